From an optimization exercise on the open Yosys and OpenROAD flow, aimed at small area; shortcuts taken in it are not production practice.
RTL that was checked went through simulation tests only; none was proved equivalent to the original.
Runs are listed by start time; runs that overlapped did not see each other's results, and the first one shown may already differ from the original design.
Some runs may be left out. An edit can pass the tests and still lose a function that they never use.
The RTL of runs 1 to 14, 16, 25, 29 to 32, 34 to 36, 43, 46, 47 and 49 was laid out without a check of its function.

File: design/flow/run.sh
#!/bin/bash
# synth_recipe.tcl (not shown) runs the flow's synth.tcl, then flattens the netlist and writes it again
# the make line also repeats each setting of config.mk as NAME=value (left out here)
make -C /OpenROAD-flow-scripts/flow DESIGN_CONFIG=/design/flow/config.mk WORK_HOME=/design/flow/orfs CLKGATE_MAP_FILE= SYNTH_SCRIPT=/design/flow/synth_recipe.tcl finish
File: design/flow/c1_weights_bias.hex
ff 4e df f9 e1
22 38 c7 f2 23
ce e1 09 f7 eb
0e 28 d3 e5 1a
23 f6 e1 f0 0d
e1
0b 03 15 e3 38
c2 02 e6 bb f8
b9 ff c5 e0 e0
43 ea 43 4d 0a
3f 56 03 14 61
0a
17 c7 f1 c1 c5
d6 23 4e f5 f1
18 1b 08 dc ce
11 ee ff 10 e9
f4 1b fe 36 05
fd
f8 eb 97 13 f6
20 c6 e3 d6 5f
1a 2b e2 f5 1a
2a 4d 12 f8 f7
ea 02 dd ff 26
fa
b8 e1 b0 dd 08
d0 40 aa f4 0d
f6 19 f5 39 0c
45 f1 f5 07 0f
fe dd 13 28 cb
1a
0f 96 dd d5 18
48 0c 34 13 db
04 24 ad 24 ee
36 cd d2 09 03
f3 e2 4a b8 d8
03
File: design/flow/constraint.sdc
create_clock -name core_clock -period 18.0 [get_ports {clk}]
set_input_delay 3.6000 -clock core_clock [delete_from_list [all_inputs] [get_ports {clk}]]
set_output_delay 3.6000 -clock core_clock [all_outputs]
set_load 0.01 [all_outputs]
File: design/flow/design.v
module adder_tree #(parameter BIT_WIDTH = 32) (
    input signed [BIT_WIDTH*25 - 1 : 0] in,
	input signed [7:0] bias,
	output signed [BIT_WIDTH - 1 : 0] out
);
    wire signed [BIT_WIDTH - 1 : 0] product [24:0];
    wire signed [BIT_WIDTH - 1 : 0] sum [22:0];
	genvar x;
	generate
		for (x = 0; x < 25; x = x + 1) begin : product_count
			assign product[x] = in[BIT_WIDTH*(x + 1) - 1 : BIT_WIDTH*x];
		end
		for (x = 0; x < 12; x = x + 1) begin : adder_tree_layer1_C1
			assign sum[x] = product[x * 2] + product[x * 2 + 1];
		end
		for (x = 0; x < 6; x = x + 1) begin : adder_tree_layer2_C1
			assign sum[x + 12] = sum[x * 2] + sum[x * 2 + 1];
		end
		for (x = 0; x < 3; x = x + 1) begin : adder_tree_layer3_C1
			assign sum[x + 18] = sum[x * 2 + 12] + sum[x * 2 + 13];
		end
		assign sum[21] = sum[18] + sum[19];
		assign sum[22] = sum[20] + product[24];
      assign out = sum[21] + sum[22] + bias;
	endgenerate
endmodule
module relu #(parameter BIT_WIDTH = 32)(
    input signed [BIT_WIDTH - 1 : 0] in,
    output signed [BIT_WIDTH - 1 : 0] out
);
    assign out = (in[BIT_WIDTH - 1]) ? 32'b0 : in;
endmodule
module multiplication #(parameter IN_WIDTH = 8, OUT_WIDTH = 32) (
    input signed [IN_WIDTH*5 - 1 : 0] in0, in1, in2, in3, in4,
    input signed [199 : 0] filter,
    output signed [OUT_WIDTH*25 - 1 : 0] out
);
    wire signed [IN_WIDTH - 1 : 0] matrix [4:0][4:0];
    wire signed [7:0] array_filter [24:0];
    genvar x, y;
    generate
		for (x = 0; x < 25; x = x + 1) begin : filter_count
			assign array_filter[x] = filter[8*(x + 1) - 1 : 8*x];
		end
      for (x = 0; x < 5; x = x + 1) begin : matrix_count
			assign matrix[0][x] = in0[IN_WIDTH*(x + 1) - 1 : IN_WIDTH*x];
         assign matrix[1][x] = in1[IN_WIDTH*(x + 1) - 1 : IN_WIDTH*x];
			assign matrix[2][x] = in2[IN_WIDTH*(x + 1) - 1 : IN_WIDTH*x];
         assign matrix[3][x] = in3[IN_WIDTH*(x + 1) - 1 : IN_WIDTH*x];
         assign matrix[4][x] = in4[IN_WIDTH*(x + 1) - 1 : IN_WIDTH*x];
			assign out[OUT_WIDTH*(x + 1) - 1 : OUT_WIDTH*x] = matrix[0][x] * array_filter[x];
			assign out[OUT_WIDTH*(x + 6) - 1 : OUT_WIDTH*(x + 5)] = matrix[1][x] * array_filter[x + 5];
			assign out[OUT_WIDTH*(x + 11) - 1 : OUT_WIDTH*(10 + x)] = matrix[2][x] * array_filter[x + 10];
			assign out[OUT_WIDTH*(x + 16) - 1 : OUT_WIDTH*(15 + x)] = matrix[3][x] * array_filter[x + 15];
			assign out[OUT_WIDTH*(x + 21) - 1 : OUT_WIDTH*(20 + x)] = matrix[4][x] * array_filter[x + 20];
		end
    endgenerate
endmodule
module row_buffer #(parameter LENGTH = 32, BIT_WIDTH = 8)(
	input [BIT_WIDTH-1:0] in,
	input clk, en,
	output [BIT_WIDTH-1:0] out
);
	reg [BIT_WIDTH-1:0] rb [LENGTH-1:0];
	integer i;
	always @(posedge clk) begin
		if (en)	begin
			for(i = LENGTH - 1; i > 0; i = i - 1) begin
				rb[i] <= rb[i-1];
			end
			rb[0] <= in;
		end
	end
	assign out = rb[LENGTH-1];
endmodule
module row_buffer_4 #(parameter LENGTH = 32, BIT_WIDTH = 8)(
	input [BIT_WIDTH-1:0] in,
	input clk, en,
	output [BIT_WIDTH-1:0] out0, out1, out2, out3
);	
	row_buffer #(.LENGTH(LENGTH), .BIT_WIDTH(BIT_WIDTH)) rb0 (
		.in(in), .clk(clk), .en(en), .out(out0)
	);
	row_buffer #(.LENGTH(LENGTH), .BIT_WIDTH(BIT_WIDTH)) rb1 (
		.in(out0), .clk(clk), .en(en), .out(out1)
	);
	row_buffer #(.LENGTH(LENGTH), .BIT_WIDTH(BIT_WIDTH)) rb2 (
		.in(out1), .clk(clk), .en(en), .out(out2)
	);
	row_buffer #(.LENGTH(LENGTH), .BIT_WIDTH(BIT_WIDTH)) rb3 (
		.in(out2), .clk(clk), .en(en), .out(out3)
	);
endmodule
module matrix_buffer #(parameter BIT_WIDTH = 8, SIZE = 32) (
    input signed [BIT_WIDTH - 1 : 0] in,
    input clk, en,
    output signed [BIT_WIDTH*5 - 1 : 0] out0, out1, out2, out3, out4
);
    reg signed [BIT_WIDTH - 1 : 0] matrix [4:0] [4:0];
    wire signed [BIT_WIDTH - 1 : 0] out_rb [3:0];
    integer i;
    row_buffer_4 #(.LENGTH(SIZE), .BIT_WIDTH(BIT_WIDTH)) rb (
        .in(in), .clk(clk), .en(en),
        .out0(out_rb[0]), .out1(out_rb[1]), .out2(out_rb[2]), .out3(out_rb[3])
    );
    always @(posedge clk) begin
        if (en) begin
            for (i = 4; i > 0; i = i - 1) begin
                matrix[0][i] <= matrix[0][i - 1];
                matrix[1][i] <= matrix[1][i - 1];
                matrix[2][i] <= matrix[2][i - 1];
                matrix[3][i] <= matrix[3][i - 1];
                matrix[4][i] <= matrix[4][i - 1];
            end
            matrix[0][0] <= in;
            matrix[1][0] <= out_rb[0];
            matrix[2][0] <= out_rb[1];
            matrix[3][0] <= out_rb[2];
            matrix[4][0] <= out_rb[3];
        end
    end
    genvar x;
    generate
        for (x = 0; x < 5; x = x + 1) begin : row_count
            assign out0[BIT_WIDTH*(x + 1) - 1 : BIT_WIDTH*x] = matrix[0][x];
            assign out1[BIT_WIDTH*(x + 1) - 1 : BIT_WIDTH*x] = matrix[1][x];
            assign out2[BIT_WIDTH*(x + 1) - 1 : BIT_WIDTH*x] = matrix[2][x];
            assign out3[BIT_WIDTH*(x + 1) - 1 : BIT_WIDTH*x] = matrix[3][x];
            assign out4[BIT_WIDTH*(x + 1) - 1 : BIT_WIDTH*x] = matrix[4][x];
        end
    endgenerate
endmodule
module weights_bias #(parameter SIZE = 26, NUM = 6, BIT_WIDTH = 8)(
	output [(BIT_WIDTH*SIZE*NUM)-1:0] out
);
	reg [BIT_WIDTH-1:0] para [SIZE*NUM - 1:0];
	genvar i;
	initial begin
		$readmemh("c1_weights_bias.hex", para);
	end
	generate
		for (i = 0; i < (SIZE*NUM); i = i + 1) begin : para_count
			assign out[BIT_WIDTH*i +: BIT_WIDTH] = para[i];
		end
	endgenerate
endmodule
module convolutional_layer_1 #(parameter IN_WIDTH = 8, OUT_WIDTH = 32, MAPS = 6) (
	input signed [IN_WIDTH - 1 : 0] in,
	input clk, en,
	output signed [OUT_WIDTH*MAPS - 1 : 0] out
);				
	genvar x, y;
	wire signed [26 * MAPS * 8 - 1 : 0] filter;
	wire signed [IN_WIDTH*5 - 1 : 0] matrix [4:0];
	wire signed [OUT_WIDTH*25 - 1 : 0] out_mul [MAPS - 1 : 0];
	wire signed [OUT_WIDTH - 1 : 0] out_add [MAPS - 1 : 0];
	weights_bias #(.SIZE(26), .NUM(MAPS)) wb (
		.out(filter)
	);
	matrix_buffer #(.BIT_WIDTH(IN_WIDTH), .SIZE(OUT_WIDTH)) mb (
		.in(in), .clk(clk), .en(en),
		.out0(matrix[0]), .out1(matrix[1]), .out2(matrix[2]), .out3(matrix[3]), .out4(matrix[4])
	);
	generate
		for (x = 0; x < MAPS; x = x + 1) begin : maps_count
			multiplication #(.IN_WIDTH(IN_WIDTH), .OUT_WIDTH(OUT_WIDTH)) mul (
				.in0(matrix[0]), .in1(matrix[1]), .in2(matrix[2]), .in3(matrix[3]), .in4(matrix[4]),
				.filter(filter[208*(x + 1) - 9 : 208*x]), .out(out_mul[x])
			);
			adder_tree #(.BIT_WIDTH(OUT_WIDTH)) add (
				.in(out_mul[x]), .bias(filter[208*(x + 1) - 1 : 208*(x + 1) - 8]), .out(out_add[x])
			);
			relu #(.BIT_WIDTH(OUT_WIDTH)) activation (
				.in(out_add[x]), .out(out[OUT_WIDTH*(x + 1) - 1 : OUT_WIDTH*x])
			);
		end
	endgenerate
endmodule
File: design/flow/config.mk
export PLATFORM = sky130hd
export DESIGN_NAME = convolutional_layer_1
export DESIGN_NICKNAME = convolutional_layer_1
export VERILOG_FILES = /design/flow/design.v
export SDC_FILE = /design/flow/constraint.sdc
export NUM_CORES = 8
export LEC_CHECK = 0
export CAP_MARGIN = 20
export CORE_MARGIN = 2
export CORE_UTILIZATION = 45
export SLEW_MARGIN = 20
==> results of run 1 <==
==> kinds of logic (layout without fill, tap and decap cells) <==
logic type,count (synthesis),in the layout,synth area share [%]
simple gates,1510,1510,3.100
xor+xnor,1390,1390,5.246
compound gates,1764,1764,4.748
fa+ha+maj,8762,8762,61.55
flops,1064,1064,13.75
buf+inv,6921,7706,11.26
other cells,1,160,0.001614
mux,79,79,0.3495
==> layout make-up <==
class	instances	area share [%]
diodes	130	0.1295
clock buffers	165	1.483
clock inverters	93	0.4188
inverters	6828	10.21
multi-input cells	13540	69.53
flip-flops and latches	1064	12.72
well taps	6890	3.431
repair buffers	620	2.081
==> sequential cells by signal, indices dropped and copies added, names as in the netlist <==
| name | flops |
|---|---|
| mb.matrix | 200 |
| mb.rb.rb0.rb | 216 |
| mb.rb.rb1.rb | 216 |
| mb.rb.rb2.rb | 216 |
| mb.rb.rb3.rb | 216 |
==> stage by stage <==
stage / setup WS, ns / instances / util [%]
final: 0.2522 / 29330 / 48.91
after global routing: -0.001542 / 29310 / 48.90
after CTS: 0.02148 / 29160 / 48.76
after detailed placement: 1.017 / 28900 / 47.83
after global placement: 1.061 / 28900 / 47.81
after floorplan: 2.419 / 21520 / -
==> worst min path at each step <==
stage	slack, ns	cells after the start	start	to
2_1_floorplan	0.40	0	mb.rb.rb1.rb[31][0]	mb.matrix[14][0]
3_3_place_gp	0.40	0	mb.rb.rb2.rb[17][7]	mb.rb.rb2.rb[18][7]
3_5_place_dp	0.40	0	mb.rb.rb1.rb[31][5]	mb.matrix[14][5]
4_1_cts	0.36	0	mb.rb.rb0.rb[31][1]	mb.matrix[19][1]
5_1_grt	0.38	0	mb.rb.rb1.rb[18][7]	mb.rb.rb1.rb[19][7]
6_report	0.37	0	mb.rb.rb0.rb[31][2]	mb.matrix[19][2]
==> layout by cell type (no fill, tap or decap), types with 26 or more instances in the layout <==
cell type / n
nand2_1: 358
edfxtp_1: 1064
nor2b_1: 110
o21a_1: 63
a21oi_1: 631
a31o_2: 32
fa_1: 4441
conb_1: 30
or2_2: 61
xor2_1: 402
clkbuf_16: 146
a21o_1: 280
inv_1: 6816
o21bai_1: 101
nand3_1: 88
nor2_1: 438
xnor2_1: 954
o41ai_1: 26
ha_1: 4315
nor3_1: 174
diode_2: 130
clkdlybuf4s50_1: 169
nand2b_1: 72
buf_4: 439
and3_1: 56
o21ai_0: 357
or3_1: 44
a21boi_0: 26
a31oi_1: 32
mux2i_1: 61
and2_1: 26
==> routing by layer <==
| layer | GRT usage [%] | part of all wire [%] |
|---|---|---|
| met1 | 45.71 | 41 |
| met2 | 54.54 | 45 |
| met3 | 5.680 | 6.2 |
| met4 | 20.14 | 7.4 |
| met5 | 0 | 0.016 |
==> worst register-to-register path: cells and delay by family (launching register included) <==
family	cells	cell delay (ns)
buffers and inverters	2	0.92
DFF	1	0.64
==> what timing repair did <==
item                                    CTS  global route
resized for setup                         1            26
cloned                                    0             0
hold endpoints to repair                  0             0
buffers inserted                          0            38
endpoints found under the setup margin   14            91
==> qor.csv, run 1 <==
metric;value;unit
fin_crit_sh;98.60;%
grt_pass1_vias;160800;
synthArstFlopShare;0;%
grt_overflow_total;0;
cts_sinks;1064;
ant_nets;0;
finClkSkew;0.09470;ns
area_delta_synth_final;8.134;%
drtIter0Drc;11920;
yosys-top-cells-count;inv_1, fa_1, ha_1;
max_freq;56.35;MHz
critical_path_class;register to output port;
cts_tree;yes;
setup_viol;0;
hpwl;801100;um
grt_start_max_net_pins;153;
synth_flop_cell;edfxtp_1;
reg2reg_to;mb.matrix[21][7];
reg2reg_slack;16.15;ns
grt_usage;34.78;%
whs;0.3726;ns
synth.largest_area_cell;fa_1;
drc;0;
totalWireLength;895600;um
ys_warn_count;9;
synth.most_common_cell;inv_1;
path_buf_inv;11;
slowest_stage;fa_1;
seqCellArea;31950;um^2
synth_top_cell_area_share;38.31;%
worstPathRequired;14.40;ns
status;timing/DRC/antenna clean;
path_delay_family;adder cells;
drive_gt1_share;3.878;%
root_buffer;clkbuf_16;
finalHoldViolCount;0;
critPathLaunchType;register;
vias_per_cell;5.180;
die_h;722.6;um
drt_pass1_iterations;8;
numCtsBuffers;145;
startpoint;mb.matrix[7][0];
ys_ff_latch;1064;
clock_path_buffers;4;
path_clk_slew;0.06;ns
design_area;251200;um^2
ys_types;91;
critPathCaptureType;output port;
die_w;722.6;um
core-area;513700;um^2
grt_pass1_wl;1248000;um
avgSynthCellArea;10.81;um^2
crit_fanout;26;
antenna_found_initial;46;
tns;0;ns
hp-class;register to register;
cp.depth;41;
worstMarginPinSlew;1.236;ns
port_buffers;171;
reg2reg_from;mb.matrix[22][7];
multi_input_area;174700;um^2
r2r_cells;2;
h-tree-depth;4;
slowest_delay;0.81;ns
gp_congestion;1.122;
vias;151900;
endpoint;out[142];
ctsHoldBuffers;0;
syn-cell-area;232300;um^2
critPathArrivalTime;14.15;ns
synth.area.top_cells;fa_1, ha_1, edfxtp_1, inv_1, xnor2_1;
drv_cap;0;
synthesis.instances;21490;
fill_cells;47750;
num_io_pins;202;
wl_per_cell;30.54;um
relSlewSlack;17.03;%
nNetsFinal;30970;
initial_core_util;45.23;%
ys_seq_area_share;13.75;%
core.rowCount;263;
placed_cell_area;245700;um^2
path_common_cell;fa_1;
slew_viol_final;0;
insertion_delay;0.93;ns
die_area;522100;um^2
finalCriticalPeriod;17.75;ns
synth_edf_count;1064;
Power of run 1 is not shown: default switching activity piles up to over one toggle a cycle in this logic, so the estimate is an artifact.
## Run 2: large edit since run 1, in outline
design/flow/design.v: 178 -> 4178 lines; modules unchanged: 0
  convolutional_layer_1: edited, 32 -> 4166 lines, shown in part
  fa_cell: new, 4 lines
  fa1_cell: new, 4 lines
  ha_cell: new, 4 lines
  removed: adder_tree, relu, multiplication, row_buffer, row_buffer_4, matrix_buffer, weights_bias
==> module convolutional_layer_1, changes in run 2, first 53 of 4198 lines <==
@@ -1,32 +1,4166 @@
-module convolutional_layer_1 #(parameter IN_WIDTH = 8, OUT_WIDTH = 32, MAPS = 6) (
-	input signed [IN_WIDTH - 1 : 0] in,
-	input clk, en,
-	output signed [OUT_WIDTH*MAPS - 1 : 0] out
-);				
-	genvar x, y;
-	wire signed [26 * MAPS * 8 - 1 : 0] filter;
-	wire signed [IN_WIDTH*5 - 1 : 0] matrix [4:0];
-	wire signed [OUT_WIDTH*25 - 1 : 0] out_mul [MAPS - 1 : 0];
-	wire signed [OUT_WIDTH - 1 : 0] out_add [MAPS - 1 : 0];
-	weights_bias #(.SIZE(26), .NUM(MAPS)) wb (
-		.out(filter)
-	);
-	matrix_buffer #(.BIT_WIDTH(IN_WIDTH), .SIZE(OUT_WIDTH)) mb (
-		.in(in), .clk(clk), .en(en),
-		.out0(matrix[0]), .out1(matrix[1]), .out2(matrix[2]), .out3(matrix[3]), .out4(matrix[4])
-	);
-	generate
-		for (x = 0; x < MAPS; x = x + 1) begin : maps_count
-			multiplication #(.IN_WIDTH(IN_WIDTH), .OUT_WIDTH(OUT_WIDTH)) mul (
-				.in0(matrix[0]), .in1(matrix[1]), .in2(matrix[2]), .in3(matrix[3]), .in4(matrix[4]),
-				.filter(filter[208*(x + 1) - 9 : 208*x]), .out(out_mul[x])
-			);
-			adder_tree #(.BIT_WIDTH(OUT_WIDTH)) add (
-				.in(out_mul[x]), .bias(filter[208*(x + 1) - 1 : 208*(x + 1) - 8]), .out(out_add[x])
-			);
-			relu #(.BIT_WIDTH(OUT_WIDTH)) activation (
-				.in(out_add[x]), .out(out[OUT_WIDTH*(x + 1) - 1 : OUT_WIDTH*x])
-			);
-		end
-	endgenerate
+module convolutional_layer_1 (
+  input signed [7:0] in,
+  input clk, en,
+  output signed [191:0] out
+);
+  reg [7:0] u [0:132];
+  integer i;
+  always @(posedge clk) begin
+    if (en) begin
+      u[0] <= {~in[7], in[6:0]};
+      for (i = 1; i < 133; i = i + 1) u[i] <= u[i-1];
+    end
+  end
+  wire [7:0] x0 = u[0];
+  wire [7:0] x1 = u[1];
+  wire [7:0] x2 = u[2];
+  wire [7:0] x3 = u[3];
+  wire [7:0] x4 = u[4];
+  wire [7:0] x5 = u[32];
+  wire [7:0] x6 = u[33];
+  wire [7:0] x7 = u[34];
==> module fa_cell as of run 2 <==
module fa_cell (input a, b, c, output s, co);
  assign s = a ^ b ^ c;
  assign co = (a & b) | (a & c) | (b & c);
endmodule
==> module fa1_cell as of run 2 <==
module fa1_cell (input a, b, output s, co);
  assign s = ~(a ^ b);
  assign co = a | b;
endmodule
==> module ha_cell as of run 2 <==
module ha_cell (input a, b, output s, co);
  assign s = a ^ b;
  assign co = a & b;
endmodule
removed: design/flow/c1_weights_bias.hex
--- a/design/flow/config.mk
+++ b/design/flow/config.mk
@@ -9,3 +9,5 @@
 export CORE_MARGIN = 2
 export CORE_UTILIZATION = 45
 export SLEW_MARGIN = 20
+export SYNTH_HIERARCHICAL = 1
+export SYNTH_MINIMUM_KEEP_SIZE = 0
==> run 2 against run 1 <==
Net effect:
- die area decreased by 67%
- clock-buffer cell count decreased by 40
- final area decreased by 67%
- worst hold slack got worse by 0.011 ns
- sequential cell count unchanged
- first-iteration DRC count decreased by 57%
- critical path depth decreased by 11
- maximum frequency decreased by 0.60%
- global-route usage increased by 5.4 points
- cell count decreased by 77%
- synthesized area decreased by 68%
- critical path type unchanged
==> qor.csv, run 2 <==
metric;value;unit;change
critPathLaunchType;register;;
max_freq;56.01;MHz;-0.60%
core.rowCount;149;;-43%
die_area;170300;um^2;-67%
wl_per_cell;48.96;um;+60%
h-tree-depth;3;;-1
critPathCaptureType;output port;;
path_common_cell;fa_1;;
port_buffers;111;;-35%
status;timing/DRC/antenna clean;;
rsz0062_at_grt;true;;
synth.largest_area_cell;fa_1;;
grt_start_max_net_pins;208;;+36%
area_delta_synth_final;11.41;%;
critPathArrivalTime;14.26;ns;+0.11 ns
synth.area.top_cells;fa_1, edfxtp_1, inv_1, ha_1, buf_4;;
num_io_pins;202;;unchanged
ys_ff_latch;1064;;unchanged
ys_seq_area_share;42.52;%;+29 points
synthesis.instances;4054;;-81%
finalCriticalPeriod;17.86;ns;+0.1076 ns
reg2reg_to;u[98][4];;
critical_path_class;register to output port;;
yosys-top-cells-count;fa_1, edfxtp_1, inv_1;;
totalWireLength;329900;um;-63%
regMostFlops;u;;
grt_overflow_total;0;;unchanged
grt_usage;40.18;%;+5.4 points
die_h;412.6;um;-43%
fin_crit_sh;99.20;%;+0.60 points
synth_edf_count;1064;;unchanged
initial_core_util;45.44;%;+0.20 points
ant_nets;0;;unchanged
hpwl;291700;um;-64%
vias;38060;;-75%
cts_sinks;1064;;unchanged
vias_per_cell;5.649;;+9.1%
crit_fanout;10;;-62%
cts_tree;yes;;
numCtsBuffers;108;;-26%
whs_path_depth;0;;unchanged
slowest_delay;0.82;ns;about the same
slowest_stage;fa_2;;
top_regs;u: 1064 flops;;
core-area;165400;um^2;-68%
hp-start;u[94][0];;
drc;0;;unchanged
worstMarginPinSlew;1.220;ns;-0.01581 ns
holdPathEnd;u[95][0];;
reg2reg_slack;16.66;ns;+0.51 ns
startpoint;u[100][0];;
drv_cap;0;;unchanged
slew_viol_final;0;;unchanged
nNetsFinal;6466;;-79%
avgSynthCellArea;18.53;um^2;+71%
syn-cell-area;75130;um^2;-68%
post-place-ws;0.4284;ns;-0.5884 ns
worstPathRequired;14.40;ns;about the same
final_cell_mix;fa_1, edfxtp_1, inv_1;;
ys_types;17;;-81%
relSlewSlack;18.61;%;+1.6 points
synthArstFlopShare;0;%;unchanged
setup_viol;0;;unchanged
grt_pass1_vias;40770;;-75%
root_buffer;clkbuf_16;;
die_w;412.6;um;-43%
synth_flop_cell;edfxtp_1;;
grt_pass1_wl;423600;um;-66%
clock_path_buffers;3;;-1
ctsHoldBuffers;0;;unchanged
reg2reg_from;u[97][4];;
synth.most_common_cell;fa_1;;
path_clk_slew;0.06;ns;about the same
hp-class;register to register;;
finalHoldViolCount;0;;unchanged
drtIter0Drc;5089;;-57%
finClkSkew;0.07949;ns;-0.01521 ns
gp_congestion;1.135;;+1.1%
drt_pass1_iterations;5;;-3
layout_setup_ws;0.1446;ns;-0.1076 ns
final_common_cell;fa_1;;
antenna_found_initial;21;;-54%
ys_warn_count;8;;-1
largest_reg_flops;1064;;
insertion_delay;0.78;ns;-0.15 ns
r2r_cells;0;;-2
synth_top_cell_area_share;48.84;%;+11 points
drive_gt1_share;8.330;%;+4.5 points
run 2: critical path, delay by kind of cell (launching register included):
family        cells  cell delay (ns)
fa+ha+maj        22            11.08
simple gates      1             0.18
flops             1             0.67
buf+inv           6             1.27
xor+xnor          1             0.27
run 2: cell families (layout without fill, tap and decap cells):
kind of cell             count (synthesis)  in the layout  synth area share, %
adder cells (fa/ha/maj)               2005           2005                51.70
flip-flops                            1064           1064                42.52
buffers and inverters                  875           1270                4.831
AND/OR/NAND/NOR                        100            100               0.7727
XOR/XNOR                                 9              9               0.1632
other                                    1            101             0.004991
run 2: per-layer routing:
layer	routed length, um	GRT usage (%)	vias to the layer above
li1	-	-	13420
met3	32420	11.71	762
met5	51	0	-
met4	30320	29.12	8
met2	141900	56.71	2487
met1	125300	53.40	21390
run 2: worst max path at each step:
| stage | depth (start not counted) | endpoint | slack (ns) |
|---|---|---|---|
| finish | 30 | out[34] | 0.14 |
| global route | 31 | out[34] | -0.02 |
| CTS | 33 | out[34] | 0.01 |
| detailed placement | 34 | out[129] | 0.43 |
| global placement | 34 | out[128] | 0.40 |
| floorplan | 31 | out[32] | 2.82 |
run 2: stage by stage:
step | instance area (um^2) | cells | hold slack [ns] | TNS (ns) | util (%)
4_1_cts | 83570 | 6719 | 0.3500 | 0 | 50.54
6_report | 83710 | 6738 | 0.3614 | 0 | 50.62
2_1_floorplan | 75470 | 4143 | 0.4003 | 0 | -
5_1_grt | 83680 | 6727 | 0.3623 | -0.01725 | 50.60
3_5_place_dp | 80000 | 6520 | 0.4045 | 0 | 48.38
3_3_place_gp | 79980 | 6519 | 0.4004 | 0 | 48.37
run 2: final cells by class:
class,instances,area [um^2]
Fill cell,13470,81650
Inverter,780,2932
Tap cell,2189,2739
Antenna cell,11,27.53
Clock buffer,125,2766
Multi-Input combinational cell,2204,39950
Clock inverter,72,778.2
Sequential cell,1064,31950
Timing Repair Buffer,293,2564
run 2: per-module statistics from Yosys, one instance, submodules excluded:
| module | copies in the design | cell area (um^2) | cells |
|---|---|---|---|
| ha_cell | 140 | 12.51 | 1 |
| convolutional_layer_1 | 1 | 35860 | 1931 |
| fa_cell | 1833 | 20.02 | 1 |
| fa1_cell | 30 | 27.53 | 5 |
run 2: timing repair:
action,4_1_cts,5_1_grt
hold endpoints to repair,0,0
pin swaps,0,1
setup buffers,2,7
endpoints found under the setup margin,34,35
resized for setup,5,13
Power of run 2 is left out for the same reason.
## Run 3: large edit since run 2, in outline
design/flow/design.v: 4178 -> 4514 lines; modules unchanged: 2
  convolutional_layer_1: edited, 4166 -> 4506 lines, shown in part
  removed: fa1_cell
==> module convolutional_layer_1, changes in run 3, first 46 of 7559 lines <==
@@ -36,4131 +36,4471 @@
   wire [7:0] x22 = u[130];
   wire [7:0] x23 = u[131];
   wire [7:0] x24 = u[132];
-  wire s1, c2;
-  ha_cell hs1 (.a(x8[0]), .b(~x15[0]), .s(s1), .co(c2));
-  wire s3, c4;
-  fa_cell fs3 (.a(x8[1]), .b(~x15[1]), .c(c2), .s(s3), .co(c4));
+  wire i1 = ~x15[0];
+  wire s2, c3;
+  ha_cell hs2 (.a(x8[0]), .b(i1), .s(s2), .co(c3));
+  wire i4 = ~x15[1];
   wire s5, c6;
-  fa_cell fs5 (.a(x8[2]), .b(~x15[2]), .c(c4), .s(s5), .co(c6));
-  wire s7, c8;
-  fa_cell fs7 (.a(x8[3]), .b(~x15[3]), .c(c6), .s(s7), .co(c8));
-  wire s9, c10;
-  fa_cell fs9 (.a(x8[4]), .b(~x15[4]), .c(c8), .s(s9), .co(c10));
+  fa_cell fs5 (.a(x8[1]), .b(i4), .c(c3), .s(s5), .co(c6));
+  wire i7 = ~x15[2];
+  wire s8, c9;
+  fa_cell fs8 (.a(x8[2]), .b(i7), .c(c6), .s(s8), .co(c9));
+  wire i10 = ~x15[3];
   wire s11, c12;
-  fa_cell fs11 (.a(x8[5]), .b(~x15[5]), .c(c10), .s(s11), .co(c12));
-  wire s13, c14;
-  fa_cell fs13 (.a(x8[6]), .b(~x15[6]), .c(c12), .s(s13), .co(c14));
-  wire s15, c16;
-  fa_cell fs15 (.a(x8[7]), .b(~x15[7]), .c(c14), .s(s15), .co(c16));
-  wire [8:0] x25 = {c16, s15, s13, s11, s9, s7, s5, s3, s1};
+  fa_cell fs11 (.a(x8[3]), .b(i10), .c(c9), .s(s11), .co(c12));
+  wire i13 = ~x15[4];
+  wire s14, c15;
+  fa_cell fs14 (.a(x8[4]), .b(i13), .c(c12), .s(s14), .co(c15));
+  wire i16 = ~x15[5];
   wire s17, c18;
-  ha_cell hs17 (.a(x17[0]), .b(~x24[0]), .s(s17), .co(c18));
-  wire s19, c20;
-  fa_cell fs19 (.a(x17[1]), .b(~x24[1]), .c(c18), .s(s19), .co(c20));
-  wire s21, c22;
-  fa_cell fs21 (.a(x17[2]), .b(~x24[2]), .c(c20), .s(s21), .co(c22));
+  fa_cell fs17 (.a(x8[5]), .b(i16), .c(c15), .s(s17), .co(c18));
+  wire i19 = ~x15[6];
+  wire s20, c21;
+  fa_cell fs20 (.a(x8[6]), .b(i19), .c(c18), .s(s20), .co(c21));
+  wire i22 = ~x15[7];
==> run 3 against run 2 <==
Net effect:
- the layout now fails its checks (setup timing)
- worst setup slack got worse by 1.5 ns
- cell count increased by 0.99%
- sequential cell count unchanged
- via count down 0.20%
- critical path depth is 14 higher
- synthesized cell count decreased by 11%
- clock skew grew 0.0080 ns
- worst hold slack worse by 0.0050 ns
- wire length decreased by 4.7%
- maximum frequency fell by 7.9%
- clock-buffer cell count rose by 1
- die area decreased by 2.2%
==> qor.csv, run 3 <==
metric;value;unit;change
critPathArrivalTime;15.79;ns;+1.53 ns
drc;0;;unchanged
fill_cells;12930;;-4.0%
placed_cell_area;82210;um^2;+2.8%
cts_tree;yes;;
reg2reg_to;u[37][6];;
hp-class;register to register;;
vias_per_cell;5.582;;-1.2%
path_delay_family;adder cells;;
drv_cap;0;;unchanged
drt_pass1_iterations;5;;unchanged
ys_warn_count;8;;unchanged
ant_nets;0;;unchanged
synthesis.instances;3593;;-11%
ys_ff_latch;1064;;unchanged
grt_overflow_total;0;;unchanged
max_freq;51.58;MHz;-7.9%
synth.most_common_cell;fa_1;;
wl_per_cell;46.20;um;-5.6%
core-area;162400;um^2;-1.8%
num_io_pins;202;;unchanged
final_common_cell;fa_1;;
top_regs;u: 1064 flops;;
slew_viol_final;0;;unchanged
ys_seq_area_share;43.50;%;+0.98 points
avgSynthCellArea;20.44;um^2;+10%
die_area;166500;um^2;-2.2%
reg2reg_slack;16.37;ns;-0.29 ns
cts_sinks;1064;;unchanged
worstMarginPinSlew;1.086;ns;-0.1338 ns
hpwl;273100;um;-6.4%
vias;37990;;-0.20%
drtIter0Drc;4513;;-11%
crit_fanout;7;;-3
clock_path_buffers;3;;unchanged
hp-start;u[28][3];;
setup_viol;85;;+85
worstPathRequired;14.40;ns;about the same
synth.area.top_cells;fa_1, edfxtp_1, ha_1, inv_1, buf_4;;
path_common_cell;fa_1;;
synth.largest_area_cell;fa_1;;
fin_crit_sh;107.7;%;+8.5 points
finClkSkew;0.08752;ns;+0.008029 ns
slowest_stage;fa_1;;
ys_types;15;;-2
die_h;408;um;-1.1%
antenna_found_initial;19;;-9.5%
layout_setup_ws;-1.389;ns;-1.533 ns
synthArstFlopShare;0;%;unchanged
die_w;408;um;-1.1%
path_buf_inv;8;;+2
critPathLaunchType;register;;
holdPathEnd;u[29][3];;
drive_gt1_share;26.71;%;+18 points
finalCriticalPeriod;19.39;ns;+1.533 ns
slowest_delay;0.57;ns;-0.25 ns
grt_start_max_net_pins;181;;-13%
core.rowCount;148;;-0.67%
whs;0.3564;ns;-0.005027 ns
grt_pass1_wl;410900;um;-3.0%
reg2reg_from;u[36][6];;
initial_core_util;45.23;%;-0.21 points
regMostFlops;u;;
grt_pass1_vias;41890;;+2.7%
area_delta_synth_final;19.28;%;
syn-cell-area;73450;um^2;-2.2%
totalWireLength;314400;um;-4.7%
port_buffers;111;;unchanged
whs_path_depth;0;;unchanged
synth_edf_count;1064;;unchanged
final_cell_mix;fa_1, edfxtp_1, buf_4;;
design_area;87610;um^2;+4.7%
grt_usage;39.12;%;-1.1 points
synth_top_cell_area_share;48.68;%;-0.16 points
critical_path_class;register to output port;;
root_buffer;clkbuf_16;;
insertion_delay;0.83;ns;+0.05 ns
r2r_cells;1;;+1
largest_reg_flops;1064;;unchanged
h-tree-depth;3;;unchanged
yosys-top-cells-count;fa_1, edfxtp_1, inv_1;;
synth_flop_cell;edfxtp_1;;
relSlewSlack;27.38;%;+8.8 points
fin_util;53.94;%;+3.3 points
numCtsBuffers;110;;+1.9%
tns;-64.80;ns;-64.80 ns
finalHoldViolCount;0;;unchanged
critPathCaptureType;output port;;
nNetsFinal;6567;;+1.6%
status;complete, but fails checks;;
gp_congestion;1.065;;-6.2%
check-failures;setup timing;;
rsz0062_at_grt;true;;
path_clk_slew;0.06;ns;about the same
[run 3: cell types whose count changed in the layout (fill, tap and decap cells not counted), moves of 33 or more]
cell             delta
and2_1             -33
inv_1             -501
fa_1              -158
nor2b_4            +35
fa_2              +111
ha_1               +35
buf_6              +92
buf_12             +43
buf_4             +451
buf_2              +33
clkdlybuf4s50_1   -102
[run 3: kinds of logic (layout without fill, tap and decap cells)]
group	count (synthesis)	count (layout)	synth area share, %
other	1	96	0.005106
AND/OR/NAND/NOR	102	102	0.9335
flip-flops	1064	1064	43.50
XOR/XNOR	7	8	0.2249
adder cells (fa/ha/maj)	2030	2030	52.84
buffers and inverters	389	1330	2.499
[run 3: worst max-delay path by stage]
stage / from / to / slack, ns / cells after the start
2_1_floorplan: u[2][0] / out[66] / -0.008 / 39
3_3_place_gp: u[100][0] / out[75] / -1.10 / 40
3_5_place_dp: u[100][0] / out[74] / -1.29 / 40
4_1_cts: u[0][0] / out[74] / -1.52 / 43
5_1_grt: u[0][0] / out[67] / -1.64 / 44
6_report: u[0][0] / out[67] / -1.39 / 44
[run 3: per-module statistics from Yosys, one instance, submodules excluded]
module / flops+latches / cells
convolutional_layer_1: 1064 / 1563
fa_cell: 0 / 1
ha_cell: 0 / 1
[run 3: final cells by class]
cell class,instances,area [um^2],area share (%)
inverters,294,1104,1.260
multi-input cells,2230,40880,46.66
clock buffers,126,2813,3.211
flip-flops and latches,1064,31950,36.47
repair buffers,827,7212,8.232
clock inverters,83,910.9,1.040
diodes,6,15.01,0.01714
well taps,2175,2721,3.106
[run 3: metal layers]
metal | wire (um) | global-route usage (%) | vias up
met2 | 133100 | 54.60 | 2256
li1 | - | - | 13700
met1 | 122500 | 53.61 | 21330
met3 | 34530 | 13.08 | 685
met5 | 69 | 0 | -
met4 | 24150 | 23.17 | 14
[run 3: repair_timing]
| item | in CTS | in global routing |
|---|---|---|
| hold buffers | 0 | 0 |
| pin swaps | 55 | 26 |
| setup buffers | 55 | 25 |
| gates cloned | 4 | 1 |
| gates resized for setup | 662 | 120 |
| setup endpoints to repair | 102 | 102 |
[run 3: per-stage QoR]
stage	worst slack [ns]	cells
after floorplan	-0.008228	3682
after global placement	-1.096	6519
after detailed placement	-1.286	6519
after CTS	-1.520	6784
after global routing	-1.639	6800
final	-1.389	6805
Power of run 3 is left out for the same reason.
==> run 4: too many edits to list; what changed since run 3 <==
design/flow/design.v: 4514 -> 4715 lines; modules unchanged: 2
  convolutional_layer_1: edited, 4506 -> 4707 lines, shown in part
==> module convolutional_layer_1, changes in run 4, first 41 of 6191 lines <==
@@ -321,7 +321,7 @@
   ha_cell hs282 (.a(i281), .b(s205), .s(s282), .co(c283));
   wire i284 = ~x5[1];
   wire s285, c286;
-  fa_cell fs285 (.a(i284), .b(s208), .c(c283), .s(s285), .co(c286));
+  fa_cell fs285 (.a(i284), .b(c283), .c(s208), .s(s285), .co(c286));
   wire i287 = ~x5[2];
   wire s288, c289;
   fa_cell fs288 (.a(i287), .b(s211), .c(c286), .s(s288), .co(c289));
@@ -343,9 +343,9 @@
   wire s305, c306;
   ha_cell hs305 (.a(x12[0]), .b(s26), .s(s305), .co(c306));
   wire s307, c308;
-  fa_cell fs307 (.a(x12[1]), .b(s29), .c(c306), .s(s307), .co(c308));
+  fa_cell fs307 (.a(x12[1]), .b(c306), .c(s29), .s(s307), .co(c308));
   wire s309, c310;
-  fa_cell fs309 (.a(x12[2]), .b(s32), .c(c308), .s(s309), .co(c310));
+  fa_cell fs309 (.a(x12[2]), .b(c308), .c(s32), .s(s309), .co(c310));
   wire s311, c312;
   fa_cell fs311 (.a(x12[3]), .b(s35), .c(c310), .s(s311), .co(c312));
   wire s313, c314;
@@ -406,32 +406,32 @@
   fa_cell fs367 (.a(x18[1]), .b(c365), .c(i366), .s(s367), .co(c368));
   wire i369 = ~s51;
   wire s370, c371;
-  fa_cell fs370 (.a(x18[2]), .b(c368), .c(i369), .s(s370), .co(c371));
+  fa_cell fs370 (.a(x18[2]), .b(i369), .c(c368), .s(s370), .co(c371));
   wire i372 = ~s53;
   wire s373, c374;
-  fa_cell fs373 (.a(x18[3]), .b(c371), .c(i372), .s(s373), .co(c374));
+  fa_cell fs373 (.a(x18[3]), .b(i372), .c(c371), .s(s373), .co(c374));
   wire i375 = ~s55;
   wire s376, c377;
-  fa_cell fs376 (.a(x18[4]), .b(c374), .c(i375), .s(s376), .co(c377));
+  fa_cell fs376 (.a(x18[4]), .b(i375), .c(c374), .s(s376), .co(c377));
   wire i378 = ~s57;
   wire s379, c380;
-  fa_cell fs379 (.a(x18[5]), .b(c377), .c(i378), .s(s379), .co(c380));
+  fa_cell fs379 (.a(x18[5]), .b(i378), .c(c377), .s(s379), .co(c380));
   wire i381 = ~s59;
   wire s382, c383;
==> run 4 against run 3 <==
Net effect:
- the run now finishes clean
- via count fell by 4.9%
- sequential share of layout area up 2.0 points
- worst setup slack improved by 1.7 ns
- worst hold slack better by 0.022 ns
- utilization down 3.5 points
- die area is 1.4% higher
- clock skew fell by 0.042 ns
- synthesized area increased by 1.4%
- critical path depth fell by 11
- synthesized cell count up 5.6%
- wire length down 11%
==> qor.csv, run 4 <==
metric;value;unit;change
status;timing/DRC/antenna clean;;
critPathArrivalTime;14.06;ns;-1.73 ns
drtIter0Drc;4638;;+2.8%
totalWireLength;281300;um;-11%
root_buffer;clkbuf_16;;
worstMarginPinSlew;1.136;ns;+0.05010 ns
ys_warn_count;8;;unchanged
relSlewSlack;24.26;%;-3.1 points
regMostFlops;u;;
final_cell_mix;fa_1, edfxtp_1, inv_1;;
worstPathRequired;14.40;ns;about the same
core.rowCount;149;;+0.68%
hpwl;242700;um;-11%
die_w;410.8;um;+0.68%
vias_per_cell;5.561;;-0.37%
synthXorXnorAreaFrac;0.2790;%;+0.054 points
path_delay_family;adder cells;;
top_regs;u: 1064 flops;;
multi_input_area;40390;um^2;-1.2%
syn-cell-area;74460;um^2;+1.4%
grt_overflow_total;0;;unchanged
path_clk_slew;0.06;ns;about the same
ctsHoldBuffers;0;;unchanged
seqCellArea;31950;um^2;unchanged
avgSynthCellArea;19.62;um^2;-4.0%
grt_start_max_net_pins;179;;-1.1%
initial_core_util;45.23;%;about the same
num_io_pins;202;;unchanged
cts_sinks;1064;;unchanged
area_delta_synth_final;11.55;%;
setup_viol;0;;-100%
grt_usage;34.24;%;-4.9 points
grt_pass1_wl;366600;um;-11%
port_buffers;111;;unchanged
critical_path_class;register to output port;;
critPathCaptureType;output port;;
clock_path_buffers;3;;unchanged
synth_compound_area_share;0;%;unchanged
critPathLaunchType;register;;
wl_per_cell;43.28;um;-6.3%
synth_edf_count;1064;;unchanged
die_h;410.8;um;+0.68%
crit_fanout;8;;+1
finalCriticalPeriod;17.66;ns;-1.728 ns
hp-class;register to register;;
finClkSkew;0.04528;ns;-0.04224 ns
ys_seq_area_share;42.91;%;-0.59 points
use_met2;51.03;%;-3.6 points
drive_gt1_share;10.13;%;-17 points
drv_cap;0;;unchanged
ant_nets;0;;unchanged
drc;0;;unchanged
synth_top_family_by_area;adder cells;;
slowest_delay;0.61;ns;+0.04 ns
grt_pass1_vias;39950;;-4.6%
finalHoldViolCount;0;;unchanged
synth_top_cell_area_share;48.56;%;-0.12 points
nNetsFinal;6260;;-4.7%
synthMuxAreaShare;0;%;unchanged
antenna_found_initial;14;;-5
yosys-top-cells-count;fa_1, edfxtp_1, inv_1;;
path_common_cell;fa_1;;
gr-usage-met3;10.41;%;-2.7 points
slowest_stage;fa_1;;
vias;36140;;-4.9%
slew_viol_final;0;;unchanged
synth.most_common_cell;fa_1;;
synthesis.instances;3795;;+5.6%
fill_cells;13530;;+4.6%
busiest_layer;met2;;
ys_ff_latch;1064;;unchanged
ys_types;18;;+3
h-tree-depth;3;;unchanged
largest_reg_flops;1064;;unchanged
placedCellCount;6258;;-4.0%
numCtsBuffers;109;;-0.91%
fin_crit_sh;98.11;%;-9.6 points
final_common_cell;fa_1;;
die_area;168700;um^2;+1.4%
drt_pass1_iterations;5;;unchanged
gp_congestion;1.059;;-0.54%
synth_fa_ha_area_share;52.46;%;-0.38 points
cts_tree;yes;;
core-area;164600;um^2;+1.4%
finalNonFillerCells;6498;;-4.5%
path_buf_inv;4;;-4
synthArstFlopShare;0;%;unchanged
synth.largest_area_cell;fa_1;;
synth.area.top_cells;fa_1, edfxtp_1, ha_1, inv_1, buf_4;;
use_met1;46.59;%;-7.0 points
max_freq;56.62;MHz;+9.8%
synth-simple-area-share;0.9495;%;+0.016 points
insertion_delay;0.75;ns;-0.08 ns
synth_flop_cell;edfxtp_1;;
[run 4: cell type report]
class | instances | share of cell area, %
Tap cell | 2189 | 3.298
Sequential cell | 1064 | 38.47
Inverter | 479 | 2.165
Clock buffer | 130 | 3.405
Multi-Input combinational cell | 2246 | 48.63
Timing Repair Buffer | 312 | 3.206
Clock inverter | 73 | 0.8180
Antenna cell | 5 | 0.01506
[run 4: per-layer routing]
layer | share of wire [%] | up-vias
li1 | - | 13050
met1 | 39 | 20520
met2 | 45 | 1989
met3 | 9.9 | 568
met4 | 5.5 | 12
met5 | 0.076 | -
[run 4: worst paths after layout]
check / endpoint / depth (start not counted) / start / slack [ns]
setup / recovery: out[98] / 33 / u[67][1] / 0.34
hold / removal: u[49][1] / 0 / u[48][1] / 0.38
setup reg to reg: u[97][3] / 1 / u[96][3] / 16.53
hold reg to reg: u[49][1] / 0 / u[48][1] / 0.38
[run 4: what timing repair did]
item	4_1_cts	5_1_grt
gates resized for setup	5	17
buffers inserted	11	21
setup endpoints to repair	34	34
pin swaps	2	9
cloned	0	0
[run 4: through the flow]
step | hold WS, ns | util [%] | setup TNS (ns) | setup slack (ns) | cell area (um^2)
6_report | 0.3788 | 50.45 | 0 | 0.3396 | 83060
2_1_floorplan | 0.4003 | - | 0 | 2.138 | 74790
3_5_place_dp | 0.4045 | 48.13 | 0 | 0.5049 | 79230
5_1_grt | 0.3998 | 50.45 | -0.02599 | -0.009721 | 83040
4_1_cts | 0.3882 | 50.32 | 0 | 0.001547 | 82830
3_3_place_gp | 0.4001 | 48.13 | 0 | 0.5802 | 79230
[run 4: Yosys stat by module (local to each module, per instance)]
module	cells inside	flops+latches
convolutional_layer_1	1757	1064
ha_cell	1	0
fa_cell	1	0
[run 4: cells by family after synthesis]
| kind of cell | Yosys count |
|---|---|
| adder cells (fa/ha/maj) | 2038 |
| XOR/XNOR | 16 |
| flip-flops | 1064 |
| buffers and inverters | 574 |
| AND/OR/NAND/NOR | 102 |
| other | 1 |
Power of run 4 is left out for the same reason.
--- run 5: outline of the changes from run 4 ---
design/flow/design.v: 4715 -> 5139 lines; modules unchanged: 2
  convolutional_layer_1: edited, 4707 -> 5131 lines, shown in part
==> module convolutional_layer_1, changes in run 5, first 40 of 6318 lines <==
@@ -1464,3244 +1464,3668 @@
   fa_cell fs1425 (.a(s731), .b(i1424), .c(s1422), .s(s1425), .co(c1426));
   wire s1427, c1428;
   fa_cell fs1427 (.a(x22[1]), .b(s187), .c(s393), .s(s1427), .co(c1428));
-  wire s1429, c1430;
-  fa_cell fs1429 (.a(s483), .b(c1423), .c(s282), .s(s1429), .co(c1430));
-  wire s1431, c1432;
-  fa_cell fs1431 (.a(s909), .b(c1426), .c(s733), .s(s1431), .co(c1432));
-  wire i1433 = ~s1429;
-  wire s1434, c1435;
-  fa_cell fs1434 (.a(c1421), .b(s1427), .c(i1433), .s(s1434), .co(c1435));
-  wire s1436, c1437;
-  fa_cell fs1436 (.a(s65), .b(s1372), .c(s26), .s(s1436), .co(c1437));
+  wire i1429 = ~c1421;
+  wire s1430, c1431;
+  fa_cell fs1430 (.a(i1429), .b(s483), .c(c1423), .s(s1430), .co(c1431));
+  wire i1432 = ~s1427;
+  wire s1433, c1434;
+  fa_cell fs1433 (.a(s282), .b(s909), .c(i1432), .s(s1433), .co(c1434));
+  wire s1435, c1436;
+  fa_cell fs1435 (.a(c1426), .b(s733), .c(s1430), .s(s1435), .co(c1436));
+  wire i1437 = ~x14[0];
   wire s1438, c1439;
-  fa_cell fs1438 (.a(s1436), .b(s189), .c(c1428), .s(s1438), .co(c1439));
+  fa_cell fs1438 (.a(i1437), .b(s65), .c(s1372), .s(s1438), .co(c1439));
   wire s1440, c1441;
-  fa_cell fs1440 (.a(x14[0]), .b(c1430), .c(s485), .s(s1440), .co(c1441));
-  wire s1442, c1443;
-  fa_cell fs1442 (.a(s285), .b(s911), .c(c1432), .s(s1442), .co(c1443));
-  wire s1444, c1445;
-  fa_cell fs1444 (.a(s395), .b(s1438), .c(c1435), .s(s1444), .co(c1445));
+  fa_cell fs1440 (.a(s26), .b(s1438), .c(s189), .s(s1440), .co(c1441));
+  wire i1442 = ~c1431;
+  wire s1443, c1444;
+  fa_cell fs1443 (.a(c1428), .b(s395), .c(i1442), .s(s1443), .co(c1444));
+  wire i1445 = ~s1440;
   wire s1446, c1447;
-  fa_cell fs1446 (.a(s1440), .b(s735), .c(s1442), .s(s1446), .co(c1447));
-  wire i1448 = ~s1444;
-  wire s1449, c1450;
==> run 5 against run 4 <==
Net effect:
- synthesized cell count increased by 11%
- sequential share of layout area fell by 0.46 points
- clock skew increased by 0.0090 ns
- sequential cell count stayed put
- still clean on timing, DRC and antenna
- synthesized area up 2.1%
- utilization down 0.24 points
- first-iteration DRC count increased by 3.0%
- register-to-register slack got worse by 0.12 ns
- highest routed layer unchanged
- via count grew 4.1%
==> qor.csv, run 5 <==
metric;value;unit;change
hpwl;263700;um;+8.6%
cts_tree;yes;;
cts_sinks;1064;;unchanged
worstPathRequired;14.40;ns;about the same
h-tree-depth;3;;unchanged
synth.most_common_cell;fa_1;;
vias_per_cell;5.487;;-1.3%
drv_cap;0;;unchanged
regMostFlops;u;;
critPathArrivalTime;14.01;ns;-0.05 ns
nNetsFinal;6612;;+5.6%
root_buffer;clkbuf_16;;
synth_edf_count;1064;;unchanged
tns;0;ns;unchanged
whs_path_depth;0;;unchanged
path_clk_slew;0.06;ns;about the same
top_regs;u: 1064 flops;;
setup_viol;0;;unchanged
r2r_cells;0;;-1
clock_path_buffers;3;;unchanged
finalCriticalPeriod;17.61;ns;-0.05328 ns
critPathLaunchType;register;;
post_cts_buffers;0;;-11
rsz0062_at_grt;false;;
slowest_stage;edfxtp_1;;
finClkSkew;0.05430;ns;+0.009017 ns
grt_overflow_total;0;;unchanged
wl_per_cell;44.10;um;+1.9%
synthArstFlopShare;0;%;unchanged
ctsResizeCount;0;;-5
totalWireLength;302400;um;+7.5%
drc;0;;unchanged
final_cell_mix;fa_1, edfxtp_1, inv_1;;
path_common_cell;fa_1;;
gp_congestion;1.068;;+0.77%
core.rowCount;150;;+0.67%
critical_path_class;register to output port;;
yosys-top-cells-count;fa_1, edfxtp_1, inv_1;;
slowest_delay;0.80;ns;+0.19 ns
slew_viol_final;0;;unchanged
core-area;167400;um^2;+1.7%
synth_top_cell_area_share;47.55;%;-1.0 points
die_area;172300;um^2;+2.1%
relSlewSlack;16.53;%;-7.7 points
synthesis.instances;4219;;+11%
crit_fanout;9;;+1
port_buffers;111;;unchanged
grt_pass1_wl;391200;um;+6.7%
largest_reg_flops;1064;;unchanged
insertion_delay;0.77;ns;+0.02 ns
antenna_found_initial;8;;-6
drt_pass1_iterations;5;;unchanged
ctsHoldBuffers;0;;unchanged
initial_core_util;45.42;%;+0.19 points
finalHoldViolCount;0;;unchanged
syn-cell-area;76030;um^2;+2.1%
avgSynthCellArea;18.02;um^2;-8.1%
grt_pass1_vias;41310;;+3.4%
ys_warn_count;8;;unchanged
vias;37620;;+4.1%
critPathCaptureType;output port;;
numCtsBuffers;108;;-0.92%
grt_usage;35.83;%;+1.6 points
num_io_pins;202;;unchanged
ys_types;18;;unchanged
final_common_cell;fa_1;;
grt_start_max_net_pins;127;;-29%
hp-class;register to register;;
status;timing/DRC/antenna clean;;
synth.area.top_cells;fa_1, edfxtp_1, inv_1, ha_1, buf_4;;
area_delta_synth_final;10.57;%;
worstMarginPinSlew;1.252;ns;+0.1160 ns
synth_flop_cell;edfxtp_1;;
fin_crit_sh;97.82;%;-0.30 points
synth.largest_area_cell;fa_1;;
drive_gt1_share;7.289;%;-2.8 points
ant_nets;0;;unchanged
drtIter0Drc;4779;;+3.0%
die_w;415.1;um;+1.0%
ys_ff_latch;1064;;unchanged
ys_seq_area_share;42.02;%;-0.89 points
die_h;415.1;um;+1.0%
max_freq;56.80;MHz;+0.30%
-- run 5: changes by cell type after synthesis --
cell     delta
nor2b_2     -8
nor2_2      -2
inv_1     +424
and2_2      +4
and2_1     +11
nor2b_1     -5
xnor2_1     -1
xor2_1      +1
-- run 5: metrics by stage --
step           hold WS [ns]  instance area [um^2]  std cells  util, %  worst slack (ns)
6_report             0.3880                 84070       6857    50.22            0.3929
3_5_place_dp         0.4045                 80500       6657    48.09             1.100
2_1_floorplan        0.4003                 76370       4308        -             3.236
4_1_cts              0.3897                 84020       6854    50.19            0.2928
3_3_place_gp         0.4004                 80500       6657    48.09             1.256
5_1_grt              0.3990                 84070       6855    50.22           0.07828
-- run 5: area by class of cell --
cell class              count  area [um^2]
diodes                      2        5.005
clock buffers             125         2788
clock inverters            72        735.7
fillers                 13800        83340
inverters                 903         3390
multi-input cells        2246        40320
flip-flops and latches   1064        31950
well taps                2204         2758
repair buffers            241         2127
-- run 5: layer usage --
metal	wire length, um	vias to the layer above	global-route usage (%)	part of all wire [%]
li1	-	13750	-	-
met1	125500	21480	50.34	42
met2	134800	1897	53.05	45
met3	28280	484	10.76	9.4
met4	13710	8	13.49	4.5
met5	61	-	0	0.020
-- run 5: final timing paths --
check                                end     start  slack [ns]
worst max register to register  u[37][5]  u[36][5]       16.41
worst min-delay path            u[22][2]  u[21][2]        0.39
worst max-delay path            out[175]  u[66][0]        0.39
worst min register to register  u[22][2]  u[21][2]        0.39
-- run 5: worst max-delay path: cells and delay by family (launching register included) --
family	cells	cell delay, ns
DFF	1	0.80
buffers and inverters	5	0.90
and+or+nand+nor	1	0.24
xor gates and xnor gates	2	0.78
adders and majority gates	25	10.56
-- run 5: logic make-up (layout without fill, tap and decap cells) --
| family | after synthesis | count (layout) | synth area share [%] |
|---|---|---|---|
| buf+inv | 998 | 1341 | 5.421 |
| simple gates | 102 | 102 | 0.9100 |
| flops | 1064 | 1064 | 42.02 |
| xor+xnor | 16 | 16 | 0.2732 |
| other cells | 1 | 92 | 0.004932 |
| fa+ha+maj | 2038 | 2038 | 51.37 |
-- run 5: modules after synthesis (local to each module, per instance) --
| module | cells inside | times used | flip-flops and latches | area (um^2) |
|---|---|---|---|---|
| ha_cell | 1 | 232 | 0 | 12.51 |
| fa_cell | 1 | 1806 | 0 | 20.02 |
| convolutional_layer_1 | 2181 | 1 | 1064 | 36980 |
Power of run 5 is left out for the same reason.
==> run 6, diff against run 5 <==
==> design/flow/design.v: back to that of run 4 <==
--- a/design/flow/config.mk
+++ b/design/flow/config.mk
@@ -8,6 +8,7 @@
 export CAP_MARGIN = 20
 export CORE_MARGIN = 2
 export CORE_UTILIZATION = 45
+export CTS_BUF_LIST = sky130_fd_sc_hd__clkbuf_8
 export SLEW_MARGIN = 20
 export SYNTH_HIERARCHICAL = 1
 export SYNTH_MINIMUM_KEEP_SIZE = 0
==> run 6 against run 5 <==
Net effect:
- critical endpoint is now out[98]
- synthesized cell count is 10% lower
- non-clock buffer count is 81 higher
- final area is 1.1% lower
- cell count is 3.3% lower
- still clean on timing, DRC and antenna
- clock-buffer cell count is 55 higher
- via count is 1.8% lower
- maximum frequency is 0.44% lower
==> qor.csv, run 6 <==
metric;value;unit;change
insertion_delay;0.93;ns;+0.16 ns
h-tree-depth;4;;+1
cts_tree;yes;;
fill_cells;13610;;-1.4%
critPathLaunchType;register;;
antenna_found_initial;23;;+15
drc;0;;unchanged
root_buffer;clkbuf_8;;
grt_pass1_vias;40730;;-1.4%
finalHoldViolCount;0;;unchanged
grt_usage;34.43;%;-1.4 points
gr-usage-met3;11.07;%;+0.31 points
yosys-top-cells-count;fa_1, edfxtp_1, inv_1;;
nNetsFinal;6338;;-4.1%
core-area;164600;um^2;-1.7%
drive_gt1_share;11.81;%;+4.5 points
drt_pass1_iterations;7;;+2
ant_nets;0;;unchanged
top_regs;u: 1064 flops;;
hp-class;register to register;;
slowest_delay;0.79;ns;about the same
max_freq;56.54;MHz;-0.44%
setup_viol;0;;unchanged
synthMuxAreaShare;0;%;unchanged
worstPathRequired;14.40;ns;about the same
regMostFlops;u;;
grt_start_max_net_pins;179;;+41%
ys_seq_area_share;42.91;%;+0.89 points
slew_viol_final;0;;unchanged
num_io_pins;202;;unchanged
clock_path_buffers;3;;unchanged
critPathArrivalTime;14.09;ns;+0.08 ns
synth_compound_area_share;0;%;unchanged
largest_reg_flops;1064;;unchanged
drv_cap;0;;unchanged
hp-start;u[20][1];;
gp_congestion;1.059;;-0.77%
die_h;410.8;um;-1.0%
critical_path_class;register to output port;;
path_clk_slew;0.06;ns;about the same
initial_core_util;45.23;%;-0.19 points
synth_top_cell_area_share;48.56;%;+1.0 points
wl_per_cell;42.62;um;-3.4%
placedCellCount;6258;;-6.0%
synth_edf_count;1064;;unchanged
synth.area.top_cells;fa_1, edfxtp_1, ha_1, inv_1, buf_4;;
use_met1;46.36;%;-4.0 points
status;timing/DRC/antenna clean;;
synth_fa_ha_area_share;52.46;%;+1.1 points
synthArstFlopShare;0;%;unchanged
holdPathEnd;u[21][1];;
path_common_cell;fa_1;;
finalNonFillerCells;6633;;-3.3%
finalCriticalPeriod;17.69;ns;+0.07796 ns
grt_overflow_total;0;;unchanged
synth.largest_area_cell;fa_1;;
grt_pass1_wl;368900;um;-5.7%
synth-simple-area-share;0.9495;%;+0.039 points
vias_per_cell;5.567;;+1.5%
synthXorXnorAreaFrac;0.2790;%;+0.0058 points
finClkSkew;0.1043;ns;+0.05001 ns
tns;0;ns;unchanged
busiest_layer;met2;;
critPathCaptureType;output port;;
vias;36930;;-1.8%
avgSynthCellArea;19.62;um^2;+8.9%
layout_setup_ws;0.3149;ns;-0.07796 ns
final_cell_mix;fa_1, edfxtp_1, inv_1;;
r2r_cells;0;;unchanged
reg2reg_from;u[100][6];;
syn-cell-area;74460;um^2;-2.1%
slowest_stage;fa_1;;
worstMarginPinSlew;1.155;ns;-0.09715 ns
synth_top_family_by_area;adder cells;;
hpwl;242700;um;-8.0%
fin_crit_sh;98.25;%;+0.43 points
cts_sinks;1064;;unchanged
reg2reg_to;u[101][6];;
totalWireLength;282700;um;-6.5%
crit_fanout;8;;-1
post-place-ws;0.5049;ns;-0.5948 ns
drtIter0Drc;4477;;-6.3%
relSlewSlack;23.00;%;+6.5 points
port_buffers;111;;unchanged
synth_flop_cell;edfxtp_1;;
die_w;410.8;um;-1.0%
numCtsBuffers;177;;+64%
core.rowCount;149;;-0.67%
ys_types;18;;unchanged
die_area;168700;um^2;-2.1%
reg2reg_slack;16.45;ns;+0.04 ns
use_met2;51.03;%;-2.0 points
area_delta_synth_final;11.63;%;
ys_ff_latch;1064;;unchanged
ys_warn_count;8;;unchanged
whs_path_depth;0;;unchanged
synthesis.instances;3795;;-10%
final_common_cell;fa_1;;
path_delay_family;adder cells;;
synth.most_common_cell;fa_1;;
path_buf_inv;4;;-1
==> run 6: changes by cell type after synthesis, sizes merged <==
cell / previous run / this run
and2: 73 / 58
inv: 903 / 479
nor2: 12 / 14
nor2b: 17 / 30
xnor2: 9 / 10
xor2: 7 / 6
==> run 6: logic make-up after synthesis <==
group | Yosys count
and+or+nand+nor | 102
other | 1
xor gates and xnor gates | 16
buffers and inverters | 574
adders and majority gates | 2038
DFF | 1064
==> run 6: worst max-delay path by stage <==
stage          slack [ns]  startpoint  cells past startpoint  endpoint
6_report             0.31    u[34][0]                     32   out[98]
5_1_grt             -0.02    u[67][1]                     34  out[103]
4_1_cts              0.05   u[132][0]                     36   out[98]
3_5_place_dp         0.50     u[3][2]                     32   out[98]
3_3_place_gp         0.58     u[3][2]                     32   out[96]
2_1_floorplan        2.14    u[68][0]                     32  out[100]
==> run 6: area by class of cell <==
class,instances,area [um^2],share of cell area [%]
multi-input combinational,2246,40430,48.64
timing repair buffer,322,2755,3.315
clock inverter,147,952.2,1.146
tap,2189,2739,3.295
clock buffer,180,2477,2.981
sequential,1064,31950,38.44
inverter,479,1798,2.163
antenna,6,15.01,0.01806
==> run 6: Yosys stat by module (local to each module, per instance) <==
module | cells | flip-flops and latches | area [um^2] | times used
ha_cell | 1 | 0 | 12.51 | 232
convolutional_layer_1 | 1757 | 1064 | 35400 | 1
fa_cell | 1 | 0 | 20.02 | 1806
==> run 6: routing by layer <==
metal,part of all wire [%],vias up
li1,-,13240
met1,39,20960
met3,11,601
met2,45,2113
met5,0.024,-
met4,5.8,10
==> run 6: through the flow <==
stage	instance area, um^2	util, %	hold slack [ns]
6_report	83110	50.49	0.3445
5_1_grt	83100	50.48	0.3766
4_1_cts	82870	50.34	0.3529
3_5_place_dp	79230	48.13	0.4045
3_3_place_gp	79230	48.13	0.4001
2_1_floorplan	74790	-	0.4003
==> run 6: repair_timing <==
item / CTS / global route
hold buffers: 0 / 0
buffers inserted: 21 / 21
setup endpoints to repair: 34 / 34
cloned: 0 / 0
gates resized for setup: 15 / 17
pin swaps: 7 / 4
Power of run 6 is left out for the same reason.
==> run 7, diff against run 6 <==
--- a/design/flow/config.mk
+++ b/design/flow/config.mk
@@ -8,7 +8,8 @@
 export CAP_MARGIN = 20
 export CORE_MARGIN = 2
 export CORE_UTILIZATION = 45
-export CTS_BUF_LIST = sky130_fd_sc_hd__clkbuf_8
+export CTS_BUF_LIST = sky130_fd_sc_hd__clkbuf_4
+export CTS_CLUSTER_SIZE = 30
 export SLEW_MARGIN = 20
 export SYNTH_HIERARCHICAL = 1
 export SYNTH_MINIMUM_KEEP_SIZE = 0
==> run 7 against run 6 <==
Net effect:
- die area unchanged
- sequential share of layout area shrank 0.12 points
- sequential cell count unchanged
- clock skew rose by 0.043 ns
- non-clock buffer count increased by 13
- wire length is 0.29% higher
- via count is 1.9% higher
- synthesized area stayed put
- synthesized cell count unchanged
- global-route usage up 0.12 points
- worst hold slack worse by 0.0054 ns
==> qor.csv, run 7 <==
metric;value;unit;change
drc;0;;unchanged
ant_nets;0;;unchanged
grt_start_max_net_pins;179;;unchanged
max_freq;56.74;MHz;+0.35%
cts_sinks;1064;;unchanged
vias_per_cell;5.531;;-0.64%
insertion_delay;1.21;ns;+0.28 ns
die_area;168700;um^2;unchanged
num_io_pins;202;;unchanged
synth.area.top_cells;fa_1, edfxtp_1, ha_1, inv_1, buf_4;;
vias;37610;;+1.9%
gp_congestion;1.059;;unchanged
slowest_stage;fa_1;;
synth_edf_count;1064;;unchanged
final_cell_mix;fa_1, edfxtp_1, inv_1;;
finalHoldViolCount;0;;unchanged
multi_input_area;40560;um^2;+0.34%
setup_viol;0;;unchanged
critPathCaptureType;output port;;
crit_fanout;5;;-3
reg2reg_from;u[100][6];;
cts_tree;yes;;
finClkSkew;0.1471;ns;+0.04280 ns
clock_path_buffers;4;;+1
ys_ff_latch;1064;;unchanged
hp-class;register to register;;
slew_viol_final;0;;unchanged
holdPathEnd;u[106][1];;
design_area;83380;um^2;+0.32%
fin_util;50.65;%;+0.16 points
numCtsBuffers;299;;+69%
critPathArrivalTime;14.02;ns;-0.07 ns
grt_usage;34.55;%;+0.12 points
area_delta_synth_final;11.98;%;
die_h;410.8;um;unchanged
syn-cell-area;74460;um^2;unchanged
synthArstFlopShare;0;%;unchanged
top_regs;u: 1064 flops;;
root_buffer;clkbuf_4;;
finalCriticalPeriod;17.62;ns;-0.06107 ns
placedCellCount;6258;;unchanged
placed_cell_area;79230;um^2;unchanged
tns;0;ns;unchanged
reg2reg_to;u[101][6];;
grt_pass1_wl;370500;um;+0.44%
yosys-top-cells-count;fa_1, edfxtp_1, inv_1;;
slowest_delay;0.77;ns;-0.02 ns
drt_pass1_iterations;6;;-1
ys_types;18;;unchanged
regMostFlops;u;;
path_clk_slew;0.06;ns;about the same
seqCellArea;31950;um^2;unchanged
finalNonFillerCells;6800;;+2.5%
path_common_cell;fa_1;;
final_common_cell;fa_1;;
synthesis.instances;3795;;unchanged
status;timing/DRC/antenna clean;;
synth_flop_cell;edfxtp_1;;
ys_warn_count;8;;unchanged
nNetsFinal;6473;;+2.1%
port_buffers;111;;unchanged
critPathLaunchType;register;;
hpwl;242700;um;unchanged
core-area;164600;um^2;unchanged
grt_overflow_total;0;;unchanged
antenna_found_initial;22;;-4.3%
ys_seq_area_share;42.91;%;unchanged
critical_path_class;register to output port;;
fin_crit_sh;97.91;%;-0.34 points
synth.largest_area_cell;fa_1;;
hp-start;u[105][1];;
largest_reg_flops;1064;;unchanged
totalWireLength;283500;um;+0.29%
relSlewSlack;22.84;%;-0.17 points
drive_gt1_share;17.00;%;+5.2 points
drtIter0Drc;4352;;-2.8%
fill_cells;13700;;+0.65%
die_w;410.8;um;unchanged
worstPathRequired;14.40;ns;about the same
whs_path_depth;0;;unchanged
core.rowCount;149;;unchanged
avgSynthCellArea;19.62;um^2;unchanged
reg2reg_slack;16.46;ns;about the same
wl_per_cell;41.69;um;-2.2%
drv_cap;0;;unchanged
r2r_cells;0;;unchanged
initial_core_util;45.23;%;unchanged
worstMarginPinSlew;1.157;ns;+0.002506 ns
synth_top_cell_area_share;48.56;%;unchanged
h-tree-depth;5;;+1
synth.most_common_cell;fa_1;;
grt_pass1_vias;41830;;+2.7%
==> run 7: cell count changes in the layout (fill, tap and decap cells not counted), moves of 23 or more <==
cell | before | now
fa_2 | 22 | 61
clkdlybuf4s50_1 | 108 | 76
clkinv_2 | 26 | 3
dlygate4sd2_1 | 0 | 23
clkbuf_8 | 180 | 0
clkbuf_4 | 0 | 421
inv_1 | 523 | 477
fa_1 | 1784 | 1745
==> run 7: logic make-up after synthesis <==
family	count (synthesis)	synth area share (%)
xor+xnor	16	0.2790
fa+ha+maj	2038	52.46
buf+inv	574	3.398
flops	1064	42.91
other cells	1	0.005037
simple gates	102	0.9495
==> run 7: worst max-delay path by stage <==
stage	start	to	slack, ns	cells after the start
floorplan	u[68][0]	out[100]	2.14	32
global placement	u[3][2]	out[96]	0.58	32
detailed placement	u[3][2]	out[98]	0.50	32
CTS	u[36][0]	out[167]	-0.02	34
global route	u[97][0]	out[96]	-0.02	36
finish	u[128][0]	out[98]	0.38	35
==> run 7: repair_timing <==
action | CTS | global route
setup buffers | 46 | 9
gates cloned | 0 | 0
setup endpoints to repair | 43 | 45
hold buffers | 0 | 0
resized for setup | 84 | 34
pin swaps | 23 | 15
==> run 7: critical path, delay by kind of cell (launching register included) <==
family	cells	cell delay (ns)
adder cells (fa/ha/maj)	25	10.91
buffers and inverters	7	0.95
flip-flops	1	0.43
XOR/XNOR	2	0.41
AND/OR/NAND/NOR	1	0.12
==> run 7: per-stage QoR <==
stage	hold slack, ns	setup slack, ns
after floorplan	0.4003	2.138
after global placement	0.4001	0.5802
after detailed placement	0.4045	0.5049
after CTS	0.3543	-0.02134
after global routing	0.3615	-0.01635
final	0.3391	0.3760
==> run 7: final cells by class <==
| class | count | area share, % |
|---|---|---|
| Multi-Input combinational cell | 2246 | 48.65 |
| Tap cell | 2189 | 3.285 |
| Sequential cell | 1064 | 38.32 |
| Clock buffer | 421 | 3.791 |
| Inverter | 479 | 2.156 |
| Antenna cell | 10 | 0.03001 |
| Clock inverter | 56 | 0.3196 |
| Timing Repair Buffer | 335 | 3.451 |
==> run 7: per-module statistics from Yosys (local to each module, per instance) <==
module	flip-flops and latches	cell area, um^2	times used	cells inside
convolutional_layer_1	1064	35400	1	1757
fa_cell	0	20.02	1806	1
ha_cell	0	12.51	232	1
==> run 7: layer usage <==
| layer | routed length, um | global-route usage, % |
|---|---|---|
| met3 | 30610 | 11.89 |
| met4 | 17140 | 18.27 |
| met5 | 138 | 0 |
| met2 | 126100 | 50.50 |
| met1 | 109500 | 45.91 |
Power of run 7 is left out for the same reason.
==> run 8, diff against run 7 <==
--- a/design/flow/config.mk
+++ b/design/flow/config.mk
@@ -8,7 +8,8 @@
 export CAP_MARGIN = 20
 export CORE_MARGIN = 2
 export CORE_UTILIZATION = 45
-export CTS_BUF_LIST = sky130_fd_sc_hd__clkbuf_4
+export CTS_BUF_LIST = sky130_fd_sc_hd__clkbuf_16
+export CTS_CLUSTER_DIAMETER = 150
 export CTS_CLUSTER_SIZE = 30
 export SLEW_MARGIN = 20
 export SYNTH_HIERARCHICAL = 1
==> run 8 against run 7 <==
Net effect:
- clock-buffer cell count fell by 373
- synthesized area did not move
- final area decreased by 2.8%
- die area stayed put
- critical path depth shrank 1
- highest routed layer unchanged
- clock skew shrank 0.088 ns
- utilization shrank 1.4 points
- still clean on timing, DRC and antenna
- sequential share of layout area increased by 1.1 points
- critical path type unchanged
- first-iteration DRC count is 4.1% higher
- cell count down 6.5%
- sequential cell count unchanged
==> qor.csv, run 8 <==
metric;value;unit;change
die_area;168700;um^2;unchanged
design_area;81020;um^2;-2.8%
whs_path_depth;0;;unchanged
slowest_stage;edfxtp_1;;
critPathArrivalTime;14.08;ns;+0.06 ns
grt_pass1_vias;39460;;-5.7%
critical_path_class;register to output port;;
grt_pass1_wl;363200;um;-2.0%
synth_top_cell_area_share;48.56;%;unchanged
tns;0;ns;unchanged
synth_flop_cell;edfxtp_1;;
hp-class;register to register;;
drv_cap;0;;unchanged
critPathLaunchType;register;;
vias_per_cell;5.649;;+2.1%
largest_reg_flops;1064;;unchanged
yosys-top-cells-count;fa_1, edfxtp_1, inv_1;;
final_common_cell;fa_1;;
wl_per_cell;43.98;um;+5.5%
regMostFlops;u;;
setup_viol;0;;unchanged
synth.area.top_cells;fa_1, edfxtp_1, ha_1, inv_1, buf_4;;
r2r_cells;0;;unchanged
fin_crit_sh;98.22;%;+0.31 points
ys_ff_latch;1064;;unchanged
top_regs;u: 1064 flops;;
synth.largest_area_cell;fa_1;;
path_common_cell;fa_1;;
slew_viol_final;0;;unchanged
core.rowCount;149;;unchanged
syn-cell-area;74460;um^2;unchanged
drive_gt1_share;7.951;%;-9.0 points
hpwl;242700;um;unchanged
num_io_pins;202;;unchanged
status;timing/DRC/antenna clean;;
synth_edf_count;1064;;unchanged
final_cell_mix;fa_1, edfxtp_1, inv_1;;
antenna_found_initial;16;;-27%
vias;35910;;-4.5%
drt_pass1_iterations;7;;+1
finClkSkew;0.05921;ns;-0.08790 ns
avgSynthCellArea;19.62;um^2;unchanged
drtIter0Drc;4532;;+4.1%
die_h;410.8;um;unchanged
port_buffers;111;;unchanged
cts_tree;yes;;
synth.most_common_cell;fa_1;;
worstPathRequired;14.40;ns;about the same
nNetsFinal;6197;;-4.3%
worstMarginPinSlew;1.169;ns;+0.01179 ns
slowest_delay;0.60;ns;-0.17 ns
die_w;410.8;um;unchanged
core-area;164600;um^2;unchanged
grt_overflow_total;0;;unchanged
clock_path_buffers;3;;-1
whs;0.3738;ns;+0.03472 ns
crit_fanout;9;;+4
grt_usage;33.89;%;-0.66 points
path_clk_slew;0.11;ns;+0.05 ns
critPathCaptureType;output port;;
max_freq;56.56;MHz;-0.31%
drc;0;;unchanged
grt_start_max_net_pins;179;;unchanged
cts_sinks;1064;;unchanged
gp_congestion;1.059;;unchanged
finalCriticalPeriod;17.68;ns;+0.05564 ns
area_delta_synth_final;8.816;%;
ant_nets;0;;unchanged
insertion_delay;0.73;ns;-0.48 ns
synthesis.instances;3795;;unchanged
synthArstFlopShare;0;%;unchanged
placed_cell_area;79230;um^2;unchanged
initial_core_util;45.23;%;unchanged
finalHoldViolCount;0;;unchanged
ys_warn_count;8;;unchanged
ys_types;18;;unchanged
numCtsBuffers;47;;-84%
ys_seq_area_share;42.91;%;unchanged
totalWireLength;279500;um;-1.4%
h-tree-depth;2;;-3
relSlewSlack;22.05;%;-0.79 points
root_buffer;clkbuf_16;;
## run 8: stage by stage
stage	std cells	util, %	setup WS, ns
after global routing	6352	49.21	-0.01234
after CTS	6328	49.07	0.003985
after floorplan	3884	-	2.138
after global placement	6258	48.13	0.5802
final	6356	49.22	0.3203
after detailed placement	6258	48.13	0.5049
## run 8: timing repair
| item | CTS | global route |
|---|---|---|
| endpoints found under the setup margin | 21 | 34 |
| resized for setup | 4 | 15 |
| setup buffers | 7 | 24 |
| hold buffers | 0 | 0 |
| pin swaps | 1 | 9 |
## run 8: cell type report
| type | count | area (um^2) |
|---|---|---|
| Fill cell | 13660 | 83600 |
| Multi-Input combinational cell | 2246 | 40380 |
| Sequential cell | 1064 | 31950 |
| Tap cell | 2189 | 2739 |
| Timing Repair Buffer | 311 | 2655 |
| Inverter | 479 | 1798 |
| Clock buffer | 48 | 1201 |
| Clock inverter | 15 | 287.8 |
| Antenna cell | 4 | 10.01 |
## run 8: modules after synthesis, one instance, submodules excluded
module,cell area (um^2),flops+latches,times used,cells
convolutional_layer_1,35400,1064,1,1757
fa_cell,20.02,0,1806,1
ha_cell,12.51,0,232,1
## run 8: cell families after synthesis
group,Yosys count,synth area share [%]
buffers and inverters,574,3.398
adders and majority gates,2038,52.46
other,1,0.005037
DFF,1064,42.91
and+or+nand+nor,102,0.9495
xor gates and xnor gates,16,0.2790
## run 8: routing by layer
| metal | part of all wire (%) | GRT usage, % |
|---|---|---|
| met5 | 0.024 | 0 |
| met4 | 5.9 | 16.08 |
| met3 | 10 | 9.787 |
| met2 | 45 | 50.34 |
| met1 | 39 | 46.40 |
## run 8: worst paths after layout
kind | startpoint | to | slack [ns]
worst max-delay path | u[34][1] | out[98] | 0.32
worst min-delay path | u[69][4] | u[70][4] | 0.37
worst max register to register | u[100][6] | u[101][6] | 16.46
worst min register to register | u[69][4] | u[70][4] | 0.37
## run 8: worst max-delay path: cells and delay by family, from the launching register on
kind                       cells  cell delay (ns)
adders and majority gates     25            11.09
and+or+nand+nor                1             0.15
buffers and inverters          6             1.13
xor gates and xnor gates       2             0.39
DFF                            1             0.60
Power of run 8 is left out for the same reason.
==> run 9, diff against run 8 <==
--- a/design/flow/config.mk
+++ b/design/flow/config.mk
@@ -9,8 +9,8 @@
 export CORE_MARGIN = 2
 export CORE_UTILIZATION = 45
 export CTS_BUF_LIST = sky130_fd_sc_hd__clkbuf_16
-export CTS_CLUSTER_DIAMETER = 150
-export CTS_CLUSTER_SIZE = 30
+export CTS_CLUSTER_DIAMETER = 100
+export CTS_CLUSTER_SIZE = 25
 export SLEW_MARGIN = 20
 export SYNTH_HIERARCHICAL = 1
 export SYNTH_MINIMUM_KEEP_SIZE = 0
==> run 9 against run 8 <==
Net effect:
- still clean on timing, DRC and antenna
- synthesized cell count stayed put
- sequential share of layout area is 0.14 points lower
- worst hold slack better by 0.032 ns
- cell count is 0.35% higher
- register-to-register slack better by 0.10 ns
- clock skew is 0.016 ns lower
- wire length is 0.14% lower
- final area is 0.35% higher
- sequential cell count stayed put
- clock-buffer cell count is 11 higher
- critical path type unchanged
==> qor.csv, run 9 <==
metric;value;unit;change
status;timing/DRC/antenna clean;;
finalNonFillerCells;6378;;+0.35%
vias;35860;;-0.13%
max_freq;56.56;MHz;about the same
nNetsFinal;6212;;+0.24%
critPathLaunchType;register;;
path_common_cell;fa_1;;
holdPathEnd;u[119][6];;
placed_cell_area;79230;um^2;unchanged
synth_fa_ha_area_share;52.46;%;unchanged
drt_pass1_iterations;5;;-2
synth_flop_cell;edfxtp_1;;
synth_top_family_by_area;adder cells;;
top_regs;u: 1064 flops;;
synth_edf_count;1064;;unchanged
num_io_pins;202;;unchanged
finalCriticalPeriod;17.68;ns;+0.0008850 ns
core-area;164600;um^2;unchanged
layout_setup_ws;0.3195;ns;-0.0008850 ns
finClkSkew;0.04294;ns;-0.01627 ns
reg2reg_to;u[97][3];;
drv_cap;0;;unchanged
numCtsBuffers;59;;+26%
slowest_stage;ha_1;;
finalHoldViolCount;0;;unchanged
insertion_delay;0.73;ns;about the same
avgSynthCellArea;19.62;um^2;unchanged
path_clk_slew;0.09;ns;-0.02 ns
final_cell_mix;fa_1, edfxtp_1, inv_1;;
drc;0;;unchanged
multi_input_area;40390;um^2;about the same
synthXorXnorAreaFrac;0.2790;%;unchanged
yosys-top-cells-count;fa_1, edfxtp_1, inv_1;;
drive_gt1_share;8.371;%;+0.42 points
crit_fanout;8;;-1
hp-start;u[118][6];;
synthArstFlopShare;0;%;unchanged
worstPathRequired;14.40;ns;about the same
cts_sinks;1064;;unchanged
cts_tree;yes;;
grt_pass1_wl;363300;um;about the same
critPathArrivalTime;14.08;ns;about the same
initial_core_util;45.23;%;unchanged
h-tree-depth;2;;unchanged
reg2reg_from;u[96][3];;
core.rowCount;149;;unchanged
grt_start_max_net_pins;179;;unchanged
synth.largest_area_cell;fa_1;;
slew_viol_final;0;;unchanged
final_common_cell;fa_1;;
fill_cells;13650;;-0.066%
hp-class;register to register;;
design_area;81300;um^2;+0.35%
root_buffer;clkbuf_16;;
hpwl;242700;um;unchanged
ant_nets;0;;unchanged
critical_path_class;register to output port;;
antenna_found_initial;15;;-1
gp_congestion;1.059;;unchanged
ys_types;18;;unchanged
grt_overflow_total;0;;unchanged
clock_path_buffers;3;;unchanged
die_area;168700;um^2;unchanged
synthMuxAreaShare;0;%;unchanged
drtIter0Drc;4519;;-0.29%
port_buffers;111;;unchanged
die_w;410.8;um;unchanged
ys_seq_area_share;42.91;%;unchanged
setup_viol;0;;unchanged
worstMarginPinSlew;1.107;ns;-0.06248 ns
synthesis.instances;3795;;unchanged
syn-cell-area;74460;um^2;unchanged
grt_pass1_vias;39500;;+0.12%
grt_usage;33.89;%;about the same
synth.area.top_cells;fa_1, edfxtp_1, ha_1, inv_1, buf_4;;
critPathCaptureType;output port;;
relSlewSlack;26.21;%;+4.2 points
slowest_delay;0.65;ns;+0.05 ns
ys_ff_latch;1064;;unchanged
reg2reg_slack;16.56;ns;+0.10 ns
seqCellArea;31950;um^2;unchanged
area_delta_synth_final;9.197;%;
synth-simple-area-share;0.9495;%;unchanged
r2r_cells;1;;+1
ctsHoldBuffers;0;;unchanged
placedCellCount;6258;;unchanged
wl_per_cell;43.77;um;-0.48%
die_h;410.8;um;unchanged
synth_compound_area_share;0;%;unchanged
ys_warn_count;8;;unchanged
totalWireLength;279100;um;-0.14%
regMostFlops;u;;
whs_path_depth;0;;unchanged
synth.most_common_cell;fa_1;;
largest_reg_flops;1064;;unchanged
synth_top_cell_area_share;48.56;%;unchanged
post-place-ws;0.5049;ns;unchanged
vias_per_cell;5.622;;-0.48%
fin_crit_sh;98.23;%;about the same
-- run 9: logic make-up (layout without fill, tap and decap cells) --
kind of cell	count (synthesis)	after routing
flops	1064	1064
buf+inv	574	871
other cells	1	98
fa+ha+maj	2038	2038
simple gates	102	102
xor+xnor	16	16
-- run 9: cell type report --
class / count / share of cell area (%)
Antenna cell: 8 / 0.02462
Clock buffer: 59 / 1.816
Clock inverter: 19 / 0.3109
Inverter: 479 / 2.211
Multi-Input combinational cell: 2246 / 49.67
Sequential cell: 1064 / 39.30
Tap cell: 2189 / 3.369
Timing Repair Buffer: 314 / 3.298
-- run 9: per-layer routing --
layer	up-vias	GRT usage (%)	wire, um
li1	12890	-	-
met1	20450	45.88	109500
met2	1956	50.51	125200
met3	566	10.42	28170
met4	4	15.87	16270
met5	-	0	23
-- run 9: modules after synthesis (local to each module, per instance) --
module | cells | flip-flops and latches | area [um^2]
convolutional_layer_1 | 1757 | 1064 | 35400
fa_cell | 1 | 0 | 20.02
ha_cell | 1 | 0 | 12.51
-- run 9: critical path, delay by kind of cell, from the launching register on --
family	cells	cell delay [ns]
AND/OR/NAND/NOR	1	0.15
buffers and inverters	7	1.05
XOR/XNOR	2	0.39
adder cells (fa/ha/maj)	25	11.41
flip-flops	1	0.37
-- run 9: worst max path at each step --
stage             start       end  depth (start not counted)
2_1_floorplan  u[68][0]  out[100]                         32
3_3_place_gp    u[3][2]   out[96]                         32
3_5_place_dp    u[3][2]   out[98]                         32
4_1_cts        u[35][0]   out[98]                         33
5_1_grt        u[67][1]  out[103]                         34
6_report       u[33][0]   out[98]                         35
-- run 9: stage by stage --
step,util [%],hold WS (ns),TNS (ns)
detailed placement,48.13,0.4045,0
finish,49.39,0.4058,0
global route,49.38,0.4125,-0.01509
CTS,49.23,0.4063,-0.001058
global placement,48.13,0.4001,0
floorplan,-,0.4003,0
-- run 9: timing repair --
action | CTS | global route
resized for setup | 5 | 17
endpoints found under the hold margin | 0 | 0
cloned | 0 | 0
setup buffers | 10 | 23
pin swaps | 1 | 9
endpoints found under the setup margin | 34 | 34
Power of run 9 is left out for the same reason.
==> run 10, diff against run 9 <==
--- a/design/flow/config.mk
+++ b/design/flow/config.mk
@@ -10,7 +10,7 @@
 export CORE_UTILIZATION = 45
 export CTS_BUF_LIST = sky130_fd_sc_hd__clkbuf_16
 export CTS_CLUSTER_DIAMETER = 100
-export CTS_CLUSTER_SIZE = 25
+export CTS_CLUSTER_SIZE = 20
 export SLEW_MARGIN = 20
 export SYNTH_HIERARCHICAL = 1
 export SYNTH_MINIMUM_KEEP_SIZE = 0
==> run 10 against run 9 <==
Net effect:
- final area is 0.44% higher
- non-clock buffer count decreased by 2
- register-to-register slack lost 0.03 ns
- highest routed layer unchanged
==> qor.csv, run 10 <==
metric;value;unit;change
num_io_pins;202;;unchanged
max_freq;56.72;MHz;+0.28%
synthMuxAreaShare;0;%;unchanged
setup_viol;0;;unchanged
drc;0;;unchanged
insertion_delay;0.72;ns;about the same
status;timing/DRC/antenna clean;;
antenna_found_initial;18;;+3
fill_cells;13620;;-0.23%
yosys-top-cells-count;fa_1, edfxtp_1, inv_1;;
die_w;410.8;um;unchanged
grt_pass1_wl;364000;um;+0.20%
critPathLaunchType;register;;
worstMarginPinSlew;1.126;ns;+0.01970 ns
ctsHoldBuffers;0;;unchanged
hp-class;register to register;;
holdPathEnd;u[26][6];;
final_common_cell;fa_1;;
cts_tree;yes;;
synth-simple-area-share;0.9495;%;unchanged
wl_per_cell;43.77;um;about the same
post-place-ws;0.5049;ns;unchanged
reg2reg_slack;16.53;ns;-0.03 ns
drv_cap;0;;unchanged
hp-start;u[25][6];;
hpwl;242700;um;unchanged
vias_per_cell;5.611;;-0.20%
ys_seq_area_share;42.91;%;unchanged
path_common_cell;fa_1;;
relSlewSlack;24.90;%;-1.3 points
seqCellArea;31950;um^2;unchanged
largest_reg_flops;1064;;unchanged
layout_setup_ws;0.3689;ns;+0.04943 ns
cts_sinks;1064;;unchanged
ys_ff_latch;1064;;unchanged
synthArstFlopShare;0;%;unchanged
slew_viol_final;0;;unchanged
fin_crit_sh;97.95;%;-0.27 points
h-tree-depth;3;;+1
grt_start_max_net_pins;179;;unchanged
ys_warn_count;8;;unchanged
critPathCaptureType;output port;;
path_clk_slew;0.09;ns;about the same
synth_top_family_by_area;adder cells;;
finalCriticalPeriod;17.63;ns;-0.04943 ns
whs_path_depth;0;;unchanged
nNetsFinal;6223;;+0.18%
finClkSkew;0.05742;ns;+0.01449 ns
drt_pass1_iterations;5;;unchanged
synth.area.top_cells;fa_1, edfxtp_1, ha_1, inv_1, buf_4;;
synth.largest_area_cell;fa_1;;
syn-cell-area;74460;um^2;unchanged
r2r_cells;0;;-1
reg2reg_to;u[97][7];;
multi_input_area;40390;um^2;about the same
drive_gt1_share;8.683;%;+0.31 points
grt_overflow_total;0;;unchanged
worstPathRequired;14.40;ns;about the same
whs;0.3919;ns;-0.01385 ns
core.rowCount;149;;unchanged
synth_fa_ha_area_share;52.46;%;unchanged
grt_usage;34.04;%;+0.15 points
port_buffers;111;;unchanged
synthXorXnorAreaFrac;0.2790;%;unchanged
critPathArrivalTime;14.03;ns;-0.05 ns
synth.most_common_cell;fa_1;;
core-area;164600;um^2;unchanged
top_regs;u: 1064 flops;;
root_buffer;clkbuf_16;;
numCtsBuffers;72;;+22%
die_area;168700;um^2;unchanged
clock_path_buffers;3;;unchanged
regMostFlops;u;;
drtIter0Drc;4359;;-3.5%
die_h;410.8;um;unchanged
gp_congestion;1.059;;unchanged
ant_nets;0;;unchanged
area_delta_synth_final;9.676;%;
final_cell_mix;fa_1, edfxtp_1, inv_1;;
crit_fanout;8;;unchanged
slowest_stage;fa_2;;
finalHoldViolCount;0;;unchanged
synth_top_cell_area_share;48.56;%;unchanged
slowest_delay;0.60;ns;-0.05 ns
critical_path_class;register to output port;;
synth_edf_count;1064;;unchanged
initial_core_util;45.23;%;unchanged
synth_flop_cell;edfxtp_1;;
synthesis.instances;3795;;unchanged
grt_pass1_vias;39690;;+0.47%
avgSynthCellArea;19.62;um^2;unchanged
totalWireLength;279500;um;+0.15%
reg2reg_from;u[96][7];;
ys_types;18;;unchanged
vias;35840;;-0.061%
synth_compound_area_share;0;%;unchanged
## run 10: how the worst max path moves through the flow
stage / startpoint / end / slack, ns / depth (start not counted)
2_1_floorplan: u[68][0] / out[100] / 2.14 / 32
3_3_place_gp: u[3][2] / out[96] / 0.58 / 32
3_5_place_dp: u[3][2] / out[98] / 0.50 / 32
4_1_cts: u[35][0] / out[98] / 0.001 / 33
5_1_grt: u[67][1] / out[103] / -0.02 / 34
6_report: u[67][1] / out[102] / 0.37 / 33
## run 10: per-module statistics from Yosys, one instance, submodules excluded
module                 times used  cells inside
ha_cell                       232             1
convolutional_layer_1           1          1757
fa_cell                      1806             1
## run 10: logic make-up (layout without fill, tap and decap cells)
kind of cell	Yosys count	after routing
buffers and inverters	574	882
flip-flops	1064	1064
XOR/XNOR	16	16
adder cells (fa/ha/maj)	2038	2038
other	1	96
AND/OR/NAND/NOR	102	102
## run 10: stage by stage
step	TNS [ns]	area [um^2]	utilization, %	cells
after CTS	0	81420	49.46	6359
after floorplan	0	74790	-	3884
after global routing	-0.08635	81650	49.60	6381
after detailed placement	0	79230	48.13	6258
after global placement	0	79230	48.13	6258
final	0	81660	49.61	6387
## run 10: worst max-delay path: cells and delay by family (launching register included)
family / cells / cell delay (ns)
xor gates and xnor gates: 2 / 0.39
adders and majority gates: 26 / 11.51
buffers and inverters: 4 / 0.83
DFF: 1 / 0.40
and+or+nand+nor: 1 / 0.16
## run 10: final cells by class
type	count	share of cell area, %
multi-input combinational	2246	49.46
sequential	1064	39.13
tap	2189	3.354
timing repair buffer	312	3.265
clock buffer	72	2.206
inverter	479	2.202
clock inverter	19	0.3693
antenna	6	0.01839
## run 10: what timing repair did
item | 4_1_cts | 5_1_grt
gates resized for setup | 5 | 18
setup endpoints to repair | 34 | 34
setup buffers | 10 | 21
pin swaps | 2 | 9
## run 10: routing by layer
layer | part of all wire, % | global-route usage, %
met1 | 39 | 45.89
met2 | 45 | 50.30
met3 | 10 | 10.76
met4 | 6.0 | 16.82
met5 | 0.033 | 0
Power of run 10 is left out for the same reason.
==> run 11, diff against run 10 <==
==> design/flow/flow/run.sh (new file) <==
#!/bin/bash
# Standard layout, with the tools' output kept in this folder.
set -e
bash standard.sh > standard.log 2>&1
==> design/flow/standard.sh (new file) <==
#!/bin/bash
# synth_recipe.tcl (not shown) runs the flow's synth.tcl, then flattens the netlist and writes it again
# the make line also repeats each setting of config.mk as NAME=value (left out here)
make -C /OpenROAD-flow-scripts/flow DESIGN_CONFIG=/design/flow/config.mk WORK_HOME=/design/flow/orfs CLKGATE_MAP_FILE= SYNTH_SCRIPT=/design/flow/synth_recipe.tcl "${@:-finish}"
--- a/design/flow/config.mk
+++ b/design/flow/config.mk
@@ -10,7 +10,7 @@
 export CORE_UTILIZATION = 45
 export CTS_BUF_LIST = sky130_fd_sc_hd__clkbuf_16
 export CTS_CLUSTER_DIAMETER = 100
-export CTS_CLUSTER_SIZE = 20
+export CTS_CLUSTER_SIZE = 25
 export SLEW_MARGIN = 20
 export SYNTH_HIERARCHICAL = 1
 export SYNTH_MINIMUM_KEEP_SIZE = 0
removed: design/flow/run.sh
==> run 11 against run 10 <==
Net effect:
- still clean
- non-clock buffer count is 2 higher
- synthesized area stayed put
- via count hardly changed
- first-iteration DRC count is 3.7% higher
- synthesized cell count stayed put
- critical path depth is 2 higher
- sequential share of layout area is 0.17 points higher
- critical endpoint is now out[98]
==> qor.csv, run 11 <==
metric;value;unit;change
area_delta_synth_final;9.197;%;
worstMarginPinSlew;1.107;ns;-0.01970 ns
ys_warn_count;8;;unchanged
dr_wl_met2;125200;um;+0.38%
hpwl;242700;um;unchanged
core-area;164600;um^2;unchanged
drv_cap;0;;unchanged
synth.most_common_cell;fa_1;;
initial_core_util;45.23;%;unchanged
synth.area.top_cells;fa_1, edfxtp_1, ha_1, inv_1, buf_4;;
vias_per_cell;5.622;;+0.20%
fin_crit_sh;98.23;%;+0.27 points
synthesis.instances;3795;;unchanged
critPathArrivalTime;14.08;ns;+0.05 ns
critPathLaunchType;register;;
synth_top_family_by_area;adder cells;;
hp-start;u[118][6];;
synth.largest_area_cell;fa_1;;
grt_pass1_vias;39500;;-0.47%
gp_congestion;1.059;;unchanged
finClkSkew;0.04294;ns;-0.01449 ns
numCtsBuffers;59;;-18%
top_regs;u: 1064 flops;;
grt_usage;33.89;%;-0.15 points
wl_per_cell;43.77;um;about the same
setup_viol;0;;unchanged
drt_pass1_iterations;5;;unchanged
syn-cell-area;74460;um^2;unchanged
h-tree-depth;2;;-1
relSlewSlack;26.21;%;+1.3 points
clock_path_buffers;3;;unchanged
critical_path_class;register to output port;;
reg2reg_slack;16.56;ns;+0.03 ns
ys_ff_latch;1064;;unchanged
grt_overflow_total;0;;unchanged
path_common_cell;fa_1;;
finalHoldViolCount;0;;unchanged
status;timing/DRC/antenna clean;;
grt_start_max_net_pins;179;;unchanged
slowest_delay;0.65;ns;+0.05 ns
slew_viol_final;0;;unchanged
cts_sinks;1064;;unchanged
slowest_stage;ha_1;;
critPathCaptureType;output port;;
route.met3.wl;28170;um;about the same
drive_gt1_share;8.371;%;-0.31 points
drtIter0Drc;4519;;+3.7%
grt_pass1_wl;363300;um;-0.20%
root_buffer;clkbuf_16;;
regMostFlops;u;;
totalWireLength;279100;um;-0.15%
synth_compound_area_share;0;%;unchanged
num_io_pins;202;;unchanged
die_area;168700;um^2;unchanged
finalCriticalPeriod;17.68;ns;+0.04943 ns
die_w;410.8;um;unchanged
ys_seq_area_share;42.91;%;unchanged
crit_fanout;8;;unchanged
ctsHoldBuffers;0;;unchanged
synthArstFlopShare;0;%;unchanged
synth_flop_cell;edfxtp_1;;
met1_length;109500;um;-0.16%
reg2reg_to;u[97][3];;
antenna_found_initial;15;;-3
placedCellCount;6258;;unchanged
highest-signal-layer;met5;;
synth-simple-area-share;0.9495;%;unchanged
nNetsFinal;6212;;-0.18%
core.rowCount;149;;unchanged
holdPathEnd;u[119][6];;
whs_path_depth;0;;unchanged
layout_setup_ws;0.3195;ns;-0.04943 ns
reg2reg_from;u[96][3];;
r2r_cells;1;;+1
port_buffers;111;;unchanged
fin_util;49.39;%;-0.22 points
synthMuxAreaShare;0;%;unchanged
hp-class;register to register;;
cts_tree;yes;;
yosys-top-cells-count;fa_1, edfxtp_1, inv_1;;
ant_nets;0;;unchanged
synthXorXnorAreaFrac;0.2790;%;unchanged
vias;35860;;+0.061%
worstPathRequired;14.40;ns;about the same
final_cell_mix;fa_1, edfxtp_1, inv_1;;
avgSynthCellArea;19.62;um^2;unchanged
ys_types;18;;unchanged
final_common_cell;fa_1;;
max_freq;56.56;MHz;-0.28%
synth_fa_ha_area_share;52.46;%;unchanged
path_clk_slew;0.09;ns;about the same
largest_reg_flops;1064;;unchanged
drc;0;;unchanged
post-place-ws;0.5049;ns;unchanged
synth_edf_count;1064;;unchanged
synth_top_cell_area_share;48.56;%;unchanged
die_h;410.8;um;unchanged
finalNonFillerCells;6378;;-0.14%
insertion_delay;0.73;ns;about the same
[run 11: per-module statistics from Yosys, one instance, submodules excluded]
module	copies in the design	flip-flops and latches	cell area (um^2)	cells
convolutional_layer_1	1	1064	35400	1757
fa_cell	1806	0	20.02	1
ha_cell	232	0	12.51	1
[run 11: cell families (layout without fill, tap and decap cells)]
kind of cell / count (synthesis) / after routing
flops: 1064 / 1064
other cells: 1 / 98
xor+xnor: 16 / 16
fa+ha+maj: 2038 / 2038
simple gates: 102 / 102
buf+inv: 574 / 871
[run 11: critical path, delay by kind of cell (launching register included)]
family | cells | cell delay, ns
flops | 1 | 0.37
xor+xnor | 2 | 0.39
buf+inv | 7 | 1.05
fa+ha+maj | 25 | 11.41
simple gates | 1 | 0.15
[run 11: worst max-delay path by stage]
| stage | start | to | slack, ns | cells past startpoint |
|---|---|---|---|---|
| detailed placement | u[3][2] | out[98] | 0.50 | 32 |
| global placement | u[3][2] | out[96] | 0.58 | 32 |
| CTS | u[35][0] | out[98] | -0.001 | 33 |
| finish | u[33][0] | out[98] | 0.32 | 35 |
| floorplan | u[68][0] | out[100] | 2.14 | 32 |
| global route | u[67][1] | out[103] | -0.006 | 34 |
[run 11: area by class of cell]
class | count | area, um^2
Fill cell | 13650 | 83310
Multi-Input combinational cell | 2246 | 40390
Sequential cell | 1064 | 31950
Tap cell | 2189 | 2739
Timing Repair Buffer | 314 | 2681
Inverter | 479 | 1798
Clock buffer | 59 | 1476
Clock inverter | 19 | 252.7
Antenna cell | 8 | 20.02
[run 11: timing repair]
item | 4_1_cts | 5_1_grt
pin swaps | 1 | 9
gates resized for setup | 5 | 17
setup endpoints to repair | 34 | 34
buffers inserted | 10 | 23
[run 11: per-stage QoR]
step | area [um^2] | TNS (ns) | hold slack, ns
2_1_floorplan | 74790 | 0 | 0.4003
4_1_cts | 81050 | -0.001058 | 0.4063
3_5_place_dp | 79230 | 0 | 0.4045
5_1_grt | 81280 | -0.01509 | 0.4125
3_3_place_gp | 79230 | 0 | 0.4001
6_report | 81300 | 0 | 0.4058
[run 11: per-layer routing]
metal  up-vias  track usage, %
met4         4           15.87
met1     20450           45.88
met5         -               0
met3       566           10.42
li1      12890               -
met2      1956           50.51
Power of run 11 is left out for the same reason.
==> run 12, diff against run 11 <==
==> design/flow/run.sh (new file) <==
#!/bin/bash
# synth_recipe.tcl (not shown) runs the flow's synth.tcl, then flattens the netlist and writes it again
# the make line also repeats each setting of config.mk as NAME=value (left out here)
make -C /OpenROAD-flow-scripts/flow DESIGN_CONFIG=/design/flow/config.mk WORK_HOME=/design/flow/orfs CLKGATE_MAP_FILE= SYNTH_SCRIPT=/design/flow/synth_recipe.tcl finish
--- a/design/flow/config.mk
+++ b/design/flow/config.mk
@@ -7,7 +7,7 @@
 export LEC_CHECK = 0
 export CAP_MARGIN = 20
 export CORE_MARGIN = 2
-export CORE_UTILIZATION = 45
+export CORE_UTILIZATION = 65
 export CTS_BUF_LIST = sky130_fd_sc_hd__clkbuf_16
 export CTS_CLUSTER_DIAMETER = 100
 export CTS_CLUSTER_SIZE = 25
removed: design/flow/flow/run.sh
removed: design/flow/standard.sh
==> run 12 against run 11 <==
Net effect:
- the layout now fails its checks (setup timing)
- wire length shrank 2.7%
- clock-buffer cell count is 3 lower
- register-to-register slack worse by 0.14 ns
- clock skew grew 0.0039 ns
- sequential share of layout area up 0.47 points
- non-clock buffer count decreased by 39
- critical path depth did not move
- worst hold slack lost 0.0075 ns
- via count grew 7.6%
- utilization grew 21 points
- worst setup slack lost 0.35 ns
- die area decreased by 30%
- highest routed layer unchanged
==> qor.csv, run 12 <==
metric;value;unit;change
status;complete, but fails checks;;
check-failures;setup timing;;
port_buffers;111;;unchanged
vias;38600;;+7.6%
layout_setup_ws;-0.02869;ns;-0.3482 ns
hpwl;223400;um;-7.9%
finalHoldViolCount;0;;unchanged
worstMarginPinSlew;1.245;ns;+0.1379 ns
drtIter0Drc;5832;;+29%
ys_ff_latch;1064;;unchanged
slew_viol_final;0;;unchanged
final_common_cell;fa_1;;
critical_path_class;register to output port;;
area_delta_synth_final;7.903;%;
largest_reg_flops;1064;;unchanged
cts_sinks;1064;;unchanged
synth_flop_cell;edfxtp_1;;
grt_pass1_wl;358000;um;-1.5%
yosys-top-cells-count;fa_1, edfxtp_1, inv_1;;
worstPathRequired;14.40;ns;about the same
synth_top_cell_area_share;48.56;%;unchanged
ys_seq_area_share;42.91;%;unchanged
core-area;114000;um^2;-31%
critPathArrivalTime;14.43;ns;+0.35 ns
clock_path_buffers;3;;unchanged
synthesis.instances;3795;;unchanged
grt_pass1_vias;42660;;+8.0%
path_common_cell;fa_1;;
relSlewSlack;17.02;%;-9.2 points
gp_congestion;1.191;;+12%
critPathCaptureType;output port;;
ctsHoldBuffers;0;;unchanged
grt_overflow_total;0;;unchanged
whs;0.3983;ns;-0.007460 ns
critPathLaunchType;register;;
synth_edf_count;1064;;unchanged
fin_util;70.45;%;+21 points
root_buffer;clkbuf_16;;
crit_fanout;8;;unchanged
max_freq;55.47;MHz;-1.9%
slowest_delay;0.63;ns;-0.02 ns
syn-cell-area;74460;um^2;unchanged
top_regs;u: 1064 flops;;
ant_nets;0;;unchanged
hp-class;register to register;;
wl_per_cell;47.95;um;+9.6%
antenna_found_initial;21;;+6
finClkSkew;0.04681;ns;+0.003870 ns
synthArstFlopShare;0;%;unchanged
slowest_stage;edfxtp_1;;
die_h;342.5;um;-17%
fill_cells;6812;;-50%
fin_crit_sh;100.2;%;+1.9 points
drc;0;;unchanged
grt_start_max_net_pins;218;;+22%
grt_usage;48.16;%;+14 points
drv_cap;0;;unchanged
ys_warn_count;8;;unchanged
setup_viol;2;;+2
initial_core_util;65.29;%;+20 points
num_io_pins;202;;unchanged
drive_gt1_share;7.979;%;-0.39 points
final_cell_mix;fa_1, edfxtp_1, inv_1;;
h-tree-depth;2;;unchanged
insertion_delay;0.74;ns;about the same
synth.largest_area_cell;fa_1;;
path_clk_slew;0.12;ns;+0.03 ns
regMostFlops;u;;
numCtsBuffers;56;;-5.1%
ys_types;18;;unchanged
synth.area.top_cells;fa_1, edfxtp_1, ha_1, inv_1, buf_4;;
totalWireLength;271500;um;-2.7%
die_area;117300;um^2;-30%
core.rowCount;124;;-17%
finalCriticalPeriod;18.03;ns;+0.3482 ns
drt_pass1_iterations;7;;+2
synth.most_common_cell;fa_1;;
die_w;342.5;um;-17%
avgSynthCellArea;19.62;um^2;unchanged
cts_tree;yes;;
vias_per_cell;6.816;;+21%
nNetsFinal;6170;;-0.68%
==> run 12: final timing paths <==
kind         slack, ns  startpoint  depth (start not counted)        to
min               0.40    u[72][6]                          0  u[73][6]
max reg2reg      16.42    u[67][4]                          0  u[68][4]
min reg2reg       0.40    u[72][6]                          0  u[73][6]
max              -0.03    u[35][0]                         35   out[97]
==> run 12: routing by layer <==
layer  part of all wire [%]  track usage [%]
met4                    8.6            31.87
met1                     31            58.32
met3                     16            24.54
met2                     44            68.04
met5                   0.23            3.268
==> run 12: layout make-up <==
cell class | instances | area, um^2 | area share (%)
clock inverter | 16 | 301.5 | 0.3753
tap | 1512 | 1892 | 2.355
timing repair buffer | 275 | 2496 | 3.107
inverter | 479 | 1798 | 2.238
sequential | 1064 | 31950 | 39.77
multi-input combinational | 2246 | 40470 | 50.37
antenna | 14 | 35.03 | 0.04361
clock buffer | 56 | 1401 | 1.744
==> run 12: repair_timing <==
item                                    in CTS  in global routing
buffers inserted                            11                 19
pin swaps                                    1                 11
gates resized for setup                     15                 41
endpoints found under the setup margin      33                 33
==> run 12: cells by family (layout without fill, tap and decap cells) <==
| kind of cell | Yosys count | after routing | synth area share (%) |
|---|---|---|---|
| adder cells (fa/ha/maj) | 2038 | 2038 | 52.46 |
| AND/OR/NAND/NOR | 102 | 102 | 0.9495 |
| flip-flops | 1064 | 1064 | 42.91 |
| other | 1 | 104 | 0.005037 |
| XOR/XNOR | 16 | 16 | 0.2790 |
| buffers and inverters | 574 | 826 | 3.398 |
==> run 12: worst max-delay path, delay by kind of cell, from the launching register on <==
kind	cells	cell delay, ns
XOR/XNOR	2	0.42
AND/OR/NAND/NOR	1	0.14
flip-flops	1	0.63
buffers and inverters	6	1.05
adder cells (fa/ha/maj)	26	11.44
==> run 12: Yosys stat by module, one instance, submodules excluded <==
| module | cell area [um^2] | copies in the design |
|---|---|---|
| convolutional_layer_1 | 35400 | 1 |
| fa_cell | 20.02 | 1806 |
| ha_cell | 12.51 | 232 |
==> run 12: stage by stage <==
step	std cells	setup WS (ns)	area, um^2	TNS [ns]
floorplan	3884	2.138	74790	0
global placement	5544	0.5470	78140	0
detailed placement	5544	0.3393	78140	0
CTS	5627	0.003684	80000	0
global route	5648	-0.1600	80310	-0.9375
finish	5662	-0.02869	80340	-0.05676
Power of run 12 is left out for the same reason.
==> run 13, diff against run 12 <==
==> design/flow/flow/run.sh (new file) <==
#!/bin/bash
# Standard synthesis, then the standard layout with small port buffers.
set -e
bash standard.sh synth > synth.log 2>&1
bash standard.sh BUFFER_PORTS_ARGS="-buffer_cell sky130_fd_sc_hd__buf_2" finish > layout.log 2>&1
==> design/flow/standard.sh (new file) <==
#!/bin/bash
# synth_recipe.tcl (not shown) runs the flow's synth.tcl, then flattens the netlist and writes it again
# the make line also repeats each setting of config.mk as NAME=value (left out here)
make -C /OpenROAD-flow-scripts/flow DESIGN_CONFIG=/design/flow/config.mk WORK_HOME=/design/flow/orfs CLKGATE_MAP_FILE= SYNTH_SCRIPT=/design/flow/synth_recipe.tcl "${@:-finish}"
--- a/design/flow/config.mk
+++ b/design/flow/config.mk
@@ -7,7 +7,7 @@
 export LEC_CHECK = 0
 export CAP_MARGIN = 20
 export CORE_MARGIN = 2
-export CORE_UTILIZATION = 65
+export CORE_UTILIZATION = 45
 export CTS_BUF_LIST = sky130_fd_sc_hd__clkbuf_16
 export CTS_CLUSTER_DIAMETER = 100
 export CTS_CLUSTER_SIZE = 25
removed: design/flow/run.sh
==> run 13 against run 12 <==
Net effect:
- now clean on timing, DRC and antenna
- wire length up 1.3%
- maximum frequency up 1.9%
- sequential share of layout area is essentially flat
- via count fell by 7.0%
- highest routed layer unchanged
- critical path type unchanged
- first-iteration DRC count decreased by 18%
- utilization down 22 points
- synthesized cell count stayed put
- register-to-register slack better by 0.11 ns
- final area hardly changed
==> qor.csv, run 13 <==
metric;value;unit;change
status;timing/DRC/antenna clean;;
design_area;80370;um^2;about the same
path_common_cell;fa_1;;
synth.most_common_cell;fa_1;;
grt_pass1_wl;358700;um;+0.20%
synth_fa_ha_area_share;52.46;%;unchanged
gp_congestion;1.101;;-7.5%
drive_gt1_share;9.437;%;+1.5 points
final_common_cell;fa_1;;
critPathCaptureType;output port;;
relSlewSlack;24.96;%;+7.9 points
synth.largest_area_cell;fa_1;;
synthXorXnorAreaFrac;0.2790;%;unchanged
critical_path_class;register to output port;;
ys_seq_area_share;42.91;%;unchanged
ant_nets;0;;unchanged
finClkSkew;0.05366;ns;+0.006856 ns
area_delta_synth_final;7.947;%;about the same
grt_pass1_vias;39550;;-7.3%
largest_reg_flops;1064;;unchanged
avgSynthCellArea;19.62;um^2;unchanged
reg2reg_slack;16.53;ns;+0.11 ns
startpoint;u[132][0];;
synth.area.top_cells;fa_1, edfxtp_1, ha_1, inv_1, buf_4;;
vias;35880;;-7.0%
reg2reg_to;u[131][6];;
slowest_delay;0.56;ns;-0.07 ns
finalCriticalPeriod;17.70;ns;-0.3297 ns
initial_core_util;45.23;%;-20 points
synth_edf_count;1064;;unchanged
worstMarginPinSlew;1.126;ns;-0.1191 ns
finalHoldViolCount;0;;unchanged
core.rowCount;149;;+20%
hp-class;register to register;;
die_area;168700;um^2;+44%
totalWireLength;275100;um;+1.3%
h-tree-depth;2;;unchanged
path_clk_slew;0.10;ns;-0.02 ns
drc;0;;unchanged
regMostFlops;u;;
slew_viol_final;0;;unchanged
grt_start_max_net_pins;207;;-5.0%
grt_overflow_total;0;;unchanged
layout_setup_ws;0.3010;ns;+0.3297 ns
fin_crit_sh;98.33;%;-1.8 points
r2r_cells;0;;unchanged
num_io_pins;202;;unchanged
hp-start;u[50][7];;
insertion_delay;0.75;ns;about the same
multi_input_area;40340;um^2;-0.31%
yosys-top-cells-count;fa_1, edfxtp_1, inv_1;;
die_h;410.8;um;+20%
ys_types;18;;unchanged
cts_sinks;1064;;unchanged
synth-simple-area-share;0.9495;%;unchanged
post-place-ws;0.7662;ns;+0.4269 ns
slowest_stage;fa_1;;
seqCellArea;31950;um^2;unchanged
drtIter0Drc;4803;;-18%
synth_compound_area_share;0;%;unchanged
setup_viol;0;;-2
nNetsFinal;6153;;-0.28%
ys_ff_latch;1064;;unchanged
hpwl;237700;um;+6.4%
reg2reg_from;u[130][6];;
synthesis.instances;3795;;unchanged
synthArstFlopShare;0;%;unchanged
synth_top_family_by_area;adder cells;;
holdPathEnd;u[51][7];;
fill_cells;13600;;+100%
drt_pass1_iterations;5;;-2
synthMuxAreaShare;0;%;unchanged
numCtsBuffers;58;;+3.6%
final_cell_mix;fa_1, edfxtp_1, inv_1;;
critPathArrivalTime;14.10;ns;-0.33 ns
grt_usage;33.38;%;-15 points
wl_per_cell;43.55;um;-9.2%
synth_flop_cell;edfxtp_1;;
path_buf_inv;7;;+1
placed_cell_area;78460;um^2;+0.40%
core-area;164600;um^2;+44%
cts_tree;yes;;
max_freq;56.50;MHz;+1.9%
critPathLaunchType;register;;
crit_fanout;8;;unchanged
drv_cap;0;;unchanged
clock_path_buffers;3;;unchanged
top_regs;u: 1064 flops;;
root_buffer;clkbuf_16;;
path_delay_family;adder cells;;
vias_per_cell;5.681;;-17%
synth_top_cell_area_share;48.56;%;unchanged
whs_path_depth;0;;unchanged
syn-cell-area;74460;um^2;unchanged
ys_warn_count;8;;unchanged
worstPathRequired;14.40;ns;about the same
antenna_found_initial;13;;-38%
tns;0;ns;+0.05676 ns
port_buffers;111;;unchanged
die_w;410.8;um;+20%
[run 13: logic make-up after synthesis]
logic type               count (synthesis)
XOR/XNOR                                16
flip-flops                            1064
AND/OR/NAND/NOR                        102
adder cells (fa/ha/maj)               2038
buffers and inverters                  574
other                                    1
[run 13: area by class of cell]
| cell class | instances | share of cell area (%) |
|---|---|---|
| multi-input cells | 2246 | 50.19 |
| flip-flops and latches | 1064 | 39.75 |
| well taps | 2189 | 3.408 |
| inverters | 479 | 2.237 |
| repair buffers | 256 | 2.103 |
| clock buffers | 58 | 1.806 |
| clock inverters | 19 | 0.4841 |
| diodes | 5 | 0.01557 |
[run 13: routing by layer]
metal  vias to the layer above  global-route usage [%]  share of wire, %
li1                      12770                       -                 -
met1                     20410                   44.61                39
met2                      2012                   49.35                45
met3                       681                   10.86                10
met4                        12                   16.91               6.3
met5                         -                       0             0.028
[run 13: metrics by stage]
step	utilization [%]	cells	hold WS (ns)
floorplan	-	3884	0.4003
global placement	47.66	6230	0.4002
detailed placement	47.66	6230	0.4045
CTS	48.78	6307	0.4073
global route	48.82	6311	0.4022
finish	48.82	6316	0.3783
[run 13: worst max path at each step]
stage               endpoint  depth (start not counted)
floorplan           out[100]                         32
global placement     out[97]                         33
detailed placement   out[98]                         34
CTS                  out[98]                         36
global route        out[100]                         37
finish               out[98]                         37
[run 13: repair_timing]
action / 4_1_cts / 5_1_grt
endpoints found under the setup margin: 8 / 19
setup buffers: 0 / 4
resized for setup: 2 / 4
pin swaps: 0 / 1
hold buffers: 0 / 0
[run 13: modules after synthesis (local to each module, per instance)]
module	cells inside	copies in the design
convolutional_layer_1	1757	1
fa_cell	1	1806
ha_cell	1	232
Power of run 13 is left out for the same reason.
==> run 14, diff against run 13 <==
--- a/design/flow/config.mk
+++ b/design/flow/config.mk
@@ -11,6 +11,7 @@
 export CTS_BUF_LIST = sky130_fd_sc_hd__clkbuf_16
 export CTS_CLUSTER_DIAMETER = 100
 export CTS_CLUSTER_SIZE = 25
+export GPL_TIMING_DRIVEN = 0
 export SLEW_MARGIN = 20
 export SYNTH_HIERARCHICAL = 1
 export SYNTH_MINIMUM_KEEP_SIZE = 0
==> run 14 against run 13 <==
Net effect:
- utilization is 0.51 points higher
- critical path type unchanged
- via count is 1.6% lower
- global-route usage is 0.84 points higher
- synthesized cell count stayed put
- sequential share of layout area is 0.41 points lower
- synthesized area stayed put
- maximum frequency is 0.35% lower
==> qor.csv, run 14 <==
metric;value;unit;change
status;timing/DRC/antenna clean;;
finClkSkew;0.05350;ns;-0.0001658 ns
fin_util;49.33;%;+0.51 points
worstMarginPinSlew;1.247;ns;+0.1219 ns
drive_gt1_share;11.48;%;+2.0 points
grt_usage;34.22;%;+0.84 points
die_w;410.8;um;unchanged
final_cell_mix;fa_1, edfxtp_1, inv_1;;
drtIter0Drc;4068;;-15%
core-area;164600;um^2;unchanged
path_clk_slew;0.10;ns;about the same
hpwl;240300;um;+1.1%
grt_overflow_total;0;;unchanged
largest_reg_flops;1064;;unchanged
hp-class;register to register;;
critPathLaunchType;register;;
ctsHoldBuffers;0;;unchanged
clock_path_buffers;3;;unchanged
vias_per_cell;5.538;;-2.5%
critPathCaptureType;output port;;
synthArstFlopShare;0;%;unchanged
fin_crit_sh;98.68;%;+0.35 points
synth.area.top_cells;fa_1, edfxtp_1, ha_1, inv_1, buf_4;;
post-place-ws;-0.002399;ns;-0.7686 ns
core.rowCount;149;;unchanged
antenna_found_initial;15;;+2
startpoint;u[68][2];;
finalHoldViolCount;0;;unchanged
slowest_stage;edfxtp_1;;
ys_seq_area_share;42.91;%;unchanged
die_h;410.8;um;unchanged
initial_core_util;45.23;%;unchanged
syn-cell-area;74460;um^2;unchanged
relSlewSlack;16.84;%;-8.1 points
reg2reg_from;u[128][4];;
path_common_cell;fa_1;;
critPathArrivalTime;14.16;ns;+0.06 ns
ys_ff_latch;1064;;unchanged
insertion_delay;0.73;ns;-0.02 ns
critical_path_class;register to output port;;
grt_start_max_net_pins;152;;-27%
drt_pass1_iterations;5;;unchanged
top_regs;u: 1064 flops;;
slowest_delay;0.73;ns;+0.17 ns
max_freq;56.30;MHz;-0.35%
h-tree-depth;2;;unchanged
regMostFlops;u;;
tns;0;ns;unchanged
totalWireLength;282100;um;+2.5%
num_io_pins;202;;unchanged
reg2reg_slack;16.40;ns;-0.13 ns
ant_nets;0;;unchanged
ys_types;18;;unchanged
numCtsBuffers;59;;+1.7%
finalCriticalPeriod;17.76;ns;+0.06286 ns
avgSynthCellArea;19.62;um^2;unchanged
wl_per_cell;44.23;um;+1.6%
area_delta_synth_final;9.074;%;
drv_cap;0;;unchanged
setup_viol;0;;unchanged
fill_cells;13580;;-0.16%
whs;0.4023;ns;+0.02399 ns
nNetsFinal;6212;;+0.96%
layout_setup_ws;0.2382;ns;-0.06286 ns
synth.most_common_cell;fa_1;;
die_area;168700;um^2;unchanged
synthesis.instances;3795;;unchanged
yosys-top-cells-count;fa_1, edfxtp_1, inv_1;;
worstPathRequired;14.40;ns;about the same
synth_top_cell_area_share;48.56;%;unchanged
endpoint;out[101];;
drc;0;;unchanged
r2r_cells;0;;unchanged
synth.largest_area_cell;fa_1;;
gp_congestion;1.026;;-6.8%
crit_fanout;6;;-2
vias;35320;;-1.6%
grt_pass1_vias;38870;;-1.7%
synth_edf_count;1064;;unchanged
slew_viol_final;0;;unchanged
grt_pass1_wl;363000;um;+1.2%
port_buffers;111;;unchanged
cts_tree;yes;;
final_common_cell;fa_1;;
reg2reg_to;u[129][4];;
cts_sinks;1064;;unchanged
synth_flop_cell;edfxtp_1;;
root_buffer;clkbuf_16;;
ys_warn_count;8;;unchanged
## run 14: cell counts after synthesis
Identical to the previous run, type by type.
## run 14: cell families (layout without fill, tap and decap cells)
family	count (synthesis)	after routing	synth area share (%)
XOR/XNOR	16	16	0.2790
adder cells (fa/ha/maj)	2038	2038	52.46
buffers and inverters	574	873	3.398
flip-flops	1064	1064	42.91
other	1	95	0.005037
AND/OR/NAND/NOR	102	102	0.9495
## run 14: per-stage QoR
step           cells  area (um^2)
3_5_place_dp    6207        78570
4_1_cts         6334        80770
5_1_grt         6375        81210
6_report        6377        81210
3_3_place_gp    6184        78080
2_1_floorplan   3884        74790
## run 14: how the worst min path moves through the flow
stage / startpoint / end / slack [ns] / cells after the start
after floorplan: u[101][0] / u[102][0] / 0.40 / 0
after global placement: u[126][3] / u[127][3] / 0.40 / 0
after detailed placement: u[101][0] / u[102][0] / 0.40 / 0
after CTS: u[26][7] / u[27][7] / 0.40 / 0
after global routing: u[26][7] / u[27][7] / 0.41 / 0
final: u[26][7] / u[27][7] / 0.40 / 0
## run 14: worst max-delay path, delay by kind of cell, from the launching register on
kind	cells	cell delay [ns]
flip-flops	1	0.73
AND/OR/NAND/NOR	1	0.20
buffers and inverters	6	0.62
adder cells (fa/ha/maj)	24	11.41
XOR/XNOR	2	0.45
## run 14: Yosys stat by module, one instance, submodules excluded
| module | copies in the design | cell area (um^2) | cells inside |
|---|---|---|---|
| fa_cell | 1806 | 20.02 | 1 |
| ha_cell | 232 | 12.51 | 1 |
| convolutional_layer_1 | 1 | 35400 | 1757 |
## run 14: layout make-up
class / count / area [um^2] / share of cell area, %
sequential: 1064 / 31950 / 39.34
clock buffer: 59 / 1476 / 1.818
timing repair buffer: 219 / 1765 / 2.174
clock inverter: 21 / 272.8 / 0.3359
tap: 2189 / 2739 / 3.372
multi-input combinational: 2246 / 40460 / 49.82
buffer: 95 / 732.0 / 0.9013
inverter: 479 / 1805 / 2.223
antenna: 5 / 12.51 / 0.01541
## run 14: layer usage
metal  global-route usage (%)  wire length, um  vias up
li1                         -                -    12890
met1                    46.97           113600    20350
met2                    52.24           129800     1660
met3                    9.634            25350      415
met4                    13.25            13280        6
met5                        0               34        -
## run 14: repair_timing
action,in CTS,in global routing
pin swaps,2,9
gates resized for setup,12,34
cloned,0,1
setup endpoints to repair,34,34
setup buffers,47,36
Power of run 14 is left out for the same reason.
==> run 15: too many edits to list; what changed since run 14 <==
design/flow/design.v: 4715 -> 4677 lines; modules unchanged: 2
  convolutional_layer_1: edited, 4707 -> 4669 lines, shown in part
==> module convolutional_layer_1, changes in run 15, first 40 of 8168 lines <==
@@ -85,4623 +85,4585 @@
   wire s47, c48;
   fa_cell fs47 (.a(x17[7]), .b(i46), .c(c45), .s(s47), .co(c48));
   wire s49, c50;
-  ha_cell hs49 (.a(x1[1]), .b(x7[0]), .s(s49), .co(c50));
+  ha_cell hs49 (.a(x1[0]), .b(x11[0]), .s(s49), .co(c50));
   wire s51, c52;
-  fa_cell fs51 (.a(x1[2]), .b(x7[1]), .c(c50), .s(s51), .co(c52));
+  fa_cell fs51 (.a(x1[1]), .b(x11[1]), .c(c50), .s(s51), .co(c52));
   wire s53, c54;
-  fa_cell fs53 (.a(x1[3]), .b(x7[2]), .c(c52), .s(s53), .co(c54));
+  fa_cell fs53 (.a(x1[2]), .b(x11[2]), .c(c52), .s(s53), .co(c54));
   wire s55, c56;
-  fa_cell fs55 (.a(x1[4]), .b(x7[3]), .c(c54), .s(s55), .co(c56));
+  fa_cell fs55 (.a(x1[3]), .b(x11[3]), .c(c54), .s(s55), .co(c56));
   wire s57, c58;
-  fa_cell fs57 (.a(x1[5]), .b(x7[4]), .c(c56), .s(s57), .co(c58));
+  fa_cell fs57 (.a(x1[4]), .b(x11[4]), .c(c56), .s(s57), .co(c58));
   wire s59, c60;
-  fa_cell fs59 (.a(x1[6]), .b(x7[5]), .c(c58), .s(s59), .co(c60));
+  fa_cell fs59 (.a(x1[5]), .b(x11[5]), .c(c58), .s(s59), .co(c60));
   wire s61, c62;
-  fa_cell fs61 (.a(x1[7]), .b(x7[6]), .c(c60), .s(s61), .co(c62));
+  fa_cell fs61 (.a(x1[6]), .b(x11[6]), .c(c60), .s(s61), .co(c62));
   wire s63, c64;
-  ha_cell hs63 (.a(x7[7]), .b(c62), .s(s63), .co(c64));
-  wire s65, c66;
-  ha_cell hs65 (.a(x9[0]), .b(x20[0]), .s(s65), .co(c66));
-  wire s67, c68;
-  fa_cell fs67 (.a(x9[1]), .b(x20[1]), .c(c66), .s(s67), .co(c68));
+  fa_cell fs63 (.a(x1[7]), .b(x11[7]), .c(c62), .s(s63), .co(c64));
+  wire i65 = ~x16[0];
+  wire s66, c67;
+  ha_cell hs66 (.a(x7[0]), .b(i65), .s(s66), .co(c67));
+  wire i68 = ~x16[1];
   wire s69, c70;
-  fa_cell fs69 (.a(x9[2]), .b(x20[2]), .c(c68), .s(s69), .co(c70));
-  wire s71, c72;
-  fa_cell fs71 (.a(x9[3]), .b(x20[3]), .c(c70), .s(s71), .co(c72));
-  wire s73, c74;
--- a/design/flow/config.mk
+++ b/design/flow/config.mk
@@ -11,7 +11,6 @@
 export CTS_BUF_LIST = sky130_fd_sc_hd__clkbuf_16
 export CTS_CLUSTER_DIAMETER = 100
 export CTS_CLUSTER_SIZE = 25
-export GPL_TIMING_DRIVEN = 0
 export SLEW_MARGIN = 20
 export SYNTH_HIERARCHICAL = 1
 export SYNTH_MINIMUM_KEEP_SIZE = 0
==> run 15 against run 14 <==
Net effect:
- synthesized area decreased by 0.35%
- die area is 0.35% lower
- largest cell class unchanged
- still clean
- clock-buffer cell count decreased by 6
- utilization decreased by 0.91 points
==> qor.csv, run 15 <==
metric;value;unit;change
synth_fa_ha_area_share;52.47;%;about the same
placedCellCount;6188;;-0.31%
vias_per_cell;5.820;;+5.1%
ys_warn_count;8;;unchanged
ys_seq_area_share;43.06;%;+0.15 points
drtIter0Drc;4918;;+21%
drv_cap;0;;unchanged
synthArstFlopShare;0;%;unchanged
fin_util;48.42;%;-0.91 points
fill_cells;13810;;+1.7%
ys_types;16;;-2
finalHoldViolCount;0;;unchanged
synthesis.instances;3778;;-0.45%
layout_setup_ws;0.1932;ns;-0.04499 ns
tns;0;ns;unchanged
wl_per_cell;49.63;um;+12%
synth_flop_cell;edfxtp_1;;
gp_congestion;1.085;;+5.7%
yosys-top-cells-count;fa_1, edfxtp_1, inv_1;;
antenna_found_initial;28;;+13
synth_top_family_by_area;adder cells;;
core.rowCount;149;;unchanged
final_cell_mix;fa_1, edfxtp_1, inv_1;;
synth-simple-area-share;0.8229;%;-0.13 points
critical_path_class;register to output port;;
synth.largest_area_cell;fa_1;;
synth.area.top_cells;fa_1, edfxtp_1, ha_1, inv_1, buf_4;;
synth.most_common_cell;fa_1;;
hp-class;register to register;;
ctsResizeCount;0;;-12
reg2reg_slack;16.27;ns;-0.13 ns
critPathArrivalTime;14.21;ns;+0.05 ns
nNetsFinal;6085;;-2.0%
top_regs;u: 1064 flops;;
post-place-ws;1.009;ns;+1.011 ns
finClkSkew;0.03542;ns;-0.01807 ns
max_freq;56.16;MHz;-0.25%
worstPathRequired;14.40;ns;about the same
drt_pass1_iterations;5;;unchanged
slowest_stage;fa_1;;
largest_reg_flops;1064;;unchanged
die_w;410.1;um;-0.17%
vias;36450;;+3.2%
critPathCaptureType;output port;;
synth_top_cell_area_share;49.08;%;+0.52 points
totalWireLength;310900;um;+10%
final_common_cell;fa_1;;
fin_crit_sh;98.93;%;+0.25 points
insertion_delay;0.72;ns;about the same
port_buffers;111;;unchanged
slowest_delay;1.14;ns;+0.41 ns
synth_edf_count;1064;;unchanged
critPathLaunchType;register;;
numCtsBuffers;53;;-10%
synthXorXnorAreaFrac;0.2631;%;-0.016 points
status;timing/DRC/antenna clean;;
rsz0062_at_grt;false;;
regMostFlops;u;;
grt_start_max_net_pins;176;;+16%
path_clk_slew;0.11;ns;about the same
post_cts_buffers;0;;-100%
cts_tree;yes;;
finalCriticalPeriod;17.81;ns;+0.04499 ns
drive_gt1_share;7.403;%;-4.1 points
slew_viol_final;0;;unchanged
relSlewSlack;14.14;%;-2.7 points
area_delta_synth_final;7.312;%;
ys_ff_latch;1064;;unchanged
grt_pass1_wl;397200;um;+9.4%
worstMarginPinSlew;1.288;ns;+0.04043 ns
h-tree-depth;2;;unchanged
root_buffer;clkbuf_16;;
drc;0;;unchanged
setup_viol;0;;unchanged
ant_nets;0;;unchanged
syn-cell-area;74190;um^2;-0.35%
grt_overflow_total;0;;unchanged
cts_sinks;1064;;unchanged
finalNonFillerCells;6264;;-1.8%
die_h;410.1;um;-0.17%
synth_compound_area_share;0;%;unchanged
grt_pass1_vias;39370;;+1.3%
grt_usage;37.83;%;+3.6 points
die_area;168100;um^2;-0.35%
ctsHoldBuffers;0;;unchanged
hpwl;273700;um;+14%
core-area;164400;um^2;-0.11%
crit_fanout;17;;+11
num_io_pins;202;;unchanged
path_common_cell;fa_1;;
initial_core_util;45.12;%;-0.11 points
clock_path_buffers;3;;unchanged
synthMuxAreaShare;0;%;unchanged
avgSynthCellArea;19.64;um^2;about the same
run 15: final timing paths:
path	start	to	depth (start not counted)
worst max-delay path	u[65][0]	out[98]	32
worst min-delay path	u[22][7]	u[23][7]	0
worst max register to register	u[68][0]	u[69][0]	1
worst min register to register	u[22][7]	u[23][7]	0
run 15: metal layers:
| layer | track usage [%] | part of all wire [%] | vias up |
|---|---|---|---|
| li1 | - | - | 12570 |
| met1 | 53.24 | 41 | 21120 |
| met2 | 54.37 | 43 | 2149 |
| met3 | 12.20 | 10 | 591 |
| met4 | 16.37 | 5.3 | 22 |
| met5 | 0 | 0.048 | - |
run 15: cell type report:
cell class | count | area (um^2) | area share [%]
antenna | 9 | 22.52 | 0.02829
tap | 2189 | 2739 | 3.440
clock buffer | 53 | 1326 | 1.666
multi-input combinational | 2230 | 40080 | 50.34
clock inverter | 13 | 222.7 | 0.2797
timing repair buffer | 229 | 1488 | 1.868
inverter | 477 | 1790 | 2.249
sequential | 1064 | 31950 | 40.13
run 15: per-module statistics from Yosys (local to each module, per instance):
module	times used	cells
convolutional_layer_1	1	1758
fa_cell	1819	1
ha_cell	201	1
run 15: worst max-delay path: cells and delay by family (launching register included):
kind / cells / cell delay, ns
adder cells (fa/ha/maj): 24 / 11.63
flip-flops: 1 / 0.74
buffers and inverters: 5 / 0.55
XOR/XNOR: 2 / 0.35
AND/OR/NAND/NOR: 1 / 0.19
run 15: cells by family (layout without fill, tap and decap cells):
logic type	after synthesis	after routing
xor+xnor	18	18
flops	1064	1064
fa+ha+maj	2020	2020
buf+inv	573	772
other cells	1	99
simple gates	102	102
run 15: metrics by stage:
stage | hold WS, ns | cell area [um^2]
after floorplan | 0.4003 | 74530
after global placement | 0.4001 | 78020
after detailed placement | 0.4045 | 78020
after CTS | 0.4123 | 79570
after global routing | 0.4183 | 79600
final | 0.4082 | 79620
Power of run 15 is left out for the same reason.
==> run 16, diff against run 15 <==
==> design/flow/design.v: back to that of run 4 <==
==> design/flow/flow/run.sh (replaced) <==
#!/bin/bash
# Standard synthesis, then the standard layout with small port buffers.
set -e
bash standard.sh synth > synth.log 2>&1
bash standard.sh BUFFER_PORTS_ARGS="-buffer_cell sky130_fd_sc_hd__buf_1" finish > layout.log 2>&1
--- a/design/flow/config.mk
+++ b/design/flow/config.mk
@@ -10,7 +10,7 @@
 export CORE_UTILIZATION = 45
 export CTS_BUF_LIST = sky130_fd_sc_hd__clkbuf_16
 export CTS_CLUSTER_DIAMETER = 100
-export CTS_CLUSTER_SIZE = 25
+export CTS_CLUSTER_SIZE = 30
 export SLEW_MARGIN = 20
 export SYNTH_HIERARCHICAL = 1
 export SYNTH_MINIMUM_KEEP_SIZE = 0
==> run 16 against run 15 <==
Net effect:
- non-clock buffer count rose by 37
- via count down 1.6%
- highest routed layer unchanged
- critical path depth grew 5
- global-route usage fell by 3.7 points
- synthesized cell count increased by 0.45%
- worst setup slack better by 0.12 ns
- clock-buffer cell count is 1 lower
==> qor.csv, run 16 <==
metric;value;unit;change
status;timing/DRC/antenna clean;;
slew_viol_final;0;;unchanged
reg2reg_to;u[97][7];;
grt_start_max_net_pins;211;;+20%
max_freq;56.53;MHz;+0.65%
relSlewSlack;27.87;%;+14 points
area_delta_synth_final;7.523;%;
yosys-top-cells-count;fa_1, edfxtp_1, inv_1;;
final_cell_mix;fa_1, edfxtp_1, inv_1;;
hp-class;register to register;;
nNetsFinal;6156;;+1.2%
grt_usage;34.14;%;-3.7 points
drt_pass1_iterations;8;;+3
r2r_cells;0;;-1
gr-usage-met3;9.060;%;-3.1 points
insertion_delay;0.70;ns;-0.02 ns
worstMarginPinSlew;1.082;ns;-0.2059 ns
syn-cell-area;74460;um^2;+0.35%
synth.most_common_cell;fa_1;;
die_w;410.8;um;+0.17%
reg2reg_slack;16.57;ns;+0.30 ns
vias_per_cell;5.675;;-2.5%
cts_sinks;1064;;unchanged
synth_top_cell_area_share;48.56;%;-0.52 points
top_regs;u: 1064 flops;;
antenna_found_initial;12;;-57%
reg2reg_from;u[96][7];;
root_buffer;clkbuf_16;;
regMostFlops;u;;
ys_ff_latch;1064;;unchanged
synth_flop_cell;edfxtp_1;;
use_met2;51.56;%;-2.8 points
cts_tree;yes;;
ys_seq_area_share;42.91;%;-0.15 points
drv_cap;0;;unchanged
critPathLaunchType;register;;
port_buffers;111;;unchanged
core-area;164600;um^2;+0.11%
clock_path_buffers;3;;unchanged
setup_viol;0;;unchanged
largest_reg_flops;1064;;unchanged
synthesis.instances;3795;;+0.45%
die_h;410.8;um;+0.17%
drtIter0Drc;4809;;-2.2%
path_common_cell;fa_1;;
drive_gt1_share;6.786;%;-0.62 points
synth_edf_count;1064;;unchanged
num_io_pins;202;;unchanged
startpoint;u[132][0];;
synthArstFlopShare;0;%;unchanged
finalCriticalPeriod;17.69;ns;-0.1156 ns
rsz0062_at_grt;false;;
vias;35860;;-1.6%
path_clk_slew;0.12;ns;about the same
numCtsBuffers;51;;-3.8%
hpwl;244800;um;-11%
critPathCaptureType;output port;;
finClkSkew;0.03617;ns;+0.0007467 ns
critical_path_class;register to output port;;
ys_types;18;;+2
use_met1;47.30;%;-5.9 points
fill_cells;13770;;-0.30%
drc;0;;unchanged
cp.depth;37;;+16%
critPathArrivalTime;14.09;ns;-0.12 ns
finalHoldViolCount;0;;unchanged
gp_congestion;1.069;;-1.4%
die_area;168700;um^2;+0.35%
grt_overflow_total;0;;unchanged
crit_fanout;8;;-9
wl_per_cell;44.46;um;-10%
grt_pass1_wl;365300;um;-8.0%
worstPathRequired;14.40;ns;about the same
path_buf_inv;7;;+2
ant_nets;0;;unchanged
endpoint;out[97];;
ys_warn_count;8;;unchanged
fin_crit_sh;98.28;%;-0.64 points
slowest_stage;fa_1;;
tns;0;ns;unchanged
synth.largest_area_cell;fa_1;;
busiest_layer;met2;;
totalWireLength;280900;um;-9.6%
initial_core_util;45.23;%;+0.11 points
core.rowCount;149;;unchanged
grt_pass1_vias;39320;;-0.12%
avgSynthCellArea;19.62;um^2;about the same
final_common_cell;fa_1;;
path_delay_family;adder cells;;
slowest_delay;0.55;ns;-0.59 ns
h-tree-depth;2;;unchanged
synth.area.top_cells;fa_1, edfxtp_1, ha_1, inv_1, buf_4;;
run 16: cell type report:
| class | instances | area, um^2 | area share, % |
|---|---|---|---|
| antenna | 3 | 7.507 | 0.009377 |
| clock buffer | 52 | 1301 | 1.625 |
| clock inverter | 19 | 304.0 | 0.3798 |
| inverter | 479 | 1798 | 2.246 |
| multi-input combinational | 2246 | 40330 | 50.37 |
| sequential | 1064 | 31950 | 39.91 |
| tap | 2189 | 2739 | 3.421 |
| timing repair buffer | 266 | 1629 | 2.035 |
run 16: worst min path at each step:
stage                    from         to  slack [ns]  cells past startpoint
floorplan           u[101][0]  u[102][0]        0.40                      0
detailed placement  u[107][1]  u[108][1]        0.40                      0
global route         u[94][5]   u[95][5]        0.42                      0
global placement    u[123][7]  u[124][7]        0.40                      0
finish               u[94][5]   u[95][5]        0.41                      0
CTS                  u[94][5]   u[95][5]        0.42                      0
run 16: Yosys stat by module, one instance, submodules excluded:
module                 cell area (um^2)  flops+latches
convolutional_layer_1             35400           1064
fa_cell                           20.02              0
ha_cell                           12.51              0
run 16: kinds of logic after synthesis:
logic type	Yosys count	synth area share [%]
fa+ha+maj	2038	52.46
other cells	1	0.005037
buf+inv	574	3.398
flops	1064	42.91
simple gates	102	0.9495
xor+xnor	16	0.2790
run 16: layer usage:
metal / vias to the layer above / share of wire (%)
met5: - / 0.0043
met4: 2 / 5.3
met3: 530 / 9.9
met2: 2020 / 45
met1: 20550 / 39
li1: 12750 / -
run 16: repair_timing:
| item | in CTS | in global routing |
|---|---|---|
| endpoints found under the setup margin | 0 | 17 |
| hold buffers | 0 | 0 |
| gates resized for setup | 0 | 3 |
| buffers inserted | 0 | 1 |
run 16: through the flow:
step | setup slack [ns] | instance area (um^2) | hold WS, ns | std cells | utilization [%]
floorplan | 2.138 | 74790 | 0.4003 | 3884 | -
global placement | 0.9077 | 78400 | 0.4002 | 6242 | 47.63
detailed placement | 0.7994 | 78400 | 0.4045 | 6242 | 47.63
CTS | 0.01725 | 80010 | 0.4178 | 6313 | 48.60
global route | 0.009624 | 80050 | 0.4193 | 6315 | 48.63
finish | 0.3088 | 80060 | 0.4113 | 6318 | 48.63
Power of run 16 is left out for the same reason.
==> run 17, diff against run 16 <==
==> design/flow/design.v: back to that of run 15 <==
--- a/design/flow/config.mk
+++ b/design/flow/config.mk
@@ -10,7 +10,7 @@
 export CORE_UTILIZATION = 45
 export CTS_BUF_LIST = sky130_fd_sc_hd__clkbuf_16
 export CTS_CLUSTER_DIAMETER = 100
-export CTS_CLUSTER_SIZE = 30
+export CTS_CLUSTER_SIZE = 25
 export SLEW_MARGIN = 20
 export SYNTH_HIERARCHICAL = 1
 export SYNTH_MINIMUM_KEEP_SIZE = 0
==> run 17 against run 16 <==
Net effect:
- still clean
- sequential share of layout area increased by 0.19 points
- utilization decreased by 0.17 points
- first-iteration DRC count decreased by 3.2%
- highest routed layer unchanged
==> qor.csv, run 17 <==
metric;value;unit;change
status;timing/DRC/antenna clean;;
die_w;410.1;um;-0.17%
die_h;410.1;um;-0.17%
slowest_stage;edfxtp_1;;
slew_viol_final;0;;unchanged
synth.largest_area_cell;fa_1;;
slowest_delay;0.84;ns;+0.29 ns
synth_fa_ha_area_share;52.47;%;about the same
drc;0;;unchanged
drv_cap;0;;unchanged
hpwl;273200;um;+12%
drtIter0Drc;4653;;-3.2%
critPathCaptureType;output port;;
grt_usage;38.03;%;+3.9 points
top_regs;u: 1064 flops;;
ctsResizeCount;0;;unchanged
fin_crit_sh;97.51;%;-0.78 points
finClkSkew;0.04969;ns;+0.01352 ns
grt_pass1_vias;38920;;-1.0%
final_common_cell;fa_1;;
synth_compound_area_share;0;%;unchanged
worstPathRequired;14.40;ns;about the same
path_clk_slew;0.11;ns;about the same
yosys-top-cells-count;fa_1, edfxtp_1, inv_1;;
core.rowCount;149;;unchanged
cts_sinks;1064;;unchanged
synth_edf_count;1064;;unchanged
rsz0062_at_grt;false;;
synth.area.top_cells;fa_1, edfxtp_1, ha_1, inv_1, buf_4;;
num_io_pins;202;;unchanged
critical_path_class;register to output port;;
core-area;164400;um^2;-0.11%
synthXorXnorAreaFrac;0.2631;%;-0.016 points
ctsHoldBuffers;0;;unchanged
synth_top_family_by_area;adder cells;;
tns;0;ns;unchanged
vias_per_cell;5.760;;+1.5%
ys_warn_count;8;;unchanged
drive_gt1_share;4.859;%;-1.9 points
numCtsBuffers;56;;+9.8%
synthMuxAreaShare;0;%;unchanged
wl_per_cell;49.76;um;+12%
h-tree-depth;2;;unchanged
synthArstFlopShare;0;%;unchanged
port_buffers;111;;unchanged
nNetsFinal;6090;;-1.1%
synth.most_common_cell;fa_1;;
antenna_found_initial;27;;+15
setup_viol;0;;unchanged
ant_nets;0;;unchanged
grt_overflow_total;0;;unchanged
ys_seq_area_share;43.06;%;+0.15 points
synth_top_cell_area_share;49.08;%;+0.52 points
hp-class;register to register;;
max_freq;56.98;MHz;+0.80%
vias;36120;;+0.74%
final_cell_mix;fa_1, edfxtp_1, inv_1;;
grt_start_max_net_pins;191;;-9.5%
post_cts_buffers;0;;unchanged
synth-simple-area-share;0.8229;%;-0.13 points
syn-cell-area;74190;um^2;-0.35%
insertion_delay;0.74;ns;+0.04 ns
avgSynthCellArea;19.64;um^2;about the same
whs;0.4082;ns;-0.003064 ns
root_buffer;clkbuf_16;;
critPathLaunchType;register;;
finalHoldViolCount;0;;unchanged
relSlewSlack;20.59;%;-7.3 points
totalWireLength;312000;um;+11%
grt_pass1_wl;397700;um;+8.9%
synthesis.instances;3778;;-0.45%
initial_core_util;45.12;%;-0.11 points
largest_reg_flops;1064;;unchanged
worstMarginPinSlew;1.188;ns;+0.1056 ns
clock_path_buffers;3;;unchanged
layout_setup_ws;0.4486;ns;+0.1398 ns
regMostFlops;u;;
ys_types;16;;-2
path_common_cell;fa_1;;
critPathArrivalTime;13.95;ns;-0.14 ns
ys_ff_latch;1064;;unchanged
die_area;168100;um^2;-0.35%
crit_fanout;18;;+10
cts_tree;yes;;
finalCriticalPeriod;17.55;ns;-0.1398 ns
post-place-ws;1.224;ns;+0.4246 ns
fin_util;48.46;%;-0.17 points
synth_flop_cell;edfxtp_1;;
fill_cells;13680;;-0.65%
drt_pass1_iterations;5;;-3
area_delta_synth_final;7.403;%;
gp_congestion;1.068;;-0.12%
[run 17: cell types whose count changed after synthesis, moves of 4 or more]
cell     previous run  this run
ha_1              232       201
nor2_2              6         0
and2_4             20         0
and2_1             35        80
nor2b_2            14         0
xnor2_1             3         7
fa_1             1806      1819
buf_6               5         1
nor2b_1            16        11
[run 17: final cells by class]
cell class,instances,area [um^2],share of cell area [%]
Antenna cell,7,17.52,0.02198
Timing Repair Buffer,231,1399,1.755
Clock buffer,56,1401,1.759
Inverter,477,1790,2.247
Sequential cell,1064,31950,40.09
Clock inverter,17,309.0,0.3878
Multi-Input combinational cell,2230,40080,50.30
Tap cell,2189,2739,3.437
[run 17: modules after synthesis (local to each module, per instance)]
module | cell area [um^2] | times used | flops+latches | cells
ha_cell | 12.51 | 201 | 0 | 1
fa_cell | 20.02 | 1819 | 0 | 1
convolutional_layer_1 | 35270 | 1 | 1064 | 1758
[run 17: cell families after synthesis]
kind of cell,count (synthesis)
other,1
AND/OR/NAND/NOR,102
adder cells (fa/ha/maj),2020
flip-flops,1064
XOR/XNOR,18
buffers and inverters,573
[run 17: final timing paths]
kind,from,to,slack (ns),cells after the start
worst max-delay path,u[96][0],out[99],0.45,35
worst min register to register,u[71][6],u[72][6],0.41,0
worst min-delay path,u[71][6],u[72][6],0.41,0
worst max register to register,u[68][0],u[69][0],16.25,1
[run 17: stage by stage]
step / instances / cell area [um^2]
2_1_floorplan: 3867 / 74530
3_3_place_gp: 6189 / 77930
3_5_place_dp: 6191 / 77960
4_1_cts: 6264 / 79670
5_1_grt: 6264 / 79670
6_report: 6271 / 79690
[run 17: metal layers]
layer	GRT usage [%]	wire (um)	vias up
li1	-	-	12620
met1	53.67	127300	20800
met2	54.21	135000	2160
met3	13.63	34680	524
met4	14.93	14820	22
met5	0	166	-
[run 17: worst max-delay path, delay by kind of cell, from the launching register on]
kind | cells | cell delay, ns
adders and majority gates | 24 | 10.97
DFF | 1 | 0.84
buffers and inverters | 8 | 0.82
xor gates and xnor gates | 2 | 0.35
and+or+nand+nor | 1 | 0.18
Power of run 17 is left out for the same reason.
==> run 18, diff against run 17 <==
--- a/design/flow/config.mk
+++ b/design/flow/config.mk
@@ -7,7 +7,7 @@
 export LEC_CHECK = 0
 export CAP_MARGIN = 20
 export CORE_MARGIN = 2
-export CORE_UTILIZATION = 45
+export CORE_UTILIZATION = 55
 export CTS_BUF_LIST = sky130_fd_sc_hd__clkbuf_16
 export CTS_CLUSTER_DIAMETER = 100
 export CTS_CLUSTER_SIZE = 25
==> run 18 against run 17 <==
Net effect:
- critical path depth decreased by 8
- sequential share of layout area increased by 0.30 points
- synthesized area unchanged
- non-clock buffer count decreased by 7
- global-route usage increased by 8.3 points
- still clean on timing, DRC and antenna
- critical endpoint is now out[143]
- first-iteration DRC count increased by 25%
- utilization increased by 11 points
- via count increased by 5.4%
- cell count decreased by 6.8%
- highest routed layer unchanged
==> qor.csv, run 18 <==
metric;value;unit;change
status;timing/DRC/antenna clean;;
tns;0;ns;unchanged
clock_path_buffers;3;;unchanged
hpwl;266300;um;-2.6%
port_buffers;111;;unchanged
top_regs;u: 1064 flops;;
synth_top_cell_area_share;49.08;%;unchanged
vias_per_cell;6.511;;+13%
ys_warn_count;8;;unchanged
area_delta_synth_final;6.607;%;
grt_start_max_net_pins;197;;+3.1%
core-area;133600;um^2;-19%
die_area;137900;um^2;-18%
final_cell_mix;fa_1, edfxtp_1, inv_1;;
die_h;371.3;um;-9.5%
antenna_found_initial;36;;+33%
hp-class;register to register;;
grt_pass1_vias;41940;;+7.7%
vias;38070;;+5.4%
finalHoldViolCount;0;;unchanged
core.rowCount;134;;-10%
ctsResizeCount;0;;unchanged
cts_tree;yes;;
wl_per_cell;52.50;um;+5.5%
ys_seq_area_share;43.06;%;unchanged
synthesis.instances;3778;;unchanged
grt_pass1_wl;397800;um;about the same
insertion_delay;0.73;ns;about the same
critPathLaunchType;register;;
placed_cell_area;77330;um^2;-0.80%
nNetsFinal;6082;;-0.13%
avgSynthCellArea;19.64;um^2;unchanged
finalNonFillerCells;5847;;-6.8%
path_delay_family;adder cells;;
relSlewSlack;17.78;%;-2.8 points
grt_overflow_total;0;;unchanged
crit_fanout;12;;-6
rsz0062_at_grt;false;;
finalCriticalPeriod;17.42;ns;-0.1308 ns
final_common_cell;fa_1;;
critPathArrivalTime;13.82;ns;-0.13 ns
cts_sinks;1064;;unchanged
setup_viol;0;;unchanged
path_buf_inv;3;;-5
critPathCaptureType;output port;;
placedCellCount;5762;;-6.9%
worstPathRequired;14.40;ns;about the same
synth.area.top_cells;fa_1, edfxtp_1, ha_1, inv_1, buf_4;;
ys_ff_latch;1064;;unchanged
slew_viol_final;0;;unchanged
yosys-top-cells-count;fa_1, edfxtp_1, inv_1;;
drc;0;;unchanged
synthArstFlopShare;0;%;unchanged
reg2reg_slack;16.45;ns;+0.20 ns
grt_usage;46.35;%;+8.3 points
h-tree-depth;2;;unchanged
design_area;79100;um^2;-0.74%
totalWireLength;307000;um;-1.6%
path_clk_slew;0.11;ns;about the same
max_freq;57.40;MHz;+0.75%
fin_crit_sh;96.78;%;-0.73 points
synth.most_common_cell;fa_1;;
drive_gt1_share;4.648;%;-0.21 points
slowest_delay;1.22;ns;+0.38 ns
worstMarginPinSlew;1.233;ns;+0.04574 ns
initial_core_util;55.52;%;+10 points
drt_pass1_iterations;5;;unchanged
drv_cap;0;;unchanged
synth_flop_cell;edfxtp_1;;
ant_nets;0;;unchanged
largest_reg_flops;1064;;unchanged
critical_path_class;register to output port;;
synth_edf_count;1064;;unchanged
post_cts_buffers;0;;unchanged
gp_congestion;1.176;;+10%
num_io_pins;202;;unchanged
slowest_stage;fa_1;;
ys_types;16;;unchanged
ctsHoldBuffers;0;;unchanged
synth.largest_area_cell;fa_1;;
numCtsBuffers;55;;-1.8%
regMostFlops;u;;
drtIter0Drc;5810;;+25%
finClkSkew;0.03735;ns;-0.01234 ns
syn-cell-area;74190;um^2;unchanged
die_w;371.3;um;-9.5%
path_common_cell;fa_1;;
root_buffer;clkbuf_16;;
-- run 18: per-layer routing --
layer	track usage [%]	part of all wire (%)	vias to the layer above
met4	26.28	7.3	30
li1	-	-	12580
met3	25.04	16	877
met2	63.90	42	3285
met5	0	0.065	-
met1	58.50	34	21300
-- run 18: kinds of logic (layout without fill, tap and decap cells) --
logic type,after synthesis,after routing,synth area share [%]
xor+xnor,18,18,0.2631
simple gates,102,102,0.8230
buf+inv,573,772,3.376
flops,1064,1064,43.06
fa+ha+maj,2020,2020,52.47
other cells,1,103,0.005054
-- run 18: stage by stage --
| step | hold WS [ns] | util (%) | setup slack (ns) |
|---|---|---|---|
| detailed placement | 0.4045 | 57.87 | 1.383 |
| floorplan | 0.4003 | - | 2.884 |
| global route | 0.4100 | 59.17 | 0.2780 |
| global placement | 0.4002 | 57.87 | 1.331 |
| finish | 0.4079 | 59.19 | 0.5794 |
| CTS | 0.3913 | 59.14 | 0.6099 |
-- run 18: per-module statistics from Yosys, one instance, submodules excluded --
| module | cells | times used |
|---|---|---|
| ha_cell | 1 | 201 |
| fa_cell | 1 | 1819 |
| convolutional_layer_1 | 1758 | 1 |
-- run 18: final cells by class --
| type | instances | area (um^2) |
|---|---|---|
| Inverter | 477 | 1790 |
| Clock buffer | 55 | 1376 |
| Tap cell | 1768 | 2212 |
| Fill cell | 9477 | 54530 |
| Clock inverter | 16 | 316.6 |
| Antenna cell | 13 | 32.53 |
| Timing Repair Buffer | 224 | 1338 |
| Multi-Input combinational cell | 2230 | 40080 |
| Sequential cell | 1064 | 31950 |
-- run 18: final timing paths --
kind	start	endpoint	depth (start not counted)
worst max register to register	u[67][2]	u[68][2]	0
worst min-delay path	u[17][5]	u[18][5]	0
worst max-delay path	u[100][1]	out[143]	27
worst min register to register	u[17][5]	u[18][5]	0
Power of run 18 is left out for the same reason.
==> run 19, diff against run 18 <==
==> design/flow/config.mk (replaced) <==
export PLATFORM = sky130hd
export DESIGN_NAME = convolutional_layer_1
export DESIGN_NICKNAME = convolutional_layer_1
export VERILOG_FILES = /design/flow/design.v
export SDC_FILE = /design/flow/constraint.sdc
export NUM_CORES = 8
export LEC_CHECK = 0
export CAP_MARGIN = 5
export CORE_MARGIN = 2
export CORE_UTILIZATION = 45
export CTS_BUF_LIST = sky130_fd_sc_hd__clkbuf_16
export CTS_CLUSTER_DIAMETER = 100
export CTS_CLUSTER_SIZE = 25
export SLEW_MARGIN = 5
export SYNTH_HIERARCHICAL = 1
export SYNTH_MINIMUM_KEEP_SIZE = 0
==> run 19 against run 18 <==
Net effect:
- sequential share of layout area is 0.29 points lower
- wire length grew 1.6%
- worst hold slack lost 0.0029 ns
- critical path depth grew 4
- non-clock buffer count increased by 5
- sequential cell count stayed put
==> qor.csv, run 19 <==
metric;value;unit;change
status;timing/DRC/antenna clean;;
ys_types;16;;unchanged
gp_congestion;1.068;;-9.2%
fill_cells;13640;;+44%
avgSynthCellArea;19.64;um^2;unchanged
finalCriticalPeriod;17.49;ns;+0.06518 ns
drt_pass1_iterations;7;;+2
clock_path_buffers;3;;unchanged
finalHoldViolCount;0;;unchanged
nNetsFinal;6088;;+0.099%
drc;0;;unchanged
ys_ff_latch;1064;;unchanged
initial_core_util;45.12;%;-10 points
syn-cell-area;74190;um^2;unchanged
final_cell_mix;fa_1, edfxtp_1, inv_1;;
antenna_found_initial;22;;-39%
path_clk_slew;0.10;ns;about the same
cts_sinks;1064;;unchanged
slew_viol_final;0;;unchanged
insertion_delay;0.73;ns;about the same
slowest_delay;0.93;ns;-0.29 ns
grt_overflow_total;0;;unchanged
finClkSkew;0.02793;ns;-0.009420 ns
core.rowCount;149;;+11%
max_freq;57.19;MHz;-0.37%
vias_per_cell;5.762;;-12%
crit_fanout;18;;+6
top_regs;u: 1064 flops;;
synth_flop_cell;edfxtp_1;;
critPathLaunchType;register;;
setup_viol;0;;unchanged
hp-class;register to register;;
synth.largest_area_cell;fa_1;;
grt_pass1_vias;39020;;-7.0%
worstMarginPinSlew;1.199;ns;-0.03422 ns
fin_crit_sh;97.14;%;+0.36 points
relSlewSlack;20.06;%;+2.3 points
critPathArrivalTime;13.89;ns;+0.07 ns
ys_warn_count;8;;unchanged
critPathCaptureType;output port;;
ctsResizeCount;0;;unchanged
grt_start_max_net_pins;191;;-3.0%
drtIter0Drc;4533;;-22%
hpwl;273200;um;+2.6%
ctsHoldBuffers;0;;unchanged
vias;36100;;-5.2%
area_delta_synth_final;7.373;%;
worstPathRequired;14.40;ns;about the same
h-tree-depth;2;;unchanged
ys_seq_area_share;43.06;%;unchanged
slowest_stage;fa_1;;
grt_usage;37.96;%;-8.4 points
synthArstFlopShare;0;%;unchanged
num_io_pins;202;;unchanged
cts_tree;yes;;
rsz0062_at_grt;false;;
regMostFlops;u;;
ant_nets;0;;unchanged
die_h;410.1;um;+10%
tns;0;ns;unchanged
drv_cap;0;;unchanged
post_cts_buffers;0;;unchanged
die_area;168100;um^2;+22%
synth_edf_count;1064;;unchanged
core-area;164400;um^2;+23%
wl_per_cell;49.77;um;-5.2%
drive_gt1_share;4.813;%;+0.17 points
grt_pass1_wl;397200;um;-0.14%
synth_top_cell_area_share;49.08;%;unchanged
path_common_cell;fa_1;;
largest_reg_flops;1064;;unchanged
totalWireLength;311900;um;+1.6%
port_buffers;111;;unchanged
synth.most_common_cell;fa_1;;
synthesis.instances;3778;;unchanged
synth.area.top_cells;fa_1, edfxtp_1, ha_1, inv_1, buf_4;;
yosys-top-cells-count;fa_1, edfxtp_1, inv_1;;
numCtsBuffers;56;;+1.8%
critical_path_class;register to output port;;
die_w;410.1;um;+10%
final_common_cell;fa_1;;
root_buffer;clkbuf_16;;
## run 19: cell count changes in the layout (fill, tap and decap cells not counted), sizes merged, moves of 2 or more
cell    change
buf         +4
clkbuf      +2
diode       -8
inv         +3
## run 19: metrics by stage
stage | util [%] | hold slack [ns] | worst slack (ns) | std cells | instance area [um^2]
after CTS | 48.44 | 0.3871 | 0.4604 | 6261 | 79650
after detailed placement | 47.39 | 0.4045 | 1.263 | 6189 | 77930
after global placement | 47.39 | 0.4003 | 1.282 | 6189 | 77930
after floorplan | - | 0.4003 | 2.884 | 3867 | 74530
final | 48.45 | 0.4050 | 0.5142 | 6266 | 79670
after global routing | 48.44 | 0.4099 | 0.1076 | 6261 | 79650
## run 19: cells by family (layout without fill, tap and decap cells)
family                   after synthesis  in the layout  share of synthesized area, %
flip-flops                          1064           1064                         43.06
adder cells (fa/ha/maj)             2020           2020                         52.47
AND/OR/NAND/NOR                      102            102                        0.8230
buffers and inverters                573            778                         3.376
other                                  1             95                      0.005054
XOR/XNOR                              18             18                        0.2631
## run 19: cell type report
class,instances,area [um^2],area share (%)
multi-input cells,2230,40080,50.31
repair buffers,229,1369,1.718
inverters,477,1790,2.247
clock inverters,16,321.6,0.4036
diodes,5,12.51,0.01571
well taps,2189,2739,3.438
clock buffers,56,1401,1.759
flip-flops and latches,1064,31950,40.11
## run 19: critical path, delay by kind of cell, from the launching register on
family	cells	cell delay (ns)
fa+ha+maj	23	11.30
flops	1	0.70
buf+inv	5	0.58
xor+xnor	2	0.35
simple gates	1	0.18
## run 19: worst paths after layout
| kind | slack [ns] | startpoint | end | cells past startpoint |
|---|---|---|---|---|
| hold / removal | 0.41 | u[29][5] | u[30][5] | 0 |
| setup / recovery | 0.51 | u[65][0] | out[98] | 31 |
| setup reg to reg | 16.27 | u[68][0] | u[69][0] | 1 |
| hold reg to reg | 0.41 | u[29][5] | u[30][5] | 0 |
## run 19: per-layer routing
metal / up-vias / track usage (%) / wire length [um]
li1: 12600 / - / -
met1: 20850 / 54.17 / 128700
met2: 2100 / 54.15 / 134300
met3: 530 / 12.67 / 33470
met4: 22 / 14.86 / 15310
met5: - / 0 / 138
## run 19: per-module statistics from Yosys (local to each module, per instance)
module | area (um^2) | cells inside | flip-flops and latches
ha_cell | 12.51 | 1 | 0
fa_cell | 20.02 | 1 | 0
convolutional_layer_1 | 35270 | 1758 | 1064
Power of run 19 is left out for the same reason.
==> run 20: too many edits to list; what changed since run 19 <==
design/flow/design.v: 4677 -> 4383 lines; modules unchanged: 2
  convolutional_layer_1: edited, 4669 -> 4375 lines, shown in part
==> module convolutional_layer_1, changes in run 20, first 46 of 7973 lines <==
@@ -60,4610 +60,4316 @@
   wire i22 = ~x15[7];
   wire s23, c24;
   fa_cell fs23 (.a(x8[7]), .b(i22), .c(c21), .s(s23), .co(c24));
-  wire i25 = ~x24[0];
-  wire s26, c27;
-  ha_cell hs26 (.a(x17[0]), .b(i25), .s(s26), .co(c27));
-  wire i28 = ~x24[1];
+  wire s25, c26;
+  ha_cell hs25 (.a(x1[0]), .b(x3[0]), .s(s25), .co(c26));
+  wire s27, c28;
+  fa_cell fs27 (.a(x1[1]), .b(x3[1]), .c(c26), .s(s27), .co(c28));
   wire s29, c30;
-  fa_cell fs29 (.a(x17[1]), .b(i28), .c(c27), .s(s29), .co(c30));
-  wire i31 = ~x24[2];
-  wire s32, c33;
-  fa_cell fs32 (.a(x17[2]), .b(i31), .c(c30), .s(s32), .co(c33));
-  wire i34 = ~x24[3];
+  fa_cell fs29 (.a(x1[2]), .b(x3[2]), .c(c28), .s(s29), .co(c30));
+  wire s31, c32;
+  fa_cell fs31 (.a(x1[3]), .b(x3[3]), .c(c30), .s(s31), .co(c32));
+  wire s33, c34;
+  fa_cell fs33 (.a(x1[4]), .b(x3[4]), .c(c32), .s(s33), .co(c34));
   wire s35, c36;
-  fa_cell fs35 (.a(x17[3]), .b(i34), .c(c33), .s(s35), .co(c36));
-  wire i37 = ~x24[4];
-  wire s38, c39;
-  fa_cell fs38 (.a(x17[4]), .b(i37), .c(c36), .s(s38), .co(c39));
-  wire i40 = ~x24[5];
-  wire s41, c42;
-  fa_cell fs41 (.a(x17[5]), .b(i40), .c(c39), .s(s41), .co(c42));
-  wire i43 = ~x24[6];
-  wire s44, c45;
-  fa_cell fs44 (.a(x17[6]), .b(i43), .c(c42), .s(s44), .co(c45));
-  wire i46 = ~x24[7];
-  wire s47, c48;
-  fa_cell fs47 (.a(x17[7]), .b(i46), .c(c45), .s(s47), .co(c48));
-  wire s49, c50;
-  ha_cell hs49 (.a(x1[0]), .b(x11[0]), .s(s49), .co(c50));
+  fa_cell fs35 (.a(x1[5]), .b(x3[5]), .c(c34), .s(s35), .co(c36));
+  wire s37, c38;
+  fa_cell fs37 (.a(x1[6]), .b(x3[6]), .c(c36), .s(s37), .co(c38));
+  wire s39, c40;
+  fa_cell fs39 (.a(x1[7]), .b(x3[7]), .c(c38), .s(s39), .co(c40));
+  wire i41 = ~x20[0];
+  wire s42, c43;
==> design/flow/config.mk (replaced) <==
export PLATFORM = sky130hd
export DESIGN_NAME = convolutional_layer_1
export DESIGN_NICKNAME = convolutional_layer_1
export VERILOG_FILES = /design/flow/design.v
export SDC_FILE = /design/flow/constraint.sdc
export NUM_CORES = 8
export LEC_CHECK = 0
export CAP_MARGIN = 20
export CORE_MARGIN = 2
export CORE_UTILIZATION = 55
export CTS_BUF_LIST = sky130_fd_sc_hd__clkbuf_16
export CTS_CLUSTER_DIAMETER = 100
export CTS_CLUSTER_SIZE = 25
export SLEW_MARGIN = 20
export SYNTH_HIERARCHICAL = 1
export SYNTH_MINIMUM_KEEP_SIZE = 0
==> run 20 against run 19 <==
Net effect:
- worst setup slack got worse by 0.15 ns
- global-route usage increased by 6.8 points
- final area decreased by 3.9%
- largest cell class unchanged
- utilization increased by 11 points
- non-clock buffer count decreased by 9
- synthesized area decreased by 3.0%
- worst hold slack improved by 0.0016 ns
- synthesized cell count decreased by 4.9%
- register-to-register slack improved by 0.24 ns
- still clean
==> qor.csv, run 20 <==
metric;value;unit;change
root_buffer;clkbuf_16;;
post-place-ws;1.072;ns;-0.1904 ns
die_w;365.7;um;-11%
num_io_pins;202;;unchanged
whs;0.4066;ns;+0.001628 ns
crit_fanout;18;;unchanged
synthArstFlopShare;0;%;unchanged
tns;0;ns;unchanged
antenna_found_initial;16;;-27%
ys_warn_count;8;;unchanged
ys_types;16;;unchanged
path_clk_slew;0.10;ns;about the same
holdPathEnd;u[71][5];;
synthesis.instances;3593;;-4.9%
die_h;365.7;um;-11%
synth.largest_area_cell;fa_1;;
gp_congestion;1.126;;+5.5%
synthXorXnorAreaFrac;0.1183;%;-0.14 points
core-area;129600;um^2;-21%
synth_flop_cell;edfxtp_1;;
synth.area.top_cells;fa_1, edfxtp_1, ha_1, inv_1, buf_4;;
initial_core_util;55.49;%;+10 points
yosys-top-cells-count;fa_1, edfxtp_1, inv_1;;
ys_seq_area_share;44.41;%;+1.3 points
relSlewSlack;17.86;%;-2.2 points
insertion_delay;0.71;ns;-0.02 ns
finalCriticalPeriod;17.64;ns;+0.1511 ns
synth_top_cell_area_share;48.95;%;-0.13 points
fin_crit_sh;97.98;%;+0.84 points
final_common_cell;fa_1;;
grt_pass1_vias;39810;;+2.0%
critical_path_class;register to output port;;
synth-simple-area-share;0.8748;%;+0.052 points
path_buf_inv;4;;-1
synth_edf_count;1064;;unchanged
die_area;133700;um^2;-20%
grt_overflow_total;0;;unchanged
path_delay_family;adder cells;;
drc;0;;unchanged
avgSynthCellArea;20.02;um^2;+2.0%
largest_reg_flops;1064;;unchanged
finClkSkew;0.05533;ns;+0.02740 ns
hp-start;u[70][5];;
top_regs;u: 1064 flops;;
area_delta_synth_final;6.452;%;
wl_per_cell;51.39;um;+3.3%
synth_compound_area_share;0;%;unchanged
port_buffers;111;;unchanged
reg2reg_slack;16.51;ns;+0.24 ns
cts_tree;yes;;
clock_path_buffers;3;;unchanged
synth.most_common_cell;fa_1;;
grt_start_max_net_pins;208;;+8.9%
drive_gt1_share;4.960;%;+0.15 points
hpwl;246300;um;-9.8%
grt_usage;44.71;%;+6.8 points
reg2reg_from;u[67][4];;
critPathCaptureType;output port;;
finalHoldViolCount;0;;unchanged
numCtsBuffers;53;;-5.4%
critPathArrivalTime;14.04;ns;+0.15 ns
h-tree-depth;2;;unchanged
hp-class;register to register;;
slowest_delay;0.89;ns;-0.04 ns
rsz0062_at_grt;false;;
synth_fa_ha_area_share;51.40;%;-1.1 points
setup_viol;0;;unchanged
ant_nets;0;;unchanged
vias_per_cell;6.465;;+12%
core.rowCount;132;;-11%
whs_path_depth;0;;unchanged
regMostFlops;u;;
critPathLaunchType;register;;
totalWireLength;288900;um;-7.4%
worstMarginPinSlew;1.232;ns;+0.03306 ns
worstPathRequired;14.40;ns;about the same
path_common_cell;fa_1;;
nNetsFinal;5772;;-5.2%
drv_cap;0;;unchanged
slowest_stage;fa_1;;
grt_pass1_wl;371800;um;-6.4%
syn-cell-area;71940;um^2;-3.0%
vias;36340;;+0.65%
r2r_cells;0;;-1
synth_top_family_by_area;adder cells;;
slew_viol_final;0;;unchanged
drt_pass1_iterations;5;;-2
reg2reg_to;u[68][4];;
drtIter0Drc;5508;;+22%
status;timing/DRC/antenna clean;;
final_cell_mix;fa_1, edfxtp_1, inv_1;;
cts_sinks;1064;;unchanged
layout_setup_ws;0.3632;ns;-0.1511 ns
ys_ff_latch;1064;;unchanged
synthMuxAreaShare;0;%;unchanged
max_freq;56.70;MHz;-0.86%
cp.depth;30;;-3.2%
-- run 20: through the flow --
step | utilization (%) | std cells | area, um^2
2_1_floorplan | - | 3682 | 72280
3_3_place_gp | 57.88 | 5549 | 75040
3_5_place_dp | 57.88 | 5549 | 75040
4_1_cts | 59.05 | 5613 | 76560
5_1_grt | 59.06 | 5614 | 76570
6_report | 59.07 | 5621 | 76590
-- run 20: modules after synthesis (local to each module, per instance) --
| module | area [um^2] | cells inside | flip-flops and latches |
|---|---|---|---|
| convolutional_layer_1 | 34970 | 1693 | 1064 |
| fa_cell | 20.02 | 1 | 0 |
| ha_cell | 12.51 | 1 | 0 |
-- run 20: logic make-up (layout without fill, tap and decap cells) --
family | after synthesis | after routing
AND/OR/NAND/NOR | 102 | 102
buffers and inverters | 518 | 707
flip-flops | 1064 | 1064
XOR/XNOR | 8 | 8
other | 1 | 98
adder cells (fa/ha/maj) | 1900 | 1900
-- run 20: worst max path at each step --
| stage | slack, ns | from | to |
|---|---|---|---|
| after floorplan | 2.83 | u[98][0] | out[10] |
| after global placement | 1.21 | u[4][0] | out[4] |
| after detailed placement | 1.07 | u[4][0] | out[2] |
| after CTS | 0.32 | u[4][0] | out[2] |
| after global routing | 0.16 | u[4][0] | out[2] |
| final | 0.36 | u[4][0] | out[2] |
-- run 20: timing repair --
action / 4_1_cts / 5_1_grt
hold buffers: 0 / 0
buffers inserted: 0 / 0
gates resized for setup: 0 / 1
setup endpoints to repair: 0 / 2
-- run 20: final cells by class --
type	count	area, um^2
well taps	1742	2180
multi-input cells	2100	38050
clock inverters	11	193.9
fillers	9157	53060
diodes	8	20.02
inverters	423	1588
clock buffers	53	1326
repair buffers	220	1280
flip-flops and latches	1064	31950
-- run 20: routing by layer --
layer,routed length [um],vias up,track usage [%]
met4,18640,18,22.71
met1,102100,20420,57.87
met2,124700,3119,63.22
met3,43100,794,21.59
li1,-,11980,-
met5,342,-,1.307
Power of run 20 is left out for the same reason.
==> run 21, diff against run 20 <==
--- a/design/flow/config.mk
+++ b/design/flow/config.mk
@@ -9,8 +9,8 @@
 export CORE_MARGIN = 2
 export CORE_UTILIZATION = 55
 export CTS_BUF_LIST = sky130_fd_sc_hd__clkbuf_16
-export CTS_CLUSTER_DIAMETER = 100
-export CTS_CLUSTER_SIZE = 25
+export CTS_CLUSTER_DIAMETER = 70
+export CTS_CLUSTER_SIZE = 30
 export SLEW_MARGIN = 20
 export SYNTH_HIERARCHICAL = 1
 export SYNTH_MINIMUM_KEEP_SIZE = 0
==> run 21 against run 20 <==
Net effect:
- via count increased by 1.4%
- final area increased by 1.3%
- critical path type unchanged
- synthesized area unchanged
- still clean on timing, DRC and antenna
- worst hold slack lost 0.0065 ns
==> qor.csv, run 21 <==
metric;value;unit;change
antenna_found_initial;18;;+2
worstMarginPinSlew;1.223;ns;-0.009452 ns
grt_start_max_net_pins;208;;unchanged
vias;36840;;+1.4%
ant_nets;0;;unchanged
grt_usage;44.88;%;+0.16 points
hpwl;246300;um;unchanged
path_common_cell;fa_1;;
finalCriticalPeriod;17.77;ns;+0.1323 ns
vias_per_cell;6.494;;+0.46%
crit_fanout;18;;unchanged
insertion_delay;0.72;ns;about the same
synth.most_common_cell;fa_1;;
worstPathRequired;14.40;ns;about the same
yosys-top-cells-count;fa_1, edfxtp_1, inv_1;;
path_delay_family;adder cells;;
die_area;133700;um^2;unchanged
syn-cell-area;71940;um^2;unchanged
synthesis.instances;3593;;unchanged
drc;0;;unchanged
ys_types;16;;unchanged
critPathArrivalTime;14.17;ns;+0.13 ns
grt_overflow_total;0;;unchanged
critPathLaunchType;register;;
synth_flop_cell;edfxtp_1;;
synth.area.top_cells;fa_1, edfxtp_1, ha_1, inv_1, buf_4;;
rsz0062_at_grt;false;;
slew_viol_final;0;;unchanged
ys_warn_count;8;;unchanged
ys_seq_area_share;44.41;%;unchanged
hp-class;register to register;;
finClkSkew;0.08435;ns;+0.02902 ns
final_common_cell;fa_1;;
setup_viol;0;;unchanged
synth_top_cell_area_share;48.95;%;unchanged
synthArstFlopShare;0;%;unchanged
finalHoldViolCount;0;;unchanged
numCtsBuffers;66;;+25%
gp_congestion;1.126;;unchanged
grt_pass1_wl;372400;um;+0.16%
core.rowCount;132;;unchanged
drt_pass1_iterations;5;;unchanged
slowest_delay;0.97;ns;+0.08 ns
drive_gt1_share;5.888;%;+0.93 points
cts_tree;yes;;
ys_ff_latch;1064;;unchanged
die_h;365.7;um;unchanged
nNetsFinal;5786;;+0.24%
area_delta_synth_final;7.826;%;
critPathCaptureType;output port;;
relSlewSlack;18.49;%;+0.63 points
num_io_pins;202;;unchanged
grt_pass1_vias;39970;;+0.41%
final_cell_mix;fa_1, edfxtp_1, inv_1;;
largest_reg_flops;1064;;unchanged
synth_edf_count;1064;;unchanged
die_w;365.7;um;unchanged
top_regs;u: 1064 flops;;
clock_path_buffers;3;;unchanged
drv_cap;0;;unchanged
port_buffers;111;;unchanged
fin_crit_sh;98.72;%;+0.73 points
h-tree-depth;3;;+1
status;timing/DRC/antenna clean;;
root_buffer;clkbuf_16;;
regMostFlops;u;;
ctsHoldBuffers;0;;unchanged
tns;0;ns;unchanged
synth.largest_area_cell;fa_1;;
path_buf_inv;4;;unchanged
slowest_stage;fa_1;;
avgSynthCellArea;20.02;um^2;unchanged
post_cts_buffers;0;;unchanged
max_freq;56.28;MHz;-0.74%
ctsResizeCount;0;;unchanged
initial_core_util;55.49;%;unchanged
core-area;129600;um^2;unchanged
totalWireLength;289800;um;+0.30%
critical_path_class;register to output port;;
wl_per_cell;51.08;um;-0.62%
path_clk_slew;0.10;ns;about the same
drtIter0Drc;5523;;+0.27%
cts_sinks;1064;;unchanged
## run 21: logic make-up after synthesis
kind of cell / Yosys count / share of synthesized area (%)
xor+xnor: 8 / 0.1183
buf+inv: 518 / 3.193
other cells: 1 / 0.005212
simple gates: 102 / 0.8748
fa+ha+maj: 1900 / 51.40
flops: 1064 / 44.41
## run 21: metal layers
layer  track usage [%]  vias to the layer above  part of all wire (%)
met4             23.16                       22                   6.6
met2             63.41                     3274                    43
met1             58.25                    20630                    35
li1                  -                    12050                     -
met3             21.35                      858                    15
met5            0.9804                        -                  0.11
## run 21: area by class of cell
cell class | instances | area (um^2)
fill | 9043 | 52070
multi-input combinational | 2100 | 38050
sequential | 1064 | 31950
tap | 1742 | 2180
clock buffer | 66 | 1652
inverter | 423 | 1588
timing repair buffer | 221 | 1311
clock inverter | 49 | 828.3
antenna | 8 | 20.02
## run 21: final timing paths
path                  from  endpoint  slack [ns]  cells after the start
hold / removal    u[37][1]  u[38][1]        0.40                      0
setup / recovery   u[4][0]    out[2]        0.23                     30
setup reg to reg  u[67][4]  u[68][4]       16.47                      0
hold reg to reg   u[37][1]  u[38][1]        0.40                      0
## run 21: metrics by stage
step	cells	cell area, um^2	hold WS, ns	setup WS, ns	util [%]
after floorplan	3682	72280	0.4003	2.834	-
after detailed placement	5549	75040	0.4045	1.072	57.88
after CTS	5664	77520	0.3984	0.3197	59.79
final	5673	77570	0.4001	0.2309	59.83
after global placement	5549	75040	0.4005	1.212	57.88
after global routing	5665	77550	0.4045	0.05416	59.82
## run 21: per-module statistics from Yosys (local to each module, per instance)
module	flops+latches	times used	area, um^2	cells inside
fa_cell	0	1759	20.02	1
convolutional_layer_1	1064	1	34970	1693
ha_cell	0	141	12.51	1
Power of run 21 is left out for the same reason.
==> run 22, diff against run 21 <==
--- a/design/flow/config.mk
+++ b/design/flow/config.mk
@@ -9,8 +9,8 @@
 export CORE_MARGIN = 2
 export CORE_UTILIZATION = 55
 export CTS_BUF_LIST = sky130_fd_sc_hd__clkbuf_16
-export CTS_CLUSTER_DIAMETER = 70
-export CTS_CLUSTER_SIZE = 30
+export CTS_CLUSTER_DIAMETER = 60
+export CTS_CLUSTER_SIZE = 35
 export SLEW_MARGIN = 20
 export SYNTH_HIERARCHICAL = 1
 export SYNTH_MINIMUM_KEEP_SIZE = 0
==> run 22 against run 21 <==
Net effect:
- first-iteration DRC count is 6.2% higher
- sequential cell count is the same
- global-route usage down 0.087 points
- still clean on timing, DRC and antenna
- worst hold slack worse by 0.015 ns
- non-clock buffer count unchanged
- via count down 0.67%
- critical endpoint unchanged
- sequential share of layout area is 0.17 points lower
- highest routed layer unchanged
- die area unchanged
==> qor.csv, run 22 <==
metric;value;unit;change
highest-signal-layer;met5;;
drtIter0Drc;5868;;+6.2%
worstMarginPinSlew;1.235;ns;+0.01198 ns
area_delta_synth_final;8.277;%;
finalCriticalPeriod;17.62;ns;-0.1521 ns
design_area;77900;um^2;+0.42%
critPathCaptureType;output port;;
cts_sinks;1064;;unchanged
met1_length;102100;um;-0.33%
grt_pass1_wl;372500;um;about the same
regMostFlops;u;;
route.met3.wl;43410;um;+1.5%
crit_fanout;17;;-1
tns;0;ns;unchanged
synthesis.instances;3593;;unchanged
synthArstFlopShare;0;%;unchanged
drv_cap;0;;unchanged
insertion_delay;0.73;ns;about the same
critical_path_class;register to output port;;
grt_pass1_vias;40110;;+0.36%
critPathLaunchType;register;;
core-area;129600;um^2;unchanged
wl_per_cell;50.68;um;-0.78%
nNetsFinal;5793;;+0.12%
finalHoldViolCount;0;;unchanged
synth.largest_area_cell;fa_1;;
seqCellArea;31950;um^2;unchanged
avgSynthCellArea;20.02;um^2;unchanged
worstPathRequired;14.40;ns;about the same
fin_crit_sh;97.87;%;-0.84 points
cts_tree;yes;;
hpwl;246300;um;unchanged
ys_types;16;;unchanged
rsz0062_at_grt;false;;
slowest_stage;fa_1;;
final_cell_mix;fa_1, edfxtp_1, inv_1;;
slew_viol_final;0;;unchanged
ant_nets;0;;unchanged
hp-class;register to register;;
setup_viol;0;;unchanged
relSlewSlack;17.69;%;-0.80 points
ys_ff_latch;1064;;unchanged
top_regs;u: 1064 flops;;
numCtsBuffers;73;;+11%
placedCellCount;5549;;unchanged
largest_reg_flops;1064;;unchanged
grt_start_max_net_pins;208;;unchanged
antenna_found_initial;18;;unchanged
dr_wl_met2;123300;um;-1.4%
die_area;133700;um^2;unchanged
die_w;365.7;um;unchanged
h-tree-depth;3;;unchanged
ys_seq_area_share;44.41;%;unchanged
post_cts_buffers;0;;unchanged
finalNonFillerCells;5688;;+0.26%
synth_top_cell_area_share;48.95;%;unchanged
totalWireLength;288300;um;-0.52%
final_common_cell;fa_1;;
drive_gt1_share;6.518;%;+0.63 points
synth.area.top_cells;fa_1, edfxtp_1, ha_1, inv_1, buf_4;;
slowest_delay;0.85;ns;-0.12 ns
yosys-top-cells-count;fa_1, edfxtp_1, inv_1;;
grt_usage;44.79;%;-0.087 points
num_io_pins;202;;unchanged
die_h;365.7;um;unchanged
status;timing/DRC/antenna clean;;
vias_per_cell;6.434;;-0.93%
reg2reg_slack;16.47;ns;about the same
max_freq;56.76;MHz;+0.86%
gp_congestion;1.126;;unchanged
multi_input_area;38050;um^2;about the same
fill_cells;9012;;-0.34%
clock_path_buffers;3;;unchanged
synth_flop_cell;edfxtp_1;;
ys_warn_count;8;;unchanged
critPathArrivalTime;14.02;ns;-0.15 ns
initial_core_util;55.49;%;unchanged
placed_cell_area;75040;um^2;unchanged
port_buffers;111;;unchanged
path_common_cell;fa_1;;
vias;36600;;-0.67%
root_buffer;clkbuf_16;;
core.rowCount;132;;unchanged
synth.most_common_cell;fa_1;;
path_clk_slew;0.09;ns;about the same
drc;0;;unchanged
finClkSkew;0.1050;ns;+0.02061 ns
drt_pass1_iterations;6;;+1
syn-cell-area;71940;um^2;unchanged
grt_overflow_total;0;;unchanged
synth_edf_count;1064;;unchanged
-- run 22: changes by cell type in the layout (fill, tap and decap cells not counted), sizes merged --
cell    change
inv        +18
clkbuf      +7
clkinv      -6
diode       -5
bufinv      +1
-- run 22: cell families (layout without fill, tap and decap cells) --
logic type    after synthesis  in the layout  share of synthesized area [%]
flops                    1064           1064                          44.41
buf+inv                   518            779                          3.193
other cells                 1             93                       0.005212
fa+ha+maj                1900           1900                          51.40
xor+xnor                    8              8                         0.1183
simple gates              102            102                         0.8748
-- run 22: repair_timing --
action                                  CTS  global route
gates resized for setup                   0             1
hold buffers                              0             0
endpoints found under the setup margin    0             3
-- run 22: worst paths after layout --
path            start       end  cells after the start
min          u[30][1]  u[31][1]                      0
min reg2reg  u[30][1]  u[31][1]                      0
max reg2reg  u[97][3]  u[98][3]                      0
max           u[4][0]    out[2]                     30
-- run 22: area by class of cell --
| cell class | count | share of cell area, % |
|---|---|---|
| antenna | 3 | 0.009637 |
| clock buffer | 73 | 2.345 |
| clock inverter | 62 | 1.272 |
| inverter | 423 | 2.038 |
| multi-input combinational | 2100 | 48.84 |
| sequential | 1064 | 41.02 |
| tap | 1742 | 2.798 |
| timing repair buffer | 221 | 1.678 |
-- run 22: critical path: cells and delay by family (launching register included) --
| kind | cells | cell delay (ns) |
|---|---|---|
| adder cells (fa/ha/maj) | 24 | 11.35 |
| buffers and inverters | 4 | 0.79 |
| flip-flops | 1 | 0.75 |
| AND/OR/NAND/NOR | 1 | 0.19 |
| XOR/XNOR | 1 | 0.16 |
-- run 22: per-module statistics from Yosys (local to each module, per instance) --
module / times used / cells inside / cell area, um^2 / flops+latches
ha_cell: 141 / 1 / 12.51 / 0
convolutional_layer_1: 1 / 1693 / 34970 / 1064
fa_cell: 1759 / 1 / 20.02 / 0
-- run 22: through the flow --
stage	worst slack, ns	util (%)	hold WS, ns
detailed placement	1.072	57.88	0.4045
finish	0.3830	60.08	0.3855
global route	0.1968	60.08	0.3892
CTS	0.2874	60.05	0.3741
floorplan	2.834	-	0.4003
global placement	1.212	57.88	0.4005
-- run 22: per-layer routing --
layer / track usage, % / vias up
li1: - / 12090
met1: 58.38 / 20320
met2: 62.83 / 3318
met3: 21.55 / 847
met4: 23.29 / 22
met5: 0.2542 / -
Power of run 22 is left out for the same reason.
==> run 23, diff against run 22 <==
==> design/flow/flow/run.sh (replaced) <==
#!/bin/bash
# Standard synthesis, then the standard layout with small port buffers.
set -e
bash standard.sh synth > synth.log 2>&1
bash standard.sh BUFFER_PORTS_ARGS="-buffer_cell sky130_fd_sc_hd__buf_1" GPL_KEEP_OVERFLOW=0 finish > layout.log 2>&1
--- a/design/flow/config.mk
+++ b/design/flow/config.mk
@@ -9,8 +9,8 @@
 export CORE_MARGIN = 2
 export CORE_UTILIZATION = 55
 export CTS_BUF_LIST = sky130_fd_sc_hd__clkbuf_16
-export CTS_CLUSTER_DIAMETER = 60
-export CTS_CLUSTER_SIZE = 35
+export CTS_CLUSTER_DIAMETER = 100
+export CTS_CLUSTER_SIZE = 25
 export SLEW_MARGIN = 20
 export SYNTH_HIERARCHICAL = 1
 export SYNTH_MINIMUM_KEEP_SIZE = 0
==> run 23 against run 22 <==
Net effect:
- synthesized cell count unchanged
- worst setup slack worse by 0.19 ns
- utilization shrank 0.78 points
- via count shrank 0.96%
- non-clock buffer count shrank 60
- sequential share of layout area grew 0.54 points
- largest cell class unchanged
- sequential cell count unchanged
==> qor.csv, run 23 <==
metric;value;unit;change
synth_flop_cell;edfxtp_1;;
grt_overflow_total;0;;unchanged
grt_start_max_net_pins;43;;-79%
relSlewSlack;12.80;%;-4.9 points
die_w;365.7;um;unchanged
synth_edf_count;1064;;unchanged
grt_pass1_wl;373200;um;+0.20%
finalCriticalPeriod;17.81;ns;+0.1929 ns
grt_usage;44.92;%;+0.13 points
status;timing/DRC/antenna clean;;
post_cts_buffers;0;;unchanged
critPathLaunchType;register;;
area_delta_synth_final;6.871;%;
clock_path_buffers;3;;unchanged
synthesis.instances;3593;;unchanged
design_area;76890;um^2;-1.3%
synth_top_cell_area_share;48.95;%;unchanged
gp_congestion;1.158;;+2.8%
drtIter0Drc;5318;;-9.4%
worstMarginPinSlew;1.308;ns;+0.07334 ns
synth.largest_area_cell;fa_1;;
hp-class;register to register;;
die_h;365.7;um;unchanged
totalWireLength;289200;um;+0.34%
root_buffer;clkbuf_16;;
antenna_found_initial;28;;+10
synth.most_common_cell;fa_1;;
critPathArrivalTime;14.21;ns;+0.19 ns
h-tree-depth;2;;-1
largest_reg_flops;1064;;unchanged
drt_pass1_iterations;5;;-1
ys_warn_count;8;;unchanged
synth.area.top_cells;fa_1, edfxtp_1, ha_1, inv_1, buf_4;;
critPathCaptureType;output port;;
insertion_delay;0.72;ns;about the same
path_common_cell;fa_1;;
ctsHoldBuffers;0;;unchanged
drv_cap;0;;unchanged
ys_ff_latch;1064;;unchanged
path_clk_slew;0.11;ns;+0.02 ns
placed_cell_area;75110;um^2;about the same
finalHoldViolCount;0;;unchanged
wl_per_cell;51.92;um;+2.4%
slowest_delay;0.93;ns;+0.08 ns
yosys-top-cells-count;fa_1, edfxtp_1, inv_1;;
initial_core_util;55.49;%;unchanged
path_delay_family;adder cells;;
vias;36250;;-0.96%
num_io_pins;202;;unchanged
syn-cell-area;71940;um^2;unchanged
finClkSkew;0.03857;ns;-0.06639 ns
hpwl;247000;um;+0.27%
tns;0;ns;unchanged
avgSynthCellArea;20.02;um^2;unchanged
crit_fanout;9;;-8
grt_pass1_vias;39610;;-1.3%
numCtsBuffers;56;;-23%
drive_gt1_share;3.742;%;-2.8 points
nNetsFinal;5716;;-1.3%
ant_nets;0;;unchanged
ys_types;16;;unchanged
final_cell_mix;fa_1, edfxtp_1, inv_1;;
cts_tree;yes;;
regMostFlops;u;;
fin_crit_sh;98.94;%;+1.1 points
cts_sinks;1064;;unchanged
top_regs;u: 1064 flops;;
drc;0;;unchanged
ctsResizeCount;0;;unchanged
path_buf_inv;4;;unchanged
rsz0062_at_grt;false;;
core.rowCount;132;;unchanged
final_common_cell;fa_1;;
ys_seq_area_share;44.41;%;unchanged
max_freq;56.15;MHz;-1.1%
vias_per_cell;6.506;;+1.1%
slew_viol_final;0;;unchanged
setup_viol;0;;unchanged
core-area;129600;um^2;unchanged
slowest_stage;fa_1;;
worstPathRequired;14.40;ns;about the same
die_area;133700;um^2;unchanged
synthArstFlopShare;0;%;unchanged
critical_path_class;register to output port;;
port_buffers;111;;unchanged
-- run 23: cell counts after synthesis --
Identical to the previous run, type by type.
-- run 23: area by class of cell --
type                       count  area, um^2
fill                        9171       52760
multi-input combinational   2100       38060
sequential                  1064       31950
tap                         1742        2180
inverter                     423        1588
clock buffer                  56        1401
timing repair buffer         161        1386
clock inverter                17       300.3
antenna                        8       20.02
-- run 23: Yosys stat by module, one instance, submodules excluded --
module	copies in the design	cells inside
ha_cell	141	1
convolutional_layer_1	1	1693
fa_cell	1759	1
-- run 23: kinds of logic (layout without fill, tap and decap cells) --
kind of cell	Yosys count	after routing	share of synthesized area [%]
xor gates and xnor gates	8	8	0.1183
adders and majority gates	1900	1900	51.40
buffers and inverters	518	657	3.193
DFF	1064	1064	44.41
other	1	98	0.005212
and+or+nand+nor	102	102	0.8748
-- run 23: per-layer routing --
| metal | vias up | part of all wire, % | track usage, % |
|---|---|---|---|
| met2 | 3180 | 43 | 62.96 |
| met4 | 22 | 6.8 | 24.24 |
| met1 | 20310 | 36 | 59.75 |
| met5 | - | 0.052 | 0 |
| met3 | 824 | 14 | 19.52 |
| li1 | 11910 | - | - |
-- run 23: worst paths after layout --
check / startpoint / end / slack, ns / depth (start not counted)
setup / recovery: u[4][0] / out[0] / 0.19 / 30
hold / removal: u[13][7] / u[14][7] / 0.41 / 0
setup reg to reg: u[0][5] / u[1][5] / 16.38 / 0
hold reg to reg: u[13][7] / u[14][7] / 0.41 / 0
-- run 23: through the flow --
| step | util, % | hold WS, ns | worst slack, ns | std cells |
|---|---|---|---|---|
| final | 59.30 | 0.4089 | 0.1900 | 5571 |
| after global placement | 57.20 | 0.4004 | -23.55 | 5440 |
| after floorplan | - | 0.4003 | 2.834 | 3682 |
| after CTS | 59.25 | 0.3954 | 0.1569 | 5561 |
| after detailed placement | 57.93 | 0.4045 | 1.030 | 5488 |
| after global routing | 59.29 | 0.4179 | 0.1270 | 5564 |
Power of run 23 is left out for the same reason.
--- run 24: outline of the changes from run 23 ---
design/flow/design.v: 4383 -> 4357 lines; modules unchanged: 2
  convolutional_layer_1: edited, 4375 -> 4349 lines, shown in part
==> module convolutional_layer_1, changes in run 24, first 48 of 7724 lines <==
@@ -60,4316 +60,4290 @@
   wire i22 = ~x15[7];
   wire s23, c24;
   fa_cell fs23 (.a(x8[7]), .b(i22), .c(c21), .s(s23), .co(c24));
-  wire s25, c26;
-  ha_cell hs25 (.a(x1[0]), .b(x3[0]), .s(s25), .co(c26));
-  wire s27, c28;
-  fa_cell fs27 (.a(x1[1]), .b(x3[1]), .c(c26), .s(s27), .co(c28));
+  wire i25 = ~x24[0];
+  wire s26, c27;
+  ha_cell hs26 (.a(x13[0]), .b(i25), .s(s26), .co(c27));
+  wire i28 = ~x24[1];
   wire s29, c30;
-  fa_cell fs29 (.a(x1[2]), .b(x3[2]), .c(c28), .s(s29), .co(c30));
-  wire s31, c32;
-  fa_cell fs31 (.a(x1[3]), .b(x3[3]), .c(c30), .s(s31), .co(c32));
-  wire s33, c34;
-  fa_cell fs33 (.a(x1[4]), .b(x3[4]), .c(c32), .s(s33), .co(c34));
+  fa_cell fs29 (.a(x13[1]), .b(i28), .c(c27), .s(s29), .co(c30));
+  wire i31 = ~x24[2];
+  wire s32, c33;
+  fa_cell fs32 (.a(x13[2]), .b(i31), .c(c30), .s(s32), .co(c33));
+  wire i34 = ~x24[3];
   wire s35, c36;
-  fa_cell fs35 (.a(x1[5]), .b(x3[5]), .c(c34), .s(s35), .co(c36));
-  wire s37, c38;
-  fa_cell fs37 (.a(x1[6]), .b(x3[6]), .c(c36), .s(s37), .co(c38));
-  wire s39, c40;
-  fa_cell fs39 (.a(x1[7]), .b(x3[7]), .c(c38), .s(s39), .co(c40));
-  wire i41 = ~x20[0];
-  wire s42, c43;
-  ha_cell hs42 (.a(x10[0]), .b(i41), .s(s42), .co(c43));
-  wire i44 = ~x20[1];
-  wire s45, c46;
-  fa_cell fs45 (.a(x10[1]), .b(i44), .c(c43), .s(s45), .co(c46));
-  wire i47 = ~x20[2];
-  wire s48, c49;
-  fa_cell fs48 (.a(x10[2]), .b(i47), .c(c46), .s(s48), .co(c49));
-  wire i50 = ~x20[3];
+  fa_cell fs35 (.a(x13[3]), .b(i34), .c(c33), .s(s35), .co(c36));
+  wire i37 = ~x24[4];
+  wire s38, c39;
+  fa_cell fs38 (.a(x13[4]), .b(i37), .c(c36), .s(s38), .co(c39));
+  wire i40 = ~x24[5];
+  wire s41, c42;
+  fa_cell fs41 (.a(x13[5]), .b(i40), .c(c39), .s(s41), .co(c42));
+  wire i43 = ~x24[6];
+  wire s44, c45;
==> design/flow/flow/run.sh (replaced) <==
#!/bin/bash
# Standard synthesis, then the standard layout with small port buffers.
set -e
bash standard.sh synth > synth.log 2>&1
bash standard.sh BUFFER_PORTS_ARGS="-buffer_cell sky130_fd_sc_hd__buf_1" finish > layout.log 2>&1
==> run 24 against run 23 <==
Net effect:
- still clean
- sequential share of layout area increased by 0.34 points
- clock skew increased by 0.018 ns
- utilization shrank 0.33 points
- register-to-register slack gained 0.14 ns
- synthesized area shrank 0.64%
- maximum frequency is 2.1% higher
- cell count rose by 0.61%
- first-iteration DRC count fell by 5.2%
- clock-buffer cell count is 1 higher
- critical endpoint is now out[128]
==> qor.csv, run 24 <==
metric;value;unit;change
ant_nets;0;;unchanged
slowest_stage;fa_1;;
cts_sinks;1064;;unchanged
initial_core_util;55.28;%;-0.21 points
critPathCaptureType;output port;;
critPathLaunchType;register;;
max_freq;57.34;MHz;+2.1%
numCtsBuffers;56;;unchanged
synthMuxAreaShare;0;%;unchanged
reg2reg_from;u[130][5];;
critical_path_class;register to output port;;
layout_setup_ws;0.5595;ns;+0.3695 ns
largest_reg_flops;1064;;unchanged
wl_per_cell;49.42;um;-4.8%
antenna_found_initial;23;;-18%
avgSynthCellArea;19.96;um^2;-0.33%
synth.largest_area_cell;fa_1;;
synthArstFlopShare;0;%;unchanged
synth_edf_count;1064;;unchanged
holdPathEnd;u[29][2];;
ys_ff_latch;1064;;unchanged
path_common_cell;fa_1;;
die_h;364.5;um;-0.32%
synth_fa_ha_area_share;51.01;%;-0.39 points
finalHoldViolCount;0;;unchanged
num_io_pins;202;;unchanged
setup_viol;0;;unchanged
grt_pass1_vias;38840;;-1.9%
core-area;129300;um^2;-0.25%
ctsResizeCount;0;;unchanged
yosys-top-cells-count;fa_1, edfxtp_1, inv_1;;
rsz0062_at_grt;false;;
drt_pass1_iterations;5;;unchanged
port_buffers;111;;unchanged
nNetsFinal;5735;;+0.33%
synth_top_cell_area_share;48.09;%;-0.86 points
r2r_cells;0;;unchanged
drtIter0Drc;5044;;-5.2%
insertion_delay;0.72;ns;about the same
ys_seq_area_share;44.70;%;+0.29 points
tns;0;ns;unchanged
path_clk_slew;0.10;ns;about the same
die_w;364.5;um;-0.32%
synthXorXnorAreaFrac;0.1155;%;-0.0027 points
core.rowCount;132;;unchanged
hpwl;235700;um;-4.6%
grt_pass1_wl;359800;um;-3.6%
synth_compound_area_share;0;%;unchanged
vias;35620;;-1.7%
drive_gt1_share;5.006;%;+1.3 points
synth-simple-area-share;0.9242;%;+0.049 points
relSlewSlack;23.57;%;+11 points
status;timing/DRC/antenna clean;;
final_cell_mix;fa_1, edfxtp_1, inv_1;;
synthesis.instances;3582;;-0.31%
grt_start_max_net_pins;200;;+370%
totalWireLength;277000;um;-4.2%
whs_path_depth;0;;unchanged
die_area;132900;um^2;-0.63%
syn-cell-area;71480;um^2;-0.64%
ys_warn_count;8;;unchanged
ctsHoldBuffers;0;;unchanged
drv_cap;0;;unchanged
critPathArrivalTime;13.84;ns;-0.37 ns
worstMarginPinSlew;1.147;ns;-0.1615 ns
synth_top_family_by_area;adder cells;;
grt_usage;43.21;%;-1.7 points
synth_flop_cell;edfxtp_1;;
post_cts_buffers;0;;unchanged
hp-start;u[28][2];;
slew_viol_final;0;;unchanged
regMostFlops;u;;
top_regs;u: 1064 flops;;
fin_crit_sh;96.89;%;-2.1 points
grt_overflow_total;0;;unchanged
crit_fanout;14;;+5
post-place-ws;1.325;ns;+0.2958 ns
clock_path_buffers;3;;unchanged
h-tree-depth;2;;unchanged
finClkSkew;0.05685;ns;+0.01828 ns
gp_congestion;1.182;;+2.0%
slowest_delay;0.82;ns;-0.11 ns
drc;0;;unchanged
reg2reg_to;u[131][5];;
cts_tree;yes;;
synth.area.top_cells;fa_1, edfxtp_1, ha_1, inv_1, buf_4;;
final_common_cell;fa_1;;
area_delta_synth_final;6.692;%;
hp-class;register to register;;
worstPathRequired;14.40;ns;about the same
vias_per_cell;6.356;;-2.3%
synth.most_common_cell;fa_1;;
reg2reg_slack;16.52;ns;+0.14 ns
root_buffer;clkbuf_16;;
finalCriticalPeriod;17.44;ns;-0.3695 ns
ys_types;18;;+2
-- run 24: changes by cell type in the layout (fill, tap and decap cells not counted), moves of 3 or more --
cell,before,now
buf_4,0,92
buf_8,10,0
and2_1,57,53
and2_2,3,0
ha_1,141,167
nor2b_2,0,9
buf_16,7,0
nor2_1,15,11
inv_1,423,429
fa_1,1757,1717
buf_12,29,3
-- run 24: metrics by stage --
step | std cells | hold slack [ns] | utilization, % | cell area [um^2]
3_5_place_dp | 5525 | 0.4045 | 57.60 | 74480
4_1_cts | 5597 | 0.3680 | 58.96 | 76240
6_report | 5605 | 0.3861 | 58.98 | 76270
2_1_floorplan | 3671 | 0.4003 | - | 71820
5_1_grt | 5597 | 0.3843 | 58.96 | 76250
3_3_place_gp | 5525 | 0.4002 | 57.59 | 74480
-- run 24: critical path: cells and delay by family (launching register included) --
| family | cells | cell delay, ns |
|---|---|---|
| AND/OR/NAND/NOR | 1 | 0.38 |
| XOR/XNOR | 1 | 0.15 |
| adder cells (fa/ha/maj) | 23 | 10.91 |
| flip-flops | 1 | 0.69 |
| buffers and inverters | 7 | 0.94 |
-- run 24: worst max-delay path by stage --
stage                          from  endpoint  slack (ns)  cells past startpoint
after floorplan            u[35][0]   out[65]        2.95                     30
after global placement     u[65][0]   out[64]        1.46                     31
after detailed placement   u[65][0]   out[64]        1.33                     31
after CTS                  u[65][0]   out[64]        0.60                     31
after global routing       u[35][0]   out[64]        0.35                     31
final                     u[132][0]  out[128]        0.56                     32
-- run 24: cell type report --
cell class / count / area [um^2]
antenna: 8 / 20.02
clock buffer: 57 / 1426
clock inverter: 15 / 335.3
fill: 9304 / 53050
inverter: 429 / 1610
multi-input combinational: 2082 / 37550
sequential: 1064 / 31950
tap: 1742 / 2180
timing repair buffer: 208 / 1194
-- run 24: layer usage --
metal  vias up  wire, um  track usage (%)  part of all wire (%)
li1      11980         -                -                     -
met1     19930     97980            55.11                    35
met4        20     19830            24.09                   7.2
met3       795     41010            21.80                    15
met2      2903    118000            60.30                    43
met5         -       218           0.6899                 0.079
-- run 24: modules after synthesis, one instance, submodules excluded --
module                 cells  times used  flops+latches
convolutional_layer_1   1698           1           1064
fa_cell                    1        1717              0
ha_cell                    1         167              0
-- run 24: logic make-up after synthesis --
logic type	after synthesis
flops	1064
simple gates	102
xor+xnor	6
fa+ha+maj	1884
other cells	1
buf+inv	525
Power of run 24 is left out for the same reason.
==> run 25: too many edits to list; what changed since run 24 <==
design/flow/design.v: 4357 -> 4330 lines; modules unchanged: 2
  convolutional_layer_1: edited, 4349 -> 4322 lines, shown in part
==> module convolutional_layer_1 as of run 25, first 64 of 4322 lines <==
module convolutional_layer_1 (
  input signed [7:0] in,
  input clk, en,
  output signed [191:0] out
);
  reg [7:0] u [0:132];
  integer i;
  always @(posedge clk) begin
    if (en) begin
      u[0] <= {~in[7], in[6:0]};
      for (i = 1; i < 133; i = i + 1) u[i] <= u[i-1];
    end
  end
  wire [7:0] x0 = u[0];
  wire [7:0] x1 = u[1];
  wire [7:0] x2 = u[2];
  wire [7:0] x3 = u[3];
  wire [7:0] x4 = u[4];
  wire [7:0] x5 = u[32];
  wire [7:0] x6 = u[33];
  wire [7:0] x7 = u[34];
  wire [7:0] x8 = u[35];
  wire [7:0] x9 = u[36];
  wire [7:0] x10 = u[64];
  wire [7:0] x11 = u[65];
  wire [7:0] x12 = u[66];
  wire [7:0] x13 = u[67];
  wire [7:0] x14 = u[68];
  wire [7:0] x15 = u[96];
  wire [7:0] x16 = u[97];
  wire [7:0] x17 = u[98];
  wire [7:0] x18 = u[99];
  wire [7:0] x19 = u[100];
  wire [7:0] x20 = u[128];
  wire [7:0] x21 = u[129];
  wire [7:0] x22 = u[130];
  wire [7:0] x23 = u[131];
  wire [7:0] x24 = u[132];
  wire i1 = ~x15[0];
  wire s2, c3;
  ha_cell hs2 (.a(x8[0]), .b(i1), .s(s2), .co(c3));
  wire i4 = ~x15[1];
  wire s5, c6;
  fa_cell fs5 (.a(x8[1]), .b(i4), .c(c3), .s(s5), .co(c6));
  wire i7 = ~x15[2];
  wire s8, c9;
  fa_cell fs8 (.a(x8[2]), .b(i7), .c(c6), .s(s8), .co(c9));
  wire i10 = ~x15[3];
  wire s11, c12;
  fa_cell fs11 (.a(x8[3]), .b(i10), .c(c9), .s(s11), .co(c12));
  wire i13 = ~x15[4];
  wire s14, c15;
  fa_cell fs14 (.a(x8[4]), .b(i13), .c(c12), .s(s14), .co(c15));
  wire i16 = ~x15[5];
  wire s17, c18;
  fa_cell fs17 (.a(x8[5]), .b(i16), .c(c15), .s(s17), .co(c18));
  wire i19 = ~x15[6];
  wire s20, c21;
  fa_cell fs20 (.a(x8[6]), .b(i19), .c(c18), .s(s20), .co(c21));
  wire i22 = ~x15[7];
  wire s23, c24;
  fa_cell fs23 (.a(x8[7]), .b(i22), .c(c21), .s(s23), .co(c24));
  wire i25 = ~x24[0];
  wire s26, c27;
==> run 25 against run 24 <==
Net effect:
- synthesized area decreased by 0.14%
- die area is 0.14% lower
- critical endpoint is now out[101]
- still clean
- largest cell class unchanged
- via count increased by 2.4%
==> qor.csv, run 25 <==
metric;value;unit;change
status;timing/DRC/antenna clean;;
synth_edf_count;1064;;unchanged
synth.largest_area_cell;fa_1;;
initial_core_util;55.27;%;about the same
critPathLaunchType;register;;
synthesis.instances;3555;;-0.75%
ctsHoldBuffers;0;;unchanged
synthMuxAreaShare;0;%;unchanged
nNetsFinal;5734;;-0.017%
vias;36470;;+2.4%
final_cell_mix;fa_1, edfxtp_1, inv_1;;
synth_top_family_by_area;adder cells;;
drive_gt1_share;5.762;%;+0.76 points
critPathArrivalTime;14.23;ns;+0.39 ns
critPathCaptureType;output port;;
insertion_delay;0.72;ns;about the same
vias_per_cell;6.499;;+2.3%
synthArstFlopShare;0;%;unchanged
synth_top_cell_area_share;48.15;%;+0.067 points
cts_tree;yes;;
drv_cap;0;;unchanged
rsz0062_at_grt;false;;
grt_pass1_vias;39210;;+0.94%
worstPathRequired;14.40;ns;about the same
finalHoldViolCount;0;;unchanged
ys_seq_area_share;44.76;%;+0.062 points
area_delta_synth_final;6.934;%;
crit_fanout;17;;+3
regMostFlops;u;;
path_clk_slew;0.10;ns;about the same
wl_per_cell;51.69;um;+4.6%
h-tree-depth;2;;unchanged
yosys-top-cells-count;fa_1, edfxtp_1, inv_1;;
synth_compound_area_share;0;%;unchanged
finalCriticalPeriod;17.83;ns;+0.3855 ns
slowest_delay;0.71;ns;-0.11 ns
grt_pass1_wl;375600;um;+4.4%
fin_crit_sh;99.03;%;+2.1 points
port_buffers;111;;unchanged
finClkSkew;0.04210;ns;-0.01475 ns
grt_usage;45.40;%;+2.2 points
synth_fa_ha_area_share;51.08;%;+0.071 points
cts_sinks;1064;;unchanged
worstMarginPinSlew;1.174;ns;+0.02716 ns
syn-cell-area;71380;um^2;-0.14%
drtIter0Drc;5764;;+14%
ys_ff_latch;1064;;unchanged
numCtsBuffers;55;;-1.8%
relSlewSlack;21.75;%;-1.8 points
gp_congestion;1.199;;+1.5%
core.rowCount;132;;unchanged
largest_reg_flops;1064;;unchanged
clock_path_buffers;3;;unchanged
die_h;364.3;um;about the same
synthXorXnorAreaFrac;0.1157;%;+0.00016 points
grt_start_max_net_pins;196;;-2.0%
ys_warn_count;8;;unchanged
synth_flop_cell;edfxtp_1;;
core-area;129200;um^2;-0.13%
final_common_cell;fa_1;;
reg2reg_slack;16.59;ns;+0.07 ns
root_buffer;clkbuf_16;;
die_area;132700;um^2;-0.14%
hpwl;249000;um;+5.6%
critical_path_class;register to output port;;
antenna_found_initial;24;;+4.3%
fill_cells;9292;;-0.13%
top_regs;u: 1064 flops;;
synth.area.top_cells;fa_1, edfxtp_1, ha_1, inv_1, buf_4;;
ant_nets;0;;unchanged
hp-class;register to register;;
slew_viol_final;0;;unchanged
ys_types;18;;unchanged
grt_overflow_total;0;;unchanged
tns;0;ns;unchanged
synth.most_common_cell;fa_1;;
num_io_pins;202;;unchanged
setup_viol;0;;unchanged
max_freq;56.10;MHz;-2.2%
die_w;364.3;um;about the same
drt_pass1_iterations;5;;unchanged
totalWireLength;290000;um;+4.7%
avgSynthCellArea;20.08;um^2;+0.62%
synth-simple-area-share;0.9290;%;+0.0048 points
drc;0;;unchanged
slowest_stage;fa_2;;
path_common_cell;fa_1;;
==> run 25: cell count changes after synthesis, sizes merged <==
cell   change
nor2b      +1
nor2       -1
inv       -27
==> run 25: logic make-up after synthesis <==
family	Yosys count
flip-flops	1064
XOR/XNOR	6
other	1
adder cells (fa/ha/maj)	1884
buffers and inverters	498
AND/OR/NAND/NOR	102
==> run 25: final timing paths <==
check                               start        end  cells past startpoint
worst max-delay path              u[2][0]   out[101]                     35
worst min-delay path            u[111][3]  u[112][3]                      0
worst max register to register   u[97][7]   u[98][7]                      0
worst min register to register  u[111][3]  u[112][3]                      0
==> run 25: modules after synthesis (local to each module, per instance) <==
module	flops+latches	times used	area [um^2]	cells inside
convolutional_layer_1	1064	1	34920	1671
fa_cell	0	1717	20.02	1
ha_cell	0	167	12.51	1
==> run 25: cell type report <==
| cell class | instances | area (um^2) | area share, % |
|---|---|---|---|
| Multi-Input combinational cell | 2082 | 37570 | 49.21 |
| Sequential cell | 1064 | 31950 | 41.86 |
| Tap cell | 1742 | 2180 | 2.855 |
| Inverter | 402 | 1509 | 1.977 |
| Timing Repair Buffer | 235 | 1416 | 1.855 |
| Clock buffer | 55 | 1376 | 1.803 |
| Clock inverter | 15 | 296.5 | 0.3885 |
| Antenna cell | 16 | 40.04 | 0.05245 |
==> run 25: routing by layer <==
| layer | GRT usage (%) | vias to the layer above | part of all wire, % |
|---|---|---|---|
| li1 | - | 11990 | - |
| met1 | 59.10 | 20280 | 35 |
| met2 | 60.11 | 3342 | 41 |
| met3 | 23.49 | 839 | 15 |
| met4 | 28.84 | 18 | 8.3 |
| met5 | 0 | - | 0.14 |
==> run 25: through the flow <==
stage / setup slack, ns / utilization (%) / hold WS (ns) / instance area [um^2] / cells
detailed placement: 0.6370 / 57.73 / 0.4045 / 74570 / 5523
floorplan: 2.263 / - / 0.4003 / 71720 / 3644
finish: 0.1740 / 59.10 / 0.3964 / 76330 / 5611
CTS: 0.1011 / 59.04 / 0.4025 / 76250 / 5594
global placement: 0.7142 / 57.73 / 0.4013 / 74570 / 5523
global route: 0.01137 / 59.07 / 0.4098 / 76300 / 5596
==> run 25: critical path, delay by kind of cell (launching register included) <==
family | cells | cell delay, ns
adders and majority gates | 26 | 11.75
and+or+nand+nor | 1 | 0.19
buffers and inverters | 7 | 0.83
xor gates and xnor gates | 1 | 0.16
DFF | 1 | 0.56
==> run 25: repair_timing <==
item,4_1_cts,5_1_grt
setup buffers,1,0
setup endpoints to repair,17,17
resized for setup,1,4
Power of run 25 is left out for the same reason.
==> run 26, diff against run 25 <==
==> design/flow/design.v: back to that of run 20 <==
--- a/design/flow/config.mk
+++ b/design/flow/config.mk
@@ -9,7 +9,7 @@
 export CORE_MARGIN = 2
 export CORE_UTILIZATION = 55
 export CTS_BUF_LIST = sky130_fd_sc_hd__clkbuf_16
-export CTS_CLUSTER_DIAMETER = 100
+export CTS_CLUSTER_DIAMETER = 150
 export CTS_CLUSTER_SIZE = 25
 export SLEW_MARGIN = 20
 export SYNTH_HIERARCHICAL = 1
==> run 26 against run 25 <==
Net effect:
- worst setup slack gained 0.021 ns
- global-route usage shrank 0.55 points
- clock-buffer cell count shrank 5
- critical path type unchanged
- critical endpoint is now out[2]
- largest cell class unchanged
==> qor.csv, run 26 <==
metric;value;unit;change
status;timing/DRC/antenna clean;;
worstMarginPinSlew;1.200;ns;+0.02676 ns
numCtsBuffers;50;;-9.1%
drv_cap;0;;unchanged
vias;36540;;+0.18%
synthesis.instances;3593;;+1.1%
setup_viol;0;;unchanged
finClkSkew;0.04567;ns;+0.003567 ns
critPathCaptureType;output port;;
die_h;365.7;um;+0.39%
crit_fanout;17;;unchanged
regMostFlops;u;;
ctsHoldBuffers;0;;unchanged
slew_viol_final;0;;unchanged
drtIter0Drc;5856;;+1.6%
top_regs;u: 1064 flops;;
synth_flop_cell;edfxtp_1;;
post_cts_buffers;0;;-1
ys_ff_latch;1064;;unchanged
finalNonFillerCells;5612;;+0.018%
grt_pass1_wl;372800;um;-0.73%
num_io_pins;202;;unchanged
insertion_delay;0.71;ns;about the same
synth.largest_area_cell;fa_1;;
hp-class;register to register;;
multi_input_area;38050;um^2;+1.3%
critPathArrivalTime;14.20;ns;-0.03 ns
fill_cells;9173;;-1.3%
synth_edf_count;1064;;unchanged
ctsResizeCount;0;;-1
core-area;129600;um^2;+0.38%
gp_congestion;1.126;;-6.1%
final_common_cell;fa_1;;
clock_path_buffers;3;;unchanged
finalHoldViolCount;0;;unchanged
critical_path_class;register to output port;;
ant_nets;0;;unchanged
vias_per_cell;6.510;;+0.17%
core.rowCount;132;;unchanged
synth.most_common_cell;fa_1;;
cts_sinks;1064;;unchanged
area_delta_synth_final;6.356;%;
hpwl;246300;um;-1.1%
totalWireLength;290000;um;unchanged
nNetsFinal;5771;;+0.65%
grt_usage;44.85;%;-0.55 points
antenna_found_initial;20;;-17%
root_buffer;clkbuf_16;;
worstPathRequired;14.40;ns;about the same
path_clk_slew;0.11;ns;about the same
relSlewSlack;19.97;%;-1.8 points
synth.area.top_cells;fa_1, edfxtp_1, ha_1, inv_1, buf_4;;
drive_gt1_share;4.833;%;-0.93 points
port_buffers;111;;unchanged
critPathLaunchType;register;;
ys_types;16;;-2
wl_per_cell;51.68;um;about the same
post-place-ws;1.072;ns;+0.4352 ns
path_common_cell;fa_1;;
fin_crit_sh;98.91;%;-0.12 points
fin_util;59.02;%;-0.085 points
seqCellArea;31950;um^2;unchanged
placedCellCount;5549;;+0.47%
grt_start_max_net_pins;208;;+6.1%
largest_reg_flops;1064;;unchanged
tns;0;ns;unchanged
die_w;365.7;um;+0.39%
finalCriticalPeriod;17.80;ns;-0.02132 ns
synth_top_cell_area_share;48.95;%;+0.79 points
grt_pass1_vias;39790;;+1.5%
layout_setup_ws;0.1953;ns;+0.02132 ns
drt_pass1_iterations;5;;unchanged
final_cell_mix;fa_1, edfxtp_1, inv_1;;
yosys-top-cells-count;fa_1, edfxtp_1, inv_1;;
syn-cell-area;71940;um^2;+0.78%
ys_warn_count;8;;unchanged
die_area;133700;um^2;+0.77%
grt_overflow_total;0;;unchanged
initial_core_util;55.49;%;+0.22 points
max_freq;56.17;MHz;+0.12%
drc;0;;unchanged
avgSynthCellArea;20.02;um^2;-0.28%
synthArstFlopShare;0;%;unchanged
h-tree-depth;2;;unchanged
slowest_stage;fa_1;;
cts_tree;yes;;
rsz0062_at_grt;false;;
ys_seq_area_share;44.41;%;-0.35 points
slowest_delay;0.99;ns;+0.28 ns
## run 26: layout make-up
type	count	share of cell area, %
Timing Repair Buffer	222	1.745
Clock buffer	50	1.635
Clock inverter	10	0.2158
Antenna cell	1	0.003270
Multi-Input combinational cell	2100	49.72
Tap cell	1742	2.849
Inverter	423	2.075
Sequential cell	1064	41.76
## run 26: metrics by stage
| stage | instance area, um^2 | hold slack (ns) |
|---|---|---|
| finish | 76520 | 0.3905 |
| global placement | 75040 | 0.4005 |
| CTS | 76460 | 0.3940 |
| global route | 76510 | 0.4004 |
| detailed placement | 75040 | 0.4045 |
| floorplan | 72280 | 0.4003 |
## run 26: logic make-up (layout without fill, tap and decap cells)
group / after synthesis / in the layout / share of synthesized area, %
xor+xnor: 8 / 8 / 0.1183
fa+ha+maj: 1900 / 1900 / 51.40
buf+inv: 518 / 705 / 3.193
flops: 1064 / 1064 / 44.41
other cells: 1 / 91 / 0.005212
simple gates: 102 / 102 / 0.8748
## run 26: modules after synthesis, one instance, submodules excluded
| module | area [um^2] | copies in the design | cells inside |
|---|---|---|---|
| convolutional_layer_1 | 34970 | 1 | 1693 |
| fa_cell | 20.02 | 1759 | 1 |
| ha_cell | 12.51 | 141 | 1 |
## run 26: routing by layer
metal | GRT usage, % | routed length [um]
met5 | 0 | 184
met4 | 23.15 | 19140
met3 | 21.33 | 43240
met2 | 63.26 | 125000
met1 | 58.40 | 102500
## run 26: worst max-delay path, delay by kind of cell (launching register included)
family | cells | cell delay [ns]
xor+xnor | 1 | 0.16
fa+ha+maj | 24 | 11.56
buf+inv | 4 | 0.78
flops | 1 | 0.74
simple gates | 1 | 0.19
## run 26: worst paths after layout
path / from / endpoint / slack, ns / cells after the start
worst min-delay path: u[17][1] / u[18][1] / 0.39 / 0
worst min register to register: u[17][1] / u[18][1] / 0.39 / 0
worst max-delay path: u[4][0] / out[2] / 0.20 / 30
worst max register to register: u[67][4] / u[68][4] / 16.46 / 0
Power of run 26 is left out for the same reason.
==> run 27, diff against run 26 <==
--- a/design/flow/config.mk
+++ b/design/flow/config.mk
@@ -8,9 +8,9 @@
 export CAP_MARGIN = 20
 export CORE_MARGIN = 2
 export CORE_UTILIZATION = 55
-export CTS_BUF_LIST = sky130_fd_sc_hd__clkbuf_16
-export CTS_CLUSTER_DIAMETER = 150
-export CTS_CLUSTER_SIZE = 25
+export CTS_BUF_LIST = sky130_fd_sc_hd__clkbuf_8
+export CTS_CLUSTER_DIAMETER = 80
+export CTS_CLUSTER_SIZE = 16
 export SLEW_MARGIN = 20
 export SYNTH_HIERARCHICAL = 1
 export SYNTH_MINIMUM_KEEP_SIZE = 0
==> run 27 against run 26 <==
Net effect:
- register-to-register slack got worse by 0.05 ns
- final area barely moved
- sequential share of layout area barely moved
- sequential cell count did not move
- via count fell by 1.2%
- critical endpoint unchanged
==> qor.csv, run 27 <==
metric;value;unit;change
totalWireLength;284100;um;-2.0%
placedCellCount;5549;;unchanged
wl_per_cell;50.17;um;-2.9%
hpwl;246300;um;unchanged
synthesis.instances;3593;;unchanged
drt_pass1_iterations;7;;+2
clock_path_buffers;3;;unchanged
nNetsFinal;5804;;+0.57%
synth_top_family_by_area;adder cells;;
avgSynthCellArea;20.02;um^2;unchanged
path_common_cell;fa_1;;
synth.largest_area_cell;fa_1;;
insertion_delay;0.85;ns;+0.14 ns
rsz0062_at_grt;false;;
synth_flop_cell;edfxtp_1;;
ctsHoldBuffers;0;;unchanged
endpoint;out[2];;
grt_pass1_wl;366000;um;-1.8%
path_clk_slew;0.12;ns;about the same
synthXorXnorAreaFrac;0.1183;%;unchanged
core.rowCount;132;;unchanged
worstPathRequired;14.40;ns;about the same
critPathArrivalTime;14.12;ns;-0.08 ns
layout_setup_ws;0.2829;ns;+0.08758 ns
whs_path_depth;0;;unchanged
synth.most_common_cell;fa_1;;
synth-simple-area-share;0.8748;%;unchanged
finalHoldViolCount;0;;unchanged
ys_seq_area_share;44.41;%;unchanged
synth_edf_count;1064;;unchanged
vias;36100;;-1.2%
yosys-top-cells-count;fa_1, edfxtp_1, inv_1;;
startpoint;u[4][0];;
grt_usage;44.09;%;-0.76 points
slew_viol_final;0;;unchanged
ys_ff_latch;1064;;unchanged
synthMuxAreaShare;0;%;unchanged
syn-cell-area;71940;um^2;unchanged
cp.depth;30;;unchanged
finalNonFillerCells;5663;;+0.91%
finalCriticalPeriod;17.72;ns;-0.08758 ns
setup_viol;0;;unchanged
area_delta_synth_final;6.374;%;about the same
post_cts_buffers;0;;unchanged
ys_warn_count;8;;unchanged
drc;0;;unchanged
num_io_pins;202;;unchanged
regMostFlops;u;;
top_regs;u: 1064 flops;;
gp_congestion;1.126;;unchanged
reg2reg_from;u[67][4];;
drtIter0Drc;5333;;-8.9%
hp-class;register to register;;
max_freq;56.44;MHz;+0.49%
final_cell_mix;fa_1, edfxtp_1, inv_1;;
port_buffers;111;;unchanged
status;timing/DRC/antenna clean;;
reg2reg_to;u[68][4];;
root_buffer;clkbuf_8;;
slowest_delay;0.82;ns;-0.17 ns
grt_pass1_vias;39840;;+0.10%
synth_top_cell_area_share;48.95;%;unchanged
path_delay_family;adder cells;;
path_buf_inv;4;;unchanged
worstMarginPinSlew;1.232;ns;+0.03127 ns
vias_per_cell;6.375;;-2.1%
die_area;133700;um^2;unchanged
cts_tree;yes;;
slowest_stage;fa_2;;
die_w;365.7;um;unchanged
tns;0;ns;unchanged
critPathLaunchType;register;;
drive_gt1_share;5.930;%;+1.1 points
relSlewSlack;17.89;%;-2.1 points
critical_path_class;register to output port;;
numCtsBuffers;84;;+68%
ys_types;16;;unchanged
h-tree-depth;3;;+1
post-place-ws;1.072;ns;unchanged
critPathCaptureType;output port;;
final_common_cell;fa_1;;
core-area;129600;um^2;unchanged
fin_crit_sh;98.43;%;-0.49 points
synth_compound_area_share;0;%;unchanged
ant_nets;0;;unchanged
grt_overflow_total;0;;unchanged
largest_reg_flops;1064;;unchanged
reg2reg_slack;16.41;ns;-0.05 ns
initial_core_util;55.49;%;unchanged
antenna_found_initial;16;;-20%
finClkSkew;0.06150;ns;+0.01583 ns
drv_cap;0;;unchanged
synth_fa_ha_area_share;51.40;%;unchanged
cts_sinks;1064;;unchanged
grt_start_max_net_pins;208;;unchanged
crit_fanout;17;;unchanged
die_h;365.7;um;unchanged
r2r_cells;0;;unchanged
synthArstFlopShare;0;%;unchanged
synth.area.top_cells;fa_1, edfxtp_1, ha_1, inv_1, buf_4;;
run 27: cell count changes in the layout (fill, tap and decap cells not counted), moves of 3 or more:
cell	change
clkinv_16	-3
clkinv_8	+5
clkbuf_16	-50
clkbuf_8	+85
inv_6	+3
diode_2	+8
inv_12	+6
run 27: metal layers:
layer / wire length, um / up-vias / track usage [%]
met1: 101100 / 20150 / 56.83
met4: 18280 / 18 / 22.57
met5: 382 / - / 0
met2: 121300 / 3092 / 61.69
li1: - / 12060 / -
met3: 42930 / 778 / 22.55
run 27: cell type report:
type,instances,area [um^2]
repair buffers,221,1308
multi-input cells,2100,38050
fillers,9169,53120
well taps,1742,2180
clock inverters,19,264.0
inverters,423,1588
diodes,9,22.52
flip-flops and latches,1064,31950
clock buffers,85,1170
run 27: worst min path at each step:
stage,from,end,slack [ns]
6_report,u[79][7],u[80][7],0.37
5_1_grt,u[79][7],u[80][7],0.39
4_1_cts,u[79][7],u[80][7],0.39
3_5_place_dp,u[112][0],u[113][0],0.40
3_3_place_gp,u[79][1],u[80][1],0.40
2_1_floorplan,u[101][0],u[102][0],0.40
run 27: cell families (layout without fill, tap and decap cells):
| kind of cell | after synthesis | after routing |
|---|---|---|
| adder cells (fa/ha/maj) | 1900 | 1900 |
| other | 1 | 99 |
| buffers and inverters | 518 | 748 |
| XOR/XNOR | 8 | 8 |
| flip-flops | 1064 | 1064 |
| AND/OR/NAND/NOR | 102 | 102 |
run 27: per-module statistics from Yosys, one instance, submodules excluded:
| module | cell area [um^2] | copies in the design | flops+latches | cells |
|---|---|---|---|---|
| convolutional_layer_1 | 34970 | 1 | 1064 | 1693 |
| fa_cell | 20.02 | 1759 | 0 | 1 |
| ha_cell | 12.51 | 141 | 0 | 1 |
run 27: what timing repair did:
action                                 CTS  global route
endpoints found under the hold margin    0             0
setup endpoints to repair                0            17
resized for setup                        0             1
run 27: metrics by stage:
stage | hold WS (ns) | area [um^2] | util [%]
final | 0.3697 | 76530 | 59.03
after floorplan | 0.4003 | 72280 | -
after global routing | 0.3948 | 76510 | 59.02
after global placement | 0.4005 | 75040 | 57.88
after detailed placement | 0.4045 | 75040 | 57.88
after CTS | 0.3927 | 76470 | 58.98
Power of run 27 is left out for the same reason.
==> run 28, diff against run 27 <==
==> design/flow/design.v: back to that of run 24 <==
==> design/flow/flow/run.sh (replaced) <==
#!/bin/bash
# Standard synthesis and layout with small port buffers; after placement the constant
# output ports of each map share one tie cell.
set -e
bash standard.sh synth > synth.log 2>&1
bash standard.sh BUFFER_PORTS_ARGS="-buffer_cell sky130_fd_sc_hd__buf_1" place > place.log 2>&1
ODB=orfs/results/sky130hd/convolutional_layer_1/base/3_place.odb openroad -no_init -exit flow/merge_ties.tcl > merge_ties.log 2>&1
bash standard.sh BUFFER_PORTS_ARGS="-buffer_cell sky130_fd_sc_hd__buf_1" finish > layout.log 2>&1
==> design/flow/flow/merge_ties.tcl (new file) <==
# Let one tie cell drive all the constant output ports of a map instead of one tie cell each.
read_db $::env(ODB)
set block [[[ord::get_db] getChip] getBlock]
array set keep {}
set removed 0
foreach inst [$block getInsts] {
  if {[[$inst getMaster] getName] ne "sky130_fd_sc_hd__conb_1"} { continue }
  set net "NULL"
  set pin ""
  foreach it [$inst getITerms] {
    set n [$it getNet]
    if {$n ne "NULL" && [[$it getMTerm] getName] in {LO HI}} { set net $n; set pin [[$it getMTerm] getName] }
  }
  if {$net eq "NULL"} { continue }
  set bts [$net getBTerms]
  if {[llength $bts] != 1 || [llength [$net getITerms]] != 1} { continue }
  set name [[lindex $bts 0] getName]
  if {![regexp {^out\[(\d+)\]$} $name -> idx]} { continue }
  set key "$pin[expr {$idx / 32}]"
  if {![info exists keep($key)]} { set keep($key) $net; continue }
  set bt [lindex $bts 0]
  $bt disconnect
  $bt connect $keep($key)
  odb::dbInst_destroy $inst
  odb::dbNet_destroy $net
  incr removed
}
puts "merge_ties: removed $removed tie cells"
write_db $::env(ODB)
--- a/design/flow/config.mk
+++ b/design/flow/config.mk
@@ -8,9 +8,9 @@
 export CAP_MARGIN = 20
 export CORE_MARGIN = 2
 export CORE_UTILIZATION = 55
-export CTS_BUF_LIST = sky130_fd_sc_hd__clkbuf_8
-export CTS_CLUSTER_DIAMETER = 80
-export CTS_CLUSTER_SIZE = 16
+export CTS_BUF_LIST = sky130_fd_sc_hd__clkbuf_16
+export CTS_CLUSTER_DIAMETER = 100
+export CTS_CLUSTER_SIZE = 25
 export SLEW_MARGIN = 20
 export SYNTH_HIERARCHICAL = 1
 export SYNTH_MINIMUM_KEEP_SIZE = 0
==> run 28 against run 27 <==
Net effect:
- final area down 0.78%
- first-iteration DRC count fell by 6.4%
- die area decreased by 0.63%
- sequential cell count stayed put
- clock-buffer cell count is 28 lower
- critical endpoint is now out[131]
==> qor.csv, run 28 <==
metric;value;unit;change
critical_path_class;register to output port;;
worstMarginPinSlew;1.221;ns;-0.01088 ns
drv_cap;0;;unchanged
synth.most_common_cell;fa_1;;
slew_viol_final;0;;unchanged
crit_fanout;4;;-13
yosys-top-cells-count;fa_1, edfxtp_1, inv_1;;
synthesis.instances;3582;;-0.31%
cts_tree;yes;;
critPathLaunchType;register;;
vias;35490;;-1.7%
critPathArrivalTime;13.89;ns;-0.23 ns
critPathCaptureType;output port;;
fin_util;58.72;%;-0.31 points
finClkSkew;0.05266;ns;-0.008837 ns
synth_edf_count;1064;;unchanged
insertion_delay;0.72;ns;-0.13 ns
synth_top_cell_area_share;48.09;%;-0.86 points
relSlewSlack;18.61;%;+0.73 points
synth_flop_cell;edfxtp_1;;
totalWireLength;280500;um;-1.3%
slowest_stage;fa_1;;
max_freq;57.16;MHz;+1.3%
ys_warn_count;8;;unchanged
syn-cell-area;71480;um^2;-0.64%
finalCriticalPeriod;17.49;ns;-0.2236 ns
antenna_found_initial;17;;+1
vias_per_cell;6.437;;+0.97%
top_regs;u: 1064 flops;;
grt_pass1_vias;38980;;-2.2%
finalNonFillerCells;5514;;-2.6%
hp-class;register to register;;
h-tree-depth;2;;-1
ys_types;18;;+2
drt_pass1_iterations;6;;-1
whs;0.3868;ns;+0.01703 ns
num_io_pins;202;;unchanged
path_common_cell;fa_1;;
rsz0062_at_grt;false;;
drc;0;;unchanged
ctsResizeCount;0;;unchanged
fin_crit_sh;97.19;%;-1.2 points
die_h;364.5;um;-0.32%
placedCellCount;5525;;-0.43%
wl_per_cell;50.86;um;+1.4%
ctsHoldBuffers;0;;unchanged
cts_sinks;1064;;unchanged
die_area;132900;um^2;-0.63%
grt_overflow_total;0;;unchanged
ant_nets;0;;unchanged
area_delta_synth_final;6.226;%;
grt_start_max_net_pins;200;;-3.8%
port_buffers;111;;unchanged
grt_pass1_wl;364500;um;-0.40%
slowest_delay;0.86;ns;+0.04 ns
final_cell_mix;fa_1, edfxtp_1, inv_1;;
hpwl;235700;um;-4.3%
status;timing/DRC/antenna clean;;
drive_gt1_share;5.118;%;-0.81 points
post_cts_buffers;0;;unchanged
clock_path_buffers;3;;unchanged
synth.area.top_cells;fa_1, edfxtp_1, ha_1, inv_1, buf_4;;
numCtsBuffers;56;;-33%
root_buffer;clkbuf_16;;
ys_ff_latch;1064;;unchanged
regMostFlops;u;;
die_w;364.5;um;-0.32%
largest_reg_flops;1064;;unchanged
avgSynthCellArea;19.96;um^2;-0.33%
setup_viol;0;;unchanged
core-area;129300;um^2;-0.25%
core.rowCount;132;;unchanged
tns;0;ns;unchanged
nNetsFinal;5651;;-2.6%
worstPathRequired;14.40;ns;about the same
synthArstFlopShare;0;%;unchanged
finalHoldViolCount;0;;unchanged
grt_usage;43.91;%;-0.18 points
final_common_cell;fa_1;;
path_clk_slew;0.10;ns;-0.02 ns
ys_seq_area_share;44.70;%;+0.29 points
drtIter0Drc;4993;;-6.4%
initial_core_util;55.28;%;-0.21 points
gp_congestion;1.182;;+4.9%
synth.largest_area_cell;fa_1;;
run 28: changes by cell type after synthesis, moves of 3 or more:
cell / before / now
and2_1: 57 / 53
and2_2: 3 / 0
fa_1: 1759 / 1717
ha_1: 141 / 167
inv_1: 423 / 429
nor2_1: 15 / 11
nor2b_2: 0 / 9
run 28: path summary, 6_finish.rpt:
check             depth (start not counted)  slack (ns)        end       from
setup reg to reg                          0       16.50  u[131][5]  u[130][5]
hold / removal                            0        0.39   u[29][2]   u[28][2]
hold reg to reg                           0        0.39   u[29][2]   u[28][2]
setup / recovery                         31        0.51   out[131]  u[132][1]
run 28: stage by stage:
stage | setup slack (ns) | area [um^2]
after detailed placement | 1.325 | 74480
after floorplan | 2.946 | 71820
final | 0.5065 | 75930
after global placement | 1.459 | 74480
after global routing | 0.2859 | 75930
after CTS | 0.6067 | 75930
run 28: logic make-up (layout without fill, tap and decap cells):
logic type,after synthesis,in the layout,share of synthesized area [%]
adder cells (fa/ha/maj),1884,1884,51.01
flip-flops,1064,1064,44.70
buffers and inverters,525,709,3.250
AND/OR/NAND/NOR,102,102,0.9242
XOR/XNOR,6,6,0.1155
other,1,7,0.005246
run 28: area by class of cell:
cell class	count	area, um^2
Sequential cell	1064	31950
Timing Repair Buffer	208	1194
Antenna cell	1	2.502
Inverter	429	1610
Tap cell	1742	2180
Multi-Input combinational cell	1998	37240
Clock inverter	15	335.3
Clock buffer	57	1426
Fill cell	9336	53390
run 28: per-module statistics from Yosys, one instance, submodules excluded:
module | flops+latches | copies in the design | area (um^2) | cells
convolutional_layer_1 | 1064 | 1 | 35020 | 1698
fa_cell | 0 | 1717 | 20.02 | 1
ha_cell | 0 | 167 | 12.51 | 1
run 28: worst max-delay path: cells and delay by family (launching register included):
family	cells	cell delay (ns)
buffers and inverters	7	0.88
XOR/XNOR	1	0.17
flip-flops	1	0.78
AND/OR/NAND/NOR	1	0.50
adder cells (fa/ha/maj)	22	10.79
run 28: metal layers:
metal	vias to the layer above	GRT usage [%]	share of wire, %
met5	-	1.271	0.13
met4	24	25.09	7.6
met3	851	22.67	15
met2	2869	60.58	42
met1	19880	55.97	35
li1	11870	-	-
Power of run 28 is left out for the same reason.
==> run 29, diff against run 28 <==
--- a/design/flow/design.v
+++ b/design/flow/design.v
@@ -5,11 +5,25 @@
 );
   reg [7:0] u [0:132];
   integer i;
-  always @(posedge clk) begin
-    if (en) begin
-      u[0] <= {~in[7], in[6:0]};
-      for (i = 1; i < 133; i = i + 1) u[i] <= u[i-1];
+  wire en_n = ~en;
+  wire [7:0] prv [0:132];
+  wire [7:0] nxt [0:132];
+  assign prv[0] = {~in[7], in[6:0]};
+  genvar g, b;
+  generate
+    for (g = 0; g < 133; g = g + 1) begin : hold
+      if (g > 0) begin : link
+        assign prv[g] = u[g-1];
+      end
+      for (b = 0; b < 8; b = b + 1) begin : bt
+        wire y;
+        hold_mux h (.d(prv[g][b]), .q(u[g][b]), .e(en), .e_n(en_n), .y(y));
+        assign nxt[g][b] = y;
+      end
     end
+  endgenerate
+  always @(posedge clk) begin
+    for (i = 0; i < 133; i = i + 1) u[i] <= nxt[i];
   end
   wire [7:0] x0 = u[0];
   wire [7:0] x1 = u[1];
@@ -4355,3 +4369,6 @@
   assign s = a ^ b;
   assign co = a & b;
 endmodule
+module hold_mux (input d, q, e, e_n, output y);
+  assign y = (d & e) | (q & e_n);
+endmodule
--- a/design/flow/config.mk
+++ b/design/flow/config.mk
@@ -11,6 +11,6 @@
 export CTS_BUF_LIST = sky130_fd_sc_hd__clkbuf_16
 export CTS_CLUSTER_DIAMETER = 100
 export CTS_CLUSTER_SIZE = 25
-export SLEW_MARGIN = 20
+export SLEW_MARGIN = 50
 export SYNTH_HIERARCHICAL = 1
 export SYNTH_MINIMUM_KEEP_SIZE = 0
==> run 29 against run 28 <==
Net effect:
- still clean
- worst hold slack better by 0.085 ns
- non-clock buffer count increased by 53
- clock-buffer cell count down 3
- critical path depth stayed put
- final area decreased by 0.97%
- clock skew is 0.025 ns higher
- synthesized cell count increased by 30%
- wire length grew 11%
- critical endpoint is now out[68]
==> qor.csv, run 29 <==
metric;value;unit;change
status;timing/DRC/antenna clean;;
hpwl;258600;um;+9.7%
finalCriticalPeriod;17.47;ns;-0.02400 ns
drive_gt1_share;5.834;%;+0.72 points
path_clk_slew;0.11;ns;about the same
die_area;130400;um^2;-1.8%
layout_setup_ws;0.5305;ns;+0.02400 ns
ys_warn_count;9;;+1
yosys-top-cells-count;fa_1, a22o_1, dfxtp_1;;
drtIter0Drc;6133;;+23%
ant_nets;0;;unchanged
synth_top_cell_area_share;49.00;%;+0.91 points
slowest_stage;fa_1;;
relSlewSlack;46.79;%;+28 points
synthArstFlopShare;0;%;unchanged
antenna_found_initial;21;;+4
insertion_delay;0.74;ns;+0.02 ns
initial_core_util;55.23;%;about the same
grt_usage;48.39;%;+4.5 points
regMostFlops;u;;
die_w;361.2;um;-0.92%
rsz0062_at_grt;false;;
cts_sinks;1064;;unchanged
synth.most_common_cell;fa_1;;
num_io_pins;202;;unchanged
post_cts_buffers;0;;unchanged
synth.area.top_cells;fa_1, dfxtp_1, a22o_1, ha_1, inv_1;;
worstPathRequired;14.40;ns;about the same
die_h;361.2;um;-0.92%
syn-cell-area;70160;um^2;-1.9%
critPathArrivalTime;13.87;ns;-0.02 ns
ys_seq_area_share;30.36;%;-14 points
hp-class;register to register;;
synth.largest_area_cell;fa_1;;
fin_crit_sh;97.05;%;-0.13 points
grt_pass1_wl;413300;um;+13%
max_freq;57.24;MHz;+0.14%
cts_tree;yes;;
top_regs;u: 1064 flops;;
synth_edf_count;0;;-100%
critPathCaptureType;output port;;
post-place-ws;1.497;ns;+0.1716 ns
grt_overflow_total;0;;unchanged
drv_cap;0;;unchanged
drc;0;;unchanged
finClkSkew;0.07802;ns;+0.02536 ns
port_buffers;111;;unchanged
crit_fanout;17;;+13
path_common_cell;fa_1;;
worstMarginPinSlew;0.7971;ns;-0.4237 ns
finalHoldViolCount;0;;unchanged
grt_pass1_vias;47550;;+22%
grt_start_max_net_pins;158;;-21%
core-area;127000;um^2;-1.8%
setup_viol;0;;unchanged
nNetsFinal;6767;;+20%
ctsResizeCount;0;;unchanged
h-tree-depth;2;;unchanged
drt_pass1_iterations;5;;-1
ctsHoldBuffers;0;;unchanged
vias;44910;;+27%
critical_path_class;register to output port;;
synthesis.instances;4647;;+30%
slowest_delay;0.86;ns;about the same
clock_path_buffers;3;;unchanged
numCtsBuffers;54;;-3.6%
core.rowCount;131;;-0.76%
largest_reg_flops;1064;;unchanged
tns;0;ns;unchanged
root_buffer;clkbuf_16;;
gp_congestion;1.144;;-3.2%
vias_per_cell;6.848;;+6.4%
ys_ff_latch;1064;;unchanged
synth_flop_cell;dfxtp_1;;
area_delta_synth_final;7.189;%;
wl_per_cell;47.53;um;-6.6%
slew_viol_final;0;;unchanged
final_cell_mix;fa_1, a22o_1, dfxtp_1;;
critPathLaunchType;register;;
avgSynthCellArea;15.10;um^2;-24%
totalWireLength;311600;um;+11%
ys_types;19;;+1
final_common_cell;fa_1;;
-- run 29: kinds of logic after synthesis --
kind of cell	synth area share, %
AOI/OAI and AO/OA	13.28
xor gates and xnor gates	0.1177
adders and majority gates	51.97
buffers and inverters	3.317
DFF	30.36
other	0.005345
and+or+nand+nor	0.9417
-- run 29: modules after synthesis, one instance, submodules excluded --
module,cell area [um^2],times used,flops+latches,cells
convolutional_layer_1,24370,1,1064,1699
fa_cell,20.02,1717,0,1
ha_cell,12.51,167,0,1
hold_mux,8.758,1064,0,1
-- run 29: layout make-up --
cell class	instances	area (um^2)
inverter	430	1618
clock buffer	54	1351
timing repair buffer	261	1848
fill	9529	51830
sequential	1064	21340
multi-input combinational	3062	46610
antenna	10	25.02
tap	1662	2079
clock inverter	14	320.3
-- run 29: worst max-delay path, delay by kind of cell (launching register included) --
kind | cells | cell delay, ns
xor+xnor | 1 | 0.14
simple gates | 1 | 0.19
flops | 1 | 0.71
buf+inv | 5 | 0.65
fa+ha+maj | 24 | 11.39
-- run 29: per-layer routing --
metal | wire (um) | up-vias | share of wire, % | GRT usage [%]
met3 | 41340 | 879 | 13 | 20.21
met4 | 22720 | 28 | 7.3 | 28.19
met5 | 220 | - | 0.071 | 0.2220
met2 | 132100 | 3334 | 42 | 68.62
met1 | 115300 | 24340 | 37 | 62.50
li1 | - | 16320 | - | -
-- run 29: stage by stage --
| stage | cell area, um^2 | hold slack [ns] | instances | utilization (%) |
|---|---|---|---|---|
| 3_3_place_gp | 73440 | 0.4564 | 6554 | 57.81 |
| 5_1_grt | 75170 | 0.4919 | 6547 | 59.18 |
| 2_1_floorplan | 70490 | 0.4434 | 4736 | - |
| 6_report | 75200 | 0.4717 | 6557 | 59.20 |
| 4_1_cts | 75050 | 0.4696 | 6544 | 59.08 |
| 3_5_place_dp | 73700 | 0.4552 | 6560 | 58.02 |
-- run 29: final timing paths --
| path | cells past startpoint | slack [ns] | from | endpoint |
|---|---|---|---|---|
| setup / recovery | 31 | 0.53 | u[65][0] | out[68] |
| hold / removal | 1 | 0.47 | u[40][6] | u[41][6] |
| setup reg to reg | 2 | 16.64 | u[130][6] | u[131][6] |
| hold reg to reg | 1 | 0.47 | u[40][6] | u[41][6] |
Power of run 29 is left out for the same reason.
==> run 30, diff against run 29 <==
--- a/design/flow/config.mk
+++ b/design/flow/config.mk
@@ -11,6 +11,6 @@
 export CTS_BUF_LIST = sky130_fd_sc_hd__clkbuf_16
 export CTS_CLUSTER_DIAMETER = 100
 export CTS_CLUSTER_SIZE = 25
-export SLEW_MARGIN = 50
+export SLEW_MARGIN = 30
 export SYNTH_HIERARCHICAL = 1
 export SYNTH_MINIMUM_KEEP_SIZE = 0
==> run 30 against run 29 <==
Net effect:
- cell count down 0.15%
- maximum frequency down 0.13%
- synthesized cell count unchanged
- register-to-register slack worse by 0.12 ns
- global-route usage about the same
- worst setup slack worse by 0.022 ns
- still clean on timing, DRC and antenna
- sequential cell count unchanged
- non-clock buffer count down 6
==> qor.csv, run 30 <==
metric;value;unit;change
finalHoldViolCount;0;;unchanged
rsz0062_at_grt;false;;
root_buffer;clkbuf_16;;
largest_reg_flops;1064;;unchanged
grt_usage;48.37;%;about the same
totalWireLength;310800;um;-0.26%
hp-class;register to register;;
reg2reg_from;u[100][4];;
critPathLaunchType;register;;
slowest_stage;fa_1;;
vias_per_cell;6.799;;-0.72%
gp_congestion;1.144;;unchanged
drt_pass1_iterations;5;;unchanged
ant_nets;0;;unchanged
synthesis.instances;4647;;unchanged
drive_gt1_share;4.939;%;-0.90 points
die_w;361.2;um;unchanged
grt_pass1_vias;47330;;-0.46%
final_common_cell;fa_1;;
finClkSkew;0.05843;ns;-0.01960 ns
ys_warn_count;9;;unchanged
critical_path_class;register to output port;;
synth_edf_count;0;;unchanged
tns;0;ns;unchanged
synth-simple-area-share;0.9417;%;unchanged
area_delta_synth_final;6.777;%;
vias;44520;;-0.87%
worstMarginPinSlew;1.180;ns;+0.3826 ns
top_regs;u: 1064 flops;;
regMostFlops;u;;
fill_cells;9561;;+0.34%
core-area;127000;um^2;unchanged
fin_crit_sh;97.17;%;+0.12 points
drtIter0Drc;6248;;+1.9%
setup_viol;0;;unchanged
port_buffers;111;;unchanged
status;timing/DRC/antenna clean;;
syn-cell-area;70160;um^2;unchanged
cts_tree;yes;;
slew_viol_final;0;;unchanged
ctsHoldBuffers;0;;unchanged
synth_top_cell_area_share;49.00;%;unchanged
nNetsFinal;6761;;-0.089%
synth_compound_area_share;13.28;%;unchanged
finalCriticalPeriod;17.49;ns;+0.02197 ns
synth.area.top_cells;fa_1, dfxtp_1, a22o_1, ha_1, inv_1;;
h-tree-depth;2;;unchanged
slowest_delay;0.85;ns;about the same
grt_start_max_net_pins;257;;+63%
final_cell_mix;fa_1, a22o_1, dfxtp_1;;
startpoint;u[65][0];;
post_cts_buffers;0;;unchanged
worstPathRequired;14.40;ns;about the same
die_h;361.2;um;unchanged
crit_fanout;17;;unchanged
wl_per_cell;47.48;um;-0.11%
critPathArrivalTime;13.89;ns;+0.02 ns
cts_sinks;1064;;unchanged
core.rowCount;131;;unchanged
num_io_pins;202;;unchanged
ys_ff_latch;1064;;unchanged
grt_pass1_wl;412800;um;-0.12%
synth_flop_cell;dfxtp_1;;
hp-start;u[31][4];;
ys_types;19;;unchanged
path_common_cell;fa_1;;
drv_cap;0;;unchanged
antenna_found_initial;21;;unchanged
insertion_delay;0.72;ns;-0.02 ns
synth_top_family_by_area;adder cells;;
finalNonFillerCells;6547;;-0.15%
yosys-top-cells-count;fa_1, a22o_1, dfxtp_1;;
initial_core_util;55.23;%;unchanged
numCtsBuffers;54;;unchanged
relSlewSlack;21.24;%;-26 points
synth.most_common_cell;fa_1;;
clock_path_buffers;3;;unchanged
placedCellCount;6554;;-0.091%
grt_overflow_total;0;;unchanged
synthMuxAreaShare;0;%;unchanged
avgSynthCellArea;15.10;um^2;unchanged
critPathCaptureType;output port;;
path_clk_slew;0.09;ns;-0.02 ns
synthXorXnorAreaFrac;0.1177;%;unchanged
hpwl;257400;um;-0.48%
synthArstFlopShare;0;%;unchanged
die_area;130400;um^2;unchanged
drc;0;;unchanged
synth.largest_area_cell;fa_1;;
synth_fa_ha_area_share;51.97;%;unchanged
max_freq;57.17;MHz;-0.13%
ys_seq_area_share;30.36;%;unchanged
ctsResizeCount;0;;unchanged
run 30: worst max-delay path, delay by kind of cell, from the launching register on:
family                   cells  cell delay, ns
buffers and inverters        5            0.70
AND/OR/NAND/NOR              1            0.19
adder cells (fa/ha/maj)     24           11.38
XOR/XNOR                     1            0.14
flip-flops                   1            0.70
run 30: path summary, 6_finish.rpt:
| check | endpoint | slack (ns) | cells after the start |
|---|---|---|---|
| setup / recovery | out[71] | 0.51 | 31 |
| hold / removal | u[31][4] | 0.48 | 1 |
| setup reg to reg | u[101][4] | 16.52 | 1 |
| hold reg to reg | u[31][4] | 0.48 | 1 |
run 30: stage by stage:
stage	worst slack, ns	cell area, um^2	util, %	hold slack, ns
floorplan	3.069	70490	-	0.4434
CTS	0.7012	74800	58.89	0.4843
finish	0.5085	74910	58.97	0.4836
global placement	1.546	73440	57.81	0.4564
detailed placement	1.479	73450	57.82	0.4552
global route	0.3527	74900	58.96	0.4936
run 30: final cells by class:
cell class	count	area, um^2	share of cell area [%]
multi-input combinational	3062	46580	62.18
antenna	5	12.51	0.01670
timing repair buffer	255	1650	2.203
clock inverter	15	314.1	0.4192
sequential	1064	21300	28.44
inverter	430	1618	2.160
tap	1662	2079	2.776
clock buffer	54	1351	1.804
run 30: cell families (layout without fill, tap and decap cells):
group / after synthesis / in the layout
compound gates: 1064 / 1064
other cells: 1 / 11
xor+xnor: 6 / 6
flops: 1064 / 1064
fa+ha+maj: 1884 / 1884
simple gates: 102 / 102
buf+inv: 526 / 754
run 30: modules after synthesis (local to each module, per instance):
module / flip-flops and latches / times used / cells
convolutional_layer_1: 1064 / 1 / 1699
fa_cell: 0 / 1717 / 1
hold_mux: 0 / 1064 / 1
ha_cell: 0 / 167 / 1
run 30: routing by layer:
layer,track usage [%],up-vias,wire length [um]
li1,-,16300,-
met1,62.32,24100,114000
met2,68.39,3201,130800
met3,20.54,898,42280
met4,28.43,24,23620
met5,0,-,154
Power of run 30 is left out for the same reason.
==> run 31, diff against run 30 <==
--- a/design/flow/design.v
+++ b/design/flow/design.v
@@ -5,11 +5,17 @@
 );
   reg [7:0] u [0:132];
   integer i;
-  wire en_n = ~en;
+  wire [16:0] en_n, en_p;
+  genvar g, b;
+  generate
+    for (g = 0; g < 17; g = g + 1) begin : sel
+      inv_cell in0 (.a(en), .y(en_n[g]));
+      inv_cell in1 (.a(en_n[g]), .y(en_p[g]));
+    end
+  endgenerate
   wire [7:0] prv [0:132];
   wire [7:0] nxt [0:132];
   assign prv[0] = {~in[7], in[6:0]};
-  genvar g, b;
   generate
     for (g = 0; g < 133; g = g + 1) begin : hold
       if (g > 0) begin : link
@@ -17,7 +23,7 @@
       end
       for (b = 0; b < 8; b = b + 1) begin : bt
         wire y;
-        hold_mux h (.d(prv[g][b]), .q(u[g][b]), .e(en), .e_n(en_n), .y(y));
+        hold_mux h (.d(prv[g][b]), .q(u[g][b]), .e(en_p[g / 8]), .e_n(en_n[g / 8]), .y(y));
         assign nxt[g][b] = y;
       end
     end
@@ -4372,3 +4378,6 @@
 module hold_mux (input d, q, e, e_n, output y);
   assign y = (d & e) | (q & e_n);
 endmodule
+module inv_cell (input a, output y);
+  assign y = ~a;
+endmodule
--- a/design/flow/config.mk
+++ b/design/flow/config.mk
@@ -11,6 +11,6 @@
 export CTS_BUF_LIST = sky130_fd_sc_hd__clkbuf_16
 export CTS_CLUSTER_DIAMETER = 100
 export CTS_CLUSTER_SIZE = 25
-export SLEW_MARGIN = 30
+export SLEW_MARGIN = 20
 export SYNTH_HIERARCHICAL = 1
 export SYNTH_MINIMUM_KEEP_SIZE = 0
==> run 31 against run 30 <==
Net effect:
- critical path depth fell by 2
- maximum frequency decreased by 0.55%
- cell count rose by 0.46%
- still clean on timing, DRC and antenna
- final area is 0.32% lower
- critical path type unchanged
- synthesized area up 0.18%
- non-clock buffer count shrank 2
- wire length decreased by 3.5%
- global-route usage fell by 1.8 points
- sequential share of layout area grew 0.089 points
==> qor.csv, run 31 <==
metric;value;unit;change
syn-cell-area;70280;um^2;+0.18%
nNetsFinal;6789;;+0.41%
die_h;361.5;um;about the same
post_cts_buffers;0;;unchanged
final_common_cell;fa_1;;
slew_viol_final;0;;unchanged
synth_top_cell_area_share;48.91;%;-0.086 points
finalCriticalPeriod;17.59;ns;+0.09614 ns
ys_types;19;;unchanged
fin_crit_sh;97.71;%;+0.53 points
fill_cells;9735;;+1.8%
final_cell_mix;fa_1, a22o_1, dfxtp_1;;
critical_path_class;register to output port;;
slowest_delay;1.11;ns;+0.26 ns
setup_viol;0;;unchanged
multi_input_area;46580;um^2;unchanged
synth.largest_area_cell;fa_1;;
finClkSkew;0.02944;ns;-0.02899 ns
vias;44220;;-0.67%
ys_seq_area_share;30.31;%;-0.054 points
numCtsBuffers;51;;-5.6%
ys_ff_latch;1064;;unchanged
crit_fanout;18;;+1
synth_flop_cell;dfxtp_1;;
synthesis.instances;4680;;+0.71%
max_freq;56.86;MHz;-0.55%
core-area;127200;um^2;+0.13%
seqCellArea;21300;um^2;about the same
port_buffers;111;;unchanged
gp_congestion;1.183;;+3.4%
totalWireLength;300000;um;-3.5%
grt_overflow_total;0;;unchanged
largest_reg_flops;1064;;unchanged
slowest_stage;fa_1;;
synth.area.top_cells;fa_1, dfxtp_1, a22o_1, ha_1, inv_1;;
hpwl;254300;um;-1.2%
drv_cap;0;;unchanged
antenna_found_initial;17;;-19%
relSlewSlack;16.35;%;-4.9 points
critPathCaptureType;output port;;
whs_path_depth;1;;unchanged
die_w;361.5;um;about the same
die_area;130700;um^2;+0.17%
status;timing/DRC/antenna clean;;
hp-class;register to register;;
grt_pass1_wl;399700;um;-3.2%
cts_tree;yes;;
core.rowCount;131;;unchanged
insertion_delay;0.69;ns;-0.03 ns
regMostFlops;u;;
path_clk_slew;0.10;ns;about the same
critPathLaunchType;register;;
synth_edf_count;0;;unchanged
clock_path_buffers;3;;unchanged
initial_core_util;55.25;%;about the same
ctsHoldBuffers;0;;unchanged
critPathArrivalTime;13.99;ns;+0.10 ns
drt_pass1_iterations;6;;+1
root_buffer;clkbuf_16;;
synthArstFlopShare;0;%;unchanged
worstMarginPinSlew;1.253;ns;+0.07324 ns
wl_per_cell;45.61;um;-3.9%
tns;0;ns;unchanged
top_regs;u: 1064 flops;;
vias_per_cell;6.723;;-1.1%
yosys-top-cells-count;fa_1, a22o_1, dfxtp_1;;
grt_pass1_vias;46810;;-1.1%
drc;0;;unchanged
area_delta_synth_final;6.251;%;
finalHoldViolCount;0;;unchanged
num_io_pins;202;;unchanged
grt_usage;46.59;%;-1.8 points
grt_start_max_net_pins;66;;-74%
ant_nets;0;;unchanged
rsz0062_at_grt;false;;
h-tree-depth;2;;unchanged
cts_sinks;1064;;unchanged
path_common_cell;fa_1;;
drive_gt1_share;5.242;%;+0.30 points
worstPathRequired;14.40;ns;about the same
ctsResizeCount;0;;unchanged
avgSynthCellArea;15.02;um^2;-0.53%
synth.most_common_cell;fa_1;;
ys_warn_count;9;;unchanged
r2r_cells;2;;+1
drtIter0Drc;5555;;-11%
[run 31: cell count changes after synthesis, sizes merged]
cell and delta:
inv +33
[run 31: critical path: cells and delay by family, from the launching register on]
family,cells,cell delay (ns)
adder cells (fa/ha/maj),24,11.47
XOR/XNOR,1,0.81
flip-flops,1,0.42
buffers and inverters,3,0.30
AND/OR/NAND/NOR,1,0.23
[run 31: final timing paths]
| kind | from | endpoint | slack (ns) |
|---|---|---|---|
| worst max-delay path | u[129][0] | out[99] | 0.41 |
| worst min-delay path | u[44][0] | u[45][0] | 0.48 |
| worst max register to register | u[128][6] | u[129][6] | 16.46 |
| worst min register to register | u[44][0] | u[45][0] | 0.48 |
[run 31: Yosys stat by module, one instance, submodules excluded]
module                 cells inside  copies in the design  flip-flops and latches  area, um^2
inv_cell                          1                    34                       0       3.754
convolutional_layer_1          1698                     1                    1064       24370
fa_cell                           1                  1717                       0       20.02
hold_mux                          1                  1064                       0       8.758
ha_cell                           1                   167                       0       12.51
[run 31: kinds of logic (layout without fill, tap and decap cells)]
family          count (synthesis)  in the layout  share of synthesized area (%)
xor+xnor                        6              6                         0.1175
flops                        1064           1064                          30.31
other cells                     1             18                       0.005336
fa+ha+maj                    1884           1884                          51.88
simple gates                  102            102                         0.9400
compound gates               1064           1064                          13.26
buf+inv                       559            777                          3.488
[run 31: per-stage QoR]
step                std cells  area (um^2)  setup slack (ns)  utilization [%]  hold WS (ns)
global placement         6588        73500             1.379            57.79        0.4563
detailed placement       6588        73500             1.343            57.79        0.4552
CTS                      6565        74640            0.5801            58.68        0.4839
global route             6567        74650            0.2628            58.69        0.4950
finish                   6577        74670            0.4124            58.71        0.4756
floorplan                4769        70610             3.069                -        0.4434
[run 31: cell type report]
cell class,count,area share [%]
multi-input cells,3062,62.38
flip-flops and latches,1064,28.53
well taps,1662,2.785
inverters,463,2.327
repair buffers,253,1.987
clock buffers,52,1.743
clock inverters,9,0.2094
diodes,12,0.04021
[run 31: layer usage]
metal,global-route usage [%],up-vias,wire [um]
met5,2.146,-,503
met4,26.27,22,21760
met3,21.71,850,40040
met2,66.60,3025,127700
met1,58.28,23960,110000
li1,-,16360,-
Power of run 31 is left out for the same reason.
==> run 32, diff against run 31 <==
==> design/flow/flow/run.sh (replaced) <==
#!/bin/bash
# Standard synthesis and layout with small port buffers; after placement the constant
# output ports of each map share one tie cell.
set -e
bash standard.sh synth > synth.log 2>&1
bash standard.sh BUFFER_PORTS_ARGS="-buffer_cell sky130_fd_sc_hd__buf_1" GPL_KEEP_OVERFLOW=0 place > place.log 2>&1
ODB=orfs/results/sky130hd/convolutional_layer_1/base/3_place.odb openroad -no_init -exit flow/merge_ties.tcl > merge_ties.log 2>&1
bash standard.sh BUFFER_PORTS_ARGS="-buffer_cell sky130_fd_sc_hd__buf_1" GPL_KEEP_OVERFLOW=0 finish > layout.log 2>&1
==> run 32 against run 31 <==
Net effect:
- still clean
- final area is 0.26% lower
- non-clock buffer count is 106 lower
- via count is 0.84% lower
- sequential cell count stayed put
- clock skew is 0.026 ns higher
- highest routed layer unchanged
==> qor.csv, run 32 <==
metric;value;unit;change
path_clk_slew;0.10;ns;about the same
synth_flop_cell;dfxtp_1;;
max_freq;56.90;MHz;about the same
root_buffer;clkbuf_16;;
synth_top_cell_area_share;48.91;%;unchanged
worstMarginPinSlew;1.283;ns;+0.02995 ns
synth_edf_count;0;;unchanged
critical_path_class;register to output port;;
ant_nets;0;;unchanged
regMostFlops;u;;
path_delay_family;adder cells;;
drt_pass1_iterations;7;;+1
initial_core_util;55.25;%;unchanged
fin_crit_sh;97.64;%;about the same
port_buffers;111;;unchanged
grt_usage;47.31;%;+0.72 points
antenna_found_initial;17;;unchanged
path_buf_inv;3;;unchanged
tns;0;ns;unchanged
drtIter0Drc;5707;;+2.7%
insertion_delay;0.71;ns;+0.02 ns
die_w;361.5;um;unchanged
largest_reg_flops;1064;;unchanged
gp_congestion;1.131;;-4.4%
drc;0;;unchanged
h-tree-depth;2;;unchanged
seqCellArea;21320;um^2;about the same
finalHoldViolCount;0;;unchanged
grt_start_max_net_pins;66;;unchanged
final_common_cell;fa_1;;
design_area;74480;um^2;-0.26%
ctsHoldBuffers;0;;unchanged
yosys-top-cells-count;fa_1, a22o_1, dfxtp_1;;
synthesis.instances;4680;;unchanged
reg2reg_from;u[64][6];;
grt_overflow_total;0;;unchanged
drive_gt1_share;3.627;%;-1.6 points
ctsResizeCount;0;;unchanged
critPathLaunchType;register;;
cts_tree;yes;;
ys_types;19;;unchanged
wl_per_cell;47.11;um;+3.3%
top_regs;u: 1064 flops;;
die_h;361.5;um;unchanged
drv_cap;0;;unchanged
endpoint;out[43];;
rsz0062_at_grt;false;;
ys_ff_latch;1064;;unchanged
hpwl;254800;um;+0.21%
multi_input_area;46590;um^2;about the same
cts_sinks;1064;;unchanged
num_io_pins;202;;unchanged
nNetsFinal;6684;;-1.5%
ys_seq_area_share;30.31;%;unchanged
reg2reg_slack;16.43;ns;-0.03 ns
numCtsBuffers;52;;+2.0%
finClkSkew;0.05538;ns;+0.02594 ns
worstPathRequired;14.40;ns;about the same
vias;43840;;-0.84%
slowest_stage;fa_1;;
vias_per_cell;6.781;;+0.87%
syn-cell-area;70280;um^2;unchanged
synthArstFlopShare;0;%;unchanged
hp-class;register to register;;
synth.most_common_cell;fa_1;;
post_cts_buffers;0;;unchanged
path_common_cell;fa_1;;
startpoint;u[66][0];;
fill_cells;9491;;-2.5%
setup_viol;0;;unchanged
placed_cell_area;73270;um^2;-0.32%
totalWireLength;304600;um;+1.5%
cp.depth;32;;+10%
grt_pass1_vias;47630;;+1.8%
finalCriticalPeriod;17.58;ns;-0.01207 ns
critPathArrivalTime;13.98;ns;about the same
slowest_delay;0.84;ns;-0.27 ns
synth.largest_area_cell;fa_1;;
final_cell_mix;fa_1, a22o_1, dfxtp_1;;
relSlewSlack;14.36;%;-2.0 points
r2r_cells;1;;-1
avgSynthCellArea;15.02;um^2;unchanged
core-area;127200;um^2;unchanged
ys_warn_count;9;;unchanged
clock_path_buffers;3;;unchanged
status;timing/DRC/antenna clean;;
critPathCaptureType;output port;;
crit_fanout;17;;-1
die_area;130700;um^2;unchanged
synth.area.top_cells;fa_1, dfxtp_1, a22o_1, ha_1, inv_1;;
core.rowCount;131;;unchanged
slew_viol_final;0;;unchanged
area_delta_synth_final;5.969;%;
grt_pass1_wl;405400;um;+1.4%
reg2reg_to;u[65][6];;
[run 32: cell counts after synthesis]
Identical to the previous run, type by type.
[run 32: kinds of logic (layout without fill, tap and decap cells)]
family	after synthesis	in the layout	synth area share [%]
compound gates	1064	1064	13.26
flops	1064	1064	30.31
fa+ha+maj	1884	1884	51.88
buf+inv	559	672	3.488
other cells	1	11	0.005336
simple gates	102	102	0.9400
xor+xnor	6	6	0.1175
[run 32: worst min path at each step]
| stage | from | end | slack (ns) | depth (start not counted) |
|---|---|---|---|---|
| 6_report | u[93][6] | u[94][6] | 0.46 | 1 |
| 2_1_floorplan | u[102][0] | u[102][0] | 0.44 | 1 |
| 4_1_cts | u[93][6] | u[94][6] | 0.44 | 1 |
| 5_1_grt | u[80][0] | u[81][0] | 0.46 | 1 |
| 3_3_place_gp | u[21][5] | u[21][5] | 0.46 | 1 |
| 3_5_place_dp | u[114][6] | u[114][6] | 0.46 | 1 |
[run 32: routing by layer]
layer  part of all wire (%)  vias up  GRT usage [%]
met5                   0.11        -          1.221
met2                     43     2977          68.83
li1                       -    16180              -
met3                     13      822          19.49
met4                    7.5       20          28.17
met1                     36    23850          59.33
[run 32: modules after synthesis (local to each module, per instance)]
module	flip-flops and latches	cells	cell area (um^2)
fa_cell	0	1	20.02
inv_cell	0	1	3.754
convolutional_layer_1	1064	1698	24370
ha_cell	0	1	12.51
hold_mux	0	1	8.758
[run 32: metrics by stage]
| stage | setup WS [ns] | hold WS, ns | util (%) | cells |
|---|---|---|---|---|
| after global placement | 0.1642 | 0.4559 | 56.92 | 6446 |
| after CTS | 0.5822 | 0.4402 | 58.54 | 6460 |
| after detailed placement | 1.360 | 0.4552 | 57.60 | 6482 |
| final | 0.4245 | 0.4567 | 58.55 | 6465 |
| after global routing | 0.3425 | 0.4607 | 58.55 | 6461 |
| after floorplan | 3.069 | 0.4434 | - | 4769 |
[run 32: area by class of cell]
type | instances | share of cell area, %
Sequential cell | 1064 | 28.63
Timing Repair Buffer | 147 | 1.625
Antenna cell | 5 | 0.01680
Multi-Input combinational cell | 3062 | 62.56
Clock buffer | 52 | 1.747
Tap cell | 1662 | 2.792
Inverter | 463 | 2.360
Clock inverter | 10 | 0.2772
Power of run 32 is left out for the same reason.
## Run 33: large edit since run 32, in outline
design/flow/design.v: 4383 -> 4321 lines; modules unchanged: 4
  convolutional_layer_1: edited, 4369 -> 4307 lines, shown in part
==> module convolutional_layer_1, changes in run 33, first 50 of 6872 lines <==
@@ -5,8 +5,8 @@
 );
   reg [7:0] u [0:132];
   integer i;
-  wire [16:0] en_n, en_p;
   genvar g, b;
+  wire [16:0] en_n, en_p;
   generate
     for (g = 0; g < 17; g = g + 1) begin : sel
       inv_cell in0 (.a(en), .y(en_n[g]));
@@ -104,46 +104,46 @@
   wire i46 = ~x24[7];
   wire s47, c48;
   fa_cell fs47 (.a(x13[7]), .b(i46), .c(c45), .s(s47), .co(c48));
-  wire s49, c50;
-  ha_cell hs49 (.a(x17[0]), .b(x21[0]), .s(s49), .co(c50));
-  wire s51, c52;
-  fa_cell fs51 (.a(x17[1]), .b(x21[1]), .c(c50), .s(s51), .co(c52));
+  wire i49 = ~x19[0];
+  wire s50, c51;
+  ha_cell hs50 (.a(x16[0]), .b(i49), .s(s50), .co(c51));
+  wire i52 = ~x19[1];
   wire s53, c54;
-  fa_cell fs53 (.a(x17[2]), .b(x21[2]), .c(c52), .s(s53), .co(c54));
-  wire s55, c56;
-  fa_cell fs55 (.a(x17[3]), .b(x21[3]), .c(c54), .s(s55), .co(c56));
-  wire s57, c58;
-  fa_cell fs57 (.a(x17[4]), .b(x21[4]), .c(c56), .s(s57), .co(c58));
+  fa_cell fs53 (.a(x16[1]), .b(i52), .c(c51), .s(s53), .co(c54));
+  wire i55 = ~x19[2];
+  wire s56, c57;
+  fa_cell fs56 (.a(x16[2]), .b(i55), .c(c54), .s(s56), .co(c57));
+  wire i58 = ~x19[3];
   wire s59, c60;
-  fa_cell fs59 (.a(x17[5]), .b(x21[5]), .c(c58), .s(s59), .co(c60));
-  wire s61, c62;
-  fa_cell fs61 (.a(x17[6]), .b(x21[6]), .c(c60), .s(s61), .co(c62));
-  wire s63, c64;
-  fa_cell fs63 (.a(x17[7]), .b(x21[7]), .c(c62), .s(s63), .co(c64));
-  wire i65 = ~x19[0];
-  wire s66, c67;
-  ha_cell hs66 (.a(x16[0]), .b(i65), .s(s66), .co(c67));
-  wire i68 = ~x19[1];
-  wire s69, c70;
-  fa_cell fs69 (.a(x16[1]), .b(i68), .c(c67), .s(s69), .co(c70));
-  wire i71 = ~x19[2];
-  wire s72, c73;
-  fa_cell fs72 (.a(x16[2]), .b(i71), .c(c70), .s(s72), .co(c73));
-  wire i74 = ~x19[3];
+  fa_cell fs59 (.a(x16[3]), .b(i58), .c(c57), .s(s59), .co(c60));
==> design/flow/flow/run.sh (replaced) <==
#!/bin/bash
# Standard synthesis and layout with small port buffers; after placement the constant
# output ports of each map share one tie cell.
set -e
bash standard.sh synth > synth.log 2>&1
bash standard.sh BUFFER_PORTS_ARGS="-buffer_cell sky130_fd_sc_hd__buf_1" place > place.log 2>&1
ODB=orfs/results/sky130hd/convolutional_layer_1/base/3_place.odb openroad -no_init -exit flow/merge_ties.tcl > merge_ties.log 2>&1
bash standard.sh BUFFER_PORTS_ARGS="-buffer_cell sky130_fd_sc_hd__buf_1" finish > layout.log 2>&1
==> run 33 against run 32 <==
Net effect:
- largest cell class unchanged
- synthesized area fell by 0.66%
- utilization rose by 0.41 points
- worst setup slack improved by 0.31 ns
- sequential cell count did not move
- first-iteration DRC count fell by 5.3%
- cell count rose by 0.76%
- via count fell by 1.2%
- highest routed layer unchanged
- clock-buffer cell count did not move
- worst hold slack improved by 0.0035 ns
- wire length fell by 6.6%
- sequential share of layout area rose by 0.10 points
==> qor.csv, run 33 <==
metric;value;unit;change
status;timing/DRC/antenna clean;;
whs_path_depth;1;;unchanged
largest_reg_flops;1064;;unchanged
rsz0062_at_grt;false;;
ctsHoldBuffers;0;;unchanged
ys_ff_latch;1064;;unchanged
synthMuxAreaShare;0;%;unchanged
path_buf_inv;5;;+2
finalHoldViolCount;0;;unchanged
ys_types;17;;-2
tns;0;ns;unchanged
synth.largest_area_cell;fa_1;;
core.rowCount;130;;-0.76%
final_cell_mix;fa_1, a22o_1, dfxtp_1;;
avgSynthCellArea;15.03;um^2;+0.11%
synth_compound_area_share;13.35;%;+0.088 points
insertion_delay;0.71;ns;about the same
placed_cell_area;72920;um^2;-0.47%
synthArstFlopShare;0;%;unchanged
slew_viol_final;0;;unchanged
ys_warn_count;9;;unchanged
cts_tree;yes;;
design_area;74140;um^2;-0.45%
worstMarginPinSlew;1.164;ns;-0.1191 ns
synth_fa_ha_area_share;51.61;%;-0.27 points
critPathLaunchType;register;;
root_buffer;clkbuf_16;;
cp.depth;31;;-3.1%
grt_overflow_total;0;;unchanged
numCtsBuffers;52;;unchanged
finClkSkew;0.05717;ns;+0.001787 ns
drv_cap;0;;unchanged
drive_gt1_share;5.227;%;+1.6 points
relSlewSlack;22.31;%;+8.0 points
h-tree-depth;2;;unchanged
num_io_pins;202;;unchanged
syn-cell-area;69820;um^2;-0.66%
critPathCaptureType;output port;;
critical_path_class;register to output port;;
vias;43310;;-1.2%
synth_edf_count;0;;unchanged
vias_per_cell;6.648;;-2.0%
port_buffers;111;;unchanged
post_cts_buffers;0;;unchanged
die_h;360.3;um;-0.33%
synth_top_family_by_area;adder cells;;
max_freq;57.91;MHz;+1.8%
hpwl;239200;um;-6.1%
grt_usage;44.41;%;-2.9 points
drtIter0Drc;5403;;-5.3%
core-area;125700;um^2;-1.1%
path_clk_slew;0.10;ns;about the same
setup_viol;0;;unchanged
wl_per_cell;43.67;um;-7.3%
regMostFlops;u;;
grt_start_max_net_pins;66;;unchanged
crit_fanout;14;;-3
antenna_found_initial;7;;-10
worstPathRequired;14.40;ns;about the same
synth.area.top_cells;fa_1, dfxtp_1, a22o_1, ha_1, inv_1;;
cts_sinks;1064;;unchanged
yosys-top-cells-count;fa_1, a22o_1, dfxtp_1;;
synthXorXnorAreaFrac;0.1057;%;-0.012 points
top_regs;u: 1064 flops;;
synth_flop_cell;dfxtp_1;;
ctsResizeCount;0;;unchanged
drc;0;;unchanged
synthesis.instances;4644;;-0.77%
path_delay_family;adder cells;;
totalWireLength;284500;um;-6.6%
synth.most_common_cell;fa_1;;
slowest_stage;fa_1;;
die_area;129800;um^2;-0.65%
ys_seq_area_share;30.51;%;+0.20 points
finalCriticalPeriod;17.27;ns;-0.3074 ns
die_w;360.3;um;-0.33%
ant_nets;0;;unchanged
fin_crit_sh;95.93;%;-1.7 points
r2r_cells;1;;unchanged
drt_pass1_iterations;6;;-1
critPathArrivalTime;13.67;ns;-0.31 ns
nNetsFinal;6717;;+0.49%
synth_top_cell_area_share;48.89;%;about the same
clock_path_buffers;3;;unchanged
slowest_delay;0.77;ns;-0.07 ns
grt_pass1_wl;381900;um;-5.8%
gp_congestion;1.153;;+2.0%
synth-simple-area-share;0.9498;%;+0.0098 points
path_common_cell;fa_1;;
initial_core_util;55.53;%;+0.27 points
grt_pass1_vias;45000;;-5.5%
final_common_cell;fa_1;;
area_delta_synth_final;6.197;%;
hp-class;register to register;;
[run 33: kinds of logic after synthesis]
kind of cell,Yosys count
fa+ha+maj,1857
compound gates,1064
buf+inv,551
xor+xnor,5
simple gates,102
flops,1064
other cells,1
[run 33: per-module statistics from Yosys, one instance, submodules excluded]
module,flops+latches,cell area [um^2]
hold_mux,0,8.758
convolutional_layer_1,1064,24330
fa_cell,0,20.02
inv_cell,0,3.754
ha_cell,0,12.51
[run 33: final timing paths]
path / from / endpoint / slack [ns]
worst max-delay path: u[65][0] / out[66] / 0.73
worst min-delay path: u[78][2] / u[79][2] / 0.46
worst max register to register: u[3][4] / u[4][4] / 16.56
worst min register to register: u[78][2] / u[79][2] / 0.46
[run 33: final cells by class]
| class | instances | area, um^2 |
|---|---|---|
| diodes | 5 | 12.51 |
| clock buffers | 52 | 1301 |
| multi-input cells | 3034 | 46130 |
| well taps | 1650 | 2064 |
| fillers | 9856 | 51590 |
| clock inverters | 11 | 206.4 |
| flip-flops and latches | 1064 | 21300 |
| inverters | 455 | 1708 |
| repair buffers | 243 | 1421 |
[run 33: metal layers]
metal	vias up	part of all wire, %	track usage, %
met4	6	7.1	25.04
met1	23250	37	57.68
met5	-	0.032	0
met3	800	15	21.64
li1	16240	-	-
met2	3013	41	60.65
[run 33: metrics by stage]
stage | hold WS (ns) | setup slack [ns] | util, % | std cells
3_5_place_dp | 0.4554 | 1.571 | 57.99 | 6529
3_3_place_gp | 0.4564 | 1.657 | 57.99 | 6529
5_1_grt | 0.4683 | 0.4978 | 58.96 | 6509
4_1_cts | 0.4401 | 0.7950 | 58.94 | 6508
6_report | 0.4602 | 0.7319 | 58.97 | 6514
2_1_floorplan | 0.4434 | 3.174 | - | 4733
Power of run 33 is left out for the same reason.
==> run 34, diff against run 33 <==
--- a/design/flow/design.v
+++ b/design/flow/design.v
@@ -6,9 +6,9 @@
   reg [7:0] u [0:132];
   integer i;
   genvar g, b;
-  wire [16:0] en_n, en_p;
+  wire [33:0] en_n, en_p;
   generate
-    for (g = 0; g < 17; g = g + 1) begin : sel
+    for (g = 0; g < 34; g = g + 1) begin : sel
       inv_cell in0 (.a(en), .y(en_n[g]));
       inv_cell in1 (.a(en_n[g]), .y(en_p[g]));
     end
@@ -23,7 +23,7 @@
       end
       for (b = 0; b < 8; b = b + 1) begin : bt
         wire y;
-        hold_mux h (.d(prv[g][b]), .q(u[g][b]), .e(en_p[g / 8]), .e_n(en_n[g / 8]), .y(y));
+        hold_mux h (.d(prv[g][b]), .q(u[g][b]), .e(en_p[g / 4]), .e_n(en_n[g / 4]), .y(y));
         assign nxt[g][b] = y;
       end
     end
==> design/flow/flow/run.sh (replaced) <==
#!/bin/bash
# Standard synthesis and layout with small port buffers; after placement the constant
# output ports of each map share one tie cell.
set -e
bash standard.sh synth > synth.log 2>&1
bash standard.sh BUFFER_PORTS_ARGS="-buffer_cell sky130_fd_sc_hd__buf_1" GPL_KEEP_OVERFLOW=0 place > place.log 2>&1
ODB=orfs/results/sky130hd/convolutional_layer_1/base/3_place.odb openroad -no_init -exit flow/merge_ties.tcl > merge_ties.log 2>&1
bash standard.sh BUFFER_PORTS_ARGS="-buffer_cell sky130_fd_sc_hd__buf_1" GPL_KEEP_OVERFLOW=0 finish > layout.log 2>&1
==> run 34 against run 33 <==
Net effect:
- still clean on timing, DRC and antenna
- wire length is 3.7% higher
- global-route usage increased by 1.6 points
- clock skew down 0.016 ns
- non-clock buffer count shrank 128
- clock-buffer cell count unchanged
- sequential cell count unchanged
- sequential share of layout area rose by 0.35 points
- synthesized area rose by 0.18%
- critical path depth fell by 1
- utilization decreased by 0.73 points
- register-to-register slack worse by 0.08 ns
- highest routed layer unchanged
==> qor.csv, run 34 <==
metric;value;unit;change
status;timing/DRC/antenna clean;;
largest_reg_flops;1064;;unchanged
critical_path_class;register to output port;;
rsz0062_at_grt;false;;
slew_viol_final;0;;unchanged
final_cell_mix;fa_1, a22o_1, dfxtp_1;;
cts_sinks;1064;;unchanged
synthesis.instances;4678;;+0.73%
insertion_delay;0.71;ns;about the same
port_buffers;111;;unchanged
relSlewSlack;15.72;%;-6.6 points
ys_seq_area_share;30.45;%;-0.056 points
slowest_stage;xor2_1;;
synth_top_family_by_area;adder cells;;
design_area;73330;um^2;-1.1%
endpoint;out[67];;
synth_flop_cell;dfxtp_1;;
vias;43230;;-0.18%
totalWireLength;295000;um;+3.7%
placed_cell_area;72140;um^2;-1.1%
finClkSkew;0.04164;ns;-0.01553 ns
drive_gt1_share;2.541;%;-2.7 points
startpoint;u[35][0];;
avgSynthCellArea;14.95;um^2;-0.55%
synthMuxAreaShare;0;%;unchanged
numCtsBuffers;51;;-1.9%
synth.largest_area_cell;fa_1;;
ant_nets;0;;unchanged
critPathCaptureType;output port;;
final_common_cell;fa_1;;
synth.area.top_cells;fa_1, dfxtp_1, a22o_1, ha_1, inv_1;;
yosys-top-cells-count;fa_1, a22o_1, dfxtp_1;;
die_h;360.6;um;about the same
clock_path_buffers;3;;unchanged
post_cts_buffers;0;;unchanged
grt_start_max_net_pins;34;;-48%
ys_warn_count;9;;unchanged
h-tree-depth;2;;unchanged
drt_pass1_iterations;6;;unchanged
die_area;130000;um^2;+0.18%
path_clk_slew;0.09;ns;about the same
finalHoldViolCount;0;;unchanged
synth-simple-area-share;0.9481;%;-0.0017 points
antenna_found_initial;9;;+2
synthArstFlopShare;0;%;unchanged
vias_per_cell;6.736;;+1.3%
top_regs;u: 1064 flops;;
critPathArrivalTime;13.97;ns;+0.30 ns
synth_compound_area_share;13.32;%;-0.024 points
finalCriticalPeriod;17.57;ns;+0.3054 ns
crit_fanout;7;;-7
max_freq;56.90;MHz;-1.7%
path_common_cell;fa_1;;
synth_edf_count;0;;unchanged
fin_crit_sh;97.63;%;+1.7 points
gp_congestion;1.128;;-2.2%
drtIter0Drc;5491;;+1.6%
num_io_pins;202;;unchanged
synth_top_cell_area_share;48.80;%;-0.089 points
core.rowCount;130;;unchanged
drc;0;;unchanged
slowest_delay;0.95;ns;+0.18 ns
synth.most_common_cell;fa_1;;
reg2reg_slack;16.48;ns;-0.08 ns
ctsResizeCount;0;;unchanged
worstMarginPinSlew;1.263;ns;+0.09876 ns
die_w;360.6;um;about the same
grt_overflow_total;0;;unchanged
wl_per_cell;45.97;um;+5.3%
ys_ff_latch;1064;;unchanged
reg2reg_from;u[131][6];;
regMostFlops;u;;
reg2reg_to;u[132][6];;
area_delta_synth_final;4.835;%;
core-area;125900;um^2;+0.13%
synthXorXnorAreaFrac;0.1055;%;-0.00019 points
r2r_cells;1;;unchanged
initial_core_util;55.56;%;about the same
synth_fa_ha_area_share;51.52;%;-0.094 points
tns;0;ns;unchanged
grt_pass1_vias;45600;;+1.3%
cts_tree;yes;;
hpwl;249300;um;+4.2%
nNetsFinal;6622;;-1.4%
root_buffer;clkbuf_16;;
syn-cell-area;69940;um^2;+0.18%
grt_pass1_wl;392900;um;+2.9%
grt_usage;45.99;%;+1.6 points
worstPathRequired;14.40;ns;about the same
setup_viol;0;;unchanged
critPathLaunchType;register;;
ctsHoldBuffers;0;;unchanged
drv_cap;0;;unchanged
ys_types;17;;unchanged
hp-class;register to register;;
run 34: changes by cell type after synthesis, sizes merged:
cell	previous run	this run
inv	455	489
run 34: critical path, delay by kind of cell, from the launching register on:
kind | cells | cell delay [ns]
DFF | 1 | 0.87
xor gates and xnor gates | 1 | 0.95
adders and majority gates | 24 | 10.90
buffers and inverters | 4 | 0.43
and+or+nand+nor | 1 | 0.09
run 34: layer usage:
layer | vias up | global-route usage (%) | part of all wire, %
met2 | 3005 | 64.03 | 42
met5 | - | 0 | 0.015
li1 | 16050 | - | -
met4 | 8 | 26.29 | 7.2
met1 | 23400 | 60.02 | 38
met3 | 767 | 20.13 | 13
run 34: worst min path at each step:
stage,from,endpoint,slack [ns],depth (start not counted)
after floorplan,u[102][0],u[102][0],0.44,1
after global placement,u[51][1],u[51][1],0.46,1
after detailed placement,u[94][7],u[94][7],0.46,1
after CTS,u[56][0],u[57][0],0.48,1
after global routing,u[22][4],u[23][4],0.49,1
final,u[28][2],u[28][2],0.48,1
run 34: modules after synthesis (local to each module, per instance):
module	flops+latches	times used
hold_mux	0	1064
inv_cell	0	68
fa_cell	0	1705
ha_cell	0	152
convolutional_layer_1	1064	1
run 34: cell families (layout without fill, tap and decap cells):
family | after synthesis | count (layout)
buffers and inverters | 585 | 664
xor gates and xnor gates | 5 | 5
adders and majority gates | 1857 | 1857
DFF | 1064 | 1064
and+or+nand+nor | 102 | 102
AOI/OAI and AO/OA | 1064 | 1064
other | 1 | 11
run 34: layout make-up:
class,count,area (um^2)
clock inverter,8,160.2
timing repair buffer,115,491.7
sequential,1064,21320
clock buffer,52,1301
antenna,5,12.51
fill,9783,52570
tap,1650,2064
multi-input combinational,3034,46140
inverter,489,1836
run 34: stage by stage:
stage | instances | utilization, % | setup slack, ns | hold slack, ns
4_1_cts | 6411 | 58.22 | 0.5820 | 0.4815
6_report | 6417 | 58.24 | 0.4265 | 0.4817
3_3_place_gp | 6432 | 57.23 | 0.2137 | 0.4560
5_1_grt | 6412 | 58.23 | 0.2602 | 0.4885
3_5_place_dp | 6435 | 57.30 | 1.292 | 0.4552
2_1_floorplan | 4767 | - | 3.174 | 0.4434
Power of run 34 is left out for the same reason.
==> run 35, diff against run 34 <==
==> design/flow/flow/run.sh (replaced) <==
#!/bin/bash
# Standard synthesis and layout with small port buffers; after placement the constant
# output ports of each map share one tie cell.
set -e
bash standard.sh synth > synth.log 2>&1
bash standard.sh BUFFER_PORTS_ARGS="-buffer_cell sky130_fd_sc_hd__buf_1" place > place.log 2>&1
ODB=orfs/results/sky130hd/convolutional_layer_1/base/3_place.odb openroad -no_init -exit flow/merge_ties.tcl > merge_ties.log 2>&1
bash standard.sh BUFFER_PORTS_ARGS="-buffer_cell sky130_fd_sc_hd__buf_1" finish > layout.log 2>&1
==> run 35 against run 34 <==
Net effect:
- still clean
- worst hold slack got worse by 0.023 ns
- global-route usage up 0.35 points
- via count grew 1.3%
- maximum frequency up 1.7%
- register-to-register slack is essentially flat
- synthesized area did not move
- utilization rose by 0.72 points
- sequential cell count did not move
- cell count increased by 1.9%
- critical path depth decreased by 1
- worst setup slack improved by 0.29 ns
- critical endpoint is now out[66]
- highest routed layer unchanged
==> qor.csv, run 35 <==
metric;value;unit;change
setup_viol;0;;unchanged
synth_edf_count;0;;unchanged
synthXorXnorAreaFrac;0.1055;%;unchanged
ant_nets;0;;unchanged
synthArstFlopShare;0;%;unchanged
insertion_delay;0.71;ns;about the same
ys_types;17;;unchanged
grt_overflow_total;0;;unchanged
worstPathRequired;14.40;ns;about the same
rsz0062_at_grt;false;;
initial_core_util;55.56;%;unchanged
worstMarginPinSlew;1.296;ns;+0.03355 ns
vias_per_cell;6.700;;-0.54%
syn-cell-area;69940;um^2;unchanged
ctsHoldBuffers;0;;unchanged
max_freq;57.84;MHz;+1.7%
grt_pass1_vias;46570;;+2.1%
finalHoldViolCount;0;;unchanged
status;timing/DRC/antenna clean;;
path_common_cell;fa_1;;
critPathLaunchType;register;;
final_cell_mix;fa_1, a22o_1, dfxtp_1;;
tns;0;ns;unchanged
r2r_cells;1;;unchanged
finalCriticalPeriod;17.29;ns;-0.2855 ns
area_delta_synth_final;6.134;%;
vias;43800;;+1.3%
synthesis.instances;4678;;unchanged
final_common_cell;fa_1;;
die_h;360.6;um;unchanged
nNetsFinal;6742;;+1.8%
hpwl;251800;um;+1.0%
grt_start_max_net_pins;35;;+2.9%
critical_path_class;register to output port;;
drtIter0Drc;5390;;-1.8%
path_clk_slew;0.11;ns;+0.02 ns
drive_gt1_share;4.484;%;+1.9 points
slowest_delay;0.91;ns;-0.04 ns
drt_pass1_iterations;8;;+2
die_w;360.6;um;unchanged
top_regs;u: 1064 flops;;
synth-simple-area-share;0.9481;%;unchanged
hp-class;register to register;;
gp_congestion;1.139;;+0.96%
critPathArrivalTime;13.69;ns;-0.28 ns
synth_fa_ha_area_share;51.52;%;unchanged
finClkSkew;0.05065;ns;+0.009011 ns
cts_tree;yes;;
ys_ff_latch;1064;;unchanged
largest_reg_flops;1064;;unchanged
avgSynthCellArea;14.95;um^2;unchanged
clock_path_buffers;3;;unchanged
synth.area.top_cells;fa_1, dfxtp_1, a22o_1, ha_1, inv_1;;
post_cts_buffers;0;;unchanged
port_buffers;111;;unchanged
cts_sinks;1064;;unchanged
reg2reg_from;u[99][7];;
critPathCaptureType;output port;;
grt_usage;46.34;%;+0.35 points
synth_flop_cell;dfxtp_1;;
synthMuxAreaShare;0;%;unchanged
yosys-top-cells-count;fa_1, a22o_1, dfxtp_1;;
synth.most_common_cell;fa_1;;
die_area;130000;um^2;unchanged
synth_compound_area_share;13.32;%;unchanged
crit_fanout;14;;+7
synth_top_cell_area_share;48.80;%;unchanged
regMostFlops;u;;
numCtsBuffers;52;;+2.0%
ys_seq_area_share;30.45;%;unchanged
reg2reg_to;u[100][7];;
drv_cap;0;;unchanged
slew_viol_final;0;;unchanged
wl_per_cell;45.43;um;-1.2%
core.rowCount;130;;unchanged
drc;0;;unchanged
totalWireLength;297000;um;+0.68%
fin_crit_sh;96.04;%;-1.6 points
relSlewSlack;13.48;%;-2.2 points
synth.largest_area_cell;fa_1;;
h-tree-depth;2;;unchanged
antenna_found_initial;7;;-2
grt_pass1_wl;396700;um;+0.96%
num_io_pins;202;;unchanged
synth_top_family_by_area;adder cells;;
root_buffer;clkbuf_16;;
core-area;125900;um^2;unchanged
slowest_stage;dfxtp_1;;
ctsResizeCount;0;;unchanged
endpoint;out[66];;
ys_warn_count;9;;unchanged
reg2reg_slack;16.47;ns;about the same
startpoint;u[34][1];;
==> run 35: cell types whose count changed in the layout (fill, tap and decap cells not counted), sizes merged <==
| cell | previous run | this run |
|---|---|---|
| buf | 115 | 233 |
| clkbuf | 52 | 53 |
| clkinv | 7 | 6 |
| diode | 5 | 4 |
| inv | 490 | 494 |
==> run 35: metal layers <==
layer / wire [um] / track usage, % / vias to the layer above
li1: - / - / 16280
met1: 113700 / 61.97 / 23790
met3: 39170 / 18.91 / 764
met5: 194 / 0.5919 / -
met2: 123800 / 64.79 / 2952
met4: 20190 / 24.53 / 16
==> run 35: per-module statistics from Yosys (local to each module, per instance) <==
module	copies in the design	cell area, um^2	cells	flops+latches
convolutional_layer_1	1	24330	1689	1064
inv_cell	68	3.754	1	0
fa_cell	1705	20.02	1	0
hold_mux	1064	8.758	1	0
ha_cell	152	12.51	1	0
==> run 35: final cells by class <==
| type | count | area [um^2] |
|---|---|---|
| Fill cell | 9728 | 51660 |
| Multi-Input combinational cell | 3034 | 46130 |
| Sequential cell | 1064 | 21300 |
| Tap cell | 1650 | 2064 |
| Inverter | 489 | 1836 |
| Timing Repair Buffer | 234 | 1376 |
| Clock buffer | 52 | 1301 |
| Clock inverter | 11 | 215.2 |
| Antenna cell | 4 | 10.01 |
==> run 35: cells by family after synthesis <==
logic type               Yosys count
AO/OA/AOI/OAI                   1064
XOR/XNOR                           5
adder cells (fa/ha/maj)         1857
buffers and inverters            585
flip-flops                      1064
other                              1
AND/OR/NAND/NOR                  102
==> run 35: per-stage QoR <==
stage | util, % | hold slack [ns] | setup slack, ns | cell area [um^2] | instances
after CTS | 58.94 | 0.4363 | 0.9011 | 74210 | 6533
after global routing | 58.96 | 0.4574 | 0.6219 | 74220 | 6534
final | 58.96 | 0.4589 | 0.7120 | 74230 | 6538
after floorplan | - | 0.4434 | 3.174 | 70280 | 4767
after detailed placement | 57.99 | 0.4554 | 1.666 | 73010 | 6554
after global placement | 57.95 | 0.4561 | 1.768 | 72960 | 6552
==> run 35: worst min-delay path by stage <==
stage | start | endpoint | slack, ns | depth (start not counted)
after floorplan | u[102][0] | u[102][0] | 0.44 | 1
after global placement | u[126][0] | u[126][0] | 0.46 | 1
after detailed placement | u[35][4] | u[35][4] | 0.46 | 1
after CTS | u[83][5] | u[84][5] | 0.44 | 1
after global routing | u[84][1] | u[85][1] | 0.46 | 1
final | u[83][5] | u[84][5] | 0.46 | 1
==> run 35: worst max-delay path: cells and delay by family, from the launching register on <==
family | cells | cell delay [ns]
fa+ha+maj | 22 | 11.00
flops | 1 | 0.91
buf+inv | 5 | 0.67
simple gates | 1 | 0.19
xor+xnor | 1 | 0.18
Power of run 35 is left out for the same reason.
## Run 36: large edit since run 35, in outline
design/flow/design.v: 4321 -> 4320 lines; modules unchanged: 4
  convolutional_layer_1: edited, 4307 -> 4306 lines, shown in part
==> module convolutional_layer_1, changes in run 36, first 38 of 7312 lines <==
@@ -129,21 +129,21 @@
   wire s71, c72;
   fa_cell fs71 (.a(x16[7]), .b(i70), .c(c69), .s(s71), .co(c72));
   wire s73, c74;
-  ha_cell hs73 (.a(x17[0]), .b(x21[0]), .s(s73), .co(c74));
+  ha_cell hs73 (.a(x2[0]), .b(x9[0]), .s(s73), .co(c74));
   wire s75, c76;
-  fa_cell fs75 (.a(x17[1]), .b(x21[1]), .c(c74), .s(s75), .co(c76));
+  fa_cell fs75 (.a(x2[1]), .b(x9[1]), .c(c74), .s(s75), .co(c76));
   wire s77, c78;
-  fa_cell fs77 (.a(x17[2]), .b(x21[2]), .c(c76), .s(s77), .co(c78));
+  fa_cell fs77 (.a(x2[2]), .b(x9[2]), .c(c76), .s(s77), .co(c78));
   wire s79, c80;
-  fa_cell fs79 (.a(x17[3]), .b(x21[3]), .c(c78), .s(s79), .co(c80));
+  fa_cell fs79 (.a(x2[3]), .b(x9[3]), .c(c78), .s(s79), .co(c80));
   wire s81, c82;
-  fa_cell fs81 (.a(x17[4]), .b(x21[4]), .c(c80), .s(s81), .co(c82));
+  fa_cell fs81 (.a(x2[4]), .b(x9[4]), .c(c80), .s(s81), .co(c82));
   wire s83, c84;
-  fa_cell fs83 (.a(x17[5]), .b(x21[5]), .c(c82), .s(s83), .co(c84));
+  fa_cell fs83 (.a(x2[5]), .b(x9[5]), .c(c82), .s(s83), .co(c84));
   wire s85, c86;
-  fa_cell fs85 (.a(x17[6]), .b(x21[6]), .c(c84), .s(s85), .co(c86));
+  fa_cell fs85 (.a(x2[6]), .b(x9[6]), .c(c84), .s(s85), .co(c86));
   wire s87, c88;
-  fa_cell fs87 (.a(x17[7]), .b(x21[7]), .c(c86), .s(s87), .co(c88));
+  fa_cell fs87 (.a(x2[7]), .b(x9[7]), .c(c86), .s(s87), .co(c88));
   wire s89, c90;
   ha_cell hs89 (.a(x1[0]), .b(x11[0]), .s(s89), .co(c90));
   wire s91, c92;
@@ -161,21 +161,21 @@
   wire s103, c104;
   fa_cell fs103 (.a(x1[7]), .b(x11[7]), .c(c102), .s(s103), .co(c104));
   wire s105, c106;
-  ha_cell hs105 (.a(x2[0]), .b(x9[0]), .s(s105), .co(c106));
+  ha_cell hs105 (.a(x17[0]), .b(x21[0]), .s(s105), .co(c106));
   wire s107, c108;
-  fa_cell fs107 (.a(x2[1]), .b(x9[1]), .c(c106), .s(s107), .co(c108));
==> design/flow/flow/run.sh (replaced) <==
#!/bin/bash
# Standard synthesis and layout with small port buffers; after placement the constant
# output ports of each map share one tie cell.
set -e
bash standard.sh synth > synth.log 2>&1
bash standard.sh BUFFER_PORTS_ARGS="-buffer_cell sky130_fd_sc_hd__buf_1" GPL_KEEP_OVERFLOW=0 place > place.log 2>&1
ODB=orfs/results/sky130hd/convolutional_layer_1/base/3_place.odb openroad -no_init -exit flow/merge_ties.tcl > merge_ties.log 2>&1
bash standard.sh BUFFER_PORTS_ARGS="-buffer_cell sky130_fd_sc_hd__buf_1" GPL_KEEP_OVERFLOW=0 finish > layout.log 2>&1
==> run 36 against run 35 <==
Net effect:
- sequential cell count did not move
- final area decreased by 0.90%
- critical path type unchanged
- critical endpoint is now out[8]
- first-iteration DRC count is 6.8% higher
- still clean on timing, DRC and antenna
- critical path depth grew 4
- die area decreased by 0.21%
==> qor.csv, run 36 <==
metric;value;unit;change
hp-class;register to register;;
syn-cell-area;69800;um^2;-0.21%
totalWireLength;310000;um;+4.4%
status;timing/DRC/antenna clean;;
cts_sinks;1064;;unchanged
crit_fanout;14;;unchanged
ys_seq_area_share;30.52;%;+0.064 points
insertion_delay;0.73;ns;+0.02 ns
synth.most_common_cell;fa_1;;
wl_per_cell;48.08;um;+5.8%
drc;0;;unchanged
port_buffers;111;;unchanged
final_common_cell;fa_1;;
max_freq;56.31;MHz;-2.6%
grt_usage;48.21;%;+1.9 points
synth_top_cell_area_share;48.53;%;-0.27 points
synth.area.top_cells;fa_1, dfxtp_1, a22o_1, ha_1, inv_1;;
cts_tree;yes;;
drtIter0Drc;5757;;+6.8%
ys_warn_count;9;;unchanged
path_clk_slew;0.10;ns;about the same
area_delta_synth_final;5.407;%;
finalCriticalPeriod;17.76;ns;+0.4700 ns
initial_core_util;55.51;%;about the same
final_cell_mix;fa_1, a22o_1, dfxtp_1;;
nNetsFinal;6634;;-1.6%
critical_path_class;register to output port;;
ys_ff_latch;1064;;unchanged
slew_viol_final;0;;unchanged
numCtsBuffers;55;;+5.8%
die_area;129800;um^2;-0.21%
yosys-top-cells-count;fa_1, a22o_1, dfxtp_1;;
rsz0062_at_grt;false;;
grt_overflow_total;0;;unchanged
vias_per_cell;6.892;;+2.9%
slowest_delay;1.20;ns;+0.29 ns
vias;44440;;+1.5%
finalNonFillerCells;6448;;-1.4%
regMostFlops;u;;
fin_crit_sh;98.66;%;+2.6 points
root_buffer;clkbuf_16;;
setup_viol;0;;unchanged
synth.largest_area_cell;fa_1;;
grt_start_max_net_pins;34;;-2.9%
worstMarginPinSlew;1.287;ns;-0.009237 ns
path_common_cell;fa_1;;
num_io_pins;202;;unchanged
antenna_found_initial;11;;+4
top_regs;u: 1064 flops;;
drv_cap;0;;unchanged
ys_types;18;;+1
clock_path_buffers;3;;unchanged
relSlewSlack;14.09;%;+0.62 points
worstPathRequired;14.40;ns;about the same
reg2reg_slack;16.45;ns;-0.02 ns
grt_pass1_vias;46840;;+0.59%
ant_nets;0;;unchanged
grt_pass1_wl;411200;um;+3.7%
core.rowCount;130;;unchanged
critPathLaunchType;register;;
critPathCaptureType;output port;;
die_w;360.2;um;-0.11%
synth_flop_cell;dfxtp_1;;
h-tree-depth;2;;unchanged
synth_edf_count;0;;unchanged
core-area;125700;um^2;-0.13%
ctsHoldBuffers;0;;unchanged
drt_pass1_iterations;5;;-3
avgSynthCellArea;14.88;um^2;-0.45%
critPathArrivalTime;14.16;ns;+0.47 ns
finClkSkew;0.04420;ns;-0.006448 ns
placedCellCount;6453;;-1.5%
drive_gt1_share;2.860;%;-1.6 points
tns;0;ns;unchanged
synthesis.instances;4689;;+0.24%
hpwl;261300;um;+3.8%
die_h;360.2;um;-0.11%
slowest_stage;fa_1;;
largest_reg_flops;1064;;unchanged
gp_congestion;1.147;;+0.68%
synthArstFlopShare;0;%;unchanged
finalHoldViolCount;0;;unchanged
==> run 36: path summary, 6_finish.rpt <==
kind,from,cells past startpoint,end
hold / removal,u[105][5],1,u[106][5]
setup reg to reg,u[131][4],1,u[132][4]
hold reg to reg,u[105][5],1,u[106][5]
setup / recovery,u[98][0],33,out[8]
==> run 36: cells by family (layout without fill, tap and decap cells) <==
| group | after synthesis | count (layout) | share of synthesized area, % |
|---|---|---|---|
| DFF | 1064 | 1064 | 30.52 |
| xor gates and xnor gates | 7 | 7 | 0.1309 |
| adders and majority gates | 1847 | 1847 | 51.31 |
| AOI/OAI and AO/OA | 1064 | 1064 | 13.35 |
| and+or+nand+nor | 102 | 102 | 0.9304 |
| other | 1 | 14 | 0.005373 |
| buffers and inverters | 604 | 700 | 3.754 |
==> run 36: timing repair <==
action,CTS,global route
setup endpoints to repair,0,14
endpoints found under the hold margin,0,0
resized for setup,0,2
buffers inserted,0,0
==> run 36: cell type report <==
cell class | count | area [um^2]
Antenna cell | 8 | 20.02
Timing Repair Buffer | 122 | 660.6
Sequential cell | 1064 | 21320
Clock inverter | 15 | 292.8
Clock buffer | 55 | 1376
Tap cell | 1650 | 2064
Inverter | 508 | 1907
Multi-Input combinational cell | 3026 | 45930
Fill cell | 9400 | 52160
==> run 36: routing by layer <==
metal / global-route usage [%] / share of wire (%) / wire length (um)
met4: 27.74 / 7.3 / 22580
met2: 69.87 / 43 / 134000
met3: 19.76 / 13 / 40080
met1: 61.28 / 36 / 112900
met5: 0.2960 / 0.17 / 528
==> run 36: worst max-delay path, delay by kind of cell, from the launching register on <==
family	cells	cell delay, ns
adders and majority gates	25	11.74
DFF	1	0.52
xor gates and xnor gates	1	0.49
buffers and inverters	6	0.45
and+or+nand+nor	1	0.21
==> run 36: stage by stage <==
stage	utilization [%]	worst slack, ns	hold WS, ns	cell area (um^2)
floorplan	-	2.614	0.4434	70130
detailed placement	57.40	0.9215	0.4552	72170
global placement	57.18	0.3691	0.4561	71900
CTS	58.47	0.1187	0.4748	73520
global route	58.50	0.02828	0.4982	73550
finish	58.51	0.2420	0.4812	73570
==> run 36: per-module statistics from Yosys, one instance, submodules excluded <==
module,area [um^2],flip-flops and latches,copies in the design
convolutional_layer_1,24410,1064,1
ha_cell,12.51,0,155
hold_mux,8.758,0,1064
fa_cell,20.02,0,1692
inv_cell,3.754,0,68
Power of run 36 is left out for the same reason.
## Run 37: large edit since run 36, in outline
design/flow/design.v: 4320 -> 4293 lines; modules unchanged: 4
  convolutional_layer_1: edited, 4306 -> 4279 lines, shown in part
==> module convolutional_layer_1, changes in run 37, first 37 of 5100 lines <==
@@ -1434,2873 +1434,2846 @@
   fa_cell fs1375 (.a(x24[1]), .b(c1361), .c(s1246), .s(s1375), .co(c1376));
   wire s1377, c1378;
   fa_cell fs1377 (.a(s1373), .b(s390), .c(s350), .s(s1377), .co(c1378));
-  wire i1379 = ~c1363;
-  wire s1380, c1381;
-  fa_cell fs1380 (.a(s589), .b(s1375), .c(i1379), .s(s1380), .co(c1381));
-  wire s1382, c1383;
-  fa_cell fs1382 (.a(s493), .b(c1367), .c(s1377), .s(s1382), .co(c1383));
-  wire s1384, c1385;
-  fa_cell fs1384 (.a(c1365), .b(s1380), .c(s840), .s(s1384), .co(c1385));
-  wire s1386, c1387;
-  fa_cell fs1386 (.a(s1119), .b(c1369), .c(s1384), .s(s1386), .co(c1387));
-  wire i1388 = ~s1382;
+  wire s1379, c1380;
+  fa_cell fs1379 (.a(s589), .b(s1375), .c(c1365), .s(s1379), .co(c1380));
+  wire s1381, c1382;
+  fa_cell fs1381 (.a(c1363), .b(s493), .c(c1367), .s(s1381), .co(c1382));
+  wire s1383, c1384;
+  fa_cell fs1383 (.a(s840), .b(s1119), .c(s1379), .s(s1383), .co(c1384));
+  wire s1385, c1386;
+  fa_cell fs1385 (.a(c1369), .b(s720), .c(s1383), .s(s1385), .co(c1386));
+  wire s1387, c1388;
+  fa_cell fs1387 (.a(s1377), .b(s1381), .c(c1372), .s(s1387), .co(c1388));
   wire s1389, c1390;
-  fa_cell fs1389 (.a(i1388), .b(s720), .c(s1386), .s(s1389), .co(c1390));
-  wire s1391, c1392;
-  fa_cell fs1391 (.a(x0[4]), .b(x23[0]), .c(x14[0]), .s(s1391), .co(c1392));
-  wire i1393 = ~s1391;
+  fa_cell fs1389 (.a(x0[4]), .b(x23[0]), .c(x14[0]), .s(s1389), .co(c1390));
+  wire i1391 = ~s1389;
+  wire s1392, c1393;
+  fa_cell fs1392 (.a(x1[0]), .b(x24[2]), .c(i1391), .s(s1392), .co(c1393));
   wire s1394, c1395;
-  fa_cell fs1394 (.a(x1[0]), .b(x24[2]), .c(i1393), .s(s1394), .co(c1395));
+  fa_cell fs1394 (.a(c1374), .b(s870), .c(s963), .s(s1394), .co(c1395));
   wire s1396, c1397;
==> run 37 against run 36 <==
Net effect:
- still clean
- synthesized area down 0.12%
- first-iteration DRC count shrank 13%
- worst hold slack lost 0.027 ns
- register-to-register slack about the same
- clock skew grew 0.0039 ns
- utilization is 0.34 points lower
- sequential cell count stayed put
- clock-buffer cell count shrank 3
- global-route usage fell by 5.7 points
- largest cell class unchanged
==> qor.csv, run 37 <==
metric;value;unit;change
drive_gt1_share;2.318;%;-0.54 points
die_w;360.0;um;about the same
critPathLaunchType;register;;
critPathCaptureType;output port;;
fin_crit_sh;97.25;%;-1.4 points
worstPathRequired;14.40;ns;about the same
h-tree-depth;2;;unchanged
cts_tree;yes;;
wl_per_cell;42.59;um;-11%
setup_viol;0;;unchanged
hp-start;u[125][1];;
ant_nets;0;;unchanged
slowest_stage;fa_1;;
use_met2;58.79;%;-11 points
path_clk_slew;0.10;ns;about the same
largest_reg_flops;1064;;unchanged
rsz0062_at_grt;false;;
synth_top_cell_area_share;48.59;%;+0.057 points
synth.area.top_cells;fa_1, dfxtp_1, a22o_1, ha_1, inv_1;;
num_io_pins;202;;unchanged
reg2reg_slack;16.46;ns;about the same
final_common_cell;fa_1;;
synthesis.instances;4660;;-0.62%
reg2reg_to;u[99][5];;
final_cell_mix;fa_1, a22o_1, dfxtp_1;;
cts_sinks;1064;;unchanged
holdPathEnd;u[126][1];;
grt_overflow_total;0;;unchanged
vias_per_cell;6.602;;-4.2%
root_buffer;clkbuf_16;;
post_cts_buffers;0;;unchanged
synth.largest_area_cell;fa_1;;
port_buffers;111;;unchanged
clock_path_buffers;3;;unchanged
ys_ff_latch;1064;;unchanged
synthArstFlopShare;0;%;unchanged
path_delay_family;adder cells;;
ys_seq_area_share;30.55;%;+0.036 points
busiest_layer;met2;;
core.rowCount;130;;unchanged
die_h;360.0;um;about the same
ctsHoldBuffers;0;;unchanged
slowest_delay;0.72;ns;-0.48 ns
drtIter0Drc;4981;;-13%
synth.most_common_cell;fa_1;;
slew_viol_final;0;;unchanged
die_area;129600;um^2;-0.12%
vias;42250;;-4.9%
yosys-top-cells-count;fa_1, a22o_1, dfxtp_1;;
avgSynthCellArea;14.96;um^2;+0.50%
whs;0.4544;ns;-0.02674 ns
top_regs;u: 1064 flops;;
drv_cap;0;;unchanged
hp-class;register to register;;
placedCellCount;6418;;-0.54%
reg2reg_from;u[99][5];;
critPathArrivalTime;13.91;ns;-0.25 ns
tns;0;ns;unchanged
initial_core_util;55.45;%;-0.066 points
area_delta_synth_final;4.925;%;
antenna_found_initial;18;;+7
syn-cell-area;69710;um^2;-0.12%
finalNonFillerCells;6400;;-0.74%
ctsResizeCount;0;;unchanged
grt_pass1_wl;366600;um;-11%
grt_pass1_vias;44730;;-4.5%
critical_path_class;register to output port;;
ys_warn_count;9;;unchanged
r2r_cells;1;;unchanged
relSlewSlack;10.90;%;-3.2 points
use_met1;53.96;%;-7.3 points
finalCriticalPeriod;17.51;ns;-0.2521 ns
grt_start_max_net_pins;34;;unchanged
path_buf_inv;3;;-3
drt_pass1_iterations;7;;+2
grt_usage;42.53;%;-5.7 points
whs_path_depth;1;;unchanged
finalHoldViolCount;0;;unchanged
nNetsFinal;6595;;-0.59%
worstMarginPinSlew;1.335;ns;+0.04779 ns
gr-usage-met3;20.94;%;+1.2 points
regMostFlops;u;;
synth_flop_cell;dfxtp_1;;
status;timing/DRC/antenna clean;;
numCtsBuffers;51;;-7.3%
insertion_delay;0.71;ns;-0.02 ns
hpwl;230700;um;-12%
crit_fanout;12;;-2
path_common_cell;fa_1;;
max_freq;57.12;MHz;+1.4%
finClkSkew;0.04808;ns;+0.003877 ns
core-area;125700;um^2;unchanged
ys_types;16;;-2
drc;0;;unchanged
synth_edf_count;0;;unchanged
totalWireLength;272600;um;-12%
gp_congestion;1.164;;+1.5%
==> run 37: cell types whose count changed in the layout (fill, tap and decap cells not counted), moves of 3 or more <==
cell | previous run | this run
diode_2 | 8 | 5
nor2b_2 | 5 | 0
inv_1 | 493 | 468
and2_4 | 10 | 20
nor2_1 | 12 | 1
clkbuf_16 | 55 | 52
and2_1 | 47 | 56
dfxtp_2 | 17 | 8
buf_16 | 6 | 2
dfxtp_1 | 1047 | 1056
and2_2 | 3 | 0
inv_2 | 13 | 10
==> run 37: final cells by class <==
cell class / instances / area (um^2)
fillers: 10130 / 52590
multi-input cells: 3024 / 45950
flip-flops and latches: 1064 / 21310
well taps: 1650 / 2064
inverters: 481 / 1805
clock buffers: 52 / 1301
repair buffers: 116 / 519.2
clock inverters: 8 / 183.9
diodes: 5 / 12.51
==> run 37: per-module statistics from Yosys (local to each module, per instance) <==
module | area [um^2] | cells | flip-flops and latches | copies in the design
hold_mux | 8.758 | 1 | 0 | 1064
convolutional_layer_1 | 24330 | 1681 | 1064 | 1
inv_cell | 3.754 | 1 | 0 | 68
ha_cell | 12.51 | 1 | 0 | 155
fa_cell | 20.02 | 1 | 0 | 1692
==> run 37: per-stage QoR <==
step | area, um^2 | util (%) | setup WS [ns]
finish | 73150 | 58.18 | 0.4942
floorplan | 70050 | - | 2.496
detailed placement | 71940 | 57.21 | 0.9161
global placement | 71820 | 57.12 | 0.5178
global route | 73130 | 58.17 | 0.1062
CTS | 73110 | 58.15 | 0.1397
==> run 37: cell families after synthesis <==
family          Yosys count  share of synthesized area [%]
flops                  1064                          30.55
compound gates         1064                          13.37
fa+ha+maj              1847                          51.37
buf+inv                 577                          3.613
simple gates            102                         0.9835
other cells               1                       0.005379
xor+xnor                  5                         0.1059
==> run 37: per-layer routing <==
| metal | wire [um] | vias to the layer above |
|---|---|---|
| met5 | 158 | - |
| met4 | 20400 | 26 |
| met3 | 38430 | 841 |
| met2 | 112300 | 2786 |
| met1 | 101300 | 22610 |
| li1 | - | 15990 |
==> run 37: how the worst max path moves through the flow <==
stage	start	endpoint	cells past startpoint	slack, ns
after floorplan	u[36][0]	out[100]	30	2.50
after global placement	u[35][0]	out[64]	30	0.52
after detailed placement	u[130][0]	out[15]	32	0.92
after CTS	u[130][0]	out[15]	32	0.14
after global routing	u[130][0]	out[14]	32	0.11
final	u[36][0]	out[97]	31	0.49
Power of run 37 is left out for the same reason.
==> run 38, diff against run 37 <==
--- a/design/flow/config.mk
+++ b/design/flow/config.mk
@@ -7,7 +7,7 @@
 export LEC_CHECK = 0
 export CAP_MARGIN = 20
 export CORE_MARGIN = 2
-export CORE_UTILIZATION = 55
+export CORE_UTILIZATION = 62
 export CTS_BUF_LIST = sky130_fd_sc_hd__clkbuf_16
 export CTS_CLUSTER_DIAMETER = 100
 export CTS_CLUSTER_SIZE = 25
==> run 38 against run 37 <==
Net effect:
- still clean
- utilization rose by 6.9 points
- wire length up 2.4%
- worst setup slack worse by 0.13 ns
- global-route usage is 6.6 points higher
- largest cell class unchanged
==> qor.csv, run 38 <==
metric;value;unit;change
final_common_cell;fa_1;;
grt_pass1_vias;45950;;+2.7%
largest_reg_flops;1064;;unchanged
die_area;115100;um^2;-11%
yosys-top-cells-count;fa_1, a22o_1, dfxtp_1;;
ctsResizeCount;0;;unchanged
fill_cells;7926;;-22%
critPathLaunchType;register;;
clock_path_buffers;3;;unchanged
synth_edf_count;0;;unchanged
ctsHoldBuffers;0;;unchanged
drt_pass1_iterations;6;;-1
die_h;339.3;um;-5.7%
ys_types;16;;unchanged
finalCriticalPeriod;17.64;ns;+0.1316 ns
avgSynthCellArea;14.96;um^2;unchanged
synth_flop_cell;dfxtp_1;;
die_w;339.3;um;-5.7%
finalHoldViolCount;0;;unchanged
status;timing/DRC/antenna clean;;
area_delta_synth_final;4.577;%;
drv_cap;0;;unchanged
hpwl;235500;um;+2.1%
tns;0;ns;unchanged
num_io_pins;202;;unchanged
reg2reg_from;u[66][3];;
synthArstFlopShare;0;%;unchanged
max_freq;56.70;MHz;-0.75%
syn-cell-area;69710;um^2;unchanged
relSlewSlack;16.46;%;+5.6 points
nNetsFinal;6595;;unchanged
ys_seq_area_share;30.55;%;unchanged
crit_fanout;17;;+5
synth.largest_area_cell;fa_1;;
h-tree-depth;2;;unchanged
grt_overflow_total;0;;unchanged
ant_nets;0;;unchanged
vias_per_cell;6.950;;+5.3%
grt_pass1_wl;373800;um;+2.0%
synth.area.top_cells;fa_1, dfxtp_1, a22o_1, ha_1, inv_1;;
setup_viol;0;;unchanged
cts_sinks;1064;;unchanged
port_buffers;111;;unchanged
root_buffer;clkbuf_16;;
vias;43440;;+2.8%
critPathCaptureType;output port;;
hp-class;register to register;;
drc;0;;unchanged
final_cell_mix;fa_1, a22o_1, dfxtp_1;;
regMostFlops;u;;
top_regs;u: 1064 flops;;
gp_congestion;1.173;;+0.76%
grt_usage;49.14;%;+6.6 points
drive_gt1_share;2.298;%;-0.021 points
numCtsBuffers;50;;-2.0%
initial_core_util;62.22;%;+6.8 points
slowest_delay;0.94;ns;+0.22 ns
rsz0062_at_grt;false;;
worstMarginPinSlew;1.251;ns;-0.08329 ns
antenna_found_initial;9;;-9
insertion_delay;0.71;ns;about the same
cts_tree;yes;;
totalWireLength;279000;um;+2.4%
core-area;112000;um^2;-11%
whs;0.4667;ns;+0.01227 ns
grt_start_max_net_pins;34;;unchanged
path_common_cell;fa_1;;
synth.most_common_cell;fa_1;;
synthesis.instances;4660;;unchanged
path_clk_slew;0.10;ns;about the same
post_cts_buffers;0;;unchanged
slowest_stage;dfxtp_1;;
startpoint;u[0][0];;
ys_warn_count;9;;unchanged
slew_viol_final;0;;unchanged
worstPathRequired;14.40;ns;about the same
finClkSkew;0.04803;ns;-0.00004410 ns
drtIter0Drc;5418;;+8.8%
synth_top_cell_area_share;48.59;%;unchanged
critPathArrivalTime;14.04;ns;+0.13 ns
ys_ff_latch;1064;;unchanged
core.rowCount;123;;-5.4%
critical_path_class;register to output port;;
wl_per_cell;44.64;um;+4.8%
fin_crit_sh;97.99;%;+0.73 points
hp-start;u[127][2];;
[run 38: cell counts after synthesis]
No cell type changed its count.
[run 38: per-stage QoR]
step,setup WS [ns],utilization [%],area (um^2),std cells
3_5_place_dp,0.8118,64.04,71740,6268
4_1_cts,0.03838,65.01,72840,6242
3_3_place_gp,0.5312,63.93,71630,6264
2_1_floorplan,2.496,-,70050,4749
6_report,0.3626,65.07,72900,6250
5_1_grt,0.2646,65.06,72890,6244
[run 38: per-layer routing]
layer / GRT usage, % / wire length, um / up-vias
met5: 0.4085 / 413 / -
met4: 31.53 / 23050 / 10
met3: 24.32 / 40560 / 906
met2: 68.25 / 116300 / 3229
met1: 61.20 / 98680 / 23280
li1: - / - / 16010
[run 38: per-module statistics from Yosys (local to each module, per instance)]
module,cells inside,flip-flops and latches
convolutional_layer_1,1681,1064
hold_mux,1,0
ha_cell,1,0
inv_cell,1,0
fa_cell,1,0
[run 38: cells by family (layout without fill, tap and decap cells)]
group | Yosys count | in the layout | share of synthesized area (%)
AOI/OAI and AO/OA | 1064 | 1064 | 13.37
DFF | 1064 | 1064 | 30.55
xor gates and xnor gates | 5 | 5 | 0.1059
adders and majority gates | 1847 | 1847 | 51.37
buffers and inverters | 577 | 656 | 3.613
and+or+nand+nor | 102 | 102 | 0.9835
other | 1 | 12 | 0.005379
[run 38: worst max-delay path, delay by kind of cell (launching register included)]
| family | cells | cell delay, ns |
|---|---|---|
| flip-flops | 1 | 0.94 |
| buffers and inverters | 4 | 0.36 |
| adder cells (fa/ha/maj) | 23 | 10.91 |
| XOR/XNOR | 1 | 0.69 |
| AND/OR/NAND/NOR | 1 | 0.44 |
[run 38: path summary, 6_finish.rpt]
| kind | to | slack [ns] | cells past startpoint |
|---|---|---|---|
| setup / recovery | out[65] | 0.36 | 29 |
| hold / removal | u[128][2] | 0.47 | 1 |
| setup reg to reg | u[67][3] | 16.47 | 1 |
| hold reg to reg | u[128][2] | 0.47 | 1 |
[run 38: final cells by class]
class                   instances  area (um^2)  share of cell area, %
multi-input cells            3024        45950                  63.03
flip-flops and latches       1064        21310                  29.23
well taps                    1500         1877                  2.574
inverters                     481         1805                  2.477
clock buffers                  50         1251                  1.716
repair buffers                117        539.3                 0.7397
clock inverters                 8        157.7                 0.2162
diodes                          6        15.01                0.02059
Power of run 38 is left out for the same reason.
==> run 39, diff against run 38 <==
--- a/design/flow/config.mk
+++ b/design/flow/config.mk
@@ -7,10 +7,10 @@
 export LEC_CHECK = 0
 export CAP_MARGIN = 20
 export CORE_MARGIN = 2
-export CORE_UTILIZATION = 62
+export CORE_UTILIZATION = 55
 export CTS_BUF_LIST = sky130_fd_sc_hd__clkbuf_16
 export CTS_CLUSTER_DIAMETER = 100
-export CTS_CLUSTER_SIZE = 25
+export CTS_CLUSTER_SIZE = 30
 export SLEW_MARGIN = 20
 export SYNTH_HIERARCHICAL = 1
 export SYNTH_MINIMUM_KEEP_SIZE = 0
==> run 39 against run 38 <==
Net effect:
- still clean
- wire length down 2.5%
- critical path depth up 4
- utilization down 7.0 points
- worst setup slack better by 0.15 ns
- cell count up 2.4%
- via count down 3.2%
- global-route usage down 6.7 points
- worst hold slack worse by 0.0020 ns
- highest routed layer unchanged
==> qor.csv, run 39 <==
metric;value;unit;change
finalCriticalPeriod;17.49;ns;-0.1504 ns
synth_fa_ha_area_share;51.37;%;unchanged
worstPathRequired;14.40;ns;about the same
synthXorXnorAreaFrac;0.1059;%;unchanged
ant_nets;0;;unchanged
synth_compound_area_share;13.37;%;unchanged
slowest_delay;0.87;ns;-0.07 ns
slew_viol_final;0;;unchanged
drive_gt1_share;2.256;%;-0.041 points
largest_reg_flops;1064;;unchanged
grt_overflow_total;0;;unchanged
worstMarginPinSlew;1.290;ns;+0.03821 ns
die_area;129600;um^2;+13%
initial_core_util;55.45;%;-6.8 points
core.rowCount;130;;+5.7%
final_cell_mix;fa_1, a22o_1, dfxtp_1;;
setup_viol;0;;unchanged
core-area;125700;um^2;+12%
fin_crit_sh;97.15;%;-0.84 points
critPathArrivalTime;13.89;ns;-0.15 ns
syn-cell-area;69710;um^2;unchanged
post_cts_buffers;0;;unchanged
slowest_stage;fa_1;;
rsz0062_at_grt;false;;
ys_warn_count;9;;unchanged
critPathCaptureType;output port;;
gp_congestion;1.164;;-0.75%
vias;42030;;-3.2%
whs;0.4647;ns;-0.001986 ns
yosys-top-cells-count;fa_1, a22o_1, dfxtp_1;;
drc;0;;unchanged
die_h;360.0;um;+6.1%
grt_pass1_vias;44640;;-2.9%
h-tree-depth;2;;unchanged
critPathLaunchType;register;;
synth.most_common_cell;fa_1;;
area_delta_synth_final;4.767;%;
antenna_found_initial;18;;+9
grt_start_max_net_pins;34;;unchanged
post-place-ws;0.9161;ns;+0.1043 ns
drv_cap;0;;unchanged
avgSynthCellArea;14.96;um^2;unchanged
numCtsBuffers;45;;-10%
top_regs;u: 1064 flops;;
ctsResizeCount;0;;unchanged
finalHoldViolCount;0;;unchanged
synth.largest_area_cell;fa_1;;
hp-class;register to register;;
synthesis.instances;4660;;unchanged
synth-simple-area-share;0.9835;%;unchanged
root_buffer;clkbuf_16;;
max_freq;57.19;MHz;+0.86%
insertion_delay;0.70;ns;about the same
cts_tree;yes;;
wl_per_cell;42.52;um;-4.7%
synthArstFlopShare;0;%;unchanged
grt_pass1_wl;366000;um;-2.1%
path_buf_inv;6;;+2
regMostFlops;u;;
drtIter0Drc;4948;;-8.7%
cts_sinks;1064;;unchanged
num_io_pins;202;;unchanged
synth_edf_count;0;;unchanged
tns;0;ns;unchanged
relSlewSlack;13.91;%;-2.6 points
ys_ff_latch;1064;;unchanged
critical_path_class;register to output port;;
ctsHoldBuffers;0;;unchanged
synth.area.top_cells;fa_1, dfxtp_1, a22o_1, ha_1, inv_1;;
ys_types;16;;unchanged
port_buffers;111;;unchanged
layout_setup_ws;0.5130;ns;+0.1504 ns
totalWireLength;272000;um;-2.5%
path_clk_slew;0.11;ns;about the same
clock_path_buffers;3;;unchanged
finClkSkew;0.04040;ns;-0.007633 ns
crit_fanout;17;;unchanged
ys_seq_area_share;30.55;%;unchanged
grt_usage;42.49;%;-6.7 points
synth_top_cell_area_share;48.59;%;unchanged
status;timing/DRC/antenna clean;;
synthMuxAreaShare;0;%;unchanged
nNetsFinal;6589;;-0.091%
synth_flop_cell;dfxtp_1;;
path_common_cell;fa_1;;
synth_top_family_by_area;adder cells;;
vias_per_cell;6.570;;-5.5%
path_delay_family;adder cells;;
fin_util;58.09;%;-7.0 points
hpwl;230700;um;-2.0%
final_common_cell;fa_1;;
drt_pass1_iterations;6;;unchanged
die_w;360.0;um;+6.1%
## run 39: cell type report
cell class,count,area (um^2)
Tap cell,1650,2064
Clock inverter,12,247.7
Inverter,481,1805
Fill cell,10140,52700
Timing Repair Buffer,116,519.2
Clock buffer,45,1126
Sequential cell,1064,21310
Multi-Input combinational cell,3024,45950
Antenna cell,5,12.51
## run 39: through the flow
step           area, um^2  std cells
6_report            73040       6397
4_1_cts             73000       6391
3_3_place_gp        71820       6414
3_5_place_dp        71940       6418
5_1_grt             73020       6392
2_1_floorplan       70050       4749
## run 39: cell families after synthesis
family | after synthesis
other | 1
AND/OR/NAND/NOR | 102
buffers and inverters | 577
AO/OA/AOI/OAI | 1064
XOR/XNOR | 5
adder cells (fa/ha/maj) | 1847
flip-flops | 1064
## run 39: per-module statistics from Yosys (local to each module, per instance)
module / cell area [um^2] / cells inside / flops+latches
convolutional_layer_1: 24330 / 1681 / 1064
fa_cell: 20.02 / 1 / 0
ha_cell: 12.51 / 1 / 0
hold_mux: 8.758 / 1 / 0
inv_cell: 3.754 / 1 / 0
## run 39: worst paths after layout
path,start,end,slack (ns),depth (start not counted)
worst max-delay path,u[1][0],out[15],0.51,33
worst max register to register,u[36][6],u[37][6],16.44,1
worst min register to register,u[5][3],u[6][3],0.46,1
worst min-delay path,u[5][3],u[6][3],0.46,1
## run 39: per-layer routing
| metal | vias to the layer above | wire length, um | global-route usage (%) |
|---|---|---|---|
| li1 | 15980 | - | - |
| met1 | 22400 | 100600 | 53.74 |
| met2 | 2738 | 111300 | 58.31 |
| met3 | 888 | 38920 | 21.19 |
| met4 | 24 | 20870 | 25.71 |
| met5 | - | 241 | 0.6289 |
Power of run 39 is left out for the same reason.
==> run 40, diff against run 39 <==
--- a/design/flow/config.mk
+++ b/design/flow/config.mk
@@ -9,8 +9,8 @@
 export CORE_MARGIN = 2
 export CORE_UTILIZATION = 55
 export CTS_BUF_LIST = sky130_fd_sc_hd__clkbuf_16
-export CTS_CLUSTER_DIAMETER = 100
-export CTS_CLUSTER_SIZE = 30
+export CTS_CLUSTER_DIAMETER = 90
+export CTS_CLUSTER_SIZE = 28
 export SLEW_MARGIN = 20
 export SYNTH_HIERARCHICAL = 1
 export SYNTH_MINIMUM_KEEP_SIZE = 0
==> run 40 against run 39 <==
Net effect:
- final area about the same
- global-route usage about the same
- cell count about the same
- via count down 0.11%
- synthesized cell count unchanged
- synthesized area unchanged
- maximum frequency about the same
- sequential share of layout area about the same
- register-to-register slack about the same
- non-clock buffer count unchanged
- sequential cell count unchanged
- highest routed layer unchanged
==> qor.csv, run 40 <==
metric;value;unit;change
status;timing/DRC/antenna clean;;
num_io_pins;202;;unchanged
worstMarginPinSlew;1.308;ns;+0.01859 ns
crit_fanout;17;;unchanged
ys_seq_area_share;30.55;%;unchanged
r2r_cells;1;;unchanged
vias;41980;;-0.11%
h-tree-depth;2;;unchanged
fin_crit_sh;97.13;%;about the same
critPathCaptureType;output port;;
slew_viol_final;0;;unchanged
drv_cap;0;;unchanged
final_cell_mix;fa_1, a22o_1, dfxtp_1;;
yosys-top-cells-count;fa_1, a22o_1, dfxtp_1;;
tns;0;ns;unchanged
port_buffers;111;;unchanged
synth_top_cell_area_share;48.59;%;unchanged
die_w;360.0;um;unchanged
fin_util;58.13;%;about the same
synth_edf_count;0;;unchanged
gp_congestion;1.164;;unchanged
grt_usage;42.47;%;about the same
clock_path_buffers;3;;unchanged
drtIter0Drc;5062;;+2.3%
initial_core_util;55.45;%;unchanged
finalHoldViolCount;0;;unchanged
synthArstFlopShare;0;%;unchanged
slowest_delay;1.04;ns;+0.17 ns
hp-class;register to register;;
critical_path_class;register to output port;;
cts_tree;yes;;
fill_cells;10130;;-0.11%
largest_reg_flops;1064;;unchanged
hpwl;230700;um;unchanged
reg2reg_from;u[36][6];;
ctsHoldBuffers;0;;unchanged
critPathLaunchType;register;;
placed_cell_area;71940;um^2;unchanged
die_area;129600;um^2;unchanged
avgSynthCellArea;14.96;um^2;unchanged
max_freq;57.20;MHz;about the same
critPathArrivalTime;13.88;ns;about the same
ys_warn_count;9;;unchanged
whs_path_depth;1;;unchanged
syn-cell-area;69710;um^2;unchanged
ys_ff_latch;1064;;unchanged
grt_start_max_net_pins;34;;unchanged
path_clk_slew;0.10;ns;about the same
reg2reg_slack;16.44;ns;about the same
numCtsBuffers;47;;+4.4%
antenna_found_initial;19;;+1
core-area;125700;um^2;unchanged
cts_sinks;1064;;unchanged
grt_pass1_wl;365900;um;about the same
root_buffer;clkbuf_16;;
insertion_delay;0.69;ns;about the same
area_delta_synth_final;4.841;%;about the same
synth.area.top_cells;fa_1, dfxtp_1, a22o_1, ha_1, inv_1;;
ys_types;16;;unchanged
vias_per_cell;6.565;;about the same
whs;0.4841;ns;+0.01943 ns
rsz0062_at_grt;false;;
top_regs;u: 1064 flops;;
post_cts_buffers;0;;unchanged
worstPathRequired;14.40;ns;about the same
holdPathEnd;u[26][5];;
nNetsFinal;6591;;+0.030%
hp-start;u[26][5];;
drt_pass1_iterations;6;;unchanged
grt_pass1_vias;44660;;+0.063%
totalWireLength;271700;um;-0.10%
drc;0;;unchanged
synth.largest_area_cell;fa_1;;
setup_viol;0;;unchanged
ant_nets;0;;unchanged
path_common_cell;fa_1;;
design_area;73090;um^2;about the same
finalCriticalPeriod;17.48;ns;-0.003606 ns
relSlewSlack;12.67;%;-1.2 points
reg2reg_to;u[37][6];;
ctsResizeCount;0;;unchanged
final_common_cell;fa_1;;
regMostFlops;u;;
core.rowCount;130;;unchanged
synth_flop_cell;dfxtp_1;;
synth.most_common_cell;fa_1;;
synthesis.instances;4660;;unchanged
wl_per_cell;42.49;um;about the same
slowest_stage;dfxtp_1;;
finClkSkew;0.03647;ns;-0.003932 ns
grt_overflow_total;0;;unchanged
drive_gt1_share;2.298;%;+0.042 points
die_h;360.0;um;unchanged
## run 40: cell types whose count changed in the layout (fill, tap and decap cells not counted), sizes merged
| cell | delta |
|---|---|
| bufinv | +1 |
| clkbuf | +2 |
| clkinv | +1 |
| clkinvlp | -1 |
| diode | -3 |
| inv | -2 |
## run 40: cell families (layout without fill, tap and decap cells)
logic type                 Yosys count  after routing  share of synthesized area (%)
AOI/OAI and AO/OA                 1064           1064                          13.37
buffers and inverters              577            655                          3.613
adders and majority gates         1847           1847                          51.37
xor gates and xnor gates             5              5                         0.1059
other                                1              8                       0.005379
and+or+nand+nor                    102            102                         0.9835
DFF                               1064           1064                          30.55
## run 40: critical path: cells and delay by family, from the launching register on
kind,cells,cell delay [ns]
xor+xnor,1,0.54
flops,1,1.04
simple gates,1,0.21
buf+inv,5,0.34
fa+ha+maj,25,11.04
## run 40: layout make-up
| type | count | area (um^2) | share of cell area (%) |
|---|---|---|---|
| sequential | 1064 | 21310 | 29.16 |
| antenna | 2 | 5.005 | 0.006848 |
| timing repair buffer | 116 | 519.2 | 0.7104 |
| clock inverter | 11 | 255.2 | 0.3492 |
| multi-input combinational | 3024 | 45950 | 62.87 |
| tap | 1650 | 2064 | 2.825 |
| inverter | 481 | 1805 | 2.470 |
| clock buffer | 47 | 1176 | 1.609 |
## run 40: per-module statistics from Yosys (local to each module, per instance)
module                 copies in the design  flops+latches
ha_cell                                 155              0
fa_cell                                1692              0
hold_mux                               1064              0
convolutional_layer_1                     1           1064
inv_cell                                 68              0
## run 40: metal layers
metal  global-route usage [%]  up-vias  share of wire (%)
li1                         -    15970                  -
met2                    58.42     2605                 41
met4                    25.58       34                7.7
met1                    54.00    22500                 37
met5                   0.3700        -               0.10
met3                    20.69      877                 14
## run 40: how the worst max path moves through the flow
stage,startpoint,end,slack [ns],depth (start not counted)
floorplan,u[36][0],out[100],2.50,30
global placement,u[35][0],out[64],0.52,30
detailed placement,u[130][0],out[15],0.92,32
CTS,u[130][0],out[15],0.15,32
global route,u[130][0],out[14],0.13,32
finish,u[130][0],out[0],0.52,32
## run 40: per-stage QoR
stage          cells  setup slack, ns
2_1_floorplan   4749            2.496
3_3_place_gp    6414           0.5178
3_5_place_dp    6418           0.9161
4_1_cts         6392           0.1545
5_1_grt         6393           0.1318
6_report        6395           0.5166
Power of run 40 is left out for the same reason.
==> run 41, diff against run 40 <==
--- a/design/flow/config.mk
+++ b/design/flow/config.mk
@@ -5,12 +5,13 @@
 export SDC_FILE = /design/flow/constraint.sdc
 export NUM_CORES = 8
 export LEC_CHECK = 0
+export ABC_AREA = 1
 export CAP_MARGIN = 20
 export CORE_MARGIN = 2
 export CORE_UTILIZATION = 55
 export CTS_BUF_LIST = sky130_fd_sc_hd__clkbuf_16
-export CTS_CLUSTER_DIAMETER = 90
-export CTS_CLUSTER_SIZE = 28
+export CTS_CLUSTER_DIAMETER = 100
+export CTS_CLUSTER_SIZE = 30
 export SLEW_MARGIN = 20
 export SYNTH_HIERARCHICAL = 1
 export SYNTH_MINIMUM_KEEP_SIZE = 0
==> run 41 against run 40 <==
Net effect:
- still clean on timing, DRC and antenna
- utilization fell by 0.098 points
- maximum frequency down 0.45%
- non-clock buffer count is 4 higher
- global-route usage up 2.3 points
- synthesized area rose by 4.0%
- clock-buffer cell count unchanged
- first-iteration DRC count rose by 13%
- cell count up 37%
- sequential cell count unchanged
- critical path type unchanged
- critical endpoint is now out[1]
==> qor.csv, run 41 <==
metric;value;unit;change
setup_viol;0;;unchanged
path_common_cell;fa_1;;
grt_pass1_vias;51750;;+16%
die_w;367.1;um;+2.0%
whs_path_depth;2;;+1
core.rowCount;133;;+2.3%
syn-cell-area;72490;um^2;+4.0%
finClkSkew;0.09384;ns;+0.05737 ns
reg2reg_to;u[132][3];;
ant_nets;0;;unchanged
core-area;131100;um^2;+4.3%
port_buffers;111;;unchanged
totalWireLength;296500;um;+9.1%
synthArstFlopShare;0;%;unchanged
drc;0;;unchanged
drive_gt1_share;1.417;%;-0.88 points
h-tree-depth;2;;unchanged
grt_start_max_net_pins;34;;unchanged
slowest_delay;1.15;ns;+0.11 ns
ys_types;14;;-2
grt_usage;44.74;%;+2.3 points
die_area;134700;um^2;+3.9%
rsz0062_at_grt;false;;
drv_cap;0;;unchanged
synth_flop_cell;dfxtp_1;;
regMostFlops;u;;
critical_path_class;register to output port;;
vias;50000;;+19%
final_cell_mix;nand2_1, fa_1, dfxtp_1;;
holdPathEnd;u[6][5];;
insertion_delay;0.74;ns;+0.05 ns
ctsHoldBuffers;0;;unchanged
nNetsFinal;8831;;+34%
wl_per_cell;33.90;um;-20%
fin_crit_sh;97.57;%;+0.44 points
tns;0;ns;unchanged
grt_pass1_wl;402700;um;+10%
cts_sinks;1064;;unchanged
worstPathRequired;14.40;ns;about the same
numCtsBuffers;47;;unchanged
max_freq;56.94;MHz;-0.45%
antenna_found_initial;13;;-6
crit_fanout;17;;unchanged
largest_reg_flops;1064;;unchanged
reg2reg_from;u[131][3];;
grt_overflow_total;0;;unchanged
area_delta_synth_final;4.971;%;
r2r_cells;2;;+1
synthesis.instances;6897;;+48%
reg2reg_slack;16.52;ns;+0.08 ns
clock_path_buffers;3;;unchanged
synth.area.top_cells;fa_1, dfxtp_1, nand2_1, inv_1, ha_1;;
finalHoldViolCount;0;;unchanged
synth.most_common_cell;nand2_1;;
final_common_cell;nand2_1;;
ys_warn_count;9;;unchanged
path_clk_slew;0.11;ns;about the same
worstMarginPinSlew;1.244;ns;-0.06442 ns
synth.largest_area_cell;fa_1;;
hp-class;register to register;;
drtIter0Drc;5703;;+13%
slew_viol_final;0;;unchanged
initial_core_util;55.28;%;-0.16 points
critPathCaptureType;output port;;
status;timing/DRC/antenna clean;;
slowest_stage;fa_1;;
synth_top_cell_area_share;46.73;%;-1.9 points
root_buffer;clkbuf_16;;
critPathLaunchType;register;;
drt_pass1_iterations;6;;unchanged
ys_ff_latch;1064;;unchanged
gp_congestion;1.139;;-2.2%
cts_tree;yes;;
hp-start;u[5][5];;
critPathArrivalTime;13.96;ns;+0.08 ns
ys_seq_area_share;29.38;%;-1.2 points
die_h;367.1;um;+2.0%
hpwl;252700;um;+9.5%
relSlewSlack;16.97;%;+4.3 points
avgSynthCellArea;10.51;um^2;-30%
num_io_pins;202;;unchanged
top_regs;u: 1064 flops;;
yosys-top-cells-count;nand2_1, fa_1, dfxtp_1;;
vias_per_cell;5.716;;-13%
finalCriticalPeriod;17.56;ns;+0.07894 ns
synth_edf_count;0;;unchanged
-- run 41: per-module statistics from Yosys, one instance, submodules excluded --
module	cells	flops+latches
hold_mux	3	0
inv_cell	1	0
convolutional_layer_1	1790	1064
ha_cell	1	0
fa_cell	1	0
-- run 41: cells by family (layout without fill, tap and decap cells) --
kind of cell	Yosys count	count (layout)	synth area share, %
xor gates and xnor gates	3	3	0.06732
adders and majority gates	1847	1847	49.40
buffers and inverters	676	760	4.016
DFF	1064	1064	29.38
other	1	12	0.005173
and+or+nand+nor	3306	3306	17.13
-- run 41: cell type report --
cell class,instances,area (um^2)
Tap cell,1755,2196
Multi-Input combinational cell,5162,48330
Fill cell,11120,55030
Inverter,579,2176
Clock inverter,14,322.8
Sequential cell,1064,21310
Clock buffer,47,1176
Antenna cell,6,15.01
Timing Repair Buffer,120,575.6
-- run 41: repair_timing --
item	in CTS	in global routing
setup endpoints to repair	0	18
setup buffers	0	2
gates resized for setup	0	1
-- run 41: worst max-delay path by stage --
stage                         from        to  slack [ns]
after detailed placement  u[36][0]  out[112]        1.05
after global routing      u[98][0]    out[4]        0.13
after global placement    u[36][0]   out[99]        0.83
after floorplan           u[36][0]  out[100]        2.66
final                     u[98][0]    out[1]        0.44
after CTS                 u[36][0]  out[112]        0.28
-- run 41: layer usage --
| metal | vias to the layer above | part of all wire, % | track usage (%) | wire, um |
|---|---|---|---|---|
| li1 | 20480 | - | - | - |
| met1 | 25800 | 37 | 56.29 | 109200 |
| met2 | 2853 | 43 | 65.53 | 128400 |
| met3 | 860 | 12 | 16.45 | 35030 |
| met4 | 10 | 8.0 | 28.56 | 23820 |
| met5 | - | 0.023 | 0 | 67 |
-- run 41: worst max-delay path, delay by kind of cell (launching register included) --
kind,cells,cell delay [ns]
adders and majority gates,25,11.40
and+or+nand+nor,1,0.12
buffers and inverters,4,0.38
DFF,1,0.59
xor gates and xnor gates,1,0.71
-- run 41: stage by stage --
step	instances	setup WS [ns]	hold WS (ns)	utilization [%]	instance area [um^2]
floorplan	6986	2.660	0.4191	-	72830
global placement	8755	0.8300	0.4271	56.97	74700
detailed placement	8760	1.047	0.4322	57.07	74840
finish	8747	0.4376	0.3869	58.03	76100
CTS	8737	0.2760	0.3725	57.97	76020
global route	8741	0.1303	0.3945	58.02	76080
Power of run 41 is left out for the same reason.
==> run 42, diff against run 41 <==
--- a/design/flow/config.mk
+++ b/design/flow/config.mk
@@ -5,10 +5,9 @@
 export SDC_FILE = /design/flow/constraint.sdc
 export NUM_CORES = 8
 export LEC_CHECK = 0
-export ABC_AREA = 1
 export CAP_MARGIN = 20
 export CORE_MARGIN = 2
-export CORE_UTILIZATION = 55
+export CORE_UTILIZATION = 62
 export CTS_BUF_LIST = sky130_fd_sc_hd__clkbuf_16
 export CTS_CLUSTER_DIAMETER = 100
 export CTS_CLUSTER_SIZE = 30
==> run 42 against run 41 <==
Net effect:
- global-route usage grew 4.4 points
- critical endpoint is now out[65]
- cell count shrank 29%
- still clean
- largest cell class unchanged
- synthesized area fell by 3.8%
==> qor.csv, run 42 <==
metric;value;unit;change
tns;0;ns;unchanged
hp-class;register to register;;
setup_viol;0;;unchanged
synthArstFlopShare;0;%;unchanged
nNetsFinal;6588;;-25%
h-tree-depth;2;;unchanged
finClkSkew;0.08075;ns;-0.01309 ns
antenna_found_initial;11;;-2
synth_edf_count;0;;unchanged
slew_viol_final;0;;unchanged
status;timing/DRC/antenna clean;;
synth.area.top_cells;fa_1, dfxtp_1, a22o_1, ha_1, inv_1;;
final_common_cell;fa_1;;
worstPathRequired;14.40;ns;about the same
totalWireLength;278500;um;-6.1%
drtIter0Drc;5261;;-7.8%
vias_per_cell;6.889;;+21%
path_common_cell;fa_1;;
die_h;339.3;um;-7.6%
hpwl;235500;um;-6.8%
clock_path_buffers;3;;unchanged
rsz0062_at_grt;false;;
ys_seq_area_share;30.55;%;+1.2 points
die_w;339.3;um;-7.6%
initial_core_util;62.22;%;+6.9 points
ctsHoldBuffers;0;;unchanged
top_regs;u: 1064 flops;;
critPathCaptureType;output port;;
critPathArrivalTime;14.12;ns;+0.16 ns
critical_path_class;register to output port;;
port_buffers;111;;unchanged
core-area;112000;um^2;-15%
avgSynthCellArea;14.96;um^2;+42%
numCtsBuffers;44;;-6.4%
post-place-ws;0.8118;ns;-0.2350 ns
finalHoldViolCount;0;;unchanged
grt_overflow_total;0;;unchanged
drc;0;;unchanged
insertion_delay;0.73;ns;about the same
drive_gt1_share;2.236;%;+0.82 points
ctsResizeCount;0;;unchanged
grt_usage;49.09;%;+4.4 points
num_io_pins;202;;unchanged
fill_cells;7924;;-29%
synth_top_cell_area_share;48.59;%;+1.9 points
drv_cap;0;;unchanged
vias;43070;;-14%
layout_setup_ws;0.2783;ns;-0.1593 ns
grt_pass1_vias;45850;;-11%
synth.largest_area_cell;fa_1;;
drt_pass1_iterations;5;;-1
area_delta_synth_final;4.435;%;
largest_reg_flops;1064;;unchanged
crit_fanout;18;;+1
path_clk_slew;0.11;ns;about the same
critPathLaunchType;register;;
cts_tree;yes;;
synth_flop_cell;dfxtp_1;;
worstMarginPinSlew;1.208;ns;-0.03588 ns
root_buffer;clkbuf_16;;
synthesis.instances;4660;;-32%
ant_nets;0;;unchanged
syn-cell-area;69710;um^2;-3.8%
die_area;115100;um^2;-15%
grt_start_max_net_pins;34;;unchanged
ys_types;16;;+2
final_cell_mix;fa_1, a22o_1, dfxtp_1;;
post_cts_buffers;0;;unchanged
wl_per_cell;44.54;um;+31%
cts_sinks;1064;;unchanged
max_freq;56.43;MHz;-0.90%
core.rowCount;123;;-7.5%
gp_congestion;1.173;;+3.0%
slowest_stage;fa_1;;
ys_warn_count;9;;unchanged
regMostFlops;u;;
slowest_delay;1.23;ns;+0.08 ns
grt_pass1_wl;373400;um;-7.3%
synth.most_common_cell;fa_1;;
yosys-top-cells-count;fa_1, a22o_1, dfxtp_1;;
finalCriticalPeriod;17.72;ns;+0.1593 ns
relSlewSlack;19.37;%;+2.4 points
ys_ff_latch;1064;;unchanged
fin_crit_sh;98.45;%;+0.88 points
run 42: area by class of cell:
class | instances | area, um^2 | area share, %
well taps | 1500 | 1877 | 2.578
multi-input cells | 3024 | 45950 | 63.11
repair buffers | 116 | 511.7 | 0.7029
flip-flops and latches | 1064 | 21310 | 29.27
clock buffers | 44 | 1101 | 1.512
diodes | 12 | 30.03 | 0.04125
clock inverters | 11 | 219.0 | 0.3007
inverters | 481 | 1805 | 2.480
run 42: per-stage QoR:
| stage | utilization (%) | cells | hold WS, ns | instance area (um^2) |
|---|---|---|---|---|
| global route | 64.96 | 6240 | 0.4445 | 72770 |
| detailed placement | 64.04 | 6268 | 0.4552 | 71740 |
| floorplan | - | 4749 | 0.4434 | 70050 |
| finish | 64.98 | 6252 | 0.4436 | 72800 |
| CTS | 64.93 | 6239 | 0.4316 | 72750 |
| global placement | 63.93 | 6264 | 0.4561 | 71630 |
run 42: cells by family (layout without fill, tap and decap cells):
kind of cell               after synthesis  count (layout)  share of synthesized area (%)
xor gates and xnor gates                 5               5                         0.1059
buffers and inverters                  577             652                          3.613
other                                    1              18                       0.005379
AOI/OAI and AO/OA                     1064            1064                          13.37
adders and majority gates             1847            1847                          51.37
and+or+nand+nor                        102             102                         0.9835
DFF                                   1064            1064                          30.55
run 42: path summary, 6_finish.rpt:
check	start	end	slack, ns	cells past startpoint
setup / recovery	u[0][0]	out[65]	0.28	28
hold / removal	u[10][6]	u[11][6]	0.44	1
setup reg to reg	u[0][3]	u[1][3]	16.49	1
hold reg to reg	u[10][6]	u[11][6]	0.44	1
run 42: critical path: cells and delay by family (launching register included):
family        cells  cell delay [ns]
fa+ha+maj        22            11.21
xor+xnor          1             0.70
flops             1             0.65
simple gates      1             0.46
buf+inv           4             0.35
run 42: per-layer routing:
metal	track usage, %	vias to the layer above	share of wire [%]
li1	-	16000	-
met1	60.90	23080	35
met2	67.89	3061	41
met3	24.66	933	15
met4	31.98	8	8.4
met5	0.7761	-	0.060
run 42: per-module statistics from Yosys (local to each module, per instance):
module                 area [um^2]  copies in the design
fa_cell                      20.02                  1692
ha_cell                      12.51                   155
convolutional_layer_1        24330                     1
hold_mux                     8.758                  1064
inv_cell                     3.754                    68
Power of run 42 is left out for the same reason.
--- run 43: outline of the changes from run 42 ---
design/flow/design.v: 4293 -> 4231 lines; modules unchanged: 4
  convolutional_layer_1: edited, 4279 -> 4217 lines, shown in part
==> module convolutional_layer_1, changes in run 43, first 45 of 7543 lines <==
@@ -104,4176 +104,4114 @@
   wire i46 = ~x24[7];
   wire s47, c48;
   fa_cell fs47 (.a(x13[7]), .b(i46), .c(c45), .s(s47), .co(c48));
-  wire i49 = ~x19[0];
-  wire s50, c51;
-  ha_cell hs50 (.a(x16[0]), .b(i49), .s(s50), .co(c51));
-  wire i52 = ~x19[1];
+  wire s49, c50;
+  ha_cell hs49 (.a(x1[0]), .b(x11[0]), .s(s49), .co(c50));
+  wire s51, c52;
+  fa_cell fs51 (.a(x1[1]), .b(x11[1]), .c(c50), .s(s51), .co(c52));
   wire s53, c54;
-  fa_cell fs53 (.a(x16[1]), .b(i52), .c(c51), .s(s53), .co(c54));
-  wire i55 = ~x19[2];
-  wire s56, c57;
-  fa_cell fs56 (.a(x16[2]), .b(i55), .c(c54), .s(s56), .co(c57));
-  wire i58 = ~x19[3];
+  fa_cell fs53 (.a(x1[2]), .b(x11[2]), .c(c52), .s(s53), .co(c54));
+  wire s55, c56;
+  fa_cell fs55 (.a(x1[3]), .b(x11[3]), .c(c54), .s(s55), .co(c56));
+  wire s57, c58;
+  fa_cell fs57 (.a(x1[4]), .b(x11[4]), .c(c56), .s(s57), .co(c58));
   wire s59, c60;
-  fa_cell fs59 (.a(x16[3]), .b(i58), .c(c57), .s(s59), .co(c60));
-  wire i61 = ~x19[4];
-  wire s62, c63;
-  fa_cell fs62 (.a(x16[4]), .b(i61), .c(c60), .s(s62), .co(c63));
-  wire i64 = ~x19[5];
+  fa_cell fs59 (.a(x1[5]), .b(x11[5]), .c(c58), .s(s59), .co(c60));
+  wire s61, c62;
+  fa_cell fs61 (.a(x1[6]), .b(x11[6]), .c(c60), .s(s61), .co(c62));
+  wire s63, c64;
+  fa_cell fs63 (.a(x1[7]), .b(x11[7]), .c(c62), .s(s63), .co(c64));
   wire s65, c66;
-  fa_cell fs65 (.a(x16[5]), .b(i64), .c(c63), .s(s65), .co(c66));
-  wire i67 = ~x19[6];
-  wire s68, c69;
-  fa_cell fs68 (.a(x16[6]), .b(i67), .c(c66), .s(s68), .co(c69));
-  wire i70 = ~x19[7];
+  ha_cell hs65 (.a(x7[0]), .b(x23[0]), .s(s65), .co(c66));
+  wire s67, c68;
+  fa_cell fs67 (.a(x7[1]), .b(x23[1]), .c(c66), .s(s67), .co(c68));
+  wire s69, c70;
+  fa_cell fs69 (.a(x7[2]), .b(x23[2]), .c(c68), .s(s69), .co(c70));
--- a/design/flow/config.mk
+++ b/design/flow/config.mk
@@ -7,7 +7,7 @@
 export LEC_CHECK = 0
 export CAP_MARGIN = 20
 export CORE_MARGIN = 2
-export CORE_UTILIZATION = 62
+export CORE_UTILIZATION = 55
 export CTS_BUF_LIST = sky130_fd_sc_hd__clkbuf_16
 export CTS_CLUSTER_DIAMETER = 100
 export CTS_CLUSTER_SIZE = 30
==> run 43 against run 42 <==
Net effect:
- still clean
- final area is 0.17% higher
- register-to-register slack worse by 0.04 ns
- first-iteration DRC count increased by 6.4%
- worst setup slack got worse by 0.084 ns
- via count up 0.11%
- clock skew is 0.0098 ns lower
- critical path type unchanged
- largest cell class unchanged
==> qor.csv, run 43 <==
metric;value;unit;change
gp_congestion;1.137;;-3.0%
port_buffers;111;;unchanged
ys_warn_count;9;;unchanged
clock_path_buffers;3;;unchanged
h-tree-depth;2;;unchanged
synth.area.top_cells;fa_1, dfxtp_1, a22o_1, ha_1, inv_1;;
core-area;125400;um^2;+12%
rsz0062_at_grt;false;;
insertion_delay;0.75;ns;+0.02 ns
cts_tree;yes;;
path_common_cell;fa_1;;
final_common_cell;fa_1;;
die_w;359.1;um;+5.8%
critical_path_class;register to output port;;
ys_types;18;;+2
vias;43120;;+0.11%
area_delta_synth_final;5.165;%;
die_h;359.1;um;+5.8%
totalWireLength;297600;um;+6.9%
hp-class;register to register;;
fin_crit_sh;98.92;%;+0.46 points
drv_cap;0;;unchanged
nNetsFinal;6533;;-0.83%
drc;0;;unchanged
relSlewSlack;13.37;%;-6.0 points
core.rowCount;130;;+5.7%
finalHoldViolCount;0;;unchanged
dr_wl_met2;121500;um;+5.3%
path_clk_slew;0.11;ns;about the same
grt_pass1_vias;45520;;-0.72%
die_area;128900;um^2;+12%
worstPathRequired;14.40;ns;about the same
ys_seq_area_share;30.71;%;+0.16 points
r2r_cells;1;;unchanged
grt_start_max_net_pins;34;;unchanged
yosys-top-cells-count;fa_1, a22o_1, dfxtp_1;;
placed_cell_area;71620;um^2;-0.17%
route.met3.wl;42070;um;+3.4%
met1_length;109800;um;+11%
drive_gt1_share;2.489;%;+0.25 points
finClkSkew;0.07096;ns;-0.009785 ns
initial_core_util;55.30;%;-6.9 points
placedCellCount;6368;;+1.6%
drt_pass1_iterations;6;;+1
synth_flop_cell;dfxtp_1;;
status;timing/DRC/antenna clean;;
slowest_stage;fa_1;;
synthArstFlopShare;0;%;unchanged
synth_edf_count;0;;unchanged
critPathCaptureType;output port;;
slowest_delay;0.92;ns;-0.31 ns
grt_overflow_total;0;;unchanged
crit_fanout;17;;-1
ys_ff_latch;1064;;unchanged
avgSynthCellArea;15.05;um^2;+0.58%
wl_per_cell;46.82;um;+5.1%
synth.most_common_cell;fa_1;;
syn-cell-area;69350;um^2;-0.52%
synth_top_cell_area_share;48.90;%;+0.31 points
critPathLaunchType;register;;
cts_sinks;1064;;unchanged
hpwl;251200;um;+6.7%
grt_usage;46.69;%;-2.4 points
antenna_found_initial;18;;+7
slew_viol_final;0;;unchanged
grt_pass1_wl;395600;um;+5.9%
top_regs;u: 1064 flops;;
critPathArrivalTime;14.21;ns;+0.09 ns
synthesis.instances;4609;;-1.1%
finalCriticalPeriod;17.81;ns;+0.08356 ns
highest-signal-layer;met5;;
whs;0.4364;ns;-0.007205 ns
largest_reg_flops;1064;;unchanged
finalNonFillerCells;6356;;+1.7%
design_area;72930;um^2;+0.17%
numCtsBuffers;49;;+11%
whs_path_depth;1;;unchanged
setup_viol;0;;unchanged
vias_per_cell;6.784;;-1.5%
final_cell_mix;fa_1, a22o_1, dfxtp_1;;
regMostFlops;u;;
tns;0;ns;unchanged
ant_nets;0;;unchanged
synth.largest_area_cell;fa_1;;
drtIter0Drc;5596;;+6.4%
root_buffer;clkbuf_16;;
max_freq;56.16;MHz;-0.47%
ctsHoldBuffers;0;;unchanged
num_io_pins;202;;unchanged
worstMarginPinSlew;1.298;ns;+0.08978 ns
==> run 43: cell families (layout without fill, tap and decap cells) <==
logic type	after synthesis	after routing	synth area share, %
compound gates	1064	1064	13.44
xor+xnor	6	6	0.09743
fa+ha+maj	1837	1837	51.48
buf+inv	535	622	3.396
flops	1064	1064	30.71
other cells	1	11	0.005407
simple gates	102	102	0.8678
==> run 43: per-module statistics from Yosys (local to each module, per instance) <==
module / cells / copies in the design
convolutional_layer_1: 1640 / 1
fa_cell: 1 / 1694
ha_cell: 1 / 143
hold_mux: 1 / 1064
inv_cell: 1 / 68
==> run 43: layout make-up <==
cell class / count / area [um^2]
Tap cell: 1650 / 2064
Sequential cell: 1064 / 21320
Timing Repair Buffer: 117 / 555.5
Clock buffer: 49 / 1226
Antenna cell: 5 / 12.51
Fill cell: 9763 / 52480
Inverter: 439 / 1653
Clock inverter: 17 / 359.1
Multi-Input combinational cell: 3015 / 45740
==> run 43: worst paths after layout <==
path / start / endpoint / slack, ns
worst max-delay path: u[68][1] / out[73] / 0.19
worst min-delay path: u[20][0] / u[21][0] / 0.44
worst max register to register: u[32][4] / u[33][4] / 16.45
worst min register to register: u[20][0] / u[21][0] / 0.44
==> run 43: through the flow <==
stage               utilization (%)  setup slack [ns]
floorplan                         -             2.857
global placement              56.98            0.6921
detailed placement            57.11            0.9325
CTS                           58.12            0.1288
global route                  58.15          0.004807
finish                        58.16            0.1948
==> run 43: layer usage <==
metal | track usage (%) | vias to the layer above
li1 | - | 15870
met1 | 59.47 | 23370
met2 | 64.17 | 2991
met3 | 22.08 | 879
met4 | 29.40 | 14
met5 | 0.1480 | -
==> run 43: critical path, delay by kind of cell (launching register included) <==
kind	cells	cell delay (ns)
XOR/XNOR	1	0.76
adder cells (fa/ha/maj)	25	11.53
buffers and inverters	4	0.31
flip-flops	1	0.64
AND/OR/NAND/NOR	1	0.24
==> run 43: what timing repair did <==
| action | in CTS | in global routing |
|---|---|---|
| gates resized for setup | 0 | 2 |
| endpoints found under the hold margin | 0 | 0 |
| setup endpoints to repair | 0 | 17 |
| setup buffers | 0 | 0 |
Power of run 43 is left out for the same reason.
==> run 44: too many edits to list; what changed since run 43 <==
design/flow/design.v: 4231 -> 4204 lines; modules unchanged: 4
  convolutional_layer_1: edited, 4217 -> 4190 lines, shown in part
==> module convolutional_layer_1, changes in run 44, first 41 of 5167 lines <==
@@ -355,7 +355,7 @@
   wire s297, c298;
   fa_cell fs297 (.a(x5[1]), .b(c296), .c(s32), .s(s297), .co(c298));
   wire s299, c300;
-  fa_cell fs299 (.a(x5[2]), .b(c298), .c(s35), .s(s299), .co(c300));
+  fa_cell fs299 (.a(x5[2]), .b(s35), .c(c298), .s(s299), .co(c300));
   wire s301, c302;
   fa_cell fs301 (.a(x5[3]), .b(s38), .c(c300), .s(s301), .co(c302));
   wire s303, c304;
@@ -424,7 +424,7 @@
   fa_cell fs365 (.a(x17[7]), .b(i364), .c(c363), .s(s365), .co(c366));
   wire i367 = ~x1[6];
   wire s368, c369;
-  fa_cell fs368 (.a(i367), .b(x11[7]), .c(c214), .s(s368), .co(c369));
+  fa_cell fs368 (.a(x11[7]), .b(i367), .c(c214), .s(s368), .co(c369));
   wire i370 = ~x1[0];
   wire s371, c372;
   ha_cell hs371 (.a(i370), .b(s203), .s(s371), .co(c372));
@@ -462,7 +462,7 @@
   wire s404, c405;
   fa_cell fs404 (.a(x14[1]), .b(c403), .c(s111), .s(s404), .co(c405));
   wire s406, c407;
-  fa_cell fs406 (.a(x14[2]), .b(s113), .c(c405), .s(s406), .co(c407));
+  fa_cell fs406 (.a(x14[2]), .b(c405), .c(s113), .s(s406), .co(c407));
   wire s408, c409;
   fa_cell fs408 (.a(x14[3]), .b(s115), .c(c407), .s(s408), .co(c409));
   wire s410, c411;
@@ -522,7 +522,7 @@
   wire s464, c465;
   fa_cell fs464 (.a(x21[1]), .b(c463), .c(s262), .s(s464), .co(c465));
   wire s466, c467;
-  fa_cell fs466 (.a(x21[2]), .b(c465), .c(s265), .s(s466), .co(c467));
+  fa_cell fs466 (.a(x21[2]), .b(s265), .c(c465), .s(s466), .co(c467));
   wire s468, c469;
   fa_cell fs468 (.a(x21[3]), .b(s268), .c(c467), .s(s468), .co(c469));
   wire s470, c471;
@@ -623,7 +623,7 @@
   fa_cell fs564 (.a(i563), .b(c80), .c(c562), .s(s564), .co(c565));
   wire i566 = ~x6[7];
   wire s567, c568;
-  fa_cell fs567 (.a(i566), .b(x20[7]), .c(c443), .s(s567), .co(c568));
==> run 44 against run 43 <==
Net effect:
- still clean on timing, DRC and antenna
- via count barely moved
- worst setup slack improved by 0.019 ns
- die area fell by 0.11%
- global-route usage rose by 0.076 points
- maximum frequency rose by 0.11%
- sequential share of layout area barely moved
- sequential cell count did not move
- critical path type unchanged
==> qor.csv, run 44 <==
metric;value;unit;change
status;timing/DRC/antenna clean;;
core.rowCount;130;;unchanged
synth.most_common_cell;fa_1;;
wl_per_cell;47.15;um;+0.71%
vias_per_cell;6.814;;+0.44%
core-area;125200;um^2;-0.13%
ys_warn_count;9;;unchanged
slowest_delay;0.78;ns;-0.14 ns
die_h;358.9;um;about the same
startpoint;u[97][0];;
synthesis.instances;4582;;-0.59%
drive_gt1_share;2.417;%;-0.072 points
slowest_stage;fa_1;;
h-tree-depth;2;;unchanged
slew_viol_final;0;;unchanged
die_area;128800;um^2;-0.11%
synth-simple-area-share;0.8760;%;+0.0082 points
hpwl;253600;um;+0.94%
reg2reg_slack;16.44;ns;about the same
critPathArrivalTime;14.19;ns;-0.02 ns
fin_crit_sh;98.81;%;-0.11 points
cts_tree;yes;;
clock_path_buffers;3;;unchanged
totalWireLength;298400;um;+0.29%
fill_cells;9770;;+0.072%
hp-class;register to register;;
relSlewSlack;12.40;%;-0.97 points
vias;43120;;+0.0093%
synthXorXnorAreaFrac;0.1319;%;+0.034 points
final_common_cell;fa_1;;
nNetsFinal;6509;;-0.37%
synthArstFlopShare;0;%;unchanged
rsz0062_at_grt;false;;
grt_pass1_vias;45360;;-0.35%
drt_pass1_iterations;5;;-1
tns;0;ns;unchanged
synth_fa_ha_area_share;51.54;%;+0.058 points
post_cts_buffers;0;;unchanged
initial_core_util;55.31;%;about the same
synth_edf_count;0;;unchanged
antenna_found_initial;10;;-8
ctsResizeCount;0;;unchanged
drtIter0Drc;5306;;-5.2%
ctsHoldBuffers;0;;unchanged
worstPathRequired;14.40;ns;about the same
crit_fanout;17;;unchanged
ys_types;18;;unchanged
drv_cap;0;;unchanged
holdPathEnd;u[117][6];;
synth_flop_cell;dfxtp_1;;
grt_start_max_net_pins;34;;unchanged
grt_pass1_wl;395300;um;about the same
regMostFlops;u;;
cts_sinks;1064;;unchanged
finalCriticalPeriod;17.79;ns;-0.01931 ns
hp-start;u[116][6];;
grt_usage;46.76;%;+0.076 points
synth_top_family_by_area;adder cells;;
synth_top_cell_area_share;48.96;%;+0.055 points
avgSynthCellArea;15.12;um^2;+0.48%
synthMuxAreaShare;0;%;unchanged
area_delta_synth_final;5.146;%;about the same
syn-cell-area;69270;um^2;-0.11%
synth.area.top_cells;fa_1, dfxtp_1, a22o_1, ha_1, inv_1;;
max_freq;56.22;MHz;+0.11%
insertion_delay;0.71;ns;-0.04 ns
r2r_cells;1;;unchanged
ant_nets;0;;unchanged
top_regs;u: 1064 flops;;
path_clk_slew;0.11;ns;about the same
whs_path_depth;1;;unchanged
gp_congestion;1.147;;+0.86%
finClkSkew;0.03905;ns;-0.03191 ns
root_buffer;clkbuf_16;;
setup_viol;0;;unchanged
critPathLaunchType;register;;
ys_seq_area_share;30.75;%;+0.034 points
synth_compound_area_share;13.45;%;+0.015 points
ys_ff_latch;1064;;unchanged
num_io_pins;202;;unchanged
synth.largest_area_cell;fa_1;;
grt_overflow_total;0;;unchanged
yosys-top-cells-count;fa_1, a22o_1, dfxtp_1;;
numCtsBuffers;48;;-2.0%
largest_reg_flops;1064;;unchanged
critical_path_class;register to output port;;
finalHoldViolCount;0;;unchanged
die_w;358.9;um;about the same
worstMarginPinSlew;1.312;ns;+0.01460 ns
critPathCaptureType;output port;;
path_common_cell;fa_1;;
final_cell_mix;fa_1, a22o_1, dfxtp_1;;
reg2reg_to;u[131][7];;
port_buffers;111;;unchanged
drc;0;;unchanged
reg2reg_from;u[130][7];;
==> run 44: changes by cell type after synthesis, moves of 2 or more <==
cell | before | now
xor2_1 | 3 | 1
nor2b_1 | 46 | 38
inv_1 | 439 | 412
nor2_1 | 26 | 24
and2_1 | 17 | 27
==> run 44: final cells by class <==
| class | count | area (um^2) | area share, % |
|---|---|---|---|
| Antenna cell | 4 | 10.01 | 0.01374 |
| Clock buffer | 48 | 1201 | 1.649 |
| Clock inverter | 15 | 324.1 | 0.4449 |
| Inverter | 412 | 1546 | 2.123 |
| Multi-Input combinational cell | 3016 | 45750 | 62.81 |
| Sequential cell | 1064 | 21310 | 29.26 |
| Tap cell | 1650 | 2064 | 2.834 |
| Timing Repair Buffer | 120 | 624.3 | 0.8572 |
==> run 44: per-module statistics from Yosys, one instance, submodules excluded <==
| module | area (um^2) | cells |
|---|---|---|
| convolutional_layer_1 | 24000 | 1613 |
| fa_cell | 20.02 | 1 |
| ha_cell | 12.51 | 1 |
| hold_mux | 8.758 | 1 |
| inv_cell | 3.754 | 1 |
==> run 44: worst max-delay path by stage <==
stage,end
after floorplan,out[64]
after global placement,out[66]
after detailed placement,out[67]
after CTS,out[67]
after global routing,out[67]
final,out[161]
==> run 44: logic make-up after synthesis <==
family | count (synthesis)
adders and majority gates | 1837
and+or+nand+nor | 102
other | 1
xor gates and xnor gates | 7
AOI/OAI and AO/OA | 1064
DFF | 1064
buffers and inverters | 507
==> run 44: layer usage <==
layer  routed length [um]  vias up  track usage, %
li1                     -    15840               -
met1               109600    23500           59.84
met2               122800     2962           64.19
met3                42790      813           22.33
met4                23150       12           28.73
met5                   79        -               0
==> run 44: per-stage QoR <==
step	util, %	setup slack (ns)	hold slack [ns]	instance area (um^2)	instances
floorplan	-	2.818	0.4434	69610	4671
global placement	57.00	0.1623	0.4562	71380	6337
detailed placement	57.14	1.077	0.4552	71560	6344
CTS	58.10	0.2954	0.4813	72770	6323
global route	58.15	0.04092	0.4990	72830	6325
finish	58.15	0.2141	0.4813	72840	6329
==> run 44: worst max-delay path, delay by kind of cell, from the launching register on <==
kind	cells	cell delay [ns]
and+or+nand+nor	1	0.26
DFF	1	0.76
adders and majority gates	23	11.13
xor gates and xnor gates	2	0.93
buffers and inverters	3	0.40
Power of run 44 is left out for the same reason.
==> run 45, diff against run 44 <==
--- a/design/flow/config.mk
+++ b/design/flow/config.mk
@@ -10,7 +10,7 @@
 export CORE_UTILIZATION = 55
 export CTS_BUF_LIST = sky130_fd_sc_hd__clkbuf_16
 export CTS_CLUSTER_DIAMETER = 100
-export CTS_CLUSTER_SIZE = 30
+export CTS_CLUSTER_SIZE = 25
 export SLEW_MARGIN = 20
 export SYNTH_HIERARCHICAL = 1
 export SYNTH_MINIMUM_KEEP_SIZE = 0
==> run 45 against run 44 <==
Net effect:
- via count is 0.37% higher
- register-to-register slack hardly changed
- clock-buffer cell count is 7 higher
- synthesized area stayed put
- wire length is 0.26% higher
- synthesized cell count stayed put
- clock skew is 0.00058 ns lower
- non-clock buffer count is 2 lower
- sequential share of layout area hardly changed
- worst setup slack better by 0.0040 ns
- utilization is 0.073 points higher
- highest routed layer unchanged
- cell count hardly changed
==> qor.csv, run 45 <==
metric;value;unit;change
tns;0;ns;unchanged
top_regs;u: 1064 flops;;
worstPathRequired;14.40;ns;about the same
cts_tree;yes;;
synth.largest_area_cell;fa_1;;
multi_input_area;45750;um^2;unchanged
grt_overflow_total;0;;unchanged
fin_crit_sh;98.79;%;about the same
whs;0.4755;ns;-0.005783 ns
synthesis.instances;4582;;unchanged
seqCellArea;21320;um^2;about the same
die_area;128800;um^2;unchanged
grt_pass1_wl;397100;um;+0.46%
post_cts_buffers;0;;unchanged
totalWireLength;299200;um;+0.26%
path_common_cell;fa_1;;
ant_nets;0;;unchanged
root_buffer;clkbuf_16;;
core-area;125200;um^2;unchanged
relSlewSlack;13.19;%;+0.79 points
critPathArrivalTime;14.18;ns;about the same
insertion_delay;0.73;ns;+0.02 ns
finalHoldViolCount;0;;unchanged
final_cell_mix;fa_1, a22o_1, dfxtp_1;;
synth.most_common_cell;fa_1;;
antenna_found_initial;11;;+1
final_common_cell;fa_1;;
slowest_stage;fa_1;;
path_clk_slew;0.10;ns;about the same
drtIter0Drc;5326;;+0.38%
max_freq;56.24;MHz;about the same
synth_flop_cell;dfxtp_1;;
critical_path_class;register to output port;;
vias_per_cell;6.835;;+0.31%
gp_congestion;1.147;;unchanged
die_w;358.9;um;unchanged
ys_seq_area_share;30.75;%;unchanged
drt_pass1_iterations;5;;unchanged
area_delta_synth_final;5.278;%;
finClkSkew;0.03847;ns;-0.0005818 ns
core.rowCount;130;;unchanged
finalCriticalPeriod;17.78;ns;-0.003951 ns
yosys-top-cells-count;fa_1, a22o_1, dfxtp_1;;
vias;43290;;+0.37%
slowest_delay;1.36;ns;+0.58 ns
nNetsFinal;6514;;+0.077%
synth_edf_count;0;;unchanged
design_area;72930;um^2;+0.13%
setup_viol;0;;unchanged
placed_cell_area;71560;um^2;unchanged
ctsHoldBuffers;0;;unchanged
numCtsBuffers;55;;+15%
grt_usage;46.93;%;+0.16 points
synth.area.top_cells;fa_1, dfxtp_1, a22o_1, ha_1, inv_1;;
cts_sinks;1064;;unchanged
synthArstFlopShare;0;%;unchanged
ys_ff_latch;1064;;unchanged
port_buffers;111;;unchanged
worstMarginPinSlew;1.300;ns;-0.01183 ns
drc;0;;unchanged
initial_core_util;55.31;%;unchanged
reg2reg_slack;16.45;ns;about the same
slew_viol_final;0;;unchanged
hpwl;253600;um;unchanged
status;timing/DRC/antenna clean;;
critPathCaptureType;output port;;
ys_types;18;;unchanged
largest_reg_flops;1064;;unchanged
syn-cell-area;69270;um^2;unchanged
grt_pass1_vias;45540;;+0.40%
drive_gt1_share;2.543;%;+0.13 points
h-tree-depth;2;;unchanged
hp-class;register to register;;
crit_fanout;10;;-7
fill_cells;9754;;-0.16%
avgSynthCellArea;15.12;um^2;unchanged
grt_start_max_net_pins;34;;unchanged
num_io_pins;202;;unchanged
wl_per_cell;47.25;um;+0.20%
regMostFlops;u;;
ys_warn_count;9;;unchanged
synth_top_cell_area_share;48.96;%;unchanged
drv_cap;0;;unchanged
critPathLaunchType;register;;
rsz0062_at_grt;false;;
clock_path_buffers;3;;unchanged
die_h;358.9;um;unchanged
==> run 45: cell count changes in the layout (fill, tap and decap cells not counted), sizes merged <==
| cell | delta |
|---|---|
| clkinv | -4 |
| buf | -1 |
| inv | +4 |
| clkbuf | +6 |
| diode | -1 |
==> run 45: repair_timing <==
item	in CTS	in global routing
hold endpoints to repair	0	0
resized for setup	0	1
setup endpoints to repair	0	2
==> run 45: per-stage QoR <==
stage / util (%) / cells / setup WS (ns)
5_1_grt: 58.22 / 6330 / 0.05584
4_1_cts: 58.22 / 6330 / 0.2995
2_1_floorplan: - / 4671 / 2.818
3_5_place_dp: 57.14 / 6344 / 1.077
6_report: 58.23 / 6333 / 0.2180
3_3_place_gp: 57.00 / 6337 / 0.1623
==> run 45: per-layer routing <==
metal | GRT usage (%) | wire, um | share of wire [%] | vias up
met1 | 60.10 | 109700 | 37 | 23620
met3 | 22.44 | 43040 | 14 | 817
li1 | - | - | - | 15820
met5 | 0 | 133 | 0.044 | -
met2 | 64.71 | 123500 | 41 | 3005
met4 | 28.02 | 22890 | 7.6 | 20
==> run 45: final cells by class <==
| type | instances | area share, % |
|---|---|---|
| diodes | 3 | 0.01029 |
| flip-flops and latches | 1064 | 29.23 |
| multi-input cells | 3016 | 62.74 |
| clock buffers | 55 | 1.887 |
| inverters | 412 | 2.121 |
| repair buffers | 118 | 0.7841 |
| well taps | 1650 | 2.831 |
| clock inverters | 15 | 0.4015 |
==> run 45: critical path, delay by kind of cell, from the launching register on <==
kind / cells / cell delay [ns]
and+or+nand+nor: 1 / 0.17
buffers and inverters: 5 / 0.54
adders and majority gates: 25 / 11.66
xor gates and xnor gates: 1 / 0.32
DFF: 1 / 0.74
==> run 45: modules after synthesis (local to each module, per instance) <==
module,flops+latches,cells inside
convolutional_layer_1,1064,1613
fa_cell,0,1
ha_cell,0,1
hold_mux,0,1
inv_cell,0,1
==> run 45: cells by family after synthesis <==
family / count (synthesis) / share of synthesized area, %
AO/OA/AOI/OAI: 1064 / 13.45
XOR/XNOR: 7 / 0.1319
AND/OR/NAND/NOR: 102 / 0.8760
flip-flops: 1064 / 30.75
other: 1 / 0.005413
adder cells (fa/ha/maj): 1837 / 51.54
buffers and inverters: 507 / 3.246
==> run 45: worst paths after layout <==
path | startpoint | to | depth (start not counted)
hold reg to reg | u[62][7] | u[63][7] | 1
setup / recovery | u[34][0] | out[72] | 32
hold / removal | u[62][7] | u[63][7] | 1
setup reg to reg | u[130][7] | u[131][7] | 1
Power of run 45 is left out for the same reason.
==> run 46, diff against run 45 <==
--- a/design/flow/design.v
+++ b/design/flow/design.v
@@ -6,9 +6,9 @@
   reg [7:0] u [0:132];
   integer i;
   genvar g, b;
-  wire [33:0] en_n, en_p;
+  wire [22:0] en_n, en_p;
   generate
-    for (g = 0; g < 34; g = g + 1) begin : sel
+    for (g = 0; g < 23; g = g + 1) begin : sel
       inv_cell in0 (.a(en), .y(en_n[g]));
       inv_cell in1 (.a(en_n[g]), .y(en_p[g]));
     end
@@ -23,7 +23,7 @@
       end
       for (b = 0; b < 8; b = b + 1) begin : bt
         wire y;
-        hold_mux h (.d(prv[g][b]), .q(u[g][b]), .e(en_p[g / 4]), .e_n(en_n[g / 4]), .y(y));
+        hold_mux h (.d(prv[g][b]), .q(u[g][b]), .e(en_p[g / 6]), .e_n(en_n[g / 6]), .y(y));
         assign nxt[g][b] = y;
       end
     end
--- a/design/flow/config.mk
+++ b/design/flow/config.mk
@@ -10,7 +10,7 @@
 export CORE_UTILIZATION = 55
 export CTS_BUF_LIST = sky130_fd_sc_hd__clkbuf_16
 export CTS_CLUSTER_DIAMETER = 100
-export CTS_CLUSTER_SIZE = 25
+export CTS_CLUSTER_SIZE = 30
 export SLEW_MARGIN = 20
 export SYNTH_HIERARCHICAL = 1
 export SYNTH_MINIMUM_KEEP_SIZE = 0
==> run 46 against run 45 <==
Net effect:
- global-route usage is 2.0 points higher
- non-clock buffer count is 7 higher
- sequential share of layout area hardly changed
- highest routed layer unchanged
==> qor.csv, run 46 <==
metric;value;unit;change
status;timing/DRC/antenna clean;;
yosys-top-cells-count;fa_1, a22o_1, dfxtp_1;;
ctsHoldBuffers;0;;unchanged
startpoint;u[132][0];;
antenna_found_initial;15;;+4
endpoint;out[131];;
rsz0062_at_grt;false;;
slowest_delay;1.01;ns;-0.35 ns
synthesis.instances;4560;;-0.48%
top_regs;u: 1064 flops;;
hpwl;258700;um;+2.0%
synth.largest_area_cell;fa_1;;
finClkSkew;0.06017;ns;+0.02170 ns
vias_per_cell;6.976;;+2.1%
area_delta_synth_final;5.476;%;
gp_congestion;1.117;;-2.6%
numCtsBuffers;50;;-9.1%
regMostFlops;u;;
worstPathRequired;14.40;ns;about the same
clock_path_buffers;3;;unchanged
reg2reg_slack;16.42;ns;-0.03 ns
avgSynthCellArea;15.17;um^2;+0.36%
ys_warn_count;9;;unchanged
reg2reg_to;u[2][3];;
num_io_pins;202;;unchanged
placedCellCount;6329;;-0.24%
cp.depth;31;;-3.1%
final_cell_mix;fa_1, a22o_1, dfxtp_1;;
crit_fanout;17;;+7
slew_viol_final;0;;unchanged
final_common_cell;fa_1;;
drive_gt1_share;3.390;%;+0.85 points
syn-cell-area;69190;um^2;-0.12%
drv_cap;0;;unchanged
synthArstFlopShare;0;%;unchanged
hp-class;register to register;;
cts_tree;yes;;
setup_viol;0;;unchanged
core-area;125200;um^2;unchanged
cts_sinks;1064;;unchanged
fin_crit_sh;98.86;%;about the same
grt_pass1_vias;45710;;+0.36%
slowest_stage;fa_1;;
grt_start_max_net_pins;50;;+47%
path_delay_family;adder cells;;
drtIter0Drc;5928;;+11%
core.rowCount;130;;unchanged
drt_pass1_iterations;5;;unchanged
critPathLaunchType;register;;
critical_path_class;register to output port;;
ys_ff_latch;1064;;unchanged
relSlewSlack;10.15;%;-3.0 points
post_cts_buffers;0;;unchanged
largest_reg_flops;1064;;unchanged
synth_top_cell_area_share;49.01;%;+0.058 points
grt_usage;48.91;%;+2.0 points
nNetsFinal;6494;;-0.31%
path_common_cell;fa_1;;
reg2reg_from;u[1][3];;
path_buf_inv;5;;unchanged
die_h;358.7;um;about the same
synth_edf_count;0;;unchanged
max_freq;56.19;MHz;about the same
ant_nets;0;;unchanged
synth.area.top_cells;fa_1, dfxtp_1, a22o_1, ha_1, inv_1;;
root_buffer;clkbuf_16;;
grt_pass1_wl;406700;um;+2.4%
h-tree-depth;2;;unchanged
synth_flop_cell;dfxtp_1;;
worstMarginPinSlew;1.346;ns;+0.04551 ns
wl_per_cell;49.08;um;+3.9%
tns;0;ns;unchanged
critPathCaptureType;output port;;
port_buffers;111;;unchanged
die_area;128700;um^2;-0.12%
totalWireLength;310500;um;+3.8%
finalHoldViolCount;0;;unchanged
ys_seq_area_share;30.79;%;+0.037 points
finalNonFillerCells;6326;;-0.11%
synth.most_common_cell;fa_1;;
ys_types;18;;unchanged
finalCriticalPeriod;17.80;ns;+0.01328 ns
drc;0;;unchanged
vias;44130;;+2.0%
r2r_cells;1;;unchanged
critPathArrivalTime;14.20;ns;+0.02 ns
path_clk_slew;0.11;ns;about the same
grt_overflow_total;0;;unchanged
die_w;358.7;um;about the same
insertion_delay;0.73;ns;about the same
ctsResizeCount;0;;unchanged
initial_core_util;55.24;%;-0.066 points
## run 46: routing by layer
metal  wire length [um]  global-route usage [%]
met5                 67                       0
met4              24060                   29.85
met3              40600                   20.71
met2             131900                   69.40
met1             113800                   62.40
## run 46: how the worst min path moves through the flow
stage,slack (ns),from,cells after the start,to
3_3_place_gp,0.46,u[27][7],1,u[27][7]
4_1_cts,0.49,u[79][3],1,u[79][3]
2_1_floorplan,0.44,u[102][0],1,u[102][0]
5_1_grt,0.50,u[71][6],1,u[71][6]
6_report,0.48,u[95][2],1,u[96][2]
3_5_place_dp,0.46,u[79][6],1,u[79][6]
## run 46: kinds of logic (layout without fill, tap and decap cells)
| kind of cell | count (synthesis) | after routing | share of synthesized area (%) |
|---|---|---|---|
| flops | 1064 | 1064 | 30.79 |
| simple gates | 102 | 102 | 0.8771 |
| fa+ha+maj | 1837 | 1837 | 51.60 |
| xor+xnor | 7 | 7 | 0.1320 |
| other cells | 1 | 21 | 0.005420 |
| compound gates | 1064 | 1064 | 13.47 |
| buf+inv | 485 | 581 | 3.130 |
## run 46: metrics by stage
stage	area, um^2	setup WS [ns]	utilization (%)	hold slack (ns)
after floorplan	69520	2.818	-	0.4434
after global placement	71300	-0.1345	56.93	0.4562
after detailed placement	71640	1.149	57.20	0.4552
after CTS	72940	0.3176	58.23	0.4876
after global routing	72940	0.09030	58.24	0.5012
final	72980	0.2048	58.27	0.4842
## run 46: area by class of cell
type | count | area, um^2
Sequential cell | 1064 | 21320
Clock inverter | 16 | 361.6
Clock buffer | 50 | 1251
Timing Repair Buffer | 125 | 714.4
Fill cell | 9380 | 52270
Tap cell | 1650 | 2064
Antenna cell | 15 | 37.54
Inverter | 390 | 1476
Multi-Input combinational cell | 3016 | 45760
## run 46: modules after synthesis, one instance, submodules excluded
module	times used	cells	flops+latches
convolutional_layer_1	1	1613	1064
fa_cell	1694	1	0
ha_cell	143	1	0
hold_mux	1064	1	0
inv_cell	46	1	0
Power of run 46 is left out for the same reason.
==> run 47: too many edits to list; what changed since run 46 <==
design/flow/design.v: 4204 -> 4209 lines; modules unchanged: 4
  convolutional_layer_1: edited, 4190 -> 4189 lines, shown in part
  xor_cell: new, 3 lines
  xnor_cell: new, 3 lines
==> module convolutional_layer_1, changes in run 47, first 45 of 4961 lines <==
@@ -6,9 +6,9 @@
   reg [7:0] u [0:132];
   integer i;
   genvar g, b;
-  wire [22:0] en_n, en_p;
+  wire [33:0] en_n, en_p;
   generate
-    for (g = 0; g < 23; g = g + 1) begin : sel
+    for (g = 0; g < 34; g = g + 1) begin : sel
       inv_cell in0 (.a(en), .y(en_n[g]));
       inv_cell in1 (.a(en_n[g]), .y(en_p[g]));
     end
@@ -23,7 +23,7 @@
       end
       for (b = 0; b < 8; b = b + 1) begin : bt
         wire y;
-        hold_mux h (.d(prv[g][b]), .q(u[g][b]), .e(en_p[g / 6]), .e_n(en_n[g / 6]), .y(y));
+        hold_mux h (.d(prv[g][b]), .q(u[g][b]), .e(en_p[g / 4]), .e_n(en_n[g / 4]), .y(y));
         assign nxt[g][b] = y;
       end
     end
@@ -1401,25 +1401,25 @@
   fa_cell fs1342 (.a(i1341), .b(s833), .c(c1340), .s(s1342), .co(c1343));
   wire s1344, c1345;
   fa_cell fs1344 (.a(c834), .b(s821), .c(c1343), .s(s1344), .co(c1345));
-  wire i1346 = ~x14[0];
-  wire s1347, c1348;
-  fa_cell fs1347 (.a(x3[0]), .b(i1346), .c(s121), .s(s1347), .co(c1348));
+  wire s1346, c1347;
+  fa_cell fs1346 (.a(x14[0]), .b(s26), .c(s1321), .s(s1346), .co(c1347));
+  wire i1348 = ~s644;
   wire s1349, c1350;
-  fa_cell fs1349 (.a(s26), .b(s1321), .c(s644), .s(s1349), .co(c1350));
-  wire i1351 = ~s1347;
+  fa_cell fs1349 (.a(x3[0]), .b(s121), .c(i1348), .s(s1349), .co(c1350));
+  wire i1351 = ~s1349;
   wire s1352, c1353;
-  ha_cell hs1352 (.a(i1351), .b(s1349), .s(s1352), .co(c1353));
+  ha_cell hs1352 (.a(s1346), .b(i1351), .s(s1352), .co(c1353));
   wire s1354, c1355;
   fa_cell fs1354 (.a(x3[1]), .b(s2), .c(s123), .s(s1354), .co(c1355));
   wire s1356, c1357;
-  fa_cell fs1356 (.a(c1348), .b(s1354), .c(s591), .s(s1356), .co(c1357));
+  fa_cell fs1356 (.a(x14[1]), .b(s29), .c(s1324), .s(s1356), .co(c1357));
   wire s1358, c1359;
==> module xor_cell as of run 47 <==
module xor_cell (input a, b, output y);
  assign y = a ^ b;
endmodule
==> module xnor_cell as of run 47 <==
module xnor_cell (input a, b, output y);
  assign y = ~(a ^ b);
endmodule
==> run 47 against run 46 <==
Net effect:
- still clean on timing, DRC and antenna
- utilization decreased by 0.052 points
- worst setup slack worse by 0.064 ns
- critical path depth down 1
- final area barely moved
- first-iteration DRC count is 1.2% higher
- wire length is 2.4% higher
- critical path type unchanged
- largest cell class unchanged
==> qor.csv, run 47 <==
metric;value;unit;change
status;timing/DRC/antenna clean;;
grt_overflow_total;0;;unchanged
area_delta_synth_final;5.342;%;
ys_ff_latch;1064;;unchanged
hp-start;u[5][6];;
finalHoldViolCount;0;;unchanged
post_cts_buffers;0;;unchanged
critPathLaunchType;register;;
grt_pass1_wl;414400;um;+1.9%
die_w;358.7;um;about the same
h-tree-depth;2;;unchanged
grt_usage;50.00;%;+1.1 points
slew_viol_final;0;;unchanged
cts_sinks;1064;;unchanged
path_common_cell;fa_1;;
reg2reg_slack;16.45;ns;+0.03 ns
hpwl;265800;um;+2.7%
drc;0;;unchanged
wl_per_cell;50.21;um;+2.3%
finalCriticalPeriod;17.86;ns;+0.06386 ns
synth_edf_count;0;;unchanged
whs_path_depth;1;;unchanged
synthesis.instances;4573;;+0.29%
die_area;128700;um^2;about the same
synth_flop_cell;dfxtp_1;;
crit_fanout;8;;-9
ctsHoldBuffers;0;;unchanged
die_h;358.7;um;about the same
drv_cap;0;;unchanged
final_cell_mix;fa_1, a22o_1, dfxtp_1;;
path_clk_slew;0.11;ns;about the same
vias_per_cell;6.984;;+0.11%
drt_pass1_iterations;8;;+3
ys_seq_area_share;30.77;%;about the same
syn-cell-area;69220;um^2;about the same
regMostFlops;u;;
critPathCaptureType;output port;;
antenna_found_initial;15;;unchanged
critical_path_class;register to output port;;
nNetsFinal;6507;;+0.20%
core.rowCount;130;;unchanged
top_regs;u: 1064 flops;;
clock_path_buffers;3;;unchanged
reg2reg_to;u[35][5];;
max_freq;55.99;MHz;-0.36%
slowest_stage;fa_1;;
vias;44220;;+0.21%
slowest_delay;0.85;ns;-0.16 ns
relSlewSlack;11.66;%;+1.5 points
worstPathRequired;14.40;ns;about the same
yosys-top-cells-count;fa_1, a22o_1, dfxtp_1;;
core-area;125200;um^2;unchanged
cts_tree;yes;;
port_buffers;111;;unchanged
synthArstFlopShare;0;%;unchanged
hp-class;register to register;;
grt_start_max_net_pins;34;;-32%
ctsResizeCount;0;;unchanged
setup_viol;0;;unchanged
worstMarginPinSlew;1.325;ns;-0.02078 ns
synth.most_common_cell;fa_1;;
synth_top_cell_area_share;49.00;%;about the same
largest_reg_flops;1064;;unchanged
critPathArrivalTime;14.26;ns;+0.06 ns
drtIter0Drc;6000;;+1.2%
r2r_cells;1;;unchanged
synth.largest_area_cell;fa_1;;
initial_core_util;55.26;%;about the same
holdPathEnd;u[6][6];;
final_common_cell;fa_1;;
num_io_pins;202;;unchanged
totalWireLength;318000;um;+2.4%
rsz0062_at_grt;false;;
root_buffer;clkbuf_16;;
grt_pass1_vias;46150;;+0.98%
finClkSkew;0.06429;ns;+0.004120 ns
reg2reg_from;u[34][5];;
gp_congestion;1.117;;about the same
fin_crit_sh;99.22;%;+0.35 points
avgSynthCellArea;15.14;um^2;-0.25%
numCtsBuffers;52;;+4.0%
synth.area.top_cells;fa_1, dfxtp_1, a22o_1, ha_1, inv_1;;
ys_warn_count;9;;unchanged
ant_nets;0;;unchanged
insertion_delay;0.75;ns;+0.02 ns
drive_gt1_share;2.545;%;-0.84 points
ys_types;14;;-4
tns;0;ns;unchanged
[run 47: changes by cell type after synthesis, moves of 10 or more]
cell	previous run	this run
inv_1	390	403
and2_4	10	0
nor2b_1	38	63
and2_1	27	0
and2b_1	0	13
[run 47: cell families (layout without fill, tap and decap cells)]
group           after synthesis  count (layout)  synth area share [%]
xor+xnor                      8               8                0.1229
compound gates             1064            1064                 13.46
other cells                   1              12              0.005418
simple gates                102             102                0.8514
fa+ha+maj                  1837            1837                 51.58
buf+inv                     497             595                 3.201
flops                      1064            1064                 30.77
[run 47: final cells by class]
type	count	area, um^2
Clock inverter	18	296.5
Multi-Input combinational cell	3017	45750
Clock buffer	52	1301
Tap cell	1650	2064
Timing Repair Buffer	122	651.9
Sequential cell	1064	21330
Fill cell	9506	52330
Inverter	403	1513
Antenna cell	6	15.01
[run 47: modules after synthesis, one instance, submodules excluded]
module | cell area [um^2] | cells
ha_cell | 12.51 | 1
inv_cell | 3.754 | 1
fa_cell | 20.02 | 1
xnor_cell | 8.758 | 1
xor_cell | 8.758 | 1
convolutional_layer_1 | 23890 | 1598
hold_mux | 8.758 | 1
[run 47: metrics by stage]
| step | utilization, % | instance area, um^2 | hold WS, ns | std cells | setup slack [ns] |
|---|---|---|---|---|---|
| 4_1_cts | 58.19 | 72880 | 0.4494 | 6326 | 0.02585 |
| 2_1_floorplan | - | 69550 | 0.4434 | 4662 | 2.876 |
| 3_3_place_gp | 56.95 | 71330 | 0.4564 | 6329 | 0.7110 |
| 5_1_grt | 58.20 | 72900 | 0.4660 | 6326 | 0.02554 |
| 3_5_place_dp | 57.17 | 71600 | 0.4553 | 6340 | 0.8396 |
| 6_report | 58.22 | 72910 | 0.4547 | 6332 | 0.1409 |
[run 47: worst max-delay path, delay by kind of cell, from the launching register on]
family	cells	cell delay, ns
xor+xnor	2	0.88
fa+ha+maj	23	11.08
simple gates	1	0.17
buf+inv	4	0.49
flops	1	0.84
[run 47: how the worst max path moves through the flow]
| stage | to | startpoint | cells after the start |
|---|---|---|---|
| 2_1_floorplan | out[79] | u[96][0] | 32 |
| 3_3_place_gp | out[163] | u[66][0] | 30 |
| 3_5_place_dp | out[69] | u[96][0] | 33 |
| 4_1_cts | out[69] | u[96][0] | 33 |
| 5_1_grt | out[172] | u[66][0] | 30 |
| 6_report | out[163] | u[66][0] | 30 |
[run 47: per-layer routing]
layer | up-vias | global-route usage [%] | wire length, um
met5 | - | 0.8889 | 279
met4 | 20 | 30.40 | 24690
met3 | 995 | 25.38 | 46340
met2 | 3499 | 69.11 | 131500
met1 | 23880 | 62.50 | 115100
li1 | 15830 | - | -
Power of run 47 is left out for the same reason.
## Run 48: large edit since run 47, in outline
design/flow/design.v: 4209 -> 4218 lines; modules unchanged: 6
  convolutional_layer_1: edited, 4189 -> 4198 lines, shown in part
==> module convolutional_layer_1, changes in run 48, first 38 of 4549 lines <==
@@ -1401,25 +1401,25 @@
   fa_cell fs1342 (.a(i1341), .b(s833), .c(c1340), .s(s1342), .co(c1343));
   wire s1344, c1345;
   fa_cell fs1344 (.a(c834), .b(s821), .c(c1343), .s(s1344), .co(c1345));
-  wire s1346, c1347;
-  fa_cell fs1346 (.a(x14[0]), .b(s26), .c(s1321), .s(s1346), .co(c1347));
-  wire i1348 = ~s644;
+  wire i1346 = ~x14[0];
+  wire s1347, c1348;
+  fa_cell fs1347 (.a(x3[0]), .b(i1346), .c(s121), .s(s1347), .co(c1348));
   wire s1349, c1350;
-  fa_cell fs1349 (.a(x3[0]), .b(s121), .c(i1348), .s(s1349), .co(c1350));
-  wire i1351 = ~s1349;
+  fa_cell fs1349 (.a(s26), .b(s1321), .c(s644), .s(s1349), .co(c1350));
+  wire i1351 = ~s1347;
   wire s1352, c1353;
-  ha_cell hs1352 (.a(s1346), .b(i1351), .s(s1352), .co(c1353));
+  ha_cell hs1352 (.a(i1351), .b(s1349), .s(s1352), .co(c1353));
   wire s1354, c1355;
   fa_cell fs1354 (.a(x3[1]), .b(s2), .c(s123), .s(s1354), .co(c1355));
   wire s1356, c1357;
-  fa_cell fs1356 (.a(x14[1]), .b(s29), .c(s1324), .s(s1356), .co(c1357));
+  fa_cell fs1356 (.a(c1348), .b(s1354), .c(s591), .s(s1356), .co(c1357));
   wire s1358, c1359;
-  fa_cell fs1358 (.a(s1354), .b(s591), .c(c1350), .s(s1358), .co(c1359));
+  fa_cell fs1358 (.a(x14[1]), .b(s29), .c(s1324), .s(s1358), .co(c1359));
   wire s1360, c1361;
-  fa_cell fs1360 (.a(s646), .b(c1347), .c(s1356), .s(s1360), .co(c1361));
-  wire i1362 = ~s1358;
+  fa_cell fs1360 (.a(s646), .b(c1350), .c(s1358), .s(s1360), .co(c1361));
+  wire i1362 = ~s1356;
   wire s1363, c1364;
-  fa_cell fs1363 (.a(c1353), .b(s1360), .c(i1362), .s(s1363), .co(c1364));
+  fa_cell fs1363 (.a(i1362), .b(c1353), .c(s1360), .s(s1363), .co(c1364));
   wire s1365, c1366;
   fa_cell fs1365 (.a(x3[2]), .b(x9[0]), .c(x18[0]), .s(s1365), .co(c1366));
   wire s1367, c1368;
@@ -1429,14 +1429,14 @@
==> run 48 against run 47 <==
Net effect:
- still clean on timing, DRC and antenna
- clock-buffer cell count stayed put
- sequential cell count stayed put
- worst setup slack better by 0.19 ns
- critical path depth is 1 higher
- maximum frequency is 1.1% higher
- register-to-register slack better by 0.04 ns
- synthesized area hardly changed
==> qor.csv, run 48 <==
metric;value;unit;change
synthArstFlopShare;0;%;unchanged
ys_warn_count;9;;unchanged
path_delay_family;adder cells;;
die_h;358.8;um;about the same
drv_cap;0;;unchanged
numCtsBuffers;52;;unchanged
relSlewSlack;15.06;%;+3.4 points
num_io_pins;202;;unchanged
syn-cell-area;69250;um^2;about the same
critPathCaptureType;output port;;
insertion_delay;0.72;ns;-0.03 ns
synthesis.instances;4582;;+0.20%
path_clk_slew;0.12;ns;about the same
fill_cells;9574;;+0.72%
drc;0;;unchanged
slowest_stage;fa_1;;
wl_per_cell;46.95;um;-6.5%
grt_usage;46.56;%;-3.4 points
post-place-ws;1.103;ns;+0.2636 ns
grt_pass1_wl;394000;um;-4.9%
die_area;128800;um^2;about the same
drt_pass1_iterations;5;;-3
drtIter0Drc;5460;;-9.0%
tns;0;ns;unchanged
layout_setup_ws;0.3309;ns;+0.1900 ns
finalCriticalPeriod;17.67;ns;-0.1900 ns
ys_seq_area_share;30.76;%;about the same
initial_core_util;55.29;%;about the same
root_buffer;clkbuf_16;;
avgSynthCellArea;15.11;um^2;-0.14%
worstMarginPinSlew;1.272;ns;-0.05278 ns
fin_crit_sh;98.16;%;-1.1 points
vias;43220;;-2.3%
ys_ff_latch;1064;;unchanged
vias_per_cell;6.816;;-2.4%
critical_path_class;register to output port;;
placedCellCount;6345;;+0.079%
core-area;125200;um^2;unchanged
synth_top_cell_area_share;48.97;%;about the same
slew_viol_final;0;;unchanged
hpwl;252600;um;-5.0%
regMostFlops;u;;
finClkSkew;0.07026;ns;+0.005976 ns
cts_sinks;1064;;unchanged
core.rowCount;130;;unchanged
largest_reg_flops;1064;;unchanged
ctsHoldBuffers;0;;unchanged
die_w;358.8;um;about the same
critPathLaunchType;register;;
worstPathRequired;14.40;ns;about the same
synth_edf_count;0;;unchanged
yosys-top-cells-count;fa_1, a22o_1, dfxtp_1;;
synth_flop_cell;dfxtp_1;;
final_cell_mix;fa_1, a22o_1, dfxtp_1;;
path_common_cell;fa_1;;
h-tree-depth;2;;unchanged
final_common_cell;fa_1;;
finalHoldViolCount;0;;unchanged
gp_congestion;1.126;;+0.80%
whs;0.4838;ns;+0.02906 ns
ant_nets;0;;unchanged
grt_overflow_total;0;;unchanged
totalWireLength;297700;um;-6.4%
synth.area.top_cells;fa_1, dfxtp_1, a22o_1, ha_1, inv_1;;
area_delta_synth_final;5.230;%;
hp-class;register to register;;
setup_viol;0;;unchanged
rsz0062_at_grt;false;;
finalNonFillerCells;6341;;+0.14%
drive_gt1_share;2.157;%;-0.39 points
reg2reg_slack;16.49;ns;+0.04 ns
cts_tree;yes;;
critPathArrivalTime;14.07;ns;-0.19 ns
grt_start_max_net_pins;34;;unchanged
grt_pass1_vias;45320;;-1.8%
slowest_delay;1.24;ns;+0.39 ns
path_buf_inv;4;;unchanged
status;timing/DRC/antenna clean;;
crit_fanout;10;;+2
max_freq;56.60;MHz;+1.1%
port_buffers;111;;unchanged
synth.most_common_cell;fa_1;;
antenna_found_initial;16;;+1
synth.largest_area_cell;fa_1;;
ys_types;14;;unchanged
top_regs;u: 1064 flops;;
clock_path_buffers;3;;unchanged
nNetsFinal;6513;;+0.092%
run 48: cell types whose count changed in the layout (fill, tap and decap cells not counted), sizes merged:
cell,previous run,this run
diode,6,9
clkinvlp,4,0
nor2b,63,65
nor2,26,24
inv,407,416
buf,122,119
clkinv,10,13
bufinv,0,1
run 48: layout make-up:
| type | instances | area, um^2 | area share [%] |
|---|---|---|---|
| diodes | 9 | 22.52 | 0.03090 |
| well taps | 1650 | 2064 | 2.833 |
| inverters | 412 | 1546 | 2.122 |
| multi-input cells | 3017 | 45750 | 62.78 |
| clock buffers | 52 | 1301 | 1.786 |
| clock inverters | 18 | 300.3 | 0.4121 |
| flip-flops and latches | 1064 | 21320 | 29.25 |
| repair buffers | 119 | 575.6 | 0.7898 |
run 48: kinds of logic after synthesis:
kind of cell	synth area share, %
AOI/OAI and AO/OA	13.46
xor gates and xnor gates	0.1229
adders and majority gates	51.55
buffers and inverters	3.248
DFF	30.76
other	0.005415
and+or+nand+nor	0.8582
run 48: modules after synthesis, one instance, submodules excluded:
module / flip-flops and latches / times used / area [um^2]
fa_cell: 0 / 1694 / 20.02
xor_cell: 0 / 4 / 8.758
convolutional_layer_1: 1064 / 1 / 23930
ha_cell: 0 / 143 / 12.51
xnor_cell: 0 / 2 / 8.758
hold_mux: 0 / 1064 / 8.758
inv_cell: 0 / 68 / 3.754
run 48: stage by stage:
step                      utilization (%)  area, um^2
after floorplan                         -       69590
after global placement              56.98       71370
after detailed placement            57.12       71540
after CTS                           58.15       72830
after global routing                58.17       72850
final                               58.19       72880
run 48: worst paths after layout:
kind            start  endpoint  cells after the start
max reg2reg  u[99][6]  u[99][6]                      1
min          u[90][1]  u[91][1]                      1
min reg2reg  u[90][1]  u[91][1]                      1
max          u[34][0]   out[66]                     31
run 48: routing by layer:
layer	track usage, %	vias up	wire length [um]
li1	-	15840	-
met1	60.72	23490	111700
met2	65.06	3024	123800
met3	20.18	844	40080
met4	26.73	18	21930
met5	0	-	132
run 48: repair_timing:
action | 4_1_cts | 5_1_grt
endpoints found under the setup margin | 0 | 1
resized for setup | 0 | 1
setup buffers | 0 | 0
Power of run 48 is left out for the same reason.
--- run 49: outline of the changes from run 48 ---
design/flow/design.v: 4218 -> 4206 lines; modules unchanged: 6
  convolutional_layer_1: edited, 4198 -> 4186 lines, shown in part
==> module convolutional_layer_1, changes in run 49, first 38 of 4984 lines <==
@@ -1401,25 +1401,25 @@
   fa_cell fs1342 (.a(i1341), .b(s833), .c(c1340), .s(s1342), .co(c1343));
   wire s1344, c1345;
   fa_cell fs1344 (.a(c834), .b(s821), .c(c1343), .s(s1344), .co(c1345));
-  wire i1346 = ~x14[0];
-  wire s1347, c1348;
-  fa_cell fs1347 (.a(x3[0]), .b(i1346), .c(s121), .s(s1347), .co(c1348));
+  wire s1346, c1347;
+  fa_cell fs1346 (.a(x14[0]), .b(s26), .c(s1321), .s(s1346), .co(c1347));
+  wire i1348 = ~s644;
   wire s1349, c1350;
-  fa_cell fs1349 (.a(s26), .b(s1321), .c(s644), .s(s1349), .co(c1350));
-  wire i1351 = ~s1347;
+  fa_cell fs1349 (.a(x3[0]), .b(s121), .c(i1348), .s(s1349), .co(c1350));
+  wire i1351 = ~s1349;
   wire s1352, c1353;
-  ha_cell hs1352 (.a(i1351), .b(s1349), .s(s1352), .co(c1353));
+  ha_cell hs1352 (.a(s1346), .b(i1351), .s(s1352), .co(c1353));
   wire s1354, c1355;
   fa_cell fs1354 (.a(x3[1]), .b(s2), .c(s123), .s(s1354), .co(c1355));
   wire s1356, c1357;
-  fa_cell fs1356 (.a(c1348), .b(s1354), .c(s591), .s(s1356), .co(c1357));
+  fa_cell fs1356 (.a(x14[1]), .b(s29), .c(s1324), .s(s1356), .co(c1357));
   wire s1358, c1359;
-  fa_cell fs1358 (.a(x14[1]), .b(s29), .c(s1324), .s(s1358), .co(c1359));
+  fa_cell fs1358 (.a(s1354), .b(s591), .c(c1350), .s(s1358), .co(c1359));
   wire s1360, c1361;
-  fa_cell fs1360 (.a(s646), .b(c1350), .c(s1358), .s(s1360), .co(c1361));
-  wire i1362 = ~s1356;
+  fa_cell fs1360 (.a(s646), .b(c1347), .c(s1356), .s(s1360), .co(c1361));
+  wire i1362 = ~s1358;
   wire s1363, c1364;
-  fa_cell fs1363 (.a(i1362), .b(c1353), .c(s1360), .s(s1363), .co(c1364));
+  fa_cell fs1363 (.a(c1353), .b(s1360), .c(i1362), .s(s1363), .co(c1364));
   wire s1365, c1366;
   fa_cell fs1365 (.a(x3[2]), .b(x9[0]), .c(x18[0]), .s(s1365), .co(c1366));
   wire s1367, c1368;
@@ -1429,14 +1429,14 @@
==> run 49 against run 48 <==
Net effect:
- still clean on timing, DRC and antenna
- wire length up 1.7%
- register-to-register slack lost 0.06 ns
- die area barely moved
- synthesized cell count is 0.26% lower
- sequential cell count did not move
- via count increased by 0.59%
- worst setup slack got worse by 0.19 ns
- worst hold slack got worse by 0.00063 ns
- critical path depth down 1
- final area about the same
- sequential share of layout area is essentially flat
- clock skew fell by 0.012 ns
- critical path type unchanged
- largest cell class unchanged
==> qor.csv, run 49 <==
metric;value;unit;change
grt_pass1_wl;397700;um;+0.95%
critical_path_class;register to output port;;
hpwl;254000;um;+0.57%
tns;0;ns;unchanged
root_buffer;clkbuf_16;;
worstPathRequired;14.40;ns;about the same
gp_congestion;1.161;;+3.1%
vias;43480;;+0.59%
ctsHoldBuffers;0;;unchanged
synth.most_common_cell;fa_1;;
critPathLaunchType;register;;
reg2reg_slack;16.43;ns;-0.06 ns
reg2reg_to;u[4][5];;
ys_ff_latch;1064;;unchanged
largest_reg_flops;1064;;unchanged
regMostFlops;u;;
clock_path_buffers;3;;unchanged
ys_seq_area_share;30.78;%;about the same
numCtsBuffers;52;;unchanged
grt_pass1_vias;45530;;+0.47%
synthArstFlopShare;0;%;unchanged
seqCellArea;21320;um^2;about the same
rsz0062_at_grt;false;;
relSlewSlack;12.65;%;-2.4 points
die_w;358.7;um;about the same
finalCriticalPeriod;17.86;ns;+0.1912 ns
finClkSkew;0.05817;ns;-0.01210 ns
vias_per_cell;6.875;;+0.87%
ys_types;14;;unchanged
r2r_cells;1;;unchanged
ys_warn_count;9;;unchanged
core-area;125200;um^2;unchanged
totalWireLength;302700;um;+1.7%
critPathArrivalTime;14.26;ns;+0.19 ns
critPathCaptureType;output port;;
finalHoldViolCount;0;;unchanged
cts_tree;yes;;
die_h;358.7;um;about the same
num_io_pins;202;;unchanged
grt_start_max_net_pins;34;;unchanged
slowest_stage;fa_1;;
drc;0;;unchanged
wl_per_cell;47.86;um;+1.9%
fill_cells;9693;;+1.2%
cts_sinks;1064;;unchanged
grt_overflow_total;0;;unchanged
path_clk_slew;0.11;ns;about the same
area_delta_synth_final;5.227;%;about the same
antenna_found_initial;25;;+9
core.rowCount;130;;unchanged
startpoint;u[66][0];;
use_met1;59.12;%;-1.6 points
synth.largest_area_cell;fa_1;;
reg2reg_from;u[3][5];;
endpoint;out[173];;
final_cell_mix;fa_1, a22o_1, dfxtp_1;;
synth_flop_cell;dfxtp_1;;
final_common_cell;fa_1;;
avgSynthCellArea;15.14;um^2;+0.19%
drive_gt1_share;2.377;%;+0.22 points
max_freq;55.99;MHz;-1.1%
drt_pass1_iterations;5;;unchanged
initial_core_util;55.25;%;about the same
drv_cap;0;;unchanged
post_cts_buffers;0;;unchanged
setup_viol;0;;unchanged
hp-class;register to register;;
die_area;128700;um^2;about the same
synth_top_cell_area_share;49.00;%;about the same
multi_input_area;45750;um^2;unchanged
gr-usage-met3;27.79;%;+7.6 points
worstMarginPinSlew;1.308;ns;+0.03607 ns
layout_setup_ws;0.1396;ns;-0.1912 ns
drtIter0Drc;5842;;+7.0%
use_met2;65.73;%;+0.67 points
port_buffers;111;;unchanged
yosys-top-cells-count;fa_1, a22o_1, dfxtp_1;;
synthesis.instances;4570;;-0.26%
path_common_cell;fa_1;;
slew_viol_final;0;;unchanged
syn-cell-area;69200;um^2;about the same
ant_nets;0;;unchanged
status;timing/DRC/antenna clean;;
slowest_delay;1.07;ns;-0.17 ns
synth_edf_count;0;;unchanged
synth.area.top_cells;fa_1, dfxtp_1, a22o_1, ha_1, inv_1;;
post-place-ws;0.7725;ns;-0.3307 ns
top_regs;u: 1064 flops;;
crit_fanout;9;;-1
busiest_layer;met2;;
insertion_delay;0.73;ns;about the same
ctsResizeCount;0;;unchanged
grt_usage;47.71;%;+1.1 points
h-tree-depth;2;;unchanged
nNetsFinal;6499;;-0.21%
fin_crit_sh;99.22;%;+1.1 points
==> run 49: changes by cell type after synthesis <==
cell / previous run / this run
nor2b_1: 65 / 63
inv_1: 412 / 400
nor2_1: 24 / 26
==> run 49: through the flow <==
| step | hold WS (ns) | utilization [%] | cell area, um^2 | cells |
|---|---|---|---|---|
| detailed placement | 0.4552 | 57.07 | 71470 | 6332 |
| CTS | 0.4796 | 58.12 | 72790 | 6319 |
| global placement | 0.4560 | 56.94 | 71320 | 6326 |
| global route | 0.4966 | 58.13 | 72810 | 6319 |
| floorplan | 0.4434 | - | 69540 | 4659 |
| finish | 0.4831 | 58.14 | 72820 | 6324 |
==> run 49: critical path, delay by kind of cell, from the launching register on <==
family / cells / cell delay, ns
adders and majority gates: 23 / 11.21
xor gates and xnor gates: 2 / 0.89
DFF: 1 / 0.77
buffers and inverters: 4 / 0.40
and+or+nand+nor: 1 / 0.27
==> run 49: how the worst min path moves through the flow <==
stage	startpoint	end	slack, ns	depth (start not counted)
floorplan	u[102][0]	u[102][0]	0.44	1
global placement	u[63][6]	u[63][6]	0.46	1
detailed placement	u[80][2]	u[80][2]	0.46	1
CTS	u[30][4]	u[30][4]	0.48	1
global route	u[28][6]	u[28][6]	0.50	1
finish	u[30][7]	u[30][7]	0.48	1
==> run 49: cells by family after synthesis <==
logic type | Yosys count | synth area share (%)
flip-flops | 1064 | 30.78
other | 1 | 0.005419
XOR/XNOR | 8 | 0.1229
AO/OA/AOI/OAI | 1064 | 13.47
buffers and inverters | 494 | 3.186
adder cells (fa/ha/maj) | 1837 | 51.59
AND/OR/NAND/NOR | 102 | 0.8516
==> run 49: final cells by class <==
| cell class | instances | area share [%] |
|---|---|---|
| flip-flops and latches | 1064 | 29.27 |
| clock inverters | 18 | 0.4210 |
| repair buffers | 117 | 0.7371 |
| diodes | 5 | 0.01718 |
| well taps | 1650 | 2.835 |
| clock buffers | 53 | 1.821 |
| multi-input cells | 3017 | 62.83 |
| inverters | 400 | 2.069 |
==> run 49: per-module statistics from Yosys (local to each module, per instance) <==
module                 cells  flip-flops and latches
convolutional_layer_1   1595                    1064
fa_cell                    1                       0
ha_cell                    1                       0
hold_mux                   1                       0
inv_cell                   1                       0
xnor_cell                  1                       0
xor_cell                   1                       0
==> run 49: routing by layer <==
metal	vias up	part of all wire (%)
met5	-	0.25
li1	15840	-
met4	48	6.6
met2	3227	41
met1	23470	36
met3	893	16
Power of run 49 is left out for the same reason.
==> run 50, diff against run 49 <==
==> design/flow/design.v: back to that of run 48 <==
--- a/design/flow/config.mk
+++ b/design/flow/config.mk
@@ -11,6 +11,7 @@
 export CTS_BUF_LIST = sky130_fd_sc_hd__clkbuf_16
 export CTS_CLUSTER_DIAMETER = 100
 export CTS_CLUSTER_SIZE = 30
+export GPL_ROUTABILITY_DRIVEN = 0
 export SLEW_MARGIN = 20
 export SYNTH_HIERARCHICAL = 1
 export SYNTH_MINIMUM_KEEP_SIZE = 0
==> run 50 against run 49 <==
Net effect:
- highest routed layer unchanged
- sequential cell count stayed put
- still clean on timing, DRC and antenna
- first-iteration DRC count is 4.5% higher
- global-route usage is 7.6 points lower
- final area hardly changed
- wire length is 15% lower
- critical path type unchanged
- largest cell class unchanged
- via count is 0.13% lower
- clock skew is 0.023 ns higher
- die area hardly changed
==> qor.csv, run 50 <==
metric;value;unit;change
status;timing/DRC/antenna clean;;
clock_path_buffers;3;;unchanged
top_regs;u: 1064 flops;;
avgSynthCellArea;15.11;um^2;-0.19%
ys_seq_area_share;30.76;%;about the same
setup_viol;0;;unchanged
grt_start_max_net_pins;34;;unchanged
numCtsBuffers;48;;-7.7%
initial_core_util;55.29;%;about the same
drc;0;;unchanged
die_h;358.8;um;about the same
nNetsFinal;6508;;+0.14%
layout_setup_ws;0.2353;ns;+0.09564 ns
grt_pass1_wl;349700;um;-12%
yosys-top-cells-count;fa_1, a22o_1, dfxtp_1;;
max_freq;56.29;MHz;+0.54%
finalCriticalPeriod;17.76;ns;-0.09563 ns
slowest_stage;dfxtp_1;;
critPathLaunchType;register;;
worstPathRequired;14.40;ns;about the same
crit_fanout;17;;+8
synthesis.instances;4582;;+0.26%
critPathArrivalTime;14.16;ns;-0.10 ns
cts_sinks;1064;;unchanged
finalHoldViolCount;0;;unchanged
syn-cell-area;69250;um^2;about the same
ys_ff_latch;1064;;unchanged
fill_cells;10010;;+3.3%
core-area;125200;um^2;unchanged
ctsResizeCount;0;;unchanged
core.rowCount;130;;unchanged
drt_pass1_iterations;10;;+5
synth_top_cell_area_share;48.97;%;about the same
insertion_delay;0.75;ns;+0.02 ns
grt_overflow_total;0;;unchanged
finClkSkew;0.08109;ns;+0.02292 ns
tns;0;ns;unchanged
h-tree-depth;2;;unchanged
synth_edf_count;0;;unchanged
vias_per_cell;6.853;;-0.32%
slowest_delay;0.99;ns;-0.08 ns
largest_reg_flops;1064;;unchanged
critical_path_class;register to output port;;
die_w;358.8;um;about the same
fin_crit_sh;98.69;%;-0.53 points
post_cts_buffers;0;;unchanged
die_area;128800;um^2;about the same
regMostFlops;u;;
antenna_found_initial;10;;-60%
port_buffers;111;;unchanged
ys_types;14;;unchanged
synth_flop_cell;dfxtp_1;;
final_common_cell;fa_1;;
worstMarginPinSlew;1.390;ns;+0.08186 ns
grt_pass1_vias;44980;;-1.2%
ctsHoldBuffers;0;;unchanged
num_io_pins;202;;unchanged
vias;43420;;-0.13%
path_clk_slew;0.12;ns;about the same
path_common_cell;fa_1;;
finalNonFillerCells;6336;;+0.19%
relSlewSlack;7.189;%;-5.5 points
root_buffer;clkbuf_16;;
synth.largest_area_cell;fa_1;;
drtIter0Drc;6105;;+4.5%
synth.most_common_cell;fa_1;;
grt_usage;40.08;%;-7.6 points
cts_tree;yes;;
critPathCaptureType;output port;;
wl_per_cell;40.56;um;-15%
area_delta_synth_final;5.144;%;about the same
post-place-ws;1.231;ns;+0.4582 ns
hpwl;204300;um;-20%
ys_warn_count;9;;unchanged
hp-class;register to register;;
slew_viol_final;0;;unchanged
drv_cap;0;;unchanged
totalWireLength;257000;um;-15%
final_cell_mix;fa_1, a22o_1, dfxtp_1;;
drive_gt1_share;1.883;%;-0.49 points
rsz0062_at_grt;false;;
synth.area.top_cells;fa_1, dfxtp_1, a22o_1, ha_1, inv_1;;
placedCellCount;6343;;+0.17%
synthArstFlopShare;0;%;unchanged
ant_nets;0;;unchanged
-- run 50: changes by cell type in the layout (fill, tap and decap cells not counted), moves of 4 or more --
cell	delta
inv_1	+14
dfxtp_1	+10
dfxtp_2	-10
diode_2	+7
clkbuf_16	-4
-- run 50: per-module statistics from Yosys (local to each module, per instance) --
module,cell area [um^2],cells inside,copies in the design,flip-flops and latches
inv_cell,3.754,1,68,0
xnor_cell,8.758,1,2,0
convolutional_layer_1,23930,1607,1,1064
xor_cell,8.758,1,4,0
fa_cell,20.02,1,1694,0
ha_cell,12.51,1,143,0
hold_mux,8.758,1,1064,0
-- run 50: cell type report --
class | instances | area (um^2) | area share, %
inverter | 412 | 1546 | 2.124
clock buffer | 49 | 1226 | 1.684
multi-input combinational | 3017 | 45750 | 62.83
tap | 1650 | 2064 | 2.835
sequential | 1064 | 21310 | 29.26
antenna | 12 | 30.03 | 0.04124
clock inverter | 14 | 307.8 | 0.4227
timing repair buffer | 118 | 588.1 | 0.8076
-- run 50: cells by family (layout without fill, tap and decap cells) --
group	count (synthesis)	count (layout)	share of synthesized area, %
adders and majority gates	1837	1837	51.55
AOI/OAI and AO/OA	1064	1064	13.46
and+or+nand+nor	102	102	0.8582
other	1	18	0.005415
DFF	1064	1064	30.76
xor gates and xnor gates	8	8	0.1229
buffers and inverters	506	593	3.248
-- run 50: worst paths after layout --
path / startpoint / endpoint / slack, ns / cells after the start
worst max-delay path: u[3][0] / out[132] / 0.24 / 31
worst min-delay path: u[86][4] / u[87][4] / 0.42 / 1
worst max register to register: u[1][4] / u[2][4] / 16.37 / 1
worst min register to register: u[86][4] / u[87][4] / 0.42 / 1
-- run 50: per-layer routing --
| metal | share of wire [%] | routed length (um) | GRT usage [%] | vias to the layer above |
|---|---|---|---|---|
| met5 | 0.67 | 1733 | 9.101 | - |
| met2 | 38 | 98850 | 52.52 | 3745 |
| met3 | 17 | 42610 | 25.61 | 1551 |
| met4 | 11 | 27250 | 30.29 | 42 |
| li1 | - | - | - | 15870 |
| met1 | 34 | 86530 | 45.83 | 22210 |
-- run 50: per-stage QoR --
stage	instance area (um^2)	util (%)	hold slack [ns]
after global placement	71370	56.98	0.4564
after detailed placement	71500	57.09	0.4552
after floorplan	69590	-	0.4434
after global routing	72790	58.12	0.4760
final	72820	58.14	0.4231
after CTS	72720	58.06	0.4778
-- run 50: worst max-delay path, delay by kind of cell, from the launching register on --
kind                     cells  cell delay (ns)
AND/OR/NAND/NOR              1             0.79
flip-flops                   1             0.99
adder cells (fa/ha/maj)     25            11.21
buffers and inverters        5             0.47
Power of run 50 is left out for the same reason.

static timing again, ports no longer ideal:
Ports are ideal in the flow. The routed layouts listed here were re-timed in OpenROAD. Step 1 (the two cells are an assumption about what drives the block):
set clk [get_ports {clk}]
set_driving_cell -lib_cell sky130_fd_sc_hd__clkbuf_16 $clk
set_driving_cell -lib_cell sky130_fd_sc_hd__buf_2 [delete_from_list [all_inputs] $clk]
Step 2, shift: input delay + t, output delay - t, t = (earliest + latest rising clock arrival at the registers) / 2. This alone moves slack from input paths to output paths. a / b / c = no drivers / after step 1 / after step 2; a / b = the first two.
run | t (ns) | setup slack, ns | worst setup path at the end | clock arrival spread, ns | slew at the worst register clock pin (ns)
run 1 | 1.029 | 0.252 / 0.121 / 1.150 | register to output | 0.131 / 0.130 | 0.09 / 0.09
run 2 | 0.812 | 0.145 / 0.056 / 0.868 | register to output | 0.109 / 0.109 | 0.08 / 0.08
run 3 | 0.870 | -1.389 / -1.477 / -0.607 | register to output | 0.094 / 0.094 | 0.08 / 0.08
run 4 | 0.812 | 0.340 / 0.258 / 1.071 | register to output | 0.060 / 0.059 | 0.08 / 0.08
run 5 | 0.832 | 0.393 / 0.306 / 1.138 | register to output | 0.060 / 0.060 | 0.07 / 0.07
run 6 | 0.960 | 0.315 / 0.235 / 1.195 | register to output | 0.116 / 0.117 | 0.07 / 0.07
run 7 | 1.220 | 0.376 / 0.299 / 1.519 | register to output | 0.152 / 0.152 | 0.08 / 0.08
run 8 | 0.778 | 0.320 / 0.234 / 1.013 | register to output | 0.072 / 0.073 | 0.13 / 0.13
run 9 | 0.789 | 0.319 / 0.233 / 1.022 | register to output | 0.052 / 0.053 | 0.11 / 0.11
run 10 | 0.772 | 0.369 / 0.290 / 1.062 | register to output | 0.065 / 0.065 | 0.09 / 0.09
run 11 | 0.789 | 0.319 / 0.233 / 1.022 | register to output | 0.052 / 0.053 | 0.11 / 0.11
run 12 | 0.791 | -0.029 / -0.112 / 0.680 | register to output | 0.061 / 0.061 | 0.12 / 0.12
run 13 | 0.800 | 0.301 / 0.216 / 1.017 | register to output | 0.061 / 0.061 | 0.11 / 0.11
run 14 | 0.787 | 0.238 / 0.155 / 0.943 | register to output | 0.061 / 0.061 | 0.10 / 0.10
run 15 | 0.790 | 0.193 / 0.106 / 0.896 | register to output | 0.042 / 0.041 | 0.11 / 0.11
run 16 | 0.780 | 0.309 / 0.220 / 1.000 | register to output | 0.061 / 0.062 | 0.12 / 0.12
run 17 | 0.790 | 0.449 / 0.362 / 1.152 | register to output | 0.064 / 0.065 | 0.11 / 0.11
run 18 | 0.791 | 0.579 / 0.494 / 1.286 | register to output | 0.047 / 0.047 | 0.11 / 0.11
run 19 | 0.795 | 0.514 / 0.427 / 1.223 | register to output | 0.046 / 0.045 | 0.12 / 0.12
run 20 | 0.764 | 0.363 / 0.280 / 1.044 | register to output | 0.062 / 0.061 | 0.11 / 0.11
run 21 | 0.762 | 0.231 / 0.147 / 0.908 | register to output | 0.089 / 0.089 | 0.11 / 0.11
run 22 | 0.761 | 0.383 / 0.301 / 1.062 | register to output | 0.112 / 0.112 | 0.12 / 0.12
run 23 | 0.791 | 0.190 / 0.107 / 0.898 | register to output | 0.056 / 0.056 | 0.12 / 0.12
run 24 | 0.779 | 0.559 / 0.480 / 1.259 | register to output | 0.070 / 0.070 | 0.11 / 0.11
run 25 | 0.776 | 0.174 / 0.093 / 0.869 | register to output | 0.048 / 0.048 | 0.11 / 0.11
run 26 | 0.772 | 0.195 / 0.115 / 0.887 | register to output | 0.067 / 0.067 | 0.12 / 0.12
run 27 | 0.890 | 0.283 / 0.203 / 1.093 | register to output | 0.083 / 0.082 | 0.12 / 0.12
run 28 | 0.778 | 0.507 / 0.427 / 1.205 | register to output | 0.058 / 0.059 | 0.10 / 0.10
run 29 | 0.796 | 0.531 / 0.439 / 1.235 | register to output | 0.091 / 0.090 | 0.11 / 0.11
run 30 | 0.786 | 0.509 / 0.419 / 1.205 | register to output | 0.076 / 0.076 | 0.11 / 0.11
run 31 | 0.754 | 0.412 / 0.335 / 1.089 | register to output | 0.034 / 0.034 | 0.11 / 0.11
run 32 | 0.770 | 0.424 / 0.339 / 1.109 | register to output | 0.065 / 0.066 | 0.10 / 0.10
run 33 | 0.758 | 0.732 / 0.654 / 1.412 | register to output | 0.062 / 0.061 | 0.10 / 0.10
run 34 | 0.764 | 0.426 / 0.347 / 1.111 | register to output | 0.041 / 0.041 | 0.10 / 0.10
run 35 | 0.760 | 0.712 / 0.635 / 1.395 | register to output | 0.063 / 0.063 | 0.11 / 0.11
run 36 | 0.790 | 0.242 / 0.160 / 0.950 | register to output | 0.048 / 0.047 | 0.11 / 0.11
run 37 | 0.758 | 0.494 / 0.418 / 1.176 | register to output | 0.061 / 0.061 | 0.10 / 0.10
run 38 | 0.753 | 0.363 / 0.286 / 1.039 | register to output | 0.062 / 0.062 | 0.11 / 0.11
run 39 | 0.756 | 0.513 / 0.439 / 1.195 | register to output | 0.045 / 0.045 | 0.11 / 0.11
run 40 | 0.748 | 0.517 / 0.443 / 1.191 | register to output | 0.038 / 0.038 | 0.11 / 0.11
run 41 | 0.778 | 0.438 / 0.358 / 1.137 | register to output | 0.115 / 0.115 | 0.12 / 0.12
run 42 | 0.763 | 0.278 / 0.200 / 0.963 | register to output | 0.082 / 0.082 | 0.12 / 0.12
run 43 | 0.794 | 0.195 / 0.107 / 0.901 | register to output | 0.091 / 0.092 | 0.12 / 0.12
run 44 | 0.775 | 0.214 / 0.128 / 0.903 | register to output | 0.042 / 0.042 | 0.11 / 0.11
run 45 | 0.784 | 0.218 / 0.141 / 0.925 | register to output | 0.041 / 0.041 | 0.10 / 0.10
run 46 | 0.788 | 0.205 / 0.122 / 0.911 | register to output | 0.068 / 0.069 | 0.12 / 0.12
run 47 | 0.797 | 0.141 / 0.052 / 0.849 | register to output | 0.078 / 0.078 | 0.12 / 0.12
run 48 | 0.768 | 0.331 / 0.247 / 1.015 | register to output | 0.082 / 0.082 | 0.12 / 0.12
run 49 | 0.789 | 0.140 / 0.055 / 0.845 | register to output | 0.060 / 0.061 | 0.12 / 0.12
run 50 | 0.784 | 0.235 / 0.157 / 0.942 | register to output | 0.085 / 0.085 | 0.12 / 0.12
